This is an optimization exercise on Yosys and OpenROAD, whose aim is small area and a short achievable clock period, not a production implementation.
In this exercise RTL edits were held to simulation tests only and were not proved equivalent to the original.
Order is by start time. A run may have started before the one above it ended, and the first run may already hold edits.
Some runs may be left out. An edit can pass the tests and still lose a function that they never use.

==> flow/design.v <==
module dff_s (din, clk, q, se, si, so);
parameter SIZE = 1;
input	[SIZE-1:0]	din ;
input			clk ;
output	[SIZE-1:0]	q ;
input			se ;
input	[SIZE-1:0]	si ;
output	[SIZE-1:0]	so ;
reg 	[SIZE-1:0]	q ;
always @ (posedge clk)
	q[SIZE-1:0]  <= din[SIZE-1:0] ;
assign so[SIZE-1:0] = q[SIZE-1:0] ;
endmodule  
module dffr_s (din, clk, rst, q, se, si, so);
parameter SIZE = 1;
input	[SIZE-1:0]	din ;
input			clk ;
input			rst ;
output	[SIZE-1:0]	q ;
input			se ;
input	[SIZE-1:0]	si ;
output	[SIZE-1:0]	so ;
reg 	[SIZE-1:0]	q ;
always @ (posedge clk)
	q[SIZE-1:0]  <= ((rst) ? {SIZE{1'b0}}  : din[SIZE-1:0] );
assign so[SIZE-1:0] = q[SIZE-1:0] ;
endmodule  
module dffe_s (din, en, clk, q, se, si, so);
parameter SIZE = 1;
input	[SIZE-1:0]	din ;
input			en ;
input			clk ;
output	[SIZE-1:0]	q ;
input			se ;
input	[SIZE-1:0]	si ;
output	[SIZE-1:0]	so ;
reg 	[SIZE-1:0]	q ;
always @ (posedge clk)
	q[SIZE-1:0]  <= ((en) ? din[SIZE-1:0] : q[SIZE-1:0]) ;
assign so[SIZE-1:0] = q[SIZE-1:0] ;
endmodule  
module dffre_s (din, rst, en, clk, q, se, si, so);
parameter SIZE = 1;
input	[SIZE-1:0]	din ;
input			en ;
input			rst ;
input			clk ;
output	[SIZE-1:0]	q ;
input			se ;
input	[SIZE-1:0]	si ;
output	[SIZE-1:0]	so ;
reg 	[SIZE-1:0]	q ;
always @ (posedge clk)
	q[SIZE-1:0]  <= (rst ? {SIZE{1'b0}} : ((en) ? din[SIZE-1:0] : q[SIZE-1:0])) ;
assign so[SIZE-1:0] = q[SIZE-1:0] ;
endmodule  
module dp_mux2es (dout, in0, in1, sel) ;
parameter SIZE = 1;
output 	[SIZE-1:0] 	dout;
input	[SIZE-1:0]	in0;
input	[SIZE-1:0]	in1;
input			sel;
assign dout = sel ? in1 : in0 ;
endmodule  
module mul64 (rs1_l, rs2, valid, areg, accreg, x2, out, rclk, si, so, se, mul_rst_l, mul_step);
input  [63:0]  	rs1_l;			 
input  [63:0]  	rs2;			 
input	       	valid;			 
input  [96:0]  	areg;			 
input  [135:129] accreg;		 
input	       	x2;			 
input	       	rclk, si, se, mul_rst_l, mul_step;
output  	so;
output [135:0] 	out;
wire	       	cyc1, cyc2, cyc3;	 
wire [2:0]	b0, b1, b2,  b3,  b4,  b5,  b6,  b7;
wire [2:0]	b8, b9, b10, b11, b12, b13, b14, b15;
wire	    	b16;
wire [63:0]	op1_l, op1;
wire [81:0]	a0sum, a1sum, a0s, a1s; 
wire [81:4]	a0cout, a1cout, a0c, a1c;
wire		pcoutx2, psumx2;
wire 		x2_c1, x2_c2, x2_c3, x2_c2c3;
wire [98:0]	psum, pcout;
wire [98:30]	pcout_in, pc;
wire [98:31]	psum_in, ps;
wire [96:0]	ary2_cout, addin_cout;
wire [97:0]	ary2_sum,  addin_sum ;
wire		add_cin, addin_cin, add_co31, add_co96;
wire [103:0]	addout;
wire		clk_enb0;
wire 		rst;
wire		clk;
wire		tm_l;
  assign clk = rclk;
  assign rst = ~mul_rst_l; 
  assign tm_l = ~se;
  assign clk_enb0 = clk;
  dffr_s  cyc1_dff(.din(valid), .clk(clk_enb0), .q(cyc1), .rst(rst), .se(se), .si(), .so());
  dffr_s  cyc2_dff(.din(cyc1),  .clk(clk_enb0), .q(cyc2), .rst(rst), .se(se), .si(), .so());
  dffr_s  cyc3_dff(.din(cyc2),  .clk(clk_enb0), .q(cyc3), .rst(rst), .se(se), .si(), .so());
  dffr_s  x2c1_dff(.din(x2),    .clk(clk_enb0), .q(x2_c1), .rst(rst), .se(se), .si(), .so());
  dffr_s  x2c2_dff(.din(x2_c1), .clk(clk_enb0), .q(x2_c2), .rst(rst), .se(se), .si(), .so());
  dffr_s  x2c3_dff(.din(x2_c2), .clk(clk_enb0), .q(x2_c3), .rst(rst), .se(se), .si(), .so());
  assign x2_c2c3 =  x2_c2 | x2_c3 ;
  dffe_s #(64)  	ffrs1  (.din(rs1_l[63:0]), .en(valid & mul_step), .clk(clk), .q(op1_l[63:0]),
			.se(se), .si(), .so());
  assign op1[63:0] = ~op1_l[63:0];
  mul_booth	 booth (.head (valid),
			.b_in (rs2),
			.b0   (b0),
			.b1   (b1),
			.b2   (b2),
			.b3   (b3),
			.b4   (b4),
			.b5   (b5),
			.b6   (b6),
			.b7   (b7),
			.b8   (b8),
			.b9   (b9),
			.b10  (b10),
			.b11  (b11),
			.b12  (b12),
			.b13  (b13),
			.b14  (b14),
			.b15  (b15),
			.b16  (b16),
			.clk  (clk), .se(se), .si(), .so(), .mul_step(mul_step), .tm_l(tm_l));
  mul_array1	ary1_a0(.cout (a0cout[81:4]),
			.sum  (a0sum[81:0]),
			.a    (op1),
			.b0   (b0),
			.b1   (b1),
			.b2   (b2),
			.b3   (b3),
			.b4   (b4),
			.b5   (b5),
			.b6   (b6),
			.b7   (b7),
			.b8   (3'b000),
			.head (cyc1),
			.bot  (1'b0));  
  dff_s #(78)  a0cot_dff (.din(a0cout[81:4]), .clk(clk_enb0), .q(a0c[81:4]),
			.se(se), .si(), .so());
  dff_s #(82)  a0sum_dff (.din(a0sum[81:0]), .clk(clk_enb0), .q(a0s[81:0]),
			.se(se), .si(), .so());
  mul_array1	ary1_a1(.cout (a1cout[81:4]),
			.sum  (a1sum[81:0]),
			.a    (op1),
			.b0   (b8),
			.b1   (b9),
			.b2   (b10),
			.b3   (b11),
			.b4   (b12),
			.b5   (b13),
			.b6   (b14),
			.b7   (b15),
			.b8   ({1'b0,b16,1'b0}),
			.head (1'b0),	 
			.bot  (cyc2)); 
  dff_s #(78)  a1cot_dff (.din(a1cout[81:4]), .clk(clk_enb0), .q(a1c[81:4]),
			.se(se), .si(), .so());
  dff_s #(82)  a1sum_dff (.din(a1sum[81:0]), .clk(clk_enb0), .q(a1s[81:0]),
			.se(se), .si(), .so());
  mul_array2 	 array2(.pcoutx2 (pcoutx2),
			.psumx2  (psumx2),
			.pcout 	 (pcout[98:0]),
			.psum    (psum[98:0]), 
			.a0c     (a0c[81:4]),
			.a0s     (a0s[81:0]),
			.a1c     (a1c[81:4]),
			.a1s     (a1s[81:0]),
			.pc	 (pc[98:30]),
			.ps	 (ps[98:31]),
			.areg    (areg[96:0]),
			.bot     (cyc3),
			.x2      (x2_c2c3));
  dp_mux2es #(97)  ary2_cmux (.dout(ary2_cout[96:0]),
                              .in0(pcout[96:0]),
                              .in1({pcout[95:0],pcoutx2}),
                              .sel(x2_c2c3));
  dff_s #(97)  a2cot_dff (.din(ary2_cout[96:0]), .clk(clk_enb0), .q(addin_cout[96:0]), 
              		.se(se), .si(), .so());
  dp_mux2es #(98) ary2_smux (.dout(ary2_sum[97:0]),
                             .in0(psum[97:0]),
                             .in1({psum[96:0],psumx2}),
                             .sel(x2_c2c3));
  dff_s #(98)  a2sum_dff (.din(ary2_sum[97:0]), .clk(clk_enb0), .q(addin_sum[97:0]), 
			.se(se), .si(), .so());
  assign psum_in[98:32]  = psum[98:32] & {67{cyc2}} ;
  assign psum_in[31]     = psum[31] & x2_c2 ;
  assign pcout_in[98:31] = pcout[98:31] & {68{cyc2}} ;
  assign pcout_in[30]    = pcout[30] & x2_c2 ;
  dff_s #(68)  psum_dff  (.din(psum_in[98:31]), .clk(clk_enb0), .q(ps[98:31]),
                	.se(se), .si(), .so());
  dff_s #(69)  pcout_dff (.din(pcout_in[98:30]), .clk(clk_enb0), .q(pc[98:30]),
            		.se(se), .si(), .so());
  assign 	add_cin = add_co31 & cyc3 ;
  assign {add_co31,addout[31:0]} =   {{1'b0},addin_sum[31:0]} 
		     		   + {{1'b0},addin_cout[30:0],addin_cin} ;
  assign {add_co96,addout[96:32]} =  addin_sum[97:32]	
				  + addin_cout[96:31]
				  + {{65'b0},add_co31} ;
  assign 	addout[103:97] =  accreg[135:129] + {{6'b0},add_co96} ;
  dff_s  	      co31_dff (.din(add_cin), .clk(clk_enb0), .q(addin_cin),
       			.se(se), .si(), .so());
  dff_s #(104)   out_dff (.din(addout[103:0]), .clk(clk_enb0), .q(out[135:32]),
              		.se(se), .si(), .so());
  dff_s #(32)    pip_dff (.din(out[63:32]), .clk(clk_enb0), .q(out[31:0]),
               		.se(se), .si(), .so());
endmodule  
module mul_array1 ( cout, sum, a, b0, b1, b2, b3, b4, b5, b6, b7, b8,
     bot, head );
input  bot, head;
output [81:4]  cout;
output [81:0]  sum;
input [2:0]  b6;
input [2:0]  b3;
input [2:0]  b8;
input [2:0]  b2;
input [2:0]  b1;
input [2:0]  b7;
input [63:0]  a;
input [2:0]  b0;
input [2:0]  b4;
input [2:0]  b5;
wire  [1:0]  b5n;
wire  [1:0]  b2n;
wire  [68:1]  c0;
wire  [69:0]  s1;
wire  [68:1]  c1;
wire  [69:0]  s2;
wire  [68:1]  c2;
wire  [70:4]  s_1;
wire  [69:2]  s0;
wire  [76:10]  s_2;
wire  [70:2]  c_1;
wire  [76:10]  c_2;
wire  [75:11]  co;
mul_negen p1n ( .b(b5[2:0]), .n1(b5n[1]), .n0(b5n[0]));
mul_negen p0n ( .b(b2[2:0]), .n1(b2n[1]), .n0(b2n[0]));
mul_csa42  sc3_71_ ( .c(s_2[71]), .cin(co[70]), .a(c_1[70]),
     .b(c_2[70]), .cout(co[71]), .sum(sum[71]), .d(s1[65]),
     .carry(cout[71]));
mul_csa42  sc3_75_ ( .c(s_2[75]), .cin(co[74]), .a(1'b0),
     .b(c_2[74]), .cout(co[75]), .sum(sum[75]), .d(s1[69]),
     .carry(cout[75]));
mul_csa42  sc3_74_ ( .c(s_2[74]), .cin(co[73]), .a(1'b0),
     .b(c_2[73]), .cout(co[74]), .sum(sum[74]), .d(s1[68]),
     .carry(cout[74]));
mul_csa42  sc3_73_ ( .c(s_2[73]), .cin(co[72]), .a(1'b0),
     .b(c_2[72]), .cout(co[73]), .sum(sum[73]), .d(s1[67]),
     .carry(cout[73]));
mul_csa42  sc3_72_ ( .c(s_2[72]), .cin(co[71]), .a(1'b0),
     .b(c_2[71]), .cout(co[72]), .sum(sum[72]), .d(s1[66]),
     .carry(cout[72]));
mul_csa42  sc3_76_ ( .c(s_2[76]), .cin(co[75]), .a(1'b0),
     .b(c_2[75]), .cout(), .sum(sum[76]), .d(1'b0),
     .carry(cout[76]));
mul_csa42  sc3_70_ ( .c(s_2[70]), .cin(co[69]), .a(c_1[69]),
     .b(c_2[69]), .cout(co[70]), .sum(sum[70]), .d(s_1[70]),
     .carry(cout[70]));
mul_csa42  sc3_69_ ( .c(s_2[69]), .cin(co[68]), .a(c_1[68]),
     .b(c_2[68]), .cout(co[69]), .sum(sum[69]), .d(s_1[69]),
     .carry(cout[69]));
mul_csa42  sc3_68_ ( .c(s_2[68]), .cin(co[67]), .a(c_1[67]),
     .b(c_2[67]), .cout(co[68]), .sum(sum[68]), .d(s_1[68]),
     .carry(cout[68]));
mul_csa42  sc3_67_ ( .c(s_2[67]), .cin(co[66]), .a(c_1[66]),
     .b(c_2[66]), .cout(co[67]), .sum(sum[67]), .d(s_1[67]),
     .carry(cout[67]));
mul_csa42  sc3_66_ ( .c(s_2[66]), .cin(co[65]), .a(c_1[65]),
     .b(c_2[65]), .cout(co[66]), .sum(sum[66]), .d(s_1[66]),
     .carry(cout[66]));
mul_csa42  sc3_65_ ( .c(s_2[65]), .cin(co[64]), .a(c_1[64]),
     .b(c_2[64]), .cout(co[65]), .sum(sum[65]), .d(s_1[65]),
     .carry(cout[65]));
mul_csa42  sc3_64_ ( .c(s_2[64]), .cin(co[63]), .a(c_1[63]),
     .b(c_2[63]), .cout(co[64]), .sum(sum[64]), .d(s_1[64]),
     .carry(cout[64]));
mul_csa42  sc3_63_ ( .c(s_2[63]), .cin(co[62]), .a(c_1[62]),
     .b(c_2[62]), .cout(co[63]), .sum(sum[63]), .d(s_1[63]),
     .carry(cout[63]));
mul_csa42  sc3_62_ ( .c(s_2[62]), .cin(co[61]), .a(c_1[61]),
     .b(c_2[61]), .cout(co[62]), .sum(sum[62]), .d(s_1[62]),
     .carry(cout[62]));
mul_csa42  sc3_61_ ( .c(s_2[61]), .cin(co[60]), .a(c_1[60]),
     .b(c_2[60]), .cout(co[61]), .sum(sum[61]), .d(s_1[61]),
     .carry(cout[61]));
mul_csa42  sc3_60_ ( .c(s_2[60]), .cin(co[59]), .a(c_1[59]),
     .b(c_2[59]), .cout(co[60]), .sum(sum[60]), .d(s_1[60]),
     .carry(cout[60]));
mul_csa42  sc3_59_ ( .c(s_2[59]), .cin(co[58]), .a(c_1[58]),
     .b(c_2[58]), .cout(co[59]), .sum(sum[59]), .d(s_1[59]),
     .carry(cout[59]));
mul_csa42  sc3_58_ ( .c(s_2[58]), .cin(co[57]), .a(c_1[57]),
     .b(c_2[57]), .cout(co[58]), .sum(sum[58]), .d(s_1[58]),
     .carry(cout[58]));
mul_csa42  sc3_57_ ( .c(s_2[57]), .cin(co[56]), .a(c_1[56]),
     .b(c_2[56]), .cout(co[57]), .sum(sum[57]), .d(s_1[57]),
     .carry(cout[57]));
mul_csa42  sc3_56_ ( .c(s_2[56]), .cin(co[55]), .a(c_1[55]),
     .b(c_2[55]), .cout(co[56]), .sum(sum[56]), .d(s_1[56]),
     .carry(cout[56]));
mul_csa42  sc3_55_ ( .c(s_2[55]), .cin(co[54]), .a(c_1[54]),
     .b(c_2[54]), .cout(co[55]), .sum(sum[55]), .d(s_1[55]),
     .carry(cout[55]));
mul_csa42  sc3_54_ ( .c(s_2[54]), .cin(co[53]), .a(c_1[53]),
     .b(c_2[53]), .cout(co[54]), .sum(sum[54]), .d(s_1[54]),
     .carry(cout[54]));
mul_csa42  sc3_53_ ( .c(s_2[53]), .cin(co[52]), .a(c_1[52]),
     .b(c_2[52]), .cout(co[53]), .sum(sum[53]), .d(s_1[53]),
     .carry(cout[53]));
mul_csa42  sc3_52_ ( .c(s_2[52]), .cin(co[51]), .a(c_1[51]),
     .b(c_2[51]), .cout(co[52]), .sum(sum[52]), .d(s_1[52]),
     .carry(cout[52]));
mul_csa42  sc3_51_ ( .c(s_2[51]), .cin(co[50]), .a(c_1[50]),
     .b(c_2[50]), .cout(co[51]), .sum(sum[51]), .d(s_1[51]),
     .carry(cout[51]));
mul_csa42  sc3_50_ ( .c(s_2[50]), .cin(co[49]), .a(c_1[49]),
     .b(c_2[49]), .cout(co[50]), .sum(sum[50]), .d(s_1[50]),
     .carry(cout[50]));
mul_csa42  sc3_49_ ( .c(s_2[49]), .cin(co[48]), .a(c_1[48]),
     .b(c_2[48]), .cout(co[49]), .sum(sum[49]), .d(s_1[49]),
     .carry(cout[49]));
mul_csa42  sc3_48_ ( .c(s_2[48]), .cin(co[47]), .a(c_1[47]),
     .b(c_2[47]), .cout(co[48]), .sum(sum[48]), .d(s_1[48]),
     .carry(cout[48]));
mul_csa42  sc3_47_ ( .c(s_2[47]), .cin(co[46]), .a(c_1[46]),
     .b(c_2[46]), .cout(co[47]), .sum(sum[47]), .d(s_1[47]),
     .carry(cout[47]));
mul_csa42  sc3_46_ ( .c(s_2[46]), .cin(co[45]), .a(c_1[45]),
     .b(c_2[45]), .cout(co[46]), .sum(sum[46]), .d(s_1[46]),
     .carry(cout[46]));
mul_csa42  sc3_45_ ( .c(s_2[45]), .cin(co[44]), .a(c_1[44]),
     .b(c_2[44]), .cout(co[45]), .sum(sum[45]), .d(s_1[45]),
     .carry(cout[45]));
mul_csa42  sc3_44_ ( .c(s_2[44]), .cin(co[43]), .a(c_1[43]),
     .b(c_2[43]), .cout(co[44]), .sum(sum[44]), .d(s_1[44]),
     .carry(cout[44]));
mul_csa42  sc3_43_ ( .c(s_2[43]), .cin(co[42]), .a(c_1[42]),
     .b(c_2[42]), .cout(co[43]), .sum(sum[43]), .d(s_1[43]),
     .carry(cout[43]));
mul_csa42  sc3_42_ ( .c(s_2[42]), .cin(co[41]), .a(c_1[41]),
     .b(c_2[41]), .cout(co[42]), .sum(sum[42]), .d(s_1[42]),
     .carry(cout[42]));
mul_csa42  sc3_41_ ( .c(s_2[41]), .cin(co[40]), .a(c_1[40]),
     .b(c_2[40]), .cout(co[41]), .sum(sum[41]), .d(s_1[41]),
     .carry(cout[41]));
mul_csa42  sc3_40_ ( .c(s_2[40]), .cin(co[39]), .a(c_1[39]),
     .b(c_2[39]), .cout(co[40]), .sum(sum[40]), .d(s_1[40]),
     .carry(cout[40]));
mul_csa42  sc3_39_ ( .c(s_2[39]), .cin(co[38]), .a(c_1[38]),
     .b(c_2[38]), .cout(co[39]), .sum(sum[39]), .d(s_1[39]),
     .carry(cout[39]));
mul_csa42  sc3_38_ ( .c(s_2[38]), .cin(co[37]), .a(c_1[37]),
     .b(c_2[37]), .cout(co[38]), .sum(sum[38]), .d(s_1[38]),
     .carry(cout[38]));
mul_csa42  sc3_37_ ( .c(s_2[37]), .cin(co[36]), .a(c_1[36]),
     .b(c_2[36]), .cout(co[37]), .sum(sum[37]), .d(s_1[37]),
     .carry(cout[37]));
mul_csa42  sc3_36_ ( .c(s_2[36]), .cin(co[35]), .a(c_1[35]),
     .b(c_2[35]), .cout(co[36]), .sum(sum[36]), .d(s_1[36]),
     .carry(cout[36]));
mul_csa42  sc3_35_ ( .c(s_2[35]), .cin(co[34]), .a(c_1[34]),
     .b(c_2[34]), .cout(co[35]), .sum(sum[35]), .d(s_1[35]),
     .carry(cout[35]));
mul_csa42  sc3_34_ ( .c(s_2[34]), .cin(co[33]), .a(c_1[33]),
     .b(c_2[33]), .cout(co[34]), .sum(sum[34]), .d(s_1[34]),
     .carry(cout[34]));
mul_csa42  sc3_33_ ( .c(s_2[33]), .cin(co[32]), .a(c_1[32]),
     .b(c_2[32]), .cout(co[33]), .sum(sum[33]), .d(s_1[33]),
     .carry(cout[33]));
mul_csa42  sc3_32_ ( .c(s_2[32]), .cin(co[31]), .a(c_1[31]),
     .b(c_2[31]), .cout(co[32]), .sum(sum[32]), .d(s_1[32]),
     .carry(cout[32]));
mul_csa42  sc3_31_ ( .c(s_2[31]), .cin(co[30]), .a(c_1[30]),
     .b(c_2[30]), .cout(co[31]), .sum(sum[31]), .d(s_1[31]),
     .carry(cout[31]));
mul_csa42  sc3_30_ ( .c(s_2[30]), .cin(co[29]), .a(c_1[29]),
     .b(c_2[29]), .cout(co[30]), .sum(sum[30]), .d(s_1[30]),
     .carry(cout[30]));
mul_csa42  sc3_29_ ( .c(s_2[29]), .cin(co[28]), .a(c_1[28]),
     .b(c_2[28]), .cout(co[29]), .sum(sum[29]), .d(s_1[29]),
     .carry(cout[29]));
mul_csa42  sc3_28_ ( .c(s_2[28]), .cin(co[27]), .a(c_1[27]),
     .b(c_2[27]), .cout(co[28]), .sum(sum[28]), .d(s_1[28]),
     .carry(cout[28]));
mul_csa42  sc3_27_ ( .c(s_2[27]), .cin(co[26]), .a(c_1[26]),
     .b(c_2[26]), .cout(co[27]), .sum(sum[27]), .d(s_1[27]),
     .carry(cout[27]));
mul_csa42  sc3_26_ ( .c(s_2[26]), .cin(co[25]), .a(c_1[25]),
     .b(c_2[25]), .cout(co[26]), .sum(sum[26]), .d(s_1[26]),
     .carry(cout[26]));
mul_csa42  sc3_25_ ( .c(s_2[25]), .cin(co[24]), .a(c_1[24]),
     .b(c_2[24]), .cout(co[25]), .sum(sum[25]), .d(s_1[25]),
     .carry(cout[25]));
mul_csa42  sc3_24_ ( .c(s_2[24]), .cin(co[23]), .a(c_1[23]),
     .b(c_2[23]), .cout(co[24]), .sum(sum[24]), .d(s_1[24]),
     .carry(cout[24]));
mul_csa42  sc3_23_ ( .c(s_2[23]), .cin(co[22]), .a(c_1[22]),
     .b(c_2[22]), .cout(co[23]), .sum(sum[23]), .d(s_1[23]),
     .carry(cout[23]));
mul_csa42  sc3_22_ ( .c(s_2[22]), .cin(co[21]), .a(c_1[21]),
     .b(c_2[21]), .cout(co[22]), .sum(sum[22]), .d(s_1[22]),
     .carry(cout[22]));
mul_csa42  sc3_21_ ( .c(s_2[21]), .cin(co[20]), .a(c_1[20]),
     .b(c_2[20]), .cout(co[21]), .sum(sum[21]), .d(s_1[21]),
     .carry(cout[21]));
mul_csa42  sc3_20_ ( .c(s_2[20]), .cin(co[19]), .a(c_1[19]),
     .b(c_2[19]), .cout(co[20]), .sum(sum[20]), .d(s_1[20]),
     .carry(cout[20]));
mul_csa42  sc3_19_ ( .c(s_2[19]), .cin(co[18]), .a(c_1[18]),
     .b(c_2[18]), .cout(co[19]), .sum(sum[19]), .d(s_1[19]),
     .carry(cout[19]));
mul_csa42  sc3_18_ ( .c(s_2[18]), .cin(co[17]), .a(c_1[17]),
     .b(c_2[17]), .cout(co[18]), .sum(sum[18]), .d(s_1[18]),
     .carry(cout[18]));
mul_csa42  sc3_17_ ( .c(s_2[17]), .cin(co[16]), .a(c_1[16]),
     .b(c_2[16]), .cout(co[17]), .sum(sum[17]), .d(s_1[17]),
     .carry(cout[17]));
mul_csa42  sc3_16_ ( .c(s_2[16]), .cin(co[15]), .a(c_1[15]),
     .b(c_2[15]), .cout(co[16]), .sum(sum[16]), .d(s_1[16]),
     .carry(cout[16]));
mul_csa42  sc3_15_ ( .c(s_2[15]), .cin(co[14]), .a(c_1[14]),
     .b(c_2[14]), .cout(co[15]), .sum(sum[15]), .d(s_1[15]),
     .carry(cout[15]));
mul_csa42  sc3_14_ ( .c(s_2[14]), .cin(co[13]), .a(c_1[13]),
     .b(c_2[13]), .cout(co[14]), .sum(sum[14]), .d(s_1[14]),
     .carry(cout[14]));
mul_csa42  sc3_13_ ( .c(s_2[13]), .cin(co[12]), .a(c_1[12]),
     .b(c_2[12]), .cout(co[13]), .sum(sum[13]), .d(s_1[13]),
     .carry(cout[13]));
mul_csa42  sc3_12_ ( .c(s_2[12]), .cin(co[11]), .a(c_1[11]),
     .b(c_2[11]), .cout(co[12]), .sum(sum[12]), .d(s_1[12]),
     .carry(cout[12]));
mul_csa42  sc3_11_ ( .c(s_2[11]), .cin(1'b0),
     .a(c_1[10]), .b(c_2[10]), .cout(co[11]), .sum(sum[11]),
     .d(s_1[11]), .carry(cout[11]));
mul_csa32  sc2_2_70_ ( .c(c1[63]), .b(c2[57]), .a(s2[58]),
     .cout(c_2[70]), .sum(s_2[70]));
mul_csa32  sc2_2_69_ ( .c(c1[62]), .b(c2[56]), .a(s2[57]),
     .cout(c_2[69]), .sum(s_2[69]));
mul_csa32  sc2_2_68_ ( .c(c1[61]), .b(c2[55]), .a(s2[56]),
     .cout(c_2[68]), .sum(s_2[68]));
mul_csa32  sc2_2_67_ ( .c(c1[60]), .b(c2[54]), .a(s2[55]),
     .cout(c_2[67]), .sum(s_2[67]));
mul_csa32  sc2_2_66_ ( .c(c1[59]), .b(c2[53]), .a(s2[54]),
     .cout(c_2[66]), .sum(s_2[66]));
mul_csa32  sc2_2_65_ ( .c(c1[58]), .b(c2[52]), .a(s2[53]),
     .cout(c_2[65]), .sum(s_2[65]));
mul_csa32  sc2_2_64_ ( .c(c1[57]), .b(c2[51]), .a(s2[52]),
     .cout(c_2[64]), .sum(s_2[64]));
mul_csa32  sc2_2_63_ ( .c(c1[56]), .b(c2[50]), .a(s2[51]),
     .cout(c_2[63]), .sum(s_2[63]));
mul_csa32  sc2_2_62_ ( .c(c1[55]), .b(c2[49]), .a(s2[50]),
     .cout(c_2[62]), .sum(s_2[62]));
mul_csa32  sc2_2_61_ ( .c(c1[54]), .b(c2[48]), .a(s2[49]),
     .cout(c_2[61]), .sum(s_2[61]));
mul_csa32  sc2_2_60_ ( .c(c1[53]), .b(c2[47]), .a(s2[48]),
     .cout(c_2[60]), .sum(s_2[60]));
mul_csa32  sc2_2_59_ ( .c(c1[52]), .b(c2[46]), .a(s2[47]),
     .cout(c_2[59]), .sum(s_2[59]));
mul_csa32  sc2_2_58_ ( .c(c1[51]), .b(c2[45]), .a(s2[46]),
     .cout(c_2[58]), .sum(s_2[58]));
mul_csa32  sc2_2_57_ ( .c(c1[50]), .b(c2[44]), .a(s2[45]),
     .cout(c_2[57]), .sum(s_2[57]));
mul_csa32  sc2_2_56_ ( .c(c1[49]), .b(c2[43]), .a(s2[44]),
     .cout(c_2[56]), .sum(s_2[56]));
mul_csa32  sc2_2_55_ ( .c(c1[48]), .b(c2[42]), .a(s2[43]),
     .cout(c_2[55]), .sum(s_2[55]));
mul_csa32  sc2_2_54_ ( .c(c1[47]), .b(c2[41]), .a(s2[42]),
     .cout(c_2[54]), .sum(s_2[54]));
mul_csa32  sc2_2_53_ ( .c(c1[46]), .b(c2[40]), .a(s2[41]),
     .cout(c_2[53]), .sum(s_2[53]));
mul_csa32  sc2_2_52_ ( .c(c1[45]), .b(c2[39]), .a(s2[40]),
     .cout(c_2[52]), .sum(s_2[52]));
mul_csa32  sc2_2_51_ ( .c(c1[44]), .b(c2[38]), .a(s2[39]),
     .cout(c_2[51]), .sum(s_2[51]));
mul_csa32  sc2_2_50_ ( .c(c1[43]), .b(c2[37]), .a(s2[38]),
     .cout(c_2[50]), .sum(s_2[50]));
mul_csa32  sc2_2_49_ ( .c(c1[42]), .b(c2[36]), .a(s2[37]),
     .cout(c_2[49]), .sum(s_2[49]));
mul_csa32  sc2_2_48_ ( .c(c1[41]), .b(c2[35]), .a(s2[36]),
     .cout(c_2[48]), .sum(s_2[48]));
mul_csa32  sc2_2_47_ ( .c(c1[40]), .b(c2[34]), .a(s2[35]),
     .cout(c_2[47]), .sum(s_2[47]));
mul_csa32  sc2_2_46_ ( .c(c1[39]), .b(c2[33]), .a(s2[34]),
     .cout(c_2[46]), .sum(s_2[46]));
mul_csa32  sc2_2_45_ ( .c(c1[38]), .b(c2[32]), .a(s2[33]),
     .cout(c_2[45]), .sum(s_2[45]));
mul_csa32  sc2_2_44_ ( .c(c1[37]), .b(c2[31]), .a(s2[32]),
     .cout(c_2[44]), .sum(s_2[44]));
mul_csa32  sc2_2_43_ ( .c(c1[36]), .b(c2[30]), .a(s2[31]),
     .cout(c_2[43]), .sum(s_2[43]));
mul_csa32  sc2_2_42_ ( .c(c1[35]), .b(c2[29]), .a(s2[30]),
     .cout(c_2[42]), .sum(s_2[42]));
mul_csa32  sc2_2_41_ ( .c(c1[34]), .b(c2[28]), .a(s2[29]),
     .cout(c_2[41]), .sum(s_2[41]));
mul_csa32  sc2_2_40_ ( .c(c1[33]), .b(c2[27]), .a(s2[28]),
     .cout(c_2[40]), .sum(s_2[40]));
mul_csa32  sc2_2_39_ ( .c(c1[32]), .b(c2[26]), .a(s2[27]),
     .cout(c_2[39]), .sum(s_2[39]));
mul_csa32  sc2_2_38_ ( .c(c1[31]), .b(c2[25]), .a(s2[26]),
     .cout(c_2[38]), .sum(s_2[38]));
mul_csa32  sc2_2_37_ ( .c(c1[30]), .b(c2[24]), .a(s2[25]),
     .cout(c_2[37]), .sum(s_2[37]));
mul_csa32  sc2_2_36_ ( .c(c1[29]), .b(c2[23]), .a(s2[24]),
     .cout(c_2[36]), .sum(s_2[36]));
mul_csa32  sc2_2_35_ ( .c(c1[28]), .b(c2[22]), .a(s2[23]),
     .cout(c_2[35]), .sum(s_2[35]));
mul_csa32  sc2_2_34_ ( .c(c1[27]), .b(c2[21]), .a(s2[22]),
     .cout(c_2[34]), .sum(s_2[34]));
mul_csa32  sc2_2_33_ ( .c(c1[26]), .b(c2[20]), .a(s2[21]),
     .cout(c_2[33]), .sum(s_2[33]));
mul_csa32  sc2_2_32_ ( .c(c1[25]), .b(c2[19]), .a(s2[20]),
     .cout(c_2[32]), .sum(s_2[32]));
mul_csa32  sc2_2_31_ ( .c(c1[24]), .b(c2[18]), .a(s2[19]),
     .cout(c_2[31]), .sum(s_2[31]));
mul_csa32  sc2_2_30_ ( .c(c1[23]), .b(c2[17]), .a(s2[18]),
     .cout(c_2[30]), .sum(s_2[30]));
mul_csa32  sc2_2_29_ ( .c(c1[22]), .b(c2[16]), .a(s2[17]),
     .cout(c_2[29]), .sum(s_2[29]));
mul_csa32  sc2_2_28_ ( .c(c1[21]), .b(c2[15]), .a(s2[16]),
     .cout(c_2[28]), .sum(s_2[28]));
mul_csa32  sc2_2_27_ ( .c(c1[20]), .b(c2[14]), .a(s2[15]),
     .cout(c_2[27]), .sum(s_2[27]));
mul_csa32  sc2_2_26_ ( .c(c1[19]), .b(c2[13]), .a(s2[14]),
     .cout(c_2[26]), .sum(s_2[26]));
mul_csa32  sc2_2_25_ ( .c(c1[18]), .b(c2[12]), .a(s2[13]),
     .cout(c_2[25]), .sum(s_2[25]));
mul_csa32  sc2_2_24_ ( .c(c1[17]), .b(c2[11]), .a(s2[12]),
     .cout(c_2[24]), .sum(s_2[24]));
mul_csa32  sc2_2_23_ ( .c(c1[16]), .b(c2[10]), .a(s2[11]),
     .cout(c_2[23]), .sum(s_2[23]));
mul_csa32  sc2_2_22_ ( .c(c1[15]), .b(c2[9]), .a(s2[10]),
     .cout(c_2[22]), .sum(s_2[22]));
mul_csa32  sc2_2_21_ ( .c(c1[14]), .b(c2[8]), .a(s2[9]),
     .cout(c_2[21]), .sum(s_2[21]));
mul_csa32  sc2_2_20_ ( .c(c1[13]), .b(c2[7]), .a(s2[8]),
     .cout(c_2[20]), .sum(s_2[20]));
mul_csa32  sc2_2_19_ ( .c(c1[12]), .b(c2[6]), .a(s2[7]),
     .cout(c_2[19]), .sum(s_2[19]));
mul_csa32  sc2_2_18_ ( .c(c1[11]), .b(c2[5]), .a(s2[6]),
     .cout(c_2[18]), .sum(s_2[18]));
mul_csa32  sc2_2_17_ ( .c(c1[10]), .b(c2[4]), .a(s2[5]),
     .cout(c_2[17]), .sum(s_2[17]));
mul_csa32  sc2_2_16_ ( .c(c1[9]), .b(c2[3]), .a(s2[4]),
     .cout(c_2[16]), .sum(s_2[16]));
mul_csa32  sc2_2_15_ ( .c(c1[8]), .b(c2[2]), .a(s2[3]),
     .cout(c_2[15]), .sum(s_2[15]));
mul_csa32  sc2_2_14_ ( .c(c1[7]), .b(c2[1]), .a(s2[2]),
     .cout(c_2[14]), .sum(s_2[14]));
mul_csa32  sc2_2_13_ ( .c(c1[6]), .b(s1[7]), .a(s2[1]),
     .cout(c_2[13]), .sum(s_2[13]));
mul_csa32  sc2_2_12_ ( .c(c1[5]), .b(s1[6]), .a(s2[0]),
     .cout(c_2[12]), .sum(s_2[12]));
mul_csa32  sc2_2_11_ ( .c(c1[4]), .b(s1[5]), .a(b5n[1]),
     .cout(c_2[11]), .sum(s_2[11]));
mul_csa32  sc2_2_10_ ( .c(c1[3]), .b(s1[4]), .a(b5n[0]),
     .cout(c_2[10]), .sum(s_2[10]));
mul_csa32  sc2_2_76_ ( .c(1'b1), .b(c2[63]), .a(s2[64]),
     .cout(c_2[76]), .sum(s_2[76]));
mul_csa32  sc2_2_77_ ( .c(c_2[76]), .b(c2[64]), .a(s2[65]),
     .cout(cout[77]), .sum(sum[77]));
mul_csa32  sc2_1_9_ ( .c(s1[3]), .b(c0[8]), .a(s0[9]), .cout(c_1[9]),
     .sum(s_1[9]));
mul_csa32  sc2_1_8_ ( .c(s1[2]), .b(c0[7]), .a(s0[8]), .cout(c_1[8]),
     .sum(s_1[8]));
mul_csa32  sc2_1_3_ ( .c(c_1[2]), .b(c0[2]), .a(s0[3]),
     .cout(c_1[3]), .sum(sum[3]));
mul_csa32  sc3_10_ ( .c(s_2[10]), .b(s_1[10]), .a(c_1[9]),
     .cout(cout[10]), .sum(sum[10]));
mul_csa32  sc3_9_ ( .c(c1[2]), .sum(sum[9]), .cout(cout[9]),
     .a(c_1[8]), .b(s_1[9]));
mul_csa32  sc3_8_ ( .c(c1[1]), .sum(sum[8]), .cout(cout[8]),
     .a(c_1[7]), .b(s_1[8]));
mul_csa32  sc2_2_71_ ( .c(c1[64]), .b(c2[58]), .a(s2[59]),
     .cout(c_2[71]), .sum(s_2[71]));
mul_csa32  sc2_2_75_ ( .c(c1[68]), .b(c2[62]), .a(s2[63]),
     .cout(c_2[75]), .sum(s_2[75]));
mul_csa32  sc2_2_74_ ( .c(c1[67]), .b(c2[61]), .a(s2[62]),
     .cout(c_2[74]), .sum(s_2[74]));
mul_csa32  sc2_2_73_ ( .c(c1[66]), .b(c2[60]), .a(s2[61]),
     .cout(c_2[73]), .sum(s_2[73]));
mul_csa32  sc2_2_72_ ( .c(c1[65]), .b(c2[59]), .a(s2[60]),
     .cout(c_2[72]), .sum(s_2[72]));
mul_csa32  sc2_1_69_ ( .c(s1[63]), .sum(s_1[69]), .cout(c_1[69]),
     .a(s0[69]), .b(c0[68]));
mul_csa32  sc2_1_68_ ( .c(s1[62]), .sum(s_1[68]), .cout(c_1[68]),
     .a(s0[68]), .b(c0[67]));
mul_csa32  sc2_1_67_ ( .c(s1[61]), .sum(s_1[67]), .cout(c_1[67]),
     .a(s0[67]), .b(c0[66]));
mul_csa32  sc2_1_66_ ( .c(s1[60]), .sum(s_1[66]), .cout(c_1[66]),
     .a(s0[66]), .b(c0[65]));
mul_csa32  sc2_1_65_ ( .c(s1[59]), .sum(s_1[65]), .cout(c_1[65]),
     .a(s0[65]), .b(c0[64]));
mul_csa32  sc2_1_64_ ( .c(s1[58]), .sum(s_1[64]), .cout(c_1[64]),
     .a(s0[64]), .b(c0[63]));
mul_csa32  sc2_1_63_ ( .c(s1[57]), .sum(s_1[63]), .cout(c_1[63]),
     .a(s0[63]), .b(c0[62]));
mul_csa32  sc2_1_62_ ( .c(s1[56]), .sum(s_1[62]), .cout(c_1[62]),
     .a(s0[62]), .b(c0[61]));
mul_csa32  sc2_1_61_ ( .c(s1[55]), .sum(s_1[61]), .cout(c_1[61]),
     .a(s0[61]), .b(c0[60]));
mul_csa32  sc2_1_60_ ( .c(s1[54]), .sum(s_1[60]), .cout(c_1[60]),
     .a(s0[60]), .b(c0[59]));
mul_csa32  sc2_1_59_ ( .c(s1[53]), .sum(s_1[59]), .cout(c_1[59]),
     .a(s0[59]), .b(c0[58]));
mul_csa32  sc2_1_58_ ( .c(s1[52]), .sum(s_1[58]), .cout(c_1[58]),
     .a(s0[58]), .b(c0[57]));
mul_csa32  sc2_1_57_ ( .c(s1[51]), .sum(s_1[57]), .cout(c_1[57]),
     .a(s0[57]), .b(c0[56]));
mul_csa32  sc2_1_56_ ( .c(s1[50]), .sum(s_1[56]), .cout(c_1[56]),
     .a(s0[56]), .b(c0[55]));
mul_csa32  sc2_1_55_ ( .c(s1[49]), .sum(s_1[55]), .cout(c_1[55]),
     .a(s0[55]), .b(c0[54]));
mul_csa32  sc2_1_54_ ( .c(s1[48]), .sum(s_1[54]), .cout(c_1[54]),
     .a(s0[54]), .b(c0[53]));
mul_csa32  sc2_1_53_ ( .c(s1[47]), .sum(s_1[53]), .cout(c_1[53]),
     .a(s0[53]), .b(c0[52]));
mul_csa32  sc2_1_52_ ( .c(s1[46]), .sum(s_1[52]), .cout(c_1[52]),
     .a(s0[52]), .b(c0[51]));
mul_csa32  sc2_1_51_ ( .c(s1[45]), .sum(s_1[51]), .cout(c_1[51]),
     .a(s0[51]), .b(c0[50]));
mul_csa32  sc2_1_50_ ( .c(s1[44]), .sum(s_1[50]), .cout(c_1[50]),
     .a(s0[50]), .b(c0[49]));
mul_csa32  sc2_1_49_ ( .c(s1[43]), .sum(s_1[49]), .cout(c_1[49]),
     .a(s0[49]), .b(c0[48]));
mul_csa32  sc2_1_48_ ( .c(s1[42]), .sum(s_1[48]), .cout(c_1[48]),
     .a(s0[48]), .b(c0[47]));
mul_csa32  sc2_1_47_ ( .c(s1[41]), .sum(s_1[47]), .cout(c_1[47]),
     .a(s0[47]), .b(c0[46]));
mul_csa32  sc2_1_46_ ( .c(s1[40]), .sum(s_1[46]), .cout(c_1[46]),
     .a(s0[46]), .b(c0[45]));
mul_csa32  sc2_1_45_ ( .c(s1[39]), .sum(s_1[45]), .cout(c_1[45]),
     .a(s0[45]), .b(c0[44]));
mul_csa32  sc2_1_44_ ( .c(s1[38]), .sum(s_1[44]), .cout(c_1[44]),
     .a(s0[44]), .b(c0[43]));
mul_csa32  sc2_1_43_ ( .c(s1[37]), .sum(s_1[43]), .cout(c_1[43]),
     .a(s0[43]), .b(c0[42]));
mul_csa32  sc2_1_42_ ( .c(s1[36]), .sum(s_1[42]), .cout(c_1[42]),
     .a(s0[42]), .b(c0[41]));
mul_csa32  sc2_1_41_ ( .c(s1[35]), .sum(s_1[41]), .cout(c_1[41]),
     .a(s0[41]), .b(c0[40]));
mul_csa32  sc2_1_40_ ( .c(s1[34]), .sum(s_1[40]), .cout(c_1[40]),
     .a(s0[40]), .b(c0[39]));
mul_csa32  sc2_1_39_ ( .c(s1[33]), .sum(s_1[39]), .cout(c_1[39]),
     .a(s0[39]), .b(c0[38]));
mul_csa32  sc2_1_38_ ( .c(s1[32]), .sum(s_1[38]), .cout(c_1[38]),
     .a(s0[38]), .b(c0[37]));
mul_csa32  sc2_1_37_ ( .c(s1[31]), .sum(s_1[37]), .cout(c_1[37]),
     .a(s0[37]), .b(c0[36]));
mul_csa32  sc2_1_36_ ( .c(s1[30]), .sum(s_1[36]), .cout(c_1[36]),
     .a(s0[36]), .b(c0[35]));
mul_csa32  sc2_1_35_ ( .c(s1[29]), .sum(s_1[35]), .cout(c_1[35]),
     .a(s0[35]), .b(c0[34]));
mul_csa32  sc2_1_34_ ( .c(s1[28]), .sum(s_1[34]), .cout(c_1[34]),
     .a(s0[34]), .b(c0[33]));
mul_csa32  sc2_1_33_ ( .c(s1[27]), .sum(s_1[33]), .cout(c_1[33]),
     .a(s0[33]), .b(c0[32]));
mul_csa32  sc2_1_32_ ( .c(s1[26]), .sum(s_1[32]), .cout(c_1[32]),
     .a(s0[32]), .b(c0[31]));
mul_csa32  sc2_1_31_ ( .c(s1[25]), .sum(s_1[31]), .cout(c_1[31]),
     .a(s0[31]), .b(c0[30]));
mul_csa32  sc2_1_30_ ( .c(s1[24]), .sum(s_1[30]), .cout(c_1[30]),
     .a(s0[30]), .b(c0[29]));
mul_csa32  sc2_1_29_ ( .c(s1[23]), .sum(s_1[29]), .cout(c_1[29]),
     .a(s0[29]), .b(c0[28]));
mul_csa32  sc2_1_28_ ( .c(s1[22]), .sum(s_1[28]), .cout(c_1[28]),
     .a(s0[28]), .b(c0[27]));
mul_csa32  sc2_1_27_ ( .c(s1[21]), .sum(s_1[27]), .cout(c_1[27]),
     .a(s0[27]), .b(c0[26]));
mul_csa32  sc2_1_26_ ( .c(s1[20]), .sum(s_1[26]), .cout(c_1[26]),
     .a(s0[26]), .b(c0[25]));
mul_csa32  sc2_1_25_ ( .c(s1[19]), .sum(s_1[25]), .cout(c_1[25]),
     .a(s0[25]), .b(c0[24]));
mul_csa32  sc2_1_24_ ( .c(s1[18]), .sum(s_1[24]), .cout(c_1[24]),
     .a(s0[24]), .b(c0[23]));
mul_csa32  sc2_1_23_ ( .c(s1[17]), .sum(s_1[23]), .cout(c_1[23]),
     .a(s0[23]), .b(c0[22]));
mul_csa32  sc2_1_22_ ( .c(s1[16]), .sum(s_1[22]), .cout(c_1[22]),
     .a(s0[22]), .b(c0[21]));
mul_csa32  sc2_1_21_ ( .c(s1[15]), .sum(s_1[21]), .cout(c_1[21]),
     .a(s0[21]), .b(c0[20]));
mul_csa32  sc2_1_20_ ( .c(s1[14]), .sum(s_1[20]), .cout(c_1[20]),
     .a(s0[20]), .b(c0[19]));
mul_csa32  sc2_1_19_ ( .c(s1[13]), .sum(s_1[19]), .cout(c_1[19]),
     .a(s0[19]), .b(c0[18]));
mul_csa32  sc2_1_18_ ( .c(s1[12]), .sum(s_1[18]), .cout(c_1[18]),
     .a(s0[18]), .b(c0[17]));
mul_csa32  sc2_1_17_ ( .c(s1[11]), .sum(s_1[17]), .cout(c_1[17]),
     .a(s0[17]), .b(c0[16]));
mul_csa32  sc2_1_16_ ( .c(s1[10]), .sum(s_1[16]), .cout(c_1[16]),
     .a(s0[16]), .b(c0[15]));
mul_csa32  sc2_1_15_ ( .c(s1[9]), .sum(s_1[15]), .cout(c_1[15]),
     .a(s0[15]), .b(c0[14]));
mul_csa32  sc2_1_14_ ( .c(s1[8]), .sum(s_1[14]), .cout(c_1[14]),
     .a(s0[14]), .b(c0[13]));
mul_csa32  sc2_1_7_ ( .c(s1[1]), .b(c0[6]), .a(s0[7]), .cout(c_1[7]),
     .sum(s_1[7]));
mul_csa32  sc2_1_6_ ( .c(s1[0]), .b(c0[5]), .a(s0[6]), .cout(c_1[6]),
     .sum(s_1[6]));
mul_csa32  sc2_1_5_ ( .c(b2n[1]), .b(c0[4]), .a(s0[5]),
     .cout(c_1[5]), .sum(s_1[5]));
mul_csa32  sc2_1_4_ ( .c(b2n[0]), .b(c0[3]), .a(s0[4]),
     .cout(c_1[4]), .sum(s_1[4]));
mul_ha sc2_1_10_ ( .sum(s_1[10]), .cout(c_1[10]), .a(s0[10]),
     .b(c0[9]));
mul_ha sc3_7_ ( .sum(sum[7]), .cout(cout[7]), .a(c_1[6]),
     .b(s_1[7]));
mul_ha sc3_6_ ( .sum(sum[6]), .cout(cout[6]), .a(c_1[5]),
     .b(s_1[6]));
mul_ha sc3_5_ ( .sum(sum[5]), .cout(cout[5]), .a(c_1[4]),
     .b(s_1[5]));
mul_ha sc3_4_ ( .sum(sum[4]), .cout(cout[4]), .a(c_1[3]),
     .b(s_1[4]));
mul_ha sc2_2_81_ ( .sum(sum[81]), .cout(cout[81]), .a(s2[69]),
     .b(c2[68]));
mul_ha sc2_2_80_ ( .sum(sum[80]), .cout(cout[80]), .a(s2[68]),
     .b(c2[67]));
mul_ha sc2_2_79_ ( .sum(sum[79]), .cout(cout[79]), .a(s2[67]),
     .b(c2[66]));
mul_ha sc2_2_78_ ( .sum(sum[78]), .cout(cout[78]), .a(s2[66]),
     .b(c2[65]));
mul_ha sc2_1_70_ ( .sum(s_1[70]), .cout(c_1[70]),
     .a(1'b1), .b(s1[64]));
mul_ha sc2_1_2_ ( .sum(sum[2]), .cout(c_1[2]), .a(s0[2]), .b(c0[1]));
mul_ha sc2_1_13_ ( .sum(s_1[13]), .cout(c_1[13]), .a(s0[13]),
     .b(c0[12]));
mul_ha sc2_1_12_ ( .sum(s_1[12]), .cout(c_1[12]), .a(s0[12]),
     .b(c0[11]));
mul_ha sc2_1_11_ ( .sum(s_1[11]), .cout(c_1[11]), .a(s0[11]),
     .b(c0[10]));
mul_ppgenrow3 I2 ( .head(1'b0), .bot(bot), .b2(b8[2:0]),
     .b1(b7[2:0]), .b0(b6[2:0]), .a(a[63:0]), .sum(s2[69:0]),
     .cout(c2[68:1]));
mul_ppgenrow3 I1 ( .head(1'b0), .bot(1'b1),
     .b2(b5[2:0]), .b1(b4[2:0]), .b0(b3[2:0]), .a(a[63:0]),
     .sum(s1[69:0]), .cout(c1[68:1]));
mul_ppgenrow3 I0 ( .head(head), .bot(1'b1), .b2(b2[2:0]),
     .b1(b1[2:0]), .b0(b0[2:0]), .a(a[63:0]), .sum({s0[69:2],
     sum[1:0]}), .cout(c0[68:1]));
endmodule  
module mul_array2 ( pcout, pcoutx2, psum, psumx2, a0c, a0s, a1c, a1s,
     areg, bot, pc, ps, x2 );
output  pcoutx2, psumx2;
input  bot, x2;
output [98:0]  psum;
output [98:0]  pcout;
input [81:4]  a1c;
input [98:30]  pc;
input [98:31]  ps;
input [81:0]  a0s;
input [96:0]  areg;
input [81:0]  a1s;
input [81:4]  a0c;
wire  [81:15]  s3;
wire  [81:15]  c3;
wire  [96:0]  ain;
wire  [67:20]  co;
wire  [82:0]  s1;
wire  [96:0]  c2;
wire  [82:0]  c1;
wire  [96:0]  s2;
wire	      ainx2, s1x2, c1x2;
mul_mux2 sh_82_ ( .d1(areg[83]), .z(ain[82]), .d0(areg[82]), .s(x2));
mul_mux2 sh_68_ ( .d1(areg[69]), .z(ain[68]), .d0(areg[68]), .s(x2));
mul_mux2 sh_67_ ( .d1(areg[68]), .z(ain[67]), .d0(areg[67]), .s(x2));
mul_mux2 sh_66_ ( .d1(areg[67]), .z(ain[66]), .d0(areg[66]), .s(x2));
mul_mux2 sh_65_ ( .d1(areg[66]), .z(ain[65]), .d0(areg[65]), .s(x2));
mul_mux2 sh_64_ ( .d1(areg[65]), .z(ain[64]), .d0(areg[64]), .s(x2));
mul_mux2 sh_63_ ( .d1(areg[64]), .z(ain[63]), .d0(areg[63]), .s(x2));
mul_mux2 sh_62_ ( .d1(areg[63]), .z(ain[62]), .d0(areg[62]), .s(x2));
mul_mux2 sh_61_ ( .d1(areg[62]), .z(ain[61]), .d0(areg[61]), .s(x2));
mul_mux2 sh_60_ ( .d1(areg[61]), .z(ain[60]), .d0(areg[60]), .s(x2));
mul_mux2 sh_59_ ( .d1(areg[60]), .z(ain[59]), .d0(areg[59]), .s(x2));
mul_mux2 sh_58_ ( .d1(areg[59]), .z(ain[58]), .d0(areg[58]), .s(x2));
mul_mux2 sh_57_ ( .d1(areg[58]), .z(ain[57]), .d0(areg[57]), .s(x2));
mul_mux2 sh_56_ ( .d1(areg[57]), .z(ain[56]), .d0(areg[56]), .s(x2));
mul_mux2 sh_55_ ( .d1(areg[56]), .z(ain[55]), .d0(areg[55]), .s(x2));
mul_mux2 sh_54_ ( .d1(areg[55]), .z(ain[54]), .d0(areg[54]), .s(x2));
mul_mux2 sh_53_ ( .d1(areg[54]), .z(ain[53]), .d0(areg[53]), .s(x2));
mul_mux2 sh_52_ ( .d1(areg[53]), .z(ain[52]), .d0(areg[52]), .s(x2));
mul_mux2 sh_51_ ( .d1(areg[52]), .z(ain[51]), .d0(areg[51]), .s(x2));
mul_mux2 sh_50_ ( .d1(areg[51]), .z(ain[50]), .d0(areg[50]), .s(x2));
mul_mux2 sh_49_ ( .d1(areg[50]), .z(ain[49]), .d0(areg[49]), .s(x2));
mul_mux2 sh_48_ ( .d1(areg[49]), .z(ain[48]), .d0(areg[48]), .s(x2));
mul_mux2 sh_47_ ( .d1(areg[48]), .z(ain[47]), .d0(areg[47]), .s(x2));
mul_mux2 sh_46_ ( .d1(areg[47]), .z(ain[46]), .d0(areg[46]), .s(x2));
mul_mux2 sh_45_ ( .d1(areg[46]), .z(ain[45]), .d0(areg[45]), .s(x2));
mul_mux2 sh_44_ ( .d1(areg[45]), .z(ain[44]), .d0(areg[44]), .s(x2));
mul_mux2 sh_43_ ( .d1(areg[44]), .z(ain[43]), .d0(areg[43]), .s(x2));
mul_mux2 sh_42_ ( .d1(areg[43]), .z(ain[42]), .d0(areg[42]), .s(x2));
mul_mux2 sh_41_ ( .d1(areg[42]), .z(ain[41]), .d0(areg[41]), .s(x2));
mul_mux2 sh_40_ ( .d1(areg[41]), .z(ain[40]), .d0(areg[40]), .s(x2));
mul_mux2 sh_39_ ( .d1(areg[40]), .z(ain[39]), .d0(areg[39]), .s(x2));
mul_mux2 sh_38_ ( .d1(areg[39]), .z(ain[38]), .d0(areg[38]), .s(x2));
mul_mux2 sh_37_ ( .d1(areg[38]), .z(ain[37]), .d0(areg[37]), .s(x2));
mul_mux2 sh_36_ ( .d1(areg[37]), .z(ain[36]), .d0(areg[36]), .s(x2));
mul_mux2 sh_35_ ( .d1(areg[36]), .z(ain[35]), .d0(areg[35]), .s(x2));
mul_mux2 sh_34_ ( .d1(areg[35]), .z(ain[34]), .d0(areg[34]), .s(x2));
mul_mux2 sh_33_ ( .d1(areg[34]), .z(ain[33]), .d0(areg[33]), .s(x2));
mul_mux2 sh_32_ ( .d1(areg[33]), .z(ain[32]), .d0(areg[32]), .s(x2));
mul_mux2 sh_31_ ( .d1(areg[32]), .z(ain[31]), .d0(areg[31]), .s(x2));
mul_mux2 sh_30_ ( .d1(areg[31]), .z(ain[30]), .d0(areg[30]), .s(x2));
mul_mux2 sh_29_ ( .d1(areg[30]), .z(ain[29]), .d0(areg[29]), .s(x2));
mul_mux2 sh_28_ ( .d1(areg[29]), .z(ain[28]), .d0(areg[28]), .s(x2));
mul_mux2 sh_27_ ( .d1(areg[28]), .z(ain[27]), .d0(areg[27]), .s(x2));
mul_mux2 sh_26_ ( .d1(areg[27]), .z(ain[26]), .d0(areg[26]), .s(x2));
mul_mux2 sh_25_ ( .d1(areg[26]), .z(ain[25]), .d0(areg[25]), .s(x2));
mul_mux2 sh_24_ ( .d1(areg[25]), .z(ain[24]), .d0(areg[24]), .s(x2));
mul_mux2 sh_23_ ( .d1(areg[24]), .z(ain[23]), .d0(areg[23]), .s(x2));
mul_mux2 sh_22_ ( .d1(areg[23]), .z(ain[22]), .d0(areg[22]), .s(x2));
mul_mux2 sh_21_ ( .d1(areg[22]), .z(ain[21]), .d0(areg[21]), .s(x2));
mul_mux2 sh_20_ ( .d1(areg[21]), .z(ain[20]), .d0(areg[20]), .s(x2));
mul_mux2 sh_96_ ( .d1(1'b0), .z(ain[96]), .d0(areg[96]),
     .s(x2));
mul_mux2 sh_95_ ( .d1(areg[96]), .z(ain[95]), .d0(areg[95]), .s(x2));
mul_mux2 sh_94_ ( .d1(areg[95]), .z(ain[94]), .d0(areg[94]), .s(x2));
mul_mux2 sh_93_ ( .d1(areg[94]), .z(ain[93]), .d0(areg[93]), .s(x2));
mul_mux2 sh_92_ ( .d1(areg[93]), .z(ain[92]), .d0(areg[92]), .s(x2));
mul_mux2 sh_91_ ( .d1(areg[92]), .z(ain[91]), .d0(areg[91]), .s(x2));
mul_mux2 sh_90_ ( .d1(areg[91]), .z(ain[90]), .d0(areg[90]), .s(x2));
mul_mux2 sh_89_ ( .d1(areg[90]), .z(ain[89]), .d0(areg[89]), .s(x2));
mul_mux2 sh_88_ ( .d1(areg[89]), .z(ain[88]), .d0(areg[88]), .s(x2));
mul_mux2 sh_87_ ( .d1(areg[88]), .z(ain[87]), .d0(areg[87]), .s(x2));
mul_mux2 sh_86_ ( .d1(areg[87]), .z(ain[86]), .d0(areg[86]), .s(x2));
mul_mux2 sh_85_ ( .d1(areg[86]), .z(ain[85]), .d0(areg[85]), .s(x2));
mul_mux2 sh_84_ ( .d1(areg[85]), .z(ain[84]), .d0(areg[84]), .s(x2));
mul_mux2 sh_0_ ( .d1(areg[1]), .z(ain[0]), .d0(areg[0]), .s(x2));
mul_mux2 sh_81_ ( .d1(areg[82]), .z(ain[81]), .d0(areg[81]), .s(x2));
mul_mux2 sh_80_ ( .d1(areg[81]), .z(ain[80]), .d0(areg[80]), .s(x2));
mul_mux2 sh_79_ ( .d1(areg[80]), .z(ain[79]), .d0(areg[79]), .s(x2));
mul_mux2 sh_78_ ( .d1(areg[79]), .z(ain[78]), .d0(areg[78]), .s(x2));
mul_mux2 sh_77_ ( .d1(areg[78]), .z(ain[77]), .d0(areg[77]), .s(x2));
mul_mux2 sh_76_ ( .d1(areg[77]), .z(ain[76]), .d0(areg[76]), .s(x2));
mul_mux2 sh_75_ ( .d1(areg[76]), .z(ain[75]), .d0(areg[75]), .s(x2));
mul_mux2 sh_74_ ( .d1(areg[75]), .z(ain[74]), .d0(areg[74]), .s(x2));
mul_mux2 sh_73_ ( .d1(areg[74]), .z(ain[73]), .d0(areg[73]), .s(x2));
mul_mux2 sh_72_ ( .d1(areg[73]), .z(ain[72]), .d0(areg[72]), .s(x2));
mul_mux2 sh_71_ ( .d1(areg[72]), .z(ain[71]), .d0(areg[71]), .s(x2));
mul_mux2 sh_70_ ( .d1(areg[71]), .z(ain[70]), .d0(areg[70]), .s(x2));
mul_mux2 sh_69_ ( .d1(areg[70]), .z(ain[69]), .d0(areg[69]), .s(x2));
mul_mux2 sh_19_ ( .d1(areg[20]), .z(ain[19]), .d0(areg[19]), .s(x2));
mul_mux2 sh_18_ ( .d1(areg[19]), .z(ain[18]), .d0(areg[18]), .s(x2));
mul_mux2 sh_17_ ( .d1(areg[18]), .z(ain[17]), .d0(areg[17]), .s(x2));
mul_mux2 sh_16_ ( .d1(areg[17]), .z(ain[16]), .d0(areg[16]), .s(x2));
mul_mux2 sh_15_ ( .d1(areg[16]), .z(ain[15]), .d0(areg[15]), .s(x2));
mul_mux2 sh_4_ ( .d1(areg[5]), .z(ain[4]), .d0(areg[4]), .s(x2));
mul_mux2 sh_3_ ( .d1(areg[4]), .z(ain[3]), .d0(areg[3]), .s(x2));
mul_mux2 sh_2_ ( .d1(areg[3]), .z(ain[2]), .d0(areg[2]), .s(x2));
mul_mux2 sh_1_ ( .d1(areg[2]), .z(ain[1]), .d0(areg[1]), .s(x2));
mul_mux2 shx2 ( .d1(areg[0]), .z(ainx2), .d0(1'b0),
     .s(x2));
mul_mux2 sh_83_ ( .d1(areg[84]), .z(ain[83]), .d0(areg[83]), .s(x2));
mul_mux2 sh_14_ ( .d1(areg[15]), .z(ain[14]), .d0(areg[14]), .s(x2));
mul_mux2 sh_13_ ( .d1(areg[14]), .z(ain[13]), .d0(areg[13]), .s(x2));
mul_mux2 sh_12_ ( .d1(areg[13]), .z(ain[12]), .d0(areg[12]), .s(x2));
mul_mux2 sh_11_ ( .d1(areg[12]), .z(ain[11]), .d0(areg[11]), .s(x2));
mul_mux2 sh_10_ ( .d1(areg[11]), .z(ain[10]), .d0(areg[10]), .s(x2));
mul_mux2 sh_9_ ( .d1(areg[10]), .z(ain[9]), .d0(areg[9]), .s(x2));
mul_mux2 sh_8_ ( .d1(areg[9]), .z(ain[8]), .d0(areg[8]), .s(x2));
mul_mux2 sh_7_ ( .d1(areg[8]), .z(ain[7]), .d0(areg[7]), .s(x2));
mul_mux2 sh_6_ ( .d1(areg[7]), .z(ain[6]), .d0(areg[6]), .s(x2));
mul_mux2 sh_5_ ( .d1(areg[6]), .z(ain[5]), .d0(areg[5]), .s(x2));
mul_csa42  sc3_68_ ( .cin(co[67]), .d(1'b0),
     .carry(c3[68]), .c(c2[67]), .b(s2[68]), .a(1'b0),
     .cout(), .sum(s3[68]));
mul_csa42  sc3_67_ ( .cin(co[66]), .d(1'b0),
     .carry(c3[67]), .c(c2[66]), .b(s2[67]), .a(s1[67]), .cout(co[67]),
     .sum(s3[67]));
mul_csa42  sc3_66_ ( .cin(co[65]), .d(c1[65]), .carry(c3[66]),
     .c(c2[65]), .b(s2[66]), .a(s1[66]), .cout(co[66]), .sum(s3[66]));
mul_csa42  sc3_65_ ( .cin(co[64]), .d(c1[64]), .carry(c3[65]),
     .c(c2[64]), .b(s2[65]), .a(s1[65]), .cout(co[65]), .sum(s3[65]));
mul_csa42  sc3_64_ ( .cin(co[63]), .d(c1[63]), .carry(c3[64]),
     .c(c2[63]), .b(s2[64]), .a(s1[64]), .cout(co[64]), .sum(s3[64]));
mul_csa42  sc3_63_ ( .cin(co[62]), .d(c1[62]), .carry(c3[63]),
     .c(c2[62]), .b(s2[63]), .a(s1[63]), .cout(co[63]), .sum(s3[63]));
mul_csa42  sc3_62_ ( .cin(co[61]), .d(c1[61]), .carry(c3[62]),
     .c(c2[61]), .b(s2[62]), .a(s1[62]), .cout(co[62]), .sum(s3[62]));
mul_csa42  sc3_61_ ( .cin(co[60]), .d(c1[60]), .carry(c3[61]),
     .c(c2[60]), .b(s2[61]), .a(s1[61]), .cout(co[61]), .sum(s3[61]));
mul_csa42  sc3_60_ ( .cin(co[59]), .d(c1[59]), .carry(c3[60]),
     .c(c2[59]), .b(s2[60]), .a(s1[60]), .cout(co[60]), .sum(s3[60]));
mul_csa42  sc3_59_ ( .cin(co[58]), .d(c1[58]), .carry(c3[59]),
     .c(c2[58]), .b(s2[59]), .a(s1[59]), .cout(co[59]), .sum(s3[59]));
mul_csa42  sc3_58_ ( .cin(co[57]), .d(c1[57]), .carry(c3[58]),
     .c(c2[57]), .b(s2[58]), .a(s1[58]), .cout(co[58]), .sum(s3[58]));
mul_csa42  sc3_57_ ( .cin(co[56]), .d(c1[56]), .carry(c3[57]),
     .c(c2[56]), .b(s2[57]), .a(s1[57]), .cout(co[57]), .sum(s3[57]));
mul_csa42  sc3_56_ ( .cin(co[55]), .d(c1[55]), .carry(c3[56]),
     .c(c2[55]), .b(s2[56]), .a(s1[56]), .cout(co[56]), .sum(s3[56]));
mul_csa42  sc3_55_ ( .cin(co[54]), .d(c1[54]), .carry(c3[55]),
     .c(c2[54]), .b(s2[55]), .a(s1[55]), .cout(co[55]), .sum(s3[55]));
mul_csa42  sc3_54_ ( .cin(co[53]), .d(c1[53]), .carry(c3[54]),
     .c(c2[53]), .b(s2[54]), .a(s1[54]), .cout(co[54]), .sum(s3[54]));
mul_csa42  sc3_53_ ( .cin(co[52]), .d(c1[52]), .carry(c3[53]),
     .c(c2[52]), .b(s2[53]), .a(s1[53]), .cout(co[53]), .sum(s3[53]));
mul_csa42  sc3_52_ ( .cin(co[51]), .d(c1[51]), .carry(c3[52]),
     .c(c2[51]), .b(s2[52]), .a(s1[52]), .cout(co[52]), .sum(s3[52]));
mul_csa42  sc3_51_ ( .cin(co[50]), .d(c1[50]), .carry(c3[51]),
     .c(c2[50]), .b(s2[51]), .a(s1[51]), .cout(co[51]), .sum(s3[51]));
mul_csa42  sc3_50_ ( .cin(co[49]), .d(c1[49]), .carry(c3[50]),
     .c(c2[49]), .b(s2[50]), .a(s1[50]), .cout(co[50]), .sum(s3[50]));
mul_csa42  sc3_49_ ( .cin(co[48]), .d(c1[48]), .carry(c3[49]),
     .c(c2[48]), .b(s2[49]), .a(s1[49]), .cout(co[49]), .sum(s3[49]));
mul_csa42  sc3_48_ ( .cin(co[47]), .d(c1[47]), .carry(c3[48]),
     .c(c2[47]), .b(s2[48]), .a(s1[48]), .cout(co[48]), .sum(s3[48]));
mul_csa42  sc3_47_ ( .cin(co[46]), .d(c1[46]), .carry(c3[47]),
     .c(c2[46]), .b(s2[47]), .a(s1[47]), .cout(co[47]), .sum(s3[47]));
mul_csa42  sc3_46_ ( .cin(co[45]), .d(c1[45]), .carry(c3[46]),
     .c(c2[45]), .b(s2[46]), .a(s1[46]), .cout(co[46]), .sum(s3[46]));
mul_csa42  sc3_45_ ( .cin(co[44]), .d(c1[44]), .carry(c3[45]),
     .c(c2[44]), .b(s2[45]), .a(s1[45]), .cout(co[45]), .sum(s3[45]));
mul_csa42  sc3_44_ ( .cin(co[43]), .d(c1[43]), .carry(c3[44]),
     .c(c2[43]), .b(s2[44]), .a(s1[44]), .cout(co[44]), .sum(s3[44]));
mul_csa42  sc3_43_ ( .cin(co[42]), .d(c1[42]), .carry(c3[43]),
     .c(c2[42]), .b(s2[43]), .a(s1[43]), .cout(co[43]), .sum(s3[43]));
mul_csa42  sc3_42_ ( .cin(co[41]), .d(c1[41]), .carry(c3[42]),
     .c(c2[41]), .b(s2[42]), .a(s1[42]), .cout(co[42]), .sum(s3[42]));
mul_csa42  sc3_41_ ( .cin(co[40]), .d(c1[40]), .carry(c3[41]),
     .c(c2[40]), .b(s2[41]), .a(s1[41]), .cout(co[41]), .sum(s3[41]));
mul_csa42  sc3_40_ ( .cin(co[39]), .d(c1[39]), .carry(c3[40]),
     .c(c2[39]), .b(s2[40]), .a(s1[40]), .cout(co[40]), .sum(s3[40]));
mul_csa42  sc3_39_ ( .cin(co[38]), .d(c1[38]), .carry(c3[39]),
     .c(c2[38]), .b(s2[39]), .a(s1[39]), .cout(co[39]), .sum(s3[39]));
mul_csa42  sc3_38_ ( .cin(co[37]), .d(c1[37]), .carry(c3[38]),
     .c(c2[37]), .b(s2[38]), .a(s1[38]), .cout(co[38]), .sum(s3[38]));
mul_csa42  sc3_37_ ( .cin(co[36]), .d(c1[36]), .carry(c3[37]),
     .c(c2[36]), .b(s2[37]), .a(s1[37]), .cout(co[37]), .sum(s3[37]));
mul_csa42  sc3_36_ ( .cin(co[35]), .d(c1[35]), .carry(c3[36]),
     .c(c2[35]), .b(s2[36]), .a(s1[36]), .cout(co[36]), .sum(s3[36]));
mul_csa42  sc3_35_ ( .cin(co[34]), .d(c1[34]), .carry(c3[35]),
     .c(c2[34]), .b(s2[35]), .a(s1[35]), .cout(co[35]), .sum(s3[35]));
mul_csa42  sc3_34_ ( .cin(co[33]), .d(c1[33]), .carry(c3[34]),
     .c(c2[33]), .b(s2[34]), .a(s1[34]), .cout(co[34]), .sum(s3[34]));
mul_csa42  sc3_33_ ( .cin(co[32]), .d(c1[32]), .carry(c3[33]),
     .c(c2[32]), .b(s2[33]), .a(s1[33]), .cout(co[33]), .sum(s3[33]));
mul_csa42  sc3_32_ ( .cin(co[31]), .d(c1[31]), .carry(c3[32]),
     .c(c2[31]), .b(s2[32]), .a(s1[32]), .cout(co[32]), .sum(s3[32]));
mul_csa42  sc3_31_ ( .cin(co[30]), .d(c1[30]), .carry(c3[31]),
     .c(c2[30]), .b(s2[31]), .a(s1[31]), .cout(co[31]), .sum(s3[31]));
mul_csa42  sc3_30_ ( .cin(co[29]), .d(c1[29]), .carry(c3[30]),
     .c(c2[29]), .b(s2[30]), .a(s1[30]), .cout(co[30]), .sum(s3[30]));
mul_csa42  sc3_29_ ( .cin(co[28]), .d(c1[28]), .carry(c3[29]),
     .c(c2[28]), .b(s2[29]), .a(s1[29]), .cout(co[29]), .sum(s3[29]));
mul_csa42  sc3_28_ ( .cin(co[27]), .d(c1[27]), .carry(c3[28]),
     .c(c2[27]), .b(s2[28]), .a(s1[28]), .cout(co[28]), .sum(s3[28]));
mul_csa42  sc3_27_ ( .cin(co[26]), .d(c1[26]), .carry(c3[27]),
     .c(c2[26]), .b(s2[27]), .a(s1[27]), .cout(co[27]), .sum(s3[27]));
mul_csa42  sc3_26_ ( .cin(co[25]), .d(c1[25]), .carry(c3[26]),
     .c(c2[25]), .b(s2[26]), .a(s1[26]), .cout(co[26]), .sum(s3[26]));
mul_csa42  sc3_25_ ( .cin(co[24]), .d(c1[24]), .carry(c3[25]),
     .c(c2[24]), .b(s2[25]), .a(s1[25]), .cout(co[25]), .sum(s3[25]));
mul_csa42  sc3_24_ ( .cin(co[23]), .d(c1[23]), .carry(c3[24]),
     .c(c2[23]), .b(s2[24]), .a(s1[24]), .cout(co[24]), .sum(s3[24]));
mul_csa42  sc3_23_ ( .cin(co[22]), .d(c1[22]), .carry(c3[23]),
     .c(c2[22]), .b(s2[23]), .a(s1[23]), .cout(co[23]), .sum(s3[23]));
mul_csa42  sc3_22_ ( .cin(co[21]), .d(c1[21]), .carry(c3[22]),
     .c(c2[21]), .b(s2[22]), .a(s1[22]), .cout(co[22]), .sum(s3[22]));
mul_csa42  sc3_21_ ( .cin(co[20]), .d(c1[20]), .carry(c3[21]),
     .c(c2[20]), .b(s2[21]), .a(s1[21]), .cout(co[21]), .sum(s3[21]));
mul_csa42  sc3_20_ ( .cin(1'b0), .d(c1[19]),
     .carry(c3[20]), .c(c2[19]), .b(s2[20]), .a(s1[20]), .cout(co[20]),
     .sum(s3[20]));
mul_csa32  sc4_82_ ( .c(c3[81]), .b(s2[82]), .a(ain[82]),
     .cout(pcout[82]), .sum(psum[82]));
mul_csa32  sc4_68_ ( .c(c3[67]), .b(s3[68]), .a(ain[68]),
     .cout(pcout[68]), .sum(psum[68]));
mul_csa32  sc4_67_ ( .c(c3[66]), .b(s3[67]), .a(ain[67]),
     .cout(pcout[67]), .sum(psum[67]));
mul_csa32  sc4_66_ ( .c(c3[65]), .b(s3[66]), .a(ain[66]),
     .cout(pcout[66]), .sum(psum[66]));
mul_csa32  sc4_65_ ( .c(c3[64]), .b(s3[65]), .a(ain[65]),
     .cout(pcout[65]), .sum(psum[65]));
mul_csa32  sc4_64_ ( .c(c3[63]), .b(s3[64]), .a(ain[64]),
     .cout(pcout[64]), .sum(psum[64]));
mul_csa32  sc4_63_ ( .c(c3[62]), .b(s3[63]), .a(ain[63]),
     .cout(pcout[63]), .sum(psum[63]));
mul_csa32  sc4_62_ ( .c(c3[61]), .b(s3[62]), .a(ain[62]),
     .cout(pcout[62]), .sum(psum[62]));
mul_csa32  sc4_61_ ( .c(c3[60]), .b(s3[61]), .a(ain[61]),
     .cout(pcout[61]), .sum(psum[61]));
mul_csa32  sc4_60_ ( .c(c3[59]), .b(s3[60]), .a(ain[60]),
     .cout(pcout[60]), .sum(psum[60]));
mul_csa32  sc4_59_ ( .c(c3[58]), .b(s3[59]), .a(ain[59]),
     .cout(pcout[59]), .sum(psum[59]));
mul_csa32  sc4_58_ ( .c(c3[57]), .b(s3[58]), .a(ain[58]),
     .cout(pcout[58]), .sum(psum[58]));
mul_csa32  sc4_57_ ( .c(c3[56]), .b(s3[57]), .a(ain[57]),
     .cout(pcout[57]), .sum(psum[57]));
mul_csa32  sc4_56_ ( .c(c3[55]), .b(s3[56]), .a(ain[56]),
     .cout(pcout[56]), .sum(psum[56]));
mul_csa32  sc4_55_ ( .c(c3[54]), .b(s3[55]), .a(ain[55]),
     .cout(pcout[55]), .sum(psum[55]));
mul_csa32  sc4_54_ ( .c(c3[53]), .b(s3[54]), .a(ain[54]),
     .cout(pcout[54]), .sum(psum[54]));
mul_csa32  sc4_53_ ( .c(c3[52]), .b(s3[53]), .a(ain[53]),
     .cout(pcout[53]), .sum(psum[53]));
mul_csa32  sc4_52_ ( .c(c3[51]), .b(s3[52]), .a(ain[52]),
     .cout(pcout[52]), .sum(psum[52]));
mul_csa32  sc4_51_ ( .c(c3[50]), .b(s3[51]), .a(ain[51]),
     .cout(pcout[51]), .sum(psum[51]));
mul_csa32  sc4_50_ ( .c(c3[49]), .b(s3[50]), .a(ain[50]),
     .cout(pcout[50]), .sum(psum[50]));
mul_csa32  sc4_49_ ( .c(c3[48]), .b(s3[49]), .a(ain[49]),
     .cout(pcout[49]), .sum(psum[49]));
mul_csa32  sc4_48_ ( .c(c3[47]), .b(s3[48]), .a(ain[48]),
     .cout(pcout[48]), .sum(psum[48]));
mul_csa32  sc4_47_ ( .c(c3[46]), .b(s3[47]), .a(ain[47]),
     .cout(pcout[47]), .sum(psum[47]));
mul_csa32  sc4_46_ ( .c(c3[45]), .b(s3[46]), .a(ain[46]),
     .cout(pcout[46]), .sum(psum[46]));
mul_csa32  sc4_45_ ( .c(c3[44]), .b(s3[45]), .a(ain[45]),
     .cout(pcout[45]), .sum(psum[45]));
mul_csa32  sc4_44_ ( .c(c3[43]), .b(s3[44]), .a(ain[44]),
     .cout(pcout[44]), .sum(psum[44]));
mul_csa32  sc4_43_ ( .c(c3[42]), .b(s3[43]), .a(ain[43]),
     .cout(pcout[43]), .sum(psum[43]));
mul_csa32  sc4_42_ ( .c(c3[41]), .b(s3[42]), .a(ain[42]),
     .cout(pcout[42]), .sum(psum[42]));
mul_csa32  sc4_41_ ( .c(c3[40]), .b(s3[41]), .a(ain[41]),
     .cout(pcout[41]), .sum(psum[41]));
mul_csa32  sc4_40_ ( .c(c3[39]), .b(s3[40]), .a(ain[40]),
     .cout(pcout[40]), .sum(psum[40]));
mul_csa32  sc4_39_ ( .c(c3[38]), .b(s3[39]), .a(ain[39]),
     .cout(pcout[39]), .sum(psum[39]));
mul_csa32  sc4_38_ ( .c(c3[37]), .b(s3[38]), .a(ain[38]),
     .cout(pcout[38]), .sum(psum[38]));
mul_csa32  sc4_37_ ( .c(c3[36]), .b(s3[37]), .a(ain[37]),
     .cout(pcout[37]), .sum(psum[37]));
mul_csa32  sc4_36_ ( .c(c3[35]), .b(s3[36]), .a(ain[36]),
     .cout(pcout[36]), .sum(psum[36]));
mul_csa32  sc4_35_ ( .c(c3[34]), .b(s3[35]), .a(ain[35]),
     .cout(pcout[35]), .sum(psum[35]));
mul_csa32  sc4_34_ ( .c(c3[33]), .b(s3[34]), .a(ain[34]),
     .cout(pcout[34]), .sum(psum[34]));
mul_csa32  sc4_33_ ( .c(c3[32]), .b(s3[33]), .a(ain[33]),
     .cout(pcout[33]), .sum(psum[33]));
mul_csa32  sc4_32_ ( .c(c3[31]), .b(s3[32]), .a(ain[32]),
     .cout(pcout[32]), .sum(psum[32]));
mul_csa32  sc4_31_ ( .c(c3[30]), .b(s3[31]), .a(ain[31]),
     .cout(pcout[31]), .sum(psum[31]));
mul_csa32  sc4_30_ ( .c(c3[29]), .b(s3[30]), .a(ain[30]),
     .cout(pcout[30]), .sum(psum[30]));
mul_csa32  sc4_29_ ( .c(c3[28]), .b(s3[29]), .a(ain[29]),
     .cout(pcout[29]), .sum(psum[29]));
mul_csa32  sc4_28_ ( .c(c3[27]), .b(s3[28]), .a(ain[28]),
     .cout(pcout[28]), .sum(psum[28]));
mul_csa32  sc4_27_ ( .c(c3[26]), .b(s3[27]), .a(ain[27]),
     .cout(pcout[27]), .sum(psum[27]));
mul_csa32  sc4_26_ ( .c(c3[25]), .b(s3[26]), .a(ain[26]),
     .cout(pcout[26]), .sum(psum[26]));
mul_csa32  sc4_25_ ( .c(c3[24]), .b(s3[25]), .a(ain[25]),
     .cout(pcout[25]), .sum(psum[25]));
mul_csa32  sc4_24_ ( .c(c3[23]), .b(s3[24]), .a(ain[24]),
     .cout(pcout[24]), .sum(psum[24]));
mul_csa32  sc4_23_ ( .c(c3[22]), .b(s3[23]), .a(ain[23]),
     .cout(pcout[23]), .sum(psum[23]));
mul_csa32  sc4_22_ ( .c(c3[21]), .b(s3[22]), .a(ain[22]),
     .cout(pcout[22]), .sum(psum[22]));
mul_csa32  sc4_21_ ( .c(c3[20]), .b(s3[21]), .a(ain[21]),
     .cout(pcout[21]), .sum(psum[21]));
mul_csa32  sc4_20_ ( .c(c3[19]), .b(s3[20]), .a(ain[20]),
     .cout(pcout[20]), .sum(psum[20]));
mul_csa32  sc4_96_ ( .c(c2[95]), .b(s2[96]), .a(ain[96]),
     .cout(pcout[96]), .sum(psum[96]));
mul_csa32  sc4_95_ ( .c(c2[94]), .b(s2[95]), .a(ain[95]),
     .cout(pcout[95]), .sum(psum[95]));
mul_csa32  sc4_94_ ( .c(c2[93]), .b(s2[94]), .a(ain[94]),
     .cout(pcout[94]), .sum(psum[94]));
mul_csa32  sc4_93_ ( .c(c2[92]), .b(s2[93]), .a(ain[93]),
     .cout(pcout[93]), .sum(psum[93]));
mul_csa32  sc4_92_ ( .c(c2[91]), .b(s2[92]), .a(ain[92]),
     .cout(pcout[92]), .sum(psum[92]));
mul_csa32  sc4_91_ ( .c(c2[90]), .b(s2[91]), .a(ain[91]),
     .cout(pcout[91]), .sum(psum[91]));
mul_csa32  sc4_90_ ( .c(c2[89]), .b(s2[90]), .a(ain[90]),
     .cout(pcout[90]), .sum(psum[90]));
mul_csa32  sc4_89_ ( .c(c2[88]), .b(s2[89]), .a(ain[89]),
     .cout(pcout[89]), .sum(psum[89]));
mul_csa32  sc4_88_ ( .c(c2[87]), .b(s2[88]), .a(ain[88]),
     .cout(pcout[88]), .sum(psum[88]));
mul_csa32  sc4_87_ ( .c(c2[86]), .b(s2[87]), .a(ain[87]),
     .cout(pcout[87]), .sum(psum[87]));
mul_csa32  sc4_86_ ( .c(c2[85]), .b(s2[86]), .a(ain[86]),
     .cout(pcout[86]), .sum(psum[86]));
mul_csa32  sc4_85_ ( .c(c2[84]), .b(s2[85]), .a(ain[85]),
     .cout(pcout[85]), .sum(psum[85]));
mul_csa32  sc4_84_ ( .c(c2[83]), .b(s2[84]), .a(ain[84]),
     .cout(pcout[84]), .sum(psum[84]));
mul_csa32  sc4_81_ ( .c(c3[80]), .b(s3[81]), .a(ain[81]),
     .cout(pcout[81]), .sum(psum[81]));
mul_csa32  sc4_80_ ( .c(c3[79]), .b(s3[80]), .a(ain[80]),
     .cout(pcout[80]), .sum(psum[80]));
mul_csa32  sc4_79_ ( .c(c3[78]), .b(s3[79]), .a(ain[79]),
     .cout(pcout[79]), .sum(psum[79]));
mul_csa32  sc4_78_ ( .c(c3[77]), .b(s3[78]), .a(ain[78]),
     .cout(pcout[78]), .sum(psum[78]));
mul_csa32  sc4_77_ ( .c(c3[76]), .b(s3[77]), .a(ain[77]),
     .cout(pcout[77]), .sum(psum[77]));
mul_csa32  sc4_76_ ( .c(c3[75]), .b(s3[76]), .a(ain[76]),
     .cout(pcout[76]), .sum(psum[76]));
mul_csa32  sc4_75_ ( .c(c3[74]), .b(s3[75]), .a(ain[75]),
     .cout(pcout[75]), .sum(psum[75]));
mul_csa32  sc4_74_ ( .c(c3[73]), .b(s3[74]), .a(ain[74]),
     .cout(pcout[74]), .sum(psum[74]));
mul_csa32  sc4_73_ ( .c(c3[72]), .b(s3[73]), .a(ain[73]),
     .cout(pcout[73]), .sum(psum[73]));
mul_csa32  sc4_72_ ( .c(c3[71]), .b(s3[72]), .a(ain[72]),
     .cout(pcout[72]), .sum(psum[72]));
mul_csa32  sc4_71_ ( .c(c3[70]), .b(s3[71]), .a(ain[71]),
     .cout(pcout[71]), .sum(psum[71]));
mul_csa32  sc4_70_ ( .c(c3[69]), .b(s3[70]), .a(ain[70]),
     .cout(pcout[70]), .sum(psum[70]));
mul_csa32  sc4_69_ ( .c(c3[68]), .b(s3[69]), .a(ain[69]),
     .cout(pcout[69]), .sum(psum[69]));
mul_csa32  acc_4_ ( .c(c2[3]), .sum(psum[4]), .cout(pcout[4]),
     .a(ain[4]), .b(s2[4]));
mul_csa32  acc_3_ ( .c(c2[2]), .sum(psum[3]), .cout(pcout[3]),
     .a(ain[3]), .b(s2[3]));
mul_csa32  acc_2_ ( .c(c2[1]), .sum(psum[2]), .cout(pcout[2]),
     .a(ain[2]), .b(s2[2]));
mul_csa32  acc_1_ ( .c(c2[0]), .sum(psum[1]), .cout(pcout[1]),
     .a(ain[1]), .b(s2[1]));
mul_csa32  sc3_97_ ( .c(c2[96]), .sum(psum[97]), .cout(pcout[97]),
     .a(a1s[81]), .b(a1c[80]));
mul_csa32  sc1_19_ ( .c(a1s[3]), .b(pc[50]), .a(ps[51]),
     .cout(c1[19]), .sum(s1[19]));
mul_csa32  sc1_18_ ( .c(a1s[2]), .b(pc[49]), .a(ps[50]),
     .cout(c1[18]), .sum(s1[18]));
mul_csa32  sc1_17_ ( .c(a1s[1]), .b(pc[48]), .a(ps[49]),
     .cout(c1[17]), .sum(s1[17]));
mul_csa32  sc1_16_ ( .c(a1s[0]), .b(pc[47]), .a(ps[48]),
     .cout(c1[16]), .sum(s1[16]));
mul_csa32  sc1_15_ ( .c(1'b0), .b(pc[46]), .a(ps[47]),
     .cout(c1[15]), .sum(s1[15]));
mul_csa32  sc4_83_ ( .c(c2[82]), .b(s2[83]), .a(ain[83]),
     .cout(pcout[83]), .sum(psum[83]));
mul_csa32  sc2_83_ ( .c(c1[82]), .b(a1c[66]), .a(a1s[67]),
     .cout(c2[83]), .sum(s2[83]));
mul_csa32  sc2_19_ ( .c(a0c[18]), .b(a0s[19]), .a(s1[19]),
     .cout(c2[19]), .sum(s2[19]));
mul_csa32  sc2_18_ ( .c(a0c[17]), .b(a0s[18]), .a(s1[18]),
     .cout(c2[18]), .sum(s2[18]));
mul_csa32  sc2_17_ ( .c(a0c[16]), .b(a0s[17]), .a(s1[17]),
     .cout(c2[17]), .sum(s2[17]));
mul_csa32  sc2_16_ ( .c(a0c[15]), .b(a0s[16]), .a(s1[16]),
     .cout(c2[16]), .sum(s2[16]));
mul_csa32  sc2_15_ ( .c(a0c[14]), .b(a0s[15]), .a(s1[15]),
     .cout(c2[15]), .sum(s2[15]));
mul_csa32  sc1_81_ ( .c(a0s[81]), .b(a1c[64]), .a(a1s[65]),
     .cout(c1[81]), .sum(s1[81]));
mul_csa32  sc1_80_ ( .c(a0s[80]), .b(a1c[63]), .a(a1s[64]),
     .cout(c1[80]), .sum(s1[80]));
mul_csa32  sc1_79_ ( .c(a0s[79]), .b(a1c[62]), .a(a1s[63]),
     .cout(c1[79]), .sum(s1[79]));
mul_csa32  sc1_78_ ( .c(a0s[78]), .b(a1c[61]), .a(a1s[62]),
     .cout(c1[78]), .sum(s1[78]));
mul_csa32  sc1_77_ ( .c(a0s[77]), .b(a1c[60]), .a(a1s[61]),
     .cout(c1[77]), .sum(s1[77]));
mul_csa32  sc1_76_ ( .c(a0s[76]), .b(a1c[59]), .a(a1s[60]),
     .cout(c1[76]), .sum(s1[76]));
mul_csa32  sc1_75_ ( .c(a0s[75]), .b(a1c[58]), .a(a1s[59]),
     .cout(c1[75]), .sum(s1[75]));
mul_csa32  sc1_74_ ( .c(a0s[74]), .b(a1c[57]), .a(a1s[58]),
     .cout(c1[74]), .sum(s1[74]));
mul_csa32  sc1_73_ ( .c(a0s[73]), .b(a1c[56]), .a(a1s[57]),
     .cout(c1[73]), .sum(s1[73]));
mul_csa32  sc1_72_ ( .c(a0s[72]), .b(a1c[55]), .a(a1s[56]),
     .cout(c1[72]), .sum(s1[72]));
mul_csa32  sc1_71_ ( .c(a0s[71]), .b(a1c[54]), .a(a1s[55]),
     .cout(c1[71]), .sum(s1[71]));
mul_csa32  sc1_70_ ( .c(a0s[70]), .b(a1c[53]), .a(a1s[54]),
     .cout(c1[70]), .sum(s1[70]));
mul_csa32  sc1_69_ ( .c(a0s[69]), .b(a1c[52]), .a(a1s[53]),
     .cout(c1[69]), .sum(s1[69]));
mul_csa32  sc1_68_ ( .c(a0s[68]), .b(a1c[51]), .a(a1s[52]),
     .cout(c1[68]), .sum(s1[68]));
mul_csa32  sc3_19_ ( .c(c2[18]), .b(c1[18]), .a(s2[19]),
     .cout(c3[19]), .sum(s3[19]));
mul_csa32  sc3_18_ ( .c(c2[17]), .b(c1[17]), .a(s2[18]),
     .cout(c3[18]), .sum(s3[18]));
mul_csa32  sc3_17_ ( .c(c2[16]), .b(c1[16]), .a(s2[17]),
     .cout(c3[17]), .sum(s3[17]));
mul_csa32  sc3_16_ ( .c(c2[15]), .b(c1[15]), .a(s2[16]),
     .cout(c3[16]), .sum(s3[16]));
mul_csa32  sc3_15_ ( .c(c2[14]), .b(c1[14]), .a(s2[15]),
     .cout(c3[15]), .sum(s3[15]));
mul_csa32  sc1_82_ ( .c(a0c[81]), .b(a1c[65]), .a(a1s[66]),
     .cout(c1[82]), .sum(s1[82]));
mul_csa32  acc_14_ ( .c(c2[13]), .sum(psum[14]), .cout(pcout[14]),
     .a(ain[14]), .b(s2[14]));
mul_csa32  acc_13_ ( .c(c2[12]), .sum(psum[13]), .cout(pcout[13]),
     .a(ain[13]), .b(s2[13]));
mul_csa32  acc_12_ ( .c(c2[11]), .sum(psum[12]), .cout(pcout[12]),
     .a(ain[12]), .b(s2[12]));
mul_csa32  acc_11_ ( .c(c2[10]), .sum(psum[11]), .cout(pcout[11]),
     .a(ain[11]), .b(s2[11]));
mul_csa32  acc_10_ ( .c(c2[9]), .sum(psum[10]), .cout(pcout[10]),
     .a(ain[10]), .b(s2[10]));
mul_csa32  acc_9_ ( .c(c2[8]), .sum(psum[9]), .cout(pcout[9]),
     .a(ain[9]), .b(s2[9]));
mul_csa32  acc_8_ ( .c(c2[7]), .sum(psum[8]), .cout(pcout[8]),
     .a(ain[8]), .b(s2[8]));
mul_csa32  acc_7_ ( .c(c2[6]), .sum(psum[7]), .cout(pcout[7]),
     .a(ain[7]), .b(s2[7]));
mul_csa32  acc_6_ ( .c(c2[5]), .sum(psum[6]), .cout(pcout[6]),
     .a(ain[6]), .b(s2[6]));
mul_csa32  acc_5_ ( .c(c2[4]), .sum(psum[5]), .cout(pcout[5]),
     .a(ain[5]), .b(s2[5]));
mul_csa32  sc2_67_ ( .c(a0c[66]), .b(c1[66]), .a(a0s[67]),
     .cout(c2[67]), .sum(s2[67]));
mul_csa32  sc1_14_ ( .c(a0s[14]), .b(pc[45]), .a(ps[46]),
     .cout(c1[14]), .sum(s1[14]));
mul_csa32  sc1_13_ ( .c(a0s[13]), .b(pc[44]), .a(ps[45]),
     .cout(c1[13]), .sum(s1[13]));
mul_csa32  sc1_12_ ( .c(a0s[12]), .b(pc[43]), .a(ps[44]),
     .cout(c1[12]), .sum(s1[12]));
mul_csa32  sc1_11_ ( .c(a0s[11]), .b(pc[42]), .a(ps[43]),
     .cout(c1[11]), .sum(s1[11]));
mul_csa32  sc1_10_ ( .c(a0s[10]), .b(pc[41]), .a(ps[42]),
     .cout(c1[10]), .sum(s1[10]));
mul_csa32  sc1_9_ ( .c(a0s[9]), .b(pc[40]), .a(ps[41]), .cout(c1[9]),
     .sum(s1[9]));
mul_csa32  sc1_8_ ( .c(a0s[8]), .b(pc[39]), .a(ps[40]), .cout(c1[8]),
     .sum(s1[8]));
mul_csa32  sc1_7_ ( .c(a0s[7]), .b(pc[38]), .a(ps[39]), .cout(c1[7]),
     .sum(s1[7]));
mul_csa32  sc1_6_ ( .c(a0s[6]), .b(pc[37]), .a(ps[38]), .cout(c1[6]),
     .sum(s1[6]));
mul_csa32  sc1_5_ ( .c(a0s[5]), .b(pc[36]), .a(ps[37]), .cout(c1[5]),
     .sum(s1[5]));
mul_csa32  sc2_14_ ( .c(a0c[13]), .b(c1[13]), .a(s1[14]),
     .cout(c2[14]), .sum(s2[14]));
mul_csa32  sc2_13_ ( .c(a0c[12]), .b(c1[12]), .a(s1[13]),
     .cout(c2[13]), .sum(s2[13]));
mul_csa32  sc2_12_ ( .c(a0c[11]), .b(c1[11]), .a(s1[12]),
     .cout(c2[12]), .sum(s2[12]));
mul_csa32  sc2_11_ ( .c(a0c[10]), .b(c1[10]), .a(s1[11]),
     .cout(c2[11]), .sum(s2[11]));
mul_csa32  sc2_10_ ( .c(a0c[9]), .b(c1[9]), .a(s1[10]),
     .cout(c2[10]), .sum(s2[10]));
mul_csa32  sc2_9_ ( .c(a0c[8]), .b(c1[8]), .a(s1[9]), .cout(c2[9]),
     .sum(s2[9]));
mul_csa32  sc2_8_ ( .c(a0c[7]), .b(c1[7]), .a(s1[8]), .cout(c2[8]),
     .sum(s2[8]));
mul_csa32  sc2_7_ ( .c(a0c[6]), .b(c1[6]), .a(s1[7]), .cout(c2[7]),
     .sum(s2[7]));
mul_csa32  sc2_6_ ( .c(a0c[5]), .b(c1[5]), .a(s1[6]), .cout(c2[6]),
     .sum(s2[6]));
mul_csa32  sc2_5_ ( .c(a0c[4]), .b(c1[4]), .a(s1[5]), .cout(c2[5]),
     .sum(s2[5]));
mul_csa32  sc2_82_ ( .c(c2[81]), .b(c1[81]), .a(s1[82]),
     .cout(c2[82]), .sum(s2[82]));
mul_csa32  sc1_4_ ( .c(a0s[4]), .b(pc[35]), .a(ps[36]), .cout(c1[4]),
     .sum(s1[4]));
mul_csa32  sc1_3_ ( .c(a0s[3]), .b(pc[34]), .a(ps[35]), .cout(c1[3]),
     .sum(s1[3]));
mul_csa32  sc1_2_ ( .c(a0s[2]), .b(pc[33]), .a(ps[34]), .cout(c1[2]),
     .sum(s1[2]));
mul_csa32  sc1_1_ ( .c(a0s[1]), .b(pc[32]), .a(ps[33]), .cout(c1[1]),
     .sum(s1[1]));
mul_csa32  sc2_66_ ( .c(a0c[65]), .b(a0s[66]), .a(a1c[49]),
     .cout(c2[66]), .sum(s2[66]));
mul_csa32  sc2_65_ ( .c(a0c[64]), .b(a0s[65]), .a(a1c[48]),
     .cout(c2[65]), .sum(s2[65]));
mul_csa32  sc2_64_ ( .c(a0c[63]), .b(a0s[64]), .a(a1c[47]),
     .cout(c2[64]), .sum(s2[64]));
mul_csa32  sc2_63_ ( .c(a0c[62]), .b(a0s[63]), .a(a1c[46]),
     .cout(c2[63]), .sum(s2[63]));
mul_csa32  sc2_62_ ( .c(a0c[61]), .b(a0s[62]), .a(a1c[45]),
     .cout(c2[62]), .sum(s2[62]));
mul_csa32  sc2_61_ ( .c(a0c[60]), .b(a0s[61]), .a(a1c[44]),
     .cout(c2[61]), .sum(s2[61]));
mul_csa32  sc2_60_ ( .c(a0c[59]), .b(a0s[60]), .a(a1c[43]),
     .cout(c2[60]), .sum(s2[60]));
mul_csa32  sc2_59_ ( .c(a0c[58]), .b(a0s[59]), .a(a1c[42]),
     .cout(c2[59]), .sum(s2[59]));
mul_csa32  sc2_58_ ( .c(a0c[57]), .b(a0s[58]), .a(a1c[41]),
     .cout(c2[58]), .sum(s2[58]));
mul_csa32  sc2_57_ ( .c(a0c[56]), .b(a0s[57]), .a(a1c[40]),
     .cout(c2[57]), .sum(s2[57]));
mul_csa32  sc2_56_ ( .c(a0c[55]), .b(a0s[56]), .a(a1c[39]),
     .cout(c2[56]), .sum(s2[56]));
mul_csa32  sc2_55_ ( .c(a0c[54]), .b(a0s[55]), .a(a1c[38]),
     .cout(c2[55]), .sum(s2[55]));
mul_csa32  sc2_54_ ( .c(a0c[53]), .b(a0s[54]), .a(a1c[37]),
     .cout(c2[54]), .sum(s2[54]));
mul_csa32  sc2_53_ ( .c(a0c[52]), .b(a0s[53]), .a(a1c[36]),
     .cout(c2[53]), .sum(s2[53]));
mul_csa32  sc2_52_ ( .c(a0c[51]), .b(a0s[52]), .a(a1c[35]),
     .cout(c2[52]), .sum(s2[52]));
mul_csa32  sc2_51_ ( .c(a0c[50]), .b(a0s[51]), .a(a1c[34]),
     .cout(c2[51]), .sum(s2[51]));
mul_csa32  sc2_50_ ( .c(a0c[49]), .b(a0s[50]), .a(a1c[33]),
     .cout(c2[50]), .sum(s2[50]));
mul_csa32  sc2_49_ ( .c(a0c[48]), .b(a0s[49]), .a(a1c[32]),
     .cout(c2[49]), .sum(s2[49]));
mul_csa32  sc2_48_ ( .c(a0c[47]), .b(a0s[48]), .a(a1c[31]),
     .cout(c2[48]), .sum(s2[48]));
mul_csa32  sc2_47_ ( .c(a0c[46]), .b(a0s[47]), .a(a1c[30]),
     .cout(c2[47]), .sum(s2[47]));
mul_csa32  sc2_46_ ( .c(a0c[45]), .b(a0s[46]), .a(a1c[29]),
     .cout(c2[46]), .sum(s2[46]));
mul_csa32  sc2_45_ ( .c(a0c[44]), .b(a0s[45]), .a(a1c[28]),
     .cout(c2[45]), .sum(s2[45]));
mul_csa32  sc2_44_ ( .c(a0c[43]), .b(a0s[44]), .a(a1c[27]),
     .cout(c2[44]), .sum(s2[44]));
mul_csa32  sc2_43_ ( .c(a0c[42]), .b(a0s[43]), .a(a1c[26]),
     .cout(c2[43]), .sum(s2[43]));
mul_csa32  sc2_42_ ( .c(a0c[41]), .b(a0s[42]), .a(a1c[25]),
     .cout(c2[42]), .sum(s2[42]));
mul_csa32  sc2_41_ ( .c(a0c[40]), .b(a0s[41]), .a(a1c[24]),
     .cout(c2[41]), .sum(s2[41]));
mul_csa32  sc2_40_ ( .c(a0c[39]), .b(a0s[40]), .a(a1c[23]),
     .cout(c2[40]), .sum(s2[40]));
mul_csa32  sc2_39_ ( .c(a0c[38]), .b(a0s[39]), .a(a1c[22]),
     .cout(c2[39]), .sum(s2[39]));
mul_csa32  sc2_38_ ( .c(a0c[37]), .b(a0s[38]), .a(a1c[21]),
     .cout(c2[38]), .sum(s2[38]));
mul_csa32  sc2_37_ ( .c(a0c[36]), .b(a0s[37]), .a(a1c[20]),
     .cout(c2[37]), .sum(s2[37]));
mul_csa32  sc2_36_ ( .c(a0c[35]), .b(a0s[36]), .a(a1c[19]),
     .cout(c2[36]), .sum(s2[36]));
mul_csa32  sc2_35_ ( .c(a0c[34]), .b(a0s[35]), .a(a1c[18]),
     .cout(c2[35]), .sum(s2[35]));
mul_csa32  sc2_34_ ( .c(a0c[33]), .b(a0s[34]), .a(a1c[17]),
     .cout(c2[34]), .sum(s2[34]));
mul_csa32  sc2_33_ ( .c(a0c[32]), .b(a0s[33]), .a(a1c[16]),
     .cout(c2[33]), .sum(s2[33]));
mul_csa32  sc2_32_ ( .c(a0c[31]), .b(a0s[32]), .a(a1c[15]),
     .cout(c2[32]), .sum(s2[32]));
mul_csa32  sc2_31_ ( .c(a0c[30]), .b(a0s[31]), .a(a1c[14]),
     .cout(c2[31]), .sum(s2[31]));
mul_csa32  sc2_30_ ( .c(a0c[29]), .b(a0s[30]), .a(a1c[13]),
     .cout(c2[30]), .sum(s2[30]));
mul_csa32  sc2_29_ ( .c(a0c[28]), .b(a0s[29]), .a(a1c[12]),
     .cout(c2[29]), .sum(s2[29]));
mul_csa32  sc2_28_ ( .c(a0c[27]), .b(a0s[28]), .a(a1c[11]),
     .cout(c2[28]), .sum(s2[28]));
mul_csa32  sc2_27_ ( .c(a0c[26]), .b(a0s[27]), .a(a1c[10]),
     .cout(c2[27]), .sum(s2[27]));
mul_csa32  sc2_26_ ( .c(a0c[25]), .b(a0s[26]), .a(a1c[9]),
     .cout(c2[26]), .sum(s2[26]));
mul_csa32  sc2_25_ ( .c(a0c[24]), .b(a0s[25]), .a(a1c[8]),
     .cout(c2[25]), .sum(s2[25]));
mul_csa32  sc2_24_ ( .c(a0c[23]), .b(a0s[24]), .a(a1c[7]),
     .cout(c2[24]), .sum(s2[24]));
mul_csa32  sc2_23_ ( .c(a0c[22]), .b(a0s[23]), .a(a1c[6]),
     .cout(c2[23]), .sum(s2[23]));
mul_csa32  sc2_22_ ( .c(a0c[21]), .b(a0s[22]), .a(a1c[5]),
     .cout(c2[22]), .sum(s2[22]));
mul_csa32  sc2_21_ ( .c(a0c[20]), .b(a0s[21]), .a(a1c[4]),
     .cout(c2[21]), .sum(s2[21]));
mul_csa32  sc2_20_ ( .c(a0c[19]), .b(a0s[20]), .a(1'b0),
     .cout(c2[20]), .sum(s2[20]));
mul_csa32  sc1_66_ ( .c(a1s[50]), .b(pc[97]), .a(ps[98]),
     .cout(c1[66]), .sum(s1[66]));
mul_csa32  sc1_65_ ( .c(a1s[49]), .b(pc[96]), .a(ps[97]),
     .cout(c1[65]), .sum(s1[65]));
mul_csa32  sc1_64_ ( .c(a1s[48]), .b(pc[95]), .a(ps[96]),
     .cout(c1[64]), .sum(s1[64]));
mul_csa32  sc1_63_ ( .c(a1s[47]), .b(pc[94]), .a(ps[95]),
     .cout(c1[63]), .sum(s1[63]));
mul_csa32  sc1_62_ ( .c(a1s[46]), .b(pc[93]), .a(ps[94]),
     .cout(c1[62]), .sum(s1[62]));
mul_csa32  sc1_61_ ( .c(a1s[45]), .b(pc[92]), .a(ps[93]),
     .cout(c1[61]), .sum(s1[61]));
mul_csa32  sc1_60_ ( .c(a1s[44]), .b(pc[91]), .a(ps[92]),
     .cout(c1[60]), .sum(s1[60]));
mul_csa32  sc1_59_ ( .c(a1s[43]), .b(pc[90]), .a(ps[91]),
     .cout(c1[59]), .sum(s1[59]));
mul_csa32  sc1_58_ ( .c(a1s[42]), .b(pc[89]), .a(ps[90]),
     .cout(c1[58]), .sum(s1[58]));
mul_csa32  sc1_57_ ( .c(a1s[41]), .b(pc[88]), .a(ps[89]),
     .cout(c1[57]), .sum(s1[57]));
mul_csa32  sc1_56_ ( .c(a1s[40]), .b(pc[87]), .a(ps[88]),
     .cout(c1[56]), .sum(s1[56]));
mul_csa32  sc1_55_ ( .c(a1s[39]), .b(pc[86]), .a(ps[87]),
     .cout(c1[55]), .sum(s1[55]));
mul_csa32  sc1_54_ ( .c(a1s[38]), .b(pc[85]), .a(ps[86]),
     .cout(c1[54]), .sum(s1[54]));
mul_csa32  sc1_53_ ( .c(a1s[37]), .b(pc[84]), .a(ps[85]),
     .cout(c1[53]), .sum(s1[53]));
mul_csa32  sc1_52_ ( .c(a1s[36]), .b(pc[83]), .a(ps[84]),
     .cout(c1[52]), .sum(s1[52]));
mul_csa32  sc1_51_ ( .c(a1s[35]), .b(pc[82]), .a(ps[83]),
     .cout(c1[51]), .sum(s1[51]));
mul_csa32  sc1_50_ ( .c(a1s[34]), .b(pc[81]), .a(ps[82]),
     .cout(c1[50]), .sum(s1[50]));
mul_csa32  sc1_49_ ( .c(a1s[33]), .b(pc[80]), .a(ps[81]),
     .cout(c1[49]), .sum(s1[49]));
mul_csa32  sc1_48_ ( .c(a1s[32]), .b(pc[79]), .a(ps[80]),
     .cout(c1[48]), .sum(s1[48]));
mul_csa32  sc1_47_ ( .c(a1s[31]), .b(pc[78]), .a(ps[79]),
     .cout(c1[47]), .sum(s1[47]));
mul_csa32  sc1_46_ ( .c(a1s[30]), .b(pc[77]), .a(ps[78]),
     .cout(c1[46]), .sum(s1[46]));
mul_csa32  sc1_45_ ( .c(a1s[29]), .b(pc[76]), .a(ps[77]),
     .cout(c1[45]), .sum(s1[45]));
mul_csa32  sc1_44_ ( .c(a1s[28]), .b(pc[75]), .a(ps[76]),
     .cout(c1[44]), .sum(s1[44]));
mul_csa32  sc1_43_ ( .c(a1s[27]), .b(pc[74]), .a(ps[75]),
     .cout(c1[43]), .sum(s1[43]));
mul_csa32  sc1_42_ ( .c(a1s[26]), .b(pc[73]), .a(ps[74]),
     .cout(c1[42]), .sum(s1[42]));
mul_csa32  sc1_41_ ( .c(a1s[25]), .b(pc[72]), .a(ps[73]),
     .cout(c1[41]), .sum(s1[41]));
mul_csa32  sc1_40_ ( .c(a1s[24]), .b(pc[71]), .a(ps[72]),
     .cout(c1[40]), .sum(s1[40]));
mul_csa32  sc1_39_ ( .c(a1s[23]), .b(pc[70]), .a(ps[71]),
     .cout(c1[39]), .sum(s1[39]));
mul_csa32  sc1_38_ ( .c(a1s[22]), .b(pc[69]), .a(ps[70]),
     .cout(c1[38]), .sum(s1[38]));
mul_csa32  sc1_37_ ( .c(a1s[21]), .b(pc[68]), .a(ps[69]),
     .cout(c1[37]), .sum(s1[37]));
mul_csa32  sc1_36_ ( .c(a1s[20]), .b(pc[67]), .a(ps[68]),
     .cout(c1[36]), .sum(s1[36]));
mul_csa32  sc1_35_ ( .c(a1s[19]), .b(pc[66]), .a(ps[67]),
     .cout(c1[35]), .sum(s1[35]));
mul_csa32  sc1_34_ ( .c(a1s[18]), .b(pc[65]), .a(ps[66]),
     .cout(c1[34]), .sum(s1[34]));
mul_csa32  sc1_33_ ( .c(a1s[17]), .b(pc[64]), .a(ps[65]),
     .cout(c1[33]), .sum(s1[33]));
mul_csa32  sc1_32_ ( .c(a1s[16]), .b(pc[63]), .a(ps[64]),
     .cout(c1[32]), .sum(s1[32]));
mul_csa32  sc1_31_ ( .c(a1s[15]), .b(pc[62]), .a(ps[63]),
     .cout(c1[31]), .sum(s1[31]));
mul_csa32  sc1_30_ ( .c(a1s[14]), .b(pc[61]), .a(ps[62]),
     .cout(c1[30]), .sum(s1[30]));
mul_csa32  sc1_29_ ( .c(a1s[13]), .b(pc[60]), .a(ps[61]),
     .cout(c1[29]), .sum(s1[29]));
mul_csa32  sc1_28_ ( .c(a1s[12]), .b(pc[59]), .a(ps[60]),
     .cout(c1[28]), .sum(s1[28]));
mul_csa32  sc1_27_ ( .c(a1s[11]), .b(pc[58]), .a(ps[59]),
     .cout(c1[27]), .sum(s1[27]));
mul_csa32  sc1_26_ ( .c(a1s[10]), .b(pc[57]), .a(ps[58]),
     .cout(c1[26]), .sum(s1[26]));
mul_csa32  sc1_25_ ( .c(a1s[9]), .b(pc[56]), .a(ps[57]),
     .cout(c1[25]), .sum(s1[25]));
mul_csa32  sc1_24_ ( .c(a1s[8]), .b(pc[55]), .a(ps[56]),
     .cout(c1[24]), .sum(s1[24]));
mul_csa32  sc1_23_ ( .c(a1s[7]), .b(pc[54]), .a(ps[55]),
     .cout(c1[23]), .sum(s1[23]));
mul_csa32  sc1_22_ ( .c(a1s[6]), .b(pc[53]), .a(ps[54]),
     .cout(c1[22]), .sum(s1[22]));
mul_csa32  sc1_21_ ( .c(a1s[5]), .b(pc[52]), .a(ps[53]),
     .cout(c1[21]), .sum(s1[21]));
mul_csa32  sc1_20_ ( .c(a1s[4]), .b(pc[51]), .a(ps[52]),
     .cout(c1[20]), .sum(s1[20]));
mul_csa32  sc2_81_ ( .c(a0c[80]), .b(c1[80]), .a(s1[81]),
     .cout(c2[81]), .sum(s2[81]));
mul_csa32  sc2_80_ ( .c(a0c[79]), .b(c1[79]), .a(s1[80]),
     .cout(c2[80]), .sum(s2[80]));
mul_csa32  sc2_79_ ( .c(a0c[78]), .b(c1[78]), .a(s1[79]),
     .cout(c2[79]), .sum(s2[79]));
mul_csa32  sc2_78_ ( .c(a0c[77]), .b(c1[77]), .a(s1[78]),
     .cout(c2[78]), .sum(s2[78]));
mul_csa32  sc2_77_ ( .c(a0c[76]), .b(c1[76]), .a(s1[77]),
     .cout(c2[77]), .sum(s2[77]));
mul_csa32  sc2_76_ ( .c(a0c[75]), .b(c1[75]), .a(s1[76]),
     .cout(c2[76]), .sum(s2[76]));
mul_csa32  sc2_75_ ( .c(a0c[74]), .b(c1[74]), .a(s1[75]),
     .cout(c2[75]), .sum(s2[75]));
mul_csa32  sc2_74_ ( .c(a0c[73]), .b(c1[73]), .a(s1[74]),
     .cout(c2[74]), .sum(s2[74]));
mul_csa32  sc2_73_ ( .c(a0c[72]), .b(c1[72]), .a(s1[73]),
     .cout(c2[73]), .sum(s2[73]));
mul_csa32  sc2_72_ ( .c(a0c[71]), .b(c1[71]), .a(s1[72]),
     .cout(c2[72]), .sum(s2[72]));
mul_csa32  sc2_71_ ( .c(a0c[70]), .b(c1[70]), .a(s1[71]),
     .cout(c2[71]), .sum(s2[71]));
mul_csa32  sc2_70_ ( .c(a0c[69]), .b(c1[69]), .a(s1[70]),
     .cout(c2[70]), .sum(s2[70]));
mul_csa32  sc2_69_ ( .c(a0c[68]), .b(c1[68]), .a(s1[69]),
     .cout(c2[69]), .sum(s2[69]));
mul_csa32  sc2_68_ ( .c(a0c[67]), .b(c1[67]), .a(s1[68]),
     .cout(c2[68]), .sum(s2[68]));
mul_csa32  acc_19_ ( .c(c3[18]), .b(s3[19]), .a(ain[19]),
     .cout(pcout[19]), .sum(psum[19]));
mul_csa32  acc_18_ ( .c(c3[17]), .b(s3[18]), .a(ain[18]),
     .cout(pcout[18]), .sum(psum[18]));
mul_csa32  acc_17_ ( .c(c3[16]), .b(s3[17]), .a(ain[17]),
     .cout(pcout[17]), .sum(psum[17]));
mul_csa32  acc_16_ ( .c(c3[15]), .b(s3[16]), .a(ain[16]),
     .cout(pcout[16]), .sum(psum[16]));
mul_csa32  acc_15_ ( .c(1'b0), .b(s3[15]), .a(ain[15]),
     .cout(pcout[15]), .sum(psum[15]));
mul_csa32  sc1_0_ ( .c(a0s[0]), .sum(s1[0]), .cout(c1[0]),
     .a(ps[32]), .b(pc[31]));
mul_csa32  sc1_67_ ( .c(a1c[50]), .b(pc[98]), .a(a1s[51]),
     .cout(c1[67]), .sum(s1[67]));
mul_ha acc_0_ ( .sum(psum[0]), .cout(pcout[0]), .a(ain[0]),
     .b(s2[0]));
mul_ha sc3_98_ ( .sum(psum[98]), .cout(pcout[98]), .a(bot),
     .b(a1c[81]));
mul_ha sc2_96_ ( .b(a1c[79]), .a(a1s[80]), .cout(c2[96]),
     .sum(s2[96]));
mul_ha sc2_95_ ( .b(a1c[78]), .a(a1s[79]), .cout(c2[95]),
     .sum(s2[95]));
mul_ha sc2_94_ ( .b(a1c[77]), .a(a1s[78]), .cout(c2[94]),
     .sum(s2[94]));
mul_ha sc2_93_ ( .b(a1c[76]), .a(a1s[77]), .cout(c2[93]),
     .sum(s2[93]));
mul_ha sc2_92_ ( .b(a1c[75]), .a(a1s[76]), .cout(c2[92]),
     .sum(s2[92]));
mul_ha sc2_91_ ( .b(a1c[74]), .a(a1s[75]), .cout(c2[91]),
     .sum(s2[91]));
mul_ha sc2_90_ ( .b(a1c[73]), .a(a1s[74]), .cout(c2[90]),
     .sum(s2[90]));
mul_ha sc2_89_ ( .b(a1c[72]), .a(a1s[73]), .cout(c2[89]),
     .sum(s2[89]));
mul_ha sc2_88_ ( .b(a1c[71]), .a(a1s[72]), .cout(c2[88]),
     .sum(s2[88]));
mul_ha sc2_87_ ( .b(a1c[70]), .a(a1s[71]), .cout(c2[87]),
     .sum(s2[87]));
mul_ha sc2_86_ ( .b(a1c[69]), .a(a1s[70]), .cout(c2[86]),
     .sum(s2[86]));
mul_ha sc2_85_ ( .b(a1c[68]), .a(a1s[69]), .cout(c2[85]),
     .sum(s2[85]));
mul_ha sc2_84_ ( .b(a1c[67]), .a(a1s[68]), .cout(c2[84]),
     .sum(s2[84]));
mul_ha sc3_81_ ( .b(c2[80]), .a(s2[81]), .cout(c3[81]),
     .sum(s3[81]));
mul_ha sc3_80_ ( .b(c2[79]), .a(s2[80]), .cout(c3[80]),
     .sum(s3[80]));
mul_ha sc3_79_ ( .b(c2[78]), .a(s2[79]), .cout(c3[79]),
     .sum(s3[79]));
mul_ha sc3_78_ ( .b(c2[77]), .a(s2[78]), .cout(c3[78]),
     .sum(s3[78]));
mul_ha sc3_77_ ( .b(c2[76]), .a(s2[77]), .cout(c3[77]),
     .sum(s3[77]));
mul_ha sc3_76_ ( .b(c2[75]), .a(s2[76]), .cout(c3[76]),
     .sum(s3[76]));
mul_ha sc3_75_ ( .b(c2[74]), .a(s2[75]), .cout(c3[75]),
     .sum(s3[75]));
mul_ha sc3_74_ ( .b(c2[73]), .a(s2[74]), .cout(c3[74]),
     .sum(s3[74]));
mul_ha sc3_73_ ( .b(c2[72]), .a(s2[73]), .cout(c3[73]),
     .sum(s3[73]));
mul_ha sc3_72_ ( .b(c2[71]), .a(s2[72]), .cout(c3[72]),
     .sum(s3[72]));
mul_ha sc3_71_ ( .b(c2[70]), .a(s2[71]), .cout(c3[71]),
     .sum(s3[71]));
mul_ha sc3_70_ ( .b(c2[69]), .a(s2[70]), .cout(c3[70]),
     .sum(s3[70]));
mul_ha sc3_69_ ( .b(c2[68]), .a(s2[69]), .cout(c3[69]),
     .sum(s3[69]));
mul_ha accx2 ( .sum(psumx2), .cout(pcoutx2), .a(ainx2), .b(s1x2));
mul_ha sc2_4_ ( .sum(s2[4]), .cout(c2[4]), .a(s1[4]), .b(c1[3]));
mul_ha sc2_3_ ( .sum(s2[3]), .cout(c2[3]), .a(s1[3]), .b(c1[2]));
mul_ha sc2_2_ ( .sum(s2[2]), .cout(c2[2]), .a(s1[2]), .b(c1[1]));
mul_ha sc2_1_ ( .sum(s2[1]), .cout(c2[1]), .a(s1[1]), .b(c1[0]));
mul_ha sc2_0_ ( .sum(s2[0]), .cout(c2[0]), .a(s1[0]), .b(c1x2));
mul_ha sc1x2 ( .sum(s1x2), .cout(c1x2), .a(ps[31]), .b(pc[30]));
endmodule  
module mul_csa32 (sum, cout, a, b, c);
output sum, cout;
input a, b, c;
wire x, y0, y1, y2;
assign x = a ^ b;
assign sum = c ^ x;
assign y0 = a & b ;
assign y1 = a & c ;
assign y2 = b & c ;
assign cout = y0 | y1 | y2 ;
endmodule  
module mul_csa42 (sum, carry, cout, a, b, c, d, cin);
output sum, carry, cout;
input a, b, c, d, cin;
wire x, y, z;
assign x = a ^ b;
assign y = c ^ d;
assign z = x ^ y;
assign sum = z ^ cin ;
assign carry = (b & ~z) | (cin & z);
assign cout = (d & ~y) | (a & y);
endmodule  
module mul_ha ( cout, sum, a, b );
output  cout, sum;
input  a, b;
assign sum = a ^ b;
assign cout = a & b ;
endmodule  
module mul_negen ( n0, n1, b );
output  n0, n1;
input [2:0]  b;
assign n0 = b[2] & b[1] & ~b[0] ;
assign n1 = b[2] & b[1] & b[0] ;
endmodule  
module mul_ppgen3lsb4 (cout, p0_l, p1_l, sum, a, b0, b1 );
output  p0_l, p1_l;
output [3:0]  sum;
output [3:1]  cout;
input [3:0]  a;
input [2:0]  b0;
input [2:0]  b1;
wire b0n, b0n_0, b0n_1, b1n_0, b1n_1;
wire p0_0, p0_1, p0_2, p0_3, p1_2, p1_3;
wire p0_l_0, p0_l_1, p0_l_2, p1_l_2;
assign b0n = b0n_1 | (b0n_0 & p0_0) ;
assign sum[0] = b0n_0 ^ p0_0 ;
mul_negen p0n ( .b(b0[2:0]), .n1(b0n_1), .n0(b0n_0));
mul_negen p1n ( .b(b1[2:0]), .n1(b1n_1), .n0(b1n_0));
mul_csa32  sc1_2_ ( .c(b1n_0), .sum(sum[2]), .cout(cout[2]),
     .a(p0_2), .b(p1_2));
mul_csa32  sc1_3_ ( .c(b1n_1), .sum(sum[3]), .cout(cout[3]),
     .a(p0_3), .b(p1_3));
mul_ha sc1_1_ ( .sum(sum[1]), .cout(cout[1]), .a(p0_1),
     .b(b0n));
mul_ppgen p0_3_ ( .pm1_l(p0_l_2), .p_l(p0_l), .b(b0[2:0]), .a(a[3]),
     .z(p0_3));
mul_ppgen p1_3_ ( .pm1_l(p1_l_2), .p_l(p1_l), .b(b1[2:0]), .a(a[1]),
     .z(p1_3));
mul_ppgen p0_2_ ( .pm1_l(p0_l_1), .p_l(p0_l_2), .b(b0[2:0]),
     .a(a[2]), .z(p0_2));
mul_ppgen p0_1_ ( .pm1_l(p0_l_0), .p_l(p0_l_1), .b(b0[2:0]),
     .a(a[1]), .z(p0_1));
mul_ppgen p0_0_ ( .pm1_l(1'b1), .p_l(p0_l_0),
     .b(b0[2:0]), .a(a[0]), .z(p0_0));
mul_ppgen p1_2_ ( .pm1_l(1'b1), .p_l(p1_l_2),
     .b(b1[2:0]), .a(a[0]), .z(p1_2));
endmodule  
module mul_ppgen3sign ( cout, sum, am1, am2, am3, am4, b0, b1, b2,
     bot, head, p0m1_l, p1m1_l, p2m1_l );
input  am1, am2, am3, am4;
input  bot, head, p0m1_l, p1m1_l, p2m1_l;
output [5:0]  sum;
output [4:0]  cout;
input [2:0]  b0;
input [2:0]  b2;
input [2:0]  b1;
wire net37, net42, net075, net088, net0117; 
wire net47, net073, net38, net0118, net078, net8, net15, net43, net48, net35;
wire p2_l_67, p2_l_66, p2_l_65, p2_l_64; 
wire p1_l_65, p1_l_64; 
assign sum[5] = bot & net075 ;
assign net0117 = head & net088 ; 
assign net37 = ~net0117 ;
assign net42 = head ^ net088 ;
mul_ppgensign p0_64_ ( .b(b0[2:0]), .z(net47), .p_l(net088),
     .pm1_l(p0m1_l));
mul_ppgensign p2_68_ ( .pm1_l(p2_l_67), .b(b2[2:0]), .z(net073),
     .p_l(net075));
mul_ppgensign p1_66_ ( .pm1_l(p1_l_65), .b(b1[2:0]), .z(net38),
     .p_l(net0118));
mul_ha sc1_68_ ( .b(net073), .a(1'b1), .cout(cout[4]),
     .sum(sum[4]));
mul_ppgen p2_67_ ( .pm1_l(p2_l_66), .b(b2[2:0]), .a(am1), .z(net078),
     .p_l(p2_l_67));
mul_ppgen p2_66_ ( .pm1_l(p2_l_65), .b(b2[2:0]), .a(am2), .z(net8),
     .p_l(p2_l_66));
mul_ppgen p2_65_ ( .pm1_l(p2_l_64), .p_l(p2_l_65), .b(b2[2:0]),
     .a(am3), .z(net15));
mul_ppgen p1_65_ ( .pm1_l(p1_l_64), .p_l(p1_l_65), .b(b1[2:0]),
     .a(am1), .z(net43));
mul_ppgen p1_64_ ( .pm1_l(p1m1_l), .p_l(p1_l_64), .b(b1[2:0]),
     .a(am2), .z(net48));
mul_ppgen p2_64_ ( .pm1_l(p2m1_l), .p_l(p2_l_64), .b(b2[2:0]),
     .a(am4), .z(net35));
mul_csa32  sc1_67_ ( .c(net078), .b(net0117), .a(net0118),
     .cout(cout[3]), .sum(sum[3]));
mul_csa32  sc1_66_ ( .c(net8), .b(net37), .a(net38), .cout(cout[2]),
     .sum(sum[2]));
mul_csa32  sc1_65_ ( .c(net15), .b(net42), .a(net43), .cout(cout[1]),
     .sum(sum[1]));
mul_csa32  sc1_64_ ( .c(net35), .b(net47), .a(net48), .cout(cout[0]),
     .sum(sum[0]));
endmodule  
module mul_ppgen3 ( cout, p0_l, p1_l, p2_l, sum, am2, am4,
     a, b0, b1, b2, p0m1_l, p1m1_l, p2m1_l );
output  cout, p0_l, p1_l, p2_l, sum;
input  am2, am4;
input  a, p0m1_l, p1m1_l, p2m1_l;
input [2:0]  b0;
input [2:0]  b2;
input [2:0]  b1;
wire net046, net32, net043;
mul_csa32  sc1 ( .a(net046), .b(net32), .cout(cout), .sum(sum),
     .c(net043));
mul_ppgen p2 ( .pm1_l(p2m1_l), .p_l(p2_l), .b(b2[2:0]), .a(am4),
     .z(net043));
mul_ppgen p1 ( .pm1_l(p1m1_l), .p_l(p1_l), .b(b1[2:0]), .a(am2),
     .z(net046));
mul_ppgen p0 ( .pm1_l(p0m1_l), .p_l(p0_l), .b(b0[2:0]), .a(a),
     .z(net32));
endmodule  
module mul_ppgenrow3 ( cout, sum, a, b0, b1, b2, bot, head );
output [68:1]  cout;
output [69:0]  sum;
input [63:0]  a;
input [2:0]  b2;
input [2:0]  b0;
input [2:0]  b1;
input  bot, head;
wire  [63:4]  p2_l;
wire  [63:3]  p1_l;
wire  [63:3]  p0_l;
mul_ppgen3sign I2 ( .am4(a[60]), .am3(a[61]), .am2(a[62]),
     .am1(a[63]), .p2m1_l(p2_l[63]), .p1m1_l(p1_l[63]),
     .p0m1_l(p0_l[63]), .b2(b2[2:0]), .head(head), .bot(bot),
     .sum(sum[69:64]), .cout(cout[68:64]), .b1(b1[2:0]), .b0(b0[2:0]));
mul_ppgen3 I1_63_ ( .p2_l(p2_l[63]), .b2(b2[2:0]),
     .am2(a[61]), .a(a[63]), .p2m1_l(p2_l[62]),
     .p1m1_l(p1_l[62]), .p0m1_l(p0_l[62]), .am4(a[59]), .sum(sum[63]),
     .cout(cout[63]), .b1(b1[2:0]), .b0(b0[2:0]), .p1_l(p1_l[63]),
     .p0_l(p0_l[63]));
mul_ppgen3 I1_62_ ( .p2_l(p2_l[62]), .b2(b2[2:0]), 
     .am2(a[60]), .a(a[62]), .p2m1_l(p2_l[61]),
     .p1m1_l(p1_l[61]), .p0m1_l(p0_l[61]), .am4(a[58]), .sum(sum[62]),
     .cout(cout[62]), .b1(b1[2:0]), .b0(b0[2:0]), .p1_l(p1_l[62]),
     .p0_l(p0_l[62]));
mul_ppgen3 I1_61_ ( .p2_l(p2_l[61]), .b2(b2[2:0]), 
     .am2(a[59]), .a(a[61]), .p2m1_l(p2_l[60]),
     .p1m1_l(p1_l[60]), .p0m1_l(p0_l[60]), .am4(a[57]), .sum(sum[61]),
     .cout(cout[61]), .b1(b1[2:0]), .b0(b0[2:0]), .p1_l(p1_l[61]),
     .p0_l(p0_l[61]));
mul_ppgen3 I1_60_ ( .p2_l(p2_l[60]), .b2(b2[2:0]), 
     .am2(a[58]), .a(a[60]), .p2m1_l(p2_l[59]),
     .p1m1_l(p1_l[59]), .p0m1_l(p0_l[59]), .am4(a[56]), .sum(sum[60]),
     .cout(cout[60]), .b1(b1[2:0]), .b0(b0[2:0]), .p1_l(p1_l[60]),
     .p0_l(p0_l[60]));
mul_ppgen3 I1_59_ ( .p2_l(p2_l[59]), .b2(b2[2:0]), 
     .am2(a[57]), .a(a[59]), .p2m1_l(p2_l[58]),
     .p1m1_l(p1_l[58]), .p0m1_l(p0_l[58]), .am4(a[55]), .sum(sum[59]),
     .cout(cout[59]), .b1(b1[2:0]), .b0(b0[2:0]), .p1_l(p1_l[59]),
     .p0_l(p0_l[59]));
mul_ppgen3 I1_58_ ( .p2_l(p2_l[58]), .b2(b2[2:0]), 
     .am2(a[56]), .a(a[58]), .p2m1_l(p2_l[57]),
     .p1m1_l(p1_l[57]), .p0m1_l(p0_l[57]), .am4(a[54]), .sum(sum[58]),
     .cout(cout[58]), .b1(b1[2:0]), .b0(b0[2:0]), .p1_l(p1_l[58]),
     .p0_l(p0_l[58]));
mul_ppgen3 I1_57_ ( .p2_l(p2_l[57]), .b2(b2[2:0]), 
     .am2(a[55]), .a(a[57]), .p2m1_l(p2_l[56]),
     .p1m1_l(p1_l[56]), .p0m1_l(p0_l[56]), .am4(a[53]), .sum(sum[57]),
     .cout(cout[57]), .b1(b1[2:0]), .b0(b0[2:0]), .p1_l(p1_l[57]),
     .p0_l(p0_l[57]));
mul_ppgen3 I1_56_ ( .p2_l(p2_l[56]), .b2(b2[2:0]), 
     .am2(a[54]), .a(a[56]), .p2m1_l(p2_l[55]),
     .p1m1_l(p1_l[55]), .p0m1_l(p0_l[55]), .am4(a[52]), .sum(sum[56]),
     .cout(cout[56]), .b1(b1[2:0]), .b0(b0[2:0]), .p1_l(p1_l[56]),
     .p0_l(p0_l[56]));
mul_ppgen3 I1_55_ ( .p2_l(p2_l[55]), .b2(b2[2:0]), 
     .am2(a[53]), .a(a[55]), .p2m1_l(p2_l[54]),
     .p1m1_l(p1_l[54]), .p0m1_l(p0_l[54]), .am4(a[51]), .sum(sum[55]),
     .cout(cout[55]), .b1(b1[2:0]), .b0(b0[2:0]), .p1_l(p1_l[55]),
     .p0_l(p0_l[55]));
mul_ppgen3 I1_54_ ( .p2_l(p2_l[54]), .b2(b2[2:0]), 
     .am2(a[52]), .a(a[54]), .p2m1_l(p2_l[53]),
     .p1m1_l(p1_l[53]), .p0m1_l(p0_l[53]), .am4(a[50]), .sum(sum[54]),
     .cout(cout[54]), .b1(b1[2:0]), .b0(b0[2:0]), .p1_l(p1_l[54]),
     .p0_l(p0_l[54]));
mul_ppgen3 I1_53_ ( .p2_l(p2_l[53]), .b2(b2[2:0]), 
     .am2(a[51]), .a(a[53]), .p2m1_l(p2_l[52]),
     .p1m1_l(p1_l[52]), .p0m1_l(p0_l[52]), .am4(a[49]), .sum(sum[53]),
     .cout(cout[53]), .b1(b1[2:0]), .b0(b0[2:0]), .p1_l(p1_l[53]),
     .p0_l(p0_l[53]));
mul_ppgen3 I1_52_ ( .p2_l(p2_l[52]), .b2(b2[2:0]), 
     .am2(a[50]), .a(a[52]), .p2m1_l(p2_l[51]),
     .p1m1_l(p1_l[51]), .p0m1_l(p0_l[51]), .am4(a[48]), .sum(sum[52]),
     .cout(cout[52]), .b1(b1[2:0]), .b0(b0[2:0]), .p1_l(p1_l[52]),
     .p0_l(p0_l[52]));
mul_ppgen3 I1_51_ ( .p2_l(p2_l[51]), .b2(b2[2:0]), 
     .am2(a[49]), .a(a[51]), .p2m1_l(p2_l[50]),
     .p1m1_l(p1_l[50]), .p0m1_l(p0_l[50]), .am4(a[47]), .sum(sum[51]),
     .cout(cout[51]), .b1(b1[2:0]), .b0(b0[2:0]), .p1_l(p1_l[51]),
     .p0_l(p0_l[51]));
mul_ppgen3 I1_50_ ( .p2_l(p2_l[50]), .b2(b2[2:0]), 
     .am2(a[48]), .a(a[50]), .p2m1_l(p2_l[49]),
     .p1m1_l(p1_l[49]), .p0m1_l(p0_l[49]), .am4(a[46]), .sum(sum[50]),
     .cout(cout[50]), .b1(b1[2:0]), .b0(b0[2:0]), .p1_l(p1_l[50]),
     .p0_l(p0_l[50]));
mul_ppgen3 I1_49_ ( .p2_l(p2_l[49]), .b2(b2[2:0]), 
     .am2(a[47]), .a(a[49]), .p2m1_l(p2_l[48]),
     .p1m1_l(p1_l[48]), .p0m1_l(p0_l[48]), .am4(a[45]), .sum(sum[49]),
     .cout(cout[49]), .b1(b1[2:0]), .b0(b0[2:0]), .p1_l(p1_l[49]),
     .p0_l(p0_l[49]));
mul_ppgen3 I1_48_ ( .p2_l(p2_l[48]), .b2(b2[2:0]), 
     .am2(a[46]), .a(a[48]), .p2m1_l(p2_l[47]),
     .p1m1_l(p1_l[47]), .p0m1_l(p0_l[47]), .am4(a[44]), .sum(sum[48]),
     .cout(cout[48]), .b1(b1[2:0]), .b0(b0[2:0]), .p1_l(p1_l[48]),
     .p0_l(p0_l[48]));
mul_ppgen3 I1_47_ ( .p2_l(p2_l[47]), .b2(b2[2:0]), 
     .am2(a[45]), .a(a[47]), .p2m1_l(p2_l[46]),
     .p1m1_l(p1_l[46]), .p0m1_l(p0_l[46]), .am4(a[43]), .sum(sum[47]),
     .cout(cout[47]), .b1(b1[2:0]), .b0(b0[2:0]), .p1_l(p1_l[47]),
     .p0_l(p0_l[47]));
mul_ppgen3 I1_46_ ( .p2_l(p2_l[46]), .b2(b2[2:0]), 
     .am2(a[44]), .a(a[46]), .p2m1_l(p2_l[45]),
     .p1m1_l(p1_l[45]), .p0m1_l(p0_l[45]), .am4(a[42]), .sum(sum[46]),
     .cout(cout[46]), .b1(b1[2:0]), .b0(b0[2:0]), .p1_l(p1_l[46]),
     .p0_l(p0_l[46]));
mul_ppgen3 I1_45_ ( .p2_l(p2_l[45]), .b2(b2[2:0]), 
     .am2(a[43]), .a(a[45]), .p2m1_l(p2_l[44]),
     .p1m1_l(p1_l[44]), .p0m1_l(p0_l[44]), .am4(a[41]), .sum(sum[45]),
     .cout(cout[45]), .b1(b1[2:0]), .b0(b0[2:0]), .p1_l(p1_l[45]),
     .p0_l(p0_l[45]));
mul_ppgen3 I1_44_ ( .p2_l(p2_l[44]), .b2(b2[2:0]), 
     .am2(a[42]), .a(a[44]), .p2m1_l(p2_l[43]),
     .p1m1_l(p1_l[43]), .p0m1_l(p0_l[43]), .am4(a[40]), .sum(sum[44]),
     .cout(cout[44]), .b1(b1[2:0]), .b0(b0[2:0]), .p1_l(p1_l[44]),
     .p0_l(p0_l[44]));
mul_ppgen3 I1_43_ ( .p2_l(p2_l[43]), .b2(b2[2:0]), 
     .am2(a[41]), .a(a[43]), .p2m1_l(p2_l[42]),
     .p1m1_l(p1_l[42]), .p0m1_l(p0_l[42]), .am4(a[39]), .sum(sum[43]),
     .cout(cout[43]), .b1(b1[2:0]), .b0(b0[2:0]), .p1_l(p1_l[43]),
     .p0_l(p0_l[43]));
mul_ppgen3 I1_42_ ( .p2_l(p2_l[42]), .b2(b2[2:0]), 
     .am2(a[40]), .a(a[42]), .p2m1_l(p2_l[41]),
     .p1m1_l(p1_l[41]), .p0m1_l(p0_l[41]), .am4(a[38]), .sum(sum[42]),
     .cout(cout[42]), .b1(b1[2:0]), .b0(b0[2:0]), .p1_l(p1_l[42]),
     .p0_l(p0_l[42]));
mul_ppgen3 I1_41_ ( .p2_l(p2_l[41]), .b2(b2[2:0]), 
     .am2(a[39]), .a(a[41]), .p2m1_l(p2_l[40]),
     .p1m1_l(p1_l[40]), .p0m1_l(p0_l[40]), .am4(a[37]), .sum(sum[41]),
     .cout(cout[41]), .b1(b1[2:0]), .b0(b0[2:0]), .p1_l(p1_l[41]),
     .p0_l(p0_l[41]));
mul_ppgen3 I1_40_ ( .p2_l(p2_l[40]), .b2(b2[2:0]), 
     .am2(a[38]), .a(a[40]), .p2m1_l(p2_l[39]),
     .p1m1_l(p1_l[39]), .p0m1_l(p0_l[39]), .am4(a[36]), .sum(sum[40]),
     .cout(cout[40]), .b1(b1[2:0]), .b0(b0[2:0]), .p1_l(p1_l[40]),
     .p0_l(p0_l[40]));
mul_ppgen3 I1_39_ ( .p2_l(p2_l[39]), .b2(b2[2:0]), 
     .am2(a[37]), .a(a[39]), .p2m1_l(p2_l[38]),
     .p1m1_l(p1_l[38]), .p0m1_l(p0_l[38]), .am4(a[35]), .sum(sum[39]),
     .cout(cout[39]), .b1(b1[2:0]), .b0(b0[2:0]), .p1_l(p1_l[39]),
     .p0_l(p0_l[39]));
mul_ppgen3 I1_38_ ( .p2_l(p2_l[38]), .b2(b2[2:0]), 
     .am2(a[36]), .a(a[38]), .p2m1_l(p2_l[37]),
     .p1m1_l(p1_l[37]), .p0m1_l(p0_l[37]), .am4(a[34]), .sum(sum[38]),
     .cout(cout[38]), .b1(b1[2:0]), .b0(b0[2:0]), .p1_l(p1_l[38]),
     .p0_l(p0_l[38]));
mul_ppgen3 I1_37_ ( .p2_l(p2_l[37]), .b2(b2[2:0]), 
     .am2(a[35]), .a(a[37]), .p2m1_l(p2_l[36]),
     .p1m1_l(p1_l[36]), .p0m1_l(p0_l[36]), .am4(a[33]), .sum(sum[37]),
     .cout(cout[37]), .b1(b1[2:0]), .b0(b0[2:0]), .p1_l(p1_l[37]),
     .p0_l(p0_l[37]));
mul_ppgen3 I1_36_ ( .p2_l(p2_l[36]), .b2(b2[2:0]), 
     .am2(a[34]), .a(a[36]), .p2m1_l(p2_l[35]),
     .p1m1_l(p1_l[35]), .p0m1_l(p0_l[35]), .am4(a[32]), .sum(sum[36]),
     .cout(cout[36]), .b1(b1[2:0]), .b0(b0[2:0]), .p1_l(p1_l[36]),
     .p0_l(p0_l[36]));
mul_ppgen3 I1_35_ ( .p2_l(p2_l[35]), .b2(b2[2:0]), 
     .am2(a[33]), .a(a[35]), .p2m1_l(p2_l[34]),
     .p1m1_l(p1_l[34]), .p0m1_l(p0_l[34]), .am4(a[31]), .sum(sum[35]),
     .cout(cout[35]), .b1(b1[2:0]), .b0(b0[2:0]), .p1_l(p1_l[35]),
     .p0_l(p0_l[35]));
mul_ppgen3 I1_34_ ( .p2_l(p2_l[34]), .b2(b2[2:0]), 
     .am2(a[32]), .a(a[34]), .p2m1_l(p2_l[33]),
     .p1m1_l(p1_l[33]), .p0m1_l(p0_l[33]), .am4(a[30]), .sum(sum[34]),
     .cout(cout[34]), .b1(b1[2:0]), .b0(b0[2:0]), .p1_l(p1_l[34]),
     .p0_l(p0_l[34]));
mul_ppgen3 I1_33_ ( .p2_l(p2_l[33]), .b2(b2[2:0]), 
     .am2(a[31]), .a(a[33]), .p2m1_l(p2_l[32]),
     .p1m1_l(p1_l[32]), .p0m1_l(p0_l[32]), .am4(a[29]), .sum(sum[33]),
     .cout(cout[33]), .b1(b1[2:0]), .b0(b0[2:0]), .p1_l(p1_l[33]),
     .p0_l(p0_l[33]));
mul_ppgen3 I1_32_ ( .p2_l(p2_l[32]), .b2(b2[2:0]), 
     .am2(a[30]), .a(a[32]), .p2m1_l(p2_l[31]),
     .p1m1_l(p1_l[31]), .p0m1_l(p0_l[31]), .am4(a[28]), .sum(sum[32]),
     .cout(cout[32]), .b1(b1[2:0]), .b0(b0[2:0]), .p1_l(p1_l[32]),
     .p0_l(p0_l[32]));
mul_ppgen3 I1_31_ ( .p2_l(p2_l[31]), .b2(b2[2:0]), 
     .am2(a[29]), .a(a[31]), .p2m1_l(p2_l[30]),
     .p1m1_l(p1_l[30]), .p0m1_l(p0_l[30]), .am4(a[27]), .sum(sum[31]),
     .cout(cout[31]), .b1(b1[2:0]), .b0(b0[2:0]), .p1_l(p1_l[31]),
     .p0_l(p0_l[31]));
mul_ppgen3 I1_30_ ( .p2_l(p2_l[30]), .b2(b2[2:0]), 
     .am2(a[28]), .a(a[30]), .p2m1_l(p2_l[29]),
     .p1m1_l(p1_l[29]), .p0m1_l(p0_l[29]), .am4(a[26]), .sum(sum[30]),
     .cout(cout[30]), .b1(b1[2:0]), .b0(b0[2:0]), .p1_l(p1_l[30]),
     .p0_l(p0_l[30]));
mul_ppgen3 I1_29_ ( .p2_l(p2_l[29]), .b2(b2[2:0]), 
     .am2(a[27]), .a(a[29]), .p2m1_l(p2_l[28]),
     .p1m1_l(p1_l[28]), .p0m1_l(p0_l[28]), .am4(a[25]), .sum(sum[29]),
     .cout(cout[29]), .b1(b1[2:0]), .b0(b0[2:0]), .p1_l(p1_l[29]),
     .p0_l(p0_l[29]));
mul_ppgen3 I1_28_ ( .p2_l(p2_l[28]), .b2(b2[2:0]), 
     .am2(a[26]), .a(a[28]), .p2m1_l(p2_l[27]),
     .p1m1_l(p1_l[27]), .p0m1_l(p0_l[27]), .am4(a[24]), .sum(sum[28]),
     .cout(cout[28]), .b1(b1[2:0]), .b0(b0[2:0]), .p1_l(p1_l[28]),
     .p0_l(p0_l[28]));
mul_ppgen3 I1_27_ ( .p2_l(p2_l[27]), .b2(b2[2:0]), 
     .am2(a[25]), .a(a[27]), .p2m1_l(p2_l[26]),
     .p1m1_l(p1_l[26]), .p0m1_l(p0_l[26]), .am4(a[23]), .sum(sum[27]),
     .cout(cout[27]), .b1(b1[2:0]), .b0(b0[2:0]), .p1_l(p1_l[27]),
     .p0_l(p0_l[27]));
mul_ppgen3 I1_26_ ( .p2_l(p2_l[26]), .b2(b2[2:0]), 
     .am2(a[24]), .a(a[26]), .p2m1_l(p2_l[25]),
     .p1m1_l(p1_l[25]), .p0m1_l(p0_l[25]), .am4(a[22]), .sum(sum[26]),
     .cout(cout[26]), .b1(b1[2:0]), .b0(b0[2:0]), .p1_l(p1_l[26]),
     .p0_l(p0_l[26]));
mul_ppgen3 I1_25_ ( .p2_l(p2_l[25]), .b2(b2[2:0]), 
     .am2(a[23]), .a(a[25]), .p2m1_l(p2_l[24]),
     .p1m1_l(p1_l[24]), .p0m1_l(p0_l[24]), .am4(a[21]), .sum(sum[25]),
     .cout(cout[25]), .b1(b1[2:0]), .b0(b0[2:0]), .p1_l(p1_l[25]),
     .p0_l(p0_l[25]));
mul_ppgen3 I1_24_ ( .p2_l(p2_l[24]), .b2(b2[2:0]), 
     .am2(a[22]), .a(a[24]), .p2m1_l(p2_l[23]),
     .p1m1_l(p1_l[23]), .p0m1_l(p0_l[23]), .am4(a[20]), .sum(sum[24]),
     .cout(cout[24]), .b1(b1[2:0]), .b0(b0[2:0]), .p1_l(p1_l[24]),
     .p0_l(p0_l[24]));
mul_ppgen3 I1_23_ ( .p2_l(p2_l[23]), .b2(b2[2:0]), 
     .am2(a[21]), .a(a[23]), .p2m1_l(p2_l[22]),
     .p1m1_l(p1_l[22]), .p0m1_l(p0_l[22]), .am4(a[19]), .sum(sum[23]),
     .cout(cout[23]), .b1(b1[2:0]), .b0(b0[2:0]), .p1_l(p1_l[23]),
     .p0_l(p0_l[23]));
mul_ppgen3 I1_22_ ( .p2_l(p2_l[22]), .b2(b2[2:0]), 
     .am2(a[20]), .a(a[22]), .p2m1_l(p2_l[21]),
     .p1m1_l(p1_l[21]), .p0m1_l(p0_l[21]), .am4(a[18]), .sum(sum[22]),
     .cout(cout[22]), .b1(b1[2:0]), .b0(b0[2:0]), .p1_l(p1_l[22]),
     .p0_l(p0_l[22]));
mul_ppgen3 I1_21_ ( .p2_l(p2_l[21]), .b2(b2[2:0]), 
     .am2(a[19]), .a(a[21]), .p2m1_l(p2_l[20]),
     .p1m1_l(p1_l[20]), .p0m1_l(p0_l[20]), .am4(a[17]), .sum(sum[21]),
     .cout(cout[21]), .b1(b1[2:0]), .b0(b0[2:0]), .p1_l(p1_l[21]),
     .p0_l(p0_l[21]));
mul_ppgen3 I1_20_ ( .p2_l(p2_l[20]), .b2(b2[2:0]), 
     .am2(a[18]), .a(a[20]), .p2m1_l(p2_l[19]),
     .p1m1_l(p1_l[19]), .p0m1_l(p0_l[19]), .am4(a[16]), .sum(sum[20]),
     .cout(cout[20]), .b1(b1[2:0]), .b0(b0[2:0]), .p1_l(p1_l[20]),
     .p0_l(p0_l[20]));
mul_ppgen3 I1_19_ ( .p2_l(p2_l[19]), .b2(b2[2:0]), 
     .am2(a[17]), .a(a[19]), .p2m1_l(p2_l[18]),
     .p1m1_l(p1_l[18]), .p0m1_l(p0_l[18]), .am4(a[15]), .sum(sum[19]),
     .cout(cout[19]), .b1(b1[2:0]), .b0(b0[2:0]), .p1_l(p1_l[19]),
     .p0_l(p0_l[19]));
mul_ppgen3 I1_18_ ( .p2_l(p2_l[18]), .b2(b2[2:0]), 
     .am2(a[16]), .a(a[18]), .p2m1_l(p2_l[17]),
     .p1m1_l(p1_l[17]), .p0m1_l(p0_l[17]), .am4(a[14]), .sum(sum[18]),
     .cout(cout[18]), .b1(b1[2:0]), .b0(b0[2:0]), .p1_l(p1_l[18]),
     .p0_l(p0_l[18]));
mul_ppgen3 I1_17_ ( .p2_l(p2_l[17]), .b2(b2[2:0]), 
     .am2(a[15]), .a(a[17]), .p2m1_l(p2_l[16]),
     .p1m1_l(p1_l[16]), .p0m1_l(p0_l[16]), .am4(a[13]), .sum(sum[17]),
     .cout(cout[17]), .b1(b1[2:0]), .b0(b0[2:0]), .p1_l(p1_l[17]),
     .p0_l(p0_l[17]));
mul_ppgen3 I1_16_ ( .p2_l(p2_l[16]), .b2(b2[2:0]), 
     .am2(a[14]), .a(a[16]), .p2m1_l(p2_l[15]),
     .p1m1_l(p1_l[15]), .p0m1_l(p0_l[15]), .am4(a[12]), .sum(sum[16]),
     .cout(cout[16]), .b1(b1[2:0]), .b0(b0[2:0]), .p1_l(p1_l[16]),
     .p0_l(p0_l[16]));
mul_ppgen3 I1_15_ ( .p2_l(p2_l[15]), .b2(b2[2:0]), 
     .am2(a[13]), .a(a[15]), .p2m1_l(p2_l[14]),
     .p1m1_l(p1_l[14]), .p0m1_l(p0_l[14]), .am4(a[11]), .sum(sum[15]),
     .cout(cout[15]), .b1(b1[2:0]), .b0(b0[2:0]), .p1_l(p1_l[15]),
     .p0_l(p0_l[15]));
mul_ppgen3 I1_14_ ( .p2_l(p2_l[14]), .b2(b2[2:0]), 
     .am2(a[12]), .a(a[14]), .p2m1_l(p2_l[13]),
     .p1m1_l(p1_l[13]), .p0m1_l(p0_l[13]), .am4(a[10]), .sum(sum[14]),
     .cout(cout[14]), .b1(b1[2:0]), .b0(b0[2:0]), .p1_l(p1_l[14]),
     .p0_l(p0_l[14]));
mul_ppgen3 I1_13_ ( .p2_l(p2_l[13]), .b2(b2[2:0]), 
     .am2(a[11]), .a(a[13]), .p2m1_l(p2_l[12]),
     .p1m1_l(p1_l[12]), .p0m1_l(p0_l[12]), .am4(a[9]), .sum(sum[13]),
     .cout(cout[13]), .b1(b1[2:0]), .b0(b0[2:0]), .p1_l(p1_l[13]),
     .p0_l(p0_l[13]));
mul_ppgen3 I1_12_ ( .p2_l(p2_l[12]), .b2(b2[2:0]), 
     .am2(a[10]), .a(a[12]), .p2m1_l(p2_l[11]),
     .p1m1_l(p1_l[11]), .p0m1_l(p0_l[11]), .am4(a[8]), .sum(sum[12]),
     .cout(cout[12]), .b1(b1[2:0]), .b0(b0[2:0]), .p1_l(p1_l[12]),
     .p0_l(p0_l[12]));
mul_ppgen3 I1_11_ ( .p2_l(p2_l[11]), .b2(b2[2:0]), 
     .am2(a[9]), .a(a[11]), .p2m1_l(p2_l[10]),
     .p1m1_l(p1_l[10]), .p0m1_l(p0_l[10]), .am4(a[7]), .sum(sum[11]),
     .cout(cout[11]), .b1(b1[2:0]), .b0(b0[2:0]), .p1_l(p1_l[11]),
     .p0_l(p0_l[11]));
mul_ppgen3 I1_10_ ( .p2_l(p2_l[10]), .b2(b2[2:0]), 
     .am2(a[8]), .a(a[10]), .p2m1_l(p2_l[9]),
     .p1m1_l(p1_l[9]), .p0m1_l(p0_l[9]), .am4(a[6]), .sum(sum[10]),
     .cout(cout[10]), .b1(b1[2:0]), .b0(b0[2:0]), .p1_l(p1_l[10]),
     .p0_l(p0_l[10]));
mul_ppgen3 I1_9_ ( .p2_l(p2_l[9]), .b2(b2[2:0]), 
     .am2(a[7]), .a(a[9]), .p2m1_l(p2_l[8]),
     .p1m1_l(p1_l[8]), .p0m1_l(p0_l[8]), .am4(a[5]), .sum(sum[9]),
     .cout(cout[9]), .b1(b1[2:0]), .b0(b0[2:0]), .p1_l(p1_l[9]),
     .p0_l(p0_l[9]));
mul_ppgen3 I1_8_ ( .p2_l(p2_l[8]), .b2(b2[2:0]), 
     .am2(a[6]), .a(a[8]), .p2m1_l(p2_l[7]),
     .p1m1_l(p1_l[7]), .p0m1_l(p0_l[7]), .am4(a[4]), .sum(sum[8]),
     .cout(cout[8]), .b1(b1[2:0]), .b0(b0[2:0]), .p1_l(p1_l[8]),
     .p0_l(p0_l[8]));
mul_ppgen3 I1_7_ ( .p2_l(p2_l[7]), .b2(b2[2:0]), 
     .am2(a[5]), .a(a[7]), .p2m1_l(p2_l[6]),
     .p1m1_l(p1_l[6]), .p0m1_l(p0_l[6]), .am4(a[3]), .sum(sum[7]),
     .cout(cout[7]), .b1(b1[2:0]), .b0(b0[2:0]), .p1_l(p1_l[7]),
     .p0_l(p0_l[7]));
mul_ppgen3 I1_6_ ( .p2_l(p2_l[6]), .b2(b2[2:0]), 
     .am2(a[4]), .a(a[6]), .p2m1_l(p2_l[5]),
     .p1m1_l(p1_l[5]), .p0m1_l(p0_l[5]), .am4(a[2]), .sum(sum[6]),
     .cout(cout[6]), .b1(b1[2:0]), .b0(b0[2:0]), .p1_l(p1_l[6]),
     .p0_l(p0_l[6]));
mul_ppgen3 I1_5_ ( .p2_l(p2_l[5]), .b2(b2[2:0]), 
     .am2(a[3]), .a(a[5]), .p2m1_l(p2_l[4]),
     .p1m1_l(p1_l[4]), .p0m1_l(p0_l[4]), .am4(a[1]), .sum(sum[5]),
     .cout(cout[5]), .b1(b1[2:0]), .b0(b0[2:0]), .p1_l(p1_l[5]),
     .p0_l(p0_l[5]));
mul_ppgen3 I1_4_ ( .p2_l(p2_l[4]), .b2(b2[2:0]), 
     .am2(a[2]), .a(a[4]), .p2m1_l(1'b1),
     .p1m1_l(p1_l[3]), .p0m1_l(p0_l[3]), .am4(a[0]), .sum(sum[4]),
     .cout(cout[4]), .b1(b1[2:0]), .b0(b0[2:0]), .p1_l(p1_l[4]),
     .p0_l(p0_l[4]));
mul_ppgen3lsb4 I0 ( .cout(cout[3:1]), .a(a[3:0]), .sum(sum[3:0]),
     .p1_l(p1_l[3]), .p0_l(p0_l[3]), .b1(b1[2:0]), .b0(b0[2:0]));
endmodule  
module mul_ppgensign ( p_l, z, b, pm1_l );
output  p_l, z;
input  pm1_l;
input [2:0]  b;
assign p_l = ~(b[1] & b[2]);
assign z = b[0] ? ~pm1_l : ~p_l ;
endmodule  
module mul_ppgen ( p_l, z, a, b, pm1_l );
output  p_l, z;
input  a, pm1_l;
input [2:0]  b;
assign p_l = ~((a ^ b[2]) & b[1]) ;
assign z = b[0] ? ~pm1_l : ~p_l ;
endmodule  
module mul_mux2 ( z, d0, d1, s );
output  z;
input  d0, d1, s;
assign z = s ? d1 : d0 ;
endmodule  
module mul_booth(
	head,
        b_in,
        b0, b1, b2, b3, b4, b5, b6, b7,
	b8, b9, b10, b11, b12, b13, b14, b15, b16,
	clk, se, si, so, mul_step, tm_l
	);
input		head;		 
input   [63:0] 	b_in;
input		clk, se, si, mul_step, tm_l;
output  [2:0]  	b0, b1, b2, b3, b4, b5, b6, b7, b8, b9, b10, b11, b12, b13, b14, b15;
output 		b16;
output 		so;
wire  [63:31] 	b;
wire [2:0] 	b0_in0, b1_in0,  b2_in0,  b3_in0,  b4_in0,  b5_in0,  b6_in0,  b7_in0 ;
wire [2:0] 	b8_in0, b9_in0, b10_in0, b11_in0, b12_in0, b13_in0, b14_in0, b15_in0 ;
wire [2:0] 	b0_in1, b1_in1,  b2_in1,  b3_in1,  b4_in1,  b5_in1,  b6_in1,  b7_in1 ;
wire [2:0] 	b8_in1, b9_in1, b10_in1, b11_in1, b12_in1, b13_in1, b14_in1, b15_in1 ;
wire 	   	b16_in1;
wire [2:0] 	b0_outmx, b1_outmx, b2_outmx, b3_outmx, b4_outmx, b5_outmx, b6_outmx;
wire [2:0] 	b7_outmx, b8_outmx, b9_outmx, b10_outmx, b11_outmx, b12_outmx, b13_outmx;
wire [2:0] 	b14_outmx, b15_outmx;
wire 	   	b16_outmx;
wire		clk_enb0;
  mul_bodec 		encode0_a(
				.x  (1'b0),
				.b  (b_in[15:0]),
				.b0 (b0_in0),
				.b1 (b1_in0),
				.b2 (b2_in0),
				.b3 (b3_in0),
				.b4 (b4_in0),
				.b5 (b5_in0),
				.b6 (b6_in0),
				.b7 (b7_in0)
				);
  mul_bodec		encode0_b(
				.x  (b_in[15]),
				.b  (b_in[31:16]),
				.b0 (b8_in0),
				.b1 (b9_in0),
				.b2 (b10_in0),
				.b3 (b11_in0),
				.b4 (b12_in0),
				.b5 (b13_in0),
				.b6 (b14_in0),
				.b7 (b15_in0)
				);
  assign clk_enb0 = clk;
  dffe_s 			hld_dff0(.din(b_in[31]), .en(head & mul_step), .clk(clk), .q(b[31]),
                        	.se(se), .si(), .so());
  dffe_s #(32) 		hld_dff(.din(b_in[63:32]), .en(head & mul_step), .clk(clk), .q(b[63:32]),
				.se(se), .si(), .so());
  mul_bodec     	encode1_a(
                        	.x  (b[31]),
                        	.b  (b[47:32]),
                        	.b0 (b0_in1),
                        	.b1 (b1_in1),
                        	.b2 (b2_in1),
                        	.b3 (b3_in1),
                        	.b4 (b4_in1),
                        	.b5 (b5_in1),
                        	.b6 (b6_in1),
                        	.b7 (b7_in1)
                        	);
  mul_bodec     	encode1_b(
                        	.x  (b[47]),
                        	.b  (b[63:48]),
                        	.b0 (b8_in1),
                        	.b1 (b9_in1),
                        	.b2 (b10_in1),
                        	.b3 (b11_in1),
                        	.b4 (b12_in1),
                        	.b5 (b13_in1),
                        	.b6 (b14_in1),
                        	.b7 (b15_in1)
                        	);
				assign b16_in1 = b[63] ;
  dp_mux2es #(3)    out_mux0(.dout(b0_outmx[2:0]),
                        .in0(b0_in0[2:0]),
                        .in1(b0_in1[2:0]),
                        .sel(~head));
  dp_mux2es #(3)    out_mux1(.dout(b1_outmx[2:0]),
                        .in0(b1_in0[2:0]),
                        .in1(b1_in1[2:0]),
                        .sel(~head));
  dp_mux2es #(3)    out_mux2(.dout(b2_outmx[2:0]),
                        .in0(b2_in0[2:0]),
                        .in1(b2_in1[2:0]),
                        .sel(~head));
  dp_mux2es #(3)    out_mux3(.dout(b3_outmx[2:0]),
                        .in0(b3_in0[2:0]),
                        .in1(b3_in1[2:0]),
                        .sel(~head));
  dp_mux2es #(3)    out_mux4(.dout(b4_outmx[2:0]),
                        .in0(b4_in0[2:0]),
                        .in1(b4_in1[2:0]),
                        .sel(~head));
  dp_mux2es #(3)    out_mux5(.dout(b5_outmx[2:0]),
                        .in0(b5_in0[2:0]),
                        .in1(b5_in1[2:0]),
                        .sel(~head));
  dp_mux2es #(3)    out_mux6(.dout(b6_outmx[2:0]),
                        .in0(b6_in0[2:0]),
                        .in1(b6_in1[2:0]),
                        .sel(~head));
  dp_mux2es #(3)    out_mux7(.dout(b7_outmx[2:0]),
                        .in0(b7_in0[2:0]),
                        .in1(b7_in1[2:0]),
                        .sel(~head));
  dp_mux2es #(3)    out_mux8(.dout(b8_outmx[2:0]),
                        .in0(b8_in0[2:0]),
                        .in1(b8_in1[2:0]),
                        .sel(~head));
  dp_mux2es #(3)    out_mux9(.dout(b9_outmx[2:0]),
                        .in0(b9_in0[2:0]),
                        .in1(b9_in1[2:0]),
                        .sel(~head));
  dp_mux2es #(3)    out_mux10(.dout(b10_outmx[2:0]),
                        .in0(b10_in0[2:0]),
                        .in1(b10_in1[2:0]),
                        .sel(~head));
  dp_mux2es #(3)    out_mux11(.dout(b11_outmx[2:0]),
                        .in0(b11_in0[2:0]),
                        .in1(b11_in1[2:0]),
                        .sel(~head));
  dp_mux2es #(3)    out_mux12(.dout(b12_outmx[2:0]),
                        .in0(b12_in0[2:0]),
                        .in1(b12_in1[2:0]),
                        .sel(~head));
  dp_mux2es #(3)    out_mux13(.dout(b13_outmx[2:0]),
                        .in0(b13_in0[2:0]),
                        .in1(b13_in1[2:0]),
                        .sel(~head));
  dp_mux2es #(3)    out_mux14(.dout(b14_outmx[2:0]),
                        .in0(b14_in0[2:0]),
                        .in1(b14_in1[2:0]),
                        .sel(~head));
  dp_mux2es #(3)    out_mux15(.dout(b15_outmx[2:0]),
                        .in0(b15_in0[2:0]),
                        .in1(b15_in1[2:0]),
                        .sel(~head));
  dp_mux2es         out_mux16(.dout(b16_outmx),
                        .in0(1'b0),
                        .in1(b16_in1),
                        .sel(~head));
  dff_s #(3)    out_dff0 (.din(b0_outmx[2:0]), .clk(clk_enb0), .q(b0[2:0]),
			.se(se), .si(), .so());
  dff_s #(3)    out_dff1 (.din(b1_outmx[2:0]), .clk(clk_enb0), .q(b1[2:0]),
			.se(se), .si(), .so());
  dff_s #(3)    out_dff2 (.din(b2_outmx[2:0]), .clk(clk_enb0), .q(b2[2:0]),
			.se(se), .si(), .so());
  dff_s #(3)    out_dff3 (.din(b3_outmx[2:0]), .clk(clk_enb0), .q(b3[2:0]),
			.se(se), .si(), .so());
  dff_s #(3)    out_dff4 (.din(b4_outmx[2:0]), .clk(clk_enb0), .q(b4[2:0]),
			.se(se), .si(), .so());
  dff_s #(3)    out_dff5 (.din(b5_outmx[2:0]), .clk(clk_enb0), .q(b5[2:0]),
			.se(se), .si(), .so());
  dff_s #(3)    out_dff6 (.din(b6_outmx[2:0]), .clk(clk_enb0), .q(b6[2:0]),
			.se(se), .si(), .so());
  dff_s #(3)    out_dff7 (.din(b7_outmx[2:0]), .clk(clk_enb0), .q(b7[2:0]),
			.se(se), .si(), .so());
  dff_s #(3)    out_dff8 (.din(b8_outmx[2:0]), .clk(clk_enb0), .q(b8[2:0]),
			.se(se), .si(), .so());
  dff_s #(3)    out_dff9 (.din(b9_outmx[2:0]), .clk(clk_enb0), .q(b9[2:0]),
			.se(se), .si(), .so());
  dff_s #(3)    out_dff10 (.din(b10_outmx[2:0]), .clk(clk_enb0), .q(b10[2:0]),
			.se(se), .si(), .so());
  dff_s #(3)    out_dff11 (.din(b11_outmx[2:0]), .clk(clk_enb0), .q(b11[2:0]),
			.se(se), .si(), .so());
  dff_s #(3)    out_dff12 (.din(b12_outmx[2:0]), .clk(clk_enb0), .q(b12[2:0]),
			.se(se), .si(), .so());
  dff_s #(3)    out_dff13 (.din(b13_outmx[2:0]), .clk(clk_enb0), .q(b13[2:0]),
			.se(se), .si(), .so());
  dff_s #(3)    out_dff14 (.din(b14_outmx[2:0]), .clk(clk_enb0), .q(b14[2:0]),
			.se(se), .si(), .so());
  dff_s #(3)    out_dff15 (.din(b15_outmx[2:0]), .clk(clk_enb0), .q(b15[2:0]),
			.se(se), .si(), .so());
  dff_s 	      out_dff16 (.din(b16_outmx), .clk(clk_enb0), .q(b16),
			.se(se), .si(), .so());
endmodule  
module mul_bodec (x, b,  
        b0, b1, b2, b3, b4, b5, b6, b7);
input	x;
input   [15:0] 	b;
output  [2:0] 	b0, b1, b2, b3, b4, b5, b6, b7; 
assign b0[2] = b[1];
assign b0[1] = ~((b[1] & b[0] & x) | (~b[1] & ~b[0] & ~x)) ;
assign b0[0] = (~b[1] & b[0] & x) | (b[1] & ~b[0] & ~x) ;
assign b1[2] = b[3]; 
assign b1[1] = ~((b[3] & b[2] & b[1]) | (~b[3] & ~b[2] & ~b[1])) ;
assign b1[0] = (~b[3] & b[2] & b[1]) | (b[3] & ~b[2] & ~b[1]) ;
assign b2[2] = b[5]; 
assign b2[1] = ~((b[5] & b[4] & b[3]) | (~b[5] & ~b[4] & ~b[3])) ;
assign b2[0] = (~b[5] & b[4] & b[3]) | (b[5] & ~b[4] & ~b[3]) ;
assign b3[2] = b[7] ;
assign b3[1] = ~((b[7] & b[6] & b[5]) | (~b[7] & ~b[6] & ~b[5])) ;
assign b3[0] = (~b[7] & b[6] & b[5]) | (b[7] & ~b[6] & ~b[5]) ;
assign b4[2] = b[9] ;
assign b4[1] = ~((b[9] & b[8] & b[7]) | (~b[9] & ~b[8] & ~b[7])) ;
assign b4[0] = (~b[9] & b[8] & b[7]) | (b[9] & ~b[8] & ~b[7]) ;
assign b5[2] = b[11] ;
assign b5[1] = ~((b[11] & b[10] & b[9]) | (~b[11] & ~b[10] & ~b[9])) ;
assign b5[0] = (~b[11] & b[10] & b[9]) | (b[11] & ~b[10] & ~b[9]) ;
assign b6[2] = b[13] ;
assign b6[1] = ~((b[13] & b[12] & b[11]) | (~b[13] & ~b[12] & ~b[11])) ;
assign b6[0] = (~b[13] & b[12] & b[11]) | (b[13] & ~b[12] & ~b[11]) ;
assign b7[2] = b[15] ;
assign b7[1] = ~((b[15] & b[14] & b[13]) | (~b[15] & ~b[14] & ~b[13])) ;
assign b7[0] = (~b[15] & b[14] & b[13]) | (b[15] & ~b[14] & ~b[13]) ;
endmodule  
module sparc_mul_cntl(
  ecl_mul_req_vld,
  spu_mul_req_vld,
  spu_mul_acc,
  spu_mul_areg_shf,
  spu_mul_areg_rst,
  spu_mul_mulres_lshft,
  c0_act,
  spick,
  byp_sel,
  byp_imm,
  acc_imm,
  acc_actc2,
  acc_actc3,
  acc_actc5,
  acc_reg_enb,
  acc_reg_rst,
  acc_reg_shf,
  x2,
  mul_ecl_ack,
  mul_spu_ack,
  mul_spu_shf_ack,
  rst_l,
  rclk
  );
input		rclk;
input		rst_l;			 
input		ecl_mul_req_vld; 	 
input		spu_mul_req_vld;	 
input		spu_mul_acc;		 
input 		spu_mul_areg_shf;	 
input 		spu_mul_areg_rst;	 
input		spu_mul_mulres_lshft;	 
output		c0_act;			 
output		spick;
output		byp_sel;		 
output		byp_imm;
output		acc_imm;
output		acc_actc2, acc_actc3;	 
output		acc_actc5;		 
output		acc_reg_enb;		 
output		acc_reg_rst;		 
output		acc_reg_shf;		 
output		x2;
output		mul_ecl_ack;		 
output		mul_spu_ack;		 
output		mul_spu_shf_ack;	 
reg 		mul_ecl_ack_d;
reg		mul_spu_ack_d;
reg		c1_act;			 
reg		c2_act;			 
reg		c3_act;			 
reg		favor_e;		 
reg 		acc_actc1, acc_actc2, acc_actc3, acc_actc4, acc_actc5;
reg		acc_reg_shf, acc_reg_rst; 
wire		exu_req_vld, spu_req_vld;
wire		epick;			 
wire		nobyps;			 
wire		noshft;			 
wire		acc_reg_shf_in;
wire 		spu_mul_byp = ~spu_mul_acc ; 
wire		clk;
assign clk = rclk ;
assign	c0_act = epick | spick ;				 
assign  nobyps = c1_act | acc_actc2 | acc_actc3 | acc_actc4 ; 	 
assign  x2 = spick & spu_mul_mulres_lshft;
assign	exu_req_vld = ecl_mul_req_vld & ~c1_act ;
assign	spu_req_vld = spu_mul_req_vld & ~c1_act & ~(nobyps & spu_mul_byp); 
assign	epick = exu_req_vld & ( favor_e | ~spu_req_vld) ; 
assign  spick = spu_req_vld & (~favor_e | ~exu_req_vld) ;
assign    mul_spu_ack = rst_l & spick ;
assign    mul_ecl_ack = rst_l & epick ;
always @(posedge clk)
  begin
	mul_ecl_ack_d <= rst_l & epick ;
	mul_spu_ack_d <= rst_l & spick ;
	c1_act <= rst_l & c0_act ;
	c2_act <= rst_l & c1_act ; 
	c3_act <= rst_l & c2_act ; 
	favor_e <= rst_l & (mul_spu_ack_d & ~mul_ecl_ack_d);		
  end
assign 	byp_sel = spick & spu_mul_byp ;	 
assign  noshft = acc_actc1 | acc_actc2 | c3_act | acc_actc4 ;
assign  acc_reg_shf_in =   spu_mul_areg_shf &	 
			  ~noshft	    &	 
			  ~acc_reg_shf ;	 
always @(posedge clk)
  begin
	acc_reg_shf <= rst_l & acc_reg_shf_in ;		 
	acc_reg_rst <=  spu_mul_areg_rst ;		 
        acc_actc1 <= rst_l & (spick & spu_mul_acc) ;	 
        acc_actc2 <= rst_l & acc_actc1 ;			 
        acc_actc3 <= rst_l & acc_actc2 ;			 
        acc_actc4 <= rst_l & acc_actc3 ;			 
        acc_actc5 <= rst_l & acc_actc4 ;			 
  end
assign  mul_spu_shf_ack = acc_reg_shf;
assign 	byp_imm = acc_actc5 ;
assign 	acc_imm = (acc_actc2 & acc_actc4) | ((acc_actc2 | acc_actc3) & acc_actc5)  ; 
assign 	acc_reg_enb = acc_actc5 | acc_reg_shf;		 
endmodule  
module sparc_mul_dp(
  ecl_mul_rs1_data,
  ecl_mul_rs2_data,
  spu_mul_op1_data,
  spu_mul_op2_data,
  valid,
  spick,
  byp_sel,
  byp_imm,
  acc_imm,
  acc_actc2,
  acc_actc3,
  acc_actc5,
  acc_reg_enb,
  acc_reg_rst,
  acc_reg_shf,
  x2,
  mul_data_out,
  rst_l,
  si,
  so,
  se,
  rclk
  );
input [63:0]	ecl_mul_rs1_data;	 
input [63:0]	ecl_mul_rs2_data;	 
input [63:0]	spu_mul_op1_data;	 
input [63:0]	spu_mul_op2_data;	 
input		valid;			 
input 		spick;			 
input		byp_sel;		 
input		byp_imm;		 
input		acc_imm;		 
input		acc_actc2, acc_actc3;	 
input		acc_actc5;		 
input		acc_reg_enb;		 
input		acc_reg_rst;		 
input 		acc_reg_shf;		 
input		x2;			 
input		rst_l;			 
input		si;			 
input		se;			 
input		rclk;
output		so;			 
output [63:0]	mul_data_out;		 
wire  [63:0]	mul_op1_d, mul_op2_d, bypreg;
wire  [63:32]	mux1_reg, mux1_mou;
wire  [96:0]    mux2_reg, areg;
wire  [135:0]	mout, acc_reg_in, acc_reg;
wire 		op2_s0, op2_s1, op2_s2;
wire 		acc_reg_shf2;
wire 		clk;
assign clk = rclk ;
  assign mul_op1_d = ({64{spick}}  & spu_mul_op1_data) |
                     ({64{~spick}} & ecl_mul_rs1_data );
  assign op2_s0 = ~spick;
  assign op2_s1 = spick & byp_sel ; 
  assign op2_s2 = spick & ~byp_sel ; 
  assign mul_op2_d = (op2_s0 & op2_s1)|(op2_s0 & op2_s2)|(op2_s1 & op2_s2) ? 64'hxx :
                     (op2_s0 ? ecl_mul_rs2_data : 
		     (op2_s1 ? bypreg : 
		     (op2_s2 ? spu_mul_op2_data : 64'hxx)
		      ));
  assign mux1_reg[63:32] = acc_actc2 ? acc_reg[31:0] 
				     : acc_reg[63:32] ;
  assign mux1_mou[63:32] = (acc_actc2 & acc_actc5) ? mout[31:0]
				     		   : mout[63:32] ;
  assign mux2_reg[96:0]  = acc_imm   ? {mout[128:64],mux1_mou[63:32]}
                                     : {acc_reg[128:64],mux1_reg[63:32]};
  assign areg[96:32] = mux2_reg[96:32] & {65{acc_actc3}} ;
  assign areg[31:0] =  mux2_reg[31:0]  & {32{(acc_actc3 | acc_actc2)}};
  mul64		mulcore(.rs1_l	(~mul_op1_d),
			.rs2	(mul_op2_d),
			.valid	(valid),
			.areg	(areg),
			.accreg	(acc_reg[135:129]),
			.x2	(x2),
			.out	(mout),
			.rclk	(clk),
			.si	(),
			.so	(),
			.se	(se),
			.mul_rst_l (rst_l),
			.mul_step  (1'b1)
			);
  dff_s        	dffshf (.din    (acc_reg_shf),
                        .clk    (clk),
                        .q      (acc_reg_shf2),
                        .se     (se),
                        .si     (),
                        .so     ()
                        );
  assign acc_reg_in  =	acc_reg_shf  ?	{64'b0,acc_reg[135:64]}
				     :	mout ;
  assign mul_data_out =	acc_reg_shf2 ?	acc_reg[63:0]
				     :	mout[63:0]	;
  dffre_s  #(136)  accum  (.din    (acc_reg_in),
                        .rst    (acc_reg_rst),
                        .en (acc_reg_enb | acc_reg_rst), .clk(clk),  
                        .q      (acc_reg),
                        .se     (se),
                        .si     (),
                        .so     ()
                        );
  assign bypreg =  byp_imm ? mout[63:0]
			   : acc_reg[63:0] ;
endmodule 
module sparc_mul_top( 
   mul_exu_ack, mul_spu_ack, mul_spu_shf_ack, mul_data_out, 
   rclk, grst_l, exu_mul_input_vld, exu_mul_rs1_data, exu_mul_rs2_data, 
   spu_mul_req_vld, spu_mul_acc, spu_mul_areg_shf, spu_mul_areg_rst, 
   spu_mul_op1_data, spu_mul_op2_data, spu_mul_mulres_lshft
   );
input		rclk;
input		grst_l;			 
input		exu_mul_input_vld;	 
input [63:0]	exu_mul_rs1_data;	 
input [63:0]	exu_mul_rs2_data;	 
input		spu_mul_req_vld;	 
input		spu_mul_acc;		 
input		spu_mul_areg_shf;	 
input		spu_mul_areg_rst;	 
input [63:0]	spu_mul_op1_data;	 
input [63:0]	spu_mul_op2_data;	 
input spu_mul_mulres_lshft;
output		mul_exu_ack;		 
output		mul_spu_ack;		 
output		mul_spu_shf_ack;	 
output [63:0]	mul_data_out;		 
wire 		acc_imm, acc_actc2, acc_actc3, acc_actc5, acc_reg_enb;
wire 		acc_reg_rst, acc_reg_shf;
wire		byp_sel, byp_imm, spick, x2;
wire		c0_act;
wire 		rst_l;
wire		clk;
assign clk = rclk ;
wire		se = 1'b0;		 
dff_s		rstff	(
			.din	(grst_l),
			.clk	(clk),
			.q	(rst_l),
			.se	(se),
			.si	(),
			.so	()); 
sparc_mul_cntl	control	(
			.ecl_mul_req_vld  	(exu_mul_input_vld),
			.spu_mul_req_vld  	(spu_mul_req_vld),
			.spu_mul_acc	  	(spu_mul_acc),
			.spu_mul_areg_shf 	(spu_mul_areg_shf),
			.spu_mul_areg_rst 	(spu_mul_areg_rst),
			.spu_mul_mulres_lshft 	(spu_mul_mulres_lshft),
			.c0_act	  	  	(c0_act),
			.spick	  	  	(spick),
			.byp_sel	  	(byp_sel),
			.byp_imm	  	(byp_imm),
			.acc_imm 	  	(acc_imm),
			.acc_actc2 	  	(acc_actc2),
			.acc_actc3	  	(acc_actc3),
			.acc_actc5	  	(acc_actc5),
			.acc_reg_enb	  	(acc_reg_enb),
			.acc_reg_rst	  	(acc_reg_rst),
			.acc_reg_shf	  	(acc_reg_shf),
			.x2		  	(x2),
			.mul_ecl_ack	  	(mul_exu_ack),
			.mul_spu_ack	  	(mul_spu_ack),
			.mul_spu_shf_ack  	(mul_spu_shf_ack),
			.rst_l		  	(rst_l),
			.rclk 		  	(clk));
sparc_mul_dp	dpath 	(
			.ecl_mul_rs1_data 	(exu_mul_rs1_data),
			.ecl_mul_rs2_data 	(exu_mul_rs2_data),
			.spu_mul_op1_data 	(spu_mul_op1_data),
			.spu_mul_op2_data 	(spu_mul_op2_data),
			.valid		  	(c0_act),
			.spick		  	(spick),
			.byp_sel	  	(byp_sel),
			.byp_imm	  	(byp_imm),
			.acc_imm          	(acc_imm),
			.acc_actc2        	(acc_actc2),
                        .acc_actc3        	(acc_actc3),  
                        .acc_actc5        	(acc_actc5),  
                        .acc_reg_enb      	(acc_reg_enb),
                        .acc_reg_rst      	(acc_reg_rst),
                        .acc_reg_shf      	(acc_reg_shf),
			.x2		  	(x2),
			.mul_data_out	  	(mul_data_out),
			.rst_l		  	(rst_l),
			.si		  	(),
			.so		  	(),
			.se		  	(se),
			.rclk		  	(clk));
endmodule  
==> flow/run.sh <==
#!/bin/bash
# synth_recipe.tcl (not shown) runs the flow's synth.tcl, then flattens the netlist and writes it again
# the make line also repeats each setting of config.mk as NAME=value (left out here)
make -C /OpenROAD-flow-scripts/flow DESIGN_CONFIG=/design/flow/config.mk WORK_HOME=/design/flow/orfs CLKGATE_MAP_FILE= SYNTH_SCRIPT=/design/flow/synth_recipe.tcl finish
==> flow/config.mk <==
export PLATFORM = sky130hd
export DESIGN_NAME = sparc_mul_top
export DESIGN_NICKNAME = sparc_mul_top
export VERILOG_FILES = /design/flow/design.v
export SDC_FILE = /design/flow/constraint.sdc
export NUM_CORES = 4
export LEC_CHECK = 0
export CAP_MARGIN = 20
export CORE_MARGIN = 2
export CORE_UTILIZATION = 40
export PLACE_DENSITY = 0.6
export SLEW_MARGIN = 20
==> flow/constraint.sdc <==
create_clock -name core_clock -period 8.0 [get_ports {rclk}]
set_input_delay 1.6000 -clock core_clock [delete_from_list [all_inputs] [get_ports {rclk}]]
set_output_delay 1.6000 -clock core_clock [all_outputs]
set_load 0.01 [all_outputs]
==> impl_metrics.tcl, run 1 <==
set metrics [dict create \
    status "no timing/DRC/antenna violations" \
    fmax_ghz 0.141 \
    syn_nets 12016 \
    cts_max_level 4 \
    post-cts-setup-buffer-count 0 \
    r2r_start "dpath.mulcore.a2sum_dff.q[0]" \
    numPlacedInstances 13604 \
    rows 182 \
    setup_violations 0 \
    dpl.hpwl_um 275000 \
    ys_warn_count 16 \
    initial_core_util 0.403 \
    fin_cells 13865 \
    synth-seq-cells 1086 \
    clkTransAtPathRegs_ns 0.07 \
    coreArea_sq_um 246000 \
    setup.worst_path.class "register to register" \
    critPathMaxFanout 4 \
    gp_congestion 0.974 \
    drive_gt1_frac 0.0597 \
    hold_viol 0 \
    hold_ws_ns 0.383 \
    drt_first_pass_iters 8 \
    cts_inserted_buffers 140 \
    portBuffers 330 \
    synthArstFlopShare 0 \
    cts.sinks 1086 \
    avgSynthCellArea_sq_um 9.31 \
    largest_reg_flops 136 \
    grt_pass1_wl_um 539000 \
    period_share 0.889 \
    via_per_inst 5.52 \
    clock_skew_ns 0.0413 \
    synth_edf_count 97 \
    grt_max_degree 100 \
    synth_top_flop_cell "dfxtp_1" \
    crit_path_top_delay_cell "fa_1" \
    clockRootBuffer "clkbuf_16" \
    ys_seq_area_frac 0.229 \
    hp-class "register to register" \
    worstSetupStartpointType "register" \
    slowest_delay_ns 0.52 \
    io_pins 331 \
    period_needed_ns 7.11 \
    endpoint_kind "register" \
    crit_required_ns 8.70 \
    path_depth 27 \
    first_iter_violations 6900 \
    worstMarginPinSlew_ns 1.18 \
    clkLatencyLatePin_ns 0.83 \
    min_to "dpath.mulcore.pip_dff.q[27]" \
    tns_ns 0 \
    wl_per_cell_um 26.9 \
    cts_buffer_depth 3 \
    vias 76583 \
    nets 11803 \
    die_w_um 502 \
    gr-total-overflow 0 \
    rr_endpoint "dpath.mulcore.out_dff.q[103]" \
    r2r_cells 27 \
    path_buf_inv 1 \
    die_h_um 502 \
    rsz0062_at_grt "no" \
    cts_tree "yes" \
    syn_area_sq_um 99100 \
    grt_usage 0.291 \
    cts_resized 0 \
    hold_start "dpath.mulcore.out_dff.q[27]" \
    grt_antenna_before_repair 27 \
    reg2reg_slack_ns 0.89 \
    synth.distinct_cells 77 \
    arrival_ns 7.81 \
    drc_errors 0 \
    syn_inst 10648 \
    postCtsHoldBufs 0 \
    whs_path_depth 0 \
    ant_nets 0 \
    cp_top_family "compound AO/OA/AOI/OAI gates" \
    area_delta_synth_final_pct 10.9 \
    fp.dieArea_sq_um 252000 \
    maxCapViolations 0 \
    grt_pass1_vias 77060 \
    routed_wl_um 372000 \
    max-slew-margin-rel 0.212 \
    maxSlewViolCount 0 \
]
==> through the flow <==
step                      cell area (sq um)   util  setup slack (ns)
after CTS                            110000  0.446             0.911
after global placement               105000  0.426             0.787
after global routing                 110000  0.446             0.575
after floorplan                       99100      -              2.29
after detailed placement             105000  0.426             0.931
final                                110000  0.446             0.889
==> per-layer routing <==
| layer | part of all wire | track usage | vias to the layer above | wire length [um] |
|---|---|---|---|---|
| met5 | 0.00012 | 0 | - | 43 |
| met4 | 0.055 | 0.150 | 6 | 20700 |
| met3 | 0.076 | 0.0497 | 687 | 28400 |
| met2 | 0.44 | 0.450 | 3314 | 164000 |
| met1 | 0.43 | 0.390 | 38475 | 159000 |
| li1 | - | - | 34101 | - |
==> worst max path at each step <==
stage | startpoint | to | slack, ns
after floorplan | dpath.mulcore.a2sum_dff.q[0] | dpath.mulcore.out_dff.q[103] | 2.29
after global placement | dpath.mulcore.a2sum_dff.q[0] | dpath.mulcore.out_dff.q[103] | 0.79
final | dpath.mulcore.a2sum_dff.q[0] | dpath.mulcore.out_dff.q[103] | 0.89
after CTS | dpath.mulcore.a2sum_dff.q[0] | dpath.mulcore.out_dff.q[103] | 0.91
after detailed placement | dpath.mulcore.a2sum_dff.q[0] | dpath.mulcore.out_dff.q[103] | 0.93
after global routing | dpath.mulcore.a2sum_dff.q[0] | dpath.mulcore.out_dff.q[103] | 0.58
==> cell usage in the layout, fill, tap and decap left out, drive strengths merged, types with 13 or more instances in the layout <==
master,n
buf,184
xnor2,651
inv,463
or3,35
a21o,80
nand2,1500
clkdlybuf4s50,329
mux4,48
and3,53
maj3,218
a21oi,309
o21bai,14
a211oi,13
clkinv,32
a31oi,47
dfxtp,989
o221ai,15
mux2,65
xor2,1181
or2,16
and3b,14
o31ai,31
mux2i,1315
nor3b,26
ha,255
nor3,33
nand4,26
nand3,98
nor2b,190
nor2,383
edfxtp,97
and2,374
fa,849
o31a,18
o21ai,219
o21a,52
nand2b,31
clkbuf,184
o22ai,17
==> cell type report <==
cell class	instances	area, sq um
multi-input cells	8249	71500
repair buffers	513	4820
inverters	445	1670
clock inverters	67	898
diodes	9	22.5
flip-flops and latches	1086	22900
well taps	3312	4140
fillers	23601	136000
clock buffers	184	3950
==> logic make-up after synthesis <==
group | Yosys count | synth area share
adder cells (fa/ha/maj) | 1322 | 0.226
AND/OR/NAND/NOR | 2797 | 0.128
AO/OA/AOI/OAI | 870 | 0.0538
XOR/XNOR | 1832 | 0.162
flip-flops | 1086 | 0.229
buffers and inverters | 1313 | 0.0500
multiplexers | 1428 | 0.151
==> synthesized netlist by cell type, drive strengths merged, types with 65 or more instances <==
library cell	instances	area share
inv	445	0.017
nor2	383	0.015
edfxtp	97	0.029
mux2i	1315	0.13
nor2b	190	0.012
and2	374	0.024
o21ai	219	0.011
buf	206	0.0081
a21oi	309	0.016
a21o	80	0.0061
nand3	98	0.0049
fa	849	0.17
ha	255	0.032
xor2	1181	0.10
nand2	1500	0.057
xnor2	651	0.058
dfxtp	989	0.20
clkbuf	662	0.025
maj3	218	0.022
mux2	65	0.0074
==> worst reg2reg max path, cell delays in order, from the launching register on <==
cell	delay (ns)
dfxtp_1	0.30
ha_1	0.22
fa_1	0.48
a211oi_1	0.31
o21ai_1	0.17
a211oi_2	0.28
o31ai_1	0.17
a41oi_2	0.35
o21ai_1	0.20
a31o_2	0.30
a31oi_1	0.27
o21ai_1	0.20
fa_1	0.52
a211oi_1	0.38
o21ai_0	0.24
nand2_1	0.12
nand3_1	0.21
o2111ai_1	0.37
buf_4	0.18
and4_1	0.21
and4b_1	0.24
a31oi_1	0.21
xnor2_1	0.18
ha_1	0.23
ha_1	0.19
and3_1	0.20
nand3_1	0.10
xnor2_1	0.16
Power of run 1 is not shown: the default activity estimate is doubtful for this run.
==> run 2: too many edits to list; what changed since run 1 <==
flow/design.v: 2531 -> 3792 lines; modules unchanged: 0
  mul64: edited, 147 -> 3488 lines, shown in part
  mul_fin: new, 14 lines
  sparc_mul_cntl: edited, 101 -> 106 lines
  sparc_mul_dp: edited, 107 -> 104 lines
  sparc_mul_top: edited, 85 -> 80 lines
  removed: dff_s, dffr_s, dffe_s, dffre_s, dp_mux2es, mul_array1, mul_array2, mul_csa32, mul_csa42, mul_ha, mul_negen, mul_ppgen3lsb4, mul_ppgen3sign, mul_ppgen3, mul_ppgenrow3, mul_ppgensign, mul_ppgen, mul_mux2, mul_booth, mul_bodec
==> module mul64 as of run 2, first 40 of 3488 lines <==
module mul64 (a, one, two, neg, e, fb_s, fb_c, p2, sum, carry);
input  [64:0] a;
input  [15:0] one, two, neg;
input         e;
input  [65:0] fb_s, fb_c;
input         p2;
output [97:0] sum, carry;
wire   [65:0] aa = {1'b0, a};
wire   [65:0] am = {a, 1'b0};
wire   [65:0] pp0 = {66{neg[0]}} ^ (({66{one[0]}} & aa) | ({66{two[0]}} & am));
wire   [65:0] pp1 = {66{neg[1]}} ^ (({66{one[1]}} & aa) | ({66{two[1]}} & am));
wire   [65:0] pp2 = {66{neg[2]}} ^ (({66{one[2]}} & aa) | ({66{two[2]}} & am));
wire   [65:0] pp3 = {66{neg[3]}} ^ (({66{one[3]}} & aa) | ({66{two[3]}} & am));
wire   [65:0] pp4 = {66{neg[4]}} ^ (({66{one[4]}} & aa) | ({66{two[4]}} & am));
wire   [65:0] pp5 = {66{neg[5]}} ^ (({66{one[5]}} & aa) | ({66{two[5]}} & am));
wire   [65:0] pp6 = {66{neg[6]}} ^ (({66{one[6]}} & aa) | ({66{two[6]}} & am));
wire   [65:0] pp7 = {66{neg[7]}} ^ (({66{one[7]}} & aa) | ({66{two[7]}} & am));
wire   [65:0] pp8 = {66{neg[8]}} ^ (({66{one[8]}} & aa) | ({66{two[8]}} & am));
wire   [65:0] pp9 = {66{neg[9]}} ^ (({66{one[9]}} & aa) | ({66{two[9]}} & am));
wire   [65:0] pp10 = {66{neg[10]}} ^ (({66{one[10]}} & aa) | ({66{two[10]}} & am));
wire   [65:0] pp11 = {66{neg[11]}} ^ (({66{one[11]}} & aa) | ({66{two[11]}} & am));
wire   [65:0] pp12 = {66{neg[12]}} ^ (({66{one[12]}} & aa) | ({66{two[12]}} & am));
wire   [65:0] pp13 = {66{neg[13]}} ^ (({66{one[13]}} & aa) | ({66{two[13]}} & am));
wire   [65:0] pp14 = {66{neg[14]}} ^ (({66{one[14]}} & aa) | ({66{two[14]}} & am));
wire   [65:0] pp15 = {66{neg[15]}} ^ (({66{one[15]}} & aa) | ({66{two[15]}} & am));
wire   [64:0] ex = {65{e}} & a;
wire s1, k2;
wire s3, k4;
wire s5, k6;
wire s7, k8;
wire s9, k10;
wire s11, k12;
wire s13, k14;
wire s15, k16;
wire s17, k18;
wire s19, k20;
wire s21, k22;
wire s23, k24;
wire s25, k26;
wire s27, k28;
==> module mul_fin as of run 2 <==
module mul_fin (s, c, a3, cin, res);
input  [97:0] s, c;
input  [96:0] a3;
input  [1:0]   cin;
output [97:0] res;
localparam [97:0] ZL = 98'h2aaaaaaac00000000;
wire   [97:0] z  = ZL | {96'b0, cin};
wire   [97:0] x1 = s ^ c ^ z;
wire   [97:0] y1 = ((s & c) | (s & z) | (c & z));
wire   [97:0] a  = {1'b0, a3};
wire   [97:0] x2 = x1 ^ {y1[96:0], 1'b0} ^ a;
wire   [97:0] y2 = (x1 & {y1[96:0], 1'b0}) | (x1 & a) | ({y1[96:0], 1'b0} & a);
assign res = x2 + {y2[96:0], 1'b0};
endmodule
==> module sparc_mul_cntl, changes in run 2 <==
@@ -14,3 +14,6 @@
   acc_actc3,
+  acc_actc4,
   acc_actc5,
+  c2_act,
+  c3_act,
   acc_reg_enb,
@@ -40,2 +43,4 @@
 output		acc_actc5;		 
+output		acc_actc4;		 
+output		c2_act, c3_act;		 
 output		acc_reg_enb;		 
==> module sparc_mul_dp as of run 2 <==
module sparc_mul_dp(
  ecl_mul_rs1_data,
  ecl_mul_rs2_data,
  spu_mul_op1_data,
  spu_mul_op2_data,
  valid,
  spick,
  byp_sel,
  byp_imm,
  acc_actc2,
  acc_actc3,
  acc_actc4,
  acc_actc5,
  c2_act,
  c3_act,
  acc_reg_enb,
  acc_reg_rst,
  acc_reg_shf,
  x2,
  mul_data_out,
  rclk
  );
input [63:0]	ecl_mul_rs1_data;
input [63:0]	ecl_mul_rs2_data;
input [63:0]	spu_mul_op1_data;
input [63:0]	spu_mul_op2_data;
input		valid;
input 		spick;
input		byp_sel;
input		byp_imm;
input		acc_actc2, acc_actc3, acc_actc4, acc_actc5;
input		c2_act, c3_act;
input		acc_reg_enb;
input		acc_reg_rst;
input 		acc_reg_shf;
input		x2;
input		rclk;
output [63:0]	mul_data_out;
reg  [64:0]	op1r;		 
reg  [31:0]	op2h;		 
reg  [15:0]	b_one, b_two, b_neg;	 
reg		b_e;		 
reg  [97:0]	sc_s, sc_c;	 
reg  [31:0]	lo;		 
reg  [1:0]	lo_c;		 
reg  [129:0]	res;		 
reg  [6:0]	top;		 
reg  [135:0]	acc_reg;
reg		acc_reg_shf2;
wire [63:0]	bypreg = byp_imm ? res[63:0] : acc_reg[63:0];
wire [63:0]	mul_op1_d = spick ? spu_mul_op1_data : ecl_mul_rs1_data;
wire [63:0]	mul_op2_d = ~spick ? ecl_mul_rs2_data :
			    byp_sel ? bypreg : spu_mul_op2_data;
wire [31:0]	bh = valid ? mul_op2_d[31:0] : op2h;
wire [32:0]	bx = {bh, 1'b0};
wire [15:0]	d_one, d_two, d_neg;
genvar i;
generate for (i = 0; i < 16; i = i + 1) begin : enc
  assign d_one[i] = bx[2*i+1] ^ bx[2*i];
  assign d_two[i] = (bx[2*i+2] & ~bx[2*i+1] & ~bx[2*i]) | (~bx[2*i+2] & bx[2*i+1] & bx[2*i]);
  assign d_neg[i] = bx[2*i+2];
end endgenerate
always @(posedge rclk) begin
  if (valid) op1r <= x2 ? {mul_op1_d, 1'b0} : {1'b0, mul_op1_d};
  op2h  <= mul_op2_d[63:32];
  b_one <= d_one;
  b_two <= d_two;
  b_neg <= d_neg;
  b_e   <= bh[31];
end
wire [97:0]	t_s, t_c;
mul64 mulcore (
  .a	(op1r),
  .one	(b_one),
  .two	(b_two),
  .neg	(b_neg),
  .e	(b_e),
  .fb_s	(sc_s[97:32] & {66{c2_act}}),
  .fb_c	(sc_c[97:32] & {66{c2_act}}),
  .p2	(c2_act),
  .sum	(t_s),
  .carry(t_c));
wire [31:0]	a2 = {32{acc_actc2}} & ((acc_actc4 | acc_actc5) ? res[31:0] : acc_reg[31:0]);
wire [96:0]	a3 = {97{acc_actc3}} & (acc_actc5 ? res[128:32] : acc_reg[128:32]);
wire [31:0]	l_x = sc_s[31:0] ^ sc_c[31:0] ^ a2;
wire [31:0]	l_y = (sc_s[31:0] & sc_c[31:0]) | (sc_s[31:0] & a2) | (sc_c[31:0] & a2);
wire [33:0]	l_sum = {2'b0, l_x} + {1'b0, l_y, 1'b0};
wire [97:0]	h_sum;
mul_fin fin (.s(sc_s), .c(sc_c), .a3(a3), .cin(lo_c), .res(h_sum));
always @(posedge rclk) begin
  sc_s <= t_s;
  sc_c <= t_c;
  {lo_c, lo} <= l_sum;
  if (c3_act) res <= {h_sum, lo};
  top <= acc_reg[135:129] + {6'b0, res[129]};
  acc_reg_shf2 <= acc_reg_shf;
end
wire [135:0]	mout = {top, res[128:0]};
wire [135:0]	acc_reg_in = acc_reg_shf ? {64'b0, acc_reg[135:64]} : mout;
always @(posedge rclk)
  if (acc_reg_rst) acc_reg <= 136'b0;
  else if (acc_reg_enb) acc_reg <= acc_reg_in;
assign mul_data_out = acc_reg_shf2 ? acc_reg[63:0] : res[63:0];
endmodule
==> module sparc_mul_top, changes in run 2 <==
@@ -22,3 +22,4 @@
 output [63:0]	mul_data_out;		 
-wire 		acc_imm, acc_actc2, acc_actc3, acc_actc5, acc_reg_enb;
+wire 		acc_imm, acc_actc2, acc_actc3, acc_actc4, acc_actc5, acc_reg_enb;
+wire		c2_act, c3_act;
 wire 		acc_reg_rst, acc_reg_shf;
@@ -26,13 +27,6 @@
 wire		c0_act;
-wire 		rst_l;
 wire		clk;
 assign clk = rclk ;
-wire		se = 1'b0;		 
-dff_s		rstff	(
-			.din	(grst_l),
-			.clk	(clk),
-			.q	(rst_l),
-			.se	(se),
-			.si	(),
-			.so	()); 
+reg		rst_l;
+always @(posedge clk) rst_l <= grst_l;
 sparc_mul_cntl	control	(
@@ -51,3 +45,6 @@
 			.acc_actc3	  	(acc_actc3),
+			.acc_actc4	  	(acc_actc4),
 			.acc_actc5	  	(acc_actc5),
+			.c2_act	  	(c2_act),
+			.c3_act	  	(c3_act),
 			.acc_reg_enb	  	(acc_reg_enb),
@@ -70,15 +67,13 @@
 			.byp_imm	  	(byp_imm),
-			.acc_imm          	(acc_imm),
 			.acc_actc2        	(acc_actc2),
-                        .acc_actc3        	(acc_actc3),  
-                        .acc_actc5        	(acc_actc5),  
-                        .acc_reg_enb      	(acc_reg_enb),
-                        .acc_reg_rst      	(acc_reg_rst),
-                        .acc_reg_shf      	(acc_reg_shf),
+			.acc_actc3        	(acc_actc3),
+			.acc_actc4        	(acc_actc4),
+			.acc_actc5        	(acc_actc5),
+			.c2_act        		(c2_act),
+			.c3_act        		(c3_act),
+			.acc_reg_enb      	(acc_reg_enb),
+			.acc_reg_rst      	(acc_reg_rst),
+			.acc_reg_shf      	(acc_reg_shf),
 			.x2		  	(x2),
 			.mul_data_out	  	(mul_data_out),
-			.rst_l		  	(rst_l),
-			.si		  	(),
-			.so		  	(),
-			.se		  	(se),
 			.rclk		  	(clk));
==> run 2 against run 1 <==
Compared with the run above:
- still clean on timing, DRC and antenna
- fmax rose by 19%
- routed wire length fell by 4.2%
- non-clock buffer count rose by 21
- critical path depth fell by 12
- design area fell by 17%
- global-route usage rose by 4.4 points
- hold slack improved by 0.016 ns
- sequential share of layout area fell by 3.9 points
- critical endpoint is now dpath.res[71]
==> impl_metrics.tcl, run 2 <==
set metrics [dict create \
    status "no timing/DRC/antenna violations" \
    cts_buffer_depth 3 \
    synth_most_common_cell "inv_1" \
    worstMarginPinSlew_ns 1.28 \
    cts_tree "yes" \
    fin_cells 11319 \
    crit_path_top_delay_cell "dfxtp_4" \
    worstSetupStartpointType "register" \
    initial_core_util 0.402 \
    arrival_ns 6.46 \
    cts.sinks 663 \
    wirelength_met1_um 134000 \
    portBuffers 330 \
    drt_first_pass_iters 9 \
    synth-seq-cells 663 \
    gp_congestion 0.976 \
    nets 10315 \
    synthArstFlopShare 0 \
    period_needed_ns 5.97 \
    drc_errors 0 \
    fmax_ghz 0.168 \
    dpl.hpwl_um 255000 \
    vias 67644 \
    setup.worst_path.class "register to register" \
    crit_chain "buf_4 > mux2i_1 > nor2b_1 > fa_1 > ha_1 > nand2_1 > nor4_4 > inv_2 > a2111oi_4 > o21ai_0 > a21oi_1 > nor2_1 > o21ai_0 > a21boi_0 > xnor2_1" \
    synth_top_flop_cell "dfxtp_1" \
    gr-total-overflow 0 \
    clockRootBuffer "clkbuf_16" \
    clkLatencyLatePin_ns 0.77 \
    first_iter_violations 8022 \
    numPlacedInstances 11145 \
    rsz0062_at_grt "no" \
    drive_gt1_frac 0.0662 \
    synth.distinct_cells 87 \
    area_delta_synth_final_pct 10.5 \
    yosys.area.top_type "fa_1" \
    final_common_cell "inv_1" \
    met3_length_um 41700 \
    synth_top_cell_area_share 0.301 \
    path_buf_inv 2 \
    avgSynthCellArea_sq_um 9.43 \
    critPathMaxFanout 46 \
    cp_top_family "compound AO/OA/AOI/OAI gates" \
    multiInputGateArea_sq_um 59100 \
    hold_viol 0 \
    register_area_sq_um 15300 \
    synthTopCellsByArea "fa_1 30%, dfxtp_1 11%, xnor2_1 9.4%" \
    synth_compound_area_frac 0.149 \
    wl_met2_um 151000 \
    synth_xor_area_frac 0.128 \
    maxCapViolations 0 \
    rows 166 \
    clkTransAtPathRegs_ns 0.07 \
    cpMostUsedCell "o21ai_0" \
    coreArea_sq_um 204000 \
    synth_adder_area_share 0.342 \
    cts_resized 0 \
    die_h_um 457 \
    synthMuxAreaShare 0.0342 \
    tns_ns 0 \
    max-slew-margin-rel 0.140 \
    dr.max_layer_used "met5" \
    synth_top_family_by_area "adder cells" \
    syn_inst 8706 \
    setup_violations 0 \
    slowest_delay_ns 0.87 \
    clock_skew_ns 0.0476 \
    ant_nets 0 \
    period_share 0.746 \
    wl_per_cell_um 31.5 \
    postCtsHoldBufs 0 \
    cts_max_level 3 \
    synth_simple_gate_area_frac 0.0650 \
    synth_commonest_cells "1286 x inv_1, 1233 x fa_1, 1025 x a22oi_1" \
    io_pins 331 \
    fill_cells 19637 \
    grt_max_degree 150 \
    fp.dieArea_sq_um 209000 \
    maxSlewViolCount 0 \
    grt_usage 0.336 \
    via_per_inst 5.98 \
    grt_pass1_wl_um 507000 \
    grt_pass1_vias 70372 \
    grt_antenna_before_repair 10 \
    ys_warn_count 3 \
    endpoint_kind "register" \
    crit_required_ns 8.50 \
    synth_edf_count 195 \
    hp-class "register to register" \
    routed_wl_um 357000 \
    cts_inserted_buffers 86 \
    syn_nets 10476 \
    syn_area_sq_um 82100 \
    layout_common_cells "1283 x inv_1, 1233 x fa_1, 1025 x a22oi_1, 880 x xnor2_1, 538 x nand2_1" \
    post-cts-setup-buffer-count 0 \
    die_w_um 457 \
    ys_seq_area_frac 0.185 \
    largest_reg_flops 136 \
]
run 2: cell types whose count changed in the layout (fill, tap and decap cells not counted), sizes merged, moves of 75 or more:
cell / change
inv: +834
maj3: -218
xnor2: +229
nand3: -75
a22oi: +1023
and2: -318
mux2i: -1155
dfxtp: -521
xor2: -860
clkbuf: -78
fa: +384
edfxtp: +98
nor2b: -89
nand2: -960
run 2: routing by layer:
metal  track usage  vias to the layer above
li1              -                    27784
met3         0.111                     1386
met2         0.497                     4777
met5       0.00161                        -
met4         0.237                        6
met1         0.410                    33691
run 2: cell families after synthesis:
group | after synthesis
buf+inv | 2079
compound gates | 1788
fa+ha+maj | 1506
simple gates | 1202
xor+xnor | 1201
flops | 663
mux | 267
run 2: per-stage QoR:
stage	util	setup WS, ns	hold slack [ns]	area (sq um)
final	0.444	2.03	0.398	90700
after global routing	0.444	1.80	0.405	90700
after CTS	0.444	1.99	0.398	90700
after detailed placement	0.429	2.00	0.378	87600
after global placement	0.429	2.06	0.386	87600
after floorplan	-	2.93	0.372	82100
run 2: cell type report:
type / count / area share
Inverter: 1296 / 0.0537
Antenna cell: 12 / 0.000331
Timing Repair Buffer: 534 / 0.0552
Tap cell: 2688 / 0.0371
Sequential cell: 663 / 0.169
Clock buffer: 106 / 0.0260
Clock inverter: 56 / 0.00745
Multi-Input combinational cell: 5964 / 0.651
run 2: path summary, 6_finish.rpt:
check / end / slack, ns / cells after the start / from
max reg2reg: dpath.res[71] / 2.03 / 15 / control.acc_actc5
max: dpath.res[71] / 2.03 / 15 / control.acc_actc5
min: control.acc_reg_shf / 0.40 / 1 / control.acc_actc1
min reg2reg: control.acc_reg_shf / 0.40 / 1 / control.acc_actc1
Power of run 2 is not shown: default switching activity piles up to over one toggle a cycle in this logic, so the estimate is an artifact.
==> run 3: changes to the inputs <==
--- a/flow/config.mk
+++ b/flow/config.mk
@@ -7,2 +7,3 @@
 export LEC_CHECK = 0
+export ABC_CLOCK_PERIOD_IN_PS = 4000
 export CAP_MARGIN = 20
@@ -11,2 +12,3 @@
 export PLACE_DENSITY = 0.6
+export SETUP_SLACK_MARGIN = 4.2
 export SLEW_MARGIN = 20
==> run 3 against run 2 <==
Compared with the run above:
- critical path depth decreased by 5
- design area is 23% higher
- routed wire length grew 28%
- via count is 12% higher
- largest cell class unchanged
==> impl_metrics.tcl, run 3 <==
set metrics [dict create \
    clkLatencyLatePin_ns 0.79 \
    crit_required_ns 8.67 \
    rsz0062_at_grt "yes" \
    clockRootBuffer "clkbuf_16" \
    worstMarginPinSlew_ns 1.35 \
    final_common_cell "inv_1" \
    synth_most_common_cell "inv_1" \
    hold_start "control.mul_ecl_ack_d" \
    grt_pass1_wl_um 614000 \
    cts_tree "yes" \
    period_share 0.594 \
    first_iter_violations 10183 \
    syn_nets 10476 \
    r2r_cells 10 \
    vias 75433 \
    hold_ws_ns 0.401 \
    clkTransAtPathRegs_ns 0.06 \
    endpoint_kind "register" \
    cts_buffer_depth 3 \
    maxCapViolations 0 \
    arrival_ns 5.42 \
    reg2reg_slack_ns 3.24 \
    drc_errors 0 \
    cts_inserted_buffers 86 \
    wl_per_cell_um 37.8 \
    syn_area_sq_um 82100 \
    fp.dieArea_sq_um 209000 \
    synthTopCellsByArea "fa_1 30%, dfxtp_1 11%, xnor2_1 9.4%" \
    drive_gt1_frac 0.313 \
    drt_first_pass_iters 9 \
    layout_common_cells "1149 x inv_1, 949 x fa_1, 715 x xnor2_1, 559 x a22oi_2, 482 x nand2_1" \
    grt_pass1_vias 75273 \
    coreArea_sq_um 204000 \
    yosys.area.top_type "fa_1" \
    ys_seq_area_frac 0.185 \
    status "no timing/DRC/antenna violations" \
    cp-startpoint "dpath.sc_s[74]" \
    syn_inst 8706 \
    grt_max_degree 93 \
    synthArstFlopShare 0 \
    synth.distinct_cells 87 \
    critPathMaxFanout 2 \
    clock_skew_ns 0.0485 \
    gr-total-overflow 0 \
    die_w_um 457 \
    maxSlewViolCount 0 \
    hp-class "register to register" \
    fill_cells 17562 \
    worstSetupStartpointType "register" \
    ant_nets 0 \
    synth_top_cell_area_share 0.301 \
    tns_ns 0 \
    largest_reg_flops 136 \
    io_pins 331 \
    grt_usage 0.424 \
    setup.worst_path.class "register to register" \
    rows 166 \
    hold_viol 0 \
    period_needed_ns 4.76 \
    cts.sinks 663 \
    portBuffers 330 \
    gp_congestion 1.00 \
    nets 11054 \
    grt_antenna_before_repair 24 \
    ys_warn_count 3 \
    via_per_inst 6.25 \
    die_h_um 457 \
    fmax_ghz 0.210 \
    r2r_start "dpath.sc_s[74]" \
    area_delta_synth_final_pct 36.0 \
    synth_top_flop_cell "dfxtp_1" \
    cts_max_level 3 \
    postCtsHoldBufs 0 \
    setup_violations 0 \
    initial_core_util 0.402 \
    synth_edf_count 195 \
    routed_wl_um 456000 \
    synth-seq-cells 663 \
    max-slew-margin-rel 0.103 \
    dpl.hpwl_um 265000 \
    synth_commonest_cells "1286 x inv_1, 1233 x fa_1, 1025 x a22oi_1" \
    avgSynthCellArea_sq_um 9.43 \
    whs_path_depth 1 \
]
==> run 3: cell counts after synthesis <==
No cell type changed its count.
==> run 3: logic make-up (layout without fill, tap and decap cells) <==
kind of cell | after synthesis | in the layout | synth area share
buffers and inverters | 2079 | 2724 | 0.0956
adders and majority gates | 1506 | 1506 | 0.342
muxes | 267 | 267 | 0.0342
and+or+nand+nor | 1202 | 1203 | 0.0650
other | 0 | 26 | 0
xor gates and xnor gates | 1201 | 1201 | 0.128
AOI/OAI and AO/OA | 1788 | 1790 | 0.149
DFF | 663 | 663 | 0.185
==> run 3: what timing repair did <==
| item | 4_1_cts | 5_1_grt |
|---|---|---|
| endpoints found under the hold margin | 0 | 0 |
| cloned | 120 | 11 |
| pin swaps | 406 | 382 |
| setup endpoints to repair | 399 | 282 |
| setup buffers | 456 | 166 |
| resized for setup | 1280 | 557 |
==> run 3: metal layers <==
metal	part of all wire	track usage	vias up
met2	0.39	0.584	6538
met5	0.0023	0.0340	-
met4	0.12	0.373	29
met1	0.34	0.484	37380
li1	-	-	29310
met3	0.15	0.202	2176
==> run 3: final cells by class <==
class	instances	area, sq um	area share
diodes	26	65.1	0.000583
clock buffers	109	2400	0.0215
clock inverters	49	531	0.00475
inverters	1296	5000	0.0447
multi-input cells	5967	67300	0.603
flip-flops and latches	663	15400	0.138
well taps	2688	3360	0.0301
repair buffers	1266	17600	0.157
repair inverters	4	42.5	0.000381
==> run 3: final timing paths <==
check / endpoint
setup reg to reg: dpath.sc_s[42]
setup / recovery: dpath.sc_s[42]
hold reg to reg: control.favor_e
hold / removal: control.favor_e
==> run 3: critical path, stage by stage (launching register included) <==
cell and delay [ns]:
dfxtp_1 0.70, nand2_1 0.51, fa_1 0.71, fa_2 0.48, fa_1 0.52, inv_1 0.05, fa_1 0.48, inv_1 0.05
fa_1 0.47, inv_1 0.05, fa_2 0.63
==> run 3: metrics by stage <==
step / utilization / worst slack [ns] / cell area [sq um] / instances
final: 0.546 / 3.24 / 112000 / 12068
after global routing: 0.546 / 3.37 / 112000 / 12054
after CTS: 0.528 / 3.51 / 108000 / 11865
after detailed placement: 0.449 / 2.33 / 91800 / 11131
after global placement: 0.449 / 2.36 / 91700 / 11126
after floorplan: - / 3.68 / 90400 / 8706
Power of run 3 is left out for the same reason.
## Run 4: large edit since run 3, in outline
flow/design.v: 3792 -> 4038 lines; modules unchanged: 0
  mul64: edited, 3488 -> 2327 lines, shown in part
  mul_fin: edited, 14 -> 16 lines
  mul_add98: new, 724 lines, not shown
  mul_add33: new, 157 lines
  mul_add66: new, 464 lines, not shown
  sparc_mul_cntl: edited, 106 -> 129 lines
  sparc_mul_dp: edited, 104 -> 130 lines
  sparc_mul_top: edited, 80 -> 91 lines
==> module mul64, changes in run 4, first 32 of 5811 lines <==
@@ -1,5 +1,6 @@
-module mul64 (a, one, two, neg, e, fb_s, fb_c, p2, sum, carry);
+module mul64 (a, t, s1, s2, s3, s4, neg, fb_s, fb_c, p2, sum, carry);
 input  [64:0] a;
-input  [15:0] one, two, neg;
-input         e;
+input  [66:0] t;
+input  [10:0] s1, s2, s3, s4;
+input  [9:0]  neg;
 input  [65:0] fb_s, fb_c;
@@ -7,3482 +8,2320 @@
 output [97:0] sum, carry;
-wire   [65:0] aa = {1'b0, a};
-wire   [65:0] am = {a, 1'b0};
-wire   [65:0] pp0 = {66{neg[0]}} ^ (({66{one[0]}} & aa) | ({66{two[0]}} & am));
-wire   [65:0] pp1 = {66{neg[1]}} ^ (({66{one[1]}} & aa) | ({66{two[1]}} & am));
-wire   [65:0] pp2 = {66{neg[2]}} ^ (({66{one[2]}} & aa) | ({66{two[2]}} & am));
-wire   [65:0] pp3 = {66{neg[3]}} ^ (({66{one[3]}} & aa) | ({66{two[3]}} & am));
-wire   [65:0] pp4 = {66{neg[4]}} ^ (({66{one[4]}} & aa) | ({66{two[4]}} & am));
-wire   [65:0] pp5 = {66{neg[5]}} ^ (({66{one[5]}} & aa) | ({66{two[5]}} & am));
-wire   [65:0] pp6 = {66{neg[6]}} ^ (({66{one[6]}} & aa) | ({66{two[6]}} & am));
-wire   [65:0] pp7 = {66{neg[7]}} ^ (({66{one[7]}} & aa) | ({66{two[7]}} & am));
-wire   [65:0] pp8 = {66{neg[8]}} ^ (({66{one[8]}} & aa) | ({66{two[8]}} & am));
-wire   [65:0] pp9 = {66{neg[9]}} ^ (({66{one[9]}} & aa) | ({66{two[9]}} & am));
-wire   [65:0] pp10 = {66{neg[10]}} ^ (({66{one[10]}} & aa) | ({66{two[10]}} & am));
-wire   [65:0] pp11 = {66{neg[11]}} ^ (({66{one[11]}} & aa) | ({66{two[11]}} & am));
-wire   [65:0] pp12 = {66{neg[12]}} ^ (({66{one[12]}} & aa) | ({66{two[12]}} & am));
-wire   [65:0] pp13 = {66{neg[13]}} ^ (({66{one[13]}} & aa) | ({66{two[13]}} & am));
-wire   [65:0] pp14 = {66{neg[14]}} ^ (({66{one[14]}} & aa) | ({66{two[14]}} & am));
-wire   [65:0] pp15 = {66{neg[15]}} ^ (({66{one[15]}} & aa) | ({66{two[15]}} & am));
-wire   [64:0] ex = {65{e}} & a;
-wire s1, k2;
==> module mul_fin as of run 4 <==
module mul_fin (s, c, a3, cin, res);
input  [97:0] s, c;
input  [96:0] a3;
input  [1:0]  cin;
output [97:0] res;
localparam [97:0] ZL = 98'h3b6db6db800000000;
wire   [97:0] z  = ZL | {96'b0, cin};
wire   [97:0] x1 = s ^ c ^ z;
wire   [97:0] y1 = ((s & c) | (s & z) | (c & z));
wire   [97:0] y1s = {y1[96:0], 1'b0};
wire   [97:0] a  = {1'b0, a3};
wire   [97:0] x2 = x1 ^ y1s ^ a;
wire   [97:0] y2 = (x1 & y1s) | (x1 & a) | (y1s & a);
wire          co;
mul_add98 add (.x(x2), .y({y2[96:0], 1'b0}), .s(res), .co(co));
endmodule
==> module mul_add33 as of run 4 <==
module mul_add33 (x, y, s, co);
input  [32:0] x, y;
output [32:0] s;
output co;
wire   [32:0] p0 = x ^ y;
wire   [32:0] g0 = x & y;
wire gg1 = g0[1] | (p0[1] & g0[0]);
wire pp1 = p0[1] & p0[0];
wire gg2 = g0[3] | (p0[3] & g0[2]);
wire pp2 = p0[3] & p0[2];
wire gg3 = g0[5] | (p0[5] & g0[4]);
wire pp3 = p0[5] & p0[4];
wire gg4 = g0[7] | (p0[7] & g0[6]);
wire pp4 = p0[7] & p0[6];
wire gg5 = g0[9] | (p0[9] & g0[8]);
wire pp5 = p0[9] & p0[8];
wire gg6 = g0[11] | (p0[11] & g0[10]);
wire pp6 = p0[11] & p0[10];
wire gg7 = g0[13] | (p0[13] & g0[12]);
wire pp7 = p0[13] & p0[12];
wire gg8 = g0[15] | (p0[15] & g0[14]);
wire pp8 = p0[15] & p0[14];
wire gg9 = g0[17] | (p0[17] & g0[16]);
wire pp9 = p0[17] & p0[16];
wire gg10 = g0[19] | (p0[19] & g0[18]);
wire pp10 = p0[19] & p0[18];
wire gg11 = g0[21] | (p0[21] & g0[20]);
wire pp11 = p0[21] & p0[20];
wire gg12 = g0[23] | (p0[23] & g0[22]);
wire pp12 = p0[23] & p0[22];
wire gg13 = g0[25] | (p0[25] & g0[24]);
wire pp13 = p0[25] & p0[24];
wire gg14 = g0[27] | (p0[27] & g0[26]);
wire pp14 = p0[27] & p0[26];
wire gg15 = g0[29] | (p0[29] & g0[28]);
wire pp15 = p0[29] & p0[28];
wire gg16 = g0[31] | (p0[31] & g0[30]);
wire pp16 = p0[31] & p0[30];
wire gg17 = gg2 | (pp2 & gg1);
wire pp17 = pp2 & pp1;
wire gg18 = gg4 | (pp4 & gg3);
wire pp18 = pp4 & pp3;
wire gg19 = gg6 | (pp6 & gg5);
wire pp19 = pp6 & pp5;
wire gg20 = gg8 | (pp8 & gg7);
wire pp20 = pp8 & pp7;
wire gg21 = gg10 | (pp10 & gg9);
wire pp21 = pp10 & pp9;
wire gg22 = gg12 | (pp12 & gg11);
wire pp22 = pp12 & pp11;
wire gg23 = gg14 | (pp14 & gg13);
wire pp23 = pp14 & pp13;
wire gg24 = gg16 | (pp16 & gg15);
wire pp24 = pp16 & pp15;
wire gg25 = gg18 | (pp18 & gg17);
wire pp25 = pp18 & pp17;
wire gg26 = gg20 | (pp20 & gg19);
wire pp26 = pp20 & pp19;
wire gg27 = gg22 | (pp22 & gg21);
wire pp27 = pp22 & pp21;
wire gg28 = gg24 | (pp24 & gg23);
wire pp28 = pp24 & pp23;
wire gg29 = gg26 | (pp26 & gg25);
wire pp29 = pp26 & pp25;
wire gg30 = gg28 | (pp28 & gg27);
wire pp30 = pp28 & pp27;
wire gg31 = gg30 | (pp30 & gg29);
wire pp31 = pp30 & pp29;
wire gg32 = gg27 | (pp27 & gg29);
wire pp32 = pp27 & pp29;
wire gg33 = gg19 | (pp19 & gg25);
wire pp33 = pp19 & pp25;
wire gg34 = gg21 | (pp21 & gg29);
wire pp34 = pp21 & pp29;
wire gg35 = gg23 | (pp23 & gg32);
wire pp35 = pp23 & pp32;
wire gg36 = gg3 | (pp3 & gg17);
wire pp36 = pp3 & pp17;
wire gg37 = gg5 | (pp5 & gg25);
wire pp37 = pp5 & pp25;
wire gg38 = gg7 | (pp7 & gg33);
wire pp38 = pp7 & pp33;
wire gg39 = gg9 | (pp9 & gg29);
wire pp39 = pp9 & pp29;
wire gg40 = gg11 | (pp11 & gg34);
wire pp40 = pp11 & pp34;
wire gg41 = gg13 | (pp13 & gg32);
wire pp41 = pp13 & pp32;
wire gg42 = gg15 | (pp15 & gg35);
wire pp42 = pp15 & pp35;
wire gg43 = g0[2] | (p0[2] & gg1);
wire pp43 = p0[2] & pp1;
wire gg44 = g0[4] | (p0[4] & gg17);
wire pp44 = p0[4] & pp17;
wire gg45 = g0[6] | (p0[6] & gg36);
wire pp45 = p0[6] & pp36;
wire gg46 = g0[8] | (p0[8] & gg25);
wire pp46 = p0[8] & pp25;
wire gg47 = g0[10] | (p0[10] & gg37);
wire pp47 = p0[10] & pp37;
wire gg48 = g0[12] | (p0[12] & gg33);
wire pp48 = p0[12] & pp33;
wire gg49 = g0[14] | (p0[14] & gg38);
wire pp49 = p0[14] & pp38;
wire gg50 = g0[16] | (p0[16] & gg29);
wire pp50 = p0[16] & pp29;
wire gg51 = g0[18] | (p0[18] & gg39);
wire pp51 = p0[18] & pp39;
wire gg52 = g0[20] | (p0[20] & gg34);
wire pp52 = p0[20] & pp34;
wire gg53 = g0[22] | (p0[22] & gg40);
wire pp53 = p0[22] & pp40;
wire gg54 = g0[24] | (p0[24] & gg32);
wire pp54 = p0[24] & pp32;
wire gg55 = g0[26] | (p0[26] & gg41);
wire pp55 = p0[26] & pp41;
wire gg56 = g0[28] | (p0[28] & gg35);
wire pp56 = p0[28] & pp35;
wire gg57 = g0[30] | (p0[30] & gg42);
wire pp57 = p0[30] & pp42;
wire gg58 = g0[32] | (p0[32] & gg31);
wire pp58 = p0[32] & pp31;
assign s[0] = p0[0];
assign s[1] = p0[1] ^ g0[0];
assign s[2] = p0[2] ^ gg1;
assign s[3] = p0[3] ^ gg43;
assign s[4] = p0[4] ^ gg17;
assign s[5] = p0[5] ^ gg44;
assign s[6] = p0[6] ^ gg36;
assign s[7] = p0[7] ^ gg45;
assign s[8] = p0[8] ^ gg25;
assign s[9] = p0[9] ^ gg46;
assign s[10] = p0[10] ^ gg37;
assign s[11] = p0[11] ^ gg47;
assign s[12] = p0[12] ^ gg33;
assign s[13] = p0[13] ^ gg48;
assign s[14] = p0[14] ^ gg38;
assign s[15] = p0[15] ^ gg49;
assign s[16] = p0[16] ^ gg29;
assign s[17] = p0[17] ^ gg50;
assign s[18] = p0[18] ^ gg39;
assign s[19] = p0[19] ^ gg51;
assign s[20] = p0[20] ^ gg34;
assign s[21] = p0[21] ^ gg52;
assign s[22] = p0[22] ^ gg40;
assign s[23] = p0[23] ^ gg53;
assign s[24] = p0[24] ^ gg32;
assign s[25] = p0[25] ^ gg54;
assign s[26] = p0[26] ^ gg41;
assign s[27] = p0[27] ^ gg55;
assign s[28] = p0[28] ^ gg35;
assign s[29] = p0[29] ^ gg56;
assign s[30] = p0[30] ^ gg42;
assign s[31] = p0[31] ^ gg57;
assign s[32] = p0[32] ^ gg31;
assign co = gg58;
endmodule
==> module sparc_mul_cntl, changes in run 4 <==
@@ -16,4 +16,9 @@
   acc_actc5,
+  c1_act,
   c2_act,
   c3_act,
+  a2_res,
+  a2_acc,
+  a3_res,
+  a3_acc,
   acc_reg_enb,
@@ -26,2 +31,3 @@
   rst_l,
+  grst_l_in,
   rclk
@@ -30,2 +36,3 @@
 input		rst_l;			 
+input		grst_l_in;		 
 input		ecl_mul_req_vld; 	 
@@ -44,3 +51,6 @@
 output		acc_actc4;		 
+output		c1_act;			 
 output		c2_act, c3_act;		 
+output		a2_res, a2_acc;		 
+output		a3_res, a3_acc;		 
 output		acc_reg_enb;		 
@@ -60,2 +70,5 @@
 reg		acc_reg_shf, acc_reg_rst; 
+reg		ok_r;			 
+reg		nb_r;			 
+reg		a2_res, a2_acc, a3_res, a3_acc;
 wire		exu_req_vld, spu_req_vld;
@@ -75,4 +88,14 @@
 assign  spick = spu_req_vld & (~favor_e | ~exu_req_vld) ;
-assign    mul_spu_ack = rst_l & spick ;
-assign    mul_ecl_ack = rst_l & epick ;
+wire	spu_ok = spu_mul_req_vld & (spu_mul_acc | ~nb_r);
+assign    mul_spu_ack = ok_r & spu_ok & ~(favor_e & ecl_mul_req_vld);
+assign    mul_ecl_ack = ok_r & ecl_mul_req_vld & (favor_e | ~spu_ok);
+always @(posedge clk)
+  begin
+	ok_r <= grst_l_in & ~(rst_l & c0_act);
+	nb_r <= rst_l & (c0_act | acc_actc1 | acc_actc2 | acc_actc3);
+	a2_res <= rst_l & acc_actc1 & (acc_actc3 | acc_actc4);
+	a2_acc <= rst_l & acc_actc1 & ~acc_actc3 & ~acc_actc4;
+	a3_res <= rst_l & acc_actc2 & acc_actc4;
+	a3_acc <= rst_l & acc_actc2 & ~acc_actc4;
+  end
 always @(posedge clk)
==> module sparc_mul_dp as of run 4 <==
module sparc_mul_dp(
  ecl_mul_rs1_data,
  ecl_mul_rs2_data,
  spu_mul_op1_data,
  spu_mul_op2_data,
  valid,
  spick,
  byp_sel,
  byp_imm,
  acc_actc2,
  acc_actc3,
  acc_actc4,
  acc_actc5,
  c1_act,
  c2_act,
  c3_act,
  a2_res,
  a2_acc,
  a3_res,
  a3_acc,
  acc_reg_enb,
  acc_reg_rst,
  acc_reg_shf,
  x2,
  mul_data_out,
  rclk
  );
input [63:0]	ecl_mul_rs1_data;
input [63:0]	ecl_mul_rs2_data;
input [63:0]	spu_mul_op1_data;
input [63:0]	spu_mul_op2_data;
input		valid;
input 		spick;
input		byp_sel;
input		byp_imm;
input		acc_actc2, acc_actc3, acc_actc4, acc_actc5;
input		c1_act, c2_act, c3_act;
input		a2_res, a2_acc, a3_res, a3_acc;
input		acc_reg_enb;
input		acc_reg_rst;
input 		acc_reg_shf;
input		x2;
input		rclk;
output [63:0]	mul_data_out;
reg  [64:0]	op1r;		 
reg  [66:0]	op1r3;		 
reg  [31:0]	op2h;		 
reg  [10:0]	b_s1, b_s2, b_s3, b_s4;	 
reg  [9:0]	b_neg;			 
reg  [97:0]	sc_s, sc_c;	 
reg  [31:0]	lo;		 
reg  [1:0]	lo_c;		 
reg  [129:0]	res;		 
reg  [6:0]	top;		 
reg  [135:0]	acc_reg;
reg		acc_reg_shf2;
wire [63:0]	bypreg = byp_imm ? res[63:0] : acc_reg[63:0];
wire [63:0]	mul_op1_d = spick ? spu_mul_op1_data : ecl_mul_rs1_data;
wire [63:0]	mul_op2_d = ~spick ? ecl_mul_rs2_data :
			    byp_sel ? bypreg : spu_mul_op2_data;
wire [65:0]	spu_x3, exu_x3;
wire		spu_x3c, exu_x3c;
mul_add66 spu_add (.x({2'b0, spu_mul_op1_data}), .y({1'b0, spu_mul_op1_data, 1'b0}), .s(spu_x3), .co(spu_x3c));
mul_add66 exu_add (.x({2'b0, ecl_mul_rs1_data}), .y({1'b0, ecl_mul_rs1_data, 1'b0}), .s(exu_x3), .co(exu_x3c));
wire [66:0]	mul_op1x3_d = ~spick ? {1'b0, exu_x3} :
			      x2 ? {spu_x3, 1'b0} : {1'b0, spu_x3};
wire [31:0]	bh = c1_act ? op2h : mul_op2_d[31:0];
wire [35:0]	bx = {3'b0, bh, 1'b0};
wire [10:0]	d_s1, d_s2, d_s3, d_s4, d_neg;
genvar i;
generate for (i = 0; i < 11; i = i + 1) begin : enc
  wire n  = bx[3*i+3];
  wire x1 = bx[3*i+2] ^ n;
  wire x0 = bx[3*i+1] ^ n;
  wire xm = bx[3*i] ^ n;
  assign d_neg[i] = n;
  assign d_s1[i] = ~x1 & (x0 ^ xm);
  assign d_s2[i] = (~x1 & x0 & xm) | (x1 & ~x0 & ~xm);
  assign d_s3[i] = x1 & (x0 ^ xm);
  assign d_s4[i] = x1 & x0 & xm;
end endgenerate
always @(posedge rclk) begin
  if (~c1_act) begin
    op1r  <= x2 ? {mul_op1_d, 1'b0} : {1'b0, mul_op1_d};
    op1r3 <= mul_op1x3_d;
  end
  op2h  <= mul_op2_d[63:32];
  b_s1  <= d_s1;
  b_s2  <= d_s2;
  b_s3  <= d_s3;
  b_s4  <= d_s4;
  b_neg <= d_neg[9:0];
end
wire [97:0]	t_s, t_c;
mul64 mulcore (
  .a	(op1r),
  .t	(op1r3),
  .s1	(b_s1),
  .s2	(b_s2),
  .s3	(b_s3),
  .s4	(b_s4),
  .neg	(b_neg),
  .fb_s	(sc_s[97:32] & {66{c2_act}}),
  .fb_c	(sc_c[97:32] & {66{c2_act}}),
  .p2	(c2_act),
  .sum	(t_s),
  .carry(t_c));
wire [31:0]	a2 = ({32{a2_res}} & res[31:0]) | ({32{a2_acc}} & acc_reg[31:0]);
wire [96:0]	a3 = ({97{a3_res}} & res[128:32]) | ({97{a3_acc}} & acc_reg[128:32]);
wire [31:0]	l_x = sc_s[31:0] ^ sc_c[31:0] ^ a2;
wire [31:0]	l_y = (sc_s[31:0] & sc_c[31:0]) | (sc_s[31:0] & a2) | (sc_c[31:0] & a2);
wire [33:0]	l_sum;
mul_add33 lo_add (.x({1'b0, l_x}), .y({l_y, 1'b0}), .s(l_sum[32:0]), .co(l_sum[33]));
wire [97:0]	h_sum;
mul_fin fin (.s(sc_s), .c(sc_c), .a3(a3), .cin(lo_c), .res(h_sum));
always @(posedge rclk) begin
  sc_s <= t_s;
  sc_c <= t_c;
  {lo_c, lo} <= l_sum;
  if (c3_act) res <= {h_sum, lo};
  top <= acc_reg[135:129] + {6'b0, res[129]};
  acc_reg_shf2 <= acc_reg_shf;
end
wire [135:0]	mout = {top, res[128:0]};
wire [135:0]	acc_reg_in = acc_reg_shf ? {64'b0, acc_reg[135:64]} : mout;
always @(posedge rclk)
  if (acc_reg_rst) acc_reg <= 136'b0;
  else if (acc_reg_enb) acc_reg <= acc_reg_in;
assign mul_data_out = acc_reg_shf2 ? acc_reg[63:0] : res[63:0];
endmodule
==> module sparc_mul_top, changes in run 4 <==
@@ -23,3 +23,3 @@
 wire 		acc_imm, acc_actc2, acc_actc3, acc_actc4, acc_actc5, acc_reg_enb;
-wire		c2_act, c3_act;
+wire		c1_act, c2_act, c3_act, a2_res, a2_acc, a3_res, a3_acc;
 wire 		acc_reg_rst, acc_reg_shf;
@@ -47,4 +47,9 @@
 			.acc_actc5	  	(acc_actc5),
+			.c1_act	  	(c1_act),
 			.c2_act	  	(c2_act),
 			.c3_act	  	(c3_act),
+			.a2_res	  	(a2_res),
+			.a2_acc	  	(a2_acc),
+			.a3_res	  	(a3_res),
+			.a3_acc	  	(a3_acc),
 			.acc_reg_enb	  	(acc_reg_enb),
@@ -57,2 +62,3 @@
 			.rst_l		  	(rst_l),
+			.grst_l_in	  	(grst_l),
 			.rclk 		  	(clk));
@@ -71,4 +77,9 @@
 			.acc_actc5        	(acc_actc5),
+			.c1_act        		(c1_act),
 			.c2_act        		(c2_act),
 			.c3_act        		(c3_act),
+			.a2_res        		(a2_res),
+			.a2_acc        		(a2_acc),
+			.a3_res        		(a3_res),
+			.a3_acc        		(a3_acc),
 			.acc_reg_enb      	(acc_reg_enb),
removed: flow/run.sh
==> flow/flow/run.sh (new file) <==
#!/bin/bash
# Layout flow: the standard synthesis, then the full adders' polarities
# are chosen to need fewer inverters (flow/polfix.py, which only removes or
# adds inverters and swaps xor2/xnor2), then the standard layout.
set -euo pipefail
WORK=$(pwd)
RES=$WORK/orfs/results/sky130hd/sparc_mul_top/base
bash standard.sh $RES/1_2_yosys.v > synth.log 2>&1
cp $RES/1_2_yosys.v $WORK/yosys_standard.v
python3 flow/polfix.py $WORK/yosys_standard.v $RES/1_2_yosys.v > polfix.log 2>&1
touch $RES/1_2_yosys.v
bash standard.sh finish BUFFER_PORTS_ARGS="-buffer_cell sky130_fd_sc_hd__buf_2" > layout.log 2>&1
==> flow/flow/polfix.py (new file) <==
#!/usr/bin/env python3
"""Choose the polarity of each full-adder cell of a mapped netlist so that
fewer inverters are needed around them, and rewrite the netlist.

A full adder with all three inputs inverted gives both outputs inverted:
fa(~a, ~b, ~c) = (~cout, ~sum).  So each fa cell may be "flipped": it then
takes the inverted version of each of its inputs and its output nets carry
the inverted values.  Every consumer pin is then wired to the root net of
its signal (following inverter chains) or to one shared inverter of it,
whichever polarity it needs.  Registers, ports and all other cells keep
their function; only inverters are removed or added.

usage: polfix.py IN.v OUT.v
"""
import re
import sys
from collections import defaultdict

src = open(sys.argv[1]).read()
m = re.search(r'^module\s+(\S+)\s*\((.*?)\);', src, re.S | re.M)
head_end = m.end()
end_mod = src.rindex('endmodule')

# cell instances: "  TYPE NAME (\n .P(net),\n ... );"
cell_re = re.compile(r'^\s*(sky130_fd_sc_hd__\w+)\s+(\S+)\s*\((.*?)\);\s*$', re.S | re.M)
pin_re = re.compile(r'\.(\w+)\((.*?)\)\s*(?:,|$)', re.S)
OUTS = {'X', 'Y', 'Q', 'Q_N', 'SUM', 'COUT', 'HI', 'LO'}

cells = []
spans = []
for cm in cell_re.finditer(src, head_end, end_mod):
    typ, name, body = cm.group(1), cm.group(2), cm.group(3)
    pins = [(p, n) for p, n in pin_re.findall(body)]
    cells.append([typ, name, pins])
    spans.append((cm.start(), cm.end()))

ports = set()
for pm in re.finditer(r'^\s*(input|output)\s+(\[[^\]]*\]\s*)?(\S+?);', src, re.M):
    rng, nm = pm.group(2), pm.group(3)
    if rng:
        hi, lo = map(int, re.findall(r'-?\d+', rng))
        for b in range(min(hi, lo), max(hi, lo) + 1):
            ports.add(f"{nm}[{b}]")
    ports.add(nm)
    if pm.group(1) == 'output':
        pass
outports = set()
for pm in re.finditer(r'^\s*output\s+(\[[^\]]*\]\s*)?(\S+?);', src, re.M):
    rng, nm = pm.group(1), pm.group(2)
    if rng:
        hi, lo = map(int, re.findall(r'-?\d+', rng))
        for b in range(min(hi, lo), max(hi, lo) + 1):
            outports.add(f"{nm}[{b}]")
    outports.add(nm)


orig_text = {}


def norm(n):
    k = re.sub(r'\s+', '', n)
    if k not in orig_text:
        t = n.strip()
        if t.startswith('\\'):
            t = t + ' '
        orig_text[k] = t
    return k


def is_inv(t):
    return re.match(r'sky130_fd_sc_hd__(inv|clkinv)_\d+$', t) is not None


def is_fa(t):
    return re.match(r'sky130_fd_sc_hd__fa_\d+$', t) is not None


def is_x(t):
    return re.match(r'sky130_fd_sc_hd__x(n?)or2_\d+$', t) is not None


driver = {}
for ci, (typ, name, pins) in enumerate(cells):
    for p, n in pins:
        if p in OUTS:
            driver[norm(n)] = (ci, p)

# inverters whose output is an output port stay as they are
fixed_inv = set()
for ci, (typ, name, pins) in enumerate(cells):
    if is_inv(typ):
        y = norm(dict(pins)['Y'])
        if y in outports:
            fixed_inv.add(ci)


def resolve(net):
    par = 0
    seen = 0
    while True:
        d = driver.get(net)
        if d is None or not is_inv(cells[d[0]][0]):
            return net, par
        net = norm(dict(cells[d[0]][2])['A'])
        par ^= 1
        seen += 1
        if seen > 50:
            raise SystemExit("inverter loop")


# consumers: every input pin of every cell that is not a removable inverter
consumers = []          # (ci, pin, root, parity)
for ci, (typ, name, pins) in enumerate(cells):
    if is_inv(typ) and ci not in fixed_inv:
        continue
    for p, n in pins:
        if p in OUTS:
            continue
        nn = norm(n)
        if not nn or nn.startswith("1'b") or nn.startswith("'"):
            consumers.append((ci, p, None, 0))
            continue
        r, par = resolve(nn)
        consumers.append((ci, p, r, par))

# output ports driven through inverters: the driving (removable) inverter
# chain must still produce the port net; such inverters are fixed above
# only if they drive the port directly, which is the case in mapped netlists.

fa_cells = [ci for ci, c in enumerate(cells) if is_fa(c[0])]
flip = defaultdict(int)
flippable = set()
for ci in fa_cells:
    outs = [norm(n) for p, n in cells[ci][2] if p in OUTS]
    if not any(o in outports for o in outs):
        flippable.add(ci)

x_cells = [ci for ci, c in enumerate(cells) if is_x(c[0])
           and not any(norm(n) in outports for p, n in c[2] if p in OUTS)]
root_driver_fa = {}
for ci in fa_cells + x_cells:
    for p, n in cells[ci][2]:
        if p in OUTS and (ci in flippable or ci in x_cells):
            root_driver_fa[norm(n)] = ci

by_root = defaultdict(list)
for k, (ci, p, r, par) in enumerate(consumers):
    if r is not None:
        by_root[r].append(k)
fa_in_roots = defaultdict(set)
for k, (ci, p, r, par) in enumerate(consumers):
    if r is not None and ci in flippable:
        fa_in_roots[ci].add(r)


def phys(r):
    d = root_driver_fa.get(r)
    return flip[d] if d is not None else 0


def need(k):
    ci, p, r, par = consumers[k]
    return par ^ (flip[ci] if ci in flippable else 0)


def root_cost(r):
    ph = phys(r)
    return 1 if any(need(k) != ph for k in by_root[r]) else 0


def fa_roots(ci):
    rs = set(fa_in_roots[ci]) if ci in flippable else set()
    for p, n in cells[ci][2]:
        if p in OUTS:
            rs.add(norm(n))
    return rs


before = sum(root_cost(r) for r in by_root)
for it in range(20):
    changed = 0
    for ci in fa_cells + x_cells:
        if ci not in flippable and ci not in x_cells:
            continue
        rs = fa_roots(ci)
        c0 = sum(root_cost(r) for r in rs)
        flip[ci] ^= 1
        c1 = sum(root_cost(r) for r in rs)
        if c1 < c0:
            changed += 1
        else:
            flip[ci] ^= 1
    if not changed:
        break
after = sum(root_cost(r) for r in by_root)
old_inv = sum(1 for c in cells if is_inv(c[0]))
sys.stderr.write(f"polfix: {len(fa_cells)} fa cells, {len(x_cells)} xor cells, {sum(flip.values())} flipped; "
                 f"inverters {old_inv} -> {after + len(fixed_inv)} (roots needing one: {before} -> {after})\n")

# rebuild
inv_net = {}
new_decl = []
new_cells = []
cnt = 0
newpins = {}
for k, (ci, p, r, par) in enumerate(consumers):
    if r is None:
        continue
    if need(k) == phys(r):
        net = orig_text[r]
    else:
        if r not in inv_net:
            cnt += 1
            w = f"_polfix_n{cnt}_"
            inv_net[r] = w
            new_decl.append(f"  wire {w};")
            new_cells.append(f"  sky130_fd_sc_hd__inv_1 _polfix_i{cnt}_ (\n    .A({orig_text[r]}),\n    .Y({w})\n  );")
        net = inv_net[r]
    newpins[(ci, p)] = net


def escape_net(n):
    return n


out = [src[:head_end]]
pos = head_end
# declarations go right after the header's port list section: insert before first cell
first_cell = spans[0][0] if spans else end_mod
out.append(src[head_end:first_cell])
out.append("\n".join(new_decl) + "\n")
pos = first_cell
for ci, (s, e) in enumerate(spans):
    out.append(src[pos:s])
    typ, name, pins = cells[ci]
    if ci in x_cells and flip[ci]:
        if 'xnor2' in typ:
            typ = typ.replace('xnor2', 'xor2')
            pins = [('X' if p == 'Y' else p, n) for p, n in pins]
            newpins.update({(ci, 'X'): newpins[(ci, 'Y')]} if (ci, 'Y') in newpins else {})
        else:
            typ = typ.replace('xor2', 'xnor2')
            pins = [('Y' if p == 'X' else p, n) for p, n in pins]
    if is_inv(typ) and ci not in fixed_inv:
        pos = e
        continue
    pl = []
    for p, n in pins:
        if (ci, p) in newpins:
            pl.append(f"    .{p}({newpins[(ci, p)]})")
        else:
            pl.append(f"    .{p}({orig_text[norm(n)] if n.strip() else n})")
    out.append(f"  {typ} {name} (\n" + ",\n".join(pl) + "\n  );")
    pos = e
out.append(src[pos:end_mod])
out.append("\n".join(new_cells) + "\n")
out.append(src[end_mod:])
open(sys.argv[2], 'w').write("".join(out))
==> flow/standard.sh (new file) <==
#!/bin/bash
# synth_recipe.tcl (not shown) runs the flow's synth.tcl, then flattens the netlist and writes it again
# the make line also repeats each setting of config.mk as NAME=value (left out here)
make -C /OpenROAD-flow-scripts/flow DESIGN_CONFIG=/design/flow/config.mk WORK_HOME=/design/flow/orfs CLKGATE_MAP_FILE= SYNTH_SCRIPT=/design/flow/synth_recipe.tcl "${@:-finish}"
--- a/flow/config.mk
+++ b/flow/config.mk
@@ -7,3 +7,2 @@
 export LEC_CHECK = 0
-export ABC_CLOCK_PERIOD_IN_PS = 4000
 export CAP_MARGIN = 20
@@ -12,3 +11,3 @@
 export PLACE_DENSITY = 0.6
-export SETUP_SLACK_MARGIN = 4.2
+export SETUP_SLACK_MARGIN = 3.6
 export SLEW_MARGIN = 20
==> run 4 against run 3 <==
Compared with the run above:
- synthesized cell count is 5.8% lower
- flip-flop and latch count is 79 higher
- count of clock-buffer cells in the layout is 4 lower
- register-to-register slack better by 0.11 ns
- first-iteration DRC count is 7.9% higher
- design area is 18% lower
- area after synthesis is 2.1% lower
- sequential share of layout area is 5.5 points higher
- global-route usage is 6.6 points lower
- core utilization is 8.8 points lower
- critical path depth is 8 higher
==> impl_metrics.tcl, run 4 <==
set metrics [dict create \
    period_needed_ns 4.65 \
    max-slew-margin-rel 0.246 \
    dpl.hpwl_um 255000 \
    cts_max_level 3 \
    cts.sinks 742 \
    die_w_um 452 \
    setup_violations 0 \
    initial_core_util 0.403 \
    path_buf_inv 3 \
    maxCapViolations 0 \
    coreArea_sq_um 200000 \
    portBuffers 330 \
    rsz0062_at_grt "yes" \
    grt_usage 0.358 \
    cts_inserted_buffers 85 \
    fp.dieArea_sq_um 205000 \
    nets 9757 \
    drt_first_pass_iters 12 \
    avgSynthCellArea_sq_um 9.80 \
    critPathMaxFanout 10 \
    syn_inst 8204 \
    grt_max_degree 182 \
    setup.worst_path.class "register to register" \
    wl_per_cell_um 34.6 \
    fill_cells 18882 \
    ys_warn_count 3 \
    syn_area_sq_um 80400 \
    endpoint_kind "register" \
    via_per_inst 6.64 \
    period_share 0.581 \
    grt_pass1_vias 71125 \
    fmax_ghz 0.215 \
    cp_top_family "compound AO/OA/AOI/OAI gates" \
    hold_viol 0 \
    clkLatencyLatePin_ns 0.74 \
    grt_antenna_before_repair 31 \
    vias 72818 \
    clkTransAtPathRegs_ns 0.06 \
    die_h_um 452 \
    cts_tree "yes" \
    largest_reg_flops 136 \
    pre_cts_ws_ns 2.33 \
    slowest_delay_ns 0.49 \
    crit_chain "buf_16 > a22oi_1 > inv_1 > fa_1 > ha_4 > o21a_1 > nor2_1 > or3_4 > nor4_4 > o211a_1 > o21bai_4 > a2111oi_4 > buf_4 > o2111ai_4 > a2111oi_4 > nor2_1 > a211o_1 > xnor2_1" \
    clockRootBuffer "clkbuf_16" \
    first_iter_violations 10991 \
    area_delta_synth_final_pct 13.9 \
    clock_skew_ns 0.0478 \
    gr-total-overflow 0 \
    crit_path_top_delay_cell "fa_1" \
    cts_buffer_depth 3 \
    setup_ws_ns 3.35 \
    maxSlewViolCount 0 \
    drc_errors 0 \
    multiInputGateArea_sq_um 58800 \
    routed_wl_um 380000 \
    rows 164 \
    io_pins 331 \
    ant_nets 0 \
    syn_nets 9747 \
    worstSetupStartpointType "register" \
    tns_ns 0 \
    crit_required_ns 8.46 \
    grt_pass1_wl_um 528000 \
    drive_gt1_frac 0.161 \
    status "no timing/DRC/antenna violations" \
    arrival_ns 5.11 \
    layout_common_cells "849 x fa_1, 704 x a22o_1, 695 x xnor2_1, 608 x a221oi_1, 607 x inv_1" \
    register_area_sq_um 17700 \
    hp-class "register to register" \
    worstMarginPinSlew_ns 1.13 \
    gp_congestion 1.04 \
    final_common_cell "fa_1" \
]
[run 4: cell types whose count changed in the layout (fill, tap and decap cells not counted), moves of 260 or more]
cell             before  now
a221oi_1              0  608
a22o_1                0  704
a22oi_1             466  189
a22oi_2             559    9
buf_2                13  327
clkdlybuf4s50_1     260    0
fa_2                284   24
inv_1              1149  607
[run 4: per-layer routing]
| metal | vias to the layer above | track usage | wire [um] |
|---|---|---|---|
| met5 | - | 0.0161 | 767 |
| met4 | 43 | 0.230 | 32400 |
| met3 | 1637 | 0.159 | 54700 |
| met2 | 5936 | 0.504 | 151000 |
| met1 | 35608 | 0.440 | 141000 |
| li1 | 29594 | - | - |
[run 4: what timing repair did]
action                     CTS  global route
gates resized for setup    196           248
pin swaps                   35            76
gates cloned                 4             4
setup endpoints to repair  235           182
hold buffers                 0             0
buffers inserted           144            81
hold endpoints to repair     0             0
[run 4: path summary, 6_finish.rpt]
kind                            slack (ns)      startpoint  cells after the start              to
worst max-delay path                  3.35  control.a3_res                     18  dpath.res[129]
worst min-delay path                  0.40    dpath.lo[16]                      0   dpath.res[16]
worst max register to register        3.35  control.a3_res                     18  dpath.res[129]
worst min register to register        0.40    dpath.lo[16]                      0   dpath.res[16]
[run 4: per-stage QoR]
stage	util	instances	hold slack (ns)	area, sq um
after floorplan	-	8204	0.386	80600
after global placement	0.421	10550	0.386	84100
after detailed placement	0.421	10550	0.389	84100
after CTS	0.448	10858	0.403	89500
after global routing	0.458	10948	0.410	91500
final	0.459	10966	0.403	91600
[run 4: area by class of cell]
class | count | share of cell area
Timing Repair Buffer | 770 | 0.0709
Multi-Input combinational cell | 5995 | 0.642
Clock buffer | 105 | 0.0248
Clock inverter | 55 | 0.00678
Sequential cell | 742 | 0.193
Antenna cell | 23 | 0.000629
Inverter | 620 | 0.0256
Tap cell | 2656 | 0.0363
[run 4: worst register-to-register path: stages, from the launching register on]
cell       delay (ns)
dfxtp_4          0.41
buf_16           0.19
a22oi_1          0.16
inv_1            0.08
fa_1             0.49
ha_4             0.30
o21a_1           0.11
nor2_1           0.06
or3_4            0.34
nor4_4           0.28
o211a_1          0.28
o21bai_4         0.11
a2111oi_4        0.29
buf_4            0.20
o2111ai_4        0.16
a2111oi_4        0.46
nor2_1           0.08
a211o_1          0.27
xnor2_1          0.12
Power of run 4 is left out for the same reason.
## Run 5: large edit since run 4, in outline
flow/design.v: 4038 -> 4715 lines; modules unchanged: 4
  mul64: edited, 2327 -> 3488 lines, shown in part
  mul_fin: edited, 16 -> 15 lines
  sparc_mul_dp: edited, 130 -> 111 lines
  removed: mul_add66
==> module mul64 as of run 5, first 37 of 3488 lines <==
module mul64 (a, one, two, neg, e, fb_s, fb_c, p2, sum, carry);
input  [64:0] a;
input  [15:0] one, two, neg;
input         e;
input  [65:0] fb_s, fb_c;
input         p2;
output [97:0] sum, carry;
wire   [65:0] aa = {1'b0, a};
wire   [65:0] am = {a, 1'b0};
wire   [65:0] pp0 = {66{neg[0]}} ^ (({66{one[0]}} & aa) | ({66{two[0]}} & am));
wire   [65:0] pp1 = {66{neg[1]}} ^ (({66{one[1]}} & aa) | ({66{two[1]}} & am));
wire   [65:0] pp2 = {66{neg[2]}} ^ (({66{one[2]}} & aa) | ({66{two[2]}} & am));
wire   [65:0] pp3 = {66{neg[3]}} ^ (({66{one[3]}} & aa) | ({66{two[3]}} & am));
wire   [65:0] pp4 = {66{neg[4]}} ^ (({66{one[4]}} & aa) | ({66{two[4]}} & am));
wire   [65:0] pp5 = {66{neg[5]}} ^ (({66{one[5]}} & aa) | ({66{two[5]}} & am));
wire   [65:0] pp6 = {66{neg[6]}} ^ (({66{one[6]}} & aa) | ({66{two[6]}} & am));
wire   [65:0] pp7 = {66{neg[7]}} ^ (({66{one[7]}} & aa) | ({66{two[7]}} & am));
wire   [65:0] pp8 = {66{neg[8]}} ^ (({66{one[8]}} & aa) | ({66{two[8]}} & am));
wire   [65:0] pp9 = {66{neg[9]}} ^ (({66{one[9]}} & aa) | ({66{two[9]}} & am));
wire   [65:0] pp10 = {66{neg[10]}} ^ (({66{one[10]}} & aa) | ({66{two[10]}} & am));
wire   [65:0] pp11 = {66{neg[11]}} ^ (({66{one[11]}} & aa) | ({66{two[11]}} & am));
wire   [65:0] pp12 = {66{neg[12]}} ^ (({66{one[12]}} & aa) | ({66{two[12]}} & am));
wire   [65:0] pp13 = {66{neg[13]}} ^ (({66{one[13]}} & aa) | ({66{two[13]}} & am));
wire   [65:0] pp14 = {66{neg[14]}} ^ (({66{one[14]}} & aa) | ({66{two[14]}} & am));
wire   [65:0] pp15 = {66{neg[15]}} ^ (({66{one[15]}} & aa) | ({66{two[15]}} & am));
wire   [64:0] ex = {65{e}} & a;
wire w_s1, w_c2;
wire w_s3, w_c4;
wire w_s5, w_c6;
wire w_s7, w_c8;
wire w_s9, w_c10;
wire w_s11, w_c12;
wire w_s13, w_c14;
wire w_s15, w_c16;
wire w_s17, w_c18;
wire w_s19, w_c20;
wire w_s21, w_c22;
==> module mul_fin as of run 5 <==
module mul_fin (s, c, a3, cin, res);
input  [97:0] s, c;
input  [96:0] a3;
input  [1:0]   cin;
output [97:0] res;
localparam [97:0] ZL = 98'h2aaaaaaac00000000;
wire   [97:0] z  = ZL | {96'b0, cin};
wire   [97:0] x1 = s ^ c ^ z;
wire   [97:0] y1 = ((s & c) | (s & z) | (c & z));
wire   [97:0] a  = {1'b0, a3};
wire   [97:0] x2 = x1 ^ {y1[96:0], 1'b0} ^ a;
wire   [97:0] y2 = (x1 & {y1[96:0], 1'b0}) | (x1 & a) | ({y1[96:0], 1'b0} & a);
wire          co;
mul_add98 add (.x(x2), .y({y2[96:0], 1'b0}), .s(res), .co(co));
endmodule
==> module sparc_mul_dp as of run 5 <==
module sparc_mul_dp(
  ecl_mul_rs1_data,
  ecl_mul_rs2_data,
  spu_mul_op1_data,
  spu_mul_op2_data,
  valid,
  spick,
  byp_sel,
  byp_imm,
  acc_actc2,
  acc_actc3,
  acc_actc4,
  acc_actc5,
  c1_act,
  c2_act,
  c3_act,
  a2_res,
  a2_acc,
  a3_res,
  a3_acc,
  acc_reg_enb,
  acc_reg_rst,
  acc_reg_shf,
  x2,
  mul_data_out,
  rclk
  );
input [63:0]	ecl_mul_rs1_data;
input [63:0]	ecl_mul_rs2_data;
input [63:0]	spu_mul_op1_data;
input [63:0]	spu_mul_op2_data;
input		valid;
input 		spick;
input		byp_sel;
input		byp_imm;
input		acc_actc2, acc_actc3, acc_actc4, acc_actc5;
input		c1_act, c2_act, c3_act;
input		a2_res, a2_acc, a3_res, a3_acc;
input		acc_reg_enb;
input		acc_reg_rst;
input 		acc_reg_shf;
input		x2;
input		rclk;
output [63:0]	mul_data_out;
reg  [64:0]	op1r;		 
reg  [31:0]	op2h;		 
reg  [15:0]	b_one, b_two, b_neg;	 
reg		b_e;		 
reg  [97:0]	sc_s, sc_c;	 
reg  [31:0]	lo;		 
reg  [1:0]	lo_c;		 
reg  [129:0]	res;		 
reg  [6:0]	top;		 
reg  [135:0]	acc_reg;
reg		acc_reg_shf2;
wire [63:0]	bypreg = byp_imm ? res[63:0] : acc_reg[63:0];
wire [63:0]	mul_op1_d = spick ? spu_mul_op1_data : ecl_mul_rs1_data;
wire [63:0]	mul_op2_d = ~spick ? ecl_mul_rs2_data :
			    byp_sel ? bypreg : spu_mul_op2_data;
wire [31:0]	bh = c1_act ? op2h : mul_op2_d[31:0];
wire [32:0]	bx = {bh, 1'b0};
wire [15:0]	d_one, d_two, d_neg;
genvar i;
generate for (i = 0; i < 16; i = i + 1) begin : enc
  assign d_one[i] = bx[2*i+1] ^ bx[2*i];
  assign d_two[i] = (bx[2*i+2] & ~bx[2*i+1] & ~bx[2*i]) | (~bx[2*i+2] & bx[2*i+1] & bx[2*i]);
  assign d_neg[i] = bx[2*i+2];
end endgenerate
always @(posedge rclk) begin
  if (~c1_act) op1r <= x2 ? {mul_op1_d, 1'b0} : {1'b0, mul_op1_d};
  op2h  <= mul_op2_d[63:32];
  b_one <= d_one;
  b_two <= d_two;
  b_neg <= d_neg;
  b_e   <= bh[31];
end
wire [97:0]	t_s, t_c;
mul64 mulcore (
  .a	(op1r),
  .one	(b_one),
  .two	(b_two),
  .neg	(b_neg),
  .e	(b_e),
  .fb_s	(sc_s[97:32] & {66{c2_act}}),
  .fb_c	(sc_c[97:32] & {66{c2_act}}),
  .p2	(c2_act),
  .sum	(t_s),
  .carry(t_c));
wire [31:0]	a2 = ({32{a2_res}} & res[31:0]) | ({32{a2_acc}} & acc_reg[31:0]);
wire [96:0]	a3 = ({97{a3_res}} & res[128:32]) | ({97{a3_acc}} & acc_reg[128:32]);
wire [31:0]	l_x = sc_s[31:0] ^ sc_c[31:0] ^ a2;
wire [31:0]	l_y = (sc_s[31:0] & sc_c[31:0]) | (sc_s[31:0] & a2) | (sc_c[31:0] & a2);
wire [33:0]	l_sum;
mul_add33 lo_add (.x({1'b0, l_x}), .y({l_y, 1'b0}), .s(l_sum[32:0]), .co(l_sum[33]));
wire [97:0]	h_sum;
mul_fin fin (.s(sc_s), .c(sc_c), .a3(a3), .cin(lo_c), .res(h_sum));
always @(posedge rclk) begin
  sc_s <= t_s;
  sc_c <= t_c;
  {lo_c, lo} <= l_sum;
  if (c3_act) res <= {h_sum, lo};
  top <= acc_reg[135:129] + {6'b0, res[129]};
  acc_reg_shf2 <= acc_reg_shf;
end
wire [135:0]	mout = {top, res[128:0]};
wire [135:0]	acc_reg_in = acc_reg_shf ? {64'b0, acc_reg[135:64]} : mout;
always @(posedge rclk)
  if (acc_reg_rst) acc_reg <= 136'b0;
  else if (acc_reg_enb) acc_reg <= acc_reg_in;
assign mul_data_out = acc_reg_shf2 ? acc_reg[63:0] : res[63:0];
endmodule
==> run 5 against run 4 <==
Compared with the run above:
- area after synthesis is 3.4% lower
- die area fell by 3.4%
- synthesized cell count shrank 9.1%
- count of clock-buffer cells in the layout rose by 12
- design area down 0.77%
- non-clock buffer count up 21
- largest cell class unchanged
- highest routed layer unchanged
==> impl_metrics.tcl, run 5 <==
set metrics [dict create \
    rsz0062_at_grt "yes" \
    grt_pass1_wl_um 505000 \
    cts_max_level 3 \
    crit_required_ns 8.63 \
    syn_inst 7454 \
    grt_pass1_vias 66345 \
    avgSynthCellArea_sq_um 10.4 \
    clkTransAtPathRegs_ns 0.06 \
    vias 65504 \
    layout_common_cells "1200 x fa_1, 988 x a22oi_1, 797 x xnor2_1, 557 x inv_1, 413 x dfxtp_1" \
    crit_chain "buf_12 > a22oi_1 > xor2_1 > fa_1 > fa_1 > fa_1 > fa_2 > fa_2 > fa_1 > inv_1" \
    hp-class "register to register" \
    die_w_um 445 \
    cpMostUsedCell "fa_1" \
    ant_nets 0 \
    setup_violations 0 \
    drc_errors 0 \
    period_needed_ns 4.59 \
    cts_tree "yes" \
    wl_per_cell_um 36.7 \
    critPathMaxFanout 17 \
    cts_inserted_buffers 87 \
    slowest_delay_ns 0.61 \
    rows 161 \
    initial_core_util 0.403 \
    gp_congestion 1.02 \
    worstSetupStartpointType "register" \
    gr-total-overflow 0 \
    cts.sinks 669 \
    fmax_ghz 0.218 \
    nets 9367 \
    tns_ns 0 \
    maxCapViolations 0 \
    drive_gt1_frac 0.183 \
    fin_cells 10185 \
    reg2reg_slack_ns 3.41 \
    routed_wl_um 373000 \
    fp.dieArea_sq_um 198000 \
    io_pins 331 \
    grt_usage 0.362 \
    setup.worst_path.class "register to register" \
    via_per_inst 6.43 \
    crit_path_top_delay_cell "dfxtp_4" \
    area_delta_synth_final_pct 17.0 \
    hold_viol 0 \
    numPlacedInstances 9740 \
    worstMarginPinSlew_ns 1.14 \
    syn_nets 9244 \
    arrival_ns 5.22 \
    grt_max_degree 90 \
    coreArea_sq_um 193000 \
    die_h_um 445 \
    drt_first_pass_iters 9 \
    dpl.hpwl_um 238000 \
    clockRootBuffer "clkbuf_16" \
    maxSlewViolCount 0 \
    syn_area_sq_um 77600 \
    grt_antenna_before_repair 15 \
    final_common_cell "fa_1" \
    first_iter_violations 10050 \
    endpoint_kind "register" \
    max-slew-margin-rel 0.239 \
    cts_buffer_depth 3 \
    largest_reg_flops 136 \
    clock_skew_ns 0.0490 \
    portBuffers 330 \
    period_share 0.573 \
    ys_warn_count 3 \
    postCtsHoldBufs 0 \
    status "no timing/DRC/antenna violations" \
    fill_cells 17580 \
    clkLatencyLatePin_ns 0.80 \
]
-- run 5: stage by stage --
step	utilization	hold slack, ns	instance area [sq um]	setup WS (ns)
final	0.471	0.378	90900	3.41
after global routing	0.471	0.378	90800	3.41
after CTS	0.460	0.358	88700	3.53
after detailed placement	0.422	0.389	81300	2.36
after global placement	0.422	0.386	81300	2.39
after floorplan	-	0.386	77700	3.62
-- run 5: final timing paths --
check / start / end / cells after the start
worst max-delay path: dpath.b_one[11] / dpath.sc_s[65] / 10
worst min-delay path: dpath.lo[21] / dpath.res[21] / 0
worst max register to register: dpath.b_one[11] / dpath.sc_s[65] / 10
worst min register to register: dpath.lo[21] / dpath.res[21] / 0
-- run 5: metal layers --
layer	part of all wire	vias up	track usage
li1	-	25342	-
met1	0.35	32920	0.446
met2	0.40	5619	0.520
met3	0.14	1615	0.126
met4	0.10	8	0.273
met5	0.00060	-	0.00708
-- run 5: worst max-delay path, delay by kind of cell, from the launching register on --
| kind | cells | cell delay, ns |
|---|---|---|
| adders and majority gates | 6 | 3.12 |
| buffers and inverters | 2 | 0.38 |
| AOI/OAI and AO/OA | 1 | 0.11 |
| xor gates and xnor gates | 1 | 0.18 |
| DFF | 1 | 0.61 |
-- run 5: repair_timing --
action                                  4_1_cts  5_1_grt
setup buffers                               185       40
pin swaps                                   102      124
gates cloned                                 26       23
gates resized for setup                     386      283
endpoints found under the setup margin      221      140
-- run 5: cell type report --
type,instances,area (sq um),area share
Inverter,572,2240,0.0246
Clock inverter,45,472,0.00519
Antenna cell,9,22.5,0.000248
Timing Repair Buffer,791,8420,0.0927
Sequential cell,669,15500,0.171
Clock buffer,117,2460,0.0270
Tap cell,2526,3160,0.0348
Multi-Input combinational cell,5456,58500,0.644
Power of run 5 is left out for the same reason.
==> run 6: changes to the inputs <==
--- a/flow/design.v
+++ b/flow/design.v
@@ -4265,86 +4265,132 @@
 wire pp16 = p0[31] & p0[30];
-wire gg17 = gg2 | (pp2 & gg1);
-wire pp17 = pp2 & pp1;
-wire gg18 = gg4 | (pp4 & gg3);
-wire pp18 = pp4 & pp3;
-wire gg19 = gg6 | (pp6 & gg5);
-wire pp19 = pp6 & pp5;
-wire gg20 = gg8 | (pp8 & gg7);
-wire pp20 = pp8 & pp7;
-wire gg21 = gg10 | (pp10 & gg9);
-wire pp21 = pp10 & pp9;
-wire gg22 = gg12 | (pp12 & gg11);
-wire pp22 = pp12 & pp11;
-wire gg23 = gg14 | (pp14 & gg13);
-wire pp23 = pp14 & pp13;
-wire gg24 = gg16 | (pp16 & gg15);
-wire pp24 = pp16 & pp15;
-wire gg25 = gg18 | (pp18 & gg17);
-wire pp25 = pp18 & pp17;
-wire gg26 = gg20 | (pp20 & gg19);
-wire pp26 = pp20 & pp19;
-wire gg27 = gg22 | (pp22 & gg21);
-wire pp27 = pp22 & pp21;
-wire gg28 = gg24 | (pp24 & gg23);
-wire pp28 = pp24 & pp23;
-wire gg29 = gg26 | (pp26 & gg25);
-wire pp29 = pp26 & pp25;
-wire gg30 = gg28 | (pp28 & gg27);
-wire pp30 = pp28 & pp27;
-wire gg31 = gg30 | (pp30 & gg29);
-wire pp31 = pp30 & pp29;
-wire gg32 = gg27 | (pp27 & gg29);
-wire pp32 = pp27 & pp29;
-wire gg33 = gg19 | (pp19 & gg25);
-wire pp33 = pp19 & pp25;
-wire gg34 = gg21 | (pp21 & gg29);
-wire pp34 = pp21 & pp29;
-wire gg35 = gg23 | (pp23 & gg32);
-wire pp35 = pp23 & pp32;
-wire gg36 = gg3 | (pp3 & gg17);
-wire pp36 = pp3 & pp17;
-wire gg37 = gg5 | (pp5 & gg25);
-wire pp37 = pp5 & pp25;
-wire gg38 = gg7 | (pp7 & gg33);
-wire pp38 = pp7 & pp33;
-wire gg39 = gg9 | (pp9 & gg29);
-wire pp39 = pp9 & pp29;
-wire gg40 = gg11 | (pp11 & gg34);
-wire pp40 = pp11 & pp34;
-wire gg41 = gg13 | (pp13 & gg32);
-wire pp41 = pp13 & pp32;
-wire gg42 = gg15 | (pp15 & gg35);
-wire pp42 = pp15 & pp35;
-wire gg43 = g0[2] | (p0[2] & gg1);
-wire pp43 = p0[2] & pp1;
-wire gg44 = g0[4] | (p0[4] & gg17);
-wire pp44 = p0[4] & pp17;
-wire gg45 = g0[6] | (p0[6] & gg36);
-wire pp45 = p0[6] & pp36;
-wire gg46 = g0[8] | (p0[8] & gg25);
-wire pp46 = p0[8] & pp25;
-wire gg47 = g0[10] | (p0[10] & gg37);
-wire pp47 = p0[10] & pp37;
-wire gg48 = g0[12] | (p0[12] & gg33);
-wire pp48 = p0[12] & pp33;
-wire gg49 = g0[14] | (p0[14] & gg38);
-wire pp49 = p0[14] & pp38;
-wire gg50 = g0[16] | (p0[16] & gg29);
-wire pp50 = p0[16] & pp29;
-wire gg51 = g0[18] | (p0[18] & gg39);
-wire pp51 = p0[18] & pp39;
-wire gg52 = g0[20] | (p0[20] & gg34);
-wire pp52 = p0[20] & pp34;
-wire gg53 = g0[22] | (p0[22] & gg40);
-wire pp53 = p0[22] & pp40;
-wire gg54 = g0[24] | (p0[24] & gg32);
-wire pp54 = p0[24] & pp32;
-wire gg55 = g0[26] | (p0[26] & gg41);
-wire pp55 = p0[26] & pp41;
-wire gg56 = g0[28] | (p0[28] & gg35);
-wire pp56 = p0[28] & pp35;
-wire gg57 = g0[30] | (p0[30] & gg42);
-wire pp57 = p0[30] & pp42;
-wire gg58 = g0[32] | (p0[32] & gg31);
-wire pp58 = p0[32] & pp31;
+wire gg17 = g0[2] | (p0[2] & gg1);
+wire pp17 = p0[2] & pp1;
+wire gg18 = gg2 | (pp2 & gg1);
+wire pp18 = pp2 & pp1;
+wire gg19 = g0[6] | (p0[6] & gg3);
+wire pp19 = p0[6] & pp3;
+wire gg20 = gg4 | (pp4 & gg3);
+wire pp20 = pp4 & pp3;
+wire gg21 = g0[10] | (p0[10] & gg5);
+wire pp21 = p0[10] & pp5;
+wire gg22 = gg6 | (pp6 & gg5);
+wire pp22 = pp6 & pp5;
+wire gg23 = g0[14] | (p0[14] & gg7);
+wire pp23 = p0[14] & pp7;
+wire gg24 = gg8 | (pp8 & gg7);
+wire pp24 = pp8 & pp7;
+wire gg25 = g0[18] | (p0[18] & gg9);
+wire pp25 = p0[18] & pp9;
+wire gg26 = gg10 | (pp10 & gg9);
+wire pp26 = pp10 & pp9;
+wire gg27 = g0[22] | (p0[22] & gg11);
+wire pp27 = p0[22] & pp11;
+wire gg28 = gg12 | (pp12 & gg11);
+wire pp28 = pp12 & pp11;
+wire gg29 = g0[26] | (p0[26] & gg13);
+wire pp29 = p0[26] & pp13;
+wire gg30 = gg14 | (pp14 & gg13);
+wire pp30 = pp14 & pp13;
+wire gg31 = g0[30] | (p0[30] & gg15);
+wire pp31 = p0[30] & pp15;
+wire gg32 = gg16 | (pp16 & gg15);
+wire pp32 = pp16 & pp15;
+wire gg33 = g0[4] | (p0[4] & gg18);
+wire pp33 = p0[4] & pp18;
+wire gg34 = gg3 | (pp3 & gg18);
+wire pp34 = pp3 & pp18;
+wire gg35 = gg19 | (pp19 & gg18);
+wire pp35 = pp19 & pp18;
+wire gg36 = gg20 | (pp20 & gg18);
+wire pp36 = pp20 & pp18;
+wire gg37 = g0[12] | (p0[12] & gg22);
+wire pp37 = p0[12] & pp22;
+wire gg38 = gg7 | (pp7 & gg22);
+wire pp38 = pp7 & pp22;
+wire gg39 = gg23 | (pp23 & gg22);
+wire pp39 = pp23 & pp22;
+wire gg40 = gg24 | (pp24 & gg22);
+wire pp40 = pp24 & pp22;
+wire gg41 = g0[20] | (p0[20] & gg26);
+wire pp41 = p0[20] & pp26;
+wire gg42 = gg11 | (pp11 & gg26);
+wire pp42 = pp11 & pp26;
+wire gg43 = gg27 | (pp27 & gg26);
+wire pp43 = pp27 & pp26;
+wire gg44 = gg28 | (pp28 & gg26);
+wire pp44 = pp28 & pp26;
+wire gg45 = g0[28] | (p0[28] & gg30);
+wire pp45 = p0[28] & pp30;
+wire gg46 = gg15 | (pp15 & gg30);
+wire pp46 = pp15 & pp30;
+wire gg47 = gg31 | (pp31 & gg30);
+wire pp47 = pp31 & pp30;
+wire gg48 = gg32 | (pp32 & gg30);
+wire pp48 = pp32 & pp30;
+wire gg49 = g0[8] | (p0[8] & gg36);
+wire pp49 = p0[8] & pp36;
+wire gg50 = gg5 | (pp5 & gg36);
+wire pp50 = pp5 & pp36;
+wire gg51 = gg21 | (pp21 & gg36);
+wire pp51 = pp21 & pp36;
+wire gg52 = gg22 | (pp22 & gg36);
+wire pp52 = pp22 & pp36;
+wire gg53 = gg37 | (pp37 & gg36);
+wire pp53 = pp37 & pp36;
+wire gg54 = gg38 | (pp38 & gg36);
+wire pp54 = pp38 & pp36;
+wire gg55 = gg39 | (pp39 & gg36);
+wire pp55 = pp39 & pp36;
+wire gg56 = gg40 | (pp40 & gg36);
+wire pp56 = pp40 & pp36;
+wire gg57 = g0[24] | (p0[24] & gg44);
+wire pp57 = p0[24] & pp44;
+wire gg58 = gg13 | (pp13 & gg44);
+wire pp58 = pp13 & pp44;
+wire gg59 = gg29 | (pp29 & gg44);
+wire pp59 = pp29 & pp44;
+wire gg60 = gg30 | (pp30 & gg44);
+wire pp60 = pp30 & pp44;
+wire gg61 = gg45 | (pp45 & gg44);
+wire pp61 = pp45 & pp44;
+wire gg62 = gg46 | (pp46 & gg44);
+wire pp62 = pp46 & pp44;
+wire gg63 = gg47 | (pp47 & gg44);
+wire pp63 = pp47 & pp44;
+wire gg64 = gg48 | (pp48 & gg44);
+wire pp64 = pp48 & pp44;
+wire gg65 = g0[16] | (p0[16] & gg56);
+wire pp65 = p0[16] & pp56;
+wire gg66 = gg9 | (pp9 & gg56);
+wire pp66 = pp9 & pp56;
+wire gg67 = gg25 | (pp25 & gg56);
+wire pp67 = pp25 & pp56;
+wire gg68 = gg26 | (pp26 & gg56);
+wire pp68 = pp26 & pp56;
+wire gg69 = gg41 | (pp41 & gg56);
+wire pp69 = pp41 & pp56;
+wire gg70 = gg42 | (pp42 & gg56);
+wire pp70 = pp42 & pp56;
+wire gg71 = gg43 | (pp43 & gg56);
+wire pp71 = pp43 & pp56;
+wire gg72 = gg44 | (pp44 & gg56);
+wire pp72 = pp44 & pp56;
+wire gg73 = gg57 | (pp57 & gg56);
+wire pp73 = pp57 & pp56;
+wire gg74 = gg58 | (pp58 & gg56);
+wire pp74 = pp58 & pp56;
+wire gg75 = gg59 | (pp59 & gg56);
+wire pp75 = pp59 & pp56;
+wire gg76 = gg60 | (pp60 & gg56);
+wire pp76 = pp60 & pp56;
+wire gg77 = gg61 | (pp61 & gg56);
+wire pp77 = pp61 & pp56;
+wire gg78 = gg62 | (pp62 & gg56);
+wire pp78 = pp62 & pp56;
+wire gg79 = gg63 | (pp63 & gg56);
+wire pp79 = pp63 & pp56;
+wire gg80 = gg64 | (pp64 & gg56);
+wire pp80 = pp64 & pp56;
+wire gg81 = g0[32] | (p0[32] & gg80);
+wire pp81 = p0[32] & pp80;
 assign s[0] = p0[0];
@@ -4352,33 +4398,33 @@
 assign s[2] = p0[2] ^ gg1;
-assign s[3] = p0[3] ^ gg43;
-assign s[4] = p0[4] ^ gg17;
-assign s[5] = p0[5] ^ gg44;
-assign s[6] = p0[6] ^ gg36;
-assign s[7] = p0[7] ^ gg45;
-assign s[8] = p0[8] ^ gg25;
-assign s[9] = p0[9] ^ gg46;
-assign s[10] = p0[10] ^ gg37;
-assign s[11] = p0[11] ^ gg47;
-assign s[12] = p0[12] ^ gg33;
-assign s[13] = p0[13] ^ gg48;
-assign s[14] = p0[14] ^ gg38;
-assign s[15] = p0[15] ^ gg49;
-assign s[16] = p0[16] ^ gg29;
-assign s[17] = p0[17] ^ gg50;
-assign s[18] = p0[18] ^ gg39;
-assign s[19] = p0[19] ^ gg51;
-assign s[20] = p0[20] ^ gg34;
-assign s[21] = p0[21] ^ gg52;
-assign s[22] = p0[22] ^ gg40;
-assign s[23] = p0[23] ^ gg53;
-assign s[24] = p0[24] ^ gg32;
-assign s[25] = p0[25] ^ gg54;
-assign s[26] = p0[26] ^ gg41;
-assign s[27] = p0[27] ^ gg55;
-assign s[28] = p0[28] ^ gg35;
-assign s[29] = p0[29] ^ gg56;
-assign s[30] = p0[30] ^ gg42;
-assign s[31] = p0[31] ^ gg57;
-assign s[32] = p0[32] ^ gg31;
-assign co = gg58;
+assign s[3] = p0[3] ^ gg17;
+assign s[4] = p0[4] ^ gg18;
+assign s[5] = p0[5] ^ gg33;
+assign s[6] = p0[6] ^ gg34;
+assign s[7] = p0[7] ^ gg35;
+assign s[8] = p0[8] ^ gg36;
+assign s[9] = p0[9] ^ gg49;
+assign s[10] = p0[10] ^ gg50;
+assign s[11] = p0[11] ^ gg51;
+assign s[12] = p0[12] ^ gg52;
+assign s[13] = p0[13] ^ gg53;
+assign s[14] = p0[14] ^ gg54;
+assign s[15] = p0[15] ^ gg55;
+assign s[16] = p0[16] ^ gg56;
+assign s[17] = p0[17] ^ gg65;
+assign s[18] = p0[18] ^ gg66;
+assign s[19] = p0[19] ^ gg67;
+assign s[20] = p0[20] ^ gg68;
+assign s[21] = p0[21] ^ gg69;
+assign s[22] = p0[22] ^ gg70;
+assign s[23] = p0[23] ^ gg71;
+assign s[24] = p0[24] ^ gg72;
+assign s[25] = p0[25] ^ gg73;
+assign s[26] = p0[26] ^ gg74;
+assign s[27] = p0[27] ^ gg75;
+assign s[28] = p0[28] ^ gg76;
+assign s[29] = p0[29] ^ gg77;
+assign s[30] = p0[30] ^ gg78;
+assign s[31] = p0[31] ^ gg79;
+assign s[32] = p0[32] ^ gg80;
+assign co = gg81;
 endmodule
--- a/flow/config.mk
+++ b/flow/config.mk
@@ -9,5 +9,5 @@
 export CORE_MARGIN = 2
-export CORE_UTILIZATION = 40
-export PLACE_DENSITY = 0.6
-export SETUP_SLACK_MARGIN = 3.6
+export CORE_UTILIZATION = 55
+export PLACE_DENSITY = 0.7
+export SETUP_SLACK_MARGIN = 3.3
 export SLEW_MARGIN = 20
==> run 6 against run 5 <==
Compared with the run above:
- core utilization up 14 points
- sequential share of layout area up 1.1 points
- cell count down 7.6%
- count of clock-buffer cells in the layout down 12
- critical path type unchanged
==> impl_metrics.tcl, run 6 <==
set metrics [dict create \
    status "no timing/DRC/antenna violations" \
    syn_nets 9267 \
    reg2reg_slack_ns 3.24 \
    worstMarginPinSlew_ns 1.09 \
    clockRootBuffer "clkbuf_16" \
    rows 137 \
    arrival_ns 5.35 \
    syn_inst 7488 \
    pre_cts_ws_ns 2.43 \
    crit_chain "buf_8 > nand2_1 > fa_1 > fa_1 > fa_1 > fa_1 > fa_1 > fa_1 > inv_1" \
    crit_path_top_delay_cell "fa_1" \
    hold_ws_ns 0.403 \
    crit_required_ns 8.59 \
    wl_per_cell_um 36.0 \
    grt_antenna_before_repair 15 \
    grt_max_degree 108 \
    final_common_cell "fa_1" \
    endpoint_kind "register" \
    tns_ns 0 \
    max-slew-margin-rel 0.275 \
    cts_buffer_depth 3 \
    cts_max_level 3 \
    drive_gt1_frac 0.135 \
    die_h_um 380 \
    hp-class "register to register" \
    setup.worst_path.class "register to register" \
    area_delta_synth_final_pct 10.1 \
    period_share 0.595 \
    largest_reg_flops 136 \
    vias 65112 \
    ant_nets 0 \
    maxSlewViolCount 0 \
    grt_pass1_wl_um 475000 \
    grt_usage 0.460 \
    routed_wl_um 339000 \
    clkLatencyLatePin_ns 0.72 \
    fin_cells 9409 \
    io_pins 331 \
    worstSetupStartpointType "register" \
    avgSynthCellArea_sq_um 10.4 \
    fmax_ghz 0.210 \
    gp_congestion 1.04 \
    postCtsHoldBufs 0 \
    path_buf_inv 2 \
    cp_top_family "adder cells" \
    cpMostUsedCell "fa_1" \
    fp.dieArea_sq_um 144000 \
    setup_ws_ns 3.24 \
    syn_area_sq_um 77600 \
    grt_pass1_vias 66528 \
    cts_tree "yes" \
    via_per_inst 6.92 \
    cts.sinks 669 \
    cts_inserted_buffers 81 \
    layout_common_cells "1240 x fa_1, 1094 x a22oi_1, 799 x xnor2_1, 568 x inv_1, 411 x dfxtp_1" \
    first_iter_violations 9985 \
    maxCapViolations 0 \
    period_needed_ns 4.76 \
    hold_viol 0 \
    gr-total-overflow 0 \
    critPathMaxFanout 44 \
    nets 9233 \
    clock_skew_ns 0.0394 \
    slowest_delay_ns 0.71 \
    rsz0062_at_grt "yes" \
    ys_warn_count 3 \
    drt_first_pass_iters 12 \
    die_w_um 380 \
    setup_violations 0 \
    initial_core_util 0.555 \
    coreArea_sq_um 140000 \
    dpl.hpwl_um 228000 \
    numPlacedInstances 9132 \
    portBuffers 330 \
    clkTransAtPathRegs_ns 0.06 \
    drc_errors 0 \
]
==> run 6: final cells by class <==
cell class / count / area (sq um)
inverter: 579 / 2210
sequential: 669 / 15500
clock inverter: 45 / 556
timing repair buffer: 640 / 5160
multi-input combinational: 5483 / 57400
tap: 1876 / 2350
antenna: 12 / 30.0
clock buffer: 105 / 2260
fill: 11491 / 54300
==> run 6: path summary, 6_finish.rpt <==
check	from	endpoint	depth (start not counted)
max	control.c2_act	dpath.sc_s[53]	9
min	dpath.lo[5]	dpath.res[5]	0
max reg2reg	control.c2_act	dpath.sc_s[53]	9
min reg2reg	dpath.lo[5]	dpath.res[5]	0
==> run 6: metrics by stage <==
step           utilization  area [sq um]
3_3_place_gp         0.575         80400
2_1_floorplan            -         77600
3_5_place_dp         0.575         80400
6_report             0.612         85400
5_1_grt              0.611         85400
4_1_cts              0.604         84400
==> run 6: per-layer routing <==
layer,wire length [um],vias up,track usage
met4,32700,20,0.343
met5,180,-,0.00298
met2,140000,5883,0.660
li1,-,25105,-
met3,51800,1769,0.186
met1,114000,32335,0.556
==> run 6: what timing repair did <==
item	CTS	global route
endpoints found under the setup margin	177	121
resized for setup	103	121
gates cloned	0	3
pin swaps	2	5
buffers inserted	68	44
==> run 6: worst reg2reg max path: stages, from the launching register on <==
cell and delay (ns):
dfxtp_4 0.51, buf_8 0.35, nand2_1 0.53, fa_1 0.71
fa_1 0.47, fa_1 0.50, fa_1 0.57, fa_1 0.45
fa_1 0.51, inv_1 0.03
Power of run 6 is left out for the same reason.
==> run 7: changes to the inputs <==
--- a/flow/design.v
+++ b/flow/design.v
@@ -4610,3 +4610,4 @@
 reg  [1:0]	lo_c;		 
-reg  [129:0]	res;		 
+reg  [63:0]	res;		 
+reg		res_c;		 
 reg  [6:0]	top;		 
@@ -4648,3 +4649,4 @@
 wire [31:0]	a2 = ({32{a2_res}} & res[31:0]) | ({32{a2_acc}} & acc_reg[31:0]);
-wire [96:0]	a3 = ({97{a3_res}} & res[128:32]) | ({97{a3_acc}} & acc_reg[128:32]);
+wire [96:0]	a3 = {{65{a3_res | a3_acc}} & acc_reg[128:64],
+		      ({32{a3_res}} & res[63:32]) | ({32{a3_acc}} & acc_reg[63:32])};
 wire [31:0]	l_x = sc_s[31:0] ^ sc_c[31:0] ^ a2;
@@ -4659,11 +4661,21 @@
   {lo_c, lo} <= l_sum;
-  if (c3_act) res <= {h_sum, lo};
-  top <= acc_reg[135:129] + {6'b0, res[129]};
+  if (c3_act) res <= {h_sum[31:0], lo};
+  res_c <= h_sum[97];
+  top <= acc_reg[135:129] + {6'b0, res_c};
   acc_reg_shf2 <= acc_reg_shf;
 end
-wire [135:0]	mout = {top, res[128:0]};
-wire [135:0]	acc_reg_in = acc_reg_shf ? {64'b0, acc_reg[135:64]} : mout;
-always @(posedge rclk)
-  if (acc_reg_rst) acc_reg <= 136'b0;
-  else if (acc_reg_enb) acc_reg <= acc_reg_in;
+wire [135:0]	acc_reg_in = acc_reg_shf ? {64'b0, acc_reg[135:64]} : {top, acc_reg[128:64], res};
+always @(posedge rclk) begin
+  if (acc_reg_rst) begin
+    acc_reg[135:129] <= 7'b0;
+    acc_reg[63:0] <= 64'b0;
+  end else if (acc_reg_enb) begin
+    acc_reg[135:129] <= acc_reg_in[135:129];
+    acc_reg[63:0] <= acc_reg_in[63:0];
+  end
+  if (acc_actc3) acc_reg[128:64] <= h_sum[96:32];
+  else if (acc_actc4) acc_reg[128:64] <= acc_reg[128:64];
+  else if (acc_reg_rst) acc_reg[128:64] <= 65'b0;
+  else if (acc_reg_shf) acc_reg[128:64] <= acc_reg_in[128:64];
+end
 assign mul_data_out = acc_reg_shf2 ? acc_reg[63:0] : res[63:0];
==> run 7 against run 6 <==
Compared with the run above:
- clock skew grew 0.029 ns
- core utilization shrank 0.36 points
- setup slack lost 0.051 ns
- sequential share of layout area fell by 1.1 points
- largest cell class unchanged
- critical endpoint is now dpath.sc_s[33]
- register-to-register slack worse by 0.05 ns
- synthesized cell count decreased by 1.6%
- flip-flop and latch count down 65
==> impl_metrics.tcl, run 7 <==
set metrics [dict create \
    register_area_sq_um 14200 \
    drc_errors 0 \
    hp-class "register to register" \
    setup_ws_ns 3.19 \
    fp.dieArea_sq_um 140000 \
    path_depth 9 \
    die_h_um 375 \
    tns_ns 0 \
    ys_warn_count 3 \
    largest_reg_flops 136 \
    via_per_inst 6.93 \
    max-slew-margin-rel 0.274 \
    vias 63843 \
    hold_viol 0 \
    whs_path_depth 0 \
    crit_path_top_delay_cell "fa_1" \
    rsz0062_at_grt "yes" \
    drive_gt1_frac 0.134 \
    endpoint_kind "register" \
    slowest_delay_ns 0.67 \
    pre_cts_ws_ns 2.36 \
    hold_start "dpath.lo[26]" \
    cp_top_family "adder cells" \
    first_iter_violations 10243 \
    reg2reg_slack_ns 3.19 \
    fin_cells 9216 \
    status "no timing/DRC/antenna violations" \
    fmax_ghz 0.208 \
    syn_nets 9150 \
    arrival_ns 5.41 \
    cpMostUsedCell "fa_1" \
    worstMarginPinSlew_ns 1.09 \
    nets 9124 \
    path_buf_inv 2 \
    maxCapViolations 0 \
    routed_wl_um 328000 \
    clkTransAtPathRegs_ns 0.06 \
    wl_per_cell_um 35.6 \
    setup.worst_path.class "register to register" \
    coreArea_sq_um 137000 \
    period_share 0.602 \
    cts_tree "yes" \
    cts_inserted_buffers 76 \
    clock_skew_ns 0.0684 \
    min_to "dpath.res[26]" \
    fill_cells 11286 \
    final_common_cell "fa_1" \
    grt_antenna_before_repair 23 \
    io_pins 331 \
    r2r_start "control.c2_act" \
    grt_pass1_wl_um 463000 \
    die_w_um 375 \
    period_needed_ns 4.81 \
    portBuffers 330 \
    clkLatencyLatePin_ns 0.75 \
    cts.sinks 604 \
    syn_inst 7371 \
    r2r_cells 9 \
    drt_first_pass_iters 10 \
    gp_congestion 1.04 \
    layout_common_cells "1238 x fa_1, 1061 x a22oi_1, 790 x xnor2_1, 555 x inv_1, 378 x nand2_1" \
    cts_buffer_depth 3 \
    rr_endpoint "dpath.sc_s[33]" \
    setup_violations 0 \
    crit_required_ns 8.60 \
    grt_max_degree 110 \
    grt_usage 0.463 \
    avgSynthCellArea_sq_um 10.3 \
    worstSetupStartpointType "register" \
    rows 136 \
    ant_nets 0 \
    multiInputGateArea_sq_um 56800 \
    clockRootBuffer "clkbuf_16" \
    numPlacedInstances 8940 \
    postCtsHoldBufs 0 \
    syn_area_sq_um 75600 \
    cts_max_level 3 \
    gr-total-overflow 0 \
    grt_pass1_vias 64966 \
    critPathMaxFanout 37 \
    area_delta_synth_final_pct 10.1 \
    maxSlewViolCount 0 \
    fin_util 0.608 \
    crit_chain "buf_6 > nand2_1 > fa_1 > fa_1 > fa_1 > fa_1 > fa_1 > fa_1 > inv_1" \
    dpl.hpwl_um 221000 \
    initial_core_util 0.552 \
]
run 7: worst register-to-register path, stage by stage (launching register included):
cell     delay (ns)
dfxtp_4        0.55
buf_6          0.37
nand2_1        0.40
fa_1           0.67
fa_1           0.46
fa_1           0.52
fa_1           0.56
fa_1           0.48
fa_1           0.63
inv_1          0.07
run 7: final cells by class:
class	instances	share of cell area
Timing Repair Buffer	637	0.0622
Tap cell	1794	0.0270
Multi-Input combinational cell	5461	0.682
Antenna cell	13	0.000391
Sequential cell	604	0.170
Inverter	565	0.0262
Clock inverter	43	0.00599
Clock buffer	99	0.0256
run 7: per-layer routing:
metal | wire length [um] | track usage | vias up
met5 | 195 | 0.00103 | -
met4 | 35700 | 0.380 | 28
met3 | 48400 | 0.182 | 1780
met2 | 134000 | 0.655 | 5715
met1 | 110000 | 0.555 | 31598
li1 | - | - | 24722
run 7: metrics by stage:
step	cell area [sq um]	hold slack (ns)
2_1_floorplan	75600	0.386
3_3_place_gp	78300	0.386
3_5_place_dp	78300	0.389
4_1_cts	82300	0.366
5_1_grt	83300	0.383
6_report	83300	0.378
run 7: worst max-delay path by stage:
stage | start | to
2_1_floorplan | dpath.b_neg[11] | dpath.sc_s[69]
3_3_place_gp | control.a3_acc | dpath.acc_reg[111]
3_5_place_dp | control.a3_acc | dpath.acc_reg[111]
4_1_cts | dpath.b_two[12] | dpath.sc_s[33]
5_1_grt | dpath.b_two[2] | dpath.sc_s[33]
6_report | control.c2_act | dpath.sc_s[33]
run 7: timing repair:
item / in CTS / in global routing
setup endpoints to repair: 172 / 108
resized for setup: 117 / 128
cloned: 2 / 2
pin swaps: 4 / 3
buffers inserted: 77 / 40
Power of run 7 is left out for the same reason.
==> run 8: changes to the inputs <==
--- a/flow/design.v
+++ b/flow/design.v
@@ -4610,4 +4610,3 @@
 reg  [1:0]	lo_c;		 
-reg  [63:0]	res;		 
-reg		res_c;		 
+reg  [129:0]	res;		 
 reg  [6:0]	top;		 
@@ -4649,4 +4648,3 @@
 wire [31:0]	a2 = ({32{a2_res}} & res[31:0]) | ({32{a2_acc}} & acc_reg[31:0]);
-wire [96:0]	a3 = {{65{a3_res | a3_acc}} & acc_reg[128:64],
-		      ({32{a3_res}} & res[63:32]) | ({32{a3_acc}} & acc_reg[63:32])};
+wire [96:0]	a3 = ({97{a3_res}} & res[128:32]) | ({97{a3_acc}} & acc_reg[128:32]);
 wire [31:0]	l_x = sc_s[31:0] ^ sc_c[31:0] ^ a2;
@@ -4661,21 +4659,11 @@
   {lo_c, lo} <= l_sum;
-  if (c3_act) res <= {h_sum[31:0], lo};
-  res_c <= h_sum[97];
-  top <= acc_reg[135:129] + {6'b0, res_c};
+  if (c3_act) res <= {h_sum, lo};
+  top <= acc_reg[135:129] + {6'b0, res[129]};
   acc_reg_shf2 <= acc_reg_shf;
 end
-wire [135:0]	acc_reg_in = acc_reg_shf ? {64'b0, acc_reg[135:64]} : {top, acc_reg[128:64], res};
-always @(posedge rclk) begin
-  if (acc_reg_rst) begin
-    acc_reg[135:129] <= 7'b0;
-    acc_reg[63:0] <= 64'b0;
-  end else if (acc_reg_enb) begin
-    acc_reg[135:129] <= acc_reg_in[135:129];
-    acc_reg[63:0] <= acc_reg_in[63:0];
-  end
-  if (acc_actc3) acc_reg[128:64] <= h_sum[96:32];
-  else if (acc_actc4) acc_reg[128:64] <= acc_reg[128:64];
-  else if (acc_reg_rst) acc_reg[128:64] <= 65'b0;
-  else if (acc_reg_shf) acc_reg[128:64] <= acc_reg_in[128:64];
-end
+wire [135:0]	mout = {top, res[128:0]};
+wire [135:0]	acc_reg_in = acc_reg_shf ? {64'b0, acc_reg[135:64]} : mout;
+always @(posedge rclk)
+  if (acc_reg_rst) acc_reg <= 136'b0;
+  else if (acc_reg_enb) acc_reg <= acc_reg_in;
 assign mul_data_out = acc_reg_shf2 ? acc_reg[63:0] : res[63:0];
--- a/flow/config.mk
+++ b/flow/config.mk
@@ -9,4 +9,4 @@
 export CORE_MARGIN = 2
-export CORE_UTILIZATION = 55
-export PLACE_DENSITY = 0.7
+export CORE_UTILIZATION = 60
+export PLACE_DENSITY = 0.75
 export SETUP_SLACK_MARGIN = 3.3
==> run 8 against run 7 <==
Compared with the run above:
- setup slack got worse by 0.050 ns
- design area rose by 2.8%
- sequential share of layout area rose by 1.1 points
- global-route usage rose by 3.8 points
- area after synthesis rose by 2.6%
==> impl_metrics.tcl, run 8 <==
set metrics [dict create \
    clock_skew_ns 0.0590 \
    wl_per_cell_um 36.2 \
    worstMarginPinSlew_ns 1.12 \
    period_share 0.608 \
    hold_viol 0 \
    io_pins 331 \
    endpoint_kind "register" \
    crit_required_ns 8.61 \
    cts_inserted_buffers 80 \
    die_w_um 364 \
    drt_first_pass_iters 14 \
    maxSlewViolCount 0 \
    fp.dieArea_sq_um 132000 \
    drive_gt1_frac 0.135 \
    maxCapViolations 0 \
    grt_pass1_wl_um 471000 \
    first_iter_violations 11794 \
    ys_warn_count 3 \
    area_delta_synth_final_pct 10.3 \
    final_common_cell "fa_1" \
    cts_max_level 3 \
    ant_nets 0 \
    worstSetupStartpointType "register" \
    clkLatencyLatePin_ns 0.74 \
    period_needed_ns 4.86 \
    fmax_ghz 0.206 \
    critPathMaxFanout 24 \
    grt_antenna_before_repair 13 \
    setup.worst_path.class "register to register" \
    cts_tree "yes" \
    initial_core_util 0.606 \
    via_per_inst 7.15 \
    syn_area_sq_um 77600 \
    gr-total-overflow 0 \
    status "no timing/DRC/antenna violations" \
    vias 66247 \
    syn_nets 9267 \
    coreArea_sq_um 128000 \
    reg2reg_slack_ns 3.14 \
    portBuffers 330 \
    rsz0062_at_grt "yes" \
    clockRootBuffer "clkbuf_16" \
    arrival_ns 5.47 \
    cts.sinks 669 \
    routed_wl_um 335000 \
    grt_pass1_vias 67844 \
    largest_reg_flops 136 \
    whs_path_depth 0 \
    max-slew-margin-rel 0.254 \
    r2r_start "dpath.b_neg[3]" \
    rr_endpoint "dpath.sc_s[33]" \
    die_h_um 364 \
    tns_ns 0 \
    hp-class "register to register" \
    grt_max_degree 115 \
    r2r_cells 10 \
    drc_errors 0 \
    min_to "dpath.res[1]" \
    syn_inst 7488 \
    clkTransAtPathRegs_ns 0.07 \
    cts_buffer_depth 3 \
    hold_start "dpath.lo[1]" \
    avgSynthCellArea_sq_um 10.4 \
    nets 9241 \
    rows 131 \
    layout_common_cells "1240 x fa_1, 1094 x a22oi_1, 804 x xnor2_1, 567 x inv_1, 421 x dfxtp_1" \
    setup_violations 0 \
    dpl.hpwl_um 218000 \
    gp_congestion 1.03 \
    grt_usage 0.500 \
]
-- run 8: cell count changes in the layout (fill, tap and decap cells not counted), sizes merged, moves of 11 or more --
cell	delta
nor2	+49
xnor2	+16
mux2i	+60
xor2	+22
and3	-11
a21oi	+12
buf	+11
nand2	-60
dfxtp	+64
o21a	-20
a22oi	+31
and2	-35
nor3	-22
a22o	+34
-- run 8: cell type report --
type,instances,area [sq um]
Timing Repair Buffer,649,5370
Clock buffer,108,2320
Tap cell,1729,2160
Clock inverter,41,509
Multi-Input combinational cell,5483,57400
Fill cell,9777,42400
Antenna cell,12,30.0
Inverter,579,2290
Sequential cell,669,15500
-- run 8: worst max-delay path, stage by stage, from the launching register on --
cell and delay [ns]:
dfxtp_2 0.35, buf_6 0.44, inv_6 0.31, xnor2_1 0.30
fa_1 0.47, fa_1 0.43, fa_1 0.58, fa_1 0.50
fa_1 0.45, fa_1 0.67, inv_1 0.13
-- run 8: what timing repair did --
item / 4_1_cts / 5_1_grt
hold buffers: 0 / 0
pin swaps: 1 / 4
setup buffers: 71 / 57
gates cloned: 0 / 5
gates resized for setup: 158 / 99
endpoints found under the setup margin: 197 / 96
-- run 8: worst max-delay path by stage --
stage                    start        endpoint  slack [ns]  cells past startpoint
6_report        dpath.b_neg[3]  dpath.sc_s[33]        3.14                     10
5_1_grt         dpath.b_neg[9]  dpath.sc_s[61]        3.23                     11
4_1_cts         dpath.b_one[3]  dpath.sc_s[61]        3.30                     11
3_5_place_dp    control.a3_res   dpath.res[94]        2.25                     14
3_3_place_gp    control.a3_res   dpath.res[94]        2.24                     14
2_1_floorplan  dpath.b_neg[14]  dpath.sc_s[71]        3.32                     12
-- run 8: metrics by stage --
| stage | area [sq um] | hold slack [ns] | util | instances | worst slack (ns) |
|---|---|---|---|---|---|
| after floorplan | 77600 | 0.386 | - | 7488 | 3.32 |
| after global placement | 80100 | 0.386 | 0.626 | 8976 | 2.24 |
| after detailed placement | 80100 | 0.389 | 0.626 | 8976 | 2.25 |
| after CTS | 84500 | 0.397 | 0.660 | 9196 | 3.30 |
| after global routing | 85600 | 0.397 | 0.668 | 9261 | 3.23 |
| final | 85600 | 0.403 | 0.669 | 9270 | 3.14 |
-- run 8: per-layer routing --
layer,wire [um],global-route usage,vias to the layer above
met5,649,0.0207,-
li1,-,-,25129
met1,106000,0.579,32211
met4,37700,0.424,20
met3,57400,0.237,2266
met2,133000,0.696,6621
Power of run 8 is left out for the same reason.
==> run 9: changes to the inputs <==
--- a/flow/design.v
+++ b/flow/design.v
@@ -4610,3 +4610,4 @@
 reg  [1:0]	lo_c;		 
-reg  [129:0]	res;		 
+reg  [63:0]	res;		 
+reg		res_c;		 
 reg  [6:0]	top;		 
@@ -4648,3 +4649,4 @@
 wire [31:0]	a2 = ({32{a2_res}} & res[31:0]) | ({32{a2_acc}} & acc_reg[31:0]);
-wire [96:0]	a3 = ({97{a3_res}} & res[128:32]) | ({97{a3_acc}} & acc_reg[128:32]);
+wire [96:0]	a3 = {{65{a3_res | a3_acc}} & acc_reg[128:64],
+		      ({32{a3_res}} & res[63:32]) | ({32{a3_acc}} & acc_reg[63:32])};
 wire [31:0]	l_x = sc_s[31:0] ^ sc_c[31:0] ^ a2;
@@ -4659,11 +4661,21 @@
   {lo_c, lo} <= l_sum;
-  if (c3_act) res <= {h_sum, lo};
-  top <= acc_reg[135:129] + {6'b0, res[129]};
+  if (c3_act) res <= {h_sum[31:0], lo};
+  res_c <= h_sum[97];
+  top <= acc_reg[135:129] + {6'b0, res_c};
   acc_reg_shf2 <= acc_reg_shf;
 end
-wire [135:0]	mout = {top, res[128:0]};
-wire [135:0]	acc_reg_in = acc_reg_shf ? {64'b0, acc_reg[135:64]} : mout;
-always @(posedge rclk)
-  if (acc_reg_rst) acc_reg <= 136'b0;
-  else if (acc_reg_enb) acc_reg <= acc_reg_in;
+wire [135:0]	acc_reg_in = acc_reg_shf ? {64'b0, acc_reg[135:64]} : {top, acc_reg[128:64], res};
+always @(posedge rclk) begin
+  if (acc_reg_rst) begin
+    acc_reg[135:129] <= 7'b0;
+    acc_reg[63:0] <= 64'b0;
+  end else if (acc_reg_enb) begin
+    acc_reg[135:129] <= acc_reg_in[135:129];
+    acc_reg[63:0] <= acc_reg_in[63:0];
+  end
+  if (acc_actc3) acc_reg[128:64] <= h_sum[96:32];
+  else if (acc_actc4) acc_reg[128:64] <= acc_reg[128:64];
+  else if (acc_reg_rst) acc_reg[128:64] <= 65'b0;
+  else if (acc_reg_shf) acc_reg[128:64] <= acc_reg_in[128:64];
+end
 assign mul_data_out = acc_reg_shf2 ? acc_reg[63:0] : res[63:0];
==> run 9 against run 8 <==
Compared with the run above:
- still clean
- register-to-register slack gained 0.16 ns
- flip-flop and latch count shrank 65
- via count is 1.1% lower
- sequential share of layout area is 0.98 points lower
- critical path type unchanged
- critical endpoint unchanged
==> impl_metrics.tcl, run 9 <==
set metrics [dict create \
    maxCapViolations 0 \
    die_h_um 359 \
    area_delta_synth_final_pct 9.42 \
    dpl.hpwl_um 217000 \
    gr-total-overflow 0 \
    worstSetupStartpointType "register" \
    nets 9102 \
    vias 65528 \
    routed_wl_um 327000 \
    die_w_um 359 \
    worstMarginPinSlew_ns 1.22 \
    grt_usage 0.498 \
    grt_pass1_wl_um 463000 \
    final_common_cell "fa_1" \
    initial_core_util 0.603 \
    period_needed_ns 4.70 \
    status "no timing/DRC/antenna violations" \
    ant_nets 0 \
    period_share 0.588 \
    clkLatencyLatePin_ns 0.75 \
    cts_tree "yes" \
    fill_cells 9708 \
    drive_gt1_frac 0.132 \
    cts_max_level 3 \
    maxSlewViolCount 0 \
    rr_endpoint "dpath.sc_s[33]" \
    syn_area_sq_um 75600 \
    path_depth 10 \
    clock_skew_ns 0.0517 \
    setup_violations 0 \
    cts_buffer_depth 3 \
    drc_errors 0 \
    path_buf_inv 2 \
    syn_nets 9150 \
    gp_congestion 1.06 \
    setup.worst_path.class "register to register" \
    layout_common_cells "1240 x fa_1, 1063 x a22oi_1, 791 x xnor2_1, 553 x inv_1, 380 x nand2_1" \
    wl_per_cell_um 36.2 \
    endpoint "dpath.sc_s[33]" \
    cts.sinks 604 \
    slowest_delay_ns 0.60 \
    hold_viol 0 \
    r2r_cells 10 \
    grt.busiest_layer "met2" \
    grt_pass1_vias 66859 \
    drt_first_pass_iters 13 \
    grt_antenna_before_repair 27 \
    clkTransAtPathRegs_ns 0.07 \
    crit_required_ns 8.62 \
    hp-class "register to register" \
    tns_ns 0 \
    r2r_start "dpath.b_two[5]" \
    cpMostUsedCell "fa_1" \
    avgSynthCellArea_sq_um 10.3 \
    coreArea_sq_um 125000 \
    reg2reg_slack_ns 3.30 \
    arrival_ns 5.32 \
    rsz0062_at_grt "yes" \
    fmax_ghz 0.213 \
    cp-startpoint "dpath.b_two[5]" \
    max-slew-margin-rel 0.187 \
    critPathMaxFanout 38 \
    portBuffers 330 \
    use_met3 0.232 \
    fp.dieArea_sq_um 129000 \
    grt_max_degree 205 \
    grtUsageMet1 0.574 \
    clockRootBuffer "clkbuf_16" \
    ys_warn_count 3 \
    cp_top_family "adder cells" \
    crit_chain "buf_12 > a22oi_1 > xnor2_1 > fa_1 > fa_1 > fa_1 > fa_1 > fa_1 > fa_1 > inv_1" \
    largest_reg_flops 136 \
    io_pins 331 \
    endpoint_kind "register" \
    syn_inst 7371 \
    via_per_inst 7.24 \
    rows 130 \
    first_iter_violations 11117 \
    cts_inserted_buffers 73 \
    use_met2 0.689 \
    crit_path_top_delay_cell "dfxtp_4" \
]
-- run 9: metrics by stage --
stage          area [sq um]  utilization  hold slack (ns)  cells  worst slack [ns]
3_3_place_gp          78100        0.623            0.386   8791              2.14
4_1_cts               81700        0.652            0.388   8979              3.30
3_5_place_dp          78100        0.623            0.389   8794              1.99
5_1_grt               82700        0.659            0.404   9041              3.29
2_1_floorplan         75600            -            0.386   7371              3.30
6_report              82700        0.660            0.386   9055              3.30
-- run 9: final cells by class --
class / instances / area, sq um / share of cell area
tap: 1650 / 2060 / 0.0250
clock inverter: 40 / 498 / 0.00602
antenna: 21 / 52.6 / 0.000635
sequential: 604 / 14200 / 0.171
clock buffer: 96 / 2130 / 0.0258
multi-input combinational: 5460 / 56800 / 0.687
timing repair inverter: 1 / 8.76 / 0.000106
timing repair buffer: 618 / 4830 / 0.0584
inverter: 565 / 2170 / 0.0263
-- run 9: worst min path at each step --
stage | startpoint | to | slack, ns | depth (start not counted)
after floorplan | dpath.lo[0] | dpath.res[0] | 0.39 | 0
after global placement | dpath.lo[15] | dpath.res[15] | 0.39 | 0
after detailed placement | dpath.lo[11] | dpath.res[11] | 0.39 | 0
after CTS | dpath.lo[24] | dpath.res[24] | 0.39 | 0
after global routing | dpath.lo[23] | dpath.res[23] | 0.40 | 0
final | dpath.lo[24] | dpath.res[24] | 0.39 | 0
-- run 9: repair_timing --
action / in CTS / in global routing
gates cloned: 1 / 3
setup buffers: 48 / 51
hold buffers: 0 / 0
endpoints found under the setup margin: 204 / 127
pin swaps: 4 / 7
gates resized for setup: 106 / 97
-- run 9: per-layer routing --
layer	wire, um	part of all wire
met5	674	0.0021
met4	38600	0.12
met3	55400	0.17
met2	130000	0.40
met1	102000	0.31
Power of run 9 is left out for the same reason.

[afterwards: timing with drivers on the ports]
In the flow no input, the clock included, has a driving cell. The finished layouts below were timed again as built, in two steps.
Step 1 assumes that a clkbuf_16 drives the clock port and a buf_2 every other input.
Step 2 times the ports against the registers' clock, not the clock port: input delays grow and output delays shrink by t, the midpoint of the rising clock arrivals with the driver on.
a / b / c = ideal ports / drivers / drivers and shift; a / b = the first two.
| run | t (ns) | setup slack, ns | worst hold slack (ns) | latest minus earliest clock arrival (ns) |
|---|---|---|---|---|
| run 1 | 0.912 | 0.889 / 0.889 / 0.889 | 0.383 / 0.383 / 0.383 | 0.042 / 0.042 |
| run 2 | 0.831 | 2.033 / 2.033 / 2.033 | 0.398 / 0.398 / 0.398 | 0.048 / 0.048 |
| run 3 | 0.857 | 3.245 / 3.245 / 3.245 | 0.401 / 0.401 / 0.401 | 0.049 / 0.049 |
| run 4 | 0.810 | 3.354 / 3.354 / 2.925 | 0.403 / 0.403 / 0.403 | 0.049 / 0.049 |
| run 5 | 0.861 | 3.414 / 3.414 / 3.208 | 0.378 / 0.378 / 0.378 | 0.049 / 0.049 |
| run 6 | 0.796 | 3.237 / 3.237 / 3.191 | 0.403 / 0.403 / 0.403 | 0.041 / 0.041 |
| run 7 | 0.805 | 3.186 / 3.186 / 3.186 | 0.378 / 0.378 / 0.378 | 0.068 / 0.069 |
| run 8 | 0.811 | 3.136 / 3.136 / 3.136 | 0.403 / 0.403 / 0.403 | 0.059 / 0.060 |
| run 9 | 0.807 | 3.299 / 3.299 / 3.299 | 0.386 / 0.386 / 0.386 | 0.052 / 0.052 |
After both steps setup and hold are still met in every run listed. For run 4, which loses most, drivers alone change the setup slack by 0.000 ns; drivers and shift together by -0.429 ns.
